This design comes from an exercise in tuning for small area on the open sky130 flow, not from production work. At most, simulation tests tie the RTL to the original design; equivalence was not proved. Runs are listed by start time; runs that overlapped did not see each other's results, and the first one shown may already differ from the original design. Not every run is shown, and edits may drop behaviour that the tests do not exercise. Function not checked in runs 6 and 7: the RTL went through the layout flow alone. Power and IR drop assume default switching activity.

[flow/config.mk]
export PLATFORM = sky130hd
export DESIGN_NAME = tetris_top
export DESIGN_NICKNAME = tetris_top
export VERILOG_FILES = /design/flow/design.v
export SDC_FILE = /design/flow/constraint.sdc
export NUM_CORES = 4
export LEC_CHECK = 0
export CAP_MARGIN = 20
export CORE_MARGIN = 2
export CORE_UTILIZATION = 45
export PLACE_DENSITY = 0.6
export SLEW_MARGIN = 20
[flow/constraint.sdc]
create_clock -name core_clock -period 28.0 [get_ports {clk}]
set_input_delay 5.6000 -clock core_clock [delete_from_list [all_inputs] [get_ports {clk}]]
set_output_delay 5.6000 -clock core_clock [all_outputs]
set_load 0.01 [all_outputs]
[flow/design.v]
`timescale 1ns / 1ps
module Tetromino(
    input [2:0] piece,
    input [3:0] piece_x,
    input [5:0] piece_y,
    input [1:0] rotation,
    output reg [3:0] piece_x_off_0,
    output reg [5:0] piece_y_off_0,
    output reg [3:0] piece_x_off_1,
    output reg [5:0] piece_y_off_1,
    output reg [3:0] piece_x_off_2,
    output reg [5:0] piece_y_off_2
    );
    parameter BOARD_EMPTY = 0;
    parameter BOARD_L = 1;
    parameter BOARD_J = 2;
    parameter BOARD_I = 3;
    parameter BOARD_O = 4;
    parameter BOARD_Z = 5;
    parameter BOARD_S = 6;
    parameter BOARD_T = 7;
    parameter ROTATION_0 = 0;
    parameter ROTATION_1 = 1;
    parameter ROTATION_2 = 2;
    parameter ROTATION_3 = 3;
    integer idx;
    reg signed [3:0] x_off[0:2];
    reg signed [5:0] y_off[0:2];
    reg signed [3:0] x_rot_off[0:2];
    reg signed [5:0] y_rot_off[0:2];
    always @(*) begin
        for (idx = 0; idx <= 2; idx = idx + 1) begin
            x_off[idx] = 0; y_off[idx] = 0;
        end
        case (piece)
            BOARD_L: begin
                x_off[0] =  1; y_off[0] =  0;
                x_off[1] = -1; y_off[1] =  0;
                x_off[2] =  1; y_off[2] =  1;
            end
            BOARD_J: begin
                x_off[0] =  1; y_off[0] =  0;
                x_off[1] = -1; y_off[1] =  0;
                x_off[2] = -1; y_off[2] =  1;
            end
            BOARD_I: begin
                x_off[0] =  1; y_off[0] =  0;
                x_off[1] = -1; y_off[1] =  0;
                x_off[2] =  2; y_off[2] =  0;
            end
            BOARD_O: begin
                x_off[0] =  1; y_off[0] =  0;
                x_off[1] =  1; y_off[1] =  1;
                x_off[2] =  0; y_off[2] =  1;
            end
            BOARD_Z: begin
                x_off[0] =  0; y_off[0] =  1;
                x_off[1] = -1; y_off[1] =  1;
                x_off[2] =  1; y_off[2] =  0;
            end
            BOARD_S: begin
                x_off[0] =  0; y_off[0] =  1;
                x_off[1] =  1; y_off[1] =  1;
                x_off[2] = -1; y_off[2] =  0;
            end
            BOARD_T: begin
                x_off[0] = -1; y_off[0] =  0;
                x_off[1] =  1; y_off[1] =  0;
                x_off[2] =  0; y_off[2] =  1;
            end
        endcase
        for (idx = 0; idx <= 2; idx = idx + 1) begin
            case (rotation)
                ROTATION_0: begin
                    x_rot_off[idx] =  x_off[idx];
                    y_rot_off[idx] =  y_off[idx];
                end
                ROTATION_1: begin
                    x_rot_off[idx] =  y_off[idx];
                    y_rot_off[idx] = -x_off[idx];
                end
                ROTATION_2: begin
                    x_rot_off[idx] = -x_off[idx];
                    y_rot_off[idx] = -y_off[idx];
                end
                ROTATION_3: begin
                    x_rot_off[idx] = -y_off[idx];
                    y_rot_off[idx] =  x_off[idx];
                end
            endcase
        end
        piece_x_off_0 = x_rot_off[0] + piece_x;
        piece_y_off_0 = y_rot_off[0] + piece_y;
        piece_x_off_1 = x_rot_off[1] + piece_x;
        piece_y_off_1 = y_rot_off[1] + piece_y;
        piece_x_off_2 = x_rot_off[2] + piece_x;
        piece_y_off_2 = y_rot_off[2] + piece_y;
    end
endmodule
`timescale 1ns / 1ps
module tetromino_rotate_datum(
    input [3:0] piece,
    input [1:0] rotation,
    input [2:0] index,
    output reg signed [3:0] x_off,
    output reg signed [5:0] y_off
    );
    parameter BOARD_EMPTY = 0;
    parameter BOARD_L = 1;
    parameter BOARD_J = 2;
    parameter BOARD_I = 3;
    parameter BOARD_O = 4;
    parameter BOARD_Z = 5;
    parameter BOARD_S = 6;
    parameter BOARD_T = 7;
    parameter ROTATION_0 = 0;
    parameter ROTATION_R = 1;
    parameter ROTATION_2 = 2;
    parameter ROTATION_L = 3;
    always @(*) begin
        x_off = 0;
        y_off = 0;
        case (piece)
            BOARD_O: begin
                case (rotation)
                    ROTATION_0: begin x_off =  0; y_off =  0; end
                    ROTATION_R: begin x_off =  0; y_off = -1; end
                    ROTATION_2: begin x_off = -1; y_off = -1; end
                    ROTATION_L: begin x_off = -1; y_off =  0; end
                endcase
            end
            BOARD_I: begin
                case (rotation)
                    ROTATION_0: begin
                        case (index)
                            0: begin x_off =  0; y_off =  0; end
                            1: begin x_off = -1; y_off =  0; end
                            2: begin x_off =  2; y_off =  0; end
                            3: begin x_off = -1; y_off =  0; end
                            4: begin x_off =  2; y_off =  0; end
                        endcase
                    end
                    ROTATION_R: begin
                        case (index)
                            0: begin x_off = -1; y_off =  0; end
                            1: begin x_off =  0; y_off =  0; end
                            2: begin x_off =  0; y_off =  0; end
                            3: begin x_off =  0; y_off =  1; end
                            4: begin x_off =  0; y_off = -2; end
                        endcase
                    end
                    ROTATION_2: begin
                        case (index)
                            0: begin x_off = -1; y_off =  1; end
                            1: begin x_off =  1; y_off =  1; end
                            2: begin x_off = -2; y_off =  1; end
                            3: begin x_off =  1; y_off =  0; end
                            4: begin x_off = -2; y_off =  0; end
                        endcase
                    end
                    ROTATION_L: begin
                        case (index)
                            0: begin x_off =  0; y_off =  1; end
                            1: begin x_off =  0; y_off =  1; end
                            2: begin x_off =  0; y_off =  1; end
                            3: begin x_off =  0; y_off = -1; end
                            4: begin x_off =  0; y_off =  2; end
                        endcase
                    end
                endcase
            end
            default: begin
                case (rotation)
                    ROTATION_0, ROTATION_2: begin
                        x_off = 0;
                        y_off = 0;
                    end
                    ROTATION_R: begin
                        case (index)
                            0: begin x_off =  0; y_off =  0; end
                            1: begin x_off =  1; y_off =  0; end
                            2: begin x_off =  1; y_off = -1; end
                            3: begin x_off =  0; y_off =  2; end
                            4: begin x_off =  1; y_off =  2; end
                        endcase
                    end
                    ROTATION_L: begin
                        case (index)
                            0: begin x_off =  0; y_off =  0; end
                            1: begin x_off = -1; y_off =  0; end
                            2: begin x_off = -1; y_off = -1; end
                            3: begin x_off =  0; y_off =  2; end
                            4: begin x_off = -1; y_off =  2; end
                        endcase
                    end
                endcase
            end
        endcase
    end
endmodule
`timescale 1ns / 1ps
module seven_permute(  
    input clk,  
    input rst,  
    input latch,
    input  [2:0]  in_val,
    output [2:0] out_val
);
reg [2:0] rand7;
reg [2:0] rand6;
reg [2:0] rand5;
reg [1:0] rand4;
reg [1:0] rand3;
reg       rand2;
wire en4 = !rand2;                           
wire en3 = en4 && !rand4[1] && rand4[0];     
wire en6 = en3 && !rand3[1] && rand3[0];     
always @(posedge clk) begin
    if (rst == 1'b0) begin
        rand7 <= 1;
    end
    else begin
        rand7[2:1] <= rand7[1:0];
        rand7[0] <= rand7[2] ^ rand7[1];
    end
end
always @(posedge clk) begin
    if (rst == 1'b0) begin
        rand6 <= 0;
    end
    else if (en6) begin
        if (rand6 == 6 - 1) begin
            rand6 <= 0;
        end
        else begin
            rand6 <= rand6 + 1;
        end
    end
end
always @(posedge clk) begin
    if (rst == 1'b0) begin
        rand5 <= 0;
    end
    else begin
        if (rand5 == 5 - 1) begin
            rand5 <= 0;
        end
        else begin
            rand5 <= rand5 + 1;
        end
    end
end
always @(posedge clk) begin
    if (rst == 1'b0) begin
        rand4 <= 0;
    end
    else if (en4) begin
        rand4[1] <= rand4[0];
        rand4[0] <= !rand4[1];
    end
end
always @(posedge clk) begin
    if (rst == 1'b0) begin
        rand3 <= 1;
    end
    else if (en3) begin
        rand3[1] <= rand3[0];
        rand3[0] <= rand3[1] ^ rand3[0];
    end
end
always @(posedge clk) begin
    if (rst == 1'b0) begin
        rand2 <= 0;
    end
    else begin
        rand2 <= !rand2;
    end
end
reg [2:0] rand7_latch;
reg [2:0] rand6_latch;
reg [2:0] rand5_latch;
reg [1:0] rand4_latch;
reg [1:0] rand3_latch;
reg       rand2_latch;
always @(negedge clk) begin
    if (rst == 1'b0) begin
        rand7_latch <= 0;
        rand6_latch <= 0;
        rand5_latch <= 0;
        rand4_latch <= 0;
        rand3_latch <= 0;
        rand2_latch <= 0;
    end
    else if (latch) begin
        rand7_latch <= rand7 - 1;
        rand6_latch <= rand6;
        rand5_latch <= rand5;
        rand4_latch <= rand4;
        rand3_latch <= rand3 - 1;
        rand2_latch <= rand2;
    end
end
reg [6:0] pool7;
reg [5:0] pool6;
reg [4:0] pool5;
reg [3:0] pool4;
reg [2:0] pool3;
reg [1:0] pool2;
reg [6:0] out_bit;
always @(*) begin
    pool7 = 0; pool6 = 0; pool5 = 0; pool4 = 0; pool3 = 0; pool2 = 0;
    case (in_val)
        0: pool7 = 7'b0000001;
        1: pool7 = 7'b0000010;
        2: pool7 = 7'b0000100;
        3: pool7 = 7'b0001000;
        4: pool7 = 7'b0010000;
        5: pool7 = 7'b0100000;
        6: pool7 = 7'b1000000;
    endcase
    out_bit[0] = pool7[rand7_latch];
    case (rand7_latch)
        0: pool6 = pool7[6:1];
        1: pool6 = {pool7[6:2], pool7[0]};
        2: pool6 = {pool7[6:3], pool7[1:0]};
        3: pool6 = {pool7[6:4], pool7[2:0]};
        4: pool6 = {pool7[6:5], pool7[3:0]};
        5: pool6 = {pool7[6], pool7[4:0]};
        6: pool6 = pool7[5:0];
    endcase
    out_bit[1] = pool6[rand6_latch];
    case (rand6_latch)
        0: pool5 = pool6[5:1];
        1: pool5 = {pool6[5:2], pool6[0]};
        2: pool5 = {pool6[5:3], pool6[1:0]};
        3: pool5 = {pool6[5:4], pool6[2:0]};
        4: pool5 = {pool6[5], pool6[3:0]};
        5: pool5 = pool6[4:0];
    endcase
    out_bit[2] = pool5[rand5_latch];
    case (rand5_latch)
        0: pool4 = pool5[4:1];
        1: pool4 = {pool5[4:2], pool5[0]};
        2: pool4 = {pool5[4:3], pool5[1:0]};
        3: pool4 = {pool5[4], pool5[2:0]};
        4: pool4 = pool5[3:0];
    endcase
    out_bit[3] = pool4[rand4_latch];
    case (rand4_latch)
        0: pool3 = pool4[3:1];
        1: pool3 = {pool4[3:2], pool4[0]};
        2: pool3 = {pool4[3], pool4[1:0]};
        3: pool3 = pool4[2:0];
    endcase
    out_bit[4] = pool3[rand3_latch];
    case (rand3_latch)
        0: pool2 = pool3[2:1];
        1: pool2 = {pool3[2], pool3[0]};
        2: pool2 = pool3[1:0];
    endcase
    out_bit[5] = pool2[rand2_latch];
    out_bit[6] = pool2[!rand2_latch];
end
assign out_val = out_bit[0] ? 1 :
                 out_bit[1] ? 2 :
                 out_bit[2] ? 3 :
                 out_bit[3] ? 4 :
                 out_bit[4] ? 5 :
                 out_bit[5] ? 6 : 7;
endmodule
`timescale 1ns / 1ps
module text_display(
    input [9:0] pixel_x,
    input [9:0] pixel_y,
    input [9:0] display_x_start,
    input [9:0] display_y_start,
    input [7:0] text_type,   
    output reg is_text_pixel,
    output reg [11:0] text_color
);
    function [4:0] char_pattern;
        input [4:0] ch;
        input [2:0] row;
        begin
            case ({ch, row})
                {5'd0, 3'd0}: char_pattern = 5'b01110;
                {5'd0, 3'd1}: char_pattern = 5'b10001;
                {5'd0, 3'd2}: char_pattern = 5'b10001;
                {5'd0, 3'd3}: char_pattern = 5'b11111;
                {5'd0, 3'd4}: char_pattern = 5'b10001;
                {5'd0, 3'd5}: char_pattern = 5'b10001;
                {5'd0, 3'd6}: char_pattern = 5'b10001;
                {5'd4, 3'd0}: char_pattern = 5'b11111;
                {5'd4, 3'd1}: char_pattern = 5'b10000;
                {5'd4, 3'd2}: char_pattern = 5'b10000;
                {5'd4, 3'd3}: char_pattern = 5'b11110;
                {5'd4, 3'd4}: char_pattern = 5'b10000;
                {5'd4, 3'd5}: char_pattern = 5'b10000;
                {5'd4, 3'd6}: char_pattern = 5'b11111;
                {5'd6, 3'd0}: char_pattern = 5'b01110;
                {5'd6, 3'd1}: char_pattern = 5'b10001;
                {5'd6, 3'd2}: char_pattern = 5'b10000;
                {5'd6, 3'd3}: char_pattern = 5'b10011;
                {5'd6, 3'd4}: char_pattern = 5'b10001;
                {5'd6, 3'd5}: char_pattern = 5'b10001;
                {5'd6, 3'd6}: char_pattern = 5'b01110;
                {5'd12, 3'd0}: char_pattern = 5'b10001;
                {5'd12, 3'd1}: char_pattern = 5'b11011;
                {5'd12, 3'd2}: char_pattern = 5'b10101;
                {5'd12, 3'd3}: char_pattern = 5'b10101;
                {5'd12, 3'd4}: char_pattern = 5'b10001;
                {5'd12, 3'd5}: char_pattern = 5'b10001;
                {5'd12, 3'd6}: char_pattern = 5'b10001;
                {5'd14, 3'd0}: char_pattern = 5'b01110;
                {5'd14, 3'd1}: char_pattern = 5'b10001;
                {5'd14, 3'd2}: char_pattern = 5'b10001;
                {5'd14, 3'd3}: char_pattern = 5'b10001;
                {5'd14, 3'd4}: char_pattern = 5'b10001;
                {5'd14, 3'd5}: char_pattern = 5'b10001;
                {5'd14, 3'd6}: char_pattern = 5'b01110;
                {5'd17, 3'd0}: char_pattern = 5'b11110;
                {5'd17, 3'd1}: char_pattern = 5'b10001;
                {5'd17, 3'd2}: char_pattern = 5'b10001;
                {5'd17, 3'd3}: char_pattern = 5'b11110;
                {5'd17, 3'd4}: char_pattern = 5'b10100;
                {5'd17, 3'd5}: char_pattern = 5'b10010;
                {5'd17, 3'd6}: char_pattern = 5'b10001;
                {5'd18, 3'd0}: char_pattern = 5'b01110;
                {5'd18, 3'd1}: char_pattern = 5'b10001;
                {5'd18, 3'd2}: char_pattern = 5'b10000;
                {5'd18, 3'd3}: char_pattern = 5'b01110;
                {5'd18, 3'd4}: char_pattern = 5'b00001;
                {5'd18, 3'd5}: char_pattern = 5'b10001;
                {5'd18, 3'd6}: char_pattern = 5'b01110;
                {5'd19, 3'd0}: char_pattern = 5'b11111;
                {5'd19, 3'd1}: char_pattern = 5'b00100;
                {5'd19, 3'd2}: char_pattern = 5'b00100;
                {5'd19, 3'd3}: char_pattern = 5'b00100;
                {5'd19, 3'd4}: char_pattern = 5'b00100;
                {5'd19, 3'd5}: char_pattern = 5'b00100;
                {5'd19, 3'd6}: char_pattern = 5'b00100;
                {5'd20, 3'd0}: char_pattern = 5'b10001;
                {5'd20, 3'd1}: char_pattern = 5'b10001;
                {5'd20, 3'd2}: char_pattern = 5'b10001;
                {5'd20, 3'd3}: char_pattern = 5'b10001;
                {5'd20, 3'd4}: char_pattern = 5'b10001;
                {5'd20, 3'd5}: char_pattern = 5'b10001;
                {5'd20, 3'd6}: char_pattern = 5'b01110;
                {5'd21, 3'd0}: char_pattern = 5'b10001;
                {5'd21, 3'd1}: char_pattern = 5'b10001;
                {5'd21, 3'd2}: char_pattern = 5'b10001;
                {5'd21, 3'd3}: char_pattern = 5'b10001;
                {5'd21, 3'd4}: char_pattern = 5'b10001;
                {5'd21, 3'd5}: char_pattern = 5'b01010;
                {5'd21, 3'd6}: char_pattern = 5'b00100;
                {5'd22, 3'd0}: char_pattern = 5'b10001;
                {5'd22, 3'd1}: char_pattern = 5'b10001;
                {5'd22, 3'd2}: char_pattern = 5'b10001;
                {5'd22, 3'd3}: char_pattern = 5'b10101;
                {5'd22, 3'd4}: char_pattern = 5'b10101;
                {5'd22, 3'd5}: char_pattern = 5'b11011;
                {5'd22, 3'd6}: char_pattern = 5'b10001;
                default: char_pattern = 5'b00000;
            endcase
        end
    endfunction
    function [4:0] digit_0_pattern;
        input [2:0] row;
        begin
            case (row)
                3'd0: digit_0_pattern = 5'b01110;
                3'd1: digit_0_pattern = 5'b10001;
                3'd2: digit_0_pattern = 5'b10011;
                3'd3: digit_0_pattern = 5'b10101;
                3'd4: digit_0_pattern = 5'b11001;
                3'd5: digit_0_pattern = 5'b10001;
                3'd6: digit_0_pattern = 5'b01110;
                default: digit_0_pattern = 5'b00000;
            endcase
        end
    endfunction
    parameter SCALE = 3;
    parameter CHAR_WIDTH = 5 * SCALE;
    parameter CHAR_HEIGHT = 7 * SCALE;
    parameter CHAR_SPACING = 2 * SCALE;
    wire [9:0] rel_x = pixel_x - display_x_start;
    wire [9:0] rel_y = pixel_y - display_y_start;
    reg [4:0] char_index;
    reg [2:0] pattern_x;
    reg [2:0] pattern_y;
    reg pixel_on;
    integer char_num;
    always @(*) begin
        is_text_pixel = 0;
        text_color = 12'h0_0_0;
        pixel_on = 0;
        char_index = 0;
        pattern_x = 0;
        pattern_y = 0;
        char_num = rel_x / (CHAR_WIDTH + CHAR_SPACING);
        if (rel_y >= 0 && rel_y < CHAR_HEIGHT) begin
            pattern_y = rel_y / SCALE;
            if (text_type == 0) begin   
                case (char_num)
                    0: char_index = 6;    
                    1: char_index = 0;    
                    2: char_index = 12;   
                    3: char_index = 4;    
                    4: char_index = 99;   
                    5: char_index = 14;   
                    6: char_index = 21;   
                    7: char_index = 4;    
                    8: char_index = 17;   
                    default: char_index = 99;
                endcase
            end
            else if (text_type == 1) begin   
                case (char_num)
                    0: char_index = 20;   
                    1: char_index = 18;   
                    2: char_index = 4;    
                    3: char_index = 99;   
                    4: char_index = 18;   
                    5: char_index = 22;   
                    6: char_index = 26;   
                    7: char_index = 99;   
                    8: char_index = 19;   
                    9: char_index = 14;   
                    10: char_index = 99;  
                    11: char_index = 18;  
                    12: char_index = 19;  
                    13: char_index = 0;   
                    14: char_index = 17;  
                    15: char_index = 19;  
                    default: char_index = 99;
                endcase
            end
            if (char_index < 26) begin
                pattern_x = (rel_x % (CHAR_WIDTH + CHAR_SPACING)) / SCALE;
                if (pattern_x < 5) begin
                    pixel_on = char_pattern(char_index, pattern_y) >> (4 - pattern_x);
                    is_text_pixel = 1;
                end
            end
            else if (char_index == 26) begin   
                pattern_x = (rel_x % (CHAR_WIDTH + CHAR_SPACING)) / SCALE;
                if (pattern_x < 5) begin
                    pixel_on = digit_0_pattern(pattern_y) >> (4 - pattern_x);
                    is_text_pixel = 1;
                end
            end
        end
        if (is_text_pixel && pixel_on) begin
            if (text_type == 0)
                text_color = 12'hF_0_0;   
            else
                text_color = 12'hF_F_0;   
        end
        else begin
            text_color = 12'h0_0_0;
        end
    end
endmodule
`timescale 1ns / 1ps
module score_display(
    input [9:0] pixel_x,
    input [9:0] pixel_y,
    input [15:0] score,
    input [9:0] display_x_start,
    input [9:0] display_y_start,
    output reg is_score_pixel,
    output reg [11:0] score_color
);
    function [4:0] digit_pattern;
        input [3:0] dg;
        input [2:0] row;
        begin
            case ({dg, row})
                {4'd0, 3'd0}: digit_pattern = 5'b01110;
                {4'd0, 3'd1}: digit_pattern = 5'b10001;
                {4'd0, 3'd2}: digit_pattern = 5'b10011;
                {4'd0, 3'd3}: digit_pattern = 5'b10101;
                {4'd0, 3'd4}: digit_pattern = 5'b11001;
                {4'd0, 3'd5}: digit_pattern = 5'b10001;
                {4'd0, 3'd6}: digit_pattern = 5'b01110;
                {4'd1, 3'd0}: digit_pattern = 5'b00100;
                {4'd1, 3'd1}: digit_pattern = 5'b01100;
                {4'd1, 3'd2}: digit_pattern = 5'b00100;
                {4'd1, 3'd3}: digit_pattern = 5'b00100;
                {4'd1, 3'd4}: digit_pattern = 5'b00100;
                {4'd1, 3'd5}: digit_pattern = 5'b00100;
                {4'd1, 3'd6}: digit_pattern = 5'b01110;
                {4'd2, 3'd0}: digit_pattern = 5'b01110;
                {4'd2, 3'd1}: digit_pattern = 5'b10001;
                {4'd2, 3'd2}: digit_pattern = 5'b00001;
                {4'd2, 3'd3}: digit_pattern = 5'b00010;
                {4'd2, 3'd4}: digit_pattern = 5'b00100;
                {4'd2, 3'd5}: digit_pattern = 5'b01000;
                {4'd2, 3'd6}: digit_pattern = 5'b11111;
                {4'd3, 3'd0}: digit_pattern = 5'b01110;
                {4'd3, 3'd1}: digit_pattern = 5'b10001;
                {4'd3, 3'd2}: digit_pattern = 5'b00001;
                {4'd3, 3'd3}: digit_pattern = 5'b00110;
                {4'd3, 3'd4}: digit_pattern = 5'b00001;
                {4'd3, 3'd5}: digit_pattern = 5'b10001;
                {4'd3, 3'd6}: digit_pattern = 5'b01110;
                {4'd4, 3'd0}: digit_pattern = 5'b00010;
                {4'd4, 3'd1}: digit_pattern = 5'b00110;
                {4'd4, 3'd2}: digit_pattern = 5'b01010;
                {4'd4, 3'd3}: digit_pattern = 5'b10010;
                {4'd4, 3'd4}: digit_pattern = 5'b11111;
                {4'd4, 3'd5}: digit_pattern = 5'b00010;
                {4'd4, 3'd6}: digit_pattern = 5'b00010;
                {4'd5, 3'd0}: digit_pattern = 5'b11111;
                {4'd5, 3'd1}: digit_pattern = 5'b10000;
                {4'd5, 3'd2}: digit_pattern = 5'b11110;
                {4'd5, 3'd3}: digit_pattern = 5'b00001;
                {4'd5, 3'd4}: digit_pattern = 5'b00001;
                {4'd5, 3'd5}: digit_pattern = 5'b10001;
                {4'd5, 3'd6}: digit_pattern = 5'b01110;
                {4'd6, 3'd0}: digit_pattern = 5'b01110;
                {4'd6, 3'd1}: digit_pattern = 5'b10000;
                {4'd6, 3'd2}: digit_pattern = 5'b10000;
                {4'd6, 3'd3}: digit_pattern = 5'b11110;
                {4'd6, 3'd4}: digit_pattern = 5'b10001;
                {4'd6, 3'd5}: digit_pattern = 5'b10001;
                {4'd6, 3'd6}: digit_pattern = 5'b01110;
                {4'd7, 3'd0}: digit_pattern = 5'b11111;
                {4'd7, 3'd1}: digit_pattern = 5'b00001;
                {4'd7, 3'd2}: digit_pattern = 5'b00010;
                {4'd7, 3'd3}: digit_pattern = 5'b00100;
                {4'd7, 3'd4}: digit_pattern = 5'b01000;
                {4'd7, 3'd5}: digit_pattern = 5'b01000;
                {4'd7, 3'd6}: digit_pattern = 5'b01000;
                {4'd8, 3'd0}: digit_pattern = 5'b01110;
                {4'd8, 3'd1}: digit_pattern = 5'b10001;
                {4'd8, 3'd2}: digit_pattern = 5'b10001;
                {4'd8, 3'd3}: digit_pattern = 5'b01110;
                {4'd8, 3'd4}: digit_pattern = 5'b10001;
                {4'd8, 3'd5}: digit_pattern = 5'b10001;
                {4'd8, 3'd6}: digit_pattern = 5'b01110;
                {4'd9, 3'd0}: digit_pattern = 5'b01110;
                {4'd9, 3'd1}: digit_pattern = 5'b10001;
                {4'd9, 3'd2}: digit_pattern = 5'b10001;
                {4'd9, 3'd3}: digit_pattern = 5'b01111;
                {4'd9, 3'd4}: digit_pattern = 5'b00001;
                {4'd9, 3'd5}: digit_pattern = 5'b00001;
                {4'd9, 3'd6}: digit_pattern = 5'b01110;
                default: digit_pattern = 5'b00000;
            endcase
        end
    endfunction
    parameter SCALE = 2;
    parameter DIGIT_WIDTH = 5 * SCALE;
    parameter DIGIT_HEIGHT = 7 * SCALE;
    parameter DIGIT_SPACING = 2 * SCALE;
    wire [9:0] rel_x = pixel_x - display_x_start;
    wire [9:0] rel_y = pixel_y - display_y_start;
    wire [3:0] digit_10000 = score / 10000;
    wire [3:0] digit_1000 = (score / 1000) % 10;
    wire [3:0] digit_100 = (score / 100) % 10;
    wire [3:0] digit_10 = (score / 10) % 10;
    wire [3:0] digit_1 = score % 10;
    wire in_digit_0 = (rel_x >= 0) && (rel_x < DIGIT_WIDTH) && 
                      (rel_y >= 8) && (rel_y < 8 + DIGIT_HEIGHT);
    wire in_digit_1 = (rel_x >= DIGIT_WIDTH + DIGIT_SPACING) && 
                      (rel_x < 2*DIGIT_WIDTH + DIGIT_SPACING) && 
                      (rel_y >= 8) && (rel_y < 8 + DIGIT_HEIGHT);
    wire in_digit_2 = (rel_x >= 2*(DIGIT_WIDTH + DIGIT_SPACING)) && 
                      (rel_x < 3*DIGIT_WIDTH + 2*DIGIT_SPACING) && 
                      (rel_y >= 8) && (rel_y < 8 + DIGIT_HEIGHT);
    wire in_digit_3 = (rel_x >= 3*(DIGIT_WIDTH + DIGIT_SPACING)) && 
                      (rel_x < 4*DIGIT_WIDTH + 3*DIGIT_SPACING) && 
                      (rel_y >= 8) && (rel_y < 8 + DIGIT_HEIGHT);
    wire in_digit_4 = (rel_x >= 4*(DIGIT_WIDTH + DIGIT_SPACING)) && 
                      (rel_x < 5*DIGIT_WIDTH + 4*DIGIT_SPACING) && 
                      (rel_y >= 8) && (rel_y < 8 + DIGIT_HEIGHT);
    reg [2:0] pattern_x;
    reg [2:0] pattern_y;
    reg [3:0] current_digit;
    reg pixel_on;
    always @(*) begin
        is_score_pixel = 0;
        score_color = 12'h0_0_0;
        pixel_on = 0;
        pattern_x = 0;
        pattern_y = 0;
        current_digit = 0;
        if (in_digit_0) begin
            pattern_x = (rel_x) / SCALE;
            pattern_y = (rel_y - 8) / SCALE;
            current_digit = digit_10000;
            pixel_on = digit_pattern(current_digit, pattern_y) >> (4 - pattern_x);
            is_score_pixel = 1;
        end
        else if (in_digit_1) begin
            pattern_x = (rel_x - (DIGIT_WIDTH + DIGIT_SPACING)) / SCALE;
            pattern_y = (rel_y - 8) / SCALE;
            current_digit = digit_1000;
            pixel_on = digit_pattern(current_digit, pattern_y) >> (4 - pattern_x);
            is_score_pixel = 1;
        end
        else if (in_digit_2) begin
            pattern_x = (rel_x - 2*(DIGIT_WIDTH + DIGIT_SPACING)) / SCALE;
            pattern_y = (rel_y - 8) / SCALE;
            current_digit = digit_100;
            pixel_on = digit_pattern(current_digit, pattern_y) >> (4 - pattern_x);
            is_score_pixel = 1;
        end
        else if (in_digit_3) begin
            pattern_x = (rel_x - 3*(DIGIT_WIDTH + DIGIT_SPACING)) / SCALE;
            pattern_y = (rel_y - 8) / SCALE;
            current_digit = digit_10;
            pixel_on = digit_pattern(current_digit, pattern_y) >> (4 - pattern_x);
            is_score_pixel = 1;
        end
        else if (in_digit_4) begin
            pattern_x = (rel_x - 4*(DIGIT_WIDTH + DIGIT_SPACING)) / SCALE;
            pattern_y = (rel_y - 8) / SCALE;
            current_digit = digit_1;
            pixel_on = digit_pattern(current_digit, pattern_y) >> (4 - pattern_x);
            is_score_pixel = 1;
        end
        if (is_score_pixel) begin
            if (pixel_on)
                score_color = 12'hF_F_0;  
            else
                score_color = 12'h3_0_0;
        end
    end
endmodule
`timescale 1ns / 1ps
module vga_sync(
  input clk, 
  input ce,
  input reset,
  output wire oHS, 
  output wire oVS, 
  output wire visible, 
  output wire p_tick,
  output wire [9:0] pixel_x, 
  output wire [9:0] pixel_y
  );
   parameter HD = 640;  
   parameter HF = 48 ;  
   parameter HB = 16 ;  
   parameter HR = 96 ;  
   parameter VD = 480;  
   parameter VF = 10;   
   parameter VB = 33;   
   parameter VR = 2;    
   reg mod2_reg;
   wire mod2_next;
   reg [9:0] h_count_reg, h_count_next;
   reg [9:0] v_count_reg, v_count_next;
   reg v_sync_reg, h_sync_reg;
   wire v_sync_next, h_sync_next;
   wire h_end, v_end, pixel_tick;
   always @(posedge clk) begin
      if (!ce)
         begin
         end
      else if (reset)
         begin
            mod2_reg <= 1'b0;
            v_count_reg <= 0;
            h_count_reg <= 0;
            v_sync_reg <= 1'b0;
            h_sync_reg <= 1'b0;
         end
      else
         begin
            mod2_reg <= mod2_next;
            v_count_reg <= v_count_next;
            h_count_reg <= h_count_next;
            v_sync_reg <= v_sync_next;
            h_sync_reg <= h_sync_next;
         end
	end
   assign mod2_next = ~mod2_reg;
   assign pixel_tick = mod2_reg;
   assign h_end = (h_count_reg==(HD+HF+HB+HR-1));
   assign v_end = (v_count_reg==(VD+VF+VB+VR-1));
   always @(*) begin
      if (pixel_tick) begin   
         if (h_end)
            h_count_next = 0;
         else
            h_count_next = h_count_reg + 1;
      end
	  else
         h_count_next = h_count_reg;
	end
   always @(*) begin
      if (pixel_tick & h_end) begin  
         if (v_end)
            v_count_next = 0;
         else
            v_count_next = v_count_reg + 1;
	  end
      else
         v_count_next = v_count_reg;
	end
   assign h_sync_next = (h_count_reg>=(HD+HB) &&
                         h_count_reg<=(HD+HB+HR-1));
   assign v_sync_next = (v_count_reg>=(VD+VB) &&
                         v_count_reg<=(VD+VB+VR-1));
   assign visible = (h_count_reg<HD) && (v_count_reg<VD);
   assign oHS = h_sync_reg;
   assign oVS = v_sync_reg;
   assign pixel_x = h_count_reg;
   assign pixel_y = v_count_reg;
   assign p_tick = pixel_tick;
endmodule
`timescale 1ns / 1ps
module tetris_top(
    input clk,  
    input reset_n,  
    input [3:0] usr_btn,
    input [3:0] usr_sw,
    output [3:0] usr_led,
    output VGA_HSYNC, VGA_VSYNC,
    output [3:0] VGA_RED, VGA_GREEN, VGA_BLUE
);
parameter system_clk = 30_720;  
reg vga_clk;
always @(posedge clk) begin
    if (reset_n == 1'b0) vga_clk <= 1'b0;
    else vga_clk <= !vga_clk;
end
parameter WIDTH = 640;
parameter HEIGHT = 480;
wire vedio_on, pixel_tick;
wire [9:0] pixel_y;
wire [9:0] pixel_x;
reg [11:0] rgb_reg;
reg [11:0] rgb_next;
assign {VGA_RED, VGA_GREEN, VGA_BLUE} = rgb_reg;
vga_sync vga(.clk(clk), .ce(!vga_clk), .reset(~reset_n), .visible(vedio_on),
            .p_tick(pixel_tick), .pixel_x(pixel_x), .pixel_y(pixel_y),
            .oHS(VGA_HSYNC), .oVS(VGA_VSYNC));
wire btn_left, btn_right, btn_soft_drop, btn_rot;
reg sw_hold;
reg [1:0] sw_state;
assign btn_right = usr_btn[0];
assign btn_left = usr_btn[1];
assign btn_soft_drop = usr_btn[2];
assign btn_rot = usr_btn[3];
assign usr_led = ~usr_btn;
parameter BOARD_EMPTY = 0, BOARD_L = 1, BOARD_J = 2,
          BOARD_I     = 3, BOARD_O = 4, BOARD_Z = 5,
          BOARD_S     = 6, BOARD_T = 7;
parameter ROTATION_0 = 0, ROTATION_1 = 1,
          ROTATION_2 = 2, ROTATION_3 = 3;
parameter Handling_DAS = 10, Handling_ARR = 2,
          Handling_ARE = 6;
reg [20:0] cnt_frame;
reg clk_frame_pulse;
always @(negedge clk) begin
    if (reset_n == 1'b0) begin
        cnt_frame <= 0;
        clk_frame_pulse <= 1'b0;
    end else if (cnt_frame == system_clk / 60 - 1) begin  
        cnt_frame <= 0;
        clk_frame_pulse <= 1'b1;
    end else begin
        cnt_frame <= cnt_frame + 1;
        clk_frame_pulse <= 1'b0;
    end
end
reg [9:0] restart_cnt;
reg prev_sw0;
reg sw0_toggled;
parameter S_INIT     = 0, S_MENU     = 1,
          S_GAMEPLAY = 2, S_GAMEOVER = 3;
parameter GAMEOVER_WAIT_TIME = 180;  
reg game_over;
reg [1:0] P_main;
reg [1:0] P_next_main;   
always @(negedge clk) begin
    if (reset_n == 1'b0) begin
        P_main <= S_INIT;
    end else begin
        P_main <= P_next_main;
    end
end
always @(posedge clk) begin
    if (reset_n == 1'b0) begin
        prev_sw0 <= usr_sw[0];
        sw0_toggled <= 1'b0;
    end else if (clk_frame_pulse) begin
        if (prev_sw0 != usr_sw[0]) begin
            sw0_toggled <= 1'b1;
            prev_sw0 <= usr_sw[0];
        end else begin
            sw0_toggled <= 1'b0;
        end
    end
end
always @(posedge clk) begin
    if (reset_n == 1'b0) begin
        P_next_main <= S_INIT;
        restart_cnt <= 0;
    end else begin
        case (P_main)
            S_INIT: begin
                P_next_main <= S_MENU;
                restart_cnt <= 0;
            end
            S_MENU: begin
                if (sw0_toggled) begin
                    P_next_main <= S_GAMEPLAY;
                end else begin
                    P_next_main <= S_MENU;
                end
            end
            S_GAMEPLAY: begin
                if (game_over) begin
                    P_next_main <= S_GAMEOVER;
                    restart_cnt <= GAMEOVER_WAIT_TIME;
                end else begin
                    P_next_main <= S_GAMEPLAY;
                end
            end
            S_GAMEOVER: begin
                if (clk_frame_pulse && restart_cnt > 0) begin
                    restart_cnt <= restart_cnt - 1;
                end
                if (restart_cnt == 0) begin
                    P_next_main <= S_MENU;
                end else begin
                    P_next_main <= S_GAMEOVER;
                end
            end
        endcase
    end
end
reg [2:0] board[0:9][0:39];
reg [2:0] piece;
reg block_write;
reg [3:0] block_x;
reg [5:0] block_y;
reg [2:0] block_data;
integer bx, by;
always @(negedge clk) begin
    if (reset_n == 1'b0) begin
        for (bx = 0; bx < 10; bx = bx + 1)
            for (by = 0; by < 40; by = by + 1)
                board[bx][by] <= BOARD_EMPTY;
    end else if (block_write && block_x < 10 && block_y < 40) begin
        board[block_x][block_y] <= block_data;
    end
end
function [2:0] board_rd;
    input [4:0] x;
    input [5:0] y;
    begin
        board_rd = (x < 10 && y < 40) ? board[x[3:0]][y] : BOARD_EMPTY;
    end
endfunction
reg test_start;  
reg test_busy;  
wire [2:0] test_piece;  
assign test_piece = piece;
reg [3:0] test_x;  
reg [5:0] test_y;  
reg [1:0] test_rotation;
reg [2:0] test_state;
reg test_result;  
reg [3:0] test_x_off;
reg [5:0] test_y_off;
wire test_collide;
assign test_collide = board_rd({1'b0, test_x_off}, test_y_off) == BOARD_EMPTY;
wire [3:0] test_x_off_0;
wire [5:0] test_y_off_0;
wire [3:0] test_x_off_1;
wire [5:0] test_y_off_1;
wire [3:0] test_x_off_2;
wire [5:0] test_y_off_2;
Tetromino tetromino_test(test_piece, test_x, test_y, test_rotation,
                        test_x_off_0, test_y_off_0,
                        test_x_off_1, test_y_off_1,
                        test_x_off_2, test_y_off_2);
always @(negedge clk) begin
    if (reset_n == 1'b0) begin
        test_state <= 0;  
        test_busy <= 1'b0;
        test_result <= 1'b1;
        test_x_off <= 0;
        test_y_off <= 0;
    end else if (test_start) begin
        test_state <= 1;
        test_busy <= 1'b1;
        test_result <= 1'b1;
    end
    if (reset_n == 1'b1) case (test_state)
        1: begin
            test_state <= 2;
            test_x_off <= test_x;
            test_y_off <= test_y;
            case (test_piece)
                BOARD_I: begin
                    case (test_rotation)  
                        ROTATION_0: test_result <= test_x < 1 || test_x > 7               || test_y > 39;
                        ROTATION_1: test_result <=               test_x > 9 || test_y < 2 || test_y > 39;
                        ROTATION_2: test_result <= test_x < 2 || test_x > 8               || test_y > 39;
                        ROTATION_3: test_result <=               test_x > 9 || test_y < 1 || test_y > 39;
                    endcase
                end
                BOARD_O: begin
                    case (test_rotation)
                        ROTATION_0: test_result <=               test_x > 8               || test_y > 39;
                        ROTATION_1: test_result <=               test_x > 8 || test_y < 1 || test_y > 39;
                        ROTATION_2: test_result <= test_x < 1 || test_x > 9 || test_y < 1 || test_y > 39;
                        ROTATION_3: test_result <= test_x < 1 || test_x > 9               || test_y > 39;
                    endcase
                end
                default: begin
                    case (test_rotation)
                        ROTATION_0: test_result <= test_x < 1 || test_x > 8               || test_y > 39;
                        ROTATION_1: test_result <=               test_x > 8 || test_y < 1 || test_y > 39;
                        ROTATION_2: test_result <= test_x < 1 || test_x > 8 || test_y < 1 || test_y > 39;
                        ROTATION_3: test_result <= test_x < 1 || test_x > 9 || test_y < 1 || test_y > 39;
                    endcase
                end
            endcase
        end
        2: begin
            test_state <= 3;
            test_result <= !test_result && test_collide;
            test_x_off <= test_x_off_0;
            test_y_off <= test_y_off_0;
        end
        3: begin
            test_state <= 4;
            test_result <= test_result && test_collide;
            test_x_off <= test_x_off_1;
            test_y_off <= test_y_off_1;
        end
        4: begin
            test_state <= 5;
            test_result <= test_result && test_collide;
            test_x_off <= test_x_off_2;
            test_y_off <= test_y_off_2;
        end
        5: begin
            test_state <= 0;
            test_busy <= 1'b0;  
            test_result <= test_result && test_collide;
        end
    endcase
end
reg [3:0] piece_x;
reg [5:0] piece_y;
reg top_out_detect;
always @(posedge clk) begin
    if (reset_n == 1'b0) top_out_detect <= 1'b0;
    else case (test_piece)
        BOARD_I: begin
            case (test_rotation)
                ROTATION_0: top_out_detect <= piece_y > 19;
                ROTATION_1: top_out_detect <= piece_y > 21;
                ROTATION_2: top_out_detect <= piece_y > 19;
                ROTATION_3: top_out_detect <= piece_y > 20;
            endcase
        end
        BOARD_O: begin
            case (test_rotation)
                ROTATION_0: top_out_detect <= piece_y > 19;
                ROTATION_1: top_out_detect <= piece_y > 20;
                ROTATION_2: top_out_detect <= piece_y > 20;
                ROTATION_3: top_out_detect <= piece_y > 19;
            endcase
        end
        default: begin
            case (test_rotation)
                ROTATION_0: top_out_detect <= piece_y > 19;
                ROTATION_1: top_out_detect <= piece_y > 20;
                ROTATION_2: top_out_detect <= piece_y > 20;
                ROTATION_3: top_out_detect <= piece_y > 20;
            endcase
        end
    endcase
end
reg [15:0] score;
reg [15:0] lines_cleared_total;
reg score_added;  
reg [15:0] final_score;  
always @(posedge clk) begin
    if (reset_n == 1'b0) begin
        score <= 0;
        lines_cleared_total <= 0;
        score_added <= 0;
        final_score <= 0;
    end
    else if (P_next_main != S_GAMEPLAY || P_piece == S_PIECE_COUNTDOWN) begin
        score <= 0;
        lines_cleared_total <= 0;
        score_added <= 0;
        if (P_main == S_INIT || P_main == S_MENU) begin
            final_score <= 0;
        end
    end
    else if (P_main == S_GAMEPLAY && game_over && score > 0) begin
        final_score <= score;
    end
    else if (P_piece == S_PIECE_LINE_CLEAR_GRAVITY_WIPE && line_cleared > 0 && !score_added) begin
        case (line_cleared)
            1: score <= score + 100;
            2: score <= score + 300;
            3: score <= score + 500;
            4: score <= score + 800;
            default: score <= score;
        endcase
        lines_cleared_total <= lines_cleared_total + line_cleared;
        score_added <= 1;
    end
    else if (P_piece != S_PIECE_LINE_CLEAR_GRAVITY_WIPE) begin
        score_added <= 0;
    end
end
parameter ACTION_NONE = 0;
parameter ACTION_MOVE_L = 1;
parameter ACTION_MOVE_R = 2;
parameter ACTION_ROT_CW = 3;
parameter ACTION_HARD_DROP = 6;
reg [2:0] action;
reg [1:0] rotation;
reg DAS_active;
reg [4:0] DAS_cnt;
reg [3:0] ARE_cnt;
reg [3:0] hold_piece;
reg hold_able;
reg btn_rot_debounce;  
reg line_full;
reg line_empty;
reg [3:0] line_x;
reg [5:0] line_y_scan;
reg [5:0] line_y_write;
wire [3:0] line_scan;
wire line_scan_is_empty;
assign line_scan = {1'b0, board_rd({1'b0, line_x}, line_y_scan)};
assign line_scan_is_empty = (line_scan == BOARD_EMPTY);
reg [2:0] line_cleared;
parameter GRAVITY_FRAMES = 14;
reg [3:0] gravity_cnt;
reg gravity_trig;
parameter LOCK_FRAMES = 30;
parameter MOVE_RESET_LIMIT = 15;
reg [4:0] lock_cnt;
reg [3:0] move_reset;
reg on_ground;
reg on_ground_trig_test;  
reg permute_latch;
reg [2:0] queue_cnt;
wire [2:0] permute_in;
wire [2:0] permute_out;
assign permute_in = queue_cnt;
seven_permute UUT(clk, reset_n, permute_latch, permute_in, permute_out);
integer kdx;
reg [3:0] queue[15:0];
reg [3:0] queue_length;
reg [3:0] queue_data;
reg queue_pop;
reg queue_add;
reg queue_clear;
always @(negedge clk) begin
    if (reset_n == 1'b0) begin
        queue_length <= 0;
        for (kdx = 0; kdx < 16; kdx = kdx + 1) begin
            queue[kdx] <= BOARD_EMPTY;
        end
    end else if (queue_clear) begin
        queue_length <= 0;
    end else if (queue_pop) begin
        for (kdx = 0; kdx < 15; kdx = kdx + 1) begin
            queue[kdx] <= queue[kdx + 1];
        end
        queue[15] <= BOARD_EMPTY;
        queue_length <= queue_length - 1;
    end else if (queue_add) begin
        queue[queue_length] <= queue_data;
        queue_length <= queue_length + 1;
    end
end
reg ghost_calc;
reg [5:0] ghost_piece_y;
reg [2:0] datum_index;
wire signed [3:0] datum_x_off;
wire signed [5:0] datum_y_off;
wire signed [3:0] datum_x_off_test;
wire signed [5:0] datum_y_off_test;
wire signed [3:0] datum_x;
wire signed [5:0] datum_y;
tetromino_rotate_datum datum1(piece, rotation, datum_index, datum_x_off, datum_y_off);
tetromino_rotate_datum datum2(piece, test_rotation, datum_index, datum_x_off_test, datum_y_off_test);
assign datum_x = (datum_x_off - datum_x_off_test);
assign datum_y = (datum_y_off - datum_y_off_test);
parameter S_PIECE_COUNTDOWN       = 0, S_PIECE_BOARD_CLEARUP   = 1,
          S_PIECE_PREPARE_QUEUE_0 = 2, S_PIECE_PREPARE_QUEUE_1 = 3,
          S_PIECE_PREPARE_QUEUE_2 = 4, S_PIECE_SETUP           = 5,
          S_PIECE_SPAWN_DETECT    = 6, S_PIECE_DROP            = 7;
parameter S_PIECE_PLACE   =  8, S_PIECE_PLACE_0 =  9, S_PIECE_PLACE_1 = 10,
          S_PIECE_PLACE_2 = 11, S_PIECE_PLACE_3 = 12;
parameter S_PIECE_LINE_CLEAR_GRAVITY = 13;
parameter S_PIECE_LINE_CLEAR_GRAVITY_WIPE = 14;
parameter S_PIECE_ARE = 15;
reg [3:0] P_piece;
reg [3:0] P_next_piece;
wire [3:0] piece_x_off[0:2];
wire [5:0] piece_y_off[0:2];
reg [2:0] P_test;
reg [2:0] P_next_test;
reg [2:0] nP_next_test;
always @(negedge clk) begin
    if (reset_n == 1'b0) begin
        P_piece <= S_PIECE_COUNTDOWN;
        P_test <= 0;
    end else begin
        P_piece <= P_next_piece;
        P_test <= P_next_test;
    end
end
always @(posedge clk) begin
    if (reset_n == 1'b0) begin
        P_next_piece <= S_PIECE_COUNTDOWN;
        P_next_test <= 0;
        nP_next_test <= 0;
        game_over <= 1'b0;
        DAS_cnt <= 0;
        DAS_active <= 1'b0;
        hold_piece <= BOARD_EMPTY;
        hold_able <= 1'b0;
        queue_pop <= 1'b0;
        queue_add <= 1'b0;
        queue_cnt <= 0;
        queue_clear <= 1'b0;
        queue_data <= 0;
        permute_latch <= 1'b0;
        line_x <= 0;
        line_y_write <= 0;
        line_y_scan <= 0;
        line_empty <= 1'b0;
        line_full <= 1'b0;
        line_cleared <= 0;
        sw_state <= 0;
        sw_hold <= 1'b0;
        block_x <= 0;
        block_y <= 0;
        block_data <= 0;
        block_write <= 1'b0;
        piece <= BOARD_EMPTY;
        piece_x <= 0;
        piece_y <= 0;
        test_x <= 0;
        test_y <= 0;
        rotation <= 0;
        test_rotation <= 0;
        btn_rot_debounce <= 1'b0;
        ARE_cnt <= 0;
        gravity_cnt <= 0;
        gravity_trig <= 1'b0;
        test_start <= 1'b0;
        lock_cnt <= 0;
        move_reset <= 0;
        action <= ACTION_NONE;
        on_ground <= 1'b0;
        on_ground_trig_test <= 1'b0;
        ghost_calc <= 1'b0;
        ghost_piece_y <= 0;
        datum_index <= 0;
    end
    else if (P_next_main != S_GAMEPLAY) begin
        P_next_piece <= S_PIECE_COUNTDOWN;
        game_over <= 1'b0;
    end
    else begin
        case (P_piece)
            S_PIECE_COUNTDOWN: begin
                P_next_piece <= S_PIECE_BOARD_CLEARUP;
                DAS_cnt <= 0;
                hold_piece <= BOARD_EMPTY;
                hold_able <= 1'b1;
                game_over <= 1'b0;
                queue_pop <= 1'b0;
                queue_add <= 1'b0;
                queue_cnt <= 0;
                queue_clear <= 1'b1;
                line_x <= 0;
                line_y_write <= 0;
                sw_state <= {2{usr_sw[3]}};
                sw_hold <= 0;
            end
            S_PIECE_BOARD_CLEARUP: begin
                block_x <= line_x;
                block_y <= line_y_write;
                block_data <= BOARD_EMPTY;
                if (line_y_write == 40) begin
                    block_write <= 1'b0;
                    P_next_piece <= S_PIECE_PREPARE_QUEUE_0;
                end
                else begin
                    block_write <= 1'b1;
                end
                if (line_x == 9) begin
                    line_x <= 0;
                    line_y_write <= line_y_write + 1;
                end
                else begin
                    line_x <= line_x + 1;
                end
            end
            S_PIECE_PREPARE_QUEUE_0: begin
                queue_clear <= 1'b0;
                if (queue_length < 7) begin
                    P_next_piece <= S_PIECE_PREPARE_QUEUE_1;
                end
                else begin
                    P_next_piece <= S_PIECE_SETUP;
                end
                queue_add <= 1'b0;
                queue_cnt <= 6;
                permute_latch <= 1'b1;
            end
            S_PIECE_PREPARE_QUEUE_1: begin
                permute_latch <= 1'b0;
                queue_data <= permute_out;
                queue_cnt <= queue_cnt - 1;
                queue_add <= 1'b1;
                if (queue_cnt == 0) begin
                    P_next_piece <= S_PIECE_PREPARE_QUEUE_2;
                end
            end
            S_PIECE_PREPARE_QUEUE_2: begin
                queue_add <= 1'b0;
                P_next_piece <= S_PIECE_SETUP;
            end
            S_PIECE_SETUP: begin
                if (hold_able || piece == BOARD_EMPTY) begin
                    piece <= queue[0];
                    queue_pop <= 1'b1;
                end
                piece_x <= 4;
                piece_y <= 21;
                test_x <= 4;
                test_y <= 21;
                if (btn_rot) begin
                    rotation <= ROTATION_1;
                    test_rotation <= ROTATION_1;
                    btn_rot_debounce <= 1'b1;  
                end
                else begin
                    rotation <= ROTATION_0;
                    test_rotation <= ROTATION_0;
                end
                P_next_piece <= S_PIECE_SPAWN_DETECT;
                ARE_cnt <= Handling_ARE;
                gravity_cnt <= 0;
                test_start <= 1'b1;
                lock_cnt <= 0;
                move_reset <= 0;
            end
            S_PIECE_SPAWN_DETECT: begin
                queue_pop <= 1'b0;
                test_start <= 1'b0;
                if (!test_busy) begin
                    if (test_result) begin
                        P_next_piece <= S_PIECE_DROP;
                    end
                    else begin
                        game_over <= 1'b1;
                    end
                end
            end
            S_PIECE_DROP: begin
                if (clk_frame_pulse) begin
                    if (btn_left ^ btn_right) begin
                        DAS_active <= 1'b1;
                        if (!DAS_active) begin  
                            DAS_cnt <= Handling_DAS;
                        end
                        else if (DAS_cnt == 0) begin
                            DAS_cnt <= Handling_ARR;
                        end
                        else begin
                            DAS_cnt <= DAS_cnt - 1;
                        end
                    end
                    else begin
                        DAS_active <= 1'b0;
                    end
                    if (gravity_cnt >= GRAVITY_FRAMES - 1 || btn_soft_drop && gravity_cnt >= GRAVITY_FRAMES / 6 - 1) begin
                        gravity_cnt <= 0;
                        gravity_trig <= 1'b1;
                    end
                    else begin
                        gravity_cnt <= gravity_cnt + 1;
                    end
                    if (btn_left && !btn_right) begin
                        if (!DAS_active || DAS_cnt == 0) begin
                            action <= ACTION_MOVE_L;
                        end
                    end
                    else if (!btn_left && btn_right) begin
                        if (!DAS_active || DAS_cnt == 0) begin
                            action <= ACTION_MOVE_R;
                        end
                    end
                    if (!btn_rot_debounce && btn_rot) begin
                        action <= ACTION_ROT_CW;
                    end
                    btn_rot_debounce <= btn_rot;
                    P_next_test <= 0;
                    if (on_ground) begin
                        lock_cnt <= lock_cnt + 1;
                    end
                    if (lock_cnt == 30 - 1 || move_reset == 15) begin
                        action <= ACTION_HARD_DROP;
                    end
                    on_ground_trig_test <= 1'b1;  
                    ghost_calc <= 1'b1;
                    sw_state <= {sw_state[0], usr_sw[3]};
                    if (^sw_state && hold_able) begin
                        piece <= hold_piece;
                        hold_piece <= piece;
                        hold_able <= 0;
                        P_next_piece <= S_PIECE_SETUP;
                    end
                end
                else begin
                    case (P_test)
                        0: begin  
                            if (action == ACTION_MOVE_L || action == ACTION_MOVE_R) begin
                                if (action == ACTION_MOVE_L) begin
                                    test_x <= piece_x - 1;
                                end
                                else begin
                                    test_x <= piece_x + 1;
                                end
                                test_y <= piece_y;
                                test_rotation <= rotation;
                                P_next_test <= 1;
                                nP_next_test <= 3;
                            end
                            else if (action == ACTION_ROT_CW ) begin
                                test_rotation <= rotation + 1;
                                P_next_test <= 1;
                                nP_next_test <= 2;
                                datum_index <= 0;
                            end
                            else if (action == ACTION_HARD_DROP) begin
                                test_x <= piece_x;
                                test_y <= piece_y - 1;
                                test_rotation <= rotation;
                                action <= ACTION_NONE;
                                P_next_test <= 1;
                                nP_next_test <= 5;
                            end
                            else if (gravity_trig) begin
                                gravity_trig <= 1'b0;
                                test_x <= piece_x;
                                test_y <= piece_y - 1;
                                test_rotation <= rotation;
                                P_next_test <= 1;
                                nP_next_test <= 4;
                            end
                            else if (on_ground_trig_test) begin
                                on_ground_trig_test <= 1'b0;
                                test_x <= piece_x;
                                test_y <= piece_y - 1;
                                test_rotation <= rotation;
                                P_next_test <= 1;
                                nP_next_test <= 6;
                            end
                            else if (ghost_calc) begin
                                ghost_calc <= 1'b0;
                                test_x <= piece_x;
                                test_y <= piece_y;
                                test_rotation <= rotation;
                                P_next_test <= 1;
                                nP_next_test <= 7;
                            end
                            else begin
                                P_next_test <= 0;
                                nP_next_test <= 0;
                            end
                            test_start <= 1'b0;
                        end
                        1: begin  
                            test_start <= 1'b1;
                            P_next_test <= nP_next_test;
                            if (nP_next_test == 2) begin
                                test_x <= piece_x + datum_x;
                                test_y <= piece_y + datum_y;
                            end
                        end
                        2: begin  
                            test_start <= 1'b0;
                            if (!test_busy) begin
                                if (test_result) begin
                                    P_next_test <= 4;
                                end
                                else if (datum_index == 4) begin
                                    P_next_test <= 0;
                                    action <= ACTION_NONE;
                                end
                                else begin
                                    datum_index <= datum_index + 1;
                                    P_next_test <= 1;
                                    nP_next_test <= 2;
                                end
                            end
                        end
                        3: begin  
                            test_start <= 1'b0;
                            if (!test_busy) begin
                                P_next_test <= 4;
                            end
                        end
                        4: begin  
                            if (!test_busy) begin
                                P_next_test <= 0;
                                action <= ACTION_NONE;
                                if (test_result) begin
                                    piece_x <= test_x;
                                    piece_y <= test_y;
                                    rotation <= test_rotation;
                                    if (lock_cnt != 0) begin
                                        lock_cnt <= 0;
                                        move_reset <= move_reset + 1;
                                    end
                                end
                            end
                        end
                        5: begin  
                            test_start <= 1'b0;
                            if (!test_busy) begin
                                if (test_result) begin
                                    test_y <= test_y - 1;
                                    test_start <= 1'b1;
                                end
                                else begin
                                    piece_y <= test_y + 1;
                                    P_next_test <= 0;
                                    P_next_piece <= S_PIECE_PLACE;
                                end
                            end
                        end
                        6: begin  
                            if (!test_busy) begin
                                P_next_test <= 0;
                                on_ground <= !test_result;
                            end
                        end
                        7: begin  
                            test_start <= 1'b0;
                            if (!test_busy) begin
                                if (test_result) begin
                                    test_y <= test_y - 1;
                                    test_start <= 1'b1;
                                end
                                else begin
                                    ghost_piece_y <= test_y + 1;
                                    P_next_test <= 0;
                                end
                            end
                        end
                    endcase
                end
            end
            S_PIECE_PLACE: begin
                block_data <= piece;
                block_write <= 1'b0;
                P_next_piece <= S_PIECE_PLACE_0;
            end
            S_PIECE_PLACE_0: begin
                block_x <= piece_x;
                block_y <= piece_y;
                block_write <= 1'b1;
                P_next_piece <= S_PIECE_PLACE_1;
            end
            S_PIECE_PLACE_1: begin
                block_x <= piece_x_off[0];
                block_y <= piece_y_off[0];
                P_next_piece <= S_PIECE_PLACE_2;
            end
            S_PIECE_PLACE_2: begin
                block_x <= piece_x_off[1];
                block_y <= piece_y_off[1];
                P_next_piece <= S_PIECE_PLACE_3;
            end
            S_PIECE_PLACE_3: begin
                block_x <= piece_x_off[2];
                block_y <= piece_y_off[2];
                P_next_piece <= S_PIECE_LINE_CLEAR_GRAVITY;
                line_x <= 0;
                line_y_scan <= 0;
                line_y_write <= 0;
                line_empty <= 1'b1;
                line_full <= 1'b1;
                if (top_out_detect) begin
                    game_over <= 1'b1;
                end
            end
            S_PIECE_LINE_CLEAR_GRAVITY: begin
                block_x <= line_x;
                block_y <= line_y_write;
                block_data <= line_scan;
                if (line_x == 9) begin
                    line_x <= 0;
                    if (line_empty && line_scan_is_empty) begin
                        line_cleared <= line_y_scan - line_y_write;
                        P_next_piece <= S_PIECE_LINE_CLEAR_GRAVITY_WIPE;
                    end
                    if (!(line_full && !line_scan_is_empty)) begin
                        line_y_write <= line_y_write + 1;
                    end
                    line_y_scan <= line_y_scan + 1;
                    line_empty <= 1'b1;
                    line_full <= 1'b1;
                end
                else begin
                    line_x <= line_x + 1;
                    line_empty <= line_empty && line_scan_is_empty;
                    line_full <= line_full && !line_scan_is_empty;
                end
            end
            S_PIECE_LINE_CLEAR_GRAVITY_WIPE: begin
                block_x <= line_x;
                block_y <= line_y_write;
                block_data <= BOARD_EMPTY;
                if (line_y_write == line_y_scan) begin
                    P_next_piece <= S_PIECE_ARE;
                end
                if (line_x == 9) begin
                    line_x <= 0;
                    line_y_write <= line_y_write + 1;
                end
                else begin
                    line_x <= line_x + 1;
                end
            end
            S_PIECE_ARE: begin
                block_write <= 1'b0;
                hold_able <= 1'b1;
                if (clk_frame_pulse) begin
                    ARE_cnt <= ARE_cnt - 1;
                    if (ARE_cnt == 0) begin
                        P_next_piece <= S_PIECE_PREPARE_QUEUE_0;
                    end
                end
            end
        endcase
    end
end
    parameter CENTER_W = WIDTH / 2;
    parameter CENTER_H = HEIGHT / 2;
    parameter BLOCK_SIZE = 16;
    parameter LINE_WIDTH = 4;  
    parameter LEFT_BOUND  = CENTER_W - BLOCK_SIZE * 5;   
    parameter RIGHT_BOUND = CENTER_W + BLOCK_SIZE * 5;   
    parameter TOP_BOUND   = CENTER_H - BLOCK_SIZE * 10;  
    parameter BOTTOM_BOUND= CENTER_H + BLOCK_SIZE * 10;  
    parameter HOLD_W_START = LEFT_BOUND - BLOCK_SIZE * 5 - 10;  
    parameter HOLD_W_END   = LEFT_BOUND - 10;
    parameter HOLD_H_START = TOP_BOUND;
    parameter HOLD_H_END   = TOP_BOUND + BLOCK_SIZE * 5;  
    parameter SCORE_W_START = RIGHT_BOUND + 10;
    parameter SCORE_W_END   = RIGHT_BOUND + BLOCK_SIZE * 5 + 10;
    parameter SCORE_H_END   = BOTTOM_BOUND;  
    parameter SCORE_H_START = BOTTOM_BOUND - BLOCK_SIZE * 4;  
    parameter NEXT_W_START = RIGHT_BOUND + 10;
    parameter NEXT_W_END   = RIGHT_BOUND + BLOCK_SIZE * 5 + 10;
    parameter NEXT_H_START = TOP_BOUND;
    parameter NEXT_H_END   = SCORE_H_START - 10;  
    wire [4:0] index_W;
    wire [3:0] index_neg_W;
    wire index_sign_W;
    wire [5:0] index_H;
    wire [3:0] index_item;
    assign index_W = (pixel_x - LEFT_BOUND) / BLOCK_SIZE;
    assign index_neg_W = 15 - (LEFT_BOUND - pixel_x) / BLOCK_SIZE;
    assign index_sign_W = LEFT_BOUND > pixel_x;
    assign index_H = (BOTTOM_BOUND - pixel_y) / BLOCK_SIZE;
    assign index_item = {1'b0, board_rd(index_W, index_H)};
    Tetromino tetromino1(piece, piece_x, piece_y, rotation, piece_x_off[0], piece_y_off[0], piece_x_off[1], piece_y_off[1], piece_x_off[2], piece_y_off[2]);
    wire index_is_piece;
    assign index_is_piece = ((index_W == piece_x && index_H == piece_y)
                            || (index_W == piece_x_off[0] && index_H == piece_y_off[0])
                            || (index_W == piece_x_off[1] && index_H == piece_y_off[1])
                            || (index_W == piece_x_off[2] && index_H == piece_y_off[2]))
                            && (P_piece == S_PIECE_DROP);
    wire [3:0] hold_piece_x_off[0:2];
    wire [5:0] hold_piece_y_off[0:2];
    Tetromino tetromino_hold(hold_piece, 12, 17, ROTATION_0, hold_piece_x_off[0], hold_piece_y_off[0], hold_piece_x_off[1], hold_piece_y_off[1], hold_piece_x_off[2], hold_piece_y_off[2]);
    wire hold_piece_render;
    assign hold_piece_render = ((index_neg_W == 12 && index_H == 17) ||
                            (index_neg_W == hold_piece_x_off[0] && index_H == hold_piece_y_off[0]) ||
                            (index_neg_W == hold_piece_x_off[1] && index_H == hold_piece_y_off[1]) ||
                            (index_neg_W == hold_piece_x_off[2] && index_H == hold_piece_y_off[2])) &&
                            hold_piece != BOARD_EMPTY && index_sign_W;
    wire [3:0] q_x_off[0:4][0:2];
    wire [5:0] q_y_off[0:4][0:2];
    wire q_render[0:4];
    genvar i;
    generate
        for(i=0; i<5; i=i+1) begin : queue_gen
            Tetromino t_q(queue[i], 12, 17 - (i*3), ROTATION_0, q_x_off[i][0], q_y_off[i][0], q_x_off[i][1], q_y_off[i][1], q_x_off[i][2], q_y_off[i][2]);
            assign q_render[i] = ((index_W == 12 && index_H == 17 - (i*3)) ||
                                (index_W == q_x_off[i][0] && index_H == q_y_off[i][0]) ||
                                (index_W == q_x_off[i][1] && index_H == q_y_off[i][1]) ||
                                (index_W == q_x_off[i][2] && index_H == q_y_off[i][2])) &&
                                !index_sign_W;
        end
    endgenerate
    wire queue_piece_render_all;
    assign queue_piece_render_all = q_render[0] || q_render[1] ||
                                    q_render[2] || q_render[3] || q_render[4];
    wire [3:0] ghost_piece_x_off[0:2];
    wire [5:0] ghost_piece_y_off[0:2];
    Tetromino tetromino_ghost(piece, piece_x, ghost_piece_y, rotation, ghost_piece_x_off[0], ghost_piece_y_off[0], ghost_piece_x_off[1], ghost_piece_y_off[1], ghost_piece_x_off[2], ghost_piece_y_off[2]);
    wire ghost_piece_render;
    assign ghost_piece_render = ((index_W == piece_x && index_H == ghost_piece_y) || (index_W == piece_x_off[0] && index_H == ghost_piece_y_off[0]) || (index_W == piece_x_off[1] && index_H == ghost_piece_y_off[1]) || (index_W == piece_x_off[2] && index_H == ghost_piece_y_off[2])) && (P_piece == S_PIECE_DROP) && !index_sign_W;
    wire is_score_pixel;
    wire [11:0] score_pixel_color;
    score_display score_disp(
        .pixel_x(pixel_x),
        .pixel_y(pixel_y),
        .score(score),
        .display_x_start(SCORE_W_START + 8),
        .display_y_start(SCORE_H_START + 8),
        .is_score_pixel(is_score_pixel),
        .score_color(score_pixel_color)
    );
    wire is_gameover_text_pixel;
    wire [11:0] gameover_text_color;
    text_display gameover_text(
        .pixel_x(pixel_x),
        .pixel_y(pixel_y),
        .display_x_start(10'd185),   
        .display_y_start(10'd180),
        .text_type(8'd0),   
        .is_text_pixel(is_gameover_text_pixel),
        .text_color(gameover_text_color)
    );
    wire is_menu_text_pixel;
    wire [11:0] menu_text_color;
    text_display menu_text(
        .pixel_x(pixel_x),
        .pixel_y(pixel_y),
        .display_x_start(10'd152),   
        .display_y_start(10'd220),
        .text_type(8'd1),   
        .is_text_pixel(is_menu_text_pixel),
        .text_color(menu_text_color)
    );
    wire is_gameover_score_pixel;
    wire [11:0] gameover_score_color;
    score_display gameover_score_disp(
        .pixel_x(pixel_x),
        .pixel_y(pixel_y),
        .score(final_score),   
        .display_x_start(10'd270),   
        .display_y_start(10'd250),
        .is_score_pixel(is_gameover_score_pixel),
        .score_color(gameover_score_color)
    );
    wire grid_line;
    assign grid_line = (pixel_x[3:0] == 0) || (pixel_y[3:0] == 0);
    always@(posedge clk) begin
        if (reset_n == 1'b0) rgb_reg <= 12'h000;
        else if(pixel_tick) rgb_reg <= rgb_next;
    end
    always @(*) begin
        if (vedio_on) begin
            if (P_main == S_MENU) begin
                if (is_menu_text_pixel && menu_text_color != 12'h0_0_0) begin
                    rgb_next = menu_text_color;
                end
                else begin
                    if ((pixel_x + pixel_y) & 16) rgb_next = 12'h1_1_2;
                    else rgb_next = 12'h0_0_1;
                end
            end
            else if (P_main == S_GAMEOVER) begin
                if (is_gameover_text_pixel && gameover_text_color != 12'h0_0_0) begin
                    rgb_next = gameover_text_color;
                end
                else if (is_gameover_score_pixel && gameover_score_color != 12'h3_0_0) begin
                    rgb_next = gameover_score_color;
                end
                else begin
                    if ((pixel_x + pixel_y) & 16) rgb_next = 12'h2_0_0;
                    else rgb_next = 12'h1_0_0;
                end
            end
            else begin
            if (((pixel_x >= LEFT_BOUND - LINE_WIDTH && pixel_x < LEFT_BOUND) ||
                (pixel_x >= RIGHT_BOUND && pixel_x < RIGHT_BOUND + LINE_WIDTH)) &&
                (pixel_y >= TOP_BOUND - LINE_WIDTH && pixel_y < BOTTOM_BOUND + LINE_WIDTH) ||
                ((pixel_y >= TOP_BOUND - LINE_WIDTH && pixel_y < TOP_BOUND) ||
                (pixel_y >= BOTTOM_BOUND && pixel_y < BOTTOM_BOUND + LINE_WIDTH)) &&
                (pixel_x >= LEFT_BOUND - LINE_WIDTH && pixel_x < RIGHT_BOUND + LINE_WIDTH) ) begin
                rgb_next = 12'h0_F_F;  
            end
            else if(((pixel_x >= HOLD_W_START - LINE_WIDTH && pixel_x < HOLD_W_START) ||
                    (pixel_x >= HOLD_W_END && pixel_x < HOLD_W_END + LINE_WIDTH)) &&
                    (pixel_y >= HOLD_H_START && pixel_y < HOLD_H_END) ||
                    ((pixel_y >= HOLD_H_START - LINE_WIDTH && pixel_y < HOLD_H_START) ||
                    (pixel_y >= HOLD_H_END && pixel_y < HOLD_H_END + LINE_WIDTH)) &&
                    (pixel_x >= HOLD_W_START && pixel_x < HOLD_W_END) ) begin
                rgb_next = 12'hF_F_F;  
            end
            else if(((pixel_x >= NEXT_W_START - LINE_WIDTH && pixel_x < NEXT_W_START) ||
                    (pixel_x >= NEXT_W_END && pixel_x < NEXT_W_END + LINE_WIDTH)) &&
                    (pixel_y >= NEXT_H_START && pixel_y < NEXT_H_END) ||
                    ((pixel_y >= NEXT_H_START - LINE_WIDTH && pixel_y < NEXT_H_START) ||
                    (pixel_y >= NEXT_H_END && pixel_y < NEXT_H_END + LINE_WIDTH)) &&
                    (pixel_x >= NEXT_W_START && pixel_x < NEXT_W_END) ) begin
                rgb_next = 12'hF_F_F;  
            end
            else if(((pixel_x >= SCORE_W_START - LINE_WIDTH && pixel_x < SCORE_W_START) ||
                    (pixel_x >= SCORE_W_END && pixel_x < SCORE_W_END + LINE_WIDTH)) &&
                    (pixel_y >= SCORE_H_START && pixel_y < SCORE_H_END) ||
                    ((pixel_y >= SCORE_H_START - LINE_WIDTH && pixel_y < SCORE_H_START) ||
                    (pixel_y >= SCORE_H_END && pixel_y < SCORE_H_END + LINE_WIDTH)) &&
                    (pixel_x >= SCORE_W_START && pixel_x < SCORE_W_END) ) begin
                rgb_next = 12'hF_A_0;  
            end
            else if (hold_piece_render && !hold_able) begin
                if (grid_line) rgb_next = 12'h2_2_2;  
                else rgb_next = 12'h4_4_4;  
            end
            else if (hold_piece_render || queue_piece_render_all) begin
                if (grid_line) rgb_next = 12'h1_1_1;  
                else begin
                    case(hold_piece_render ? hold_piece : (
                        q_render[0] ? queue[0] : (
                        q_render[1] ? queue[1] : (
                        q_render[2] ? queue[2] : (
                        q_render[3] ? queue[3] : queue[4] )))))
                        BOARD_L: rgb_next = 12'hf_8_0;
                        BOARD_J: rgb_next = 12'h0_0_f;
                        BOARD_I: rgb_next = 12'h0_f_f;
                        BOARD_O: rgb_next = 12'hf_f_0;
                        BOARD_Z: rgb_next = 12'hf_0_0;
                        BOARD_S: rgb_next = 12'h0_f_0;
                        BOARD_T: rgb_next = 12'h8_0_8;
                        default: rgb_next = 12'h5_5_5;
                    endcase
                end
            end
            else if(pixel_x >= LEFT_BOUND && pixel_x < RIGHT_BOUND &&
                    pixel_y >= TOP_BOUND && pixel_y < BOTTOM_BOUND) begin
                if (index_is_piece || (index_H <= 19 && index_item != BOARD_EMPTY)) begin  
                    if (grid_line) rgb_next = 12'h2_2_2;  
                    else if (index_is_piece) begin
                        case(piece)
                            BOARD_L: rgb_next = 12'hf_8_0;
                            BOARD_J: rgb_next = 12'h0_0_f;
                            BOARD_I: rgb_next = 12'h0_f_f;
                            BOARD_O: rgb_next = 12'hf_f_0;
                            BOARD_Z: rgb_next = 12'hf_0_0;
                            BOARD_S: rgb_next = 12'h0_f_0;
                            BOARD_T: rgb_next = 12'h8_0_8;
                            default: rgb_next = 12'hF_F_F;
                        endcase
                    end
                    else begin
                        case(index_item)
                            BOARD_L: rgb_next = 12'hf_8_0;
                            BOARD_J: rgb_next = 12'h0_0_f;
                            BOARD_I: rgb_next = 12'h0_f_f;
                            BOARD_O: rgb_next = 12'hf_f_0;
                            BOARD_Z: rgb_next = 12'hf_0_0;
                            BOARD_S: rgb_next = 12'h0_f_0;
                            BOARD_T: rgb_next = 12'h8_0_8;
                            default: rgb_next = 12'h8_8_8;
                        endcase
                    end
                end
                else if (ghost_piece_render) begin
                    if (grid_line) rgb_next = 12'h0_0_0;
                    else rgb_next = 12'h4_4_4;  
                end
                else begin
                    if (grid_line) rgb_next = 12'h2_2_2;  
                    else rgb_next = 12'h0_0_0;  
                end
            end
            else if(pixel_x >= HOLD_W_START && pixel_x < HOLD_W_END &&
                    pixel_y >= HOLD_H_START && pixel_y < HOLD_H_END) begin
                rgb_next = 12'h0_0_2;  
            end
            else if(pixel_x >= NEXT_W_START && pixel_x < NEXT_W_END &&
                    pixel_y >= NEXT_H_START && pixel_y < NEXT_H_END) begin
                rgb_next = 12'h0_0_2;  
            end
            else if(pixel_x >= SCORE_W_START && pixel_x < SCORE_W_END &&
                    pixel_y >= SCORE_H_START && pixel_y < SCORE_H_END) begin
                if (is_score_pixel) begin
                    rgb_next = score_pixel_color;
                end
                else begin
                    rgb_next = 12'h3_0_0;  
                end
            end
            else begin
                if ((pixel_x + pixel_y) & 16) rgb_next = 12'h1_1_2;
                else rgb_next = 12'h0_0_1;
            end
            end  
        end
        else begin
            rgb_next = 12'h0_0_0;  
        end
    end
endmodule
[flow/run.sh]
#!/bin/bash
# synth_recipe.tcl (not shown) runs the flow's synth.tcl, then flattens the netlist and writes it again
# the make line also repeats each setting of config.mk as NAME=value (left out here)
make -C /OpenROAD-flow-scripts/flow DESIGN_CONFIG=/design/flow/config.mk WORK_HOME=/design/flow/orfs CLKGATE_MAP_FILE= SYNTH_SCRIPT=/design/flow/synth_recipe.tcl finish
==> flow_summary.yaml, run 1 <==
global_route:
  grt_antenna_before_repair: 22
  grt_max_degree: 138
  grt_pass1_vias: 143000
  grt_pass1_wl_mm: 835
  grt_use_total_pct: 29.7
  overflow: 0
floorplanning:
  placementRows: 217
  coreArea_um2: 349000
  die_w_um: 596
  start_util_pct: 45.2
  die_y_um: 596
  dieArea_um2: 355000
  io_pins: 28
worst_setup_path:
  crit_type: "input pin to flop"
  worstReg2RegEnd: "rgb_reg[6]$_SDFFE_PN0P_"
  worstRegToRegCells: 15
  start_kind: "input pin"
  arrival_ns: 9.17
  crit_fanout: 60
  reg2reg_slack_ns: 8.37
  crit-reg2reg-launch: "board[372][0]$_SDFFCE_NN0P_"
  crit_required_ns: 14.58
  cp-end-kind: "flop"
synth:
  synth.yosys.seq_area_share_pct: 34.0
  yosys.area.top_type_share_pct: 30.6
  synth_edf_count: 1608
  synth-compound-area-share_pct: 18.9
  ys_top_cells_by_area: "edfxtp_1 (31%), mux4_2 (11%), and3_1 (5.1%), nand2_1 (4.5%), a21oi_1 (4.2%)"
  syn-cell-area_um2: 158000
  synthSimpleGateAreaFrac_pct: 21.2
  yosys.area_share.adder_pct: 3.03
  syn_area_per_cell_um2: 9.06
  yosysUniqueCellTypes: 134
  synth_top_flop_cell: "edfxtp_1"
  synthMuxAreaShare_pct: 15.4
  synth_top_area_cell: "edfxtp_1"
  yosys_warnings: 22
  synth_top_family_by_area: "simple AND/OR/NAND/NOR gates"
  synth_cells: 17400
  syn_nets: 17800
  async_reset_ff_share_pct: 0
  synth_seq_cells: 1872
  synth-xor-area-share_pct: 3.14
finish:
  finalInstanceArea_um2: 176000
  final_cell_mix: "inv_1 (1982), nand2_1 (1878), edfxtp_1 (1608)"
  regMostFlops: "board"
  multi_input_area_um2: 97800
  layout-drive-gt1-share_pct: 10.6
  fin_nets: 18500
  final_common_cell: "inv_1"
  seqCellArea_um2: 53600
  fillers: 32600
  area_growth_pct: 11.3
  largest_reg_flops: 1536
min_path:
  worstHoldEndpoint: "P_next_piece[1]$_SDFFE_PP0P_"
  hp-class: "flop to flop"
  whs_path_depth: 2
  hold_path_startpoint: "P_next_piece[1]$_SDFFE_PP0P_"
power_and_ir_drop:
  p_per_area_nw_per_um2: 77.1
  peakVddDrop_v: 0.000694
  p_leak_uw: 0.0710
flow_run:
  drv_cap: 0
place:
  place_congestion: 0.931
  portBuffers: 25
  place_area_um2: 161000
  dp.final_hpwl_mm: 358
routing:
  drcViolationCount: 0
  vias_per_cell: 6.51
  ant_nets: 0
  dr_total_vias: 149000
  drt_iter0_drc: 16800
  wl_per_cell_um: 23.9
  drt_pass1_iterations: 8
  totalWireLength_mm: 548
sta:
  finalSetupViolCount: 0
  rsz0062_at_grt: "false"
  tns_ns: 0
  max-slew-margin-rel_pct: 17.8
  finalClockSkew_ns: 0.108
  finalMaxSlewViolations: 0
  hold_viol_final: 0
  worstMarginPinSlew_ns: 1.23
clock_network:
  cts_tree: "built"
  cts-root-buf: "clkbuf_16"
  hold_buffers: 0
  worstSkewPairLatency_ns: 0.96
  cts_htree_levels: 4
  cts_buffers: 218
  post_cts_resized: 0
  clock-sinks: 1872
  post_cts_buffers: 0
  ctsLongestPathBuffers: 4
  clk_pin_slew_ns: 0.06
run_status:
  status: "finished clean"
-- through the flow --
step / setup slack (ns) / util, % / hold WS, ns / power (uW) / std cells
after detailed placement: 4.62 / 46.2 / 0.440 / 9690 / 20900
final: 5.42 / 50.3 / 0.448 / 13500 / 22900
after CTS: 5.54 / 50.1 / 0.449 / 13500 / 22900
after global placement: 4.64 / 46.2 / 0.411 / 9640 / 20900
after floorplan: 6.19 / - / 0.398 / 8230 / 17400
after global routing: 5.39 / 50.3 / 0.468 / 14600 / 22900
-- cells by family (layout without fill, tap and decap cells) --
logic type,after synthesis,in the layout
AO/OA/AOI/OAI,4540,4540
XOR/XNOR,562,562
adder cells (fa/ha/maj),370,370
buffers and inverters,1845,2744
flip-flops,1872,1872
multiplexers,1453,1453
other,0,9
AND/OR/NAND/NOR,6778,6778
-- how the worst max path moves through the flow --
stage                        from                     endpoint  slack [ns]  cells past startpoint
final                     reset_n  board[300][0]$_SDFFCE_NN0P_        5.42                      7
after global routing      reset_n  board[300][2]$_SDFFCE_NN0P_        5.39                      7
after CTS                 reset_n  board[364][1]$_SDFFCE_NN0P_        5.54                      7
after detailed placement  reset_n  board[300][0]$_SDFFCE_NN0P_        4.62                      7
after global placement    reset_n   board[60][1]$_SDFFCE_NN0P_        4.64                      7
after floorplan           reset_n  board[113][0]$_SDFFCE_NN0P_        6.19                      9
-- Yosys cell counts, drive strengths merged, types with 62 or more instances --
cell type and count:
nor3 664, mux2i 530, or3 90, xnor2 424
mux2 165, a21oi 1330, a211oi 262, o2111ai 62
nor4 228, o21ai 913, o31ai 114, a21o 125
o221ai 150, nor2 1458, dfxtp 264, nand2 1885
ha 305, clkbuf 1260, or2 82, and2 134
nand3 346, and3 1296, a22oi 91, nand4 116
mux4 758, a31oi 226, o22ai 189, o211ai 140
edfxtp 1608, inv 323, buf 246, xor2 137
nand2b 128, o21a 79, nor2b 119
-- layer usage --
metal | vias to the layer above | track usage, % | wire, um
li1 | 68400 | - | -
met1 | 72000 | 39.5 | 226000
met2 | 7512 | 46.7 | 249000
met3 | 1277 | 5.96 | 50200
met4 | 10 | 13.3 | 22700
met5 | - | 0 | 59
-- where the power goes --
part	leakage [uW]	switching (uW)	internal, uW
Sequential	0.0184	84.9	3110
Clock	0.0126	1930	2170
Combinational	0.0401	3910	2340
-- critical path, stage by stage --
cell     delay, ns
buf_8         0.34
nand4_1       0.48
or3_1         0.63
nor2_4        0.89
buf_4         0.81
nand2_1       0.12
nand2_1       0.18
-- area by class of cell --
| class | count | share of cell area [%] |
|---|---|---|
| Clock buffer | 226 | 3.17 |
| Antenna cell | 9 | 0.0128 |
| Clock inverter | 1819 | 4.75 |
| Sequential cell | 1872 | 30.5 |
| Multi-Input combinational cell | 13700 | 55.7 |
| Timing Repair Buffer | 361 | 1.79 |
| Tap cell | 4599 | 3.28 |
| Inverter | 338 | 0.727 |
==> run 2: changes to the inputs <==
--- a/flow/design.v
+++ b/flow/design.v
@@ -99,2 +99,172 @@
 endmodule
+module tetromino_cell(
+    input [2:0] piece,
+    input [1:0] rotation,
+    input [3:0] dx,
+    input [5:0] dy,
+    output reg on
+    );
+    always @(*) begin
+        on = 1'b0;
+        case ({piece, rotation, dx, dy})
+            15'd0: on = 1'b1;
+            15'd1024: on = 1'b1;
+            15'd2048: on = 1'b1;
+            15'd3072: on = 1'b1;
+            15'd5056: on = 1'b1;
+            15'd4096: on = 1'b1;
+            15'd4160: on = 1'b1;
+            15'd4161: on = 1'b1;
+            15'd5183: on = 1'b1;
+            15'd5120: on = 1'b1;
+            15'd5121: on = 1'b1;
+            15'd5247: on = 1'b1;
+            15'd7167: on = 1'b1;
+            15'd7104: on = 1'b1;
+            15'd6144: on = 1'b1;
+            15'd6208: on = 1'b1;
+            15'd8129: on = 1'b1;
+            15'd7231: on = 1'b1;
+            15'd7168: on = 1'b1;
+            15'd7169: on = 1'b1;
+            15'd9152: on = 1'b1;
+            15'd9153: on = 1'b1;
+            15'd8192: on = 1'b1;
+            15'd8256: on = 1'b1;
+            15'd9279: on = 1'b1;
+            15'd9216: on = 1'b1;
+            15'd9217: on = 1'b1;
+            15'd9281: on = 1'b1;
+            15'd11200: on = 1'b1;
+            15'd10240: on = 1'b1;
+            15'd10367: on = 1'b1;
+            15'd10304: on = 1'b1;
+            15'd12287: on = 1'b1;
+            15'd11327: on = 1'b1;
+            15'd11264: on = 1'b1;
+            15'd11265: on = 1'b1;
+            15'd13248: on = 1'b1;
+            15'd12288: on = 1'b1;
+            15'd12352: on = 1'b1;
+            15'd12416: on = 1'b1;
+            15'd13374: on = 1'b1;
+            15'd13375: on = 1'b1;
+            15'd13312: on = 1'b1;
+            15'd13313: on = 1'b1;
+            15'd15232: on = 1'b1;
+            15'd15296: on = 1'b1;
+            15'd14336: on = 1'b1;
+            15'd14400: on = 1'b1;
+            15'd15423: on = 1'b1;
+            15'd15360: on = 1'b1;
+            15'd15361: on = 1'b1;
+            15'd15362: on = 1'b1;
+            15'd16384: on = 1'b1;
+            15'd16385: on = 1'b1;
+            15'd16448: on = 1'b1;
+            15'd16449: on = 1'b1;
+            15'd17471: on = 1'b1;
+            15'd17408: on = 1'b1;
+            15'd17535: on = 1'b1;
+            15'd17472: on = 1'b1;
+            15'd19455: on = 1'b1;
+            15'd19392: on = 1'b1;
+            15'd18495: on = 1'b1;
+            15'd18432: on = 1'b1;
+            15'd20416: on = 1'b1;
+            15'd20417: on = 1'b1;
+            15'd19456: on = 1'b1;
+            15'd19457: on = 1'b1;
+            15'd21441: on = 1'b1;
+            15'd20480: on = 1'b1;
+            15'd20481: on = 1'b1;
+            15'd20544: on = 1'b1;
+            15'd21567: on = 1'b1;
+            15'd21504: on = 1'b1;
+            15'd21568: on = 1'b1;
+            15'd21569: on = 1'b1;
+            15'd23488: on = 1'b1;
+            15'd22591: on = 1'b1;
+            15'd22528: on = 1'b1;
+            15'd22655: on = 1'b1;
+            15'd24575: on = 1'b1;
+            15'd24512: on = 1'b1;
+            15'd23552: on = 1'b1;
+            15'd23553: on = 1'b1;
+            15'd25536: on = 1'b1;
+            15'd24576: on = 1'b1;
+            15'd24577: on = 1'b1;
+            15'd24641: on = 1'b1;
+            15'd25600: on = 1'b1;
+            15'd25601: on = 1'b1;
+            15'd25727: on = 1'b1;
+            15'd25664: on = 1'b1;
+            15'd27647: on = 1'b1;
+            15'd26687: on = 1'b1;
+            15'd26624: on = 1'b1;
+            15'd26688: on = 1'b1;
+            15'd28608: on = 1'b1;
+            15'd28609: on = 1'b1;
+            15'd27711: on = 1'b1;
+            15'd27648: on = 1'b1;
+            15'd29632: on = 1'b1;
+            15'd28672: on = 1'b1;
+            15'd28673: on = 1'b1;
+            15'd28736: on = 1'b1;
+            15'd29759: on = 1'b1;
+            15'd29696: on = 1'b1;
+            15'd29697: on = 1'b1;
+            15'd29760: on = 1'b1;
+            15'd31680: on = 1'b1;
+            15'd30783: on = 1'b1;
+            15'd30720: on = 1'b1;
+            15'd30784: on = 1'b1;
+            15'd32704: on = 1'b1;
+            15'd31807: on = 1'b1;
+            15'd31744: on = 1'b1;
+            15'd31745: on = 1'b1;
+        endcase
+    end
+endmodule
+module tetromino_cell0(
+    input [2:0] piece,
+    input [1:0] cx,
+    input cy,
+    output reg on
+    );
+    always @(*) begin
+        on = 1'b0;
+        case ({piece, cx, cy})
+            6'd2: on = 1'b1;
+            6'd8: on = 1'b1;
+            6'd10: on = 1'b1;
+            6'd12: on = 1'b1;
+            6'd13: on = 1'b1;
+            6'd16: on = 1'b1;
+            6'd17: on = 1'b1;
+            6'd18: on = 1'b1;
+            6'd20: on = 1'b1;
+            6'd24: on = 1'b1;
+            6'd26: on = 1'b1;
+            6'd28: on = 1'b1;
+            6'd30: on = 1'b1;
+            6'd34: on = 1'b1;
+            6'd35: on = 1'b1;
+            6'd36: on = 1'b1;
+            6'd37: on = 1'b1;
+            6'd41: on = 1'b1;
+            6'd42: on = 1'b1;
+            6'd43: on = 1'b1;
+            6'd44: on = 1'b1;
+            6'd48: on = 1'b1;
+            6'd50: on = 1'b1;
+            6'd51: on = 1'b1;
+            6'd53: on = 1'b1;
+            6'd56: on = 1'b1;
+            6'd58: on = 1'b1;
+            6'd59: on = 1'b1;
+            6'd60: on = 1'b1;
+        endcase
+    end
+endmodule
 `timescale 1ns / 1ps
@@ -374,190 +544,650 @@
     input [9:0] pixel_y,
-    input [9:0] display_x_start,
-    input [9:0] display_y_start,
-    input [7:0] text_type,   
-    output reg is_text_pixel,
-    output reg [11:0] text_color
+    input go,
+    output lit
 );
-    function [4:0] char_pattern;
-        input [4:0] ch;
-        input [2:0] row;
-        begin
-            case ({ch, row})
-                {5'd0, 3'd0}: char_pattern = 5'b01110;
-                {5'd0, 3'd1}: char_pattern = 5'b10001;
-                {5'd0, 3'd2}: char_pattern = 5'b10001;
-                {5'd0, 3'd3}: char_pattern = 5'b11111;
-                {5'd0, 3'd4}: char_pattern = 5'b10001;
-                {5'd0, 3'd5}: char_pattern = 5'b10001;
-                {5'd0, 3'd6}: char_pattern = 5'b10001;
-                {5'd4, 3'd0}: char_pattern = 5'b11111;
-                {5'd4, 3'd1}: char_pattern = 5'b10000;
-                {5'd4, 3'd2}: char_pattern = 5'b10000;
-                {5'd4, 3'd3}: char_pattern = 5'b11110;
-                {5'd4, 3'd4}: char_pattern = 5'b10000;
-                {5'd4, 3'd5}: char_pattern = 5'b10000;
-                {5'd4, 3'd6}: char_pattern = 5'b11111;
-                {5'd6, 3'd0}: char_pattern = 5'b01110;
-                {5'd6, 3'd1}: char_pattern = 5'b10001;
-                {5'd6, 3'd2}: char_pattern = 5'b10000;
-                {5'd6, 3'd3}: char_pattern = 5'b10011;
-                {5'd6, 3'd4}: char_pattern = 5'b10001;
-                {5'd6, 3'd5}: char_pattern = 5'b10001;
-                {5'd6, 3'd6}: char_pattern = 5'b01110;
-                {5'd12, 3'd0}: char_pattern = 5'b10001;
-                {5'd12, 3'd1}: char_pattern = 5'b11011;
-                {5'd12, 3'd2}: char_pattern = 5'b10101;
-                {5'd12, 3'd3}: char_pattern = 5'b10101;
-                {5'd12, 3'd4}: char_pattern = 5'b10001;
-                {5'd12, 3'd5}: char_pattern = 5'b10001;
-                {5'd12, 3'd6}: char_pattern = 5'b10001;
-                {5'd14, 3'd0}: char_pattern = 5'b01110;
-                {5'd14, 3'd1}: char_pattern = 5'b10001;
-                {5'd14, 3'd2}: char_pattern = 5'b10001;
-                {5'd14, 3'd3}: char_pattern = 5'b10001;
-                {5'd14, 3'd4}: char_pattern = 5'b10001;
-                {5'd14, 3'd5}: char_pattern = 5'b10001;
-                {5'd14, 3'd6}: char_pattern = 5'b01110;
-                {5'd17, 3'd0}: char_pattern = 5'b11110;
-                {5'd17, 3'd1}: char_pattern = 5'b10001;
-                {5'd17, 3'd2}: char_pattern = 5'b10001;
-                {5'd17, 3'd3}: char_pattern = 5'b11110;
-                {5'd17, 3'd4}: char_pattern = 5'b10100;
-                {5'd17, 3'd5}: char_pattern = 5'b10010;
-                {5'd17, 3'd6}: char_pattern = 5'b10001;
-                {5'd18, 3'd0}: char_pattern = 5'b01110;
-                {5'd18, 3'd1}: char_pattern = 5'b10001;
-                {5'd18, 3'd2}: char_pattern = 5'b10000;
-                {5'd18, 3'd3}: char_pattern = 5'b01110;
-                {5'd18, 3'd4}: char_pattern = 5'b00001;
-                {5'd18, 3'd5}: char_pattern = 5'b10001;
-                {5'd18, 3'd6}: char_pattern = 5'b01110;
-                {5'd19, 3'd0}: char_pattern = 5'b11111;
-                {5'd19, 3'd1}: char_pattern = 5'b00100;
-                {5'd19, 3'd2}: char_pattern = 5'b00100;
-                {5'd19, 3'd3}: char_pattern = 5'b00100;
-                {5'd19, 3'd4}: char_pattern = 5'b00100;
-                {5'd19, 3'd5}: char_pattern = 5'b00100;
-                {5'd19, 3'd6}: char_pattern = 5'b00100;
-                {5'd20, 3'd0}: char_pattern = 5'b10001;
-                {5'd20, 3'd1}: char_pattern = 5'b10001;
-                {5'd20, 3'd2}: char_pattern = 5'b10001;
-                {5'd20, 3'd3}: char_pattern = 5'b10001;
-                {5'd20, 3'd4}: char_pattern = 5'b10001;
-                {5'd20, 3'd5}: char_pattern = 5'b10001;
-                {5'd20, 3'd6}: char_pattern = 5'b01110;
-                {5'd21, 3'd0}: char_pattern = 5'b10001;
-                {5'd21, 3'd1}: char_pattern = 5'b10001;
-                {5'd21, 3'd2}: char_pattern = 5'b10001;
-                {5'd21, 3'd3}: char_pattern = 5'b10001;
-                {5'd21, 3'd4}: char_pattern = 5'b10001;
-                {5'd21, 3'd5}: char_pattern = 5'b01010;
-                {5'd21, 3'd6}: char_pattern = 5'b00100;
-                {5'd22, 3'd0}: char_pattern = 5'b10001;
-                {5'd22, 3'd1}: char_pattern = 5'b10001;
-                {5'd22, 3'd2}: char_pattern = 5'b10001;
-                {5'd22, 3'd3}: char_pattern = 5'b10101;
-                {5'd22, 3'd4}: char_pattern = 5'b10101;
-                {5'd22, 3'd5}: char_pattern = 5'b11011;
-                {5'd22, 3'd6}: char_pattern = 5'b10001;
-                default: char_pattern = 5'b00000;
-            endcase
-        end
-    endfunction
-    function [4:0] digit_0_pattern;
-        input [2:0] row;
-        begin
-            case (row)
-                3'd0: digit_0_pattern = 5'b01110;
-                3'd1: digit_0_pattern = 5'b10001;
-                3'd2: digit_0_pattern = 5'b10011;
-                3'd3: digit_0_pattern = 5'b10101;
-                3'd4: digit_0_pattern = 5'b11001;
-                3'd5: digit_0_pattern = 5'b10001;
-                3'd6: digit_0_pattern = 5'b01110;
-                default: digit_0_pattern = 5'b00000;
-            endcase
-        end
-    endfunction
-    parameter SCALE = 3;
-    parameter CHAR_WIDTH = 5 * SCALE;
-    parameter CHAR_HEIGHT = 7 * SCALE;
-    parameter CHAR_SPACING = 2 * SCALE;
-    wire [9:0] rel_x = pixel_x - display_x_start;
-    wire [9:0] rel_y = pixel_y - display_y_start;
-    reg [4:0] char_index;
-    reg [2:0] pattern_x;
-    reg [2:0] pattern_y;
-    reg pixel_on;
-    integer char_num;
+    wire [9:0] rel_x = pixel_x - (go ? 10'd185 : 10'd152);
+    wire [9:0] rel_y = pixel_y - (go ? 10'd180 : 10'd220);
+    reg [6:0] u;       
     always @(*) begin
-        is_text_pixel = 0;
-        text_color = 12'h0_0_0;
-        pixel_on = 0;
-        char_index = 0;
-        pattern_x = 0;
-        pattern_y = 0;
-        char_num = rel_x / (CHAR_WIDTH + CHAR_SPACING);
-        if (rel_y >= 0 && rel_y < CHAR_HEIGHT) begin
-            pattern_y = rel_y / SCALE;
-            if (text_type == 0) begin   
-                case (char_num)
-                    0: char_index = 6;    
-                    1: char_index = 0;    
-                    2: char_index = 12;   
-                    3: char_index = 4;    
-                    4: char_index = 99;   
-                    5: char_index = 14;   
-                    6: char_index = 21;   
-                    7: char_index = 4;    
-                    8: char_index = 17;   
-                    default: char_index = 99;
-                endcase
-            end
-            else if (text_type == 1) begin   
-                case (char_num)
-                    0: char_index = 20;   
-                    1: char_index = 18;   
-                    2: char_index = 4;    
-                    3: char_index = 99;   
-                    4: char_index = 18;   
-                    5: char_index = 22;   
-                    6: char_index = 26;   
-                    7: char_index = 99;   
-                    8: char_index = 19;   
-                    9: char_index = 14;   
-                    10: char_index = 99;  
-                    11: char_index = 18;  
-                    12: char_index = 19;  
-                    13: char_index = 0;   
-                    14: char_index = 17;  
-                    15: char_index = 19;  
-                    default: char_index = 99;
-                endcase
-            end
-            if (char_index < 26) begin
-                pattern_x = (rel_x % (CHAR_WIDTH + CHAR_SPACING)) / SCALE;
-                if (pattern_x < 5) begin
-                    pixel_on = char_pattern(char_index, pattern_y) >> (4 - pattern_x);
-                    is_text_pixel = 1;
-                end
-            end
-            else if (char_index == 26) begin   
-                pattern_x = (rel_x % (CHAR_WIDTH + CHAR_SPACING)) / SCALE;
-                if (pattern_x < 5) begin
-                    pixel_on = digit_0_pattern(pattern_y) >> (4 - pattern_x);
-                    is_text_pixel = 1;
-                end
-            end
-        end
-        if (is_text_pixel && pixel_on) begin
-            if (text_type == 0)
-                text_color = 12'hF_0_0;   
-            else
-                text_color = 12'hF_F_0;   
-        end
-        else begin
-            text_color = 12'h0_0_0;
-        end
+        case (rel_x[8:0])
+            9'd0: u = 7'd0;
+            9'd1: u = 7'd0;
+            9'd2: u = 7'd0;
+            9'd3: u = 7'd1;
+            9'd4: u = 7'd1;
+            9'd5: u = 7'd1;
+            9'd6: u = 7'd2;
+            9'd7: u = 7'd2;
+            9'd8: u = 7'd2;
+            9'd9: u = 7'd3;
+            9'd10: u = 7'd3;
+            9'd11: u = 7'd3;
+            9'd12: u = 7'd4;
+            9'd13: u = 7'd4;
+            9'd14: u = 7'd4;
+            9'd15: u = 7'd5;
+            9'd16: u = 7'd5;
+            9'd17: u = 7'd5;
+            9'd18: u = 7'd6;
+            9'd19: u = 7'd6;
+            9'd20: u = 7'd6;
+            9'd21: u = 7'd7;
+            9'd22: u = 7'd7;
+            9'd23: u = 7'd7;
+            9'd24: u = 7'd8;
+            9'd25: u = 7'd8;
+            9'd26: u = 7'd8;
+            9'd27: u = 7'd9;
+            9'd28: u = 7'd9;
+            9'd29: u = 7'd9;
+            9'd30: u = 7'd10;
+            9'd31: u = 7'd10;
+            9'd32: u = 7'd10;
+            9'd33: u = 7'd11;
+            9'd34: u = 7'd11;
+            9'd35: u = 7'd11;
+            9'd36: u = 7'd12;
+            9'd37: u = 7'd12;
+            9'd38: u = 7'd12;
+            9'd39: u = 7'd13;
+            9'd40: u = 7'd13;
+            9'd41: u = 7'd13;
+            9'd42: u = 7'd14;
+            9'd43: u = 7'd14;
+            9'd44: u = 7'd14;
+            9'd45: u = 7'd15;
+            9'd46: u = 7'd15;
+            9'd47: u = 7'd15;
+            9'd48: u = 7'd16;
+            9'd49: u = 7'd16;
+            9'd50: u = 7'd16;
+            9'd51: u = 7'd17;
+            9'd52: u = 7'd17;
+            9'd53: u = 7'd17;
+            9'd54: u = 7'd18;
+            9'd55: u = 7'd18;
+            9'd56: u = 7'd18;
+            9'd57: u = 7'd19;
+            9'd58: u = 7'd19;
+            9'd59: u = 7'd19;
+            9'd60: u = 7'd20;
+            9'd61: u = 7'd20;
+            9'd62: u = 7'd20;
+            9'd63: u = 7'd21;
+            9'd64: u = 7'd21;
+            9'd65: u = 7'd21;
+            9'd66: u = 7'd22;
+            9'd67: u = 7'd22;
+            9'd68: u = 7'd22;
+            9'd69: u = 7'd23;
+            9'd70: u = 7'd23;
+            9'd71: u = 7'd23;
+            9'd72: u = 7'd24;
+            9'd73: u = 7'd24;
+            9'd74: u = 7'd24;
+            9'd75: u = 7'd25;
+            9'd76: u = 7'd25;
+            9'd77: u = 7'd25;
+            9'd78: u = 7'd26;
+            9'd79: u = 7'd26;
+            9'd80: u = 7'd26;
+            9'd81: u = 7'd27;
+            9'd82: u = 7'd27;
+            9'd83: u = 7'd27;
+            9'd84: u = 7'd28;
+            9'd85: u = 7'd28;
+            9'd86: u = 7'd28;
+            9'd87: u = 7'd29;
+            9'd88: u = 7'd29;
+            9'd89: u = 7'd29;
+            9'd90: u = 7'd30;
+            9'd91: u = 7'd30;
+            9'd92: u = 7'd30;
+            9'd93: u = 7'd31;
+            9'd94: u = 7'd31;
+            9'd95: u = 7'd31;
+            9'd96: u = 7'd32;
+            9'd97: u = 7'd32;
+            9'd98: u = 7'd32;
+            9'd99: u = 7'd33;
+            9'd100: u = 7'd33;
+            9'd101: u = 7'd33;
+            9'd102: u = 7'd34;
+            9'd103: u = 7'd34;
+            9'd104: u = 7'd34;
+            9'd105: u = 7'd35;
+            9'd106: u = 7'd35;
+            9'd107: u = 7'd35;
+            9'd108: u = 7'd36;
+            9'd109: u = 7'd36;
+            9'd110: u = 7'd36;
+            9'd111: u = 7'd37;
+            9'd112: u = 7'd37;
+            9'd113: u = 7'd37;
+            9'd114: u = 7'd38;
+            9'd115: u = 7'd38;
+            9'd116: u = 7'd38;
+            9'd117: u = 7'd39;
+            9'd118: u = 7'd39;
+            9'd119: u = 7'd39;
+            9'd120: u = 7'd40;
+            9'd121: u = 7'd40;
+            9'd122: u = 7'd40;
+            9'd123: u = 7'd41;
+            9'd124: u = 7'd41;
+            9'd125: u = 7'd41;
+            9'd126: u = 7'd42;
+            9'd127: u = 7'd42;
+            9'd128: u = 7'd42;
+            9'd129: u = 7'd43;
+            9'd130: u = 7'd43;
+            9'd131: u = 7'd43;
+            9'd132: u = 7'd44;
+            9'd133: u = 7'd44;
+            9'd134: u = 7'd44;
+            9'd135: u = 7'd45;
+            9'd136: u = 7'd45;
+            9'd137: u = 7'd45;
+            9'd138: u = 7'd46;
+            9'd139: u = 7'd46;
+            9'd140: u = 7'd46;
+            9'd141: u = 7'd47;
+            9'd142: u = 7'd47;
+            9'd143: u = 7'd47;
+            9'd144: u = 7'd48;
+            9'd145: u = 7'd48;
+            9'd146: u = 7'd48;
+            9'd147: u = 7'd49;
+            9'd148: u = 7'd49;
+            9'd149: u = 7'd49;
+            9'd150: u = 7'd50;
+            9'd151: u = 7'd50;
+            9'd152: u = 7'd50;
+            9'd153: u = 7'd51;
+            9'd154: u = 7'd51;
+            9'd155: u = 7'd51;
+            9'd156: u = 7'd52;
+            9'd157: u = 7'd52;
+            9'd158: u = 7'd52;
+            9'd159: u = 7'd53;
+            9'd160: u = 7'd53;
+            9'd161: u = 7'd53;
+            9'd162: u = 7'd54;
+            9'd163: u = 7'd54;
+            9'd164: u = 7'd54;
+            9'd165: u = 7'd55;
+            9'd166: u = 7'd55;
+            9'd167: u = 7'd55;
+            9'd168: u = 7'd56;
+            9'd169: u = 7'd56;
+            9'd170: u = 7'd56;
+            9'd171: u = 7'd57;
+            9'd172: u = 7'd57;
+            9'd173: u = 7'd57;
+            9'd174: u = 7'd58;
+            9'd175: u = 7'd58;
+            9'd176: u = 7'd58;
+            9'd177: u = 7'd59;
+            9'd178: u = 7'd59;
+            9'd179: u = 7'd59;
+            9'd180: u = 7'd60;
+            9'd181: u = 7'd60;
+            9'd182: u = 7'd60;
+            9'd183: u = 7'd61;
+            9'd184: u = 7'd61;
+            9'd185: u = 7'd61;
+            9'd186: u = 7'd62;
+            9'd187: u = 7'd62;
+            9'd188: u = 7'd62;
+            9'd189: u = 7'd63;
+            9'd190: u = 7'd63;
+            9'd191: u = 7'd63;
+            9'd192: u = 7'd64;
+            9'd193: u = 7'd64;
+            9'd194: u = 7'd64;
+            9'd195: u = 7'd65;
+            9'd196: u = 7'd65;
+            9'd197: u = 7'd65;
+            9'd198: u = 7'd66;
+            9'd199: u = 7'd66;
+            9'd200: u = 7'd66;
+            9'd201: u = 7'd67;
+            9'd202: u = 7'd67;
+            9'd203: u = 7'd67;
+            9'd204: u = 7'd68;
+            9'd205: u = 7'd68;
+            9'd206: u = 7'd68;
+            9'd207: u = 7'd69;
+            9'd208: u = 7'd69;
+            9'd209: u = 7'd69;
+            9'd210: u = 7'd70;
+            9'd211: u = 7'd70;
+            9'd212: u = 7'd70;
+            9'd213: u = 7'd71;
+            9'd214: u = 7'd71;
+            9'd215: u = 7'd71;
+            9'd216: u = 7'd72;
+            9'd217: u = 7'd72;
+            9'd218: u = 7'd72;
+            9'd219: u = 7'd73;
+            9'd220: u = 7'd73;
+            9'd221: u = 7'd73;
+            9'd222: u = 7'd74;
+            9'd223: u = 7'd74;
+            9'd224: u = 7'd74;
+            9'd225: u = 7'd75;
+            9'd226: u = 7'd75;
+            9'd227: u = 7'd75;
+            9'd228: u = 7'd76;
+            9'd229: u = 7'd76;
+            9'd230: u = 7'd76;
+            9'd231: u = 7'd77;
+            9'd232: u = 7'd77;
+            9'd233: u = 7'd77;
+            9'd234: u = 7'd78;
+            9'd235: u = 7'd78;
+            9'd236: u = 7'd78;
+            9'd237: u = 7'd79;
+            9'd238: u = 7'd79;
+            9'd239: u = 7'd79;
+            9'd240: u = 7'd80;
+            9'd241: u = 7'd80;
+            9'd242: u = 7'd80;
+            9'd243: u = 7'd81;
+            9'd244: u = 7'd81;
+            9'd245: u = 7'd81;
+            9'd246: u = 7'd82;
+            9'd247: u = 7'd82;
+            9'd248: u = 7'd82;
+            9'd249: u = 7'd83;
+            9'd250: u = 7'd83;
+            9'd251: u = 7'd83;
+            9'd252: u = 7'd84;
+            9'd253: u = 7'd84;
+            9'd254: u = 7'd84;
+            9'd255: u = 7'd85;
+            9'd256: u = 7'd85;
+            9'd257: u = 7'd85;
+            9'd258: u = 7'd86;
+            9'd259: u = 7'd86;
+            9'd260: u = 7'd86;
+            9'd261: u = 7'd87;
+            9'd262: u = 7'd87;
+            9'd263: u = 7'd87;
+            9'd264: u = 7'd88;
+            9'd265: u = 7'd88;
+            9'd266: u = 7'd88;
+            9'd267: u = 7'd89;
+            9'd268: u = 7'd89;
+            9'd269: u = 7'd89;
+            9'd270: u = 7'd90;
+            9'd271: u = 7'd90;
+            9'd272: u = 7'd90;
+            9'd273: u = 7'd91;
+            9'd274: u = 7'd91;
+            9'd275: u = 7'd91;
+            9'd276: u = 7'd92;
+            9'd277: u = 7'd92;
+            9'd278: u = 7'd92;
+            9'd279: u = 7'd93;
+            9'd280: u = 7'd93;
+            9'd281: u = 7'd93;
+            9'd282: u = 7'd94;
+            9'd283: u = 7'd94;
+            9'd284: u = 7'd94;
+            9'd285: u = 7'd95;
+            9'd286: u = 7'd95;
+            9'd287: u = 7'd95;
+            9'd288: u = 7'd96;
+            9'd289: u = 7'd96;
+            9'd290: u = 7'd96;
+            9'd291: u = 7'd97;
+            9'd292: u = 7'd97;
+            9'd293: u = 7'd97;
+            9'd294: u = 7'd98;
+            9'd295: u = 7'd98;
+            9'd296: u = 7'd98;
+            9'd297: u = 7'd99;
+            9'd298: u = 7'd99;
+            9'd299: u = 7'd99;
+            9'd300: u = 7'd100;
+            9'd301: u = 7'd100;
+            9'd302: u = 7'd100;
+            9'd303: u = 7'd101;
+            9'd304: u = 7'd101;
+            9'd305: u = 7'd101;
+            9'd306: u = 7'd102;
+            9'd307: u = 7'd102;
+            9'd308: u = 7'd102;
+            9'd309: u = 7'd103;
+            9'd310: u = 7'd103;
+            9'd311: u = 7'd103;
+            9'd312: u = 7'd104;
+            9'd313: u = 7'd104;
+            9'd314: u = 7'd104;
+            9'd315: u = 7'd105;
+            9'd316: u = 7'd105;
+            9'd317: u = 7'd105;
+            9'd318: u = 7'd106;
+            9'd319: u = 7'd106;
+            9'd320: u = 7'd106;
+            9'd321: u = 7'd107;
+            9'd322: u = 7'd107;
+            9'd323: u = 7'd107;
+            9'd324: u = 7'd108;
+            9'd325: u = 7'd108;
+            9'd326: u = 7'd108;
+            9'd327: u = 7'd109;
+            9'd328: u = 7'd109;
+            9'd329: u = 7'd109;
+            9'd330: u = 7'd110;
+            9'd331: u = 7'd110;
+            9'd332: u = 7'd110;
+            9'd333: u = 7'd111;
+            9'd334: u = 7'd111;
+            9'd335: u = 7'd111;
+            default: u = 7'd127;
+        endcase
+        if (rel_x[9]) u = 7'd127;
+    end
+    reg [2:0] py; reg yv;
+    always @(*) begin
+        yv = 1'b1;
+        case (rel_y)
+            10'd0: py = 3'd0;
+            10'd1: py = 3'd0;
+            10'd2: py = 3'd0;
+            10'd3: py = 3'd1;
+            10'd4: py = 3'd1;
+            10'd5: py = 3'd1;
+            10'd6: py = 3'd2;
+            10'd7: py = 3'd2;
+            10'd8: py = 3'd2;
+            10'd9: py = 3'd3;
+            10'd10: py = 3'd3;
+            10'd11: py = 3'd3;
+            10'd12: py = 3'd4;
+            10'd13: py = 3'd4;
+            10'd14: py = 3'd4;
+            10'd15: py = 3'd5;
+            10'd16: py = 3'd5;
+            10'd17: py = 3'd5;
+            10'd18: py = 3'd6;
+            10'd19: py = 3'd6;
+            10'd20: py = 3'd6;
+            default: begin py = 3'd0; yv = 1'b0; end
+        endcase
+    end
+    reg [3:0] c; reg [2:0] px;
+    always @(*) begin
+        case (u)
+            7'd0: begin c = 4'd0; px = 3'd0; end
+            7'd1: begin c = 4'd0; px = 3'd1; end
+            7'd2: begin c = 4'd0; px = 3'd2; end
+            7'd3: begin c = 4'd0; px = 3'd3; end
+            7'd4: begin c = 4'd0; px = 3'd4; end
+            7'd5: begin c = 4'd0; px = 3'd5; end
+            7'd6: begin c = 4'd0; px = 3'd6; end
+            7'd7: begin c = 4'd1; px = 3'd0; end
+            7'd8: begin c = 4'd1; px = 3'd1; end
+            7'd9: begin c = 4'd1; px = 3'd2; end
+            7'd10: begin c = 4'd1; px = 3'd3; end
+            7'd11: begin c = 4'd1; px = 3'd4; end
+            7'd12: begin c = 4'd1; px = 3'd5; end
+            7'd13: begin c = 4'd1; px = 3'd6; end
+            7'd14: begin c = 4'd2; px = 3'd0; end
+            7'd15: begin c = 4'd2; px = 3'd1; end
+            7'd16: begin c = 4'd2; px = 3'd2; end
+            7'd17: begin c = 4'd2; px = 3'd3; end
+            7'd18: begin c = 4'd2; px = 3'd4; end
+            7'd19: begin c = 4'd2; px = 3'd5; end
+            7'd20: begin c = 4'd2; px = 3'd6; end
+            7'd21: begin c = 4'd3; px = 3'd0; end
+            7'd22: begin c = 4'd3; px = 3'd1; end
+            7'd23: begin c = 4'd3; px = 3'd2; end
+            7'd24: begin c = 4'd3; px = 3'd3; end
+            7'd25: begin c = 4'd3; px = 3'd4; end
+            7'd26: begin c = 4'd3; px = 3'd5; end
+            7'd27: begin c = 4'd3; px = 3'd6; end
+            7'd28: begin c = 4'd4; px = 3'd0; end
+            7'd29: begin c = 4'd4; px = 3'd1; end
+            7'd30: begin c = 4'd4; px = 3'd2; end
+            7'd31: begin c = 4'd4; px = 3'd3; end
+            7'd32: begin c = 4'd4; px = 3'd4; end
+            7'd33: begin c = 4'd4; px = 3'd5; end
+            7'd34: begin c = 4'd4; px = 3'd6; end
+            7'd35: begin c = 4'd5; px = 3'd0; end
+            7'd36: begin c = 4'd5; px = 3'd1; end
+            7'd37: begin c = 4'd5; px = 3'd2; end
+            7'd38: begin c = 4'd5; px = 3'd3; end
+            7'd39: begin c = 4'd5; px = 3'd4; end
+            7'd40: begin c = 4'd5; px = 3'd5; end
+            7'd41: begin c = 4'd5; px = 3'd6; end
+            7'd42: begin c = 4'd6; px = 3'd0; end
+            7'd43: begin c = 4'd6; px = 3'd1; end
+            7'd44: begin c = 4'd6; px = 3'd2; end
+            7'd45: begin c = 4'd6; px = 3'd3; end
+            7'd46: begin c = 4'd6; px = 3'd4; end
+            7'd47: begin c = 4'd6; px = 3'd5; end
+            7'd48: begin c = 4'd6; px = 3'd6; end
+            7'd49: begin c = 4'd7; px = 3'd0; end
+            7'd50: begin c = 4'd7; px = 3'd1; end
+            7'd51: begin c = 4'd7; px = 3'd2; end
+            7'd52: begin c = 4'd7; px = 3'd3; end
+            7'd53: begin c = 4'd7; px = 3'd4; end
+            7'd54: begin c = 4'd7; px = 3'd5; end
+            7'd55: begin c = 4'd7; px = 3'd6; end
+            7'd56: begin c = 4'd8; px = 3'd0; end
+            7'd57: begin c = 4'd8; px = 3'd1; end
+            7'd58: begin c = 4'd8; px = 3'd2; end
+            7'd59: begin c = 4'd8; px = 3'd3; end
+            7'd60: begin c = 4'd8; px = 3'd4; end
+            7'd61: begin c = 4'd8; px = 3'd5; end
+            7'd62: begin c = 4'd8; px = 3'd6; end
+            7'd63: begin c = 4'd9; px = 3'd0; end
+            7'd64: begin c = 4'd9; px = 3'd1; end
+            7'd65: begin c = 4'd9; px = 3'd2; end
+            7'd66: begin c = 4'd9; px = 3'd3; end
+            7'd67: begin c = 4'd9; px = 3'd4; end
+            7'd68: begin c = 4'd9; px = 3'd5; end
+            7'd69: begin c = 4'd9; px = 3'd6; end
+            7'd70: begin c = 4'd10; px = 3'd0; end
+            7'd71: begin c = 4'd10; px = 3'd1; end
+            7'd72: begin c = 4'd10; px = 3'd2; end
+            7'd73: begin c = 4'd10; px = 3'd3; end
+            7'd74: begin c = 4'd10; px = 3'd4; end
+            7'd75: begin c = 4'd10; px = 3'd5; end
+            7'd76: begin c = 4'd10; px = 3'd6; end
+            7'd77: begin c = 4'd11; px = 3'd0; end
+            7'd78: begin c = 4'd11; px = 3'd1; end
+            7'd79: begin c = 4'd11; px = 3'd2; end
+            7'd80: begin c = 4'd11; px = 3'd3; end
+            7'd81: begin c = 4'd11; px = 3'd4; end
+            7'd82: begin c = 4'd11; px = 3'd5; end
+            7'd83: begin c = 4'd11; px = 3'd6; end
+            7'd84: begin c = 4'd12; px = 3'd0; end
+            7'd85: begin c = 4'd12; px = 3'd1; end
+            7'd86: begin c = 4'd12; px = 3'd2; end
+            7'd87: begin c = 4'd12; px = 3'd3; end
+            7'd88: begin c = 4'd12; px = 3'd4; end
+            7'd89: begin c = 4'd12; px = 3'd5; end
+            7'd90: begin c = 4'd12; px = 3'd6; end
+            7'd91: begin c = 4'd13; px = 3'd0; end
+            7'd92: begin c = 4'd13; px = 3'd1; end
+            7'd93: begin c = 4'd13; px = 3'd2; end
+            7'd94: begin c = 4'd13; px = 3'd3; end
+            7'd95: begin c = 4'd13; px = 3'd4; end
+            7'd96: begin c = 4'd13; px = 3'd5; end
+            7'd97: begin c = 4'd13; px = 3'd6; end
+            7'd98: begin c = 4'd14; px = 3'd0; end
+            7'd99: begin c = 4'd14; px = 3'd1; end
+            7'd100: begin c = 4'd14; px = 3'd2; end
+            7'd101: begin c = 4'd14; px = 3'd3; end
+            7'd102: begin c = 4'd14; px = 3'd4; end
+            7'd103: begin c = 4'd14; px = 3'd5; end
+            7'd104: begin c = 4'd14; px = 3'd6; end
+            7'd105: begin c = 4'd15; px = 3'd0; end
+            7'd106: begin c = 4'd15; px = 3'd1; end
+            7'd107: begin c = 4'd15; px = 3'd2; end
+            7'd108: begin c = 4'd15; px = 3'd3; end
+            7'd109: begin c = 4'd15; px = 3'd4; end
+            7'd110: begin c = 4'd15; px = 3'd5; end
+            7'd111: begin c = 4'd15; px = 3'd6; end
+            default: begin c = 4'd15; px = 3'd7; end
+        endcase
+    end
+    reg [4:0] row;
+    always @(*) begin
+        case ({go, c, py})
+            8'd0: row = 5'b10001;
+            8'd1: row = 5'b10001;
+            8'd2: row = 5'b10001;
+            8'd3: row = 5'b10001;
+            8'd4: row = 5'b10001;
+            8'd5: row = 5'b10001;
+            8'd6: row = 5'b01110;
+            8'd8: row = 5'b01110;
+            8'd9: row = 5'b10001;
+            8'd10: row = 5'b10000;
+            8'd11: row = 5'b01110;
+            8'd12: row = 5'b00001;
+            8'd13: row = 5'b10001;
+            8'd14: row = 5'b01110;
+            8'd16: row = 5'b11111;
+            8'd17: row = 5'b10000;
+            8'd18: row = 5'b10000;
+            8'd19: row = 5'b11110;
+            8'd20: row = 5'b10000;
+            8'd21: row = 5'b10000;
+            8'd22: row = 5'b11111;
+            8'd32: row = 5'b01110;
+            8'd33: row = 5'b10001;
+            8'd34: row = 5'b10000;
+            8'd35: row = 5'b01110;
+            8'd36: row = 5'b00001;
+            8'd37: row = 5'b10001;
+            8'd38: row = 5'b01110;
+            8'd40: row = 5'b10001;
+            8'd41: row = 5'b10001;
+            8'd42: row = 5'b10001;
+            8'd43: row = 5'b10101;
+            8'd44: row = 5'b10101;
+            8'd45: row = 5'b11011;
+            8'd46: row = 5'b10001;
+            8'd48: row = 5'b01110;
+            8'd49: row = 5'b10001;
+            8'd50: row = 5'b10011;
+            8'd51: row = 5'b10101;
+            8'd52: row = 5'b11001;
+            8'd53: row = 5'b10001;
+            8'd54: row = 5'b01110;
+            8'd64: row = 5'b11111;
+            8'd65: row = 5'b00100;
+            8'd66: row = 5'b00100;
+            8'd67: row = 5'b00100;
+            8'd68: row = 5'b00100;
+            8'd69: row = 5'b00100;
+            8'd70: row = 5'b00100;
+            8'd72: row = 5'b01110;
+            8'd73: row = 5'b10001;
+            8'd74: row = 5'b10001;
+            8'd75: row = 5'b10001;
+            8'd76: row = 5'b10001;
+            8'd77: row = 5'b10001;
+            8'd78: row = 5'b01110;
+            8'd88: row = 5'b01110;
+            8'd89: row = 5'b10001;
+            8'd90: row = 5'b10000;
+            8'd91: row = 5'b01110;
+            8'd92: row = 5'b00001;
+            8'd93: row = 5'b10001;
+            8'd94: row = 5'b01110;
+            8'd96: row = 5'b11111;
+            8'd97: row = 5'b00100;
+            8'd98: row = 5'b00100;
+            8'd99: row = 5'b00100;
+            8'd100: row = 5'b00100;
+            8'd101: row = 5'b00100;
+            8'd102: row = 5'b00100;
+            8'd104: row = 5'b01110;
+            8'd105: row = 5'b10001;
+            8'd106: row = 5'b10001;
+            8'd107: row = 5'b11111;
+            8'd108: row = 5'b10001;
+            8'd109: row = 5'b10001;
+            8'd110: row = 5'b10001;
+            8'd112: row = 5'b11110;
+            8'd113: row = 5'b10001;
+            8'd114: row = 5'b10001;
+            8'd115: row = 5'b11110;
+            8'd116: row = 5'b10100;
+            8'd117: row = 5'b10010;
+            8'd118: row = 5'b10001;
+            8'd120: row = 5'b11111;
+            8'd121: row = 5'b00100;
+            8'd122: row = 5'b00100;
+            8'd123: row = 5'b00100;
+            8'd124: row = 5'b00100;
+            8'd125: row = 5'b00100;
+            8'd126: row = 5'b00100;
+            8'd128: row = 5'b01110;
+            8'd129: row = 5'b10001;
+            8'd130: row = 5'b10000;
+            8'd131: row = 5'b10011;
+            8'd132: row = 5'b10001;
+            8'd133: row = 5'b10001;
+            8'd134: row = 5'b01110;
+            8'd136: row = 5'b01110;
+            8'd137: row = 5'b10001;
+            8'd138: row = 5'b10001;
+            8'd139: row = 5'b11111;
+            8'd140: row = 5'b10001;
+            8'd141: row = 5'b10001;
+            8'd142: row = 5'b10001;
+            8'd144: row = 5'b10001;
+            8'd145: row = 5'b11011;
+            8'd146: row = 5'b10101;
+            8'd147: row = 5'b10101;
+            8'd148: row = 5'b10001;
+            8'd149: row = 5'b10001;
+            8'd150: row = 5'b10001;
+            8'd152: row = 5'b11111;
+            8'd153: row = 5'b10000;
+            8'd154: row = 5'b10000;
+            8'd155: row = 5'b11110;
+            8'd156: row = 5'b10000;
+            8'd157: row = 5'b10000;
+            8'd158: row = 5'b11111;
+            8'd168: row = 5'b01110;
+            8'd169: row = 5'b10001;
+            8'd170: row = 5'b10001;
+            8'd171: row = 5'b10001;
+            8'd172: row = 5'b10001;
+            8'd173: row = 5'b10001;
+            8'd174: row = 5'b01110;
+            8'd176: row = 5'b10001;
+            8'd177: row = 5'b10001;
+            8'd178: row = 5'b10001;
+            8'd179: row = 5'b10001;
+            8'd180: row = 5'b10001;
+            8'd181: row = 5'b01010;
+            8'd182: row = 5'b00100;
+            8'd184: row = 5'b11111;
+            8'd185: row = 5'b10000;
+            8'd186: row = 5'b10000;
+            8'd187: row = 5'b11110;
+            8'd188: row = 5'b10000;
+            8'd189: row = 5'b10000;
+            8'd190: row = 5'b11111;
+            8'd192: row = 5'b11110;
+            8'd193: row = 5'b10001;
+            8'd194: row = 5'b10001;
+            8'd195: row = 5'b11110;
+            8'd196: row = 5'b10100;
+            8'd197: row = 5'b10010;
+            8'd198: row = 5'b10001;
+            default: row = 5'b00000;
+        endcase
     end
+    assign lit = yv && px < 5 && row[3'd4 - px];
 endmodule
@@ -567,165 +1197,126 @@
     input [9:0] pixel_y,
-    input [15:0] score,
-    input [9:0] display_x_start,
-    input [9:0] display_y_start,
-    output reg is_score_pixel,
-    output reg [11:0] score_color
+    input go,
+    input [18:0] digits,
+    output lit
 );
-    function [4:0] digit_pattern;
-        input [3:0] dg;
-        input [2:0] row;
-        begin
-            case ({dg, row})
-                {4'd0, 3'd0}: digit_pattern = 5'b01110;
-                {4'd0, 3'd1}: digit_pattern = 5'b10001;
-                {4'd0, 3'd2}: digit_pattern = 5'b10011;
-                {4'd0, 3'd3}: digit_pattern = 5'b10101;
-                {4'd0, 3'd4}: digit_pattern = 5'b11001;
-                {4'd0, 3'd5}: digit_pattern = 5'b10001;
-                {4'd0, 3'd6}: digit_pattern = 5'b01110;
-                {4'd1, 3'd0}: digit_pattern = 5'b00100;
-                {4'd1, 3'd1}: digit_pattern = 5'b01100;
-                {4'd1, 3'd2}: digit_pattern = 5'b00100;
-                {4'd1, 3'd3}: digit_pattern = 5'b00100;
-                {4'd1, 3'd4}: digit_pattern = 5'b00100;
-                {4'd1, 3'd5}: digit_pattern = 5'b00100;
-                {4'd1, 3'd6}: digit_pattern = 5'b01110;
-                {4'd2, 3'd0}: digit_pattern = 5'b01110;
-                {4'd2, 3'd1}: digit_pattern = 5'b10001;
-                {4'd2, 3'd2}: digit_pattern = 5'b00001;
-                {4'd2, 3'd3}: digit_pattern = 5'b00010;
-                {4'd2, 3'd4}: digit_pattern = 5'b00100;
-                {4'd2, 3'd5}: digit_pattern = 5'b01000;
-                {4'd2, 3'd6}: digit_pattern = 5'b11111;
-                {4'd3, 3'd0}: digit_pattern = 5'b01110;
-                {4'd3, 3'd1}: digit_pattern = 5'b10001;
-                {4'd3, 3'd2}: digit_pattern = 5'b00001;
-                {4'd3, 3'd3}: digit_pattern = 5'b00110;
-                {4'd3, 3'd4}: digit_pattern = 5'b00001;
-                {4'd3, 3'd5}: digit_pattern = 5'b10001;
-                {4'd3, 3'd6}: digit_pattern = 5'b01110;
-                {4'd4, 3'd0}: digit_pattern = 5'b00010;
-                {4'd4, 3'd1}: digit_pattern = 5'b00110;
-                {4'd4, 3'd2}: digit_pattern = 5'b01010;
-                {4'd4, 3'd3}: digit_pattern = 5'b10010;
-                {4'd4, 3'd4}: digit_pattern = 5'b11111;
-                {4'd4, 3'd5}: digit_pattern = 5'b00010;
-                {4'd4, 3'd6}: digit_pattern = 5'b00010;
-                {4'd5, 3'd0}: digit_pattern = 5'b11111;
-                {4'd5, 3'd1}: digit_pattern = 5'b10000;
-                {4'd5, 3'd2}: digit_pattern = 5'b11110;
-                {4'd5, 3'd3}: digit_pattern = 5'b00001;
-                {4'd5, 3'd4}: digit_pattern = 5'b00001;
-                {4'd5, 3'd5}: digit_pattern = 5'b10001;
-                {4'd5, 3'd6}: digit_pattern = 5'b01110;
-                {4'd6, 3'd0}: digit_pattern = 5'b01110;
-                {4'd6, 3'd1}: digit_pattern = 5'b10000;
-                {4'd6, 3'd2}: digit_pattern = 5'b10000;
-                {4'd6, 3'd3}: digit_pattern = 5'b11110;
-                {4'd6, 3'd4}: digit_pattern = 5'b10001;
-                {4'd6, 3'd5}: digit_pattern = 5'b10001;
-                {4'd6, 3'd6}: digit_pattern = 5'b01110;
-                {4'd7, 3'd0}: digit_pattern = 5'b11111;
-                {4'd7, 3'd1}: digit_pattern = 5'b00001;
-                {4'd7, 3'd2}: digit_pattern = 5'b00010;
-                {4'd7, 3'd3}: digit_pattern = 5'b00100;
-                {4'd7, 3'd4}: digit_pattern = 5'b01000;
-                {4'd7, 3'd5}: digit_pattern = 5'b01000;
-                {4'd7, 3'd6}: digit_pattern = 5'b01000;
-                {4'd8, 3'd0}: digit_pattern = 5'b01110;
-                {4'd8, 3'd1}: digit_pattern = 5'b10001;
-                {4'd8, 3'd2}: digit_pattern = 5'b10001;
-                {4'd8, 3'd3}: digit_pattern = 5'b01110;
-                {4'd8, 3'd4}: digit_pattern = 5'b10001;
-                {4'd8, 3'd5}: digit_pattern = 5'b10001;
-                {4'd8, 3'd6}: digit_pattern = 5'b01110;
-                {4'd9, 3'd0}: digit_pattern = 5'b01110;
-                {4'd9, 3'd1}: digit_pattern = 5'b10001;
-                {4'd9, 3'd2}: digit_pattern = 5'b10001;
-                {4'd9, 3'd3}: digit_pattern = 5'b01111;
-                {4'd9, 3'd4}: digit_pattern = 5'b00001;
-                {4'd9, 3'd5}: digit_pattern = 5'b00001;
-                {4'd9, 3'd6}: digit_pattern = 5'b01110;
-                default: digit_pattern = 5'b00000;
-            endcase
-        end
-    endfunction
-    parameter SCALE = 2;
-    parameter DIGIT_WIDTH = 5 * SCALE;
-    parameter DIGIT_HEIGHT = 7 * SCALE;
-    parameter DIGIT_SPACING = 2 * SCALE;
-    wire [9:0] rel_x = pixel_x - display_x_start;
-    wire [9:0] rel_y = pixel_y - display_y_start;
-    wire [3:0] digit_10000 = score / 10000;
-    wire [3:0] digit_1000 = (score / 1000) % 10;
-    wire [3:0] digit_100 = (score / 100) % 10;
-    wire [3:0] digit_10 = (score / 10) % 10;
-    wire [3:0] digit_1 = score % 10;
-    wire in_digit_0 = (rel_x >= 0) && (rel_x < DIGIT_WIDTH) && 
-                      (rel_y >= 8) && (rel_y < 8 + DIGIT_HEIGHT);
-    wire in_digit_1 = (rel_x >= DIGIT_WIDTH + DIGIT_SPACING) && 
-                      (rel_x < 2*DIGIT_WIDTH + DIGIT_SPACING) && 
-                      (rel_y >= 8) && (rel_y < 8 + DIGIT_HEIGHT);
-    wire in_digit_2 = (rel_x >= 2*(DIGIT_WIDTH + DIGIT_SPACING)) && 
-                      (rel_x < 3*DIGIT_WIDTH + 2*DIGIT_SPACING) && 
-                      (rel_y >= 8) && (rel_y < 8 + DIGIT_HEIGHT);
-    wire in_digit_3 = (rel_x >= 3*(DIGIT_WIDTH + DIGIT_SPACING)) && 
-                      (rel_x < 4*DIGIT_WIDTH + 3*DIGIT_SPACING) && 
-                      (rel_y >= 8) && (rel_y < 8 + DIGIT_HEIGHT);
-    wire in_digit_4 = (rel_x >= 4*(DIGIT_WIDTH + DIGIT_SPACING)) && 
-                      (rel_x < 5*DIGIT_WIDTH + 4*DIGIT_SPACING) && 
-                      (rel_y >= 8) && (rel_y < 8 + DIGIT_HEIGHT);
-    reg [2:0] pattern_x;
-    reg [2:0] pattern_y;
-    reg [3:0] current_digit;
-    reg pixel_on;
+    wire [8:0] ux = pixel_x[9:1] - (go ? 9'd135 : 9'd209);
+    wire [8:0] uy = pixel_y[9:1] - (go ? 9'd129 : 9'd176);
+    reg [2:0] k; reg [2:0] px;
     always @(*) begin
-        is_score_pixel = 0;
-        score_color = 12'h0_0_0;
-        pixel_on = 0;
-        pattern_x = 0;
-        pattern_y = 0;
-        current_digit = 0;
-        if (in_digit_0) begin
-            pattern_x = (rel_x) / SCALE;
-            pattern_y = (rel_y - 8) / SCALE;
-            current_digit = digit_10000;
-            pixel_on = digit_pattern(current_digit, pattern_y) >> (4 - pattern_x);
-            is_score_pixel = 1;
-        end
-        else if (in_digit_1) begin
-            pattern_x = (rel_x - (DIGIT_WIDTH + DIGIT_SPACING)) / SCALE;
-            pattern_y = (rel_y - 8) / SCALE;
-            current_digit = digit_1000;
-            pixel_on = digit_pattern(current_digit, pattern_y) >> (4 - pattern_x);
-            is_score_pixel = 1;
-        end
-        else if (in_digit_2) begin
-            pattern_x = (rel_x - 2*(DIGIT_WIDTH + DIGIT_SPACING)) / SCALE;
-            pattern_y = (rel_y - 8) / SCALE;
-            current_digit = digit_100;
-            pixel_on = digit_pattern(current_digit, pattern_y) >> (4 - pattern_x);
-            is_score_pixel = 1;
-        end
-        else if (in_digit_3) begin
-            pattern_x = (rel_x - 3*(DIGIT_WIDTH + DIGIT_SPACING)) / SCALE;
-            pattern_y = (rel_y - 8) / SCALE;
-            current_digit = digit_10;
-            pixel_on = digit_pattern(current_digit, pattern_y) >> (4 - pattern_x);
-            is_score_pixel = 1;
-        end
-        else if (in_digit_4) begin
-            pattern_x = (rel_x - 4*(DIGIT_WIDTH + DIGIT_SPACING)) / SCALE;
-            pattern_y = (rel_y - 8) / SCALE;
-            current_digit = digit_1;
-            pixel_on = digit_pattern(current_digit, pattern_y) >> (4 - pattern_x);
-            is_score_pixel = 1;
-        end
-        if (is_score_pixel) begin
-            if (pixel_on)
-                score_color = 12'hF_F_0;  
-            else
-                score_color = 12'h3_0_0;
-        end
+        case (ux)
+            9'd0: begin k = 3'd0; px = 3'd0; end
+            9'd1: begin k = 3'd0; px = 3'd1; end
+            9'd2: begin k = 3'd0; px = 3'd2; end
+            9'd3: begin k = 3'd0; px = 3'd3; end
+            9'd4: begin k = 3'd0; px = 3'd4; end
+            9'd7: begin k = 3'd1; px = 3'd0; end
+            9'd8: begin k = 3'd1; px = 3'd1; end
+            9'd9: begin k = 3'd1; px = 3'd2; end
+            9'd10: begin k = 3'd1; px = 3'd3; end
+            9'd11: begin k = 3'd1; px = 3'd4; end
+            9'd14: begin k = 3'd2; px = 3'd0; end
+            9'd15: begin k = 3'd2; px = 3'd1; end
+            9'd16: begin k = 3'd2; px = 3'd2; end
+            9'd17: begin k = 3'd2; px = 3'd3; end
+            9'd18: begin k = 3'd2; px = 3'd4; end
+            9'd21: begin k = 3'd3; px = 3'd0; end
+            9'd22: begin k = 3'd3; px = 3'd1; end
+            9'd23: begin k = 3'd3; px = 3'd2; end
+            9'd24: begin k = 3'd3; px = 3'd3; end
+            9'd25: begin k = 3'd3; px = 3'd4; end
+            9'd28: begin k = 3'd4; px = 3'd0; end
+            9'd29: begin k = 3'd4; px = 3'd1; end
+            9'd30: begin k = 3'd4; px = 3'd2; end
+            9'd31: begin k = 3'd4; px = 3'd3; end
+            9'd32: begin k = 3'd4; px = 3'd4; end
+            default: begin k = 3'd7; px = 3'd7; end
+        endcase
+    end
+    reg [3:0] d;
+    always @(*) begin
+        case (k)
+            3'd0: d = {1'b0, digits[18:16]};
+            3'd1: d = digits[15:12];
+            3'd2: d = digits[11:8];
+            3'd3: d = digits[7:4];
+            default: d = digits[3:0];
+        endcase
     end
+    reg [4:0] row;
+    always @(*) begin
+        case ({d, uy[2:0]})
+            7'd0: row = 5'b01110;
+            7'd1: row = 5'b10001;
+            7'd2: row = 5'b10011;
+            7'd3: row = 5'b10101;
+            7'd4: row = 5'b11001;
+            7'd5: row = 5'b10001;
+            7'd6: row = 5'b01110;
+            7'd8: row = 5'b00100;
+            7'd9: row = 5'b01100;
+            7'd10: row = 5'b00100;
+            7'd11: row = 5'b00100;
+            7'd12: row = 5'b00100;
+            7'd13: row = 5'b00100;
+            7'd14: row = 5'b01110;
+            7'd16: row = 5'b01110;
+            7'd17: row = 5'b10001;
+            7'd18: row = 5'b00001;
+            7'd19: row = 5'b00010;
+            7'd20: row = 5'b00100;
+            7'd21: row = 5'b01000;
+            7'd22: row = 5'b11111;
+            7'd24: row = 5'b01110;
+            7'd25: row = 5'b10001;
+            7'd26: row = 5'b00001;
+            7'd27: row = 5'b00110;
+            7'd28: row = 5'b00001;
+            7'd29: row = 5'b10001;
+            7'd30: row = 5'b01110;
+            7'd32: row = 5'b00010;
+            7'd33: row = 5'b00110;
+            7'd34: row = 5'b01010;
+            7'd35: row = 5'b10010;
+            7'd36: row = 5'b11111;
+            7'd37: row = 5'b00010;
+            7'd38: row = 5'b00010;
+            7'd40: row = 5'b11111;
+            7'd41: row = 5'b10000;
+            7'd42: row = 5'b11110;
+            7'd43: row = 5'b00001;
+            7'd44: row = 5'b00001;
+            7'd45: row = 5'b10001;
+            7'd46: row = 5'b01110;
+            7'd48: row = 5'b01110;
+            7'd49: row = 5'b10000;
+            7'd50: row = 5'b10000;
+            7'd51: row = 5'b11110;
+            7'd52: row = 5'b10001;
+            7'd53: row = 5'b10001;
+            7'd54: row = 5'b01110;
+            7'd56: row = 5'b11111;
+            7'd57: row = 5'b00001;
+            7'd58: row = 5'b00010;
+            7'd59: row = 5'b00100;
+            7'd60: row = 5'b01000;
+            7'd61: row = 5'b01000;
+            7'd62: row = 5'b01000;
+            7'd64: row = 5'b01110;
+            7'd65: row = 5'b10001;
+            7'd66: row = 5'b10001;
+            7'd67: row = 5'b01110;
+            7'd68: row = 5'b10001;
+            7'd69: row = 5'b10001;
+            7'd70: row = 5'b01110;
+            7'd72: row = 5'b01110;
+            7'd73: row = 5'b10001;
+            7'd74: row = 5'b10001;
+            7'd75: row = 5'b01111;
+            7'd76: row = 5'b00001;
+            7'd77: row = 5'b00001;
+            7'd78: row = 5'b01110;
+            default: row = 5'b00000;
+        endcase
+    end
+    assign lit = k != 3'd7 && uy < 7 && row[3'd4 - px];
 endmodule
@@ -878,3 +1469,3 @@
 reg [1:0] P_main;
-reg [1:0] P_next_main;   
+reg [1:0] P_next_main;  
 always @(negedge clk) begin
@@ -937,3 +1528,4 @@
 end
-reg [2:0] board[0:9][0:39];
+reg [2:0] board[0:9][0:22];
+reg board_clr;
 reg [2:0] piece;
@@ -943,9 +1535,4 @@
 reg [2:0] block_data;
-integer bx, by;
 always @(negedge clk) begin
-    if (reset_n == 1'b0) begin
-        for (bx = 0; bx < 10; bx = bx + 1)
-            for (by = 0; by < 40; by = by + 1)
-                board[bx][by] <= BOARD_EMPTY;
-    end else if (block_write && block_x < 10 && block_y < 40) begin
+    if (block_write && block_x < 10 && block_y < 23) begin
         board[block_x][block_y] <= block_data;
@@ -953,2 +1540,6 @@
 end
+always @(negedge clk) begin
+    if (reset_n == 1'b0) board_clr <= 1'b1;
+    else if (block_write && block_x == 9 && block_y == 22) board_clr <= 1'b0;
+end
 function [2:0] board_rd;
@@ -957,3 +1548,3 @@
     begin
-        board_rd = (x < 10 && y < 40) ? board[x[3:0]][y] : BOARD_EMPTY;
+        board_rd = (x < 10 && y < 23 && !board_clr) ? board[x[3:0]][y] : BOARD_EMPTY;
     end
@@ -962,3 +1553,3 @@
 reg test_busy;  
-wire [2:0] test_piece;  
+wire [2:0] test_piece;
 assign test_piece = piece;
@@ -972,3 +1563,4 @@
 wire test_collide;
-assign test_collide = board_rd({1'b0, test_x_off}, test_y_off) == BOARD_EMPTY;
+wire [2:0] port2_data;
+assign test_collide = port2_data == BOARD_EMPTY;
 wire [3:0] test_x_off_0;
@@ -1084,33 +1676,68 @@
 end
-reg [15:0] score;
-reg [15:0] lines_cleared_total;
-reg score_added;  
-reg [15:0] final_score;  
+reg [2:0] score_d4;
+reg [3:0] score_d3, score_d2, score_d1, score_d0;
+reg score_added;
+reg [2:0] final_d4;  
+reg [3:0] final_d3, final_d2, final_d1, final_d0;
+wire score_nz = |{score_d4, score_d3, score_d2, score_d1, score_d0};
+reg [3:0] add_k;
+reg [4:0] add_t2;
+reg add_c2, add_c3, add_wrap;
+reg [3:0] add_n2, add_n3, add_t3;
+reg [2:0] add_t4;
+reg [4:0] sub_t0, sub_t1, sub_t2;
+reg [2:0] new_d4;
+reg [3:0] new_d3, new_d2, new_d1, new_d0;
+always @(*) begin
+    case (line_cleared)
+        1: add_k = 4'd1;
+        2: add_k = 4'd3;
+        3: add_k = 4'd5;
+        default: add_k = 4'd8;
+    endcase
+    add_t2 = score_d2 + add_k;
+    add_c2 = add_t2 > 9;
+    add_n2 = add_c2 ? add_t2 - 10 : add_t2;
+    add_t3 = score_d3 + add_c2;
+    add_c3 = add_t3 > 9;
+    add_n3 = add_c3 ? 4'd0 : add_t3;
+    add_t4 = score_d4 + add_c3;
+    add_wrap = add_t4 == 6 && (add_n3 > 5 || add_n3 == 5 && (add_n2 > 5 || add_n2 == 5 &&
+               (score_d1 > 3 || score_d1 == 3 && score_d0 >= 6)));
+    sub_t0 = {1'b0, score_d0} - 5'd6;
+    sub_t1 = {1'b0, score_d1} - 5'd3 - sub_t0[4];
+    sub_t2 = {1'b0, add_n2} - 5'd5 - sub_t1[4];
+    if (add_wrap) begin
+        new_d4 = 3'd0;
+        new_d3 = 4'd0;
+        new_d2 = sub_t2[4] ? sub_t2[3:0] + 4'd10 : sub_t2[3:0];
+        new_d1 = sub_t1[4] ? sub_t1[3:0] + 4'd10 : sub_t1[3:0];
+        new_d0 = sub_t0[4] ? sub_t0[3:0] + 4'd10 : sub_t0[3:0];
+    end else begin
+        new_d4 = add_t4;
+        new_d3 = add_n3;
+        new_d2 = add_n2;
+        new_d1 = score_d1;
+        new_d0 = score_d0;
+    end
+end
 always @(posedge clk) begin
     if (reset_n == 1'b0) begin
-        score <= 0;
-        lines_cleared_total <= 0;
+        {score_d4, score_d3, score_d2, score_d1, score_d0} <= 0;
         score_added <= 0;
-        final_score <= 0;
+        {final_d4, final_d3, final_d2, final_d1, final_d0} <= 0;
     end
     else if (P_next_main != S_GAMEPLAY || P_piece == S_PIECE_COUNTDOWN) begin
-        score <= 0;
-        lines_cleared_total <= 0;
+        {score_d4, score_d3, score_d2, score_d1, score_d0} <= 0;
         score_added <= 0;
         if (P_main == S_INIT || P_main == S_MENU) begin
-            final_score <= 0;
+            {final_d4, final_d3, final_d2, final_d1, final_d0} <= 0;
         end
     end
-    else if (P_main == S_GAMEPLAY && game_over && score > 0) begin
-        final_score <= score;
+    else if (P_main == S_GAMEPLAY && game_over && score_nz) begin
+        {final_d4, final_d3, final_d2, final_d1, final_d0} <= {score_d4, score_d3, score_d2, score_d1, score_d0};
     end
     else if (P_piece == S_PIECE_LINE_CLEAR_GRAVITY_WIPE && line_cleared > 0 && !score_added) begin
-        case (line_cleared)
-            1: score <= score + 100;
-            2: score <= score + 300;
-            3: score <= score + 500;
-            4: score <= score + 800;
-            default: score <= score;
-        endcase
-        lines_cleared_total <= lines_cleared_total + line_cleared;
+        if (line_cleared <= 4)
+            {score_d4, score_d3, score_d2, score_d1, score_d0} <= {new_d4, new_d3, new_d2, new_d1, new_d0};
         score_added <= 1;
@@ -1141,3 +1768,3 @@
 wire line_scan_is_empty;
-assign line_scan = {1'b0, board_rd({1'b0, line_x}, line_y_scan)};
+assign line_scan = {1'b0, port2_data};
 assign line_scan_is_empty = (line_scan == BOARD_EMPTY);
@@ -1209,2 +1836,5 @@
 reg [3:0] P_next_piece;
+wire port2_line = (P_piece == S_PIECE_LINE_CLEAR_GRAVITY);
+assign port2_data = board_rd(port2_line ? {1'b0, line_x} : {1'b0, test_x_off},
+                             port2_line ? line_y_scan : test_y_off);
 wire [3:0] piece_x_off[0:2];
@@ -1658,3 +2288,3 @@
     parameter BLOCK_SIZE = 16;
-    parameter LINE_WIDTH = 4;  
+    parameter LINE_WIDTH = 4;
     parameter LEFT_BOUND  = CENTER_W - BLOCK_SIZE * 5;   
@@ -1663,3 +2293,3 @@
     parameter BOTTOM_BOUND= CENTER_H + BLOCK_SIZE * 10;  
-    parameter HOLD_W_START = LEFT_BOUND - BLOCK_SIZE * 5 - 10;  
+    parameter HOLD_W_START = LEFT_BOUND - BLOCK_SIZE * 5 - 10;
     parameter HOLD_W_END   = LEFT_BOUND - 10;
@@ -1669,3 +2299,3 @@
     parameter SCORE_W_END   = RIGHT_BOUND + BLOCK_SIZE * 5 + 10;
-    parameter SCORE_H_END   = BOTTOM_BOUND;  
+    parameter SCORE_H_END   = BOTTOM_BOUND;
     parameter SCORE_H_START = BOTTOM_BOUND - BLOCK_SIZE * 4;  
@@ -1674,97 +2304,77 @@
     parameter NEXT_H_START = TOP_BOUND;
-    parameter NEXT_H_END   = SCORE_H_START - 10;  
-    wire [4:0] index_W;
-    wire [3:0] index_neg_W;
-    wire index_sign_W;
-    wire [5:0] index_H;
-    wire [3:0] index_item;
-    assign index_W = (pixel_x - LEFT_BOUND) / BLOCK_SIZE;
-    assign index_neg_W = 15 - (LEFT_BOUND - pixel_x) / BLOCK_SIZE;
-    assign index_sign_W = LEFT_BOUND > pixel_x;
-    assign index_H = (BOTTOM_BOUND - pixel_y) / BLOCK_SIZE;
-    assign index_item = {1'b0, board_rd(index_W, index_H)};
+    parameter NEXT_H_END   = SCORE_H_START - 10;
+    wire [9:0] h = pixel_x;
+    wire [9:0] v = pixel_y;
+    wire [5:0] bw = h[9:4] - 6'd15;                         
+    wire [5:0] bh = 6'd25 - v[9:4] - (v[3:0] != 4'd0);      
     Tetromino tetromino1(piece, piece_x, piece_y, rotation, piece_x_off[0], piece_y_off[0], piece_x_off[1], piece_y_off[1], piece_x_off[2], piece_y_off[2]);
-    wire index_is_piece;
-    assign index_is_piece = ((index_W == piece_x && index_H == piece_y)
-                            || (index_W == piece_x_off[0] && index_H == piece_y_off[0])
-                            || (index_W == piece_x_off[1] && index_H == piece_y_off[1])
-                            || (index_W == piece_x_off[2] && index_H == piece_y_off[2]))
-                            && (P_piece == S_PIECE_DROP);
-    wire [3:0] hold_piece_x_off[0:2];
-    wire [5:0] hold_piece_y_off[0:2];
-    Tetromino tetromino_hold(hold_piece, 12, 17, ROTATION_0, hold_piece_x_off[0], hold_piece_y_off[0], hold_piece_x_off[1], hold_piece_y_off[1], hold_piece_x_off[2], hold_piece_y_off[2]);
-    wire hold_piece_render;
-    assign hold_piece_render = ((index_neg_W == 12 && index_H == 17) ||
-                            (index_neg_W == hold_piece_x_off[0] && index_H == hold_piece_y_off[0]) ||
-                            (index_neg_W == hold_piece_x_off[1] && index_H == hold_piece_y_off[1]) ||
-                            (index_neg_W == hold_piece_x_off[2] && index_H == hold_piece_y_off[2])) &&
-                            hold_piece != BOARD_EMPTY && index_sign_W;
-    wire [3:0] q_x_off[0:4][0:2];
-    wire [5:0] q_y_off[0:4][0:2];
-    wire q_render[0:4];
-    genvar i;
-    generate
-        for(i=0; i<5; i=i+1) begin : queue_gen
-            Tetromino t_q(queue[i], 12, 17 - (i*3), ROTATION_0, q_x_off[i][0], q_y_off[i][0], q_x_off[i][1], q_y_off[i][1], q_x_off[i][2], q_y_off[i][2]);
-            assign q_render[i] = ((index_W == 12 && index_H == 17 - (i*3)) ||
-                                (index_W == q_x_off[i][0] && index_H == q_y_off[i][0]) ||
-                                (index_W == q_x_off[i][1] && index_H == q_y_off[i][1]) ||
-                                (index_W == q_x_off[i][2] && index_H == q_y_off[i][2])) &&
-                                !index_sign_W;
+    wire [3:0] pdx = bw[3:0] - piece_x;
+    wire [5:0] pdy = bh - piece_y;
+    wire [5:0] gdy = bh - ghost_piece_y;
+    wire piece_cell, ghost_cell;
+    tetromino_cell cell_piece(piece, rotation, pdx, pdy, piece_cell);
+    tetromino_cell cell_ghost(piece, rotation, pdx, gdy, ghost_cell);
+    wire index_is_piece = piece_cell && (P_piece == S_PIECE_DROP);
+    wire ghost_piece_render = ghost_cell && (P_piece == S_PIECE_DROP);
+    wire [2:0] index_item = (bh < 20 && !board_clr) ? board[bw[3:0]][bh] : BOARD_EMPTY;
+    wire [9:0] hn = 10'd240 - h;
+    wire [5:0] hj = hn[9:4];
+    wire hold_col = hj >= 1 && hj <= 4;
+    wire [1:0] hold_cx = 3'd4 - hj[2:0];
+    wire hold_row = bh == 17 || bh == 18;
+    wire hold_cell;
+    tetromino_cell0 cell_hold(hold_piece[2:0], hold_cx, bh == 18, hold_cell);
+    wire hold_piece_render = hold_col && hold_row && hold_cell && hold_piece != BOARD_EMPTY;
+    reg [2:0] q_slot_piece;
+    reg q_row, q_cy;
+    always @(*) begin
+        q_row = 1'b1;
+        q_cy = 1'b0;
+        q_slot_piece = queue[0][2:0];
+        case (bh)
+            6'd17: q_slot_piece = queue[0][2:0];
+            6'd18: begin q_slot_piece = queue[0][2:0]; q_cy = 1'b1; end
+            6'd14: q_slot_piece = queue[1][2:0];
+            6'd15: begin q_slot_piece = queue[1][2:0]; q_cy = 1'b1; end
+            6'd11: q_slot_piece = queue[2][2:0];
+            6'd12: begin q_slot_piece = queue[2][2:0]; q_cy = 1'b1; end
+            6'd8:  q_slot_piece = queue[3][2:0];
+            6'd9:  begin q_slot_piece = queue[3][2:0]; q_cy = 1'b1; end
+            6'd5:  q_slot_piece = queue[4][2:0];
+            6'd6:  begin q_slot_piece = queue[4][2:0]; q_cy = 1'b1; end
+            default: q_row = 1'b0;
+        endcase
+    end
+    wire q_col = bw >= 11 && bw <= 14;
+    wire [5:0] q_cx6 = bw - 6'd11;
+    wire q_cell;
+    tetromino_cell0 cell_queue(q_slot_piece, q_cx6[1:0], q_cy, q_cell);
+    wire queue_piece_render_all = q_col && q_row && q_cell;
+    wire go_screen = (P_main == S_GAMEOVER);
+    wire text_lit;
+    text_display text(.pixel_x(h), .pixel_y(v), .go(go_screen), .lit(text_lit));
+    wire digit_lit;
+    score_display digits(.pixel_x(h), .pixel_y(v), .go(go_screen),
+        .digits(go_screen ? {final_d4, final_d3, final_d2, final_d1, final_d0}
+                          : {score_d4, score_d3, score_d2, score_d1, score_d0}),
+        .lit(digit_lit));
+    wire grid_line = (h[3:0] == 0) || (v[3:0] == 0);
+    wire [4:0] diag = h[4:0] + v[4:0];
+    wire stripe = diag[4];
+    function [11:0] piece_color;
+        input [2:0] p;
+        input [11:0] dflt;
+        begin
+            case (p)
+                BOARD_L: piece_color = 12'hf_8_0;
+                BOARD_J: piece_color = 12'h0_0_f;
+                BOARD_I: piece_color = 12'h0_f_f;
+                BOARD_O: piece_color = 12'hf_f_0;
+                BOARD_Z: piece_color = 12'hf_0_0;
+                BOARD_S: piece_color = 12'h0_f_0;
+                BOARD_T: piece_color = 12'h8_0_8;
+                default: piece_color = dflt;
+            endcase
         end
-    endgenerate
-    wire queue_piece_render_all;
-    assign queue_piece_render_all = q_render[0] || q_render[1] ||
-                                    q_render[2] || q_render[3] || q_render[4];
-    wire [3:0] ghost_piece_x_off[0:2];
-    wire [5:0] ghost_piece_y_off[0:2];
-    Tetromino tetromino_ghost(piece, piece_x, ghost_piece_y, rotation, ghost_piece_x_off[0], ghost_piece_y_off[0], ghost_piece_x_off[1], ghost_piece_y_off[1], ghost_piece_x_off[2], ghost_piece_y_off[2]);
-    wire ghost_piece_render;
-    assign ghost_piece_render = ((index_W == piece_x && index_H == ghost_piece_y) || (index_W == piece_x_off[0] && index_H == ghost_piece_y_off[0]) || (index_W == piece_x_off[1] && index_H == ghost_piece_y_off[1]) || (index_W == piece_x_off[2] && index_H == ghost_piece_y_off[2])) && (P_piece == S_PIECE_DROP) && !index_sign_W;
-    wire is_score_pixel;
-    wire [11:0] score_pixel_color;
-    score_display score_disp(
-        .pixel_x(pixel_x),
-        .pixel_y(pixel_y),
-        .score(score),
-        .display_x_start(SCORE_W_START + 8),
-        .display_y_start(SCORE_H_START + 8),
-        .is_score_pixel(is_score_pixel),
-        .score_color(score_pixel_color)
-    );
-    wire is_gameover_text_pixel;
-    wire [11:0] gameover_text_color;
-    text_display gameover_text(
-        .pixel_x(pixel_x),
-        .pixel_y(pixel_y),
-        .display_x_start(10'd185),   
-        .display_y_start(10'd180),
-        .text_type(8'd0),   
-        .is_text_pixel(is_gameover_text_pixel),
-        .text_color(gameover_text_color)
-    );
-    wire is_menu_text_pixel;
-    wire [11:0] menu_text_color;
-    text_display menu_text(
-        .pixel_x(pixel_x),
-        .pixel_y(pixel_y),
-        .display_x_start(10'd152),   
-        .display_y_start(10'd220),
-        .text_type(8'd1),   
-        .is_text_pixel(is_menu_text_pixel),
-        .text_color(menu_text_color)
-    );
-    wire is_gameover_score_pixel;
-    wire [11:0] gameover_score_color;
-    score_display gameover_score_disp(
-        .pixel_x(pixel_x),
-        .pixel_y(pixel_y),
-        .score(final_score),   
-        .display_x_start(10'd270),   
-        .display_y_start(10'd250),
-        .is_score_pixel(is_gameover_score_pixel),
-        .score_color(gameover_score_color)
-    );
-    wire grid_line;
-    assign grid_line = (pixel_x[3:0] == 0) || (pixel_y[3:0] == 0);
+    endfunction
     always@(posedge clk) begin
@@ -1776,106 +2386,59 @@
             if (P_main == S_MENU) begin
-                if (is_menu_text_pixel && menu_text_color != 12'h0_0_0) begin
-                    rgb_next = menu_text_color;
-                end
-                else begin
-                    if ((pixel_x + pixel_y) & 16) rgb_next = 12'h1_1_2;
-                    else rgb_next = 12'h0_0_1;
-                end
+                if (text_lit) rgb_next = 12'hF_F_0;
+                else if (stripe) rgb_next = 12'h1_1_2;
+                else rgb_next = 12'h0_0_1;
             end
             else if (P_main == S_GAMEOVER) begin
-                if (is_gameover_text_pixel && gameover_text_color != 12'h0_0_0) begin
-                    rgb_next = gameover_text_color;
-                end
-                else if (is_gameover_score_pixel && gameover_score_color != 12'h3_0_0) begin
-                    rgb_next = gameover_score_color;
-                end
-                else begin
-                    if ((pixel_x + pixel_y) & 16) rgb_next = 12'h2_0_0;
-                    else rgb_next = 12'h1_0_0;
-                end
+                if (text_lit) rgb_next = 12'hF_0_0;
+                else if (digit_lit) rgb_next = 12'hF_F_0;
+                else if (stripe) rgb_next = 12'h2_0_0;
+                else rgb_next = 12'h1_0_0;
             end
             else begin
-            if (((pixel_x >= LEFT_BOUND - LINE_WIDTH && pixel_x < LEFT_BOUND) ||
-                (pixel_x >= RIGHT_BOUND && pixel_x < RIGHT_BOUND + LINE_WIDTH)) &&
-                (pixel_y >= TOP_BOUND - LINE_WIDTH && pixel_y < BOTTOM_BOUND + LINE_WIDTH) ||
-                ((pixel_y >= TOP_BOUND - LINE_WIDTH && pixel_y < TOP_BOUND) ||
-                (pixel_y >= BOTTOM_BOUND && pixel_y < BOTTOM_BOUND + LINE_WIDTH)) &&
-                (pixel_x >= LEFT_BOUND - LINE_WIDTH && pixel_x < RIGHT_BOUND + LINE_WIDTH) ) begin
-                rgb_next = 12'h0_F_F;  
-            end
-            else if(((pixel_x >= HOLD_W_START - LINE_WIDTH && pixel_x < HOLD_W_START) ||
-                    (pixel_x >= HOLD_W_END && pixel_x < HOLD_W_END + LINE_WIDTH)) &&
-                    (pixel_y >= HOLD_H_START && pixel_y < HOLD_H_END) ||
-                    ((pixel_y >= HOLD_H_START - LINE_WIDTH && pixel_y < HOLD_H_START) ||
-                    (pixel_y >= HOLD_H_END && pixel_y < HOLD_H_END + LINE_WIDTH)) &&
-                    (pixel_x >= HOLD_W_START && pixel_x < HOLD_W_END) ) begin
-                rgb_next = 12'hF_F_F;  
-            end
-            else if(((pixel_x >= NEXT_W_START - LINE_WIDTH && pixel_x < NEXT_W_START) ||
-                    (pixel_x >= NEXT_W_END && pixel_x < NEXT_W_END + LINE_WIDTH)) &&
-                    (pixel_y >= NEXT_H_START && pixel_y < NEXT_H_END) ||
-                    ((pixel_y >= NEXT_H_START - LINE_WIDTH && pixel_y < NEXT_H_START) ||
-                    (pixel_y >= NEXT_H_END && pixel_y < NEXT_H_END + LINE_WIDTH)) &&
-                    (pixel_x >= NEXT_W_START && pixel_x < NEXT_W_END) ) begin
-                rgb_next = 12'hF_F_F;  
-            end
-            else if(((pixel_x >= SCORE_W_START - LINE_WIDTH && pixel_x < SCORE_W_START) ||
-                    (pixel_x >= SCORE_W_END && pixel_x < SCORE_W_END + LINE_WIDTH)) &&
-                    (pixel_y >= SCORE_H_START && pixel_y < SCORE_H_END) ||
-                    ((pixel_y >= SCORE_H_START - LINE_WIDTH && pixel_y < SCORE_H_START) ||
-                    (pixel_y >= SCORE_H_END && pixel_y < SCORE_H_END + LINE_WIDTH)) &&
-                    (pixel_x >= SCORE_W_START && pixel_x < SCORE_W_END) ) begin
-                rgb_next = 12'hF_A_0;  
+            if (((h >= LEFT_BOUND - LINE_WIDTH && h < LEFT_BOUND) ||
+                (h >= RIGHT_BOUND && h < RIGHT_BOUND + LINE_WIDTH)) &&
+                (v >= TOP_BOUND - LINE_WIDTH && v < BOTTOM_BOUND + LINE_WIDTH) ||
+                ((v >= TOP_BOUND - LINE_WIDTH && v < TOP_BOUND) ||
+                (v >= BOTTOM_BOUND && v < BOTTOM_BOUND + LINE_WIDTH)) &&
+                (h >= LEFT_BOUND - LINE_WIDTH && h < RIGHT_BOUND + LINE_WIDTH) ) begin
+                rgb_next = 12'h0_F_F;
+            end
+            else if(((h >= HOLD_W_START - LINE_WIDTH && h < HOLD_W_START) ||
+                    (h >= HOLD_W_END && h < HOLD_W_END + LINE_WIDTH)) &&
+                    (v >= HOLD_H_START && v < HOLD_H_END) ||
+                    ((v >= HOLD_H_START - LINE_WIDTH && v < HOLD_H_START) ||
+                    (v >= HOLD_H_END && v < HOLD_H_END + LINE_WIDTH)) &&
+                    (h >= HOLD_W_START && h < HOLD_W_END) ) begin
+                rgb_next = 12'hF_F_F;
+            end
+            else if(((h >= NEXT_W_START - LINE_WIDTH && h < NEXT_W_START) ||
+                    (h >= NEXT_W_END && h < NEXT_W_END + LINE_WIDTH)) &&
+                    (v >= NEXT_H_START && v < NEXT_H_END) ||
+                    ((v >= NEXT_H_START - LINE_WIDTH && v < NEXT_H_START) ||
+                    (v >= NEXT_H_END && v < NEXT_H_END + LINE_WIDTH)) &&
+                    (h >= NEXT_W_START && h < NEXT_W_END) ) begin
+                rgb_next = 12'hF_F_F;
+            end
+            else if(((h >= SCORE_W_START - LINE_WIDTH && h < SCORE_W_START) ||
+                    (h >= SCORE_W_END && h < SCORE_W_END + LINE_WIDTH)) &&
+                    (v >= SCORE_H_START && v < SCORE_H_END) ||
+                    ((v >= SCORE_H_START - LINE_WIDTH && v < SCORE_H_START) ||
+                    (v >= SCORE_H_END && v < SCORE_H_END + LINE_WIDTH)) &&
+                    (h >= SCORE_W_START && h < SCORE_W_END) ) begin
+                rgb_next = 12'hF_A_0;
             end
             else if (hold_piece_render && !hold_able) begin
-                if (grid_line) rgb_next = 12'h2_2_2;  
-                else rgb_next = 12'h4_4_4;  
+                if (grid_line) rgb_next = 12'h2_2_2;
+                else rgb_next = 12'h4_4_4;
             end
             else if (hold_piece_render || queue_piece_render_all) begin
-                if (grid_line) rgb_next = 12'h1_1_1;  
-                else begin
-                    case(hold_piece_render ? hold_piece : (
-                        q_render[0] ? queue[0] : (
-                        q_render[1] ? queue[1] : (
-                        q_render[2] ? queue[2] : (
-                        q_render[3] ? queue[3] : queue[4] )))))
-                        BOARD_L: rgb_next = 12'hf_8_0;
-                        BOARD_J: rgb_next = 12'h0_0_f;
-                        BOARD_I: rgb_next = 12'h0_f_f;
-                        BOARD_O: rgb_next = 12'hf_f_0;
-                        BOARD_Z: rgb_next = 12'hf_0_0;
-                        BOARD_S: rgb_next = 12'h0_f_0;
-                        BOARD_T: rgb_next = 12'h8_0_8;
-                        default: rgb_next = 12'h5_5_5;
-                    endcase
-                end
+                if (grid_line) rgb_next = 12'h1_1_1;
+                else rgb_next = piece_color(hold_piece_render ? hold_piece[2:0] : q_slot_piece, 12'h5_5_5);
             end
-            else if(pixel_x >= LEFT_BOUND && pixel_x < RIGHT_BOUND &&
-                    pixel_y >= TOP_BOUND && pixel_y < BOTTOM_BOUND) begin
-                if (index_is_piece || (index_H <= 19 && index_item != BOARD_EMPTY)) begin  
-                    if (grid_line) rgb_next = 12'h2_2_2;  
-                    else if (index_is_piece) begin
-                        case(piece)
-                            BOARD_L: rgb_next = 12'hf_8_0;
-                            BOARD_J: rgb_next = 12'h0_0_f;
-                            BOARD_I: rgb_next = 12'h0_f_f;
-                            BOARD_O: rgb_next = 12'hf_f_0;
-                            BOARD_Z: rgb_next = 12'hf_0_0;
-                            BOARD_S: rgb_next = 12'h0_f_0;
-                            BOARD_T: rgb_next = 12'h8_0_8;
-                            default: rgb_next = 12'hF_F_F;
-                        endcase
-                    end
-                    else begin
-                        case(index_item)
-                            BOARD_L: rgb_next = 12'hf_8_0;
-                            BOARD_J: rgb_next = 12'h0_0_f;
-                            BOARD_I: rgb_next = 12'h0_f_f;
-                            BOARD_O: rgb_next = 12'hf_f_0;
-                            BOARD_Z: rgb_next = 12'hf_0_0;
-                            BOARD_S: rgb_next = 12'h0_f_0;
-                            BOARD_T: rgb_next = 12'h8_0_8;
-                            default: rgb_next = 12'h8_8_8;
-                        endcase
-                    end
+            else if(h >= LEFT_BOUND && h < RIGHT_BOUND &&
+                    v >= TOP_BOUND && v < BOTTOM_BOUND) begin
+                if (index_is_piece || index_item != BOARD_EMPTY) begin
+                    if (grid_line) rgb_next = 12'h2_2_2;
+                    else if (index_is_piece) rgb_next = piece_color(piece, 12'hF_F_F);
+                    else rgb_next = piece_color(index_item, 12'h8_8_8);
                 end
@@ -1883,31 +2446,27 @@
                     if (grid_line) rgb_next = 12'h0_0_0;
-                    else rgb_next = 12'h4_4_4;  
+                    else rgb_next = 12'h4_4_4;
                 end
                 else begin
-                    if (grid_line) rgb_next = 12'h2_2_2;  
-                    else rgb_next = 12'h0_0_0;  
+                    if (grid_line) rgb_next = 12'h2_2_2;
+                    else rgb_next = 12'h0_0_0;
                 end
             end
-            else if(pixel_x >= HOLD_W_START && pixel_x < HOLD_W_END &&
-                    pixel_y >= HOLD_H_START && pixel_y < HOLD_H_END) begin
-                rgb_next = 12'h0_0_2;  
-            end
-            else if(pixel_x >= NEXT_W_START && pixel_x < NEXT_W_END &&
-                    pixel_y >= NEXT_H_START && pixel_y < NEXT_H_END) begin
-                rgb_next = 12'h0_0_2;  
-            end
-            else if(pixel_x >= SCORE_W_START && pixel_x < SCORE_W_END &&
-                    pixel_y >= SCORE_H_START && pixel_y < SCORE_H_END) begin
-                if (is_score_pixel) begin
-                    rgb_next = score_pixel_color;
-                end
-                else begin
-                    rgb_next = 12'h3_0_0;  
-                end
+            else if(h >= HOLD_W_START && h < HOLD_W_END &&
+                    v >= HOLD_H_START && v < HOLD_H_END) begin
+                rgb_next = 12'h0_0_2;
+            end
+            else if(h >= NEXT_W_START && h < NEXT_W_END &&
+                    v >= NEXT_H_START && v < NEXT_H_END) begin
+                rgb_next = 12'h0_0_2;
+            end
+            else if(h >= SCORE_W_START && h < SCORE_W_END &&
+                    v >= SCORE_H_START && v < SCORE_H_END) begin
+                if (digit_lit) rgb_next = 12'hF_F_0;
+                else rgb_next = 12'h3_0_0;
             end
             else begin
-                if ((pixel_x + pixel_y) & 16) rgb_next = 12'h1_1_2;
+                if (stripe) rgb_next = 12'h1_1_2;
                 else rgb_next = 12'h0_0_1;
             end
-            end  
+            end
         end
--- a/flow/config.mk
+++ b/flow/config.mk
@@ -7,2 +7,3 @@
 export LEC_CHECK = 0
+export ABC_AREA = 1
 export CAP_MARGIN = 20
==> run 2 against run 1 <==
  * Still clean
  * Core utilization up 1.3 points
  * Non-clock buffer count is 259 lower
  * Flip-flop and latch count shrank 837
  * Critical path type is now flop to flop
  * Largest cell class unchanged
  * Largest power group is now the clock network
==> flow_summary.yaml, run 2 <==
run_status:
  status: "finished clean"
global_route:
  grt_max_degree: 206
  grt_use_total_pct: 29.3
  overflow: 0
  grt_pass1_wl_mm: 353
  grt_pass1_vias: 64000
  grt_antenna_before_repair: 1
sta:
  finalClockSkew_ns: 0.0747
  max-slew-margin-rel_pct: 23.5
  finalMaxSlewViolations: 0
  worstMarginPinSlew_ns: 1.14
  tns_ns: 0
  timing.final.ws_setup_ns: 4.63
  finalSetupViolCount: 0
  rsz0062_at_grt: "false"
  hold_viol_final: 0
clock_network:
  ctsLongestPathBuffers: 3
  clock-sinks: 1035
  cts_htree_levels: 3
  clk_pin_slew_ns: 0.07
  cts-root-buf: "clkbuf_16"
  worstSkewPairLatency_ns: 0.78
  cts_buffers: 121
  hold_buffers: 0
  post_cts_resized: 0
  cts_tree: "built"
  post_cts_buffers: 0
routing:
  wl_per_cell_um: 20.2
  totalWireLength_mm: 231
  drt_iter0_drc: 7485
  drt_pass1_iterations: 8
  drcViolationCount: 0
  dr_total_vias: 66800
  ant_nets: 0
  vias_per_cell: 5.83
finish:
  finalInstanceArea_um2: 76300
  utilization_pct: 51.6
  layout-drive-gt1-share_pct: 4.49
  area_growth_pct: 13.5
  antennaDiodeCount: 0
  largest_reg_flops: 690
  final_cell_mix: "inv_1 (1783), nand2_1 (1689), nor2_1 (968)"
  regMostFlops: "board"
  final_common_cell: "inv_1"
  fin_nets: 9715
  fillers: 14300
worst_setup_path:
  worstReg2RegEnd: "line_cleared[1]$_SDFFE_PN0P_"
  worstSetupStartpoint: "P_piece[0]$_SDFF_NN0_"
  worstPathBufferInverterCount: 7
  crit_fanout: 34
  slowest_stage: "fa_4"
  crit_path_frequent_cell: "inv_1"
  cp-end-kind: "flop"
  crit_family: "simple AND/OR/NAND/NOR gates"
  crit_type: "flop to flop"
  start_kind: "flop"
  critical_path.max_stage_delay_ns: 1.13
  arrival_ns: 24.04
  worstRegToRegCells: 25
  crit_required_ns: 28.67
  reg2reg_slack_ns: 4.63
  crit-reg2reg-launch: "P_piece[0]$_SDFF_NN0_"
place:
  dp.final_hpwl_mm: 148
  place_area_um2: 69000
  place_congestion: 0.948
  pre_cts_ws_ns: 4.83
  portBuffers: 25
synth:
  synth_top_area_cell: "edfxtp_1"
  syn_nets: 9137
  synth_cells: 8851
  syn_area_per_cell_um2: 7.59
  synth.most_common_cell: "nand2_1"
  synth_top_flop_cell: "edfxtp_1"
  yosysUniqueCellTypes: 72
  syn-cell-area_um2: 67200
  synth_edf_count: 762
  yosys.area.top_type_share_pct: 34.0
  yosys_warnings: 15
  ys_top_cells_by_area: "edfxtp_1 (34%), nand2_1 (9.5%), dfxtp_1 (8.1%), a21oi_1 (6.9%), o21ai_0 (5.5%)"
  synth.top_cells.by_count: "nand2_1 (1701), inv_1 (970), nor2_1 (970)"
  synth_seq_cells: 1035
  async_reset_ff_share_pct: 0
  synth.yosys.seq_area_share_pct: 42.2
floorplanning:
  die_y_um: 390
  placementRows: 141
  start_util_pct: 45.4
  die_w_um: 390
  io_pins: 28
  coreArea_um2: 148000
  dieArea_um2: 152000
power_and_ir_drop:
  p_per_area_nw_per_um2: 72.0
  p_leak_uw: 0.0333
  peakVddDrop_v: 0.000104
min_path:
  hp-class: "flop to flop"
  worstHoldEndpoint: "UUT.rand4[0]$_SDFFE_PN0N_"
  hold_path_startpoint: "UUT.rand4[1]$_SDFFE_PN0N_"
  whs_path_depth: 1
flow_run:
  drv_cap: 0
==> run 2: changes by cell type after synthesis, sizes merged, moves of 307 or more <==
cell    change
nor2      -472
a21oi     -395
and3     -1294
mux4      -758
xnor2     -391
nand3     +307
nor3      -533
mux2i     -527
clkbuf    -883
edfxtp    -846
inv       +670
==> run 2: layout make-up <==
cell class | count | area [um^2] | area share (%)
Timing Repair Buffer | 102 | 948 | 1.24
Multi-Input combinational cell | 6361 | 33500 | 43.9
Inverter | 1005 | 3800 | 4.98
Clock buffer | 137 | 3260 | 4.27
Clock inverter | 895 | 4050 | 5.31
Sequential cell | 1035 | 28400 | 37.2
Tap cell | 1930 | 2410 | 3.16
==> run 2: layer usage <==
metal	GRT usage [%]	routed length (um)	share of wire, %
met4	13.9	8520	3.7
met1	38.8	97400	42
met5	0	0	0
met3	5.93	21300	9.2
met2	46.1	104000	45
==> run 2: worst max-delay path by stage <==
stage               cells past startpoint                           end  slack [ns]
global route                           25  line_cleared[0]$_SDFFE_PN0P_        3.98
global placement                       25  line_cleared[1]$_SDFFE_PN0P_        4.85
CTS                                    24  line_cleared[1]$_SDFFE_PN0P_        4.77
finish                                 25  line_cleared[1]$_SDFFE_PN0P_        4.63
floorplan                               6         queue[0][0]$_DFFE_NP_        7.05
detailed placement                     24  line_cleared[1]$_SDFFE_PN0P_        4.83
==> run 2: cells by family after synthesis <==
kind of cell / Yosys count / synth area share [%]
flops: 1035 / 42.2
fa+ha+maj: 276 / 5.62
mux: 3 / 0.0447
simple gates: 3637 / 22.6
compound gates: 2336 / 19.8
buf+inv: 1455 / 8.25
xor+xnor: 109 / 1.43
==> run 2: stage by stage <==
| step | instances | total power, uW | hold WS [ns] |
|---|---|---|---|
| after floorplan | 8851 | 2850 | 0.410 |
| after CTS | 11500 | 5470 | 0.434 |
| final | 11500 | 5500 | 0.432 |
| after global routing | 11500 | 5780 | 0.447 |
| after global placement | 10400 | 3450 | 0.417 |
| after detailed placement | 10400 | 3460 | 0.425 |
==> run 2: report_power, final <==
group	internal [uW]	switching, uW
sequential	1650	14.4
combinational	438	1240
clock	1140	1020
total	3230	2270
==> run 3: changes to the inputs <==
--- a/flow/config.mk
+++ b/flow/config.mk
@@ -7,3 +7,2 @@
 export LEC_CHECK = 0
-export ABC_AREA = 1
 export CAP_MARGIN = 20
==> run 3 against run 2 <==
  * Still clean on timing, DRC and antenna
  * Register-to-register slack barely moved
  * Clock power fell by 3%
  * Design area fell by 0.30%
  * Synthesized cell count fell by 29%
  * Hold slack improved by 0.020 ns
  * Die area fell by 0.28%
  * Setup slack got worse by 0.012 ns
  * First-iteration DRC count fell by 20%
  * Clock-buffer cell count fell by 14
  * Critical path type unchanged
  * Highest routed layer unchanged
==> flow_summary.yaml, run 3 <==
global_route:
  grt_pass1_vias: 54900
  grt_antenna_before_repair: 3
  overflow: 0
  grt_use_total_pct: 26.5
  grt_pass1_wl_mm: 315
  grt_max_degree: 118
min_path:
  hp-class: "flop to flop"
sta:
  worstMarginPinSlew_ns: 1.17
  finalMaxSlewViolations: 0
  max-slew-margin-rel_pct: 21.4
  finalClockSkew_ns: 0.0903
  tns_ns: 0
  hold_viol_final: 0
  timing.final.ws_setup_ns: 4.62
  rsz0062_at_grt: "false"
  finalSetupViolCount: 0
synth:
  yosys.area.top_type_share_pct: 34.1
  synth.top_cells.by_count: "edfxtp_1 (762), nor2_1 (762), nand2_1 (536)"
  syn-cell-area_um2: 67000
  synth.yosys.seq_area_share_pct: 42.3
  syn_nets: 6583
  async_reset_ff_share_pct: 0
  yosysUniqueCellTypes: 118
  synth_top_flop_cell: "edfxtp_1"
  ys_top_cells_by_area: "edfxtp_1 (34%), mux4_2 (14%), dfxtp_1 (8.2%), ha_1 (4.3%), nor2_1 (4.3%)"
  synth_cells: 6297
  yosys_warnings: 15
  synth_top_area_cell: "edfxtp_1"
  syn_area_per_cell_um2: 10.6
  synth_seq_cells: 1035
  synth_edf_count: 762
clock_network:
  post_cts_resized: 0
  cts_tree: "built"
  hold_buffers: 0
  worstSkewPairLatency_ns: 0.80
  clk_pin_slew_ns: 0.07
  cts_htree_levels: 3
  ctsLongestPathBuffers: 3
  clock-sinks: 1035
  cts-root-buf: "clkbuf_16"
  cts_buffers: 116
  post_cts_buffers: 0
run_status:
  status: "finished clean"
floorplanning:
  start_util_pct: 45.3
  placementRows: 141
  dieArea_um2: 152000
  die_y_um: 390
  coreArea_um2: 148000
  io_pins: 28
  die_w_um: 390
flow_run:
  drv_cap: 0
finish:
  seqCellArea_um2: 28400
  multi_input_area_um2: 36200
  finalInstanceArea_um2: 76100
  regMostFlops: "board"
  area_growth_pct: 13.5
  utilization_pct: 51.5
  final_cell_mix: "inv_1 (1059), edfxtp_1 (762), nor2_1 (760)"
  fillers: 13200
  layout-drive-gt1-share_pct: 12.2
  largest_reg_flops: 690
  final_common_cell: "inv_1"
  fin_nets: 7215
power_and_ir_drop:
  p_leak_uw: 0.0289
  p_per_area_nw_per_um2: 72.7
  peakVddDrop_v: 0.000171
worst_setup_path:
  cp-end-kind: "flop"
  arrival_ns: 24.08
  start_kind: "flop"
  crit_required_ns: 28.70
  crit_type: "flop to flop"
  crit_fanout: 36
routing:
  totalWireLength_mm: 205
  drcViolationCount: 0
  vias_per_cell: 6.20
  dr_total_vias: 55500
  drt_pass1_iterations: 8
  drt_iter0_drc: 6014
  wl_per_cell_um: 22.9
  ant_nets: 0
place:
  portBuffers: 25
  dp.final_hpwl_mm: 135
  place_congestion: 0.940
  pre_cts_ws_ns: 4.71
  place_area_um2: 69000
[run 3: cell type report]
cell class / count / share of cell area (%)
timing repair buffer: 131 / 1.40
sequential: 1035 / 37.3
clock buffer: 123 / 3.95
multi-input combinational: 4588 / 47.6
tap: 1930 / 3.17
clock inverter: 893 / 5.37
inverter: 254 / 1.26
antenna: 1 / 0.00329
[run 3: routing by layer]
metal  GRT usage (%)  up-vias  part of all wire (%)
met5               0        -                     0
li1                -    25300                     -
met4            11.2        0                   3.5
met1            35.5    27300                    42
met2            41.8     2491                    47
met3            5.61      438                   8.0
[run 3: through the flow]
| step | hold slack [ns] | std cells | total power (uW) |
|---|---|---|---|
| 5_1_grt | 0.478 | 8954 | 5800 |
| 2_1_floorplan | 0.411 | 6297 | 3030 |
| 6_report | 0.453 | 8955 | 5530 |
| 3_5_place_dp | 0.440 | 7938 | 3590 |
| 3_3_place_gp | 0.423 | 7938 | 3580 |
| 4_1_cts | 0.454 | 8953 | 5540 |
[run 3: worst paths after layout]
kind	from	end	slack [ns]	cells past startpoint
hold / removal	vga_clk$_SDFF_PN0_	vga_clk$_SDFF_PN0_	0.45	1
setup / recovery	P_piece[2]$_SDFF_NN0_	P_next_piece[1]$_SDFFE_PP0P_	4.62	19
setup reg to reg	P_piece[2]$_SDFF_NN0_	P_next_piece[1]$_SDFFE_PP0P_	4.62	19
hold reg to reg	vga_clk$_SDFF_PN0_	vga_clk$_SDFF_PN0_	0.45	1
[run 3: power breakdown]
part,switching (uW),total (uW),internal (uW)
Clock,1010,2090,1090
Combinational,1060,1780,720
Sequential,16.6,1660,1650
[run 3: logic make-up after synthesis]
kind of cell               share of synthesized area, %
AOI/OAI and AO/OA                                  15.3
xor gates and xnor gates                           2.90
adders and majority gates                          5.65
buffers and inverters                              4.00
DFF                                                42.3
muxes                                              16.0
and+or+nand+nor                                    13.8
[run 3: critical path: stages (launching register included)]
cell	delay, ns
dfxtp_1	0.77
nand2_1	0.37
or3_1	0.64
o21ai_0	0.75
ha_1	0.37
ha_1	0.31
fa_1	0.58
inv_1	0.07
fa_4	1.26
buf_4	0.66
mux4_2	0.64
mux4_2	0.49
a21oi_1	0.45
a211oi_1	0.24
nor3_1	0.22
buf_4	0.18
a21oi_1	0.08
or4_1	0.71
a211o_1	0.33
a21oi_1	0.14
==> run 4: changes to the inputs <==
--- a/flow/design.v
+++ b/flow/design.v
@@ -1,13 +1,11 @@
 `timescale 1ns / 1ps
-module Tetromino(
+module tetromino_offsets(
     input [2:0] piece,
-    input [3:0] piece_x,
-    input [5:0] piece_y,
     input [1:0] rotation,
-    output reg [3:0] piece_x_off_0,
-    output reg [5:0] piece_y_off_0,
-    output reg [3:0] piece_x_off_1,
-    output reg [5:0] piece_y_off_1,
-    output reg [3:0] piece_x_off_2,
-    output reg [5:0] piece_y_off_2
+    output reg signed [2:0] ox0,
+    output reg signed [2:0] oy0,
+    output reg signed [2:0] ox1,
+    output reg signed [2:0] oy1,
+    output reg signed [2:0] ox2,
+    output reg signed [2:0] oy2
     );
@@ -21,11 +19,7 @@
     parameter BOARD_T = 7;
-    parameter ROTATION_0 = 0;
-    parameter ROTATION_1 = 1;
-    parameter ROTATION_2 = 2;
-    parameter ROTATION_3 = 3;
     integer idx;
-    reg signed [3:0] x_off[0:2];
-    reg signed [5:0] y_off[0:2];
-    reg signed [3:0] x_rot_off[0:2];
-    reg signed [5:0] y_rot_off[0:2];
+    reg signed [2:0] x_off[0:2];
+    reg signed [2:0] y_off[0:2];
+    reg signed [2:0] x_rot_off[0:2];
+    reg signed [2:0] y_rot_off[0:2];
     always @(*) begin
@@ -73,3 +67,3 @@
             case (rotation)
-                ROTATION_0: begin
+                2'd0: begin
                     x_rot_off[idx] =  x_off[idx];
@@ -77,3 +71,3 @@
                 end
-                ROTATION_1: begin
+                2'd1: begin
                     x_rot_off[idx] =  y_off[idx];
@@ -81,3 +75,3 @@
                 end
-                ROTATION_2: begin
+                2'd2: begin
                     x_rot_off[idx] = -x_off[idx];
@@ -85,3 +79,3 @@
                 end
-                ROTATION_3: begin
+                2'd3: begin
                     x_rot_off[idx] = -y_off[idx];
@@ -91,137 +85,5 @@
         end
-        piece_x_off_0 = x_rot_off[0] + piece_x;
-        piece_y_off_0 = y_rot_off[0] + piece_y;
-        piece_x_off_1 = x_rot_off[1] + piece_x;
-        piece_y_off_1 = y_rot_off[1] + piece_y;
-        piece_x_off_2 = x_rot_off[2] + piece_x;
-        piece_y_off_2 = y_rot_off[2] + piece_y;
-    end
-endmodule
-module tetromino_cell(
-    input [2:0] piece,
-    input [1:0] rotation,
-    input [3:0] dx,
-    input [5:0] dy,
-    output reg on
-    );
-    always @(*) begin
-        on = 1'b0;
-        case ({piece, rotation, dx, dy})
-            15'd0: on = 1'b1;
-            15'd1024: on = 1'b1;
-            15'd2048: on = 1'b1;
-            15'd3072: on = 1'b1;
-            15'd5056: on = 1'b1;
-            15'd4096: on = 1'b1;
-            15'd4160: on = 1'b1;
-            15'd4161: on = 1'b1;
-            15'd5183: on = 1'b1;
-            15'd5120: on = 1'b1;
-            15'd5121: on = 1'b1;
-            15'd5247: on = 1'b1;
-            15'd7167: on = 1'b1;
-            15'd7104: on = 1'b1;
-            15'd6144: on = 1'b1;
-            15'd6208: on = 1'b1;
-            15'd8129: on = 1'b1;
-            15'd7231: on = 1'b1;
-            15'd7168: on = 1'b1;
-            15'd7169: on = 1'b1;
-            15'd9152: on = 1'b1;
-            15'd9153: on = 1'b1;
-            15'd8192: on = 1'b1;
-            15'd8256: on = 1'b1;
-            15'd9279: on = 1'b1;
-            15'd9216: on = 1'b1;
-            15'd9217: on = 1'b1;
-            15'd9281: on = 1'b1;
-            15'd11200: on = 1'b1;
-            15'd10240: on = 1'b1;
-            15'd10367: on = 1'b1;
-            15'd10304: on = 1'b1;
-            15'd12287: on = 1'b1;
-            15'd11327: on = 1'b1;
-            15'd11264: on = 1'b1;
-            15'd11265: on = 1'b1;
-            15'd13248: on = 1'b1;
-            15'd12288: on = 1'b1;
-            15'd12352: on = 1'b1;
-            15'd12416: on = 1'b1;
-            15'd13374: on = 1'b1;
-            15'd13375: on = 1'b1;
-            15'd13312: on = 1'b1;
-            15'd13313: on = 1'b1;
-            15'd15232: on = 1'b1;
-            15'd15296: on = 1'b1;
-            15'd14336: on = 1'b1;
-            15'd14400: on = 1'b1;
-            15'd15423: on = 1'b1;
-            15'd15360: on = 1'b1;
-            15'd15361: on = 1'b1;
-            15'd15362: on = 1'b1;
-            15'd16384: on = 1'b1;
-            15'd16385: on = 1'b1;
-            15'd16448: on = 1'b1;
-            15'd16449: on = 1'b1;
-            15'd17471: on = 1'b1;
-            15'd17408: on = 1'b1;
-            15'd17535: on = 1'b1;
-            15'd17472: on = 1'b1;
-            15'd19455: on = 1'b1;
-            15'd19392: on = 1'b1;
-            15'd18495: on = 1'b1;
-            15'd18432: on = 1'b1;
-            15'd20416: on = 1'b1;
-            15'd20417: on = 1'b1;
-            15'd19456: on = 1'b1;
-            15'd19457: on = 1'b1;
-            15'd21441: on = 1'b1;
-            15'd20480: on = 1'b1;
-            15'd20481: on = 1'b1;
-            15'd20544: on = 1'b1;
-            15'd21567: on = 1'b1;
-            15'd21504: on = 1'b1;
-            15'd21568: on = 1'b1;
-            15'd21569: on = 1'b1;
-            15'd23488: on = 1'b1;
-            15'd22591: on = 1'b1;
-            15'd22528: on = 1'b1;
-            15'd22655: on = 1'b1;
-            15'd24575: on = 1'b1;
-            15'd24512: on = 1'b1;
-            15'd23552: on = 1'b1;
-            15'd23553: on = 1'b1;
-            15'd25536: on = 1'b1;
-            15'd24576: on = 1'b1;
-            15'd24577: on = 1'b1;
-            15'd24641: on = 1'b1;
-            15'd25600: on = 1'b1;
-            15'd25601: on = 1'b1;
-            15'd25727: on = 1'b1;
-            15'd25664: on = 1'b1;
-            15'd27647: on = 1'b1;
-            15'd26687: on = 1'b1;
-            15'd26624: on = 1'b1;
-            15'd26688: on = 1'b1;
-            15'd28608: on = 1'b1;
-            15'd28609: on = 1'b1;
-            15'd27711: on = 1'b1;
-            15'd27648: on = 1'b1;
-            15'd29632: on = 1'b1;
-            15'd28672: on = 1'b1;
-            15'd28673: on = 1'b1;
-            15'd28736: on = 1'b1;
-            15'd29759: on = 1'b1;
-            15'd29696: on = 1'b1;
-            15'd29697: on = 1'b1;
-            15'd29760: on = 1'b1;
-            15'd31680: on = 1'b1;
-            15'd30783: on = 1'b1;
-            15'd30720: on = 1'b1;
-            15'd30784: on = 1'b1;
-            15'd32704: on = 1'b1;
-            15'd31807: on = 1'b1;
-            15'd31744: on = 1'b1;
-            15'd31745: on = 1'b1;
-        endcase
+        ox0 = x_rot_off[0]; oy0 = y_rot_off[0];
+        ox1 = x_rot_off[1]; oy1 = y_rot_off[1];
+        ox2 = x_rot_off[2]; oy2 = y_rot_off[2];
     end
@@ -542,2 +404,6 @@
 module text_display(
+    input clk,
+    input ce,
+    input reset,
+    input p_tick,
     input [9:0] pixel_x,
@@ -547,347 +413,32 @@
 );
-    wire [9:0] rel_x = pixel_x - (go ? 10'd185 : 10'd152);
-    wire [9:0] rel_y = pixel_y - (go ? 10'd180 : 10'd220);
-    reg [6:0] u;       
-    always @(*) begin
-        case (rel_x[8:0])
-            9'd0: u = 7'd0;
-            9'd1: u = 7'd0;
-            9'd2: u = 7'd0;
-            9'd3: u = 7'd1;
-            9'd4: u = 7'd1;
-            9'd5: u = 7'd1;
-            9'd6: u = 7'd2;
-            9'd7: u = 7'd2;
-            9'd8: u = 7'd2;
-            9'd9: u = 7'd3;
-            9'd10: u = 7'd3;
-            9'd11: u = 7'd3;
-            9'd12: u = 7'd4;
-            9'd13: u = 7'd4;
-            9'd14: u = 7'd4;
-            9'd15: u = 7'd5;
-            9'd16: u = 7'd5;
-            9'd17: u = 7'd5;
-            9'd18: u = 7'd6;
-            9'd19: u = 7'd6;
-            9'd20: u = 7'd6;
-            9'd21: u = 7'd7;
-            9'd22: u = 7'd7;
-            9'd23: u = 7'd7;
-            9'd24: u = 7'd8;
-            9'd25: u = 7'd8;
-            9'd26: u = 7'd8;
-            9'd27: u = 7'd9;
-            9'd28: u = 7'd9;
-            9'd29: u = 7'd9;
-            9'd30: u = 7'd10;
-            9'd31: u = 7'd10;
-            9'd32: u = 7'd10;
-            9'd33: u = 7'd11;
-            9'd34: u = 7'd11;
-            9'd35: u = 7'd11;
-            9'd36: u = 7'd12;
-            9'd37: u = 7'd12;
-            9'd38: u = 7'd12;
-            9'd39: u = 7'd13;
-            9'd40: u = 7'd13;
-            9'd41: u = 7'd13;
-            9'd42: u = 7'd14;
-            9'd43: u = 7'd14;
-            9'd44: u = 7'd14;
-            9'd45: u = 7'd15;
-            9'd46: u = 7'd15;
-            9'd47: u = 7'd15;
-            9'd48: u = 7'd16;
-            9'd49: u = 7'd16;
-            9'd50: u = 7'd16;
-            9'd51: u = 7'd17;
-            9'd52: u = 7'd17;
-            9'd53: u = 7'd17;
-            9'd54: u = 7'd18;
-            9'd55: u = 7'd18;
-            9'd56: u = 7'd18;
-            9'd57: u = 7'd19;
-            9'd58: u = 7'd19;
-            9'd59: u = 7'd19;
-            9'd60: u = 7'd20;
-            9'd61: u = 7'd20;
-            9'd62: u = 7'd20;
-            9'd63: u = 7'd21;
-            9'd64: u = 7'd21;
-            9'd65: u = 7'd21;
-            9'd66: u = 7'd22;
-            9'd67: u = 7'd22;
-            9'd68: u = 7'd22;
-            9'd69: u = 7'd23;
-            9'd70: u = 7'd23;
-            9'd71: u = 7'd23;
-            9'd72: u = 7'd24;
-            9'd73: u = 7'd24;
-            9'd74: u = 7'd24;
-            9'd75: u = 7'd25;
-            9'd76: u = 7'd25;
-            9'd77: u = 7'd25;
-            9'd78: u = 7'd26;
-            9'd79: u = 7'd26;
-            9'd80: u = 7'd26;
-            9'd81: u = 7'd27;
-            9'd82: u = 7'd27;
-            9'd83: u = 7'd27;
-            9'd84: u = 7'd28;
-            9'd85: u = 7'd28;
-            9'd86: u = 7'd28;
-            9'd87: u = 7'd29;
-            9'd88: u = 7'd29;
-            9'd89: u = 7'd29;
-            9'd90: u = 7'd30;
-            9'd91: u = 7'd30;
-            9'd92: u = 7'd30;
-            9'd93: u = 7'd31;
-            9'd94: u = 7'd31;
-            9'd95: u = 7'd31;
-            9'd96: u = 7'd32;
-            9'd97: u = 7'd32;
-            9'd98: u = 7'd32;
-            9'd99: u = 7'd33;
-            9'd100: u = 7'd33;
-            9'd101: u = 7'd33;
-            9'd102: u = 7'd34;
-            9'd103: u = 7'd34;
-            9'd104: u = 7'd34;
-            9'd105: u = 7'd35;
-            9'd106: u = 7'd35;
-            9'd107: u = 7'd35;
-            9'd108: u = 7'd36;
-            9'd109: u = 7'd36;
-            9'd110: u = 7'd36;
-            9'd111: u = 7'd37;
-            9'd112: u = 7'd37;
-            9'd113: u = 7'd37;
-            9'd114: u = 7'd38;
-            9'd115: u = 7'd38;
-            9'd116: u = 7'd38;
-            9'd117: u = 7'd39;
-            9'd118: u = 7'd39;
-            9'd119: u = 7'd39;
-            9'd120: u = 7'd40;
-            9'd121: u = 7'd40;
-            9'd122: u = 7'd40;
-            9'd123: u = 7'd41;
-            9'd124: u = 7'd41;
-            9'd125: u = 7'd41;
-            9'd126: u = 7'd42;
-            9'd127: u = 7'd42;
-            9'd128: u = 7'd42;
-            9'd129: u = 7'd43;
-            9'd130: u = 7'd43;
-            9'd131: u = 7'd43;
-            9'd132: u = 7'd44;
-            9'd133: u = 7'd44;
-            9'd134: u = 7'd44;
-            9'd135: u = 7'd45;
-            9'd136: u = 7'd45;
-            9'd137: u = 7'd45;
-            9'd138: u = 7'd46;
-            9'd139: u = 7'd46;
-            9'd140: u = 7'd46;
-            9'd141: u = 7'd47;
-            9'd142: u = 7'd47;
-            9'd143: u = 7'd47;
-            9'd144: u = 7'd48;
-            9'd145: u = 7'd48;
-            9'd146: u = 7'd48;
-            9'd147: u = 7'd49;
-            9'd148: u = 7'd49;
-            9'd149: u = 7'd49;
-            9'd150: u = 7'd50;
-            9'd151: u = 7'd50;
-            9'd152: u = 7'd50;
-            9'd153: u = 7'd51;
-            9'd154: u = 7'd51;
-            9'd155: u = 7'd51;
-            9'd156: u = 7'd52;
-            9'd157: u = 7'd52;
-            9'd158: u = 7'd52;
-            9'd159: u = 7'd53;
-            9'd160: u = 7'd53;
-            9'd161: u = 7'd53;
-            9'd162: u = 7'd54;
-            9'd163: u = 7'd54;
-            9'd164: u = 7'd54;
-            9'd165: u = 7'd55;
-            9'd166: u = 7'd55;
-            9'd167: u = 7'd55;
-            9'd168: u = 7'd56;
-            9'd169: u = 7'd56;
-            9'd170: u = 7'd56;
-            9'd171: u = 7'd57;
-            9'd172: u = 7'd57;
-            9'd173: u = 7'd57;
-            9'd174: u = 7'd58;
-            9'd175: u = 7'd58;
-            9'd176: u = 7'd58;
-            9'd177: u = 7'd59;
-            9'd178: u = 7'd59;
-            9'd179: u = 7'd59;
-            9'd180: u = 7'd60;
-            9'd181: u = 7'd60;
-            9'd182: u = 7'd60;
-            9'd183: u = 7'd61;
-            9'd184: u = 7'd61;
-            9'd185: u = 7'd61;
-            9'd186: u = 7'd62;
-            9'd187: u = 7'd62;
-            9'd188: u = 7'd62;
-            9'd189: u = 7'd63;
-            9'd190: u = 7'd63;
-            9'd191: u = 7'd63;
-            9'd192: u = 7'd64;
-            9'd193: u = 7'd64;
-            9'd194: u = 7'd64;
-            9'd195: u = 7'd65;
-            9'd196: u = 7'd65;
-            9'd197: u = 7'd65;
-            9'd198: u = 7'd66;
-            9'd199: u = 7'd66;
-            9'd200: u = 7'd66;
-            9'd201: u = 7'd67;
-            9'd202: u = 7'd67;
-            9'd203: u = 7'd67;
-            9'd204: u = 7'd68;
-            9'd205: u = 7'd68;
-            9'd206: u = 7'd68;
-            9'd207: u = 7'd69;
-            9'd208: u = 7'd69;
-            9'd209: u = 7'd69;
-            9'd210: u = 7'd70;
-            9'd211: u = 7'd70;
-            9'd212: u = 7'd70;
-            9'd213: u = 7'd71;
-            9'd214: u = 7'd71;
-            9'd215: u = 7'd71;
-            9'd216: u = 7'd72;
-            9'd217: u = 7'd72;
-            9'd218: u = 7'd72;
-            9'd219: u = 7'd73;
-            9'd220: u = 7'd73;
-            9'd221: u = 7'd73;
-            9'd222: u = 7'd74;
-            9'd223: u = 7'd74;
-            9'd224: u = 7'd74;
-            9'd225: u = 7'd75;
-            9'd226: u = 7'd75;
-            9'd227: u = 7'd75;
-            9'd228: u = 7'd76;
-            9'd229: u = 7'd76;
-            9'd230: u = 7'd76;
-            9'd231: u = 7'd77;
-            9'd232: u = 7'd77;
-            9'd233: u = 7'd77;
-            9'd234: u = 7'd78;
-            9'd235: u = 7'd78;
-            9'd236: u = 7'd78;
-            9'd237: u = 7'd79;
-            9'd238: u = 7'd79;
-            9'd239: u = 7'd79;
-            9'd240: u = 7'd80;
-            9'd241: u = 7'd80;
-            9'd242: u = 7'd80;
-            9'd243: u = 7'd81;
-            9'd244: u = 7'd81;
-            9'd245: u = 7'd81;
-            9'd246: u = 7'd82;
-            9'd247: u = 7'd82;
-            9'd248: u = 7'd82;
-            9'd249: u = 7'd83;
-            9'd250: u = 7'd83;
-            9'd251: u = 7'd83;
-            9'd252: u = 7'd84;
-            9'd253: u = 7'd84;
-            9'd254: u = 7'd84;
-            9'd255: u = 7'd85;
-            9'd256: u = 7'd85;
-            9'd257: u = 7'd85;
-            9'd258: u = 7'd86;
-            9'd259: u = 7'd86;
-            9'd260: u = 7'd86;
-            9'd261: u = 7'd87;
-            9'd262: u = 7'd87;
-            9'd263: u = 7'd87;
-            9'd264: u = 7'd88;
-            9'd265: u = 7'd88;
-            9'd266: u = 7'd88;
-            9'd267: u = 7'd89;
-            9'd268: u = 7'd89;
-            9'd269: u = 7'd89;
-            9'd270: u = 7'd90;
-            9'd271: u = 7'd90;
-            9'd272: u = 7'd90;
-            9'd273: u = 7'd91;
-            9'd274: u = 7'd91;
-            9'd275: u = 7'd91;
-            9'd276: u = 7'd92;
-            9'd277: u = 7'd92;
-            9'd278: u = 7'd92;
-            9'd279: u = 7'd93;
-            9'd280: u = 7'd93;
-            9'd281: u = 7'd93;
-            9'd282: u = 7'd94;
-            9'd283: u = 7'd94;
-            9'd284: u = 7'd94;
-            9'd285: u = 7'd95;
-            9'd286: u = 7'd95;
-            9'd287: u = 7'd95;
-            9'd288: u = 7'd96;
-            9'd289: u = 7'd96;
-            9'd290: u = 7'd96;
-            9'd291: u = 7'd97;
-            9'd292: u = 7'd97;
-            9'd293: u = 7'd97;
-            9'd294: u = 7'd98;
-            9'd295: u = 7'd98;
-            9'd296: u = 7'd98;
-            9'd297: u = 7'd99;
-            9'd298: u = 7'd99;
-            9'd299: u = 7'd99;
-            9'd300: u = 7'd100;
-            9'd301: u = 7'd100;
-            9'd302: u = 7'd100;
-            9'd303: u = 7'd101;
-            9'd304: u = 7'd101;
-            9'd305: u = 7'd101;
-            9'd306: u = 7'd102;
-            9'd307: u = 7'd102;
-            9'd308: u = 7'd102;
-            9'd309: u = 7'd103;
-            9'd310: u = 7'd103;
-            9'd311: u = 7'd103;
-            9'd312: u = 7'd104;
-            9'd313: u = 7'd104;
-            9'd314: u = 7'd104;
-            9'd315: u = 7'd105;
-            9'd316: u = 7'd105;
-            9'd317: u = 7'd105;
-            9'd318: u = 7'd106;
-            9'd319: u = 7'd106;
-            9'd320: u = 7'd106;
-            9'd321: u = 7'd107;
-            9'd322: u = 7'd107;
-            9'd323: u = 7'd107;
-            9'd324: u = 7'd108;
-            9'd325: u = 7'd108;
-            9'd326: u = 7'd108;
-            9'd327: u = 7'd109;
-            9'd328: u = 7'd109;
-            9'd329: u = 7'd109;
-            9'd330: u = 7'd110;
-            9'd331: u = 7'd110;
-            9'd332: u = 7'd110;
-            9'd333: u = 7'd111;
-            9'd334: u = 7'd111;
-            9'd335: u = 7'd111;
-            default: u = 7'd127;
-        endcase
-        if (rel_x[9]) u = 7'd127;
+    reg [1:0] s3;
+    reg [2:0] p7;
+    reg [4:0] c;
+    always @(posedge clk) begin
+        if (ce) begin
+            if (reset || (p_tick && pixel_x == 10'd799)) begin
+                c <= 5'd31; p7 <= 3'd0; s3 <= 2'd0;
+            end
+            else if (p_tick) begin
+                if (pixel_x == 10'd151) begin
+                    c <= 5'd0; p7 <= 3'd0; s3 <= 2'd0;
+                end
+                else if (c != 5'd31) begin
+                    if (s3 == 2'd2) begin
+                        s3 <= 2'd0;
+                        if (p7 == 3'd6) begin p7 <= 3'd0; c <= c + 5'd1; end
+                        else p7 <= p7 + 3'd1;
+                    end
+                    else s3 <= s3 + 2'd1;
+                end
+            end
+        end
     end
+    wire [4:0] cg = (p7 >= 3'd4) ? c - 5'd1 : c - 5'd2;
+    wire [2:0] pg = (p7 >= 3'd4) ? p7 - 3'd4 : p7 + 3'd3;
+    wire go_ok = c != 5'd31 && (c >= 5'd2 || c == 5'd1 && p7 >= 3'd4) && cg < 5'd9;
+    wire menu_ok = c < 5'd16;
+    wire [3:0] ch = go ? cg[3:0] : c[3:0];
+    wire [2:0] px = go ? pg : p7;
+    wire x_ok = (go ? go_ok : menu_ok) && px < 3'd5;
     reg [2:0] py; reg yv;
@@ -895,24 +446,45 @@
         yv = 1'b1;
-        case (rel_y)
-            10'd0: py = 3'd0;
-            10'd1: py = 3'd0;
-            10'd2: py = 3'd0;
-            10'd3: py = 3'd1;
-            10'd4: py = 3'd1;
-            10'd5: py = 3'd1;
-            10'd6: py = 3'd2;
-            10'd7: py = 3'd2;
-            10'd8: py = 3'd2;
-            10'd9: py = 3'd3;
-            10'd10: py = 3'd3;
-            10'd11: py = 3'd3;
-            10'd12: py = 3'd4;
-            10'd13: py = 3'd4;
-            10'd14: py = 3'd4;
-            10'd15: py = 3'd5;
-            10'd16: py = 3'd5;
-            10'd17: py = 3'd5;
-            10'd18: py = 3'd6;
-            10'd19: py = 3'd6;
-            10'd20: py = 3'd6;
+        case ({go, pixel_y})
+            11'd220: py = 3'd0;
+            11'd221: py = 3'd0;
+            11'd222: py = 3'd0;
+            11'd223: py = 3'd1;
+            11'd224: py = 3'd1;
+            11'd225: py = 3'd1;
+            11'd226: py = 3'd2;
+            11'd227: py = 3'd2;
+            11'd228: py = 3'd2;
+            11'd229: py = 3'd3;
+            11'd230: py = 3'd3;
+            11'd231: py = 3'd3;
+            11'd232: py = 3'd4;
+            11'd233: py = 3'd4;
+            11'd234: py = 3'd4;
+            11'd235: py = 3'd5;
+            11'd236: py = 3'd5;
+            11'd237: py = 3'd5;
+            11'd238: py = 3'd6;
+            11'd239: py = 3'd6;
+            11'd240: py = 3'd6;
+            11'd1204: py = 3'd0;
+            11'd1205: py = 3'd0;
+            11'd1206: py = 3'd0;
+            11'd1207: py = 3'd1;
+            11'd1208: py = 3'd1;
+            11'd1209: py = 3'd1;
+            11'd1210: py = 3'd2;
+            11'd1211: py = 3'd2;
+            11'd1212: py = 3'd2;
+            11'd1213: py = 3'd3;
+            11'd1214: py = 3'd3;
+            11'd1215: py = 3'd3;
+            11'd1216: py = 3'd4;
+            11'd1217: py = 3'd4;
+            11'd1218: py = 3'd4;
+            11'd1219: py = 3'd5;
+            11'd1220: py = 3'd5;
+            11'd1221: py = 3'd5;
+            11'd1222: py = 3'd6;
+            11'd1223: py = 3'd6;
+            11'd1224: py = 3'd6;
             default: begin py = 3'd0; yv = 1'b0; end
@@ -920,123 +492,5 @@
     end
-    reg [3:0] c; reg [2:0] px;
-    always @(*) begin
-        case (u)
-            7'd0: begin c = 4'd0; px = 3'd0; end
-            7'd1: begin c = 4'd0; px = 3'd1; end
-            7'd2: begin c = 4'd0; px = 3'd2; end
-            7'd3: begin c = 4'd0; px = 3'd3; end
-            7'd4: begin c = 4'd0; px = 3'd4; end
-            7'd5: begin c = 4'd0; px = 3'd5; end
-            7'd6: begin c = 4'd0; px = 3'd6; end
-            7'd7: begin c = 4'd1; px = 3'd0; end
-            7'd8: begin c = 4'd1; px = 3'd1; end
-            7'd9: begin c = 4'd1; px = 3'd2; end
-            7'd10: begin c = 4'd1; px = 3'd3; end
-            7'd11: begin c = 4'd1; px = 3'd4; end
-            7'd12: begin c = 4'd1; px = 3'd5; end
-            7'd13: begin c = 4'd1; px = 3'd6; end
-            7'd14: begin c = 4'd2; px = 3'd0; end
-            7'd15: begin c = 4'd2; px = 3'd1; end
-            7'd16: begin c = 4'd2; px = 3'd2; end
-            7'd17: begin c = 4'd2; px = 3'd3; end
-            7'd18: begin c = 4'd2; px = 3'd4; end
-            7'd19: begin c = 4'd2; px = 3'd5; end
-            7'd20: begin c = 4'd2; px = 3'd6; end
-            7'd21: begin c = 4'd3; px = 3'd0; end
-            7'd22: begin c = 4'd3; px = 3'd1; end
-            7'd23: begin c = 4'd3; px = 3'd2; end
-            7'd24: begin c = 4'd3; px = 3'd3; end
-            7'd25: begin c = 4'd3; px = 3'd4; end
-            7'd26: begin c = 4'd3; px = 3'd5; end
-            7'd27: begin c = 4'd3; px = 3'd6; end
-            7'd28: begin c = 4'd4; px = 3'd0; end
-            7'd29: begin c = 4'd4; px = 3'd1; end
-            7'd30: begin c = 4'd4; px = 3'd2; end
-            7'd31: begin c = 4'd4; px = 3'd3; end
-            7'd32: begin c = 4'd4; px = 3'd4; end
-            7'd33: begin c = 4'd4; px = 3'd5; end
-            7'd34: begin c = 4'd4; px = 3'd6; end
-            7'd35: begin c = 4'd5; px = 3'd0; end
-            7'd36: begin c = 4'd5; px = 3'd1; end
-            7'd37: begin c = 4'd5; px = 3'd2; end
-            7'd38: begin c = 4'd5; px = 3'd3; end
-            7'd39: begin c = 4'd5; px = 3'd4; end
-            7'd40: begin c = 4'd5; px = 3'd5; end
-            7'd41: begin c = 4'd5; px = 3'd6; end
-            7'd42: begin c = 4'd6; px = 3'd0; end
-            7'd43: begin c = 4'd6; px = 3'd1; end
-            7'd44: begin c = 4'd6; px = 3'd2; end
-            7'd45: begin c = 4'd6; px = 3'd3; end
-            7'd46: begin c = 4'd6; px = 3'd4; end
-            7'd47: begin c = 4'd6; px = 3'd5; end
-            7'd48: begin c = 4'd6; px = 3'd6; end
-            7'd49: begin c = 4'd7; px = 3'd0; end
-            7'd50: begin c = 4'd7; px = 3'd1; end
-            7'd51: begin c = 4'd7; px = 3'd2; end
-            7'd52: begin c = 4'd7; px = 3'd3; end
-            7'd53: begin c = 4'd7; px = 3'd4; end
-            7'd54: begin c = 4'd7; px = 3'd5; end
-            7'd55: begin c = 4'd7; px = 3'd6; end
-            7'd56: begin c = 4'd8; px = 3'd0; end
-            7'd57: begin c = 4'd8; px = 3'd1; end
-            7'd58: begin c = 4'd8; px = 3'd2; end
-            7'd59: begin c = 4'd8; px = 3'd3; end
-            7'd60: begin c = 4'd8; px = 3'd4; end
-            7'd61: begin c = 4'd8; px = 3'd5; end
-            7'd62: begin c = 4'd8; px = 3'd6; end
-            7'd63: begin c = 4'd9; px = 3'd0; end
-            7'd64: begin c = 4'd9; px = 3'd1; end
-            7'd65: begin c = 4'd9; px = 3'd2; end
-            7'd66: begin c = 4'd9; px = 3'd3; end
-            7'd67: begin c = 4'd9; px = 3'd4; end
-            7'd68: begin c = 4'd9; px = 3'd5; end
-            7'd69: begin c = 4'd9; px = 3'd6; end
-            7'd70: begin c = 4'd10; px = 3'd0; end
-            7'd71: begin c = 4'd10; px = 3'd1; end
-            7'd72: begin c = 4'd10; px = 3'd2; end
-            7'd73: begin c = 4'd10; px = 3'd3; end
-            7'd74: begin c = 4'd10; px = 3'd4; end
-            7'd75: begin c = 4'd10; px = 3'd5; end
-            7'd76: begin c = 4'd10; px = 3'd6; end
-            7'd77: begin c = 4'd11; px = 3'd0; end
-            7'd78: begin c = 4'd11; px = 3'd1; end
-            7'd79: begin c = 4'd11; px = 3'd2; end
-            7'd80: begin c = 4'd11; px = 3'd3; end
-            7'd81: begin c = 4'd11; px = 3'd4; end
-            7'd82: begin c = 4'd11; px = 3'd5; end
-            7'd83: begin c = 4'd11; px = 3'd6; end
-            7'd84: begin c = 4'd12; px = 3'd0; end
-            7'd85: begin c = 4'd12; px = 3'd1; end
-            7'd86: begin c = 4'd12; px = 3'd2; end
-            7'd87: begin c = 4'd12; px = 3'd3; end
-            7'd88: begin c = 4'd12; px = 3'd4; end
-            7'd89: begin c = 4'd12; px = 3'd5; end
-            7'd90: begin c = 4'd12; px = 3'd6; end
-            7'd91: begin c = 4'd13; px = 3'd0; end
-            7'd92: begin c = 4'd13; px = 3'd1; end
-            7'd93: begin c = 4'd13; px = 3'd2; end
-            7'd94: begin c = 4'd13; px = 3'd3; end
-            7'd95: begin c = 4'd13; px = 3'd4; end
-            7'd96: begin c = 4'd13; px = 3'd5; end
-            7'd97: begin c = 4'd13; px = 3'd6; end
-            7'd98: begin c = 4'd14; px = 3'd0; end
-            7'd99: begin c = 4'd14; px = 3'd1; end
-            7'd100: begin c = 4'd14; px = 3'd2; end
-            7'd101: begin c = 4'd14; px = 3'd3; end
-            7'd102: begin c = 4'd14; px = 3'd4; end
-            7'd103: begin c = 4'd14; px = 3'd5; end
-            7'd104: begin c = 4'd14; px = 3'd6; end
-            7'd105: begin c = 4'd15; px = 3'd0; end
-            7'd106: begin c = 4'd15; px = 3'd1; end
-            7'd107: begin c = 4'd15; px = 3'd2; end
-            7'd108: begin c = 4'd15; px = 3'd3; end
-            7'd109: begin c = 4'd15; px = 3'd4; end
-            7'd110: begin c = 4'd15; px = 3'd5; end
-            7'd111: begin c = 4'd15; px = 3'd6; end
-            default: begin c = 4'd15; px = 3'd7; end
-        endcase
-    end
     reg [4:0] row;
     always @(*) begin
-        case ({go, c, py})
+        case ({go, ch, py})
             8'd0: row = 5'b10001;
@@ -1191,3 +645,3 @@
     end
-    assign lit = yv && px < 5 && row[3'd4 - px];
+    assign lit = yv && x_ok && row[3'd4 - px];
 endmodule
@@ -1195,2 +649,6 @@
 module score_display(
+    input clk,
+    input ce,
+    input reset,
+    input p_tick,
     input [9:0] pixel_x,
@@ -1201,33 +659,60 @@
 );
-    wire [8:0] ux = pixel_x[9:1] - (go ? 9'd135 : 9'd209);
-    wire [8:0] uy = pixel_y[9:1] - (go ? 9'd129 : 9'd176);
-    reg [2:0] k; reg [2:0] px;
+    reg [2:0] p7;
+    reg [4:0] k;
+    always @(posedge clk) begin
+        if (ce) begin
+            if (reset || (p_tick && pixel_x == 10'd799)) begin
+                k <= 5'd31; p7 <= 3'd0;
+            end
+            else if (p_tick) begin
+                if (pixel_x == 10'd269) begin
+                    k <= 5'd0; p7 <= 3'd0;
+                end
+                else if (k != 5'd31 && pixel_x[0]) begin
+                    if (p7 == 3'd6) begin p7 <= 3'd0; k <= k + 5'd1; end
+                    else p7 <= p7 + 3'd1;
+                end
+            end
+        end
+    end
+    wire [4:0] ks = (p7 >= 3'd4) ? k - 5'd10 : k - 5'd11;
+    wire [2:0] ps = (p7 >= 3'd4) ? p7 - 3'd4 : p7 + 3'd3;
+    wire s_ok = k != 5'd31 && (k >= 5'd11 || k == 5'd10 && p7 >= 3'd4) && ks < 5'd5;
+    wire g_ok = k < 5'd5;
+    wire [2:0] di = go ? k[2:0] : ks[2:0];
+    wire [2:0] px = go ? p7 : ps;
+    wire x_ok = (go ? g_ok : s_ok) && px < 3'd5;
+    reg [2:0] py; reg yv;
     always @(*) begin
-        case (ux)
-            9'd0: begin k = 3'd0; px = 3'd0; end
-            9'd1: begin k = 3'd0; px = 3'd1; end
-            9'd2: begin k = 3'd0; px = 3'd2; end
-            9'd3: begin k = 3'd0; px = 3'd3; end
-            9'd4: begin k = 3'd0; px = 3'd4; end
-            9'd7: begin k = 3'd1; px = 3'd0; end
-            9'd8: begin k = 3'd1; px = 3'd1; end
-            9'd9: begin k = 3'd1; px = 3'd2; end
-            9'd10: begin k = 3'd1; px = 3'd3; end
-            9'd11: begin k = 3'd1; px = 3'd4; end
-            9'd14: begin k = 3'd2; px = 3'd0; end
-            9'd15: begin k = 3'd2; px = 3'd1; end
-            9'd16: begin k = 3'd2; px = 3'd2; end
-            9'd17: begin k = 3'd2; px = 3'd3; end
-            9'd18: begin k = 3'd2; px = 3'd4; end
-            9'd21: begin k = 3'd3; px = 3'd0; end
-            9'd22: begin k = 3'd3; px = 3'd1; end
-            9'd23: begin k = 3'd3; px = 3'd2; end
-            9'd24: begin k = 3'd3; px = 3'd3; end
-            9'd25: begin k = 3'd3; px = 3'd4; end
-            9'd28: begin k = 3'd4; px = 3'd0; end
-            9'd29: begin k = 3'd4; px = 3'd1; end
-            9'd30: begin k = 3'd4; px = 3'd2; end
-            9'd31: begin k = 3'd4; px = 3'd3; end
-            9'd32: begin k = 3'd4; px = 3'd4; end
-            default: begin k = 3'd7; px = 3'd7; end
+        yv = 1'b1;
+        case ({go, pixel_y})
+            11'd352: py = 3'd0;
+            11'd353: py = 3'd0;
+            11'd354: py = 3'd1;
+            11'd355: py = 3'd1;
+            11'd356: py = 3'd2;
+            11'd357: py = 3'd2;
+            11'd358: py = 3'd3;
+            11'd359: py = 3'd3;
+            11'd360: py = 3'd4;
+            11'd361: py = 3'd4;
+            11'd362: py = 3'd5;
+            11'd363: py = 3'd5;
+            11'd364: py = 3'd6;
+            11'd365: py = 3'd6;
+            11'd1282: py = 3'd0;
+            11'd1283: py = 3'd0;
+            11'd1284: py = 3'd1;
+            11'd1285: py = 3'd1;
+            11'd1286: py = 3'd2;
+            11'd1287: py = 3'd2;
+            11'd1288: py = 3'd3;
+            11'd1289: py = 3'd3;
+            11'd1290: py = 3'd4;
+            11'd1291: py = 3'd4;
+            11'd1292: py = 3'd5;
+            11'd1293: py = 3'd5;
+            11'd1294: py = 3'd6;
+            11'd1295: py = 3'd6;
+            default: begin py = 3'd0; yv = 1'b0; end
         endcase
@@ -1236,3 +721,3 @@
     always @(*) begin
-        case (k)
+        case (di)
             3'd0: d = {1'b0, digits[18:16]};
@@ -1246,3 +731,3 @@
     always @(*) begin
-        case ({d, uy[2:0]})
+        case ({d, py})
             7'd0: row = 5'b01110;
@@ -1320,3 +805,3 @@
     end
-    assign lit = k != 3'd7 && uy < 7 && row[3'd4 - px];
+    assign lit = yv && x_ok && row[3'd4 - px];
 endmodule
@@ -1432,2 +917,6 @@
             .oHS(VGA_HSYNC), .oVS(VGA_VSYNC));
+wire [9:0] h = pixel_x;
+wire [9:0] v = pixel_y;
+wire [5:0] bw = h[9:4] - 6'd15;                         
+wire [5:0] bh = 6'd25 - v[9:4] - (v[3:0] != 4'd0);      
 wire btn_left, btn_right, btn_soft_drop, btn_rot;
@@ -1447,3 +936,3 @@
           Handling_ARE = 6;
-reg [20:0] cnt_frame;
+reg [8:0] cnt_frame;  
 reg clk_frame_pulse;
@@ -1453,3 +942,3 @@
         clk_frame_pulse <= 1'b0;
-    end else if (cnt_frame == system_clk / 60 - 1) begin  
+    end else if (cnt_frame == 9'd511) begin
         cnt_frame <= 0;
@@ -1461,3 +950,3 @@
 end
-reg [9:0] restart_cnt;
+reg [7:0] restart_cnt;  
 reg prev_sw0;
@@ -1528,3 +1017,4 @@
 end
-reg [2:0] board[0:9][0:22];
+reg [2:0] board[0:9][0:21];
+reg [9:0] board22;
 reg board_clr;
@@ -1535,8 +1025,11 @@
 reg [2:0] block_data;
-always @(negedge clk) begin
-    if (block_write && block_x < 10 && block_y < 23) begin
+always @(posedge clk) begin
+    if (block_write && block_x < 10 && block_y < 22) begin
         board[block_x][block_y] <= block_data;
     end
+    if (block_write && block_x < 10 && block_y == 22) begin
+        board22[block_x] <= (block_data == BOARD_I);
+    end
 end
-always @(negedge clk) begin
+always @(posedge clk) begin
     if (reset_n == 1'b0) board_clr <= 1'b1;
@@ -1545,6 +1038,20 @@
 function [2:0] board_rd;
-    input [4:0] x;
+    input [3:0] x;
     input [5:0] y;
+    input [5:0] nrows;
+    integer i, j;
+    reg [2:0] row_v;
     begin
-        board_rd = (x < 10 && y < 23 && !board_clr) ? board[x[3:0]][y] : BOARD_EMPTY;
+        board_rd = BOARD_EMPTY;
+        for (j = 0; j < 23; j = j + 1) begin
+            row_v = BOARD_EMPTY;
+            for (i = 0; i < 10; i = i + 1)
+                if (j < 22)
+                    row_v = row_v | (board[i][j] & {3{x == i}});
+                else
+                    row_v = row_v | ({1'b0, board22[i], board22[i]} & {3{x == i}});
+            if (j < nrows)
+                board_rd = board_rd | (row_v & {3{y == j}});
+        end
+        board_rd = board_rd & {3{!board_clr}};
     end
@@ -1565,12 +1072,19 @@
 assign test_collide = port2_data == BOARD_EMPTY;
-wire [3:0] test_x_off_0;
-wire [5:0] test_y_off_0;
-wire [3:0] test_x_off_1;
-wire [5:0] test_y_off_1;
-wire [3:0] test_x_off_2;
-wire [5:0] test_y_off_2;
-Tetromino tetromino_test(test_piece, test_x, test_y, test_rotation,
-                        test_x_off_0, test_y_off_0,
-                        test_x_off_1, test_y_off_1,
-                        test_x_off_2, test_y_off_2);
+wire signed [2:0] off_x0, off_y0, off_x1, off_y1, off_x2, off_y2;
+tetromino_offsets offsets(piece, ph ? test_rotation : rotation,
+                          off_x0, off_y0, off_x1, off_y1, off_x2, off_y2);
+reg signed [2:0] off_x, off_y;
+always @(*) begin
+    if (ph ? test_state == 3'd3 : P_piece == S_PIECE_PLACE_2) begin
+        off_x = off_x1; off_y = off_y1;
+    end
+    else if (ph ? test_state == 3'd4 : P_piece == S_PIECE_PLACE_3) begin
+        off_x = off_x2; off_y = off_y2;
+    end
+    else begin
+        off_x = off_x0; off_y = off_y0;
+    end
+end
+wire [3:0] pos_x = (ph ? test_x : piece_x) + {off_x[2], off_x};
+wire [5:0] pos_y = (ph ? test_y : piece_y) + {{3{off_y[2]}}, off_y};
 always @(negedge clk) begin
@@ -1622,4 +1136,4 @@
             test_result <= !test_result && test_collide;
-            test_x_off <= test_x_off_0;
-            test_y_off <= test_y_off_0;
+            test_x_off <= pos_x;
+            test_y_off <= pos_y;
         end
@@ -1628,4 +1142,4 @@
             test_result <= test_result && test_collide;
-            test_x_off <= test_x_off_1;
-            test_y_off <= test_y_off_1;
+            test_x_off <= pos_x;
+            test_y_off <= pos_y;
         end
@@ -1634,4 +1148,4 @@
             test_result <= test_result && test_collide;
-            test_x_off <= test_x_off_2;
-            test_y_off <= test_y_off_2;
+            test_x_off <= pos_x;
+            test_y_off <= pos_y;
         end
@@ -1758,3 +1272,3 @@
 reg [3:0] ARE_cnt;
-reg [3:0] hold_piece;
+reg [2:0] hold_piece;
 reg hold_able;
@@ -1768,3 +1282,3 @@
 wire line_scan_is_empty;
-assign line_scan = {1'b0, port2_data};
+assign line_scan = {1'b0, line_rd};
 assign line_scan_is_empty = (line_scan == BOARD_EMPTY);
@@ -1787,5 +1301,5 @@
 integer kdx;
-reg [3:0] queue[15:0];
+reg [2:0] queue[0:12];  
 reg [3:0] queue_length;
-reg [3:0] queue_data;
+reg [2:0] queue_data;
 reg queue_pop;
@@ -1796,3 +1310,3 @@
         queue_length <= 0;
-        for (kdx = 0; kdx < 16; kdx = kdx + 1) begin
+        for (kdx = 0; kdx < 13; kdx = kdx + 1) begin
             queue[kdx] <= BOARD_EMPTY;
@@ -1802,6 +1316,6 @@
     end else if (queue_pop) begin
-        for (kdx = 0; kdx < 15; kdx = kdx + 1) begin
+        for (kdx = 0; kdx < 12; kdx = kdx + 1) begin
             queue[kdx] <= queue[kdx + 1];
         end
-        queue[15] <= BOARD_EMPTY;
+        queue[12] <= BOARD_EMPTY;
         queue_length <= queue_length - 1;
@@ -1822,5 +1336,9 @@
 tetromino_rotate_datum datum1(piece, rotation, datum_index, datum_x_off, datum_y_off);
-tetromino_rotate_datum datum2(piece, test_rotation, datum_index, datum_x_off_test, datum_y_off_test);
+tetromino_rotate_datum datum2(piece, rotation + 2'd1, datum_index, datum_x_off_test, datum_y_off_test);
 assign datum_x = (datum_x_off - datum_x_off_test);
 assign datum_y = (datum_y_off - datum_y_off_test);
+wire [3:0] tx_sum = piece_x + ((P_test == 3'd1) ? datum_x : (action == ACTION_MOVE_L) ? 4'hF : 4'h1);
+wire [5:0] ty_sum = ((P_test == 3'd5 || P_test == 3'd7) ? test_y : piece_y) +
+                    ((P_test == 3'd1) ? datum_y : 6'h3F);
+wire [5:0] ty_inc = test_y + 6'd1;
 parameter S_PIECE_COUNTDOWN       = 0, S_PIECE_BOARD_CLEARUP   = 1,
@@ -1836,7 +1354,16 @@
 reg [3:0] P_next_piece;
-wire port2_line = (P_piece == S_PIECE_LINE_CLEAR_GRAVITY);
-assign port2_data = board_rd(port2_line ? {1'b0, line_x} : {1'b0, test_x_off},
-                             port2_line ? line_y_scan : test_y_off);
-wire [3:0] piece_x_off[0:2];
-wire [5:0] piece_y_off[0:2];
+reg ph_p, ph_n;
+always @(posedge clk) ph_p <= !ph_p;
+always @(negedge clk) ph_n <= ph_p;
+wire ph = ph_p ^ ph_n;
+wire [3:0] rd_x = !ph ? bw[3:0] : (test_state != 0) ? test_x_off : line_x;
+wire [5:0] rd_y = !ph ? bh : (test_state != 0) ? test_y_off : line_y_scan;
+assign port2_data = board_rd(rd_x, rd_y, 6'd23);
+reg [2:0] line_rd;
+always @(negedge clk) begin
+    if (block_write && block_x < 10 && block_y < 23 && block_x == line_x && block_y == line_y_scan)
+        line_rd <= (block_y < 22) ? block_data : {1'b0, {2{block_data == BOARD_I}}};
+    else
+        line_rd <= port2_data;
+end
 reg [2:0] P_test;
@@ -2064,6 +1591,6 @@
                                 if (action == ACTION_MOVE_L) begin
-                                    test_x <= piece_x - 1;
+                                    test_x <= tx_sum;
                                 end
                                 else begin
-                                    test_x <= piece_x + 1;
+                                    test_x <= tx_sum;
                                 end
@@ -2082,3 +1609,3 @@
                                 test_x <= piece_x;
-                                test_y <= piece_y - 1;
+                                test_y <= ty_sum;
                                 test_rotation <= rotation;
@@ -2091,3 +1618,3 @@
                                 test_x <= piece_x;
-                                test_y <= piece_y - 1;
+                                test_y <= ty_sum;
                                 test_rotation <= rotation;
@@ -2099,3 +1626,3 @@
                                 test_x <= piece_x;
-                                test_y <= piece_y - 1;
+                                test_y <= ty_sum;
                                 test_rotation <= rotation;
@@ -2122,4 +1649,4 @@
                             if (nP_next_test == 2) begin
-                                test_x <= piece_x + datum_x;
-                                test_y <= piece_y + datum_y;
+                                test_x <= tx_sum;
+                                test_y <= ty_sum;
                             end
@@ -2168,3 +1695,3 @@
                                 if (test_result) begin
-                                    test_y <= test_y - 1;
+                                    test_y <= ty_sum;
                                     test_start <= 1'b1;
@@ -2172,3 +1699,3 @@
                                 else begin
-                                    piece_y <= test_y + 1;
+                                    piece_y <= ty_inc;
                                     P_next_test <= 0;
@@ -2188,3 +1715,3 @@
                                 if (test_result) begin
-                                    test_y <= test_y - 1;
+                                    test_y <= ty_sum;
                                     test_start <= 1'b1;
@@ -2192,3 +1719,3 @@
                                 else begin
-                                    ghost_piece_y <= test_y + 1;
+                                    ghost_piece_y <= ty_inc;
                                     P_next_test <= 0;
@@ -2212,4 +1739,4 @@
             S_PIECE_PLACE_1: begin
-                block_x <= piece_x_off[0];
-                block_y <= piece_y_off[0];
+                block_x <= pos_x;
+                block_y <= pos_y;
                 P_next_piece <= S_PIECE_PLACE_2;
@@ -2217,4 +1744,4 @@
             S_PIECE_PLACE_2: begin
-                block_x <= piece_x_off[1];
-                block_y <= piece_y_off[1];
+                block_x <= pos_x;
+                block_y <= pos_y;
                 P_next_piece <= S_PIECE_PLACE_3;
@@ -2222,4 +1749,4 @@
             S_PIECE_PLACE_3: begin
-                block_x <= piece_x_off[2];
-                block_y <= piece_y_off[2];
+                block_x <= pos_x;
+                block_y <= pos_y;
                 P_next_piece <= S_PIECE_LINE_CLEAR_GRAVITY;
@@ -2305,7 +1832,2 @@
     parameter NEXT_H_END   = SCORE_H_START - 10;
-    wire [9:0] h = pixel_x;
-    wire [9:0] v = pixel_y;
-    wire [5:0] bw = h[9:4] - 6'd15;                         
-    wire [5:0] bh = 6'd25 - v[9:4] - (v[3:0] != 4'd0);      
-    Tetromino tetromino1(piece, piece_x, piece_y, rotation, piece_x_off[0], piece_y_off[0], piece_x_off[1], piece_y_off[1], piece_x_off[2], piece_y_off[2]);
     wire [3:0] pdx = bw[3:0] - piece_x;
@@ -2313,8 +1835,18 @@
     wire [5:0] gdy = bh - ghost_piece_y;
-    wire piece_cell, ghost_cell;
-    tetromino_cell cell_piece(piece, rotation, pdx, pdy, piece_cell);
-    tetromino_cell cell_ghost(piece, rotation, pdx, gdy, ghost_cell);
+    function cell_match;
+        input [3:0] dx;
+        input [5:0] dy;
+        begin
+            cell_match = (dx == 4'd0 && dy == 6'd0) ||
+                         (dx == {off_x0[2], off_x0} && dy == {{3{off_y0[2]}}, off_y0}) ||
+                         (dx == {off_x1[2], off_x1} && dy == {{3{off_y1[2]}}, off_y1}) ||
+                         (dx == {off_x2[2], off_x2} && dy == {{3{off_y2[2]}}, off_y2});
+        end
+    endfunction
+    wire piece_cell = cell_match(pdx, pdy);
+    wire ghost_cell = cell_match(pdx, gdy);
     wire index_is_piece = piece_cell && (P_piece == S_PIECE_DROP);
     wire ghost_piece_render = ghost_cell && (P_piece == S_PIECE_DROP);
-    wire [2:0] index_item = (bh < 20 && !board_clr) ? board[bw[3:0]][bh] : BOARD_EMPTY;
+    wire render_fwd = block_write && block_x < 10 && block_y < 23 && block_x == bw[3:0] && block_y == bh && !board_clr;
+    wire [2:0] index_item = render_fwd ? ((block_y < 22) ? block_data : {1'b0, {2{block_data == BOARD_I}}}) : port2_data;
     wire [9:0] hn = 10'd240 - h;
@@ -2325,3 +1857,3 @@
     wire hold_cell;
-    tetromino_cell0 cell_hold(hold_piece[2:0], hold_cx, bh == 18, hold_cell);
+    tetromino_cell0 cell_hold(hold_piece, hold_cx, bh == 18, hold_cell);
     wire hold_piece_render = hold_col && hold_row && hold_cell && hold_piece != BOARD_EMPTY;
@@ -2332,14 +1864,14 @@
         q_cy = 1'b0;
-        q_slot_piece = queue[0][2:0];
+        q_slot_piece = queue[0];
         case (bh)
-            6'd17: q_slot_piece = queue[0][2:0];
-            6'd18: begin q_slot_piece = queue[0][2:0]; q_cy = 1'b1; end
-            6'd14: q_slot_piece = queue[1][2:0];
-            6'd15: begin q_slot_piece = queue[1][2:0]; q_cy = 1'b1; end
-            6'd11: q_slot_piece = queue[2][2:0];
-            6'd12: begin q_slot_piece = queue[2][2:0]; q_cy = 1'b1; end
-            6'd8:  q_slot_piece = queue[3][2:0];
-            6'd9:  begin q_slot_piece = queue[3][2:0]; q_cy = 1'b1; end
-            6'd5:  q_slot_piece = queue[4][2:0];
-            6'd6:  begin q_slot_piece = queue[4][2:0]; q_cy = 1'b1; end
+            6'd17: q_slot_piece = queue[0];
+            6'd18: begin q_slot_piece = queue[0]; q_cy = 1'b1; end
+            6'd14: q_slot_piece = queue[1];
+            6'd15: begin q_slot_piece = queue[1]; q_cy = 1'b1; end
+            6'd11: q_slot_piece = queue[2];
+            6'd12: begin q_slot_piece = queue[2]; q_cy = 1'b1; end
+            6'd8:  q_slot_piece = queue[3];
+            6'd9:  begin q_slot_piece = queue[3]; q_cy = 1'b1; end
+            6'd5:  q_slot_piece = queue[4];
+            6'd6:  begin q_slot_piece = queue[4]; q_cy = 1'b1; end
             default: q_row = 1'b0;
@@ -2354,5 +1886,7 @@
     wire text_lit;
-    text_display text(.pixel_x(h), .pixel_y(v), .go(go_screen), .lit(text_lit));
+    text_display text(.clk(clk), .ce(!vga_clk), .reset(~reset_n), .p_tick(pixel_tick),
+        .pixel_x(h), .pixel_y(v), .go(go_screen), .lit(text_lit));
     wire digit_lit;
-    score_display digits(.pixel_x(h), .pixel_y(v), .go(go_screen),
+    score_display digits(.clk(clk), .ce(!vga_clk), .reset(~reset_n), .p_tick(pixel_tick),
+        .pixel_x(h), .pixel_y(v), .go(go_screen),
         .digits(go_screen ? {final_d4, final_d3, final_d2, final_d1, final_d0}
@@ -2435,3 +1969,3 @@
                 if (grid_line) rgb_next = 12'h1_1_1;
-                else rgb_next = piece_color(hold_piece_render ? hold_piece[2:0] : q_slot_piece, 12'h5_5_5);
+                else rgb_next = piece_color(hold_piece_render ? hold_piece : q_slot_piece, 12'h5_5_5);
             end
==> run 4 against run 3 <==
  * Still clean on timing, DRC and antenna
  * Critical path depth decreased by 1
  * Die area decreased by 15%
  * Synthesized area down 15%
  * Sequential power about the same
  * Critical endpoint is now rgb_reg[4]$_SDFFE_PN0P_
  * Highest routed layer is now met5
==> flow_summary.yaml, run 4 <==
run_status:
  status: "finished clean"
finish:
  final_common_cell: "edfxtp_1"
  finalInstanceArea_um2: 63100
  final_cell_mix: "edfxtp_1 (751), nor2_1 (697), nand2_1 (541)"
  largest_reg_flops: 660
  layout-drive-gt1-share_pct: 7.78
  area_growth_pct: 10.9
  final_cells: 7500
  fin_nets: 5982
  utilization_pct: 50.3
routing:
  met2_length_mm: 87.1
  dr_total_vias: 48100
  totalWireLength_mm: 197
  drcViolationCount: 0
  wl_per_cell_um: 26.2
  met1Wirelength_mm: 80.9
  top_layer: "met5"
  vias_per_cell: 6.42
  drt_pass1_iterations: 6
  drt_iter0_drc: 5989
  wl_met3_mm: 20.6
  ant_nets: 0
synth:
  yosys.area.top_type_share_pct: 39.6
  ys_top_cells_by_area: "edfxtp_1 (40%), dfxtp_1 (9.3%), nor2_1 (4.6%), ha_1 (4.4%), nand2_1 (3.6%)"
  async_reset_ff_share_pct: 0
  synth.most_common_cell: "edfxtp_1"
  synth_seq_cells: 1015
  syn-cell-area_um2: 56900
  synthSimpleGateAreaFrac_pct: 16.6
  synth-xor-area-share_pct: 3.13
  syn_nets: 5994
  synth_top_flop_cell: "edfxtp_1"
  syn_area_per_cell_um2: 9.87
  synth_edf_count: 751
  synth-compound-area-share_pct: 18.8
  synthMuxAreaShare_pct: 3.58
  yosys.area_share.adder_pct: 5.03
  yosys_warnings: 14
  synth_top_family_by_area: "compound AO/OA/AOI/OAI gates"
  synth.top_cells.by_count: "edfxtp_1 (751), nor2_1 (704), nand2_1 (547)"
  yosysUniqueCellTypes: 107
  synth_top_area_cell: "edfxtp_1"
  synth.yosys.seq_area_share_pct: 48.9
  synth_cells: 5766
clock_network:
  post_cts_buffers: 0
  clk_pin_slew_ns: 0.06
  ctsLongestPathBuffers: 3
  cts-root-buf: "clkbuf_16"
  post_cts_resized: 0
  cts_htree_levels: 3
  hold_buffers: 0
  worstSkewPairLatency_ns: 0.78
  clock-sinks: 1015
  cts_tree: "built"
  cts_buffers: 110
worst_setup_path:
  reg2reg_slack_ns: 6.41
  cp-end-kind: "flop"
  crit_path_frequent_cell: "buf_4"
  worstRegToRegCells: 18
  critical_path.max_stage_delay_ns: 0.69
  crit_required_ns: 28.59
  cp_cell_sequence: "or3_1 -> a221oi_4 -> buf_4 -> nor2_4 -> buf_4 -> buf_4 -> mux2_4 -> a222oi_1 -> a31oi_1 -> nor4_1 -> o2111ai_1 -> nor4_4 -> o22ai_1 -> ha_1 -> o21a_1 -> o221a_2 -> o2111ai_1 -> a21oi_1"
  worstPathBufferInverterCount: 3
  start_kind: "flop"
  worstReg2RegEnd: "rgb_reg[4]$_SDFFE_PN0P_"
  crit_fanout: 40
  crit_family: "compound AO/OA/AOI/OAI gates"
  crit-reg2reg-launch: "test_state[1]$_DFF_N_"
  arrival_ns: 22.18
  slowest_stage: "buf_4"
  crit_type: "flop to flop"
  worstSetupStartpoint: "test_state[1]$_DFF_N_"
global_route:
  grt_antenna_before_repair: 4
  grt_use_total_pct: 29.4
  grt_pass1_wl_mm: 291
  overflow: 0
  grt_pass1_vias: 44900
  grt_max_degree: 109
floorplanning:
  die_y_um: 360
  start_util_pct: 45.3
  io_pins: 28
  die_w_um: 360
  placementRows: 130
  coreArea_um2: 126000
  dieArea_um2: 129000
place:
  portBuffers: 25
  dp.final_hpwl_mm: 130
  placed_cells: 7196
  place_congestion: 0.921
  place_area_um2: 58800
sta:
  hold_viol_final: 0
  tns_ns: 0
  whs_ns: 0.438
  finalSetupViolCount: 0
  finalClockSkew_ns: 0.0692
  finalMaxSlewViolations: 0
  rsz0062_at_grt: "false"
  max-slew-margin-rel_pct: 18.7
  worstMarginPinSlew_ns: 1.22
power_and_ir_drop:
  p_clk_share_pct: 45.8
  p_sw_share_pct: 25.4
  p_per_area_nw_per_um2: 55.6
  switching_power_uw: 892
  power_frac_comb_pct: 7.7
  p_leak_uw: 0.0215
  seq_power_share_pct: 46.5
  peakVddDrop_v: 0.0000542
  power.internal_uw: 2610
min_path:
  hold_path_startpoint: "DAS_cnt[4]$_SDFFE_PN0P_"
  whs_path_depth: 2
  hp-class: "flop to flop"
  worstHoldEndpoint: "DAS_cnt[4]$_SDFFE_PN0P_"
flow_run:
  drv_cap: 0
==> run 4: cell count changes in the layout (fill, tap and decap cells not counted), moves of 29 or more <==
| cell | delta |
|---|---|
| mux4_2 | -420 |
| a21oi_1 | -71 |
| mux2i_1 | +35 |
| nand3_1 | +30 |
| a211oi_1 | -37 |
| ha_1 | -29 |
| nor2_1 | -63 |
| mux2_2 | +31 |
| o21ai_0 | -36 |
| inv_1 | -768 |
| nor3_1 | -30 |
| a22oi_1 | +67 |
| a32oi_1 | +29 |
| o22ai_1 | +34 |
==> run 4: how the worst max path moves through the flow <==
stage          slack [ns]                      end  cells past startpoint
2_1_floorplan        6.54    queue[0][0]$_DFFE_NP_                      8
3_3_place_gp         6.26    queue[7][1]$_DFFE_NP_                      5
3_5_place_dp         6.22    queue[3][1]$_DFFE_NP_                      5
4_1_cts              6.72  rgb_reg[4]$_SDFFE_PN0P_                     18
5_1_grt              6.35  rgb_reg[4]$_SDFFE_PN0P_                     18
6_report             6.41  rgb_reg[4]$_SDFFE_PN0P_                     18
==> run 4: per-layer routing <==
layer	up-vias	track usage, %
met2	2598	45.6
li1	21600	-
met4	8	10.8
met1	23500	40.0
met5	-	0
met3	463	7.04
==> run 4: power groups by stage <==
stage | combinational (uW) | sequential [uW] | clock [uW]
final | 272 | 1630 | 1610
after global routing | 292 | 1630 | 1690
after CTS | 265 | 1630 | 1620
after detailed placement | 263 | 1660 | 20.6
after global placement | 261 | 1660 | 20.6
after floorplan | 187 | 1650 | 20.6
==> run 4: cells by family after synthesis <==
| family | Yosys count |
|---|---|
| and+or+nand+nor | 2031 |
| buffers and inverters | 563 |
| AOI/OAI and AO/OA | 1549 |
| DFF | 1015 |
| adders and majority gates | 218 |
| muxes | 191 |
| xor gates and xnor gates | 199 |
==> run 4: per-stage QoR <==
stage | total power (uW) | worst slack (ns)
detailed placement | 1940 | 6.22
CTS | 3510 | 6.72
global route | 3610 | 6.35
floorplan | 1850 | 6.54
global placement | 1940 | 6.26
finish | 3510 | 6.41
==> run 4: cell type report <==
class	instances	area, um^2
Inverter	201	757
Clock buffer	139	3070
Fill cell	11500	62400
Tap cell	1650	2060
Sequential cell	1015	27800
Multi-Input combinational cell	4188	27000
Timing Repair Buffer	143	1170
Antenna cell	3	7.51
Clock inverter	161	1160
==> run 4: worst min-delay path, cell delays in order (launching register included) <==
cell and delay (ns):
dfxtp_1 0.30, nand2_1 0.06, nor2_1 0.04
==> run 5: changes to the inputs <==
--- a/flow/config.mk
+++ b/flow/config.mk
@@ -7,6 +7,7 @@
 export LEC_CHECK = 0
-export CAP_MARGIN = 20
+export CAP_MARGIN = 5
 export CORE_MARGIN = 2
 export CORE_UTILIZATION = 45
+export CTS_BUF_LIST = sky130_fd_sc_hd__clkbuf_8
 export PLACE_DENSITY = 0.6
-export SLEW_MARGIN = 20
+export SLEW_MARGIN = 5
==> run 5 against run 4 <==
  * Still clean on timing, DRC and antenna
  * Sequential share of layout area increased by 0.28 points
  * Via count increased by 0.85%
  * Setup slack got worse by 0.062 ns
  * Synthesized cell count unchanged
  * Design area decreased by 0.62%
  * Largest power group unchanged
  * Highest routed layer unchanged
==> flow_summary.yaml, run 5 <==
clock_network:
  clock-sinks: 1015
  clk_pin_slew_ns: 0.06
  cts-root-buf: "clkbuf_8"
  post_cts_resized: 0
  hold_buffers: 0
  cts_buffers: 173
  cts_htree_levels: 4
  worstSkewPairLatency_ns: 0.95
  ctsLongestPathBuffers: 3
  cts_tree: "built"
  post_cts_buffers: 0
synth:
  yosysUniqueCellTypes: 107
  yosys.area.top_type_share_pct: 39.6
  synth_edf_count: 751
  synth_seq_cells: 1015
  synth_cells: 5766
  synth_top_flop_cell: "edfxtp_1"
  ys_top_cells_by_area: "edfxtp_1 (40%), dfxtp_1 (9.3%), nor2_1 (4.6%), ha_1 (4.4%), nand2_1 (3.6%)"
  syn_area_per_cell_um2: 9.87
  yosys_warnings: 14
  syn-cell-area_um2: 56900
  syn_nets: 5994
  synth.yosys.seq_area_share_pct: 48.9
  synth.most_common_cell: "edfxtp_1"
  synth.top_cells.by_count: "edfxtp_1 (751), nor2_1 (704), nand2_1 (547)"
  async_reset_ff_share_pct: 0
  synth_top_area_cell: "edfxtp_1"
finish:
  final_common_cell: "edfxtp_1"
  area_growth_pct: 10.2
  seqCellArea_um2: 27800
  utilization_pct: 50.0
  fin_nets: 6043
  largest_reg_flops: 660
  fillers: 11600
  multi_input_area_um2: 27000
  final_cell_mix: "edfxtp_1 (751), nor2_1 (698), nand2_1 (541)"
  layout-drive-gt1-share_pct: 8.57
sta:
  worstMarginPinSlew_ns: 1.30
  tns_ns: 0
  finalSetupViolCount: 0
  finalMaxSlewViolations: 0
  rsz0062_at_grt: "false"
  max-slew-margin-rel_pct: 13.4
  finalClockSkew_ns: 0.147
  hold_viol_final: 0
worst_setup_path:
  crit_fanout: 25
  crit-reg2reg-launch: "test_state[1]$_DFF_N_"
  cp-end-kind: "flop"
  crit_required_ns: 28.77
  worstSetupStartpoint: "test_state[1]$_DFF_N_"
  crit_type: "flop to flop"
  arrival_ns: 22.42
  start_kind: "flop"
min_path:
  hold_path_startpoint: "DAS_cnt[4]$_SDFFE_PN0P_"
  hp-class: "flop to flop"
flow_run:
  drv_cap: 0
floorplanning:
  coreArea_um2: 126000
  die_y_um: 360
  die_w_um: 360
  dieArea_um2: 129000
  io_pins: 28
  start_util_pct: 45.3
  placementRows: 130
global_route:
  overflow: 0
  grt_antenna_before_repair: 5
  grt_max_degree: 109
  grt_pass1_wl_mm: 291
  grt_use_total_pct: 29.5
  grt_pass1_vias: 45400
routing:
  totalWireLength_mm: 197
  wl_per_cell_um: 25.9
  drcViolationCount: 0
  ant_nets: 0
  dr_total_vias: 48500
  vias_per_cell: 6.38
  drt_pass1_iterations: 8
  drt_iter0_drc: 6498
power_and_ir_drop:
  peakVddDrop_v: 0.0000441
  p_per_area_nw_per_um2: 53.6
  p_leak_uw: 0.0216
place:
  place_congestion: 0.921
  dp.final_hpwl_mm: 130
  portBuffers: 25
run_status:
  status: "finished clean"
==> run 5: critical path, cell delays in order, from the launching register on <==
cell	delay, ns
dfxtp_1	0.60
or3_1	0.68
a221oi_2	0.29
nor2_4	0.74
buf_4	0.44
buf_4	0.48
nor3_1	0.23
buf_4	0.23
a221o_1	0.29
o31ai_1	0.35
o21ai_0	0.22
or3_1	0.45
nor4_1	1.03
a311oi_2	0.56
nor2_1	0.36
o311ai_1	0.14
a311oi_1	0.36
o21ai_1	0.09
==> run 5: stage by stage <==
stage / total power [uW] / area, um^2 / cells / setup WS (ns) / hold WS, ns
2_1_floorplan: 1850 / 56900 / 5766 / 6.54 / 0.397
6_report: 3360 / 62700 / 7607 / 6.35 / 0.439
3_3_place_gp: 1940 / 58800 / 7196 / 6.26 / 0.427
4_1_cts: 3370 / 62700 / 7604 / 6.82 / 0.442
3_5_place_dp: 1940 / 58800 / 7196 / 6.23 / 0.433
5_1_grt: 3470 / 62700 / 7605 / 6.33 / 0.469
==> run 5: cell families after synthesis <==
logic type | share of synthesized area, %
adders and majority gates | 5.03
AOI/OAI and AO/OA | 18.8
xor gates and xnor gates | 3.13
muxes | 3.58
and+or+nand+nor | 16.6
buffers and inverters | 3.93
DFF | 48.9
==> run 5: path summary, 6_finish.rpt <==
kind / end / slack [ns] / cells after the start
worst max-delay path: rgb_reg[7]$_SDFFE_PN0P_ / 6.35 / 17
worst min-delay path: DAS_cnt[4]$_SDFFE_PN0P_ / 0.44 / 2
worst max register to register: rgb_reg[7]$_SDFFE_PN0P_ / 6.35 / 17
worst min register to register: DAS_cnt[4]$_SDFFE_PN0P_ / 0.44 / 2
==> run 5: area by class of cell <==
| type | count | area share (%) |
|---|---|---|
| antenna | 3 | 0.0120 |
| clock buffer | 178 | 3.90 |
| clock inverter | 231 | 2.30 |
| inverter | 201 | 1.21 |
| multi-input combinational | 4188 | 43.1 |
| sequential | 1015 | 44.4 |
| tap | 1650 | 3.29 |
| timing repair buffer | 141 | 1.80 |
==> run 5: metal layers <==
| layer | GRT usage, % | wire length, um | vias up |
|---|---|---|---|
| met3 | 6.51 | 21600 | 513 |
| met2 | 45.4 | 86700 | 2842 |
| met1 | 40.4 | 80800 | 23500 |
| met5 | 0 | 9 | - |
| li1 | - | - | 21700 |
| met4 | 11.6 | 8050 | 2 |
==> run 5: power by group <==
part	switching [uW]	total, uW	internal [uW]
clock network	710	1460	749
registers	21.9	1630	1610
logic	180	272	92.2
==> run 6: changes to the inputs <==
--- a/flow/design.v
+++ b/flow/design.v
@@ -133,98 +133,160 @@
 module tetromino_rotate_datum(
-    input [3:0] piece,
+    input [2:0] piece,
     input [1:0] rotation,
     input [2:0] index,
-    output reg signed [3:0] x_off,
-    output reg signed [5:0] y_off
+    output reg [3:0] x_off,
+    output reg [5:0] y_off
     );
-    parameter BOARD_EMPTY = 0;
-    parameter BOARD_L = 1;
-    parameter BOARD_J = 2;
-    parameter BOARD_I = 3;
-    parameter BOARD_O = 4;
-    parameter BOARD_Z = 5;
-    parameter BOARD_S = 6;
-    parameter BOARD_T = 7;
-    parameter ROTATION_0 = 0;
-    parameter ROTATION_R = 1;
-    parameter ROTATION_2 = 2;
-    parameter ROTATION_L = 3;
     always @(*) begin
-        x_off = 0;
-        y_off = 0;
-        case (piece)
-            BOARD_O: begin
-                case (rotation)
-                    ROTATION_0: begin x_off =  0; y_off =  0; end
-                    ROTATION_R: begin x_off =  0; y_off = -1; end
-                    ROTATION_2: begin x_off = -1; y_off = -1; end
-                    ROTATION_L: begin x_off = -1; y_off =  0; end
-                endcase
-            end
-            BOARD_I: begin
-                case (rotation)
-                    ROTATION_0: begin
-                        case (index)
-                            0: begin x_off =  0; y_off =  0; end
-                            1: begin x_off = -1; y_off =  0; end
-                            2: begin x_off =  2; y_off =  0; end
-                            3: begin x_off = -1; y_off =  0; end
-                            4: begin x_off =  2; y_off =  0; end
-                        endcase
-                    end
-                    ROTATION_R: begin
-                        case (index)
-                            0: begin x_off = -1; y_off =  0; end
-                            1: begin x_off =  0; y_off =  0; end
-                            2: begin x_off =  0; y_off =  0; end
-                            3: begin x_off =  0; y_off =  1; end
-                            4: begin x_off =  0; y_off = -2; end
-                        endcase
-                    end
-                    ROTATION_2: begin
-                        case (index)
-                            0: begin x_off = -1; y_off =  1; end
-                            1: begin x_off =  1; y_off =  1; end
-                            2: begin x_off = -2; y_off =  1; end
-                            3: begin x_off =  1; y_off =  0; end
-                            4: begin x_off = -2; y_off =  0; end
-                        endcase
-                    end
-                    ROTATION_L: begin
-                        case (index)
-                            0: begin x_off =  0; y_off =  1; end
-                            1: begin x_off =  0; y_off =  1; end
-                            2: begin x_off =  0; y_off =  1; end
-                            3: begin x_off =  0; y_off = -1; end
-                            4: begin x_off =  0; y_off =  2; end
-                        endcase
-                    end
-                endcase
-            end
-            default: begin
-                case (rotation)
-                    ROTATION_0, ROTATION_2: begin
-                        x_off = 0;
-                        y_off = 0;
-                    end
-                    ROTATION_R: begin
-                        case (index)
-                            0: begin x_off =  0; y_off =  0; end
-                            1: begin x_off =  1; y_off =  0; end
-                            2: begin x_off =  1; y_off = -1; end
-                            3: begin x_off =  0; y_off =  2; end
-                            4: begin x_off =  1; y_off =  2; end
-                        endcase
-                    end
-                    ROTATION_L: begin
-                        case (index)
-                            0: begin x_off =  0; y_off =  0; end
-                            1: begin x_off = -1; y_off =  0; end
-                            2: begin x_off = -1; y_off = -1; end
-                            3: begin x_off =  0; y_off =  2; end
-                            4: begin x_off = -1; y_off =  2; end
-                        endcase
-                    end
-                endcase
-            end
+        x_off = 4'd0;
+        y_off = 6'd0;
+        case ({piece, rotation, index})
+            8'd1: begin x_off = 4'd15; y_off = 6'd0; end
+            8'd2: begin x_off = 4'd15; y_off = 6'd1; end
+            8'd3: begin x_off = 4'd0; y_off = 6'd62; end
+            8'd4: begin x_off = 4'd15; y_off = 6'd62; end
+            8'd9: begin x_off = 4'd1; y_off = 6'd0; end
+            8'd10: begin x_off = 4'd1; y_off = 6'd63; end
+            8'd11: begin x_off = 4'd0; y_off = 6'd2; end
+            8'd12: begin x_off = 4'd1; y_off = 6'd2; end
+            8'd17: begin x_off = 4'd1; y_off = 6'd0; end
+            8'd18: begin x_off = 4'd1; y_off = 6'd1; end
+            8'd19: begin x_off = 4'd0; y_off = 6'd62; end
+            8'd20: begin x_off = 4'd1; y_off = 6'd62; end
+            8'd25: begin x_off = 4'd15; y_off = 6'd0; end
+            8'd26: begin x_off = 4'd15; y_off = 6'd63; end
+            8'd27: begin x_off = 4'd0; y_off = 6'd2; end
+            8'd28: begin x_off = 4'd15; y_off = 6'd2; end
+            8'd33: begin x_off = 4'd15; y_off = 6'd0; end
+            8'd34: begin x_off = 4'd15; y_off = 6'd1; end
+            8'd35: begin x_off = 4'd0; y_off = 6'd62; end
+            8'd36: begin x_off = 4'd15; y_off = 6'd62; end
+            8'd41: begin x_off = 4'd1; y_off = 6'd0; end
+            8'd42: begin x_off = 4'd1; y_off = 6'd63; end
+            8'd43: begin x_off = 4'd0; y_off = 6'd2; end
+            8'd44: begin x_off = 4'd1; y_off = 6'd2; end
+            8'd49: begin x_off = 4'd1; y_off = 6'd0; end
+            8'd50: begin x_off = 4'd1; y_off = 6'd1; end
+            8'd51: begin x_off = 4'd0; y_off = 6'd62; end
+            8'd52: begin x_off = 4'd1; y_off = 6'd62; end
+            8'd57: begin x_off = 4'd15; y_off = 6'd0; end
+            8'd58: begin x_off = 4'd15; y_off = 6'd63; end
+            8'd59: begin x_off = 4'd0; y_off = 6'd2; end
+            8'd60: begin x_off = 4'd15; y_off = 6'd2; end
+            8'd65: begin x_off = 4'd15; y_off = 6'd0; end
+            8'd66: begin x_off = 4'd15; y_off = 6'd1; end
+            8'd67: begin x_off = 4'd0; y_off = 6'd62; end
+            8'd68: begin x_off = 4'd15; y_off = 6'd62; end
+            8'd73: begin x_off = 4'd1; y_off = 6'd0; end
+            8'd74: begin x_off = 4'd1; y_off = 6'd63; end
+            8'd75: begin x_off = 4'd0; y_off = 6'd2; end
+            8'd76: begin x_off = 4'd1; y_off = 6'd2; end
+            8'd81: begin x_off = 4'd1; y_off = 6'd0; end
+            8'd82: begin x_off = 4'd1; y_off = 6'd1; end
+            8'd83: begin x_off = 4'd0; y_off = 6'd62; end
+            8'd84: begin x_off = 4'd1; y_off = 6'd62; end
+            8'd89: begin x_off = 4'd15; y_off = 6'd0; end
+            8'd90: begin x_off = 4'd15; y_off = 6'd63; end
+            8'd91: begin x_off = 4'd0; y_off = 6'd2; end
+            8'd92: begin x_off = 4'd15; y_off = 6'd2; end
+            8'd96: begin x_off = 4'd1; y_off = 6'd0; end
+            8'd97: begin x_off = 4'd15; y_off = 6'd0; end
+            8'd98: begin x_off = 4'd2; y_off = 6'd0; end
+            8'd99: begin x_off = 4'd15; y_off = 6'd63; end
+            8'd100: begin x_off = 4'd2; y_off = 6'd2; end
+            8'd104: begin x_off = 4'd0; y_off = 6'd63; end
+            8'd105: begin x_off = 4'd15; y_off = 6'd63; end
+            8'd106: begin x_off = 4'd2; y_off = 6'd63; end
+            8'd107: begin x_off = 4'd15; y_off = 6'd1; end
+            8'd108: begin x_off = 4'd2; y_off = 6'd62; end
+            8'd112: begin x_off = 4'd15; y_off = 6'd0; end
+            8'd113: begin x_off = 4'd1; y_off = 6'd0; end
+            8'd114: begin x_off = 4'd14; y_off = 6'd0; end
+            8'd115: begin x_off = 4'd1; y_off = 6'd1; end
+            8'd116: begin x_off = 4'd14; y_off = 6'd62; end
+            8'd120: begin x_off = 4'd0; y_off = 6'd1; end
+            8'd121: begin x_off = 4'd1; y_off = 6'd1; end
+            8'd122: begin x_off = 4'd14; y_off = 6'd1; end
+            8'd123: begin x_off = 4'd1; y_off = 6'd63; end
+            8'd124: begin x_off = 4'd14; y_off = 6'd2; end
+            8'd128: begin x_off = 4'd0; y_off = 6'd1; end
+            8'd129: begin x_off = 4'd0; y_off = 6'd1; end
+            8'd130: begin x_off = 4'd0; y_off = 6'd1; end
+            8'd131: begin x_off = 4'd0; y_off = 6'd1; end
+            8'd132: begin x_off = 4'd0; y_off = 6'd1; end
+            8'd133: begin x_off = 4'd0; y_off = 6'd1; end
+            8'd134: begin x_off = 4'd0; y_off = 6'd1; end
+            8'd135: begin x_off = 4'd0; y_off = 6'd1; end
+            8'd136: begin x_off = 4'd1; y_off = 6'd0; end
+            8'd137: begin x_off = 4'd1; y_off = 6'd0; end
+            8'd138: begin x_off = 4'd1; y_off = 6'd0; end
+            8'd139: begin x_off = 4'd1; y_off = 6'd0; end
+            8'd140: begin x_off = 4'd1; y_off = 6'd0; end
+            8'd141: begin x_off = 4'd1; y_off = 6'd0; end
+            8'd142: begin x_off = 4'd1; y_off = 6'd0; end
+            8'd143: begin x_off = 4'd1; y_off = 6'd0; end
+            8'd144: begin x_off = 4'd0; y_off = 6'd63; end
+            8'd145: begin x_off = 4'd0; y_off = 6'd63; end
+            8'd146: begin x_off = 4'd0; y_off = 6'd63; end
+            8'd147: begin x_off = 4'd0; y_off = 6'd63; end
+            8'd148: begin x_off = 4'd0; y_off = 6'd63; end
+            8'd149: begin x_off = 4'd0; y_off = 6'd63; end
+            8'd150: begin x_off = 4'd0; y_off = 6'd63; end
+            8'd151: begin x_off = 4'd0; y_off = 6'd63; end
+            8'd152: begin x_off = 4'd15; y_off = 6'd0; end
+            8'd153: begin x_off = 4'd15; y_off = 6'd0; end
+            8'd154: begin x_off = 4'd15; y_off = 6'd0; end
+            8'd155: begin x_off = 4'd15; y_off = 6'd0; end
+            8'd156: begin x_off = 4'd15; y_off = 6'd0; end
+            8'd157: begin x_off = 4'd15; y_off = 6'd0; end
+            8'd158: begin x_off = 4'd15; y_off = 6'd0; end
+            8'd159: begin x_off = 4'd15; y_off = 6'd0; end
+            8'd161: begin x_off = 4'd15; y_off = 6'd0; end
+            8'd162: begin x_off = 4'd15; y_off = 6'd1; end
+            8'd163: begin x_off = 4'd0; y_off = 6'd62; end
+            8'd164: begin x_off = 4'd15; y_off = 6'd62; end
+            8'd169: begin x_off = 4'd1; y_off = 6'd0; end
+            8'd170: begin x_off = 4'd1; y_off = 6'd63; end
+            8'd171: begin x_off = 4'd0; y_off = 6'd2; end
+            8'd172: begin x_off = 4'd1; y_off = 6'd2; end
+            8'd177: begin x_off = 4'd1; y_off = 6'd0; end
+            8'd178: begin x_off = 4'd1; y_off = 6'd1; end
+            8'd179: begin x_off = 4'd0; y_off = 6'd62; end
+            8'd180: begin x_off = 4'd1; y_off = 6'd62; end
+            8'd185: begin x_off = 4'd15; y_off = 6'd0; end
+            8'd186: begin x_off = 4'd15; y_off = 6'd63; end
+            8'd187: begin x_off = 4'd0; y_off = 6'd2; end
+            8'd188: begin x_off = 4'd15; y_off = 6'd2; end
+            8'd193: begin x_off = 4'd15; y_off = 6'd0; end
+            8'd194: begin x_off = 4'd15; y_off = 6'd1; end
+            8'd195: begin x_off = 4'd0; y_off = 6'd62; end
+            8'd196: begin x_off = 4'd15; y_off = 6'd62; end
+            8'd201: begin x_off = 4'd1; y_off = 6'd0; end
+            8'd202: begin x_off = 4'd1; y_off = 6'd63; end
+            8'd203: begin x_off = 4'd0; y_off = 6'd2; end
+            8'd204: begin x_off = 4'd1; y_off = 6'd2; end
+            8'd209: begin x_off = 4'd1; y_off = 6'd0; end
+            8'd210: begin x_off = 4'd1; y_off = 6'd1; end
+            8'd211: begin x_off = 4'd0; y_off = 6'd62; end
+            8'd212: begin x_off = 4'd1; y_off = 6'd62; end
+            8'd217: begin x_off = 4'd15; y_off = 6'd0; end
+            8'd218: begin x_off = 4'd15; y_off = 6'd63; end
+            8'd219: begin x_off = 4'd0; y_off = 6'd2; end
+            8'd220: begin x_off = 4'd15; y_off = 6'd2; end
+            8'd225: begin x_off = 4'd15; y_off = 6'd0; end
+            8'd226: begin x_off = 4'd15; y_off = 6'd1; end
+            8'd227: begin x_off = 4'd0; y_off = 6'd62; end
+            8'd228: begin x_off = 4'd15; y_off = 6'd62; end
+            8'd233: begin x_off = 4'd1; y_off = 6'd0; end
+            8'd234: begin x_off = 4'd1; y_off = 6'd63; end
+            8'd235: begin x_off = 4'd0; y_off = 6'd2; end
+            8'd236: begin x_off = 4'd1; y_off = 6'd2; end
+            8'd241: begin x_off = 4'd1; y_off = 6'd0; end
+            8'd242: begin x_off = 4'd1; y_off = 6'd1; end
+            8'd243: begin x_off = 4'd0; y_off = 6'd62; end
+            8'd244: begin x_off = 4'd1; y_off = 6'd62; end
+            8'd249: begin x_off = 4'd15; y_off = 6'd0; end
+            8'd250: begin x_off = 4'd15; y_off = 6'd63; end
+            8'd251: begin x_off = 4'd0; y_off = 6'd2; end
+            8'd252: begin x_off = 4'd15; y_off = 6'd2; end
         endcase
@@ -411,3 +473,6 @@
     input go,
-    output lit
+    output valid,
+    output reg [4:0] code,
+    output reg [2:0] py,
+    output [2:0] px
 );
@@ -441,5 +506,5 @@
     wire [3:0] ch = go ? cg[3:0] : c[3:0];
-    wire [2:0] px = go ? pg : p7;
+    assign px = go ? pg : p7;
     wire x_ok = (go ? go_ok : menu_ok) && px < 3'd5;
-    reg [2:0] py; reg yv;
+    reg yv;
     always @(*) begin
@@ -492,156 +557,29 @@
     end
-    reg [4:0] row;
     always @(*) begin
-        case ({go, ch, py})
-            8'd0: row = 5'b10001;
-            8'd1: row = 5'b10001;
-            8'd2: row = 5'b10001;
-            8'd3: row = 5'b10001;
-            8'd4: row = 5'b10001;
-            8'd5: row = 5'b10001;
-            8'd6: row = 5'b01110;
-            8'd8: row = 5'b01110;
-            8'd9: row = 5'b10001;
-            8'd10: row = 5'b10000;
-            8'd11: row = 5'b01110;
-            8'd12: row = 5'b00001;
-            8'd13: row = 5'b10001;
-            8'd14: row = 5'b01110;
-            8'd16: row = 5'b11111;
-            8'd17: row = 5'b10000;
-            8'd18: row = 5'b10000;
-            8'd19: row = 5'b11110;
-            8'd20: row = 5'b10000;
-            8'd21: row = 5'b10000;
-            8'd22: row = 5'b11111;
-            8'd32: row = 5'b01110;
-            8'd33: row = 5'b10001;
-            8'd34: row = 5'b10000;
-            8'd35: row = 5'b01110;
-            8'd36: row = 5'b00001;
-            8'd37: row = 5'b10001;
-            8'd38: row = 5'b01110;
-            8'd40: row = 5'b10001;
-            8'd41: row = 5'b10001;
-            8'd42: row = 5'b10001;
-            8'd43: row = 5'b10101;
-            8'd44: row = 5'b10101;
-            8'd45: row = 5'b11011;
-            8'd46: row = 5'b10001;
-            8'd48: row = 5'b01110;
-            8'd49: row = 5'b10001;
-            8'd50: row = 5'b10011;
-            8'd51: row = 5'b10101;
-            8'd52: row = 5'b11001;
-            8'd53: row = 5'b10001;
-            8'd54: row = 5'b01110;
-            8'd64: row = 5'b11111;
-            8'd65: row = 5'b00100;
-            8'd66: row = 5'b00100;
-            8'd67: row = 5'b00100;
-            8'd68: row = 5'b00100;
-            8'd69: row = 5'b00100;
-            8'd70: row = 5'b00100;
-            8'd72: row = 5'b01110;
-            8'd73: row = 5'b10001;
-            8'd74: row = 5'b10001;
-            8'd75: row = 5'b10001;
-            8'd76: row = 5'b10001;
-            8'd77: row = 5'b10001;
-            8'd78: row = 5'b01110;
-            8'd88: row = 5'b01110;
-            8'd89: row = 5'b10001;
-            8'd90: row = 5'b10000;
-            8'd91: row = 5'b01110;
-            8'd92: row = 5'b00001;
-            8'd93: row = 5'b10001;
-            8'd94: row = 5'b01110;
-            8'd96: row = 5'b11111;
-            8'd97: row = 5'b00100;
-            8'd98: row = 5'b00100;
-            8'd99: row = 5'b00100;
-            8'd100: row = 5'b00100;
-            8'd101: row = 5'b00100;
-            8'd102: row = 5'b00100;
-            8'd104: row = 5'b01110;
-            8'd105: row = 5'b10001;
-            8'd106: row = 5'b10001;
-            8'd107: row = 5'b11111;
-            8'd108: row = 5'b10001;
-            8'd109: row = 5'b10001;
-            8'd110: row = 5'b10001;
-            8'd112: row = 5'b11110;
-            8'd113: row = 5'b10001;
-            8'd114: row = 5'b10001;
-            8'd115: row = 5'b11110;
-            8'd116: row = 5'b10100;
-            8'd117: row = 5'b10010;
-            8'd118: row = 5'b10001;
-            8'd120: row = 5'b11111;
-            8'd121: row = 5'b00100;
-            8'd122: row = 5'b00100;
-            8'd123: row = 5'b00100;
-            8'd124: row = 5'b00100;
-            8'd125: row = 5'b00100;
-            8'd126: row = 5'b00100;
-            8'd128: row = 5'b01110;
-            8'd129: row = 5'b10001;
-            8'd130: row = 5'b10000;
-            8'd131: row = 5'b10011;
-            8'd132: row = 5'b10001;
-            8'd133: row = 5'b10001;
-            8'd134: row = 5'b01110;
-            8'd136: row = 5'b01110;
-            8'd137: row = 5'b10001;
-            8'd138: row = 5'b10001;
-            8'd139: row = 5'b11111;
-            8'd140: row = 5'b10001;
-            8'd141: row = 5'b10001;
-            8'd142: row = 5'b10001;
-            8'd144: row = 5'b10001;
-            8'd145: row = 5'b11011;
-            8'd146: row = 5'b10101;
-            8'd147: row = 5'b10101;
-            8'd148: row = 5'b10001;
-            8'd149: row = 5'b10001;
-            8'd150: row = 5'b10001;
-            8'd152: row = 5'b11111;
-            8'd153: row = 5'b10000;
-            8'd154: row = 5'b10000;
-            8'd155: row = 5'b11110;
-            8'd156: row = 5'b10000;
-            8'd157: row = 5'b10000;
-            8'd158: row = 5'b11111;
-            8'd168: row = 5'b01110;
-            8'd169: row = 5'b10001;
-            8'd170: row = 5'b10001;
-            8'd171: row = 5'b10001;
-            8'd172: row = 5'b10001;
-            8'd173: row = 5'b10001;
-            8'd174: row = 5'b01110;
-            8'd176: row = 5'b10001;
-            8'd177: row = 5'b10001;
-            8'd178: row = 5'b10001;
-            8'd179: row = 5'b10001;
-            8'd180: row = 5'b10001;
-            8'd181: row = 5'b01010;
-            8'd182: row = 5'b00100;
-            8'd184: row = 5'b11111;
-            8'd185: row = 5'b10000;
-            8'd186: row = 5'b10000;
-            8'd187: row = 5'b11110;
-            8'd188: row = 5'b10000;
-            8'd189: row = 5'b10000;
-            8'd190: row = 5'b11111;
-            8'd192: row = 5'b11110;
-            8'd193: row = 5'b10001;
-            8'd194: row = 5'b10001;
-            8'd195: row = 5'b11110;
-            8'd196: row = 5'b10100;
-            8'd197: row = 5'b10010;
-            8'd198: row = 5'b10001;
-            default: row = 5'b00000;
+        case ({go, ch})
+            5'd0: code = 5'd18;
+            5'd1: code = 5'd16;
+            5'd2: code = 5'd11;
+            5'd4: code = 5'd16;
+            5'd5: code = 5'd20;
+            5'd6: code = 5'd0;
+            5'd8: code = 5'd17;
+            5'd9: code = 5'd14;
+            5'd11: code = 5'd16;
+            5'd12: code = 5'd17;
+            5'd13: code = 5'd10;
+            5'd14: code = 5'd15;
+            5'd15: code = 5'd17;
+            5'd16: code = 5'd12;
+            5'd17: code = 5'd10;
+            5'd18: code = 5'd13;
+            5'd19: code = 5'd11;
+            5'd21: code = 5'd14;
+            5'd22: code = 5'd19;
+            5'd23: code = 5'd11;
+            5'd24: code = 5'd15;
+            default: code = 5'd31;
         endcase
     end
-    assign lit = yv && x_ok && row[3'd4 - px];
+    assign valid = yv && x_ok;
 endmodule
@@ -657,3 +595,6 @@
     input [18:0] digits,
-    output lit
+    output valid,
+    output reg [4:0] code,
+    output reg [2:0] py,
+    output [2:0] px
 );
@@ -682,5 +623,5 @@
     wire [2:0] di = go ? k[2:0] : ks[2:0];
-    wire [2:0] px = go ? p7 : ps;
+    assign px = go ? p7 : ps;
     wire x_ok = (go ? g_ok : s_ok) && px < 3'd5;
-    reg [2:0] py; reg yv;
+    reg yv;
     always @(*) begin
@@ -719,85 +660,169 @@
     end
-    reg [3:0] d;
     always @(*) begin
         case (di)
-            3'd0: d = {1'b0, digits[18:16]};
-            3'd1: d = digits[15:12];
-            3'd2: d = digits[11:8];
-            3'd3: d = digits[7:4];
-            default: d = digits[3:0];
+            3'd0: code = {2'b00, digits[18:16]};
+            3'd1: code = {1'b0, digits[15:12]};
+            3'd2: code = {1'b0, digits[11:8]};
+            3'd3: code = {1'b0, digits[7:4]};
+            default: code = {1'b0, digits[3:0]};
         endcase
     end
+    assign valid = yv && x_ok;
+endmodule
+module glyph_row(
+    input [4:0] code,
+    input [2:0] py,
+    input [2:0] px,
+    output on
+);
     reg [4:0] row;
     always @(*) begin
-        case ({d, py})
-            7'd0: row = 5'b01110;
-            7'd1: row = 5'b10001;
-            7'd2: row = 5'b10011;
-            7'd3: row = 5'b10101;
-            7'd4: row = 5'b11001;
-            7'd5: row = 5'b10001;
-            7'd6: row = 5'b01110;
-            7'd8: row = 5'b00100;
-            7'd9: row = 5'b01100;
-            7'd10: row = 5'b00100;
-            7'd11: row = 5'b00100;
-            7'd12: row = 5'b00100;
-            7'd13: row = 5'b00100;
-            7'd14: row = 5'b01110;
-            7'd16: row = 5'b01110;
-            7'd17: row = 5'b10001;
-            7'd18: row = 5'b00001;
-            7'd19: row = 5'b00010;
-            7'd20: row = 5'b00100;
-            7'd21: row = 5'b01000;
-            7'd22: row = 5'b11111;
-            7'd24: row = 5'b01110;
-            7'd25: row = 5'b10001;
-            7'd26: row = 5'b00001;
-            7'd27: row = 5'b00110;
-            7'd28: row = 5'b00001;
-            7'd29: row = 5'b10001;
-            7'd30: row = 5'b01110;
-            7'd32: row = 5'b00010;
-            7'd33: row = 5'b00110;
-            7'd34: row = 5'b01010;
-            7'd35: row = 5'b10010;
-            7'd36: row = 5'b11111;
-            7'd37: row = 5'b00010;
-            7'd38: row = 5'b00010;
-            7'd40: row = 5'b11111;
-            7'd41: row = 5'b10000;
-            7'd42: row = 5'b11110;
-            7'd43: row = 5'b00001;
-            7'd44: row = 5'b00001;
-            7'd45: row = 5'b10001;
-            7'd46: row = 5'b01110;
-            7'd48: row = 5'b01110;
-            7'd49: row = 5'b10000;
-            7'd50: row = 5'b10000;
-            7'd51: row = 5'b11110;
-            7'd52: row = 5'b10001;
-            7'd53: row = 5'b10001;
-            7'd54: row = 5'b01110;
-            7'd56: row = 5'b11111;
-            7'd57: row = 5'b00001;
-            7'd58: row = 5'b00010;
-            7'd59: row = 5'b00100;
-            7'd60: row = 5'b01000;
-            7'd61: row = 5'b01000;
-            7'd62: row = 5'b01000;
-            7'd64: row = 5'b01110;
-            7'd65: row = 5'b10001;
-            7'd66: row = 5'b10001;
-            7'd67: row = 5'b01110;
-            7'd68: row = 5'b10001;
-            7'd69: row = 5'b10001;
-            7'd70: row = 5'b01110;
-            7'd72: row = 5'b01110;
-            7'd73: row = 5'b10001;
-            7'd74: row = 5'b10001;
-            7'd75: row = 5'b01111;
-            7'd76: row = 5'b00001;
-            7'd77: row = 5'b00001;
-            7'd78: row = 5'b01110;
+        case ({code, py})
+            8'd0: row = 5'b01110;
+            8'd1: row = 5'b10001;
+            8'd2: row = 5'b10011;
+            8'd3: row = 5'b10101;
+            8'd4: row = 5'b11001;
+            8'd5: row = 5'b10001;
+            8'd6: row = 5'b01110;
+            8'd8: row = 5'b00100;
+            8'd9: row = 5'b01100;
+            8'd10: row = 5'b00100;
+            8'd11: row = 5'b00100;
+            8'd12: row = 5'b00100;
+            8'd13: row = 5'b00100;
+            8'd14: row = 5'b01110;
+            8'd16: row = 5'b01110;
+            8'd17: row = 5'b10001;
+            8'd18: row = 5'b00001;
+            8'd19: row = 5'b00010;
+            8'd20: row = 5'b00100;
+            8'd21: row = 5'b01000;
+            8'd22: row = 5'b11111;
+            8'd24: row = 5'b01110;
+            8'd25: row = 5'b10001;
+            8'd26: row = 5'b00001;
+            8'd27: row = 5'b00110;
+            8'd28: row = 5'b00001;
+            8'd29: row = 5'b10001;
+            8'd30: row = 5'b01110;
+            8'd32: row = 5'b00010;
+            8'd33: row = 5'b00110;
+            8'd34: row = 5'b01010;
+            8'd35: row = 5'b10010;
+            8'd36: row = 5'b11111;
+            8'd37: row = 5'b00010;
+            8'd38: row = 5'b00010;
+            8'd40: row = 5'b11111;
+            8'd41: row = 5'b10000;
+            8'd42: row = 5'b11110;
+            8'd43: row = 5'b00001;
+            8'd44: row = 5'b00001;
+            8'd45: row = 5'b10001;
+            8'd46: row = 5'b01110;
+            8'd48: row = 5'b01110;
+            8'd49: row = 5'b10000;
+            8'd50: row = 5'b10000;
+            8'd51: row = 5'b11110;
+            8'd52: row = 5'b10001;
+            8'd53: row = 5'b10001;
+            8'd54: row = 5'b01110;
+            8'd56: row = 5'b11111;
+            8'd57: row = 5'b00001;
+            8'd58: row = 5'b00010;
+            8'd59: row = 5'b00100;
+            8'd60: row = 5'b01000;
+            8'd61: row = 5'b01000;
+            8'd62: row = 5'b01000;
+            8'd64: row = 5'b01110;
+            8'd65: row = 5'b10001;
+            8'd66: row = 5'b10001;
+            8'd67: row = 5'b01110;
+            8'd68: row = 5'b10001;
+            8'd69: row = 5'b10001;
+            8'd70: row = 5'b01110;
+            8'd72: row = 5'b01110;
+            8'd73: row = 5'b10001;
+            8'd74: row = 5'b10001;
+            8'd75: row = 5'b01111;
+            8'd76: row = 5'b00001;
+            8'd77: row = 5'b00001;
+            8'd78: row = 5'b01110;
+            8'd80: row = 5'b01110;
+            8'd81: row = 5'b10001;
+            8'd82: row = 5'b10001;
+            8'd83: row = 5'b11111;
+            8'd84: row = 5'b10001;
+            8'd85: row = 5'b10001;
+            8'd86: row = 5'b10001;
+            8'd88: row = 5'b11111;
+            8'd89: row = 5'b10000;
+            8'd90: row = 5'b10000;
+            8'd91: row = 5'b11110;
+            8'd92: row = 5'b10000;
+            8'd93: row = 5'b10000;
+            8'd94: row = 5'b11111;
+            8'd96: row = 5'b01110;
+            8'd97: row = 5'b10001;
+            8'd98: row = 5'b10000;
+            8'd99: row = 5'b10011;
+            8'd100: row = 5'b10001;
+            8'd101: row = 5'b10001;
+            8'd102: row = 5'b01110;
+            8'd104: row = 5'b10001;
+            8'd105: row = 5'b11011;
+            8'd106: row = 5'b10101;
+            8'd107: row = 5'b10101;
+            8'd108: row = 5'b10001;
+            8'd109: row = 5'b10001;
+            8'd110: row = 5'b10001;
+            8'd112: row = 5'b01110;
+            8'd113: row = 5'b10001;
+            8'd114: row = 5'b10001;
+            8'd115: row = 5'b10001;
+            8'd116: row = 5'b10001;
+            8'd117: row = 5'b10001;
+            8'd118: row = 5'b01110;
+            8'd120: row = 5'b11110;
+            8'd121: row = 5'b10001;
+            8'd122: row = 5'b10001;
+            8'd123: row = 5'b11110;
+            8'd124: row = 5'b10100;
+            8'd125: row = 5'b10010;
+            8'd126: row = 5'b10001;
+            8'd128: row = 5'b01110;
+            8'd129: row = 5'b10001;
+            8'd130: row = 5'b10000;
+            8'd131: row = 5'b01110;
+            8'd132: row = 5'b00001;
+            8'd133: row = 5'b10001;
+            8'd134: row = 5'b01110;
+            8'd136: row = 5'b11111;
+            8'd137: row = 5'b00100;
+            8'd138: row = 5'b00100;
+            8'd139: row = 5'b00100;
+            8'd140: row = 5'b00100;
+            8'd141: row = 5'b00100;
+            8'd142: row = 5'b00100;
+            8'd144: row = 5'b10001;
+            8'd145: row = 5'b10001;
+            8'd146: row = 5'b10001;
+            8'd147: row = 5'b10001;
+            8'd148: row = 5'b10001;
+            8'd149: row = 5'b10001;
+            8'd150: row = 5'b01110;
+            8'd152: row = 5'b10001;
+            8'd153: row = 5'b10001;
+            8'd154: row = 5'b10001;
+            8'd155: row = 5'b10001;
+            8'd156: row = 5'b10001;
+            8'd157: row = 5'b01010;
+            8'd158: row = 5'b00100;
+            8'd160: row = 5'b10001;
+            8'd161: row = 5'b10001;
+            8'd162: row = 5'b10001;
+            8'd163: row = 5'b10101;
+            8'd164: row = 5'b10101;
+            8'd165: row = 5'b11011;
+            8'd166: row = 5'b10001;
             default: row = 5'b00000;
@@ -805,3 +830,3 @@
     end
-    assign lit = yv && x_ok && row[3'd4 - px];
+    assign on = row[3'd4 - px];
 endmodule
@@ -911,5 +936,19 @@
 wire [9:0] pixel_x;
-reg [11:0] rgb_reg;
-reg [11:0] rgb_next;
-assign {VGA_RED, VGA_GREEN, VGA_BLUE} = rgb_reg;
+reg [4:0] rgb_reg;
+reg [4:0] rgb_next;
+wire [20:0] rgb_oh = 21'd1 << rgb_reg;
+wire [11:0] rgb_out;
+assign rgb_out[0] = |(rgb_oh & 21'h03120c);
+assign rgb_out[1] = |(rgb_oh & 21'h08510c);
+assign rgb_out[2] = |(rgb_oh & 21'h02900c);
+assign rgb_out[3] = |(rgb_oh & 21'h04108c);
+assign rgb_out[4] = |(rgb_oh & 21'h031158);
+assign rgb_out[5] = |(rgb_oh & 21'h007058);
+assign rgb_out[6] = |(rgb_oh & 21'h029058);
+assign rgb_out[7] = |(rgb_oh & 21'h04305a);
+assign rgb_out[8] = |(rgb_oh & 21'h133932);
+assign rgb_out[9] = |(rgb_oh & 21'h107432);
+assign rgb_out[10] = |(rgb_oh & 21'h02b032);
+assign rgb_out[11] = |(rgb_oh & 21'h0430b2);
+assign {VGA_RED, VGA_GREEN, VGA_BLUE} = rgb_out;
 vga_sync vga(.clk(clk), .ce(!vga_clk), .reset(~reset_n), .visible(vedio_on),
@@ -937,15 +976,12 @@
 reg [8:0] cnt_frame;  
-reg clk_frame_pulse;
-always @(negedge clk) begin
+always @(posedge clk) begin
     if (reset_n == 1'b0) begin
         cnt_frame <= 0;
-        clk_frame_pulse <= 1'b0;
     end else if (cnt_frame == 9'd511) begin
         cnt_frame <= 0;
-        clk_frame_pulse <= 1'b1;
     end else begin
         cnt_frame <= cnt_frame + 1;
-        clk_frame_pulse <= 1'b0;
     end
 end
+wire clk_frame_pulse = reset_n && cnt_frame == 9'd511;
 reg [7:0] restart_cnt;  
@@ -957,11 +993,4 @@
 reg game_over;
-reg [1:0] P_main;
 reg [1:0] P_next_main;  
-always @(negedge clk) begin
-    if (reset_n == 1'b0) begin
-        P_main <= S_INIT;
-    end else begin
-        P_main <= P_next_main;
-    end
-end
+wire [1:0] P_main = reset_n ? P_next_main : S_INIT;
 always @(posedge clk) begin
@@ -1193,4 +1222,2 @@
 reg score_added;
-reg [2:0] final_d4;  
-reg [3:0] final_d3, final_d2, final_d1, final_d0;
 wire score_nz = |{score_d4, score_d3, score_d2, score_d1, score_d0};
@@ -1241,9 +1268,7 @@
         score_added <= 0;
-        {final_d4, final_d3, final_d2, final_d1, final_d0} <= 0;
     end
     else if (P_next_main != S_GAMEPLAY || P_piece == S_PIECE_COUNTDOWN) begin
-        {score_d4, score_d3, score_d2, score_d1, score_d0} <= 0;
         score_added <= 0;
         if (P_main == S_INIT || P_main == S_MENU) begin
-            {final_d4, final_d3, final_d2, final_d1, final_d0} <= 0;
+            {score_d4, score_d3, score_d2, score_d1, score_d0} <= 0;
         end
@@ -1251,3 +1276,2 @@
     else if (P_main == S_GAMEPLAY && game_over && score_nz) begin
-        {final_d4, final_d3, final_d2, final_d1, final_d0} <= {score_d4, score_d3, score_d2, score_d1, score_d0};
     end
@@ -1301,4 +1325,6 @@
 integer kdx;
-reg [2:0] queue[0:12];  
-reg [3:0] queue_length;
+reg [2:0] queue_q[0:12];  
+reg [3:0] queue_length_q;
+reg [2:0] queue[0:12];    
+reg [3:0] queue_length;   
 reg [2:0] queue_data;
@@ -1307,20 +1333,32 @@
 reg queue_clear;
-always @(negedge clk) begin
+always @(*) begin
+    for (kdx = 0; kdx < 13; kdx = kdx + 1) begin
+        queue[kdx] = queue_q[kdx];
+    end
+    queue_length = queue_length_q;
     if (reset_n == 1'b0) begin
-        queue_length <= 0;
+        queue_length = 0;
         for (kdx = 0; kdx < 13; kdx = kdx + 1) begin
-            queue[kdx] <= BOARD_EMPTY;
+            queue[kdx] = BOARD_EMPTY;
         end
     end else if (queue_clear) begin
-        queue_length <= 0;
+        queue_length = 0;
     end else if (queue_pop) begin
         for (kdx = 0; kdx < 12; kdx = kdx + 1) begin
-            queue[kdx] <= queue[kdx + 1];
+            queue[kdx] = queue_q[kdx + 1];
         end
-        queue[12] <= BOARD_EMPTY;
-        queue_length <= queue_length - 1;
+        queue[12] = BOARD_EMPTY;
+        queue_length = queue_length_q - 1;
     end else if (queue_add) begin
-        queue[queue_length] <= queue_data;
-        queue_length <= queue_length + 1;
+        for (kdx = 0; kdx < 13; kdx = kdx + 1) begin
+            if (queue_length_q == kdx) queue[kdx] = queue_data;
+        end
+        queue_length = queue_length_q + 1;
+    end
+end
+always @(posedge clk) begin
+    for (kdx = 0; kdx < 13; kdx = kdx + 1) begin
+        queue_q[kdx] <= queue[kdx];
     end
+    queue_length_q <= queue_length;
 end
@@ -1329,12 +1367,5 @@
 reg [2:0] datum_index;
-wire signed [3:0] datum_x_off;
-wire signed [5:0] datum_y_off;
-wire signed [3:0] datum_x_off_test;
-wire signed [5:0] datum_y_off_test;
-wire signed [3:0] datum_x;
-wire signed [5:0] datum_y;
-tetromino_rotate_datum datum1(piece, rotation, datum_index, datum_x_off, datum_y_off);
-tetromino_rotate_datum datum2(piece, rotation + 2'd1, datum_index, datum_x_off_test, datum_y_off_test);
-assign datum_x = (datum_x_off - datum_x_off_test);
-assign datum_y = (datum_y_off - datum_y_off_test);
+wire [3:0] datum_x;
+wire [5:0] datum_y;
+tetromino_rotate_datum kick(piece, rotation, datum_index, datum_x, datum_y);
 wire [3:0] tx_sum = piece_x + ((P_test == 3'd1) ? datum_x : (action == ACTION_MOVE_L) ? 4'hF : 4'h1);
@@ -1352,3 +1383,3 @@
 parameter S_PIECE_ARE = 15;
-reg [3:0] P_piece;
+wire [3:0] P_piece;
 reg [3:0] P_next_piece;
@@ -1368,14 +1399,7 @@
 end
-reg [2:0] P_test;
+wire [2:0] P_test;
 reg [2:0] P_next_test;
 reg [2:0] nP_next_test;
-always @(negedge clk) begin
-    if (reset_n == 1'b0) begin
-        P_piece <= S_PIECE_COUNTDOWN;
-        P_test <= 0;
-    end else begin
-        P_piece <= P_next_piece;
-        P_test <= P_next_test;
-    end
-end
+assign P_piece = reset_n ? P_next_piece : S_PIECE_COUNTDOWN;
+assign P_test = reset_n ? P_next_test : 3'd0;
 always @(posedge clk) begin
@@ -1885,11 +1909,17 @@
     wire go_screen = (P_main == S_GAMEOVER);
-    wire text_lit;
+    wire text_valid, digit_valid;
+    wire [4:0] text_code, digit_code;
+    wire [2:0] text_py, text_px, digit_py, digit_px;
     text_display text(.clk(clk), .ce(!vga_clk), .reset(~reset_n), .p_tick(pixel_tick),
-        .pixel_x(h), .pixel_y(v), .go(go_screen), .lit(text_lit));
-    wire digit_lit;
+        .pixel_x(h), .pixel_y(v), .go(go_screen),
+        .valid(text_valid), .code(text_code), .py(text_py), .px(text_px));
     score_display digits(.clk(clk), .ce(!vga_clk), .reset(~reset_n), .p_tick(pixel_tick),
         .pixel_x(h), .pixel_y(v), .go(go_screen),
-        .digits(go_screen ? {final_d4, final_d3, final_d2, final_d1, final_d0}
-                          : {score_d4, score_d3, score_d2, score_d1, score_d0}),
-        .lit(digit_lit));
+        .digits({score_d4, score_d3, score_d2, score_d1, score_d0}),
+        .valid(digit_valid), .code(digit_code), .py(digit_py), .px(digit_px));
+    wire glyph_on;
+    glyph_row glyph(text_valid ? text_code : digit_code, text_valid ? text_py : digit_py,
+                    text_valid ? text_px : digit_px, glyph_on);
+    wire text_lit = text_valid && glyph_on;
+    wire digit_lit = digit_valid && !text_valid && glyph_on;
     wire grid_line = (h[3:0] == 0) || (v[3:0] == 0);
@@ -1897,16 +1927,7 @@
     wire stripe = diag[4];
-    function [11:0] piece_color;
+    function [4:0] piece_color;
         input [2:0] p;
-        input [11:0] dflt;
+        input [4:0] dflt;
         begin
-            case (p)
-                BOARD_L: piece_color = 12'hf_8_0;
-                BOARD_J: piece_color = 12'h0_0_f;
-                BOARD_I: piece_color = 12'h0_f_f;
-                BOARD_O: piece_color = 12'hf_f_0;
-                BOARD_Z: piece_color = 12'hf_0_0;
-                BOARD_S: piece_color = 12'h0_f_0;
-                BOARD_T: piece_color = 12'h8_0_8;
-                default: piece_color = dflt;
-            endcase
+            piece_color = (p != BOARD_EMPTY) ? {2'b00, p} : dflt;
         end
@@ -1914,3 +1935,3 @@
     always@(posedge clk) begin
-        if (reset_n == 1'b0) rgb_reg <= 12'h000;
+        if (reset_n == 1'b0) rgb_reg <= 5'd0;
         else if(pixel_tick) rgb_reg <= rgb_next;
@@ -1920,11 +1941,11 @@
             if (P_main == S_MENU) begin
-                if (text_lit) rgb_next = 12'hF_F_0;
-                else if (stripe) rgb_next = 12'h1_1_2;
-                else rgb_next = 12'h0_0_1;
+                if (text_lit) rgb_next = 5'd4;
+                else if (stripe) rgb_next = 5'd8;
+                else rgb_next = 5'd9;
             end
             else if (P_main == S_GAMEOVER) begin
-                if (text_lit) rgb_next = 12'hF_0_0;
-                else if (digit_lit) rgb_next = 12'hF_F_0;
-                else if (stripe) rgb_next = 12'h2_0_0;
-                else rgb_next = 12'h1_0_0;
+                if (text_lit) rgb_next = 5'd5;
+                else if (digit_lit) rgb_next = 5'd4;
+                else if (stripe) rgb_next = 5'd10;
+                else rgb_next = 5'd11;
             end
@@ -1937,3 +1958,3 @@
                 (h >= LEFT_BOUND - LINE_WIDTH && h < RIGHT_BOUND + LINE_WIDTH) ) begin
-                rgb_next = 12'h0_F_F;
+                rgb_next = 5'd3;
             end
@@ -1945,3 +1966,3 @@
                     (h >= HOLD_W_START && h < HOLD_W_END) ) begin
-                rgb_next = 12'hF_F_F;
+                rgb_next = 5'd12;
             end
@@ -1953,3 +1974,3 @@
                     (h >= NEXT_W_START && h < NEXT_W_END) ) begin
-                rgb_next = 12'hF_F_F;
+                rgb_next = 5'd12;
             end
@@ -1961,11 +1982,11 @@
                     (h >= SCORE_W_START && h < SCORE_W_END) ) begin
-                rgb_next = 12'hF_A_0;
+                rgb_next = 5'd13;
             end
             else if (hold_piece_render && !hold_able) begin
-                if (grid_line) rgb_next = 12'h2_2_2;
-                else rgb_next = 12'h4_4_4;
+                if (grid_line) rgb_next = 5'd14;
+                else rgb_next = 5'd15;
             end
             else if (hold_piece_render || queue_piece_render_all) begin
-                if (grid_line) rgb_next = 12'h1_1_1;
-                else rgb_next = piece_color(hold_piece_render ? hold_piece : q_slot_piece, 12'h5_5_5);
+                if (grid_line) rgb_next = 5'd16;
+                else rgb_next = piece_color(hold_piece_render ? hold_piece : q_slot_piece, 5'd17);
             end
@@ -1973,14 +1994,14 @@
                     v >= TOP_BOUND && v < BOTTOM_BOUND) begin
-                if (index_is_piece || index_item != BOARD_EMPTY) begin
-                    if (grid_line) rgb_next = 12'h2_2_2;
-                    else if (index_is_piece) rgb_next = piece_color(piece, 12'hF_F_F);
-                    else rgb_next = piece_color(index_item, 12'h8_8_8);
+                if (index_is_piece || (bh <= 19 && index_item != BOARD_EMPTY)) begin
+                    if (grid_line) rgb_next = 5'd14;
+                    else if (index_is_piece) rgb_next = piece_color(piece, 5'd12);
+                    else rgb_next = piece_color(index_item, 5'd18);
                 end
                 else if (ghost_piece_render) begin
-                    if (grid_line) rgb_next = 12'h0_0_0;
-                    else rgb_next = 12'h4_4_4;
+                    if (grid_line) rgb_next = 5'd0;
+                    else rgb_next = 5'd15;
                 end
                 else begin
-                    if (grid_line) rgb_next = 12'h2_2_2;
-                    else rgb_next = 12'h0_0_0;
+                    if (grid_line) rgb_next = 5'd14;
+                    else rgb_next = 5'd0;
                 end
@@ -1989,3 +2010,3 @@
                     v >= HOLD_H_START && v < HOLD_H_END) begin
-                rgb_next = 12'h0_0_2;
+                rgb_next = 5'd19;
             end
@@ -1993,3 +2014,3 @@
                     v >= NEXT_H_START && v < NEXT_H_END) begin
-                rgb_next = 12'h0_0_2;
+                rgb_next = 5'd19;
             end
@@ -1997,8 +2018,8 @@
                     v >= SCORE_H_START && v < SCORE_H_END) begin
-                if (digit_lit) rgb_next = 12'hF_F_0;
-                else rgb_next = 12'h3_0_0;
+                if (digit_lit) rgb_next = 5'd4;
+                else rgb_next = 5'd20;
             end
             else begin
-                if (stripe) rgb_next = 12'h1_1_2;
-                else rgb_next = 12'h0_0_1;
+                if (stripe) rgb_next = 5'd8;
+                else rgb_next = 5'd9;
             end
@@ -2007,3 +2028,3 @@
         else begin
-            rgb_next = 12'h0_0_0;  
+            rgb_next = 5'd0;  
         end
--- a/flow/config.mk
+++ b/flow/config.mk
@@ -11,2 +11,4 @@
 export CTS_BUF_LIST = sky130_fd_sc_hd__clkbuf_8
+export CTS_CLUSTER_DIAMETER = 70
+export CTS_CLUSTER_SIZE = 14
 export PLACE_DENSITY = 0.6
==> run 6 against run 5 <==
  * Still clean on timing, DRC and antenna
  * Clock-buffer cell count down 84
  * Design area is 7.3% lower
  * Sequential share of layout area grew 1.6 points
  * Clock skew is 0.033 ns lower
  * Critical path type is now input pin to flop
  * Critical endpoint is now test_y_off[5]$_DFF_N_
==> flow_summary.yaml, run 6 <==
run_status:
  status: "finished clean"
clock_network:
  ctsLongestPathBuffers: 3
  hold_buffers: 0
  clock-sinks: 980
  worstSkewPairLatency_ns: 0.85
  cts-root-buf: "clkbuf_8"
  cts_buffers: 94
  clk_pin_slew_ns: 0.10
  post_cts_buffers: 0
  cts_htree_levels: 3
  post_cts_resized: 0
  cts_tree: "built"
finish:
  area_growth_pct: 7.23
  final_cell_mix: "edfxtp_1 (712), nor2_1 (673), nand2_1 (497)"
  largest_reg_flops: 660
  regMostFlops: "board"
  seqCellArea_um2: 26800
  final_common_cell: "edfxtp_1"
  fin_nets: 5659
  fillers: 11100
  multi_input_area_um2: 25600
  layout-drive-gt1-share_pct: 7.20
floorplanning:
  io_pins: 28
  coreArea_um2: 120000
  die_w_um: 351
  placementRows: 127
  start_util_pct: 45.3
  dieArea_um2: 123000
  die_y_um: 351
worst_setup_path:
  critical_path.max_stage_delay_ns: 0.51
  reg2reg_slack_ns: 6.48
  worstRegToRegCells: 18
  worstReg2RegEnd: "test_result$_DFF_N_"
  crit_type: "input pin to flop"
  worstPathBufferInverterCount: 1
  slowest_stage: "o21ai_0"
  arrival_ns: 9.14
  crit_required_ns: 14.63
  crit_family: "compound AO/OA/AOI/OAI gates"
  crit-reg2reg-launch: "vga.v_count_reg[2]$_SDFFCE_PP0P_"
  cp_cell_sequence: "buf_4 -> nand3_1 -> or3_1 -> o21ai_0 -> nand2_1 -> o211ai_1 -> o21ai_0 -> ha_1 -> a21o_1 -> a21oi_1 -> o21bai_1 -> a21oi_1 -> xor2_1 -> xnor2_1 -> nor2_1 -> a221oi_1 -> nor2_1"
  crit_fanout: 25
  start_kind: "input pin"
  cp-end-kind: "flop"
routing:
  drcViolationCount: 0
  dr_total_vias: 46000
  wl_per_cell_um: 27.2
  drt_pass1_iterations: 6
  totalWireLength_mm: 193
  vias_per_cell: 6.46
  ant_nets: 0
  drt_iter0_drc: 6273
synth:
  yosysUniqueCellTypes: 98
  synth.yosys.seq_area_share_pct: 49.3
  yosys.area.top_type_share_pct: 39.4
  synth.top_cells.by_count: "edfxtp_1 (712), nor2_1 (678), nand2_1 (506)"
  synth_top_area_cell: "edfxtp_1"
  synth.most_common_cell: "edfxtp_1"
  async_reset_ff_share_pct: 0
  synth_seq_cells: 980
  syn_area_per_cell_um2: 9.81
  syn-cell-area_um2: 54200
  synth_edf_count: 712
  ys_top_cells_by_area: "edfxtp_1 (39%), dfxtp_1 (9.9%), nor2_1 (4.7%), ha_1 (4.4%), nand2_1 (3.5%)"
  yosys_warnings: 15
  syn_nets: 5739
  synth_top_flop_cell: "edfxtp_1"
  synth_cells: 5525
sta:
  rsz0062_at_grt: "false"
  finalClockSkew_ns: 0.114
  max-slew-margin-rel_pct: 5.55
  finalMaxSlewViolations: 0
  tns_ns: 0
  worstMarginPinSlew_ns: 1.42
  finalSetupViolCount: 0
  hold_viol_final: 0
power_and_ir_drop:
  p_per_area_nw_per_um2: 47.4
  power_frac_comb_pct: 9.6
  p_clk_share_pct: 33.6
  p_leak_uw: 0.0186
  p_sw_share_pct: 28.2
  seq_power_share_pct: 56.8
  totalPowerFinal_uw: 2760
  switching_power_uw: 777
  power.internal_uw: 1980
  peakVddDrop_v: 0.0000424
global_route:
  overflow: 0
  grt_max_degree: 100
  grt_use_total_pct: 30.7
  grt_pass1_wl_mm: 285
  grt_antenna_before_repair: 6
  grt_pass1_vias: 43000
place:
  place_congestion: 0.980
  portBuffers: 25
  dp.final_hpwl_mm: 126
flow_run:
  drv_cap: 0
min_path:
  hold_path_startpoint: "DAS_cnt[4]$_SDFFE_PN0P_"
  hp-class: "flop to flop"
  whs_path_depth: 2
  worstHoldEndpoint: "DAS_cnt[4]$_SDFFE_PN0P_"
==> run 6: metal layers <==
layer  global-route usage [%]  share of wire, %
met5                    0.118             0.016
met4                     15.6               5.8
met1                     40.5                39
met3                     6.03                10
met2                     48.2                45
==> run 6: worst min-delay path, stage by stage (launching register included) <==
cell	delay (ns)
dfxtp_1	0.32
nand2_1	0.05
nor2_1	0.03
==> run 6: worst max-delay path by stage <==
stage	startpoint	end	slack (ns)	depth (start not counted)
floorplan	reset_n	test_y_off[5]$_DFF_N_	5.30	18
global route	reset_n	test_y_off[5]$_DFF_N_	5.19	17
detailed placement	reset_n	test_y_off[5]$_DFF_N_	4.78	17
CTS	reset_n	test_y_off[5]$_DFF_N_	5.59	17
finish	reset_n	test_y_off[5]$_DFF_N_	5.49	17
global placement	reset_n	test_y_off[5]$_DFF_N_	4.81	17
==> run 6: power groups by stage <==
stage / combinational [uW] / sequential (uW) / clock, uW
global route: 283 / 1570 / 985
finish: 264 / 1570 / 927
CTS: 256 / 1570 / 933
detailed placement: 255 / 1600 / 7.42
global placement: 253 / 1600 / 7.42
floorplan: 181 / 1580 / 7.42
==> run 6: final cells by class <==
class | instances | area share, %
flip-flops and latches | 980 | 46.0
multi-input cells | 3997 | 44.0
well taps | 1612 | 3.47
clock buffers | 94 | 2.22
repair buffers | 147 | 2.04
inverters | 192 | 1.25
clock inverters | 87 | 1.02
diodes | 2 | 0.00861
==> run 6: per-stage QoR <==
step	utilization, %	setup WS [ns]	instance area, um^2	hold slack, ns	cells
6_report	48.6	5.49	58100	0.435	7111
5_1_grt	48.6	5.19	58100	0.474	7110
4_1_cts	48.6	5.59	58100	0.437	7109
3_5_place_dp	47.0	4.78	56300	0.423	6929
3_3_place_gp	47.0	4.81	56300	0.419	6929
2_1_floorplan	-	5.30	54200	0.397	5525
==> run 6: logic make-up (layout without fill, tap and decap cells) <==
family                   Yosys count  in the layout  synth area share [%]
AND/OR/NAND/NOR                 1954           1954                  16.8
AO/OA/AOI/OAI                   1484           1484                  18.4
flip-flops                       980            980                  49.3
buffers and inverters            548            520                  3.89
adder cells (fa/ha/maj)          206            206                  4.92
multiplexers                     178            178                  3.76
XOR/XNOR                         175            175                  2.88
other                              0              2                     0
==> run 7: changes to the inputs <==
--- a/flow/config.mk
+++ b/flow/config.mk
@@ -10,5 +10,5 @@
 export CORE_UTILIZATION = 45
-export CTS_BUF_LIST = sky130_fd_sc_hd__clkbuf_8
-export CTS_CLUSTER_DIAMETER = 70
-export CTS_CLUSTER_SIZE = 14
+export CTS_BUF_LIST = sky130_fd_sc_hd__clkbuf_16
+export CTS_CLUSTER_DIAMETER = 100
+export CTS_CLUSTER_SIZE = 25
 export PLACE_DENSITY = 0.6
==> run 7 against run 6 <==
  * Non-clock buffer count stayed put
  * Highest routed layer unchanged
  * Setup slack worse by 0.078 ns
  * Clock power is 5.2% lower
  * Power is 1.8% lower
  * Synthesized cell count stayed put
  * Routed wire length is 0.99% lower
  * Critical path type unchanged
  * Hold slack worse by 0.00059 ns
  * Via count is 0.66% lower
  * Die area stayed put
  * Critical endpoint unchanged
==> flow_summary.yaml, run 7 <==
worst_setup_path:
  arrival_ns: 9.13
  reg2reg_slack_ns: 6.58
  crit_fanout: 25
  cp-end-kind: "flop"
  worstRegToRegCells: 18
  start_kind: "input pin"
  crit_required_ns: 14.54
  crit_type: "input pin to flop"
synth:
  synth_edf_count: 712
  yosysUniqueCellTypes: 98
  synth_seq_cells: 980
  synth_top_area_cell: "edfxtp_1"
  async_reset_ff_share_pct: 0
  synth_cells: 5525
  synth.top_cells.by_count: "edfxtp_1 (712), nor2_1 (678), nand2_1 (506)"
  syn_nets: 5739
  synth.most_common_cell: "edfxtp_1"
  synth.yosys.seq_area_share_pct: 49.3
  synth_top_flop_cell: "edfxtp_1"
  ys_top_cells_by_area: "edfxtp_1 (39%), dfxtp_1 (9.9%), nor2_1 (4.7%), ha_1 (4.4%), nand2_1 (3.5%)"
  syn-cell-area_um2: 54200
  syn_area_per_cell_um2: 9.81
  yosys_warnings: 15
  yosys.area.top_type_share_pct: 39.4
sta:
  rsz0062_at_grt: "false"
  tns_ns: 0
  hold_viol_final: 0
  finalClockSkew_ns: 0.0469
  worstMarginPinSlew_ns: 1.40
  max-slew-margin-rel_pct: 6.45
  finalSetupViolCount: 0
  timing.final.ws_setup_ns: 5.42
  finalMaxSlewViolations: 0
routing:
  met2_length_mm: 86.4
  totalWireLength_mm: 191
  dr_total_vias: 45700
  met1Wirelength_mm: 74.8
  wl_met3_mm: 19.3
  wl_per_cell_um: 27.2
  ant_nets: 0
  top_layer: "met5"
  vias_per_cell: 6.49
  drt_iter0_drc: 5948
  drcViolationCount: 0
  drt_pass1_iterations: 9
finish:
  final_cell_mix: "edfxtp_1 (712), nor2_1 (673), nand2_1 (497)"
  regMostFlops: "board"
  fillers: 11100
  layout-drive-gt1-share_pct: 6.13
  utilization_pct: 48.4
  largest_reg_flops: 660
  area_growth_pct: 6.81
  fin_nets: 5614
  final_common_cell: "edfxtp_1"
min_path:
  whs_path_depth: 2
  hp-class: "flop to flop"
clock_network:
  cts_htree_levels: 2
  hold_buffers: 0
  ctsLongestPathBuffers: 3
  cts_tree: "built"
  clock-sinks: 980
  cts_buffers: 49
  cts-root-buf: "clkbuf_16"
  worstSkewPairLatency_ns: 0.70
  post_cts_resized: 0
  clk_pin_slew_ns: 0.09
  post_cts_buffers: 0
global_route:
  grt_antenna_before_repair: 3
  overflow: 0
  grt_use_total_pct: 30.4
  grt_pass1_vias: 42500
  grt_max_degree: 100
  grt_pass1_wl_mm: 282
place:
  place_congestion: 0.980
  portBuffers: 25
  pre_cts_ws_ns: 4.78
  dp.final_hpwl_mm: 126
floorplanning:
  io_pins: 28
  die_y_um: 351
  die_w_um: 351
  dieArea_um2: 123000
  coreArea_um2: 120000
  placementRows: 127
  start_util_pct: 45.3
power_and_ir_drop:
  peakVddDrop_v: 0.0000479
  p_per_area_nw_per_um2: 46.8
  p_leak_uw: 0.0184
flow_run:
  drv_cap: 0
run_status:
  status: "finished clean"
## run 7: cell counts after synthesis
Identical to the previous run, type by type.
## run 7: power breakdown
group          switching (uW)  total (uW)  leakage, uW  internal (uW)
registers                22.5        1570      0.00757           1550
logic                     175         264      0.00994           88.9
clock network             517         879     0.000932            362
total                     714        2710       0.0184           2000
## run 7: per-layer routing
metal  global-route usage (%)  vias up
li1                         -    20400
met1                     40.5    22200
met2                     48.0     2570
met3                     5.40      536
met4                     14.7        2
met5                        0        -
## run 7: path summary, 6_finish.rpt
path	from	end
max	reset_n	test_y_off[5]$_DFF_N_
min	DAS_cnt[4]$_SDFFE_PN0P_	DAS_cnt[4]$_SDFFE_PN0P_
max reg2reg	vga.v_count_reg[2]$_SDFFCE_PP0P_	test_result$_DFF_N_
min reg2reg	DAS_cnt[4]$_SDFFE_PN0P_	DAS_cnt[4]$_SDFFE_PN0P_
## run 7: per-stage QoR
step	power [uW]	hold slack, ns	area (um^2)	instances
after floorplan	1770	0.397	54200	5525
after global placement	1860	0.419	56300	6929
after detailed placement	1860	0.423	56300	6929
after CTS	2710	0.435	57900	7031
after global routing	2790	0.473	57900	7031
final	2710	0.434	57900	7036
## run 7: final cells by class
| cell class | instances | area, um^2 | share of cell area, % |
|---|---|---|---|
| Inverter | 192 | 726 | 1.25 |
| Antenna cell | 5 | 12.5 | 0.0216 |
| Clock inverter | 52 | 374 | 0.646 |
| Clock buffer | 51 | 1280 | 2.20 |
| Tap cell | 1612 | 2020 | 3.48 |
| Sequential cell | 980 | 26800 | 46.2 |
| Multi-Input combinational cell | 3997 | 25600 | 44.1 |
| Timing Repair Buffer | 147 | 1190 | 2.05 |
## run 7: cells by family (layout without fill, tap and decap cells)
| group | count (synthesis) | after routing | synth area share (%) |
|---|---|---|---|
| buf+inv | 548 | 442 | 3.89 |
| fa+ha+maj | 206 | 206 | 4.92 |
| flops | 980 | 980 | 49.3 |
| other cells | 0 | 5 | 0 |
| compound gates | 1484 | 1484 | 18.4 |
| xor+xnor | 175 | 175 | 2.88 |
| mux | 178 | 178 | 3.76 |
| simple gates | 1954 | 1954 | 16.8 |
## run 7: critical path, cell delays in order
cell,delay [ns]
buf_4,0.30
nand3_1,0.16
or3_1,0.49
o21ai_0,0.51
nand2_1,0.10
o211ai_1,0.11
o21ai_0,0.14
ha_1,0.29
a21o_1,0.18
a21oi_1,0.25
o21bai_1,0.10
a21oi_1,0.18
xor2_1,0.19
xnor2_1,0.17
nor2_1,0.06
a221oi_1,0.21
nor2_1,0.06
==> run 8: changes to the inputs <==
--- a/flow/design.v
+++ b/flow/design.v
@@ -396,69 +396,19 @@
 end
-reg [6:0] pool7;
-reg [5:0] pool6;
-reg [4:0] pool5;
-reg [3:0] pool4;
-reg [2:0] pool3;
-reg [1:0] pool2;
-reg [6:0] out_bit;
+reg [2:0] p6, p5, p4, p3, p2;
+reg [2:0] out_r;
 always @(*) begin
-    pool7 = 0; pool6 = 0; pool5 = 0; pool4 = 0; pool3 = 0; pool2 = 0;
-    case (in_val)
-        0: pool7 = 7'b0000001;
-        1: pool7 = 7'b0000010;
-        2: pool7 = 7'b0000100;
-        3: pool7 = 7'b0001000;
-        4: pool7 = 7'b0010000;
-        5: pool7 = 7'b0100000;
-        6: pool7 = 7'b1000000;
-    endcase
-    out_bit[0] = pool7[rand7_latch];
-    case (rand7_latch)
-        0: pool6 = pool7[6:1];
-        1: pool6 = {pool7[6:2], pool7[0]};
-        2: pool6 = {pool7[6:3], pool7[1:0]};
-        3: pool6 = {pool7[6:4], pool7[2:0]};
-        4: pool6 = {pool7[6:5], pool7[3:0]};
-        5: pool6 = {pool7[6], pool7[4:0]};
-        6: pool6 = pool7[5:0];
-    endcase
-    out_bit[1] = pool6[rand6_latch];
-    case (rand6_latch)
-        0: pool5 = pool6[5:1];
-        1: pool5 = {pool6[5:2], pool6[0]};
-        2: pool5 = {pool6[5:3], pool6[1:0]};
-        3: pool5 = {pool6[5:4], pool6[2:0]};
-        4: pool5 = {pool6[5], pool6[3:0]};
-        5: pool5 = pool6[4:0];
-    endcase
-    out_bit[2] = pool5[rand5_latch];
-    case (rand5_latch)
-        0: pool4 = pool5[4:1];
-        1: pool4 = {pool5[4:2], pool5[0]};
-        2: pool4 = {pool5[4:3], pool5[1:0]};
-        3: pool4 = {pool5[4], pool5[2:0]};
-        4: pool4 = pool5[3:0];
-    endcase
-    out_bit[3] = pool4[rand4_latch];
-    case (rand4_latch)
-        0: pool3 = pool4[3:1];
-        1: pool3 = {pool4[3:2], pool4[0]};
-        2: pool3 = {pool4[3], pool4[1:0]};
-        3: pool3 = pool4[2:0];
-    endcase
-    out_bit[4] = pool3[rand3_latch];
-    case (rand3_latch)
-        0: pool2 = pool3[2:1];
-        1: pool2 = {pool3[2], pool3[0]};
-        2: pool2 = pool3[1:0];
-    endcase
-    out_bit[5] = pool2[rand2_latch];
-    out_bit[6] = pool2[!rand2_latch];
+    p6 = in_val - (in_val > rand7_latch);
+    p5 = p6 - (p6 > rand6_latch);
+    p4 = p5 - (p5 > rand5_latch);
+    p3 = p4 - (p4 > {1'b0, rand4_latch});
+    p2 = p3 - (p3 > {1'b0, rand3_latch});
+    if (in_val == rand7_latch) out_r = 1;
+    else if (p6 == rand6_latch) out_r = 2;
+    else if (p5 == rand5_latch) out_r = 3;
+    else if (p4 == {1'b0, rand4_latch}) out_r = 4;
+    else if (p3 == {1'b0, rand3_latch}) out_r = 5;
+    else if (p2 == {2'b0, rand2_latch}) out_r = 6;
+    else out_r = 7;
 end
-assign out_val = out_bit[0] ? 1 :
-                 out_bit[1] ? 2 :
-                 out_bit[2] ? 3 :
-                 out_bit[3] ? 4 :
-                 out_bit[4] ? 5 :
-                 out_bit[5] ? 6 : 7;
+assign out_val = out_r;
 endmodule
@@ -975,5 +925,7 @@
           Handling_ARE = 6;
+reg rn_neg;
+always @(negedge clk) rn_neg <= reset_n;
 reg [8:0] cnt_frame;  
 always @(posedge clk) begin
-    if (reset_n == 1'b0) begin
+    if (rn_neg == 1'b0) begin
         cnt_frame <= 0;
@@ -985,3 +937,3 @@
 end
-wire clk_frame_pulse = reset_n && cnt_frame == 9'd511;
+wire clk_frame_pulse = rn_neg && cnt_frame == 9'd511;
 reg [7:0] restart_cnt;  
@@ -994,3 +946,3 @@
 reg [1:0] P_next_main;  
-wire [1:0] P_main = reset_n ? P_next_main : S_INIT;
+wire [1:0] P_main = rn_neg ? P_next_main : S_INIT;
 always @(posedge clk) begin
@@ -1062,3 +1014,3 @@
 end
-always @(posedge clk) begin
+always @(negedge clk) begin
     if (reset_n == 1'b0) board_clr <= 1'b1;
@@ -1338,3 +1290,3 @@
     queue_length = queue_length_q;
-    if (reset_n == 1'b0) begin
+    if (rn_neg == 1'b0) begin
         queue_length = 0;
@@ -1395,5 +1347,5 @@
     if (block_write && block_x < 10 && block_y < 23 && block_x == line_x && block_y == line_y_scan)
-        line_rd <= (block_y < 22) ? block_data : {1'b0, {2{block_data == BOARD_I}}};
+        line_rd <= !reset_n ? BOARD_EMPTY : (block_y < 22) ? block_data : {1'b0, {2{block_data == BOARD_I}}};
     else
-        line_rd <= port2_data;
+        line_rd <= !reset_n ? BOARD_EMPTY : port2_data;
 end
@@ -1402,4 +1354,4 @@
 reg [2:0] nP_next_test;
-assign P_piece = reset_n ? P_next_piece : S_PIECE_COUNTDOWN;
-assign P_test = reset_n ? P_next_test : 3'd0;
+assign P_piece = rn_neg ? P_next_piece : S_PIECE_COUNTDOWN;
+assign P_test = rn_neg ? P_next_test : 3'd0;
 always @(posedge clk) begin
--- a/flow/config.mk
+++ b/flow/config.mk
@@ -7,2 +7,3 @@
 export LEC_CHECK = 0
+export ABC_AREA = 1
 export CAP_MARGIN = 5
@@ -11,4 +12,4 @@
 export CTS_BUF_LIST = sky130_fd_sc_hd__clkbuf_16
-export CTS_CLUSTER_DIAMETER = 100
-export CTS_CLUSTER_SIZE = 25
+export CTS_CLUSTER_DIAMETER = 90
+export CTS_CLUSTER_SIZE = 20
 export PLACE_DENSITY = 0.6
==> run 8 against run 7 <==
  * Flip-flop and latch count is 1 higher
  * Register-to-register slack worse by 0.08 ns
  * First-iteration DRC count is 22% lower
  * Sequential power hardly changed
  * Synthesized area is 1.2% lower
  * Global-route usage is 3.3 points lower
  * Synthesized cell count is 18% higher
  * Die area is 1.2% lower
  * Power is 1.2% lower
  * Clock-buffer cell count is 8 higher
  * Hold slack better by 0.0035 ns
  * Combinational power is 27% lower
  * Critical path type is now flop to flop
  * Largest cell class unchanged
  * Largest power group unchanged
==> flow_summary.yaml, run 8 <==
run_status:
  status: "finished clean"
finish:
  area_growth_pct: 6.63
  final_cell_mix: "nand2_1 (1693), nor2_1 (808), inv_1 (738)"
  finalInstanceArea_um2: 57100
  largest_reg_flops: 660
  layout-drive-gt1-share_pct: 3.85
  regMostFlops: "board"
  final_common_cell: "nand2_1"
  antennaDiodeCount: 0
  fin_nets: 6694
place:
  portBuffers: 25
  place_area_um2: 55200
  dp.final_hpwl_mm: 111
  pre_cts_ws_ns: 6.49
  place_congestion: 0.971
floorplanning:
  die_w_um: 349
  die_y_um: 349
  io_pins: 28
  placementRows: 126
  start_util_pct: 45.4
  dieArea_um2: 122000
  coreArea_um2: 118000
worst_setup_path:
  worstSetupStartpoint: "UUT.rand7_latch[2]$_SDFFE_NN0P_"
  crit_required_ns: 28.58
  start_kind: "flop"
  worstReg2RegEnd: "queue_data[0]$_SDFFE_PN0P_"
  crit_fanout: 2
  slowest_stage: "nor2_1"
  worstRegToRegCells: 46
  crit_path_frequent_cell: "ha_1"
  reg2reg_slack_ns: 6.50
  arrival_ns: 22.08
  cp-end-kind: "flop"
  crit-reg2reg-launch: "UUT.rand7_latch[2]$_SDFFE_NN0P_"
  critical_path.max_stage_delay_ns: 0.41
  crit_type: "flop to flop"
  crit_end: "queue_data[0]$_SDFFE_PN0P_"
global_route:
  grt_use_total_pct: 27.1
  overflow: 0
  grt_max_degree: 186
  grt_pass1_wl_mm: 255
  grt_pass1_vias: 42400
  grt_antenna_before_repair: 0
synth:
  syn_nets: 6722
  synth_edf_count: 712
  yosys_warnings: 15
  yosys.area.top_type_share_pct: 39.9
  synth.most_common_cell: "nand2_1"
  syn-cell-area_um2: 53600
  syn_area_per_cell_um2: 8.25
  synth_top_area_cell: "edfxtp_1"
  synth_cells: 6492
  synth_top_flop_cell: "edfxtp_1"
  synth_seq_cells: 981
  async_reset_ff_share_pct: 0
  synth.top_cells.by_count: "nand2_1 (1698), nor2_1 (811), edfxtp_1 (712)"
  synth.yosys.seq_area_share_pct: 50.0
  yosysUniqueCellTypes: 69
  ys_top_cells_by_area: "edfxtp_1 (40%), nand2_1 (12%), dfxtp_1 (10%), nor2_1 (5.7%), ha_1 (4.9%)"
sta:
  finalClockSkew_ns: 0.0844
  finalMaxSlewViolations: 0
  tns_ns: 0
  timing.final.ws_setup_ns: 6.50
  finalSetupViolCount: 0
  worstMarginPinSlew_ns: 1.20
  rsz0062_at_grt: "false"
  hold_viol_final: 0
  max-slew-margin-rel_pct: 19.7
power_and_ir_drop:
  switching_power_uw: 674
  power_frac_comb_pct: 7.2
  peakVddDrop_v: 0.0000532
  totalPowerFinal_uw: 2680
  power.internal_uw: 2000
  p_leak_uw: 0.0242
  p_clk_share_pct: 34.6
  p_sw_share_pct: 25.2
  p_per_area_nw_per_um2: 46.9
  seq_power_share_pct: 58.1
routing:
  drcViolationCount: 0
  wl_per_cell_um: 20.8
  vias_per_cell: 5.58
  dr_total_vias: 44800
  drt_iter0_drc: 4626
  totalWireLength_mm: 167
  ant_nets: 0
  drt_pass1_iterations: 6
clock_network:
  post_cts_buffers: 0
  hold_buffers: 0
  ctsLongestPathBuffers: 3
  clock-sinks: 981
  worstSkewPairLatency_ns: 0.74
  clk_pin_slew_ns: 0.09
  cts_buffers: 58
  post_cts_resized: 0
  cts-root-buf: "clkbuf_16"
  cts_tree: "built"
  cts_htree_levels: 2
min_path:
  hp-class: "flop to flop"
flow_run:
  drv_cap: 0
[run 8: power by group through the flow]
stage	Sequential [uW]	Clock [uW]	Combinational, uW
after CTS	1560	946	191
after detailed placement	1590	7.85	190
after global routing	1560	991	217
after global placement	1590	7.85	188
after floorplan	1580	7.85	139
final	1560	928	194
[run 8: worst min-delay path by stage]
| stage | slack (ns) | cells after the start | from | endpoint |
|---|---|---|---|---|
| after floorplan | 0.40 | 1 | ph_p$_DFF_P_ | ph_p$_DFF_P_ |
| after global placement | 0.41 | 1 | ph_p$_DFF_P_ | ph_p$_DFF_P_ |
| after detailed placement | 0.42 | 1 | ph_p$_DFF_P_ | ph_p$_DFF_P_ |
| after CTS | 0.44 | 1 | ph_p$_DFF_P_ | ph_p$_DFF_P_ |
| after global routing | 0.46 | 1 | ph_p$_DFF_P_ | ph_p$_DFF_P_ |
| final | 0.44 | 1 | ph_p$_DFF_P_ | ph_p$_DFF_P_ |
[run 8: critical path, delay by kind of cell, from the launching register on]
family	cells	cell delay, ns
fa+ha+maj	15	3.56
compound gates	10	1.33
buf+inv	7	0.37
simple gates	12	1.34
flops	1	0.29
xor+xnor	2	0.44
[run 8: through the flow]
stage | hold slack (ns) | std cells | util [%]
after floorplan | 0.400 | 6492 | -
after global placement | 0.410 | 7906 | 46.8
after detailed placement | 0.423 | 7906 | 46.8
after CTS | 0.443 | 8034 | 48.4
after global routing | 0.457 | 8034 | 48.4
final | 0.438 | 8034 | 48.4
[run 8: area by class of cell]
cell class	instances	area (um^2)
Clock inverter	70	398
Clock buffer	59	1480
Sequential cell	981	26800
Multi-Input combinational cell	4567	23000
Inverter	730	2740
Timing Repair Buffer	91	756
Fill cell	11500	61000
Tap cell	1536	1920
[run 8: cells by family (layout without fill, tap and decap cells)]
| logic type | count (synthesis) | in the layout | share of synthesized area (%) |
|---|---|---|---|
| xor gates and xnor gates | 126 | 126 | 2.06 |
| and+or+nand+nor | 3212 | 3212 | 24.9 |
| muxes | 1 | 1 | 0.0187 |
| DFF | 981 | 981 | 50.0 |
| AOI/OAI and AO/OA | 1008 | 1008 | 10.7 |
| adders and majority gates | 220 | 220 | 5.31 |
| buffers and inverters | 944 | 950 | 7.07 |
[run 8: metal layers]
layer	track usage, %	share of wire (%)
met5	0	0
met2	45.0	47
met1	36.7	43
met4	9.47	3.5
met3	3.12	7.3
==> run 9: changes to the inputs <==
--- a/flow/config.mk
+++ b/flow/config.mk
@@ -7,3 +7,2 @@
 export LEC_CHECK = 0
-export ABC_AREA = 1
 export CAP_MARGIN = 5
==> run 9 against run 8 <==
  * Now fails the layout checks on slew limit
  * Final cell count down 12%
  * Hold slack better by 0.018 ns
  * Synthesized cell count down 15%
  * Clock skew down 0.016 ns
  * Sequential share of layout area down 1.0 points
  * First-iteration DRC count up 36%
  * Sequential power about the same
  * Combinational power up 27%
  * Core utilization up 0.32 points
  * Flip-flop and latch count unchanged
  * Clock-buffer cell count up 1
  * Synthesized area up 1.7%
  * Critical endpoint is now rgb_reg[3]$_SDFFE_PN0P_
  * Largest power group unchanged
==> flow_summary.yaml, run 9 <==
floorplanning:
  dieArea_um2: 124000
  start_util_pct: 45.4
  io_pins: 28
  die_y_um: 352
  placementRows: 127
  die_w_um: 352
  coreArea_um2: 120000
sta:
  max-slew-margin-rel_pct: -7.20
  finalMaxSlewViolations: 75
  rsz0062_at_grt: "false"
  finalClockSkew_ns: 0.0688
  hold_viol_final: 0
  finalSetupViolCount: 0
  tns_ns: 0
  whs_ns: 0.455
  timing.final.ws_setup_ns: 6.25
  worstMarginPinSlew_ns: 1.61
clock_network:
  clk_pin_slew_ns: 0.09
  clock-sinks: 981
  post_cts_buffers: 0
  cts_buffers: 59
  worstSkewPairLatency_ns: 0.75
  cts-root-buf: "clkbuf_16"
  post_cts_resized: 0
  cts_htree_levels: 2
  cts_tree: "built"
  ctsLongestPathBuffers: 3
  hold_buffers: 0
synth:
  ys_top_cells_by_area: "edfxtp_1 (39%), dfxtp_1 (9.9%), nor2_1 (4.8%), ha_1 (4.8%), a21oi_1 (3.4%)"
  synth_edf_count: 712
  yosys.area.top_type_share_pct: 39.2
  syn-cell-area_um2: 54500
  syn_area_per_cell_um2: 9.89
  syn_nets: 5740
  synth_top_flop_cell: "edfxtp_1"
  synth.top_cells.by_count: "edfxtp_1 (712), nor2_1 (701), nand2_1 (457)"
  async_reset_ff_share_pct: 0
  synth_cells: 5510
  synth.yosys.seq_area_share_pct: 49.1
  synth.most_common_cell: "edfxtp_1"
  synth_top_area_cell: "edfxtp_1"
  yosysUniqueCellTypes: 104
  yosys_warnings: 15
  synth_seq_cells: 981
min_path:
  hp-class: "flop to flop"
routing:
  wl_per_cell_um: 26.5
  drt_pass1_iterations: 8
  totalWireLength_mm: 187
  ant_nets: 0
  dr_total_vias: 45400
  drcViolationCount: 0
  drt_iter0_drc: 6309
  vias_per_cell: 6.46
flow_run:
  drv_cap: 0
worst_setup_path:
  slowest_stage: "a2111oi_0"
  crit_required_ns: 28.59
  cp-end-kind: "flop"
  crit_fanout: 28
  cp_cell_sequence: "nor3_4 -> a211o_1 -> a22oi_2 -> buf_4 -> nand2_1 -> o221ai_1 -> o31a_1 -> a2111oi_0 -> nand4_1 -> nor3_2 -> a31oi_1 -> nor3b_2 -> mux2_1 -> o2111a_1 -> o31a_1"
  crit_type: "flop to flop"
  critical_path.max_stage_delay_ns: 1.01
  arrival_ns: 22.34
  crit_path_frequent_cell: "o31a_1"
  start_kind: "flop"
global_route:
  grt_pass1_wl_mm: 276
  grt_max_degree: 225
  grt_pass1_vias: 42200
  overflow: 0
  grt_antenna_before_repair: 3
  grt_use_total_pct: 29.1
power_and_ir_drop:
  p_per_area_nw_per_um2: 47.7
  peakVddDrop_v: 0.0000525
  seq_power_share_pct: 56.3
  totalPowerFinal_uw: 2780
  power.internal_uw: 2060
  power_frac_comb_pct: 8.8
  p_leak_uw: 0.0198
  p_clk_share_pct: 34.9
  switching_power_uw: 720
  p_sw_share_pct: 25.9
place:
  place_congestion: 0.929
  dp.final_hpwl_mm: 123
  portBuffers: 25
  pre_cts_ws_ns: 6.40
  placed_cells: 6920
finish:
  final_cells: 7039
  final_cell_mix: "edfxtp_1 (712), nor2_1 (698), nand2_1 (451)"
  final_common_cell: "edfxtp_1"
  largest_reg_flops: 660
  area_growth_pct: 7.19
  regMostFlops: "board"
  fin_nets: 5633
  layout-drive-gt1-share_pct: 6.62
run_status:
  status: "complete, but fails checks"
  failed_checks: "slew limit"
run 9: power groups by stage:
stage	logic (uW)	registers [uW]	clock network [uW]
global placement	237	1600	7.85
detailed placement	240	1600	7.85
CTS	241	1570	979
finish	246	1570	971
global route	265	1570	1030
floorplan	176	1590	7.85
run 9: logic make-up after synthesis:
logic type | share of synthesized area, %
adder cells (fa/ha/maj) | 5.22
buffers and inverters | 3.99
AND/OR/NAND/NOR | 16.5
flip-flops | 49.1
AO/OA/AOI/OAI | 18.4
XOR/XNOR | 3.19
multiplexers | 3.60
run 9: final timing paths:
| path | from | endpoint | slack [ns] | depth (start not counted) |
|---|---|---|---|---|
| setup reg to reg | test_state[2]$_DFF_N_ | rgb_reg[3]$_SDFFE_PN0P_ | 6.25 | 15 |
| setup / recovery | test_state[2]$_DFF_N_ | rgb_reg[3]$_SDFFE_PN0P_ | 6.25 | 15 |
| hold / removal | cnt_frame[0]$_SDFF_PP0_ | cnt_frame[0]$_SDFF_PP0_ | 0.46 | 1 |
| hold reg to reg | cnt_frame[0]$_SDFF_PP0_ | cnt_frame[0]$_SDFF_PP0_ | 0.46 | 1 |
run 9: final cells by class:
type / instances / area (um^2)
Fill cell: 11100 / 61600
Tap cell: 1612 / 2020
Multi-Input combinational cell: 3980 / 25700
Inverter: 200 / 756
Antenna cell: 1 / 2.50
Sequential cell: 981 / 26800
Clock buffer: 60 / 1500
Clock inverter: 59 / 453
Timing Repair Buffer: 146 / 1180
run 9: stage by stage:
step / util [%] / cell area (um^2)
floorplan: - / 54500
global placement: 47.1 / 56500
detailed placement: 47.1 / 56500
CTS: 48.7 / 58400
global route: 48.7 / 58400
finish: 48.7 / 58400
run 9: worst max-delay path: cells and delay by family, from the launching register on:
family	cells	cell delay [ns]
flops	1	0.49
buf+inv	1	0.31
mux	1	0.40
simple gates	5	3.18
compound gates	8	3.20
run 9: per-layer routing:
layer | vias up | global-route usage, % | part of all wire [%]
met4 | 2 | 14.1 | 5.6
met5 | - | 0.0769 | 0.0054
met3 | 518 | 5.34 | 9.9
met1 | 22000 | 38.7 | 39
li1 | 20400 | - | -
met2 | 2480 | 45.7 | 45
==> run 10: changes to the inputs <==
--- a/flow/design.v
+++ b/flow/design.v
@@ -1338,3 +1338,3 @@
 reg ph_p, ph_n;
-always @(posedge clk) ph_p <= !ph_p;
+always @(posedge clk) ph_p <= reset_n ? !ph_p : 1'b0;
 always @(negedge clk) ph_n <= ph_p;
--- a/flow/config.mk
+++ b/flow/config.mk
@@ -7,3 +7,4 @@
 export LEC_CHECK = 0
-export CAP_MARGIN = 5
+export ABC_AREA = 1
+export CAP_MARGIN = 10
 export CORE_MARGIN = 2
@@ -14,2 +15,2 @@
 export PLACE_DENSITY = 0.6
-export SLEW_MARGIN = 5
+export SLEW_MARGIN = 10
==> run 10 against run 9 <==
  * The run now finishes clean
  * Via count decreased by 0.75%
  * Routed wire length shrank 10%
  * Sequential power barely moved
  * Sequential share of layout area increased by 0.57 points
  * Clock-buffer cell count increased by 1
  * First-iteration DRC count is 29% lower
  * Synthesized area down 1.0%
==> flow_summary.yaml, run 10 <==
floorplanning:
  start_util_pct: 45.2
  io_pins: 28
  coreArea_um2: 119000
  placementRows: 127
  dieArea_um2: 123000
  die_w_um: 350
  die_y_um: 350
clock_network:
  clk_pin_slew_ns: 0.10
  ctsLongestPathBuffers: 3
  post_cts_buffers: 0
  cts_buffers: 60
  cts_htree_levels: 2
  worstSkewPairLatency_ns: 0.75
  hold_buffers: 0
  post_cts_resized: 0
  cts-root-buf: "clkbuf_16"
  cts_tree: "built"
  clock-sinks: 981
power_and_ir_drop:
  p_clk_share_pct: 32.2
  p_sw_share_pct: 29.9
  p_leak_uw: 0.0230
  peakVddDrop_v: 0.0000489
  power.internal_uw: 2110
  seq_power_share_pct: 51.7
  power_frac_comb_pct: 16.0
  switching_power_uw: 901
  p_per_area_nw_per_um2: 52.2
synth:
  synth_seq_cells: 981
  syn-cell-area_um2: 53900
  syn_nets: 6770
  synth_top_area_cell: "edfxtp_1"
  ys_top_cells_by_area: "edfxtp_1 (40%), nand2_1 (11%), dfxtp_1 (10%), nor2_1 (5.8%), inv_1 (4.9%)"
  synth.most_common_cell: "nand2_1"
  syn_area_per_cell_um2: 8.25
  synth_top_flop_cell: "edfxtp_1"
  synth_edf_count: 712
  yosysUniqueCellTypes: 75
  synth_cells: 6540
  async_reset_ff_share_pct: 0
  yosys.area.top_type_share_pct: 39.6
  synth.top_cells.by_count: "nand2_1 (1651), nor2_1 (831), edfxtp_1 (712)"
  yosys_warnings: 15
  synth.yosys.seq_area_share_pct: 49.6
sta:
  hold_viol_final: 0
  finalSetupViolCount: 0
  tns_ns: 0
  max-slew-margin-rel_pct: 20.9
  finalClockSkew_ns: 0.0632
  rsz0062_at_grt: "false"
  worstMarginPinSlew_ns: 1.19
  finalMaxSlewViolations: 0
worst_setup_path:
  crit_type: "flop to flop"
  crit_required_ns: 28.57
  arrival_ns: 22.16
  cp-end-kind: "flop"
  start_kind: "flop"
  critical_path.max_stage_delay_ns: 0.34
  slowest_stage: "nor2_1"
  crit_path_frequent_cell: "ha_1"
  crit_fanout: 2
finish:
  layout-drive-gt1-share_pct: 4.20
  final_cell_mix: "nand2_1 (1646), nor2_1 (830), inv_1 (754)"
  largest_reg_flops: 660
  fillers: 11600
  area_growth_pct: 6.98
  regMostFlops: "board"
  antennaDiodeCount: 0
  utilization_pct: 48.3
  final_cells: 8162
  final_common_cell: "nand2_1"
  fin_nets: 6745
  finalInstanceArea_um2: 57700
global_route:
  overflow: 0
  grt_max_degree: 102
  grt_pass1_wl_mm: 256
  grt_antenna_before_repair: 0
  grt_pass1_vias: 42700
  grt_use_total_pct: 27.1
place:
  place_congestion: 0.948
  placed_cells: 8031
  dp.final_hpwl_mm: 113
  place_area_um2: 55700
  portBuffers: 25
routing:
  vias_per_cell: 5.53
  wl_per_cell_um: 20.6
  drt_iter0_drc: 4492
  drt_pass1_iterations: 8
  drcViolationCount: 0
  totalWireLength_mm: 168
  ant_nets: 0
  dr_total_vias: 45100
flow_run:
  drv_cap: 0
run_status:
  status: "finished clean"
min_path:
  hp-class: "flop to flop"
[run 10: cell types whose count changed after synthesis, sizes merged, moves of 50 or more]
cell	delta
xnor2	-79
nand2	+1226
mux2i	-128
a22oi	-75
nor2b	-50
mux2	-54
nor2	+146
nand3	+331
inv	+541
o21ai	+171
clkbuf	-130
nand2b	-52
[run 10: cell families after synthesis]
group                    Yosys count  share of synthesized area (%)
AND/OR/NAND/NOR                 3247                           25.2
AO/OA/AOI/OAI                   1010                           10.7
flip-flops                       981                           49.6
buffers and inverters            958                           7.11
adder cells (fa/ha/maj)          220                           5.27
XOR/XNOR                         121                           1.98
multiplexers                       3                         0.0557
[run 10: worst paths after layout]
check,start,endpoint,slack [ns],depth (start not counted)
min reg2reg,UUT.rand7[1]$_SDFF_PN0_,UUT.rand7[2]$_SDFF_PN0_,0.44,2
max reg2reg,UUT.rand7_latch[2]$_SDFFE_NN0P_,queue_data[0]$_SDFFE_PN0P_,6.41,46
max,UUT.rand7_latch[2]$_SDFFE_NN0P_,queue_data[0]$_SDFFE_PN0P_,6.41,46
min,UUT.rand7[1]$_SDFF_PN0_,UUT.rand7[2]$_SDFF_PN0_,0.44,2
[run 10: power by group through the flow]
stage               registers (uW)  clock network [uW]  logic (uW)
floorplan                     1580                7.85         323
global placement              1590                7.85         475
detailed placement            1590                7.85         476
CTS                           1560                 985         478
global route                  1560                1030         532
finish                        1560                 970         483
[run 10: critical path: cells and delay by family, from the launching register on]
family | cells | cell delay (ns)
AO/OA/AOI/OAI | 10 | 1.37
XOR/XNOR | 2 | 0.48
adder cells (fa/ha/maj) | 15 | 3.58
buffers and inverters | 7 | 0.41
flip-flops | 1 | 0.30
AND/OR/NAND/NOR | 12 | 1.29
[run 10: final cells by class]
| cell class | count | area (um^2) | share of cell area, % |
|---|---|---|---|
| Tap cell | 1612 | 2020 | 3.50 |
| Sequential cell | 981 | 26800 | 46.4 |
| Clock inverter | 71 | 479 | 0.831 |
| Timing Repair Buffer | 91 | 743 | 1.29 |
| Inverter | 745 | 2800 | 4.85 |
| Multi-Input combinational cell | 4601 | 23400 | 40.5 |
| Clock buffer | 61 | 1530 | 2.65 |
[run 10: routing by layer]
layer	up-vias	share of wire [%]	track usage [%]
met5	-	0	0
met4	0	3.8	9.69
met3	305	6.5	2.79
met2	1596	47	45.6
met1	21400	43	36.1
li1	21800	-	-
[run 10: per-stage QoR]
step	hold slack, ns	setup WS, ns	power [uW]
6_report	0.443	6.41	3010
5_1_grt	0.477	5.90	3130
4_1_cts	0.440	6.38	3020
3_5_place_dp	0.428	6.39	2080
3_3_place_gp	0.422	6.52	2070
2_1_floorplan	0.413	7.51	1920
==> run 11: changes to the inputs <==
--- a/flow/config.mk
+++ b/flow/config.mk
@@ -8,3 +8,3 @@
 export ABC_AREA = 1
-export CAP_MARGIN = 10
+export CAP_MARGIN = 20
 export CORE_MARGIN = 2
@@ -15,2 +15,2 @@
 export PLACE_DENSITY = 0.6
-export SLEW_MARGIN = 10
+export SLEW_MARGIN = 20
==> run 11 against run 10 <==
  * Global-route usage about the same
  * Routed wire length grew 0.14%
  * Power decreased by 0.49%
  * Largest power group unchanged
  * Combinational power hardly changed
  * Via count is 0.58% higher
  * Clock power shrank 1%
  * Non-clock buffer count is the same
  * Design area barely moved
  * Largest cell class unchanged
==> flow_summary.yaml, run 11 <==
worst_setup_path:
  worstReg2RegEnd: "queue_data[0]$_SDFFE_PN0P_"
  worstRegToRegCells: 46
  reg2reg_slack_ns: 6.44
  crit-reg2reg-launch: "UUT.rand7_latch[2]$_SDFFE_NN0P_"
  start_kind: "flop"
  crit_fanout: 2
  crit_path_frequent_cell: "ha_1"
  slowest_stage: "nor2_1"
  crit_required_ns: 28.59
  critical_path.max_stage_delay_ns: 0.34
  arrival_ns: 22.15
  cp-end-kind: "flop"
  crit_type: "flop to flop"
finish:
  largest_reg_flops: 660
  layout-drive-gt1-share_pct: 4.18
  antennaDiodeCount: 0
  area_growth_pct: 6.90
  regMostFlops: "board"
  finalInstanceArea_um2: 57700
  final_cell_mix: "nand2_1 (1646), nor2_1 (830), inv_1 (754)"
  final_common_cell: "nand2_1"
  utilization_pct: 48.3
  fin_nets: 6745
  final_cells: 8162
global_route:
  grt_max_degree: 102
  grt_pass1_vias: 42300
  overflow: 0
  grt_use_total_pct: 27.1
  grt_antenna_before_repair: 2
  grt_pass1_wl_mm: 255
synth:
  ys_top_cells_by_area: "edfxtp_1 (40%), nand2_1 (11%), dfxtp_1 (10%), nor2_1 (5.8%), inv_1 (4.9%)"
  synth.most_common_cell: "nand2_1"
  synth_top_flop_cell: "edfxtp_1"
  synth.top_cells.by_count: "nand2_1 (1651), nor2_1 (831), edfxtp_1 (712)"
  synth_cells: 6540
  synth.yosys.seq_area_share_pct: 49.6
  yosys.area.top_type_share_pct: 39.6
  synth_edf_count: 712
  syn_area_per_cell_um2: 8.25
  syn_nets: 6770
  yosysUniqueCellTypes: 75
  syn-cell-area_um2: 53900
  yosys_warnings: 15
  synth_top_area_cell: "edfxtp_1"
  synth_seq_cells: 981
  async_reset_ff_share_pct: 0
clock_network:
  worstSkewPairLatency_ns: 0.74
  cts_buffers: 60
  cts_htree_levels: 2
  post_cts_resized: 0
  cts_tree: "built"
  clock-sinks: 981
  hold_buffers: 0
  cts-root-buf: "clkbuf_16"
  ctsLongestPathBuffers: 3
  post_cts_buffers: 0
  clk_pin_slew_ns: 0.10
routing:
  drt_pass1_iterations: 6
  totalWireLength_mm: 168
  wl_per_cell_um: 20.6
  drcViolationCount: 0
  drt_iter0_drc: 4713
  dr_total_vias: 45400
  ant_nets: 0
  vias_per_cell: 5.56
floorplanning:
  io_pins: 28
  start_util_pct: 45.2
  dieArea_um2: 123000
  die_y_um: 350
  coreArea_um2: 119000
  placementRows: 127
  die_w_um: 350
place:
  place_congestion: 0.948
  portBuffers: 25
  place_area_um2: 55700
  dp.final_hpwl_mm: 113
  placed_cells: 8031
min_path:
  whs_path_depth: 1
  worstHoldEndpoint: "vga_clk$_SDFF_PN0_"
  hp-class: "flop to flop"
  hold_path_startpoint: "vga_clk$_SDFF_PN0_"
sta:
  rsz0062_at_grt: "false"
  finalSetupViolCount: 0
  hold_viol_final: 0
  finalMaxSlewViolations: 0
  tns_ns: 0
  finalClockSkew_ns: 0.0501
  max-slew-margin-rel_pct: 23.0
  worstMarginPinSlew_ns: 1.15
power_and_ir_drop:
  p_leak_uw: 0.0230
  peakVddDrop_v: 0.0000583
  p_per_area_nw_per_um2: 52.0
  totalPowerFinal_uw: 3000
flow_run:
  drv_cap: 0
run_status:
  status: "finished clean"
==> run 11: cell counts after synthesis <==
No cell type changed its count.
==> run 11: worst max path at each step <==
stage	startpoint	end	slack, ns	cells after the start
4_1_cts	UUT.rand7_latch[2]$_SDFFE_NN0P_	queue_data[0]$_SDFFE_PN0P_	6.43	46
2_1_floorplan	UUT.rand7_latch[2]$_SDFFE_NN0P_	queue_data[0]$_SDFFE_PN0P_	7.51	47
3_5_place_dp	UUT.rand7_latch[2]$_SDFFE_NN0P_	queue_data[0]$_SDFFE_PN0P_	6.45	46
6_report	UUT.rand7_latch[2]$_SDFFE_NN0P_	queue_data[0]$_SDFFE_PN0P_	6.44	46
3_3_place_gp	UUT.rand7_latch[2]$_SDFFE_NN0P_	queue_data[0]$_SDFFE_PN0P_	6.52	46
5_1_grt	UUT.rand7_latch[2]$_SDFFE_NN0P_	queue_data[0]$_SDFFE_PN0P_	5.87	46
==> run 11: layer usage <==
metal | wire [um] | vias up | global-route usage, % | share of wire [%]
met5 | 22 | - | 0 | 0.013
met4 | 6360 | 4 | 9.60 | 3.8
met3 | 11300 | 325 | 2.97 | 6.7
met2 | 79300 | 1674 | 45.6 | 47
met1 | 71300 | 21500 | 36.1 | 42
li1 | - | 21800 | - | -
==> run 11: critical path: cells and delay by family, from the launching register on <==
kind,cells,cell delay (ns)
compound gates,10,1.34
xor+xnor,2,0.49
fa+ha+maj,15,3.60
buf+inv,7,0.40
flops,1,0.30
simple gates,12,1.28
==> run 11: logic make-up after synthesis <==
family,count (synthesis),share of synthesized area (%)
fa+ha+maj,220,5.27
flops,981,49.6
mux,3,0.0557
buf+inv,958,7.11
compound gates,1010,10.7
xor+xnor,121,1.98
simple gates,3247,25.2
==> run 11: layout make-up <==
class | count | area (um^2)
Fill cell | 11600 | 61700
Sequential cell | 981 | 26800
Inverter | 745 | 2800
Tap cell | 1612 | 2020
Clock buffer | 60 | 1500
Multi-Input combinational cell | 4601 | 23400
Timing Repair Buffer | 91 | 751
Clock inverter | 72 | 453
==> run 11: through the flow <==
| step | setup WS, ns | hold WS [ns] |
|---|---|---|
| after CTS | 6.43 | 0.442 |
| after floorplan | 7.51 | 0.413 |
| after detailed placement | 6.45 | 0.429 |
| final | 6.44 | 0.439 |
| after global placement | 6.52 | 0.422 |
| after global routing | 5.87 | 0.484 |
==> run 11: where the power goes <==
| part | total [uW] | internal, uW | switching, uW |
|---|---|---|---|
| clock | 956 | 416 | 540 |
| sequential | 1560 | 1550 | 12.5 |
| combinational | 483 | 134 | 349 |
| total | 3000 | 2100 | 901 |
==> run 12: changes to the inputs <==
--- a/flow/config.mk
+++ b/flow/config.mk
@@ -14,2 +14,3 @@
 export CTS_CLUSTER_SIZE = 20
+export GPL_TIMING_DRIVEN = 0
 export PLACE_DENSITY = 0.6
==> run 12 against run 11 <==
  * Setup slack lost 0.57 ns
  * Combinational power grew 22%
  * Non-clock buffer count grew 161
  * Routed wire length grew 24%
  * Design area grew 1.3%
  * Synthesized area is the same
  * Highest routed layer unchanged
  * Critical path type is now input pin to flop
  * Sequential share of layout area shrank 0.59 points
==> flow_summary.yaml, run 12 <==
sta:
  finalClockSkew_ns: 0.0890
  finalMaxSlewViolations: 0
  hold_viol_final: 0
  finalSetupViolCount: 0
  max-slew-margin-rel_pct: 8.95
  worstMarginPinSlew_ns: 1.37
  rsz0062_at_grt: "false"
  whs_ns: 0.438
  tns_ns: 0
place:
  portBuffers: 25
  place_congestion: 1.03
  dp.final_hpwl_mm: 149
finish:
  multi_input_area_um2: 23300
  regMostFlops: "board"
  fillers: 11800
  final_common_cell: "nand2_1"
  fin_nets: 6903
  seqCellArea_um2: 26800
  final_cell_mix: "nand2_1 (1651), nor2_1 (831), inv_1 (754)"
  area_growth_pct: 8.28
  largest_reg_flops: 660
  layout-drive-gt1-share_pct: 4.95
synth:
  syn_area_per_cell_um2: 8.25
  ys_top_cells_by_area: "edfxtp_1 (40%), nand2_1 (11%), dfxtp_1 (10%), nor2_1 (5.8%), inv_1 (4.9%)"
  yosys_warnings: 15
  synth.most_common_cell: "nand2_1"
  synth_cells: 6540
  synthSimpleGateAreaFrac_pct: 25.2
  async_reset_ff_share_pct: 0
  yosys.area.top_type_share_pct: 39.6
  synth-xor-area-share_pct: 1.98
  syn_nets: 6770
  synth_seq_cells: 981
  synth_edf_count: 712
  syn-cell-area_um2: 53900
  synth_top_flop_cell: "edfxtp_1"
  synth.top_cells.by_count: "nand2_1 (1651), nor2_1 (831), edfxtp_1 (712)"
  synth-compound-area-share_pct: 10.7
  synthMuxAreaShare_pct: 0.0557
  synth_top_family_by_area: "simple AND/OR/NAND/NOR gates"
  synth_top_area_cell: "edfxtp_1"
  yosysUniqueCellTypes: 75
  yosys.area_share.adder_pct: 5.27
  synth.yosys.seq_area_share_pct: 49.6
floorplanning:
  coreArea_um2: 119000
  dieArea_um2: 123000
  io_pins: 28
  start_util_pct: 45.2
  placementRows: 127
  die_y_um: 350
  die_w_um: 350
global_route:
  grt_antenna_before_repair: 7
  overflow: 0
  grt_max_degree: 69
  grt_pass1_wl_mm: 299
  grt_pass1_vias: 44200
  grt_use_total_pct: 33.5
power_and_ir_drop:
  peakVddDrop_v: 0.0000589
  p_per_area_nw_per_um2: 52.7
  p_leak_uw: 0.0234
routing:
  drcViolationCount: 0
  drt_iter0_drc: 5881
  wl_per_cell_um: 25.2
  drt_pass1_iterations: 6
  totalWireLength_mm: 210
  ant_nets: 0
  vias_per_cell: 5.76
  dr_total_vias: 48000
clock_network:
  cts_tree: "built"
  worstSkewPairLatency_ns: 0.76
  cts_htree_levels: 2
  hold_buffers: 0
  cts_buffers: 57
  clk_pin_slew_ns: 0.09
  post_cts_resized: 0
  clock-sinks: 981
  post_cts_buffers: 0
  ctsLongestPathBuffers: 3
  cts-root-buf: "clkbuf_16"
min_path:
  worstHoldEndpoint: "UUT.rand7[2]$_SDFF_PN0_"
  hp-class: "flop to flop"
  hold_path_startpoint: "UUT.rand7[1]$_SDFF_PN0_"
  whs_path_depth: 2
worst_setup_path:
  crit_fanout: 10
  arrival_ns: 8.71
  cp-end-kind: "flop"
  worstRegToRegCells: 46
  reg2reg_slack_ns: 6.36
  worstReg2RegEnd: "queue_data[0]$_SDFFE_PN0P_"
  start_kind: "input pin"
  crit_type: "input pin to flop"
  crit_required_ns: 14.58
  crit-reg2reg-launch: "UUT.rand7_latch[1]$_SDFFE_NN0P_"
run_status:
  status: "finished clean"
flow_run:
  drv_cap: 0
run 12: cell counts after synthesis:
No cell type changed its count.
run 12: critical path, stage by stage:
cell and delay, ns:
clkdlybuf4s50_1 0.71, inv_1 0.54, clkbuf_1 0.87, clkbuf_1 0.87
nor2_1 0.10
run 12: metal layers:
metal | track usage, % | routed length, um
met5 | 0 | 40
met1 | 41.6 | 79700
met2 | 53.9 | 94500
met3 | 6.54 | 20300
met4 | 20.4 | 15000
run 12: worst max path at each step:
stage	slack [ns]	startpoint	end
after floorplan	7.51	UUT.rand7_latch[2]$_SDFFE_NN0P_	queue_data[0]$_SDFFE_PN0P_
after global placement	5.19	reset_n	test_y_off[1]$_DFF_N_
after detailed placement	5.19	reset_n	test_y_off[1]$_DFF_N_
after CTS	5.94	reset_n	test_y_off[1]$_DFF_N_
after global routing	5.57	UUT.rand7_latch[1]$_SDFFE_NN0P_	queue_data[0]$_SDFFE_PN0P_
final	5.87	reset_n	test_y_off[1]$_DFF_N_
run 12: layout make-up:
| class | instances | share of cell area, % |
|---|---|---|
| Clock inverter | 70 | 0.651 |
| Clock buffer | 58 | 2.49 |
| Tap cell | 1612 | 3.45 |
| Inverter | 745 | 4.79 |
| Antenna cell | 3 | 0.0129 |
| Sequential cell | 981 | 45.9 |
| Multi-Input combinational cell | 4601 | 40.0 |
| Buffer | 212 | 1.84 |
| Timing Repair Buffer | 40 | 0.958 |
run 12: per-stage QoR:
step / cell area (um^2) / cells / utilization (%) / worst slack, ns / power, uW
2_1_floorplan: 53900 / 6540 / - / 7.51 / 1920
5_1_grt: 58400 / 8319 / 48.9 / 5.57 / 3160
4_1_cts: 58400 / 8316 / 48.9 / 5.94 / 3050
6_report: 58400 / 8322 / 48.9 / 5.87 / 3080
3_5_place_dp: 56500 / 8189 / 47.4 / 5.19 / 2160
3_3_place_gp: 56200 / 8177 / 47.1 / 5.19 / 2160
run 12: where the power goes:
group,internal (uW),total [uW],switching (uW)
clock,393,932,539
combinational,146,591,445
sequential,1550,1550,8.32
total,2080,3080,993
run 12: logic make-up (layout without fill, tap and decap cells):
logic type | Yosys count | after routing
buffers and inverters | 958 | 1125
XOR/XNOR | 121 | 121
flip-flops | 981 | 981
adder cells (fa/ha/maj) | 220 | 220
AO/OA/AOI/OAI | 1010 | 1010
multiplexers | 3 | 3
other | 0 | 3
AND/OR/NAND/NOR | 3247 | 3247
==> run 13: changes to the inputs <==
--- a/flow/config.mk
+++ b/flow/config.mk
@@ -10,3 +10,3 @@
 export CORE_MARGIN = 2
-export CORE_UTILIZATION = 45
+export CORE_UTILIZATION = 60
 export CTS_BUF_LIST = sky130_fd_sc_hd__clkbuf_16
@@ -14,4 +14,3 @@
 export CTS_CLUSTER_SIZE = 20
-export GPL_TIMING_DRIVEN = 0
-export PLACE_DENSITY = 0.6
+export PLACE_DENSITY = 0.7
 export SLEW_MARGIN = 20
==> run 13 against run 12 <==
  * Register-to-register slack improved by 0.28 ns
  * Clock power about the same
  * Global-route usage rose by 0.99 points
  * Die area shrank 25%
  * Sequential power barely moved
  * Design area decreased by 2.3%
==> flow_summary.yaml, run 13 <==
run_status:
  status: "finished clean"
clock_network:
  cts-root-buf: "clkbuf_16"
  cts_buffers: 58
  cts_tree: "built"
  hold_buffers: 0
  clock-sinks: 981
  post_cts_resized: 0
  worstSkewPairLatency_ns: 0.72
  post_cts_buffers: 0
  ctsLongestPathBuffers: 3
  cts_htree_levels: 2
  clk_pin_slew_ns: 0.09
finish:
  layout-drive-gt1-share_pct: 4.08
  final_cells: 7716
  fin_nets: 6743
  area_growth_pct: 5.77
  largest_reg_flops: 660
  utilization_pct: 64.3
  regMostFlops: "board"
  final_common_cell: "nand2_1"
  final_cell_mix: "nand2_1 (1649), nor2_1 (830), inv_1 (757)"
floorplanning:
  coreArea_um2: 88800
  die_y_um: 304
  start_util_pct: 60.7
  dieArea_um2: 92300
  io_pins: 28
  placementRows: 109
  die_w_um: 304
synth:
  synthMuxAreaShare_pct: 0.0557
  yosys.area_share.adder_pct: 5.27
  yosys_warnings: 15
  synth.most_common_cell: "nand2_1"
  synth.yosys.seq_area_share_pct: 49.6
  ys_top_cells_by_area: "edfxtp_1 (40%), nand2_1 (11%), dfxtp_1 (10%), nor2_1 (5.8%), inv_1 (4.9%)"
  synth-compound-area-share_pct: 10.7
  yosys.area.top_type_share_pct: 39.6
  synth_seq_cells: 981
  synthSimpleGateAreaFrac_pct: 25.2
  synth.top_cells.by_count: "nand2_1 (1651), nor2_1 (831), edfxtp_1 (712)"
  synth_edf_count: 712
  synth_top_family_by_area: "simple AND/OR/NAND/NOR gates"
  syn_area_per_cell_um2: 8.25
  synth_top_flop_cell: "edfxtp_1"
  yosysUniqueCellTypes: 75
  synth_cells: 6540
  synth-xor-area-share_pct: 1.98
  syn_nets: 6770
  async_reset_ff_share_pct: 0
  synth_top_area_cell: "edfxtp_1"
  syn-cell-area_um2: 53900
routing:
  drcViolationCount: 0
  ant_nets: 0
  vias_per_cell: 5.96
  totalWireLength_mm: 163
  drt_pass1_iterations: 7
  dr_total_vias: 46000
  wl_per_cell_um: 21.1
  drt_iter0_drc: 4936
global_route:
  grt_antenna_before_repair: 1
  grt_pass1_wl_mm: 248
  grt_use_total_pct: 34.5
  grt_max_degree: 105
  overflow: 0
  grt_pass1_vias: 42700
place:
  dp.final_hpwl_mm: 110
  portBuffers: 25
  placed_cells: 7584
  place_congestion: 1.01
worst_setup_path:
  reg2reg_slack_ns: 6.64
  crit_type: "flop to flop"
  cp-end-kind: "flop"
  crit_family: "adder cells"
  slowest_stage: "dfxtp_1"
  critical_path.max_stage_delay_ns: 0.32
  worstPathBufferInverterCount: 7
  start_kind: "flop"
  arrival_ns: 21.88
  crit_required_ns: 28.52
  crit_fanout: 2
  crit_path_frequent_cell: "ha_1"
power_and_ir_drop:
  totalPowerFinal_uw: 2960
  p_per_area_nw_per_um2: 51.9
  p_leak_uw: 0.0229
  peakVddDrop_v: 0.0000658
sta:
  max-slew-margin-rel_pct: 18.2
  worstMarginPinSlew_ns: 1.22
  finalMaxSlewViolations: 0
  finalSetupViolCount: 0
  finalClockSkew_ns: 0.0711
  rsz0062_at_grt: "false"
  hold_viol_final: 0
  tns_ns: 0
min_path:
  hp-class: "flop to flop"
flow_run:
  drv_cap: 0
run 13: cell counts after synthesis:
No cell type changed its count.
run 13: cells by family after synthesis:
| group | count (synthesis) |
|---|---|
| buffers and inverters | 958 |
| flip-flops | 981 |
| AND/OR/NAND/NOR | 3247 |
| multiplexers | 3 |
| XOR/XNOR | 121 |
| adder cells (fa/ha/maj) | 220 |
| AO/OA/AOI/OAI | 1010 |
run 13: per-layer routing:
metal	track usage [%]	vias to the layer above	share of wire, %
met2	56.3	2240	46
met3	4.68	446	9.4
met4	15.7	2	5.2
li1	-	21800	-
met1	45.9	21500	40
met5	0	-	0.0061
run 13: layout make-up:
type	instances	area, um^2
fill	7804	31700
sequential	981	26800
multi-input combinational	4601	23300
inverter	745	2800
clock buffer	60	1500
tap	1165	1460
timing repair buffer	91	756
clock inverter	72	405
antenna	1	2.50
run 13: path summary, 6_finish.rpt:
kind                                endpoint  cells past startpoint                            start
setup / recovery  queue_data[0]$_SDFFE_PN0P_                     47  UUT.rand7_latch[1]$_SDFFE_NN0P_
hold reg to reg      cnt_frame[0]$_SDFF_PP0_                      1          cnt_frame[0]$_SDFF_PP0_
hold / removal       cnt_frame[0]$_SDFF_PP0_                      1          cnt_frame[0]$_SDFF_PP0_
setup reg to reg  queue_data[0]$_SDFFE_PN0P_                     47  UUT.rand7_latch[1]$_SDFFE_NN0P_
run 13: stage by stage:
stage	setup slack (ns)	hold slack [ns]	area [um^2]
after floorplan	7.51	0.413	53900
after global placement	6.43	0.418	55100
after detailed placement	6.40	0.435	55100
after CTS	6.67	0.450	57000
after global routing	5.97	0.472	57000
final	6.64	0.446	57000
run 13: where the power goes:
| group | total (uW) | internal [uW] | switching [uW] |
|---|---|---|---|
| Clock | 929 | 407 | 522 |
| Combinational | 474 | 134 | 340 |
| Sequential | 1560 | 1550 | 11.4 |
==> run 14: changes to the inputs <==
--- a/flow/design.v
+++ b/flow/design.v
@@ -1018,21 +1018,16 @@
 end
-function [2:0] board_rd;
-    input [3:0] x;
-    input [5:0] y;
-    input [5:0] nrows;
-    integer i, j;
-    reg [2:0] row_v;
+function [2:0] or10;
+    input [29:0] c;
+    integer i;
     begin
-        board_rd = BOARD_EMPTY;
-        for (j = 0; j < 23; j = j + 1) begin
-            row_v = BOARD_EMPTY;
-            for (i = 0; i < 10; i = i + 1)
-                if (j < 22)
-                    row_v = row_v | (board[i][j] & {3{x == i}});
-                else
-                    row_v = row_v | ({1'b0, board22[i], board22[i]} & {3{x == i}});
-            if (j < nrows)
-                board_rd = board_rd | (row_v & {3{y == j}});
-        end
-        board_rd = board_rd & {3{!board_clr}};
+        or10 = 3'd0;
+        for (i = 0; i < 10; i = i + 1) or10 = or10 | c[3*i +: 3];
+    end
+endfunction
+function [2:0] or23;
+    input [68:0] c;
+    integer i;
+    begin
+        or23 = 3'd0;
+        for (i = 0; i < 23; i = i + 1) or23 = or23 | c[3*i +: 3];
     end
@@ -1343,3 +1338,25 @@
 wire [5:0] rd_y = !ph ? bh : (test_state != 0) ? test_y_off : line_y_scan;
-assign port2_data = board_rd(rd_x, rd_y, 6'd23);
+wire [9:0] rd_col;
+wire [22:0] rd_row;
+wire [68:0] rd_rowv;
+genvar gi, gj;
+generate
+    for (gi = 0; gi < 10; gi = gi + 1) begin : g_rd_col
+        assign rd_col[gi] = (rd_x == gi);
+    end
+    for (gj = 0; gj < 23; gj = gj + 1) begin : g_rd_row
+        wire [29:0] cells;
+        assign rd_row[gj] = (rd_y == gj);
+        for (gi = 0; gi < 10; gi = gi + 1) begin : g_cell
+            if (gj < 22) begin : g_full
+                assign cells[3*gi +: 3] = board[gi][gj] & {3{rd_col[gi]}};
+            end
+            else begin : g_top
+                assign cells[3*gi +: 3] = {1'b0, board22[gi], board22[gi]} & {3{rd_col[gi]}};
+            end
+        end
+        assign rd_rowv[3*gj +: 3] = or10(cells) & {3{rd_row[gj]}};
+    end
+endgenerate
+assign port2_data = or23(rd_rowv) & {3{!board_clr}};
 reg [2:0] line_rd;
@@ -1814,11 +1831,13 @@
         input [5:0] dy;
+        input [17:0] o;    
         begin
             cell_match = (dx == 4'd0 && dy == 6'd0) ||
-                         (dx == {off_x0[2], off_x0} && dy == {{3{off_y0[2]}}, off_y0}) ||
-                         (dx == {off_x1[2], off_x1} && dy == {{3{off_y1[2]}}, off_y1}) ||
-                         (dx == {off_x2[2], off_x2} && dy == {{3{off_y2[2]}}, off_y2});
+                         (dx == {o[17], o[17:15]} && dy == {{3{o[14]}}, o[14:12]}) ||
+                         (dx == {o[11], o[11:9]}  && dy == {{3{o[8]}},  o[8:6]})   ||
+                         (dx == {o[5], o[5:3]}    && dy == {{3{o[2]}},  o[2:0]});
         end
     endfunction
-    wire piece_cell = cell_match(pdx, pdy);
-    wire ghost_cell = cell_match(pdx, gdy);
+    wire [17:0] piece_offs = {off_x0, off_y0, off_x1, off_y1, off_x2, off_y2};
+    wire piece_cell = cell_match(pdx, pdy, piece_offs);
+    wire ghost_cell = cell_match(pdx, gdy, piece_offs);
     wire index_is_piece = piece_cell && (P_piece == S_PIECE_DROP);
--- a/flow/config.mk
+++ b/flow/config.mk
@@ -10,3 +10,3 @@
 export CORE_MARGIN = 2
-export CORE_UTILIZATION = 60
+export CORE_UTILIZATION = 45
 export CTS_BUF_LIST = sky130_fd_sc_hd__clkbuf_16
@@ -14,3 +14,3 @@
 export CTS_CLUSTER_SIZE = 20
-export PLACE_DENSITY = 0.7
+export PLACE_DENSITY = 0.6
 export SLEW_MARGIN = 20
==> run 14 against run 13 <==
  * Sequential power is essentially flat
  * Sequential share of layout area decreased by 0.37 points
  * Largest power group unchanged
  * Register-to-register slack gained 0.17 ns
  * Clock power is 2% lower
  * Critical path depth stayed put
  * Non-clock buffer count shrank 16
  * Design area increased by 0.80%
==> flow_summary.yaml, run 14 <==
run_status:
  status: "finished clean"
finish:
  finalInstanceArea_um2: 57500
  largest_reg_flops: 660
  final_common_cell: "nand2_1"
  area_growth_pct: 6.14
  fin_nets: 6776
  final_cell_mix: "nand2_1 (1575), nor2_1 (871), inv_1 (798)"
  layout-drive-gt1-share_pct: 3.47
  antennaDiodeCount: 0
  regMostFlops: "board"
  utilization_pct: 48.1
global_route:
  grt_pass1_wl_mm: 254
  grt_use_total_pct: 26.8
  grt_use_met1_pct: 39.1
  busiest_layer: "met2"
  use_met3_pct: 3.91
  grtUsageMet2_pct: 42.2
  grt_max_degree: 125
  grt_pass1_vias: 42200
  overflow: 0
  grt_antenna_before_repair: 2
clock_network:
  clock-sinks: 981
  cts_htree_levels: 2
  cts_tree: "built"
  ctsLongestPathBuffers: 3
  hold_buffers: 0
  clk_pin_slew_ns: 0.09
  post_cts_buffers: 0
  cts_buffers: 57
  worstSkewPairLatency_ns: 0.72
  cts-root-buf: "clkbuf_16"
  post_cts_resized: 0
synth:
  synth_top_flop_cell: "edfxtp_1"
  synth_top_area_cell: "edfxtp_1"
  synth_cells: 6597
  yosys.area.top_type_share_pct: 39.5
  synth_edf_count: 712
  syn_nets: 6830
  syn_area_per_cell_um2: 8.21
  yosysUniqueCellTypes: 75
  synth.yosys.seq_area_share_pct: 49.4
  yosys_warnings: 15
  async_reset_ff_share_pct: 0
  synth.most_common_cell: "nand2_1"
  synth_seq_cells: 981
  synth.top_cells.by_count: "nand2_1 (1582), nor2_1 (875), inv_1 (756)"
  ys_top_cells_by_area: "edfxtp_1 (39%), nand2_1 (11%), dfxtp_1 (9.9%), nor2_1 (6.1%), inv_1 (5.2%)"
  syn-cell-area_um2: 54200
routing:
  totalWireLength_mm: 168
  drt_iter0_drc: 4955
  wl_per_cell_um: 20.5
  drcViolationCount: 0
  vias_per_cell: 5.58
  ant_nets: 0
  drt_pass1_iterations: 9
  dr_total_vias: 45600
sta:
  max-slew-margin-rel_pct: 22.0
  tns_ns: 0
  finalMaxSlewViolations: 0
  worstMarginPinSlew_ns: 1.17
  finalSetupViolCount: 0
  rsz0062_at_grt: "false"
  finalClockSkew_ns: 0.0491
  hold_viol_final: 0
  whs_ns: 0.441
floorplanning:
  die_y_um: 351
  io_pins: 28
  start_util_pct: 45.3
  dieArea_um2: 123000
  coreArea_um2: 120000
  die_w_um: 351
  placementRows: 127
place:
  place_area_um2: 55700
  dp.final_hpwl_mm: 110
  portBuffers: 25
  place_congestion: 0.960
power_and_ir_drop:
  peakVddDrop_v: 0.0000616
  totalPowerFinal_uw: 2870
  p_per_area_nw_per_um2: 49.8
  p_leak_uw: 0.0248
min_path:
  hp-class: "flop to flop"
worst_setup_path:
  crit_type: "flop to flop"
  critical_path.max_stage_delay_ns: 0.30
  crit_required_ns: 28.51
  crit_fanout: 2
  crit_path_frequent_cell: "ha_1"
  arrival_ns: 21.70
  slowest_stage: "dfxtp_1"
  start_kind: "flop"
  cp-end-kind: "flop"
flow_run:
  drv_cap: 0
==> run 14: critical path: cells and delay by family, from the launching register on <==
kind	cells	cell delay, ns
AOI/OAI and AO/OA	11	1.46
xor gates and xnor gates	2	0.46
adders and majority gates	15	3.58
buffers and inverters	7	0.39
DFF	1	0.30
and+or+nand+nor	12	0.87
==> run 14: where the power goes <==
part / leakage [uW] / total [uW] / switching [uW] / internal (uW)
clock: 0.00103 / 910 / 523 / 387
sequential: 0.0103 / 1560 / 14.1 / 1550
combinational: 0.0134 / 394 / 311 / 83.5
total: 0.0248 / 2870 / 848 / 2020
==> run 14: per-layer routing <==
metal	vias up	wire length, um
met4	0	3750
met2	1861	74100
met1	21700	75200
li1	21900	-
met3	201	14900
met5	-	0
==> run 14: cells by family (layout without fill, tap and decap cells) <==
kind of cell	Yosys count	after routing	synth area share, %
DFF	981	981	49.4
adders and majority gates	223	223	5.33
muxes	1	1	0.0208
xor gates and xnor gates	121	121	1.96
AOI/OAI and AO/OA	1006	1006	10.6
and+or+nand+nor	3266	3266	25.1
buffers and inverters	999	967	7.63
==> run 14: area by class of cell <==
class / instances / area, um^2
Clock buffer: 58 / 1450
Inverter: 776 / 2920
Clock inverter: 58 / 343
Tap cell: 1612 / 2020
Sequential cell: 981 / 26800
Timing Repair Buffer: 75 / 668
Fill cell: 11700 / 62100
Multi-Input combinational cell: 4617 / 23300
==> run 14: worst paths after layout <==
check / start / to / slack [ns] / depth (start not counted)
setup / recovery: UUT.rand7_latch[2]$_SDFFE_NN0P_ / queue_data[0]$_SDFFE_PN0P_ / 6.81 / 47
hold / removal: UUT.rand7[1]$_SDFF_PN0_ / UUT.rand7[2]$_SDFF_PN0_ / 0.44 / 2
setup reg to reg: UUT.rand7_latch[2]$_SDFFE_NN0P_ / queue_data[0]$_SDFFE_PN0P_ / 6.81 / 47
hold reg to reg: UUT.rand7[1]$_SDFF_PN0_ / UUT.rand7[2]$_SDFF_PN0_ / 0.44 / 2
==> run 14: per-stage QoR <==
step | instances | setup slack, ns
floorplan | 6597 | 7.42
global placement | 8061 | 6.58
detailed placement | 8061 | 6.57
CTS | 8176 | 6.77
global route | 8177 | 6.20
finish | 8177 | 6.81
